Background: an optimization exercise with open tools, aiming at small area and a short achievable clock period. Do not read the settings as production practice. At most, simulation tests tie the RTL to the original design; equivalence was not proved. Runs are listed by start time; runs that overlapped did not see each other's results, and the first one shown may already differ from the original design. Some runs may be left out. An edit can pass the tests and still lose a function that they never use. For runs 1 to 8, 12 to 17, 22, 25 to 28 and 32, only the layout was checked, not whether the RTL still works.

==> config.mk <==
export PLATFORM = sky130hd
export DESIGN_NAME = router_extended
export DESIGN_NICKNAME = router_extended
export VERILOG_FILES = /design/flow/design.v
export SDC_FILE = /design/flow/constraint.sdc
export NUM_CORES = 4
export LEC_CHECK = 0
export CAP_MARGIN = 20
export CORE_MARGIN = 2
export CORE_UTILIZATION = 40
export SLEW_MARGIN = 20
==> constraint.sdc <==
create_clock -name core_clock -period 10.0 [get_ports {clk}]
set_input_delay 2.0000 -clock core_clock [delete_from_list [all_inputs] [get_ports {clk}]]
set_output_delay 2.0000 -clock core_clock [all_outputs]
set_load 0.01 [all_outputs]
==> design.v <==
`timescale 1ns/1ps
module base2_alu #(
  parameter LAT_BIN = 1,   
  parameter LAT_DEC = 8,   
  parameter LAT_DUO = 6    
)(
  input  wire        clk,
  input  wire        rst,
  input  wire        start,
  input  wire [3:0]  opcode,
  input  wire [15:0] a,
  input  wire [15:0] b,
  output reg         busy,
  output reg         done,
  output reg  [31:0] result
);
  reg [7:0] countdown;
  wire [7:0] lat_sel =
      (opcode <= 4'd2) ? LAT_BIN :
      ((opcode <= 4'd5) ? LAT_DEC : LAT_DUO);
  wire [31:0] res_bin =
      (opcode==4'd0)   ? (a + b) :
      (opcode==4'd1)   ? (a - b) :
      (opcode==4'd2)   ? (a * b) :
      (opcode==4'd3)   ? (a + b) :
      (opcode==4'd4)   ? (a - b) :
      (opcode==4'd5) ? (a * 16'd10) :
      (opcode==4'd6) ? (a + b) :
      (opcode==4'd7) ? (a - b) :
      (opcode==4'd8)  ? (a * 16'd3) : 32'd0;
  always @(posedge clk) begin
    if (rst) begin
      busy <= 1'b0; done <= 1'b0; countdown <= 8'd0; result <= 32'd0;
    end else begin
      done <= 1'b0;
      if (start && !busy) begin
        busy      <= 1'b1;
        countdown <= (lat_sel==0) ? 1 : lat_sel;
      end else if (busy) begin
        if (countdown > 8'd1) begin
          countdown <= countdown - 8'd1;
        end else begin
          busy   <= 1'b0;
          done   <= 1'b1;
          result <= res_bin;
        end
      end
    end
  end
endmodule
`timescale 1ns/1ps
module base10_alu #(
  parameter LAT_DEC = 1,   
  parameter LAT_BIN = 6,   
  parameter LAT_DUO = 6    
)(
  input  wire        clk,
  input  wire        rst,
  input  wire        start,
  input  wire [3:0]  opcode,
  input  wire [15:0] a,
  input  wire [15:0] b,
  output reg         busy,
  output reg         done,
  output reg  [31:0] result
);
  reg [7:0] countdown;
  wire [7:0] lat_sel =
      ((opcode>=4'd3) && (opcode<=4'd5)) ? LAT_DEC :
      ((opcode<=4'd2) ? LAT_BIN : LAT_DUO);
  wire [31:0] res_bin =
      (opcode==4'd0)   ? (a + b) :
      (opcode==4'd1)   ? (a - b) :
      (opcode==4'd2)   ? (a * b) :
      (opcode==4'd3)   ? (a + b) :
      (opcode==4'd4)   ? (a - b) :
      (opcode==4'd5) ? (a * 16'd10) :
      (opcode==4'd6) ? (a + b) :
      (opcode==4'd7) ? (a - b) :
      (opcode==4'd8)  ? (a * 16'd3) : 32'd0;
  always @(posedge clk) begin
    if (rst) begin
      busy <= 1'b0; done <= 1'b0; countdown <= 8'd0; result <= 32'd0;
    end else begin
      done <= 1'b0;
      if (start && !busy) begin
        busy      <= 1'b1;
        countdown <= (lat_sel==0) ? 1 : lat_sel;
      end else if (busy) begin
        if (countdown > 8'd1) begin
          countdown <= countdown - 8'd1;
        end else begin
          busy   <= 1'b0;
          done   <= 1'b1;
          result <= res_bin;
        end
      end
    end
  end
endmodule
`timescale 1ns/1ps
module base12_alu #(
  parameter LAT_DUO = 1,   
  parameter LAT_BIN = 6,   
  parameter LAT_DEC = 8    
)(
  input  wire        clk,
  input  wire        rst,
  input  wire        start,
  input  wire [3:0]  opcode,
  input  wire [15:0] a,
  input  wire [15:0] b,
  output reg         busy,
  output reg         done,
  output reg  [31:0] result
);
  reg [7:0] countdown;
  wire [7:0] lat_sel =
      ((opcode>=4'd6) && (opcode<=4'd8)) ? LAT_DUO :
      ((opcode<=4'd2) ? LAT_BIN : LAT_DEC);
  wire [31:0] res_bin =
      (opcode==4'd0)   ? (a + b) :
      (opcode==4'd1)   ? (a - b) :
      (opcode==4'd2)   ? (a * b) :
      (opcode==4'd3)   ? (a + b) :
      (opcode==4'd4)   ? (a - b) :
      (opcode==4'd5) ? (a * 16'd10) :
      (opcode==4'd6) ? (a + b) :
      (opcode==4'd7) ? (a - b) :
      (opcode==4'd8)  ? (a * 16'd3) : 32'd0;
  always @(posedge clk) begin
    if (rst) begin
      busy <= 1'b0; done <= 1'b0; countdown <= 8'd0; result <= 32'd0;
    end else begin
      done <= 1'b0;
      if (start && !busy) begin
        busy      <= 1'b1;
        countdown <= (lat_sel==0) ? 1 : lat_sel;
      end else if (busy) begin
        if (countdown > 8'd1) begin
          countdown <= countdown - 8'd1;
        end else begin
          busy   <= 1'b0;
          done   <= 1'b1;
          result <= res_bin;
        end
      end
    end
  end
endmodule
`timescale 1ns/1ps
module router_extended #(
  parameter B2_LAT_BIN  = 1, B2_LAT_DEC  = 8, B2_LAT_DUO  = 6,
  parameter B10_LAT_DEC = 1, B10_LAT_BIN = 6, B10_LAT_DUO = 6,
  parameter B12_LAT_DUO = 1, B12_LAT_BIN = 6, B12_LAT_DEC = 8
)(
  input  wire        clk,
  input  wire        rst,
  input  wire        start,
  input  wire [2:0]  cond_sel,
  input  wire [3:0]  opcode,
  input  wire [15:0] op_a,
  input  wire [15:0] op_b,
  output reg         busy,
  output reg         done,
  output reg  [31:0] result
);
  localparam [1:0] ROUTE_SENTINEL = 2'd3;
  wire [1:0] forced_target = (cond_sel <= 3'd2) ? cond_sel[1:0] : ROUTE_SENTINEL;
  wire [1:0] full_router_target =
      (opcode <= 4'd2)   ? 2'd0 :
      (opcode <= 4'd5) ? 2'd1 :
                                  2'd2;
  localparam [1:0] DUO_FALLBACK_TARGET = (B10_LAT_DUO <= B2_LAT_DUO) ? 2'd1 : 2'd0;
  wire [1:0] router_210_target =
      (opcode <= 4'd2)   ? 2'd0 :
      (opcode <= 4'd5) ? 2'd1 :
                                  DUO_FALLBACK_TARGET;
  wire [1:0] routed_target =
      (forced_target != ROUTE_SENTINEL) ? forced_target :
      (cond_sel == 3'd3) ? full_router_target :
      (cond_sel == 3'd4) ? router_210_target :
                           full_router_target;  
  reg  start_b2, start_b10, start_b12;
  wire busy_b2, done_b2;   wire [31:0] res_b2;
  wire busy_b10, done_b10; wire [31:0] res_b10;
  wire busy_b12, done_b12; wire [31:0] res_b12;
  base2_alu #(.LAT_BIN(B2_LAT_BIN), .LAT_DEC(B2_LAT_DEC), .LAT_DUO(B2_LAT_DUO)) u_b2(
    .clk(clk), .rst(rst), .start(start_b2), .opcode(opcode), .a(op_a), .b(op_b),
    .busy(busy_b2), .done(done_b2), .result(res_b2)
  );
  base10_alu #(.LAT_DEC(B10_LAT_DEC), .LAT_BIN(B10_LAT_BIN), .LAT_DUO(B10_LAT_DUO)) u_b10(
    .clk(clk), .rst(rst), .start(start_b10), .opcode(opcode), .a(op_a), .b(op_b),
    .busy(busy_b10), .done(done_b10), .result(res_b10)
  );
  base12_alu #(.LAT_DUO(B12_LAT_DUO), .LAT_BIN(B12_LAT_BIN), .LAT_DEC(B12_LAT_DEC)) u_b12(
    .clk(clk), .rst(rst), .start(start_b12), .opcode(opcode), .a(op_a), .b(op_b),
    .busy(busy_b12), .done(done_b12), .result(res_b12)
  );
  localparam S_IDLE=0, S_WAIT=1;
  reg [0:0] st;
  always @(posedge clk) begin
    if (rst) begin
      st <= S_IDLE; busy <= 1'b0; done <= 1'b0;
      start_b2 <= 1'b0; start_b10 <= 1'b0; start_b12 <= 1'b0;
      result <= 32'd0;
    end else begin
      done <= 1'b0;
      start_b2 <= 1'b0; start_b10 <= 1'b0; start_b12 <= 1'b0;
      case (st)
        S_IDLE: begin
          if (start) begin
            busy <= 1'b1;
            if (routed_target==2'd0) start_b2  <= 1'b1;
            if (routed_target==2'd1) start_b10 <= 1'b1;
            if (routed_target==2'd2) start_b12 <= 1'b1;
            st <= S_WAIT;
          end
        end
        S_WAIT: begin
          if ( (routed_target==2'd0 && done_b2) ||
               (routed_target==2'd1 && done_b10) ||
               (routed_target==2'd2 && done_b12) ) begin
            result <= (routed_target==2'd0) ? res_b2 :
                      (routed_target==2'd1) ? res_b10 :
                                              res_b12;
            done   <= 1'b1;
            busy   <= 1'b0;
            st     <= S_IDLE;
          end
        end
      endcase
    end
  end
endmodule
==> run.sh <==
#!/bin/bash
# synth_recipe.tcl (not shown) runs the flow's synth.tcl, then flattens the netlist and writes it again
# the make line also repeats each setting of config.mk as NAME=value (left out here)
make -C /OpenROAD-flow-scripts/flow DESIGN_CONFIG=/design/flow/config.mk WORK_HOME=/design/flow/orfs CLKGATE_MAP_FILE= SYNTH_SCRIPT=/design/flow/synth_recipe.tcl finish
==> flow_metrics.py, run 1 <==
metrics = {
    "outcome": {
        "outcome": "no timing/DRC/antenna violations",
    },
    "global_routing": {
        "groute.usage.overall_pct": 25.12,
        "grt_first_pass_wirelength_um": 99120,
        "grt_antenna_before_repair": 0,
        "via_count_of_the_first_global_routing_pass": 17588,
        "pin_count_of_the_biggest_net_entering_global_routing": 73,
        "grt_remaining_overflow": 0,
    },
    "critical_path": {
        "cp-start-kind": "input port",
        "path_class": "in2reg",
        "critPathCaptureType": "register",
        "slowest_stage": "sky130_fd_sc_hd__clkdlybuf4s50_1",
        "worst_ep_arrival_time_ps": 9120,
        "cp_slowest_stage_delay_ps": 800,
        "crit_required_ps": 10350,
        "ff2ff_path_depth": 6,
        "critical_path.max_fanout": 8,
    },
    "sta": {
        "report.final.hold_viol_count": 0,
        "worst_pin_slew_ps": 1249,
        "setup-violations-final": 0,
        "worst_clock_skew_ps": 8.002,
        "worst_slew_margin_rel_pct": 15.65,
        "maxClockFrequency_ghz": 0.1140,
        "final_report_max_slew_violation_count": 0,
        "finalCriticalPeriod_ps": 8772,
        "tns_ps": 0,
        "final_min_period_over_clock_period_pct": 87.72,
        "grt_setup_unrepaired": "no",
    },
    "cts": {
        "tritoncts": "done",
        "cts-buffers-inserted": 17,
        "worst_skew_pair.late_latency_ps": 420,
        "htree_num_levels": 4,
        "cts.hold.buffers_added": 0,
        "clkSinkCount": 164,
        "clockBufferDepth": 2,
        "clock-root-buffer": "sky130_fd_sc_hd__clkbuf_16",
        "post_cts.resized_instances": 0,
        "cts.clk_slew.worst_paths_ps": 60,
        "post_cts.repair.setup_buffers": 0,
    },
    "detailed_routing": {
        "wirelength_routed_um": 62080,
        "route.detailed.vias_per_inst": 5.718,
        "final_antenna_net_count": 0,
        "drt_iter0_drc": 1387,
        "remaining_drc_errors": 0,
        "drtPass1Iterations": 6,
        "vias": 17412,
        "avgRoutedWirePerCell_um": 20.39,
    },
    "floorplanning": {
        "initial_standard_cell_utilization_of_the_core_pct": 40.65,
        "area_enclosed_by_the_die_boundary_um2": 50400,
        "dieWidth_um": 224.5,
        "chipHeight_um": 224.5,
        "floorplan.rows": 80,
        "core_um2": 47850,
        "num_io_pins": 76,
    },
    "finish": {
        "fin_nets": 2843,
        "layout_stage_area_growth_over_the_synthesis_result_pct": 9.837,
        "commonest_cells_after_routing_fill_and_taps_aside": "312 x sky130_fd_sc_hd__nand2_1, 290 x sky130_fd_sc_hd__inv_1, 201 x sky130_fd_sc_hd__nor2_1",
        "commonest_non_fill_non_tap_cell_in_the_layout": "sky130_fd_sc_hd__nand2_1",
        "layout-drive-gt1-share_pct": 4.033,
        "insertedDiodeCount": 0,
    },
    "yosys": {
        "post_synth.cell_area_avg_um2": 8.083,
        "ys_async_sr_fraction_pct": 0,
        "syn-cell-area_um2": 19450,
        "synth_enable_flop_cells": 0,
        "yosysWarnings": 4,
        "postSynthCellCount": 2406,
        "ys.flop_type": "sky130_fd_sc_hd__dfxtp_1",
        "ys_seq_elements": 164,
        "synth.net_count": 2832,
        "synth_cell_types": 80,
        "seq_area_frac_synth_pct": 16.88,
    },
    "placed_design": {
        "place.port_buffers": 75,
        "detailed_placement_wirelength_estimate_um": 48470,
        "routability_cong": 0.9325,
    },
    "flow_run": {
        "drv_cap": 0,
    },
    "worst_hold_path": {
        "min_path_cells": 2,
        "hold_path.class": "reg2reg",
    },
}
path summary, 6_finish.rpt:
path | from | end | slack [ps]
setup / recovery | op_a[7] | u_b12.result[30] | 1230
hold / removal | u_b10.result[24] | u_b10.result[24] | 450
setup reg to reg | u_b12.countdown[2] | u_b12.result[24] | 6920
hold reg to reg | u_b10.result[24] | u_b10.result[24] | 450
cells by family (layout without fill, tap and decap cells):
group                      Yosys count  count (layout)  share of synthesized area (%)
buffers and inverters              415             439                          8.261
DFF                                164             164                          16.88
and+or+nand+nor                    759             759                          17.67
xor gates and xnor gates            81              81                          3.648
AOI/OAI and AO/OA                  554             554                          18.64
muxes                               48              48                          2.496
adders and majority gates          385             385                          32.40
state kept, by name (all words and copies together) (netlist names), 8 cells and up:
signal           count
result              32
u_b10.result        32
u_b12.result        32
u_b2.result         32
u_b10.countdown      8
u_b12.countdown      8
u_b2.countdown       8
stage by stage:
| stage | setup slack, ps | instances | hold slack, ps | cell area [um2] | util, % |
|---|---|---|---|---|---|
| after floorplan | 2284 | 2406 | 424.4 | 19450 | - |
| after global placement | 982.2 | 3012 | 436.5 | 20770 | 43.41 |
| after detailed placement | 805.0 | 3013 | 440.1 | 20800 | 43.47 |
| after CTS | 1247 | 3045 | 453.8 | 21360 | 44.64 |
| after global routing | 787.9 | 3045 | 474.7 | 21360 | 44.64 |
| final | 1228 | 3045 | 451.1 | 21360 | 44.64 |
synthesized netlist by cell type (8+ instances only):
master	count	area (um2)
sky130_fd_sc_hd__a211oi_1	58	435.4
sky130_fd_sc_hd__a21o_1	19	142.6
sky130_fd_sc_hd__a21oi_1	165	825.8
sky130_fd_sc_hd__a221oi_1	8	70.07
sky130_fd_sc_hd__a22o_1	14	122.6
sky130_fd_sc_hd__a31oi_1	19	118.9
sky130_fd_sc_hd__and2_1	92	575.6
sky130_fd_sc_hd__and3_1	11	68.82
sky130_fd_sc_hd__buf_2	12	60.06
sky130_fd_sc_hd__clkbuf_1	97	364.1
sky130_fd_sc_hd__dfxtp_1	164	3283
sky130_fd_sc_hd__fa_1	198	3964
sky130_fd_sc_hd__ha_1	186	2327
sky130_fd_sc_hd__inv_1	290	1089
sky130_fd_sc_hd__mux2i_1	44	440.4
sky130_fd_sc_hd__nand2_1	312	1171
sky130_fd_sc_hd__nand2b_1	22	137.6
sky130_fd_sc_hd__nand3_1	19	95.09
sky130_fd_sc_hd__nor2_1	201	754.5
sky130_fd_sc_hd__nor2b_1	13	81.33
sky130_fd_sc_hd__nor3_1	34	170.2
sky130_fd_sc_hd__nor4_1	8	50.05
sky130_fd_sc_hd__o211ai_1	50	375.4
sky130_fd_sc_hd__o21a_1	20	150.1
sky130_fd_sc_hd__o21ai_0	98	490.5
sky130_fd_sc_hd__o221ai_1	8	70.07
sky130_fd_sc_hd__o22ai_1	9	56.30
sky130_fd_sc_hd__o31ai_1	12	90.09
sky130_fd_sc_hd__or3_1	13	81.33
sky130_fd_sc_hd__or4_1	10	75.07
sky130_fd_sc_hd__xnor2_1	48	420.4
sky130_fd_sc_hd__xor2_1	33	289.0
area by class of cell:
type	instances	area [um2]
fill	4806	26490
multi-input combinational	1827	14590
sequential	164	3283
inverter	293	1100
timing repair buffer	114	1061
tap	615	769.5
clock buffer	25	515.5
clock inverter	7	46.29
worst max-delay path, delay by kind of cell:
kind	cells	cell delay (ps)
adder cells (fa/ha/maj)	8	3450
AO/OA/AOI/OAI	7	1650
AND/OR/NAND/NOR	2	580
buffers and inverters	8	1430
metal layers:
metal / GRT usage (%) / up-vias / part of all wire, %
met5: 0 / - / 0
met1: 33.52 / 8563 / 44
met3: 2.691 / 131 / 5.5
li1: - / 8116 / -
met2: 42.26 / 602 / 47
met4: 8.908 / 0 / 3.6
Power of run 1 is not shown: the default activity estimate is doubtful for this run.
==> run 2, diff against run 1 <==
==> design.v (replaced) <==
`timescale 1ns/1ps
module router_extended (
  input  wire        clk,
  input  wire        rst,
  input  wire        start,
  input  wire [2:0]  cond_sel,
  input  wire [3:0]  opcode,
  input  wire [15:0] op_a,
  input  wire [15:0] op_b,
  output reg         busy,
  output reg         done,
  output reg  [31:0] result
);
  wire f_bin = (opcode <= 4'd2);
  wire f_dec = (opcode >= 4'd3)   && (opcode <= 4'd5);
  wire f_duo = (opcode >= 4'd6) && (opcode <= 4'd8);
  reg [3:0] lat1;
  always @(*) begin
    case (cond_sel)
      3'd0:    lat1 = f_bin ? 4'd2 : f_dec ? 4'd9 : 4'd7;
      3'd1:    lat1 = f_dec ? 4'd2 : 4'd7;
      3'd2:    lat1 = f_duo ? 4'd2 : f_bin ? 4'd7 : 4'd9;
      3'd4:    lat1 = (f_bin | f_dec) ? 4'd2 : 4'd7;
      default: lat1 = (f_bin | f_dec | f_duo) ? 4'd2 : 4'd9;
    endcase
  end
  reg  [3:0] cnt;
  wire       last = (cnt == 4'd0);
  always @(posedge clk) begin
    if (rst) begin
      busy <= 1'b0;
      done <= 1'b0;
      cnt  <= 4'd0;
    end else begin
      done <= busy & last;
      if (!busy) begin
        busy <= start;
        if (start) cnt <= lat1;
      end else if (last) begin
        busy <= 1'b0;
      end else begin
        cnt <= cnt - 4'd1;
      end
    end
  end
  wire is_add = (opcode == 4'd0) || (opcode == 4'd3) || (opcode == 4'd6);
  wire is_sub = (opcode == 4'd1) || (opcode == 4'd4) || (opcode == 4'd7);
  wire [16:0] h_init = is_add ? {1'b0, op_b} : is_sub ? {1'b1, ~op_b} : 17'd0;
  wire [15:0] m_init = (opcode == 4'd2)   ? op_b  :
                       (opcode == 4'd5) ? 16'd10 :
                       (opcode == 4'd8)  ? 16'd3  :
                       (is_add | is_sub)         ? 16'd1  : 16'd0;
  reg  [15:0] a_r;      
  reg  [16:0] h;        
  reg  [15:0] lb;       
  reg         ci;       
  wire        load  = !busy | (cnt == 4'd3);
  wire [5:0]  chunk = {lb[5:4] & {2{~last}}, lb[3:0]};
  wire [22:0] s     = {{6{h[16]}}, h} + a_r * chunk + {22'd0, ci};
  always @(posedge clk) begin
    a_r <= op_a;
    if (load) begin
      h  <= h_init;
      lb <= m_init;
      ci <= is_sub;
    end else begin
      h  <= s[22:6];
      lb <= {s[5:0], lb[15:6]};
      ci <= 1'b0;
    end
  end
  always @(posedge clk) begin
    if (rst)
      result <= 32'd0;
    else if (busy & last)
      result <= {s[19:0], lb[15:4]};
  end
endmodule
==> flow_metrics.py, run 2 <==
metrics = {
    "floorplanning": {
        "floorplan.rows": 49,
        "core_um2": 17960,
        "chipHeight_um": 139.3,
        "num_io_pins": 76,
        "initial_standard_cell_utilization_of_the_core_pct": 40.74,
        "dieWidth_um": 139.3,
        "area_enclosed_by_the_die_boundary_um2": 19390,
    },
    "sta": {
        "worst_clock_skew_ps": 8.492,
        "hold_slack_ps": 458.2,
        "tns_ps": 0,
        "finalCriticalPeriod_ps": 5524,
        "worst_slew_margin_rel_pct": 47.49,
        "final_min_period_over_clock_period_pct": 55.24,
        "maxClockFrequency_ghz": 0.1810,
        "setup-violations-final": 0,
        "report.final.hold_viol_count": 0,
        "grt_setup_unrepaired": "no",
        "final_critical_path_setup_slack_ps": 4476,
        "final_report_max_slew_violation_count": 0,
        "worst_pin_slew_ps": 786.6,
    },
    "placed_design": {
        "detailed_placement_wirelength_estimate_um": 14140,
        "place.port_buffers": 75,
        "preCtsSetupSlack_ps": 4491,
        "routability_cong": 0.9190,
    },
    "critical_path": {
        "worst_ep_arrival_time_ps": 5800,
        "path_class": "reg2reg",
        "r2r_start": "cnt[2]",
        "crit_path_cells": "nor2_1 > a21boi_0 > buf_4 > and2_1 > fa_1 > inv_1 > fa_1 > inv_1 > fa_1 > inv_1 > fa_1 > inv_1 > ha_1 > a41oi_1 > o21ai_1 > a221oi_4 > a31oi_2 > o211a_1 > nor3_1",
        "slowest_stage": "sky130_fd_sc_hd__fa_1",
        "cp-start-kind": "register",
        "timing.critical_path.from": "cnt[2]",
        "crit_required_ps": 10270,
        "critPathCaptureType": "register",
        "critical_path.max_fanout": 16,
        "cp_slowest_stage_delay_ps": 530,
    },
    "finish": {
        "multi_input_comb_area_um2": 4791,
        "reg.largest.list": "result: 32 flops, h: 17 flops",
        "final-seq-area_um2": 1762,
        "layout_stage_area_growth_over_the_synthesis_result_pct": 17.25,
        "largest_register": "result",
        "layout-drive-gt1-share_pct": 3.878,
        "commonest_cells_after_routing_fill_and_taps_aside": "167 x sky130_fd_sc_hd__inv_1, 117 x sky130_fd_sc_hd__nand2_1, 88 x sky130_fd_sc_hd__dfxtp_1",
        "largest_register_ffs": 32,
        "fin_nets": 1109,
        "commonest_non_fill_non_tap_cell_in_the_layout": "sky130_fd_sc_hd__inv_1",
        "insertedDiodeCount": 0,
        "final.fill_count": 1790,
    },
    "yosys": {
        "synthTopCellsByCount": "167 x sky130_fd_sc_hd__inv_1, 117 x sky130_fd_sc_hd__nand2_1, 88 x sky130_fd_sc_hd__dfxtp_1",
        "yosysTopAreaCellShare_pct": 24.07,
        "yosysMostFrequentCell": "sky130_fd_sc_hd__inv_1",
        "syn-cell-area_um2": 7318,
        "post_synth.cell_area_avg_um2": 8.195,
        "synth_cell_types": 62,
        "ys.flop_type": "sky130_fd_sc_hd__dfxtp_1",
        "seq_area_frac_synth_pct": 24.07,
        "ys_seq_elements": 88,
        "synth_top_cells_by_area": "sky130_fd_sc_hd__dfxtp_1 24%, sky130_fd_sc_hd__fa_1 21%, sky130_fd_sc_hd__inv_1 8.6%, sky130_fd_sc_hd__ha_1 7.0%, sky130_fd_sc_hd__nand2_1 6.0%",
        "synth.net_count": 1053,
        "postSynthCellCount": 893,
        "synth_enable_flop_cells": 0,
        "ys_async_sr_fraction_pct": 0,
        "synth_area_leader_cell": "sky130_fd_sc_hd__dfxtp_1",
        "yosysWarnings": 1,
    },
    "cts": {
        "cts.hold.buffers_added": 0,
        "cts.clk_slew.worst_paths_ps": 80,
        "cts-buffers-inserted": 9,
        "worst_skew_pair.late_latency_ps": 360,
        "clkSinkCount": 88,
        "post_cts.resized_instances": 0,
        "post_cts.repair.setup_buffers": 0,
        "clockBufferDepth": 2,
        "htree_num_levels": 3,
        "tritoncts": "done",
        "clock-root-buffer": "sky130_fd_sc_hd__clkbuf_16",
    },
    "detailed_routing": {
        "drt_iter0_drc": 385,
        "avgRoutedWirePerCell_um": 15.59,
        "vias": 6047,
        "route.detailed.vias_per_inst": 5.112,
        "drtPass1Iterations": 5,
        "wirelength_routed_um": 18450,
        "final_antenna_net_count": 0,
        "remaining_drc_errors": 0,
    },
    "worst_hold_path": {
        "hold_path.class": "reg2reg",
        "worst_min_delay_path_startpoint": "result[12]",
    },
    "outcome": {
        "outcome": "no timing/DRC/antenna violations",
    },
    "global_routing": {
        "grt_first_pass_wirelength_um": 30640,
        "via_count_of_the_first_global_routing_pass": 5818,
        "grt_antenna_before_repair": 0,
        "pin_count_of_the_biggest_net_entering_global_routing": 47,
        "groute.usage.overall_pct": 19.62,
        "grt_remaining_overflow": 0,
    },
    "flow_run": {
        "drv_cap": 0,
    },
}
==> run 2: cell count changes in the layout (fill, tap and decap cells not counted), sizes merged, moves of 49 or more <==
cell / before / now
nand2: 312 / 117
nor2: 202 / 46
ha: 186 / 41
fa: 198 / 77
inv: 291 / 170
a21oi: 166 / 67
dfxtp: 164 / 88
o21ai: 102 / 26
o211ai: 52 / 3
==> run 2: cells by family after synthesis <==
group	Yosys count	synth area share, %
fa+ha+maj	118	28.07
flops	88	24.07
mux	1	0.1368
xor+xnor	13	1.556
simple gates	288	18.82
buf+inv	204	10.62
compound gates	181	16.72
==> run 2: path summary, 6_finish.rpt <==
| kind | endpoint | slack, ps | depth (start not counted) |
|---|---|---|---|
| setup reg to reg | h[11] | 4480 | 19 |
| hold / removal | result[12] | 460 | 2 |
| setup / recovery | h[11] | 4480 | 19 |
| hold reg to reg | result[12] | 460 | 2 |
==> run 2: cell type report <==
cell class | instances | share of cell area [%]
sequential | 88 | 20.53
timing repair buffer | 82 | 9.361
inverter | 167 | 7.305
clock buffer | 9 | 2.625
clock inverter | 7 | 1.006
multi-input combinational | 601 | 55.83
tap | 229 | 3.339
==> run 2: layer usage <==
| layer | part of all wire, % | wire length [um] | track usage [%] |
|---|---|---|---|
| met1 | 48 | 8909 | 28.89 |
| met2 | 47 | 8581 | 30.50 |
| met3 | 3.7 | 682 | 2.615 |
| met4 | 1.5 | 272 | 5.051 |
| met5 | 0 | 0 | 0 |
==> run 2: worst max-delay path: cells and delay by family, from the launching register on <==
family / cells / cell delay [ps]
AO/OA/AOI/OAI: 6 / 1470
adder cells (fa/ha/maj): 5 / 2440
buffers and inverters: 5 / 400
flip-flops: 1 / 350
AND/OR/NAND/NOR: 3 / 750
==> run 2: metrics by stage <==
| stage | instance area, um2 | cells | utilization (%) |
|---|---|---|---|
| 2_1_floorplan | 7318 | 893 | - |
| 3_3_place_gp | 8269 | 1167 | 46.03 |
| 3_5_place_dp | 8269 | 1167 | 46.03 |
| 4_1_cts | 8581 | 1183 | 47.77 |
| 5_1_grt | 8581 | 1183 | 47.77 |
| 6_report | 8581 | 1183 | 47.77 |
Power of run 2 is not shown: the default activity estimate is doubtful for this run.
==> run 3, diff against run 2 <==
--- a/config.mk
+++ b/config.mk
@@ -5,7 +5,9 @@
 export SDC_FILE = /design/flow/constraint.sdc
 export NUM_CORES = 4
 export LEC_CHECK = 0
+export ABC_CLOCK_PERIOD_IN_PS = 3000
 export CAP_MARGIN = 20
 export CORE_MARGIN = 2
 export CORE_UTILIZATION = 40
+export SETUP_SLACK_MARGIN = 5
 export SLEW_MARGIN = 20
==> flow_metrics.py, run 3 <==
metrics = {
    "critical_path": {
        "crit_required_ps": 10280,
        "cp-start-kind": "register",
        "ff2ff_path_depth": 21,
        "worst_ep_arrival_time_ps": 5200,
        "r2r_start": "cnt[2]",
        "critical_path.max_fanout": 8,
        "path_class": "reg2reg",
        "timing.critical_path.from": "cnt[2]",
        "critPathCaptureType": "register",
    },
    "sta": {
        "final_min_period_over_clock_period_pct": 49.22,
        "worst_slew_margin_rel_pct": 51.63,
        "worst_pin_slew_ps": 723.7,
        "worst_clock_skew_ps": 14.85,
        "grt_setup_unrepaired": "yes",
        "maxClockFrequency_ghz": 0.2032,
        "setup-violations-final": 0,
        "tns_ps": 0,
        "finalCriticalPeriod_ps": 4922,
        "final_report_max_slew_violation_count": 0,
        "report.final.hold_viol_count": 0,
    },
    "detailed_routing": {
        "remaining_drc_errors": 0,
        "wl_met3_um": 966,
        "final_antenna_net_count": 0,
        "route.detailed.vias_per_inst": 5.260,
        "top_layer": "met4",
        "routedLengthMet1_um": 9376,
        "met2WireLength_um": 9750,
        "avgRoutedWirePerCell_um": 16.64,
        "wirelength_routed_um": 20290,
        "vias": 6412,
        "drt_iter0_drc": 459,
        "drtPass1Iterations": 5,
    },
    "yosys": {
        "yosysTopAreaCellShare_pct": 24.07,
        "synth_top_cells_by_area": "sky130_fd_sc_hd__dfxtp_1 24%, sky130_fd_sc_hd__fa_1 21%, sky130_fd_sc_hd__inv_1 8.6%, sky130_fd_sc_hd__ha_1 7.0%, sky130_fd_sc_hd__nand2_1 6.0%",
        "yosysWarnings": 1,
        "synthXorXnorAreaFrac_pct": 1.556,
        "multiplexer_share_of_the_synthesized_area_pct": 0.1368,
        "synth-simple-area-share_pct": 18.82,
        "ys_seq_elements": 88,
        "syn-cell-area_um2": 7318,
        "combinational_family_with_the_most_area_after_synthesis": "adder cells",
        "synth_cell_types": 62,
        "synth_area_leader_cell": "sky130_fd_sc_hd__dfxtp_1",
        "seq_area_frac_synth_pct": 24.07,
        "synth_enable_flop_cells": 0,
        "ys_async_sr_fraction_pct": 0,
        "post_synth.cell_area_avg_um2": 8.195,
        "ys.flop_type": "sky130_fd_sc_hd__dfxtp_1",
        "postSynthCellCount": 893,
        "synth.net_count": 1053,
        "synthTopCellsByCount": "167 x sky130_fd_sc_hd__inv_1, 117 x sky130_fd_sc_hd__nand2_1, 88 x sky130_fd_sc_hd__dfxtp_1",
        "synth_compound_gate_area_share_pct": 16.72,
        "yosysMostFrequentCell": "sky130_fd_sc_hd__inv_1",
        "synthAdderAreaFrac_pct": 28.07,
    },
    "finish": {
        "commonest_cells_after_routing_fill_and_taps_aside": "139 x sky130_fd_sc_hd__inv_1, 117 x sky130_fd_sc_hd__nand2_1, 81 x sky130_fd_sc_hd__dfxtp_1",
        "commonest_non_fill_non_tap_cell_in_the_layout": "sky130_fd_sc_hd__inv_1",
        "largest_register_ffs": 32,
        "largest_register": "result",
        "layout_stage_area_growth_over_the_synthesis_result_pct": 27.12,
        "insertedDiodeCount": 0,
        "reg.largest.list": "result: 32 flops, h: 17 flops",
        "layout-drive-gt1-share_pct": 15.86,
        "fin_nets": 1145,
    },
    "global_routing": {
        "grt_remaining_overflow": 0,
        "grt_first_pass_wirelength_um": 31680,
        "via_count_of_the_first_global_routing_pass": 6043,
        "grt_antenna_before_repair": 1,
        "groute.usage.overall_pct": 20.39,
        "pin_count_of_the_biggest_net_entering_global_routing": 47,
    },
    "placed_design": {
        "detailed_placement_wirelength_estimate_um": 14150,
        "routability_cong": 0.9511,
        "place.port_buffers": 75,
    },
    "cts": {
        "clock-root-buffer": "sky130_fd_sc_hd__clkbuf_16",
        "cts.hold.buffers_added": 0,
        "cts.clk_slew.worst_paths_ps": 90,
        "worst_skew_pair.late_latency_ps": 360,
        "htree_num_levels": 3,
        "clockBufferDepth": 2,
        "cts-buffers-inserted": 9,
        "tritoncts": "done",
        "clkSinkCount": 88,
    },
    "worst_hold_path": {
        "min_path_cells": 2,
        "worst_min_delay_path_startpoint": "result[19]",
        "hold_path.class": "reg2reg",
    },
    "floorplanning": {
        "initial_standard_cell_utilization_of_the_core_pct": 40.74,
        "num_io_pins": 76,
        "chipHeight_um": 139.3,
        "floorplan.rows": 49,
        "dieWidth_um": 139.3,
        "area_enclosed_by_the_die_boundary_um2": 19390,
        "core_um2": 17960,
    },
    "flow_run": {
        "drv_cap": 0,
    },
    "outcome": {
        "outcome": "no timing/DRC/antenna violations",
    },
}
-- run 3: cell counts after synthesis --
No cell type changed its count.
-- run 3: cell families (layout without fill, tap and decap cells) --
group / count (synthesis) / after routing
AO/OA/AOI/OAI: 181 / 182
XOR/XNOR: 13 / 13
adder cells (fa/ha/maj): 118 / 118
buffers and inverters: 204 / 300
flip-flops: 88 / 88
multiplexers: 1 / 1
AND/OR/NAND/NOR: 288 / 288
-- run 3: layer usage --
metal / global-route usage (%) / vias up
met2: 32.48 / 150
met3: 3.544 / 15
met1: 29.35 / 3172
li1: - / 3075
met4: 4.040 / 0
met5: 0 / -
-- run 3: what timing repair did --
| item | 4_1_cts | 5_1_grt |
|---|---|---|
| pin swaps | 11 | 63 |
| gates resized for setup | 35 | 74 |
| setup buffers | 9 | 26 |
| endpoints found under the setup margin | 23 | 22 |
| gates cloned | 1 | 1 |
-- run 3: stage by stage --
step	setup WS (ps)	cell area, um2	std cells	util (%)	hold WS (ps)
final	5078	9303	1219	51.79	454.9
after floorplan	4996	7337	893	-	424.9
after global routing	4933	9303	1219	51.79	479.6
after detailed placement	4531	8283	1166	46.11	445.9
after CTS	5006	8876	1192	49.41	456.7
after global placement	4287	8279	1166	46.09	443.9
-- run 3: critical path, cell delays in order (launching register included) --
cell                       delay (ps)
sky130_fd_sc_hd__dfxtp_4          360
sky130_fd_sc_hd__nor2_4           220
sky130_fd_sc_hd__buf_12           150
sky130_fd_sc_hd__a21boi_4          90
sky130_fd_sc_hd__and2_4           180
sky130_fd_sc_hd__fa_1             530
sky130_fd_sc_hd__inv_2             50
sky130_fd_sc_hd__fa_1             530
sky130_fd_sc_hd__inv_1             50
sky130_fd_sc_hd__fa_1             530
sky130_fd_sc_hd__inv_1             50
sky130_fd_sc_hd__fa_1             500
sky130_fd_sc_hd__inv_1             60
sky130_fd_sc_hd__ha_4             190
sky130_fd_sc_hd__a41oi_4          220
sky130_fd_sc_hd__o21ai_4          110
sky130_fd_sc_hd__a221oi_4         270
sky130_fd_sc_hd__buf_12           160
sky130_fd_sc_hd__a31oi_4          110
sky130_fd_sc_hd__buf_4            160
sky130_fd_sc_hd__o211a_1          190
sky130_fd_sc_hd__nor3_1           120
-- run 3: area by class of cell --
cell class	instances	area, um2
fill	1709	8661
multi-input combinational	602	5185
sequential	88	1775
timing repair buffer	117	1115
inverter	167	629.4
tap	229	286.5
clock buffer	9	225.2
clock inverter	7	86.33
-- run 3: final timing paths --
path	slack, ps	endpoint
setup reg to reg	5080	h[11]
setup / recovery	5080	h[11]
hold reg to reg	450	result[19]
hold / removal	450	result[19]
Power of run 3 is not shown: the default activity estimate is doubtful for this run.
==> run 4, diff against run 3 <==
--- a/design.v
+++ b/design.v
@@ -51,14 +51,25 @@
                        (opcode == 4'd8)  ? 16'd3  :
                        (is_add | is_sub)         ? 16'd1  : 16'd0;
   reg  [15:0] a_r;      
+  reg  [17:0] a3_r;     
   reg  [16:0] h;        
   reg  [15:0] lb;       
   reg         ci;       
-  wire        load  = !busy | (cnt == 4'd3);
-  wire [5:0]  chunk = {lb[5:4] & {2{~last}}, lb[3:0]};
-  wire [22:0] s     = {{6{h[16]}}, h} + a_r * chunk + {22'd0, ci};
+  wire        load = !busy | (cnt == 4'd3);
+  wire [5:0]  c = {lb[5:4] & {2{~last}}, lb[3:0]};
+  wire [17:0] r0 = ({18{~c[1] &  c[0]}} & {2'b0, a_r}) |
+                   ({18{ c[1] & ~c[0]}} & {1'b0, a_r, 1'b0}) |
+                   ({18{ c[1] &  c[0]}} & a3_r);
+  wire [17:0] r1 = ({18{~c[3] &  c[2]}} & {2'b0, a_r}) |
+                   ({18{ c[3] & ~c[2]}} & {1'b0, a_r, 1'b0}) |
+                   ({18{ c[3] &  c[2]}} & a3_r);
+  wire [17:0] r2 = ({18{~c[5] &  c[4]}} & {2'b0, a_r}) |
+                   ({18{ c[5] & ~c[4]}} & {1'b0, a_r, 1'b0}) |
+                   ({18{ c[5] &  c[4]}} & a3_r);
+  wire [22:0] s = {{6{h[16]}}, h} + {5'b0, r0} + {3'b0, r1, 2'b0} + {1'b0, r2, 4'b0} + {22'd0, ci};
   always @(posedge clk) begin
-    a_r <= op_a;
+    a_r  <= op_a;
+    a3_r <= {2'b0, op_a} + {1'b0, op_a, 1'b0};
     if (load) begin
       h  <= h_init;
       lb <= m_init;
==> flow/run.sh (new file) <==
#!/bin/bash
# The standard layout, with timing repair aimed past the 10 ns constraint.
set -euo pipefail
bash standard.sh SETUP_SLACK_MARGIN=7 finish > standard.log 2>&1
==> standard.sh (new file) <==
#!/bin/bash
# synth_recipe.tcl (not shown) runs the flow's synth.tcl, then flattens the netlist and writes it again
# the make line also repeats each setting of config.mk as NAME=value (left out here)
make -C /OpenROAD-flow-scripts/flow DESIGN_CONFIG=/design/flow/config.mk WORK_HOME=/design/flow/orfs CLKGATE_MAP_FILE= SYNTH_SCRIPT=/design/flow/synth_recipe.tcl "${@:-finish}"
--- a/config.mk
+++ b/config.mk
@@ -9,5 +9,4 @@
 export CAP_MARGIN = 20
 export CORE_MARGIN = 2
 export CORE_UTILIZATION = 40
-export SETUP_SLACK_MARGIN = 5
 export SLEW_MARGIN = 20
removed: run.sh
==> flow_metrics.py, run 4 <==
metrics = {
    "outcome": {
        "outcome": "no timing/DRC/antenna violations",
    },
    "finish": {
        "largest_register": "result",
        "commonest_cells_after_routing_fill_and_taps_aside": "100 x sky130_fd_sc_hd__dfxtp_1, 91 x sky130_fd_sc_hd__nand2_1, 77 x sky130_fd_sc_hd__nor2_1",
        "insertedDiodeCount": 0,
        "fin_nets": 1194,
        "commonest_non_fill_non_tap_cell_in_the_layout": "sky130_fd_sc_hd__dfxtp_1",
        "largest_register_ffs": 32,
        "layout-drive-gt1-share_pct": 30.51,
        "layout_stage_area_growth_over_the_synthesis_result_pct": 35.05,
        "reg.largest.list": "result: 32 flops, a3_r: 18 flops, h: 17 flops",
        "final.fill_count": 1823,
    },
    "floorplanning": {
        "chipHeight_um": 144.1,
        "floorplan.rows": 51,
        "core_um2": 19330,
        "initial_standard_cell_utilization_of_the_core_pct": 40.60,
        "dieWidth_um": 144.1,
        "num_io_pins": 76,
        "area_enclosed_by_the_die_boundary_um2": 20760,
    },
    "critical_path": {
        "path_class": "reg2reg",
        "critical_path.max_fanout": 8,
        "cp-start-kind": "register",
        "critPathCaptureType": "register",
        "crit_required_ps": 10290,
        "worst_ep_arrival_time_ps": 4900,
    },
    "cts": {
        "cts.hold.buffers_added": 0,
        "clkSinkCount": 105,
        "clockBufferDepth": 2,
        "worst_skew_pair.late_latency_ps": 360,
        "cts.clk_slew.worst_paths_ps": 80,
        "clock-root-buffer": "sky130_fd_sc_hd__clkbuf_16",
        "htree_num_levels": 3,
        "tritoncts": "done",
        "cts-buffers-inserted": 9,
    },
    "yosys": {
        "synth_area_leader_cell": "sky130_fd_sc_hd__dfxtp_1",
        "ys.flop_type": "sky130_fd_sc_hd__dfxtp_1",
        "postSynthCellCount": 968,
        "synthTopCellsByCount": "105 x sky130_fd_sc_hd__dfxtp_1, 94 x sky130_fd_sc_hd__nand2_1, 89 x sky130_fd_sc_hd__nor2_1",
        "synth_enable_flop_cells": 0,
        "synth_top_cells_by_area": "sky130_fd_sc_hd__dfxtp_1 27%, sky130_fd_sc_hd__ha_1 10%, sky130_fd_sc_hd__mux2_2 6.6%, sky130_fd_sc_hd__a21oi_1 5.5%, sky130_fd_sc_hd__fa_1 4.6%",
        "synth.net_count": 1091,
        "yosysTopAreaCellShare_pct": 26.78,
        "synth_cell_types": 64,
        "post_synth.cell_area_avg_um2": 8.110,
        "ys_async_sr_fraction_pct": 0,
        "yosysMostFrequentCell": "sky130_fd_sc_hd__dfxtp_1",
        "yosysWarnings": 1,
        "seq_area_frac_synth_pct": 26.78,
        "ys_seq_elements": 105,
        "syn-cell-area_um2": 7850,
    },
    "worst_hold_path": {
        "hold_path.class": "reg2reg",
    },
    "detailed_routing": {
        "avgRoutedWirePerCell_um": 16.76,
        "route.detailed.vias_per_inst": 5.393,
        "vias": 7226,
        "drt_iter0_drc": 453,
        "final_antenna_net_count": 0,
        "drtPass1Iterations": 5,
        "remaining_drc_errors": 0,
        "wirelength_routed_um": 22460,
    },
    "sta": {
        "grt_setup_unrepaired": "yes",
        "final_min_period_over_clock_period_pct": 46.07,
        "finalCriticalPeriod_ps": 4607,
        "maxClockFrequency_ghz": 0.2171,
        "worst_clock_skew_ps": 9.664,
        "worst_pin_slew_ps": 1097,
        "tns_ps": 0,
        "setup-violations-final": 0,
        "final_report_max_slew_violation_count": 0,
        "report.final.hold_viol_count": 0,
        "worst_slew_margin_rel_pct": 26.69,
    },
    "placed_design": {
        "routability_cong": 0.8956,
        "detailed_placement_wirelength_estimate_um": 16480,
        "place.port_buffers": 75,
    },
    "flow_run": {
        "drv_cap": 0,
    },
    "global_routing": {
        "pin_count_of_the_biggest_net_entering_global_routing": 47,
        "grt_antenna_before_repair": 0,
        "grt_first_pass_wirelength_um": 35610,
        "via_count_of_the_first_global_routing_pass": 6842,
        "groute.usage.overall_pct": 21.81,
        "grt_remaining_overflow": 0,
    },
}
[run 4: cells by family after synthesis]
| kind of cell | share of synthesized area (%) |
|---|---|
| and+or+nand+nor | 16.59 |
| DFF | 26.78 |
| buffers and inverters | 5.610 |
| AOI/OAI and AO/OA | 24.31 |
| adders and majority gates | 14.63 |
| muxes | 6.854 |
| xor gates and xnor gates | 5.228 |
[run 4: critical path, stage by stage (launching register included)]
cell and delay [ps]:
sky130_fd_sc_hd__dfxtp_4 420, sky130_fd_sc_hd__mux2_4 310, sky130_fd_sc_hd__a22o_1 190, sky130_fd_sc_hd__fa_2 570
sky130_fd_sc_hd__ha_4 220, sky130_fd_sc_hd__a211oi_4 270, sky130_fd_sc_hd__o21ai_2 90, sky130_fd_sc_hd__a211o_1 330
sky130_fd_sc_hd__a21o_1 220, sky130_fd_sc_hd__a211o_1 340, sky130_fd_sc_hd__a211oi_2 280, sky130_fd_sc_hd__nor2_4 60
sky130_fd_sc_hd__ha_4 310, sky130_fd_sc_hd__nand4_1 130, sky130_fd_sc_hd__nor4_4 190, sky130_fd_sc_hd__nor3_1 90
sky130_fd_sc_hd__or3b_1 390, sky130_fd_sc_hd__a21oi_2 110
[run 4: area by class of cell]
cell class              count  area, um2  share of cell area (%)
repair buffers            144       1256                   11.85
well taps                 265      331.6                   3.128
flip-flops and latches    105       2121                   20.00
inverters                  64      240.2                   2.266
clock inverters             5      41.29                  0.3895
clock buffers              10      229.0                   2.160
multi-input cells         747       6382                   60.20
[run 4: worst paths after layout]
path / slack (ps) / cells past startpoint / start / endpoint
min reg2reg: 460 / 2 / lb[14] / result[10]
max: 5390 / 17 / lb[0] / result[31]
min: 460 / 2 / lb[14] / result[10]
max reg2reg: 5390 / 17 / lb[0] / result[31]
[run 4: through the flow]
stage	area [um2]	hold WS, ps	util [%]	setup WS [ps]	cells
floorplan	8351	424.9	-	5648	968
global placement	9135	445.6	47.25	4703	1260
detailed placement	9135	449.5	47.25	4679	1260
CTS	10100	458.0	52.25	5498	1313
global route	10600	475.5	54.83	5209	1340
finish	10600	456.8	54.83	5393	1340
[run 4: routing by layer]
| layer | global-route usage, % | vias to the layer above | share of wire, % |
|---|---|---|---|
| met3 | 2.616 | 22 | 2.9 |
| met1 | 29.28 | 3437 | 46 |
| met5 | 0 | - | 0 |
| li1 | - | 3646 | - |
| met4 | 5.934 | 0 | 1.7 |
| met2 | 37.12 | 121 | 49 |
[run 4: what timing repair did]
action | 4_1_cts | 5_1_grt
setup buffers | 38 | 27
gates resized for setup | 221 | 111
endpoints found under the hold margin | 0 | 0
setup endpoints to repair | 106 | 72
pin swaps | 66 | 60
Power of run 4 is not shown: the default activity estimate is doubtful for this run.
==> run 5, diff against run 4 <==
==> run.sh (new file) <==
#!/bin/bash
# synth_recipe.tcl (not shown) runs the flow's synth.tcl, then flattens the netlist and writes it again
# the make line also repeats each setting of config.mk as NAME=value (left out here)
make -C /OpenROAD-flow-scripts/flow DESIGN_CONFIG=/design/flow/config.mk WORK_HOME=/design/flow/orfs CLKGATE_MAP_FILE= SYNTH_SCRIPT=/design/flow/synth_recipe.tcl finish
--- a/config.mk
+++ b/config.mk
@@ -9,4 +9,5 @@
 export CAP_MARGIN = 20
 export CORE_MARGIN = 2
 export CORE_UTILIZATION = 40
+export SETUP_SLACK_MARGIN = 5
 export SLEW_MARGIN = 20
removed: flow/run.sh
removed: standard.sh
==> flow_metrics.py, run 5 <==
metrics = {
    "outcome": {
        "outcome": "no timing/DRC/antenna violations",
    },
    "yosys": {
        "postSynthCellCount": 968,
        "yosysTopAreaCellShare_pct": 26.78,
        "synth_enable_flop_cells": 0,
        "ys_seq_elements": 105,
        "synth_cell_types": 64,
        "yosysMostFrequentCell": "sky130_fd_sc_hd__dfxtp_1",
        "synth.net_count": 1091,
        "synth_top_cells_by_area": "sky130_fd_sc_hd__dfxtp_1 27%, sky130_fd_sc_hd__ha_1 10%, sky130_fd_sc_hd__mux2_2 6.6%, sky130_fd_sc_hd__a21oi_1 5.5%, sky130_fd_sc_hd__fa_1 4.6%",
        "syn-cell-area_um2": 7850,
        "ys_async_sr_fraction_pct": 0,
        "post_synth.cell_area_avg_um2": 8.110,
        "ys.flop_type": "sky130_fd_sc_hd__dfxtp_1",
        "synthTopCellsByCount": "105 x sky130_fd_sc_hd__dfxtp_1, 94 x sky130_fd_sc_hd__nand2_1, 89 x sky130_fd_sc_hd__nor2_1",
        "seq_area_frac_synth_pct": 26.78,
        "synth_area_leader_cell": "sky130_fd_sc_hd__dfxtp_1",
        "yosysWarnings": 1,
    },
    "critical_path": {
        "cp-start-kind": "register",
        "cp_slowest_stage_delay_ps": 530,
        "slowest_stage": "sky130_fd_sc_hd__fa_1",
        "ff2ff_setup_slack_ps": 5180,
        "critPathCaptureType": "register",
        "worst_ep_arrival_time_ps": 5120,
        "cp_num_buf_inv": 1,
        "crit_required_ps": 10300,
        "crit_path_cells": "mux2_2 > a22o_1 > fa_1 > inv_1 > fa_2 > or2b_1 > a21oi_2 > o21ai_1 > nand2b_1 > a21oi_1 > xnor2_1 > ha_2 > nand2_1 > o21ai_0 > o21ba_2 > o21ba_2 > or4_1 > nand3_1",
        "cpLargestDelayFamily": "adder cells",
        "cpMostUsedCell": "sky130_fd_sc_hd__o21ba_2",
        "path_class": "reg2reg",
        "critical_path.max_fanout": 8,
    },
    "floorplanning": {
        "floorplan.rows": 51,
        "chipHeight_um": 144.1,
        "initial_standard_cell_utilization_of_the_core_pct": 40.60,
        "area_enclosed_by_the_die_boundary_um2": 20760,
        "dieWidth_um": 144.1,
        "num_io_pins": 76,
        "core_um2": 19330,
    },
    "worst_hold_path": {
        "hold_path.class": "reg2reg",
    },
    "placed_design": {
        "detailed_placement_wirelength_estimate_um": 16170,
        "place.port_buffers": 75,
        "routability_cong": 0.9288,
    },
    "finish": {
        "final.fill_count": 1927,
        "largest_register_ffs": 32,
        "layout-drive-gt1-share_pct": 11.84,
        "largest_register": "result",
        "commonest_cells_after_routing_fill_and_taps_aside": "101 x sky130_fd_sc_hd__dfxtp_1, 94 x sky130_fd_sc_hd__nand2_1, 86 x sky130_fd_sc_hd__nor2_1",
        "fin_nets": 1140,
        "reg.largest.list": "result: 32 flops, a3_r: 18 flops, h: 17 flops",
        "commonest_non_fill_non_tap_cell_in_the_layout": "sky130_fd_sc_hd__dfxtp_1",
        "insertedDiodeCount": 0,
        "layout_stage_area_growth_over_the_synthesis_result_pct": 18.71,
    },
    "detailed_routing": {
        "wirelength_routed_um": 21110,
        "avgRoutedWirePerCell_um": 16.40,
        "vias": 7029,
        "drt_iter0_drc": 445,
        "remaining_drc_errors": 0,
        "route.detailed.vias_per_inst": 5.462,
        "drtPass1Iterations": 7,
        "final_antenna_net_count": 0,
    },
    "sta": {
        "report.final.hold_viol_count": 0,
        "grt_setup_unrepaired": "yes",
        "final_report_max_slew_violation_count": 0,
        "final_min_period_over_clock_period_pct": 48.19,
        "worst_pin_slew_ps": 1009,
        "worst_slew_margin_rel_pct": 32.69,
        "worst_clock_skew_ps": 10.38,
        "maxClockFrequency_ghz": 0.2075,
        "setup-violations-final": 0,
        "tns_ps": 0,
        "finalCriticalPeriod_ps": 4819,
    },
    "global_routing": {
        "via_count_of_the_first_global_routing_pass": 6716,
        "grt_first_pass_wirelength_um": 34510,
        "groute.usage.overall_pct": 20.94,
        "grt_antenna_before_repair": 0,
        "pin_count_of_the_biggest_net_entering_global_routing": 47,
        "grt_remaining_overflow": 0,
    },
    "cts": {
        "cts.hold.buffers_added": 0,
        "clockBufferDepth": 2,
        "clkSinkCount": 105,
        "tritoncts": "done",
        "htree_num_levels": 3,
        "cts-buffers-inserted": 9,
        "clock-root-buffer": "sky130_fd_sc_hd__clkbuf_16",
        "cts.clk_slew.worst_paths_ps": 80,
        "worst_skew_pair.late_latency_ps": 360,
    },
    "flow_run": {
        "drv_cap": 0,
    },
}
## run 5: cell counts after synthesis
No cell type changed its count.
## run 5: layout make-up
class / instances / area (um2) / area share (%)
multi-input cells: 748 / 5461 / 58.61
flip-flops and latches: 105 / 2115 / 22.69
repair buffers: 89 / 880.8 / 9.452
well taps: 265 / 331.6 / 3.558
inverters: 64 / 240.2 / 2.578
clock buffers: 10 / 229.0 / 2.457
clock inverters: 6 / 61.31 / 0.6579
## run 5: per-layer routing
| metal | wire [um] | global-route usage, % | up-vias |
|---|---|---|---|
| met5 | 0 | 0 | - |
| met4 | 317 | 5.315 | 0 |
| met3 | 804 | 3.444 | 22 |
| met2 | 9996 | 34.99 | 145 |
| met1 | 9991 | 28.17 | 3324 |
| li1 | - | - | 3538 |
## run 5: path summary, 6_finish.rpt
path | startpoint | to | depth (start not counted)
max | lb[0] | result[28] | 18
min | result[5] | result[5] | 2
max reg2reg | lb[0] | result[28] | 18
min reg2reg | result[5] | result[5] | 2
## run 5: per-stage QoR
step,std cells,util [%],worst slack [ps],hold WS [ps],area [um2]
floorplan,968,-,4998,424.9,7856
global placement,1261,45.40,4334,445.2,8777
detailed placement,1261,45.40,4285,449.4,8777
CTS,1282,47.32,4992,460.2,9150
global route,1287,48.20,4928,475.7,9319
finish,1287,48.20,5181,457.9,9319
## run 5: cells by family after synthesis
| group | after synthesis | share of synthesized area [%] |
|---|---|---|
| buffers and inverters | 116 | 5.610 |
| AND/OR/NAND/NOR | 279 | 16.59 |
| multiplexers | 48 | 6.854 |
| AO/OA/AOI/OAI | 293 | 24.31 |
| flip-flops | 105 | 26.78 |
| XOR/XNOR | 46 | 5.228 |
| adder cells (fa/ha/maj) | 81 | 14.63 |
## run 5: what timing repair did
item	CTS	global route
setup buffers	5	4
cloned	0	1
setup endpoints to repair	23	16
pin swaps	1	4
hold endpoints to repair	0	0
gates resized for setup	12	32
## run 5: worst register-to-register path: cells and delay by family (launching register included)
kind	cells	cell delay [ps]
xor gates and xnor gates	1	140
muxes	1	340
AOI/OAI and AO/OA	7	1340
and+or+nand+nor	5	1080
adders and majority gates	3	1390
buffers and inverters	1	70
DFF	1	410
Power of run 5 is not shown: the default activity estimate is doubtful for this run.
==> run 6, diff against run 5 <==
--- a/design.v
+++ b/design.v
@@ -1,3 +1,289 @@
+module step_dp (
+  input  wire [16:0] h,
+  input  wire [17:0] r0,
+  input  wire [17:0] r1,
+  input  wire [17:0] r2,
+  input  wire        ci,
+  output wire [22:0] s
+);
+  wire t1 = h[4] ^ r0[4];
+  wire t2 = h[4] & r0[4];
+  wire t3 = h[5] ^ r0[5] ^ r1[3];
+  wire t4 = (h[5] & r0[5]) | (h[5] & r1[3]) | (r0[5] & r1[3]);
+  wire t5 = h[6] ^ r0[6] ^ r1[4];
+  wire t6 = (h[6] & r0[6]) | (h[6] & r1[4]) | (r0[6] & r1[4]);
+  wire t7 = h[7] ^ r0[7] ^ r1[5];
+  wire t8 = (h[7] & r0[7]) | (h[7] & r1[5]) | (r0[7] & r1[5]);
+  wire t9 = h[8] ^ r0[8] ^ r1[6];
+  wire t10 = (h[8] & r0[8]) | (h[8] & r1[6]) | (r0[8] & r1[6]);
+  wire t11 = h[9] ^ r0[9] ^ r1[7];
+  wire t12 = (h[9] & r0[9]) | (h[9] & r1[7]) | (r0[9] & r1[7]);
+  wire t13 = h[10] ^ r0[10] ^ r1[8];
+  wire t14 = (h[10] & r0[10]) | (h[10] & r1[8]) | (r0[10] & r1[8]);
+  wire t15 = h[11] ^ r0[11] ^ r1[9];
+  wire t16 = (h[11] & r0[11]) | (h[11] & r1[9]) | (r0[11] & r1[9]);
+  wire t17 = h[12] ^ r0[12] ^ r1[10];
+  wire t18 = (h[12] & r0[12]) | (h[12] & r1[10]) | (r0[12] & r1[10]);
+  wire t19 = h[13] ^ r0[13] ^ r1[11];
+  wire t20 = (h[13] & r0[13]) | (h[13] & r1[11]) | (r0[13] & r1[11]);
+  wire t21 = h[14] ^ r0[14] ^ r1[12];
+  wire t22 = (h[14] & r0[14]) | (h[14] & r1[12]) | (r0[14] & r1[12]);
+  wire t23 = h[15] ^ r0[15] ^ r1[13];
+  wire t24 = (h[15] & r0[15]) | (h[15] & r1[13]) | (r0[15] & r1[13]);
+  wire t25 = h[16] ^ r0[16] ^ r1[14];
+  wire t26 = (h[16] & r0[16]) | (h[16] & r1[14]) | (r0[16] & r1[14]);
+  wire t27 = r0[17] ^ r1[15];
+  wire t28 = r0[17] & r1[15];
+  wire t29 = h[0] ^ r0[0];
+  wire t30 = h[0] & r0[0];
+  wire t31 = h[1] ^ r0[1];
+  wire t32 = h[1] & r0[1];
+  wire t33 = h[2] ^ r0[2] ^ r1[0];
+  wire t34 = (h[2] & r0[2]) | (h[2] & r1[0]) | (r0[2] & r1[0]);
+  wire t35 = h[3] ^ r0[3] ^ r1[1];
+  wire t36 = (h[3] & r0[3]) | (h[3] & r1[1]) | (r0[3] & r1[1]);
+  wire t37 = r1[2] ^ r2[0] ^ t1;
+  wire t38 = (r1[2] & r2[0]) | (r1[2] & t1) | (r2[0] & t1);
+  wire t39 = r2[1] ^ t3 ^ t2;
+  wire t40 = (r2[1] & t3) | (r2[1] & t2) | (t3 & t2);
+  wire t41 = r2[2] ^ t5 ^ t4;
+  wire t42 = (r2[2] & t5) | (r2[2] & t4) | (t5 & t4);
+  wire t43 = r2[3] ^ t7 ^ t6;
+  wire t44 = (r2[3] & t7) | (r2[3] & t6) | (t7 & t6);
+  wire t45 = r2[4] ^ t9 ^ t8;
+  wire t46 = (r2[4] & t9) | (r2[4] & t8) | (t9 & t8);
+  wire t47 = r2[5] ^ t11 ^ t10;
+  wire t48 = (r2[5] & t11) | (r2[5] & t10) | (t11 & t10);
+  wire t49 = r2[6] ^ t13 ^ t12;
+  wire t50 = (r2[6] & t13) | (r2[6] & t12) | (t13 & t12);
+  wire t51 = r2[7] ^ t15 ^ t14;
+  wire t52 = (r2[7] & t15) | (r2[7] & t14) | (t15 & t14);
+  wire t53 = r2[8] ^ t17 ^ t16;
+  wire t54 = (r2[8] & t17) | (r2[8] & t16) | (t17 & t16);
+  wire t55 = r2[9] ^ t19 ^ t18;
+  wire t56 = (r2[9] & t19) | (r2[9] & t18) | (t19 & t18);
+  wire t57 = r2[10] ^ t21 ^ t20;
+  wire t58 = (r2[10] & t21) | (r2[10] & t20) | (t21 & t20);
+  wire t59 = r2[11] ^ t23 ^ t22;
+  wire t60 = (r2[11] & t23) | (r2[11] & t22) | (t23 & t22);
+  wire t61 = r2[12] ^ t25 ^ t24;
+  wire t62 = (r2[12] & t25) | (r2[12] & t24) | (t25 & t24);
+  wire t63 = r2[13] ^ t27 ^ t26;
+  wire t64 = (r2[13] & t27) | (r2[13] & t26) | (t27 & t26);
+  wire t65 = r1[16] ^ r2[14] ^ t28;
+  wire t66 = (r1[16] & r2[14]) | (r1[16] & t28) | (r2[14] & t28);
+  wire t67 = r1[17] ^ r2[15];
+  wire t68 = r1[17] & r2[15];
+  wire t69 = ci & t29;
+  wire t70 = ci ^ t29;
+  wire t71 = t31 & t30;
+  wire t72 = t31 ^ t30;
+  wire t73 = t33 & t32;
+  wire t74 = t33 ^ t32;
+  wire t75 = t35 & t34;
+  wire t76 = t35 ^ t34;
+  wire t77 = t37 & t36;
+  wire t78 = t37 ^ t36;
+  wire t79 = t39 & t38;
+  wire t80 = t39 ^ t38;
+  wire t81 = t41 & t40;
+  wire t82 = t41 ^ t40;
+  wire t83 = t43 & t42;
+  wire t84 = t43 ^ t42;
+  wire t85 = t45 & t44;
+  wire t86 = t45 ^ t44;
+  wire t87 = t47 & t46;
+  wire t88 = t47 ^ t46;
+  wire t89 = t49 & t48;
+  wire t90 = t49 ^ t48;
+  wire t91 = t51 & t50;
+  wire t92 = t51 ^ t50;
+  wire t93 = t53 & t52;
+  wire t94 = t53 ^ t52;
+  wire t95 = t55 & t54;
+  wire t96 = t55 ^ t54;
+  wire t97 = t57 & t56;
+  wire t98 = t57 ^ t56;
+  wire t99 = t59 & t58;
+  wire t100 = t59 ^ t58;
+  wire t101 = t61 & t60;
+  wire t102 = t61 ^ t60;
+  wire t103 = t63 & t62;
+  wire t104 = t63 ^ t62;
+  wire t105 = t65 & t64;
+  wire t106 = t65 ^ t64;
+  wire t107 = t67 & t66;
+  wire t108 = t67 ^ t66;
+  wire t109 = r2[16] & t68;
+  wire t110 = r2[16] ^ t68;
+  wire t111 = t71 | (t72 & t69);
+  wire t112 = t73 | (t74 & t71);
+  wire t113 = t74 & t72;
+  wire t114 = t75 | (t76 & t73);
+  wire t115 = t76 & t74;
+  wire t116 = t77 | (t78 & t75);
+  wire t117 = t78 & t76;
+  wire t118 = t79 | (t80 & t77);
+  wire t119 = t80 & t78;
+  wire t120 = t81 | (t82 & t79);
+  wire t121 = t82 & t80;
+  wire t122 = t83 | (t84 & t81);
+  wire t123 = t84 & t82;
+  wire t124 = t85 | (t86 & t83);
+  wire t125 = t86 & t84;
+  wire t126 = t87 | (t88 & t85);
+  wire t127 = t88 & t86;
+  wire t128 = t89 | (t90 & t87);
+  wire t129 = t90 & t88;
+  wire t130 = t91 | (t92 & t89);
+  wire t131 = t92 & t90;
+  wire t132 = t93 | (t94 & t91);
+  wire t133 = t94 & t92;
+  wire t134 = t95 | (t96 & t93);
+  wire t135 = t96 & t94;
+  wire t136 = t97 | (t98 & t95);
+  wire t137 = t98 & t96;
+  wire t138 = t99 | (t100 & t97);
+  wire t139 = t100 & t98;
+  wire t140 = t101 | (t102 & t99);
+  wire t141 = t102 & t100;
+  wire t142 = t103 | (t104 & t101);
+  wire t143 = t104 & t102;
+  wire t144 = t105 | (t106 & t103);
+  wire t145 = t106 & t104;
+  wire t146 = t107 | (t108 & t105);
+  wire t147 = t108 & t106;
+  wire t148 = t109 | (t110 & t107);
+  wire t149 = t110 & t108;
+  wire t150 = r2[17] & t109;
+  wire t151 = r2[17] & t110;
+  wire t152 = t112 | (t113 & t69);
+  wire t153 = t114 | (t115 & t111);
+  wire t154 = t116 | (t117 & t112);
+  wire t155 = t117 & t113;
+  wire t156 = t118 | (t119 & t114);
+  wire t157 = t119 & t115;
+  wire t158 = t120 | (t121 & t116);
+  wire t159 = t121 & t117;
+  wire t160 = t122 | (t123 & t118);
+  wire t161 = t123 & t119;
+  wire t162 = t124 | (t125 & t120);
+  wire t163 = t125 & t121;
+  wire t164 = t126 | (t127 & t122);
+  wire t165 = t127 & t123;
+  wire t166 = t128 | (t129 & t124);
+  wire t167 = t129 & t125;
+  wire t168 = t130 | (t131 & t126);
+  wire t169 = t131 & t127;
+  wire t170 = t132 | (t133 & t128);
+  wire t171 = t133 & t129;
+  wire t172 = t134 | (t135 & t130);
+  wire t173 = t135 & t131;
+  wire t174 = t136 | (t137 & t132);
+  wire t175 = t137 & t133;
+  wire t176 = t138 | (t139 & t134);
+  wire t177 = t139 & t135;
+  wire t178 = t140 | (t141 & t136);
+  wire t179 = t141 & t137;
+  wire t180 = t142 | (t143 & t138);
+  wire t181 = t143 & t139;
+  wire t182 = t144 | (t145 & t140);
+  wire t183 = t145 & t141;
+  wire t184 = t146 | (t147 & t142);
+  wire t185 = t147 & t143;
+  wire t186 = t148 | (t149 & t144);
+  wire t187 = t149 & t145;
+  wire t188 = t150 | (t151 & t146);
+  wire t189 = t151 & t147;
+  wire t190 = h[16] & t148;
+  wire t191 = h[16] & t149;
+  wire t192 = t154 | (t155 & t69);
+  wire t193 = t156 | (t157 & t111);
+  wire t194 = t158 | (t159 & t152);
+  wire t195 = t160 | (t161 & t153);
+  wire t196 = t162 | (t163 & t154);
+  wire t197 = t163 & t155;
+  wire t198 = t164 | (t165 & t156);
+  wire t199 = t165 & t157;
+  wire t200 = t166 | (t167 & t158);
+  wire t201 = t167 & t159;
+  wire t202 = t168 | (t169 & t160);
+  wire t203 = t169 & t161;
+  wire t204 = t170 | (t171 & t162);
+  wire t205 = t171 & t163;
+  wire t206 = t172 | (t173 & t164);
+  wire t207 = t173 & t165;
+  wire t208 = t174 | (t175 & t166);
+  wire t209 = t175 & t167;
+  wire t210 = t176 | (t177 & t168);
+  wire t211 = t177 & t169;
+  wire t212 = t178 | (t179 & t170);
+  wire t213 = t179 & t171;
+  wire t214 = t180 | (t181 & t172);
+  wire t215 = t181 & t173;
+  wire t216 = t182 | (t183 & t174);
+  wire t217 = t183 & t175;
+  wire t218 = t184 | (t185 & t176);
+  wire t219 = t185 & t177;
+  wire t220 = t186 | (t187 & t178);
+  wire t221 = t187 & t179;
+  wire t222 = t188 | (t189 & t180);
+  wire t223 = t189 & t181;
+  wire t224 = t190 | (t191 & t182);
+  wire t225 = t191 & t183;
+  wire t226 = t196 | (t197 & t69);
+  wire t227 = t198 | (t199 & t111);
+  wire t228 = t200 | (t201 & t152);
+  wire t229 = t202 | (t203 & t153);
+  wire t230 = t204 | (t205 & t192);
+  wire t231 = t206 | (t207 & t193);
+  wire t232 = t208 | (t209 & t194);
+  wire t233 = t210 | (t211 & t195);
+  wire t234 = t212 | (t213 & t196);
+  wire t235 = t213 & t197;
+  wire t236 = t214 | (t215 & t198);
+  wire t237 = t215 & t199;
+  wire t238 = t216 | (t217 & t200);
+  wire t239 = t217 & t201;
+  wire t240 = t218 | (t219 & t202);
+  wire t241 = t219 & t203;
+  wire t242 = t220 | (t221 & t204);
+  wire t243 = t221 & t205;
+  wire t244 = t222 | (t223 & t206);
+  wire t245 = t223 & t207;
+  wire t246 = t224 | (t225 & t208);
+  wire t247 = t225 & t209;
+  wire t248 = t234 | (t235 & t69);
+  wire t249 = t236 | (t237 & t111);
+  wire t250 = t238 | (t239 & t152);
+  wire t251 = t240 | (t241 & t153);
+  wire t252 = t242 | (t243 & t192);
+  wire t253 = t244 | (t245 & t193);
+  wire t254 = t246 | (t247 & t194);
+  wire t255 = t72 ^ t69;
+  wire t256 = t74 ^ t111;
+  wire t257 = t76 ^ t152;
+  wire t258 = t78 ^ t153;
+  wire t259 = t80 ^ t192;
+  wire t260 = t82 ^ t193;
+  wire t261 = t84 ^ t194;
+  wire t262 = t86 ^ t195;
+  wire t263 = t88 ^ t226;
+  wire t264 = t90 ^ t227;
+  wire t265 = t92 ^ t228;
+  wire t266 = t94 ^ t229;
+  wire t267 = t96 ^ t230;
+  wire t268 = t98 ^ t231;
+  wire t269 = t100 ^ t232;
+  wire t270 = t102 ^ t233;
+  wire t271 = t104 ^ t248;
+  wire t272 = t106 ^ t249;
+  wire t273 = t108 ^ t250;
+  wire t274 = t110 ^ t251;
+  wire t275 = r2[17] ^ t252;
+  wire t276 = h[16] ^ t253;
+  assign s = {t276, t275, t274, t273, t272, t271, t270, t269, t268, t267, t266, t265, t264, t263, t262, t261, t260, t259, t258, t257, t256, t255, t70};
+endmodule
 `timescale 1ns/1ps
 module router_extended (
   input  wire        clk,
@@ -56,17 +342,19 @@
   reg  [15:0] lb;       
   reg         ci;       
   wire        load = !busy | (cnt == 4'd3);
-  wire [5:0]  c = {lb[5:4] & {2{~last}}, lb[3:0]};
-  wire [17:0] r0 = ({18{~c[1] &  c[0]}} & {2'b0, a_r}) |
-                   ({18{ c[1] & ~c[0]}} & {1'b0, a_r, 1'b0}) |
-                   ({18{ c[1] &  c[0]}} & a3_r);
-  wire [17:0] r1 = ({18{~c[3] &  c[2]}} & {2'b0, a_r}) |
-                   ({18{ c[3] & ~c[2]}} & {1'b0, a_r, 1'b0}) |
-                   ({18{ c[3] &  c[2]}} & a3_r);
-  wire [17:0] r2 = ({18{~c[5] &  c[4]}} & {2'b0, a_r}) |
-                   ({18{ c[5] & ~c[4]}} & {1'b0, a_r, 1'b0}) |
-                   ({18{ c[5] &  c[4]}} & a3_r);
-  wire [22:0] s = {{6{h[16]}}, h} + {5'b0, r0} + {3'b0, r1, 2'b0} + {1'b0, r2, 4'b0} + {22'd0, ci};
+  wire [5:0]  c  = {lb[5:4] & {2{~last}}, lb[3:0]};
+  wire        hs = h[16];
+  wire [17:0] r0, r1, r2;
+  assign r0 = row(c[1:0], a_r, a3_r) | {hs, 17'd0};
+  assign r1 = row(c[3:2], a_r, a3_r) | {hs, hs, 16'd0};
+  assign r2 = row(c[5:4], a_r, a3_r) | {hs, hs, 16'd0};
+  function [17:0] row(input [1:0] d, input [15:0] a, input [17:0] a3);
+    row = ({18{~d[1] &  d[0]}} & {2'b0, a}) |
+          ({18{ d[1] & ~d[0]}} & {1'b0, a, 1'b0}) |
+          ({18{ d[1] &  d[0]}} & a3);
+  endfunction
+  wire [22:0] s;
+  step_dp u_dp (.h(h), .r0(r0), .r1(r1), .r2(r2), .ci(ci), .s(s));
   always @(posedge clk) begin
     a_r  <= op_a;
     a3_r <= {2'b0, op_a} + {1'b0, op_a, 1'b0};
==> flow/run.sh (new file) <==
#!/bin/bash
# The standard layout, with timing repair aimed past the 10 ns constraint.
set -euo pipefail
bash standard.sh SETUP_SLACK_MARGIN=7 finish > standard.log 2>&1
==> standard.sh (new file) <==
#!/bin/bash
# synth_recipe.tcl (not shown) runs the flow's synth.tcl, then flattens the netlist and writes it again
# the make line also repeats each setting of config.mk as NAME=value (left out here)
make -C /OpenROAD-flow-scripts/flow DESIGN_CONFIG=/design/flow/config.mk WORK_HOME=/design/flow/orfs CLKGATE_MAP_FILE= SYNTH_SCRIPT=/design/flow/synth_recipe.tcl "${@:-finish}"
--- a/config.mk
+++ b/config.mk
@@ -9,5 +9,4 @@
 export CAP_MARGIN = 20
 export CORE_MARGIN = 2
 export CORE_UTILIZATION = 40
-export SETUP_SLACK_MARGIN = 5
 export SLEW_MARGIN = 20
removed: run.sh
==> flow_metrics.py, run 6 <==
metrics = {
    "floorplanning": {
        "initial_standard_cell_utilization_of_the_core_pct": 40.70,
        "floorplan.rows": 50,
        "num_io_pins": 76,
        "chipHeight_um": 142.0,
        "area_enclosed_by_the_die_boundary_um2": 20150,
        "core_um2": 18710,
        "dieWidth_um": 142.0,
    },
    "yosys": {
        "yosysTopAreaCellShare_pct": 27.61,
        "synth_area_leader_cell": "sky130_fd_sc_hd__dfxtp_1",
        "syn-cell-area_um2": 7614,
        "post_synth.cell_area_avg_um2": 8.802,
        "yosysWarnings": 1,
        "synth.net_count": 983,
        "synth_top_cells_by_area": "sky130_fd_sc_hd__dfxtp_1 28%, sky130_fd_sc_hd__fa_1 8.2%, sky130_fd_sc_hd__ha_1 7.4%, sky130_fd_sc_hd__mux2_2 7.0%, sky130_fd_sc_hd__a21oi_1 4.7%",
        "synth_enable_flop_cells": 0,
        "ys_seq_elements": 105,
        "yosysMostFrequentCell": "sky130_fd_sc_hd__dfxtp_1",
        "ys_async_sr_fraction_pct": 0,
        "ys.flop_type": "sky130_fd_sc_hd__dfxtp_1",
        "postSynthCellCount": 865,
        "synth_cell_types": 79,
        "synthTopCellsByCount": "105 x sky130_fd_sc_hd__dfxtp_1, 75 x sky130_fd_sc_hd__nand2_1, 71 x sky130_fd_sc_hd__a21oi_1",
        "seq_area_frac_synth_pct": 27.61,
    },
    "outcome": {
        "outcome": "no timing/DRC/antenna violations",
    },
    "sta": {
        "finalCriticalPeriod_ps": 3829,
        "maxClockFrequency_ghz": 0.2612,
        "worst_pin_slew_ps": 1006,
        "final_report_max_slew_violation_count": 0,
        "setup-violations-final": 0,
        "final_min_period_over_clock_period_pct": 38.29,
        "grt_setup_unrepaired": "yes",
        "tns_ps": 0,
        "worst_slew_margin_rel_pct": 32.91,
        "report.final.hold_viol_count": 0,
        "worst_clock_skew_ps": 7.834,
    },
    "cts": {
        "clockBufferDepth": 2,
        "worst_skew_pair.late_latency_ps": 360,
        "tritoncts": "done",
        "clkSinkCount": 105,
        "htree_num_levels": 3,
        "cts.clk_slew.worst_paths_ps": 80,
        "cts-buffers-inserted": 9,
        "clock-root-buffer": "sky130_fd_sc_hd__clkbuf_16",
    },
    "placed_design": {
        "routability_cong": 0.8924,
        "place.port_buffers": 75,
        "detailed_placement_wirelength_estimate_um": 15640,
    },
    "finish": {
        "layout_stage_area_growth_over_the_synthesis_result_pct": 35.87,
        "multi_input_comb_area_um2": 6076,
        "commonest_non_fill_non_tap_cell_in_the_layout": "sky130_fd_sc_hd__dfxtp_1",
        "largest_register_ffs": 32,
        "final-seq-area_um2": 2125,
        "insertedDiodeCount": 0,
        "reg.largest.list": "result: 32 flops, a3_r: 18 flops, h: 17 flops",
        "final.fill_count": 1672,
        "fin_nets": 1097,
        "layout-drive-gt1-share_pct": 33.33,
        "largest_register": "result",
        "final_util_pct": 55.30,
        "commonest_cells_after_routing_fill_and_taps_aside": "97 x sky130_fd_sc_hd__dfxtp_1, 72 x sky130_fd_sc_hd__nand2_1, 64 x sky130_fd_sc_hd__buf_4",
    },
    "critical_path": {
        "cp-start-kind": "register",
        "crit_path_cells": "buf_4 > mux2_4 > a22o_1 > fa_1 > fa_1 > ha_4 > and3_4 > and4_4 > a21boi_4 > o31ai_4 > or4_1 > a31oi_1",
        "cp_num_buf_inv": 1,
        "critical_path.max_fanout": 8,
        "crit_required_ps": 10280,
        "slowest_stage": "sky130_fd_sc_hd__fa_1",
        "worst_ep_arrival_time_ps": 4110,
        "critPathCaptureType": "register",
        "ff2ff_path_depth": 12,
        "ff2ff_setup_slack_ps": 6170,
        "cp_slowest_stage_delay_ps": 500,
        "cpMostUsedCell": "sky130_fd_sc_hd__fa_1",
        "r2r_start": "lb[0]",
        "crit-reg2reg-capture": "result[31]",
        "path_class": "reg2reg",
        "cpLargestDelayFamily": "adder cells",
    },
    "global_routing": {
        "grt_remaining_overflow": 0,
        "groute.usage.overall_pct": 22.69,
        "pin_count_of_the_biggest_net_entering_global_routing": 53,
        "via_count_of_the_first_global_routing_pass": 6787,
        "grt_antenna_before_repair": 0,
        "grt_first_pass_wirelength_um": 36270,
    },
    "detailed_routing": {
        "remaining_drc_errors": 0,
        "route.detailed.vias_per_inst": 5.725,
        "drt_iter0_drc": 386,
        "wirelength_routed_um": 22360,
        "final_antenna_net_count": 0,
        "vias": 6973,
        "avgRoutedWirePerCell_um": 18.35,
        "drtPass1Iterations": 7,
    },
    "flow_run": {
        "drv_cap": 0,
    },
    "worst_hold_path": {
        "worstHoldEndpoint": "result[0]",
        "worst_min_delay_path_startpoint": "result[0]",
        "min_path_cells": 2,
        "hold_path.class": "reg2reg",
    },
}
-- run 6: cell count changes in the layout (fill, tap and decap cells not counted), sizes merged, moves of 25 or more --
cell and delta:
clkdlybuf4s50 -56, a22o +26, buf +85, a22oi -26, inv -29, nor2 -25
-- run 6: worst max path at each step --
stage,cells past startpoint,startpoint,end,slack (ps)
6_report,12,lb[0],result[31],6170
5_1_grt,13,lb[0],result[31],6050
4_1_cts,13,lb[0],result[31],6210
3_5_place_dp,7,opcode[1],h[14],5170
3_3_place_gp,7,opcode[1],h[14],5150
2_1_floorplan,14,lb[0],h[15],6180
-- run 6: stage by stage --
step | hold slack, ps | setup WS [ps] | instances | area [um2]
4_1_cts | 455.3 | 6212 | 1197 | 9966
6_report | 452.7 | 6171 | 1218 | 10340
3_5_place_dp | 445.6 | 5170 | 1124 | 8705
5_1_grt | 479.3 | 6052 | 1218 | 10340
2_1_floorplan | 424.9 | 6178 | 865 | 7990
3_3_place_gp | 439.9 | 5152 | 1123 | 8697
-- run 6: tightest hold or removal path: stages (launching register included) --
cell and delay, ps:
sky130_fd_sc_hd__dfxtp_1 310, sky130_fd_sc_hd__nand2_1 50, sky130_fd_sc_hd__a21oi_1 50
-- run 6: what timing repair did --
item | in CTS | in global routing
hold buffers | 0 | 0
pin swaps | 85 | 45
setup buffers | 57 | 21
setup endpoints to repair | 107 | 79
gates cloned | 0 | 0
resized for setup | 241 | 97
-- run 6: area by class of cell --
cell class | count | share of cell area [%]
clock buffers | 9 | 2.177
clock inverters | 7 | 0.8587
inverters | 33 | 1.234
multi-input cells | 671 | 58.73
flip-flops and latches | 105 | 20.54
well taps | 234 | 2.830
repair buffers | 159 | 13.63
-- run 6: cell families (layout without fill, tap and decap cells) --
group | count (synthesis) | count (layout) | synth area share [%]
AO/OA/AOI/OAI | 270 | 270 | 25.23
XOR/XNOR | 24 | 24 | 2.761
adder cells (fa/ha/maj) | 76 | 76 | 15.55
buffers and inverters | 89 | 208 | 5.045
flip-flops | 105 | 105 | 27.61
multiplexers | 55 | 55 | 8.003
AND/OR/NAND/NOR | 246 | 246 | 15.81
-- run 6: metal layers --
metal / share of wire, % / GRT usage, % / up-vias / wire [um]
li1: - / - / 3399 / -
met2: 51 / 40.29 / 166 / 11310
met4: 1.9 / 4.105 / 0 / 419
met1: 44 / 29.78 / 3374 / 9866
met5: 0 / 0 / - / 0
met3: 3.4 / 3.129 / 34 / 760
Power of run 6 is not shown: the default activity estimate is doubtful for this run.
==> run 7, diff against run 6 <==
==> run.sh (new file) <==
#!/bin/bash
# synth_recipe.tcl (not shown) runs the flow's synth.tcl, then flattens the netlist and writes it again
# the make line also repeats each setting of config.mk as NAME=value (left out here)
make -C /OpenROAD-flow-scripts/flow DESIGN_CONFIG=/design/flow/config.mk WORK_HOME=/design/flow/orfs CLKGATE_MAP_FILE= SYNTH_SCRIPT=/design/flow/synth_recipe.tcl finish
--- a/config.mk
+++ b/config.mk
@@ -9,4 +9,5 @@
 export CAP_MARGIN = 20
 export CORE_MARGIN = 2
 export CORE_UTILIZATION = 40
+export SETUP_SLACK_MARGIN = 5
 export SLEW_MARGIN = 20
removed: flow/run.sh
removed: standard.sh
==> flow_metrics.py, run 7 <==
metrics = {
    "cts": {
        "post_cts.repair.setup_buffers": 0,
        "cts.hold.buffers_added": 0,
        "cts.clk_slew.worst_paths_ps": 80,
        "cts-buffers-inserted": 9,
        "clkSinkCount": 105,
        "post_cts.resized_instances": 2,
        "clockBufferDepth": 2,
        "clock-root-buffer": "sky130_fd_sc_hd__clkbuf_16",
        "htree_num_levels": 3,
        "tritoncts": "done",
        "worst_skew_pair.late_latency_ps": 370,
    },
    "yosys": {
        "multiplexer_share_of_the_synthesized_area_pct": 8.003,
        "synth-simple-area-share_pct": 15.81,
        "ys_seq_elements": 105,
        "yosysTopAreaCellShare_pct": 27.61,
        "syn-cell-area_um2": 7614,
        "synth.net_count": 983,
        "yosysMostFrequentCell": "sky130_fd_sc_hd__dfxtp_1",
        "synthXorXnorAreaFrac_pct": 2.761,
        "synthAdderAreaFrac_pct": 15.55,
        "yosysWarnings": 1,
        "synth_enable_flop_cells": 0,
        "synth_area_leader_cell": "sky130_fd_sc_hd__dfxtp_1",
        "ys.flop_type": "sky130_fd_sc_hd__dfxtp_1",
        "synth_top_cells_by_area": "sky130_fd_sc_hd__dfxtp_1 28%, sky130_fd_sc_hd__fa_1 8.2%, sky130_fd_sc_hd__ha_1 7.4%, sky130_fd_sc_hd__mux2_2 7.0%, sky130_fd_sc_hd__a21oi_1 4.7%",
        "synthTopCellsByCount": "105 x sky130_fd_sc_hd__dfxtp_1, 75 x sky130_fd_sc_hd__nand2_1, 71 x sky130_fd_sc_hd__a21oi_1",
        "post_synth.cell_area_avg_um2": 8.802,
        "ys_async_sr_fraction_pct": 0,
        "synth_compound_gate_area_share_pct": 25.23,
        "postSynthCellCount": 865,
        "synth_cell_types": 79,
        "combinational_family_with_the_most_area_after_synthesis": "compound AO/OA/AOI/OAI gates",
        "seq_area_frac_synth_pct": 27.61,
    },
    "finish": {
        "layout_stage_area_growth_over_the_synthesis_result_pct": 15.53,
        "commonest_cells_after_routing_fill_and_taps_aside": "103 x sky130_fd_sc_hd__dfxtp_1, 75 x sky130_fd_sc_hd__nand2_1, 74 x sky130_fd_sc_hd__clkdlybuf4s50_1",
        "largest_register": "result",
        "final.fill_count": 1818,
        "fin_nets": 1023,
        "insertedDiodeCount": 0,
        "commonest_non_fill_non_tap_cell_in_the_layout": "sky130_fd_sc_hd__dfxtp_1",
        "layout-drive-gt1-share_pct": 10.99,
        "reg.largest.list": "result: 32 flops, a3_r: 18 flops, h: 17 flops",
        "largest_register_ffs": 32,
    },
    "global_routing": {
        "grt_first_pass_wirelength_um": 33040,
        "pin_count_of_the_biggest_net_entering_global_routing": 53,
        "grt_remaining_overflow": 0,
        "grt_antenna_before_repair": 0,
        "via_count_of_the_first_global_routing_pass": 6246,
        "groute.usage.overall_pct": 20.62,
    },
    "sta": {
        "final_report_max_slew_violation_count": 0,
        "finalCriticalPeriod_ps": 4663,
        "grt_setup_unrepaired": "no",
        "worst_pin_slew_ps": 1033,
        "tns_ps": 0,
        "report.final.hold_viol_count": 0,
        "maxClockFrequency_ghz": 0.2145,
        "setup-violations-final": 0,
        "final_min_period_over_clock_period_pct": 46.63,
        "worst_clock_skew_ps": 11.19,
        "worst_slew_margin_rel_pct": 30.91,
    },
    "critical_path": {
        "cp_num_buf_inv": 0,
        "worst_ep_arrival_time_ps": 4970,
        "crit_required_ps": 10310,
        "crit_path_cells": "nor2b_2 > a22o_1 > fa_1 > fa_1 > ha_1 > a21o_1 > a21o_1 > a211oi_1 > a21boi_1 > or4_1 > nand3b_1",
        "cp_slowest_stage_delay_ps": 610,
        "cpLargestDelayFamily": "compound AO/OA/AOI/OAI gates",
        "critical_path.max_fanout": 19,
        "path_class": "reg2reg",
        "critPathCaptureType": "register",
        "cp-start-kind": "register",
        "slowest_stage": "sky130_fd_sc_hd__nor2b_2",
    },
    "floorplanning": {
        "initial_standard_cell_utilization_of_the_core_pct": 40.70,
        "floorplan.rows": 50,
        "core_um2": 18710,
        "dieWidth_um": 142.0,
        "num_io_pins": 76,
        "area_enclosed_by_the_die_boundary_um2": 20150,
        "chipHeight_um": 142.0,
    },
    "detailed_routing": {
        "vias": 6550,
        "wirelength_routed_um": 20150,
        "remaining_drc_errors": 0,
        "drtPass1Iterations": 6,
        "final_antenna_net_count": 0,
        "route.detailed.vias_per_inst": 5.726,
        "avgRoutedWirePerCell_um": 17.62,
        "drt_iter0_drc": 440,
    },
    "placed_design": {
        "detailed_placement_wirelength_estimate_um": 15360,
        "place.port_buffers": 75,
        "routability_cong": 0.8554,
    },
    "worst_hold_path": {
        "hold_path.class": "reg2reg",
    },
    "flow_run": {
        "drv_cap": 0,
    },
    "outcome": {
        "outcome": "no timing/DRC/antenna violations",
    },
}
run 7: cell count changes in the layout (fill, tap and decap cells not counted), sizes merged:
cell and delta:
buf -88, clkinvlp -1, clkbuf -11, dlygate4sd2 -8
clkdlybuf4s50 +55, clkdlybuf4s15 -22, clkinv +1
run 7: kinds of logic after synthesis:
kind of cell | after synthesis
AO/OA/AOI/OAI | 270
XOR/XNOR | 24
adder cells (fa/ha/maj) | 76
buffers and inverters | 89
flip-flops | 105
multiplexers | 55
AND/OR/NAND/NOR | 246
run 7: metal layers:
layer,routed length [um],part of all wire [%],global-route usage (%),vias up
met5,0,0,0,-
met1,9233,46,27.59,3147
li1,-,-,-,3247
met4,395,2.0,6.579,0
met3,544,2.7,2.221,24
met2,9979,50,35.08,132
run 7: worst paths after layout:
check        startpoint    endpoint  slack, ps  depth (start not counted)
min          result[12]  result[12]        460                          2
max reg2reg       lb[0]       h[16]       5340                         11
min reg2reg  result[12]  result[12]        460                          2
max               lb[0]       h[16]       5340                         11
run 7: worst register-to-register path, cell delays in order (launching register included):
cell and delay, ps:
sky130_fd_sc_hd__dfxtp_2 600, sky130_fd_sc_hd__nor2b_2 620, sky130_fd_sc_hd__a22o_1 270, sky130_fd_sc_hd__fa_1 450, sky130_fd_sc_hd__fa_1 470, sky130_fd_sc_hd__ha_1 400, sky130_fd_sc_hd__a21o_1 220, sky130_fd_sc_hd__a21o_1 190
sky130_fd_sc_hd__a211oi_1 520, sky130_fd_sc_hd__a21boi_1 220, sky130_fd_sc_hd__or4_1 550, sky130_fd_sc_hd__nand3b_1 90
run 7: area by class of cell:
cell class,count,area (um2),share of cell area [%]
Multi-Input combinational cell,671,5140,58.44
Sequential cell,105,2105,23.93
Timing Repair Buffer,85,820.8,9.331
Tap cell,234,292.8,3.329
Clock buffer,9,225.2,2.560
Inverter,33,123.9,1.408
Clock inverter,7,88.84,1.010
run 7: through the flow:
step / std cells / utilization (%) / hold slack, ps / setup WS [ps] / cell area [um2]
after global placement: 1128 / 45.29 / 443.5 / 4982 / 8472
after CTS: 1144 / 47.00 / 457.4 / 5149 / 8791
after detailed placement: 1128 / 45.29 / 445.7 / 4928 / 8472
final: 1144 / 47.02 / 457.0 / 5337 / 8796
after floorplan: 865 / - / 424.9 / 5569 / 7614
after global routing: 1144 / 47.02 / 478.5 / 5002 / 8796
Power of run 7 is not shown: the default activity estimate is doubtful for this run.
==> run 8, diff against run 7 <==
--- a/config.mk
+++ b/config.mk
@@ -5,9 +5,9 @@
 export SDC_FILE = /design/flow/constraint.sdc
 export NUM_CORES = 4
 export LEC_CHECK = 0
-export ABC_CLOCK_PERIOD_IN_PS = 3000
+export ABC_CLOCK_PERIOD_IN_PS = 1500
 export CAP_MARGIN = 20
 export CORE_MARGIN = 2
-export CORE_UTILIZATION = 40
+export CORE_UTILIZATION = 60
 export SETUP_SLACK_MARGIN = 5
 export SLEW_MARGIN = 20
==> flow_metrics.py, run 8 <==
metrics = {
    "yosys": {
        "seq_area_frac_synth_pct": 27.61,
        "synth.net_count": 983,
        "yosysMostFrequentCell": "sky130_fd_sc_hd__dfxtp_1",
        "postSynthCellCount": 865,
        "yosysTopAreaCellShare_pct": 27.61,
        "ys.flop_type": "sky130_fd_sc_hd__dfxtp_1",
        "synth-simple-area-share_pct": 15.81,
        "post_synth.cell_area_avg_um2": 8.802,
        "syn-cell-area_um2": 7614,
        "ys_seq_elements": 105,
        "yosysWarnings": 1,
        "synthTopCellsByCount": "105 x sky130_fd_sc_hd__dfxtp_1, 75 x sky130_fd_sc_hd__nand2_1, 71 x sky130_fd_sc_hd__a21oi_1",
        "synthAdderAreaFrac_pct": 15.55,
        "multiplexer_share_of_the_synthesized_area_pct": 8.003,
        "ys_async_sr_fraction_pct": 0,
        "synth_top_cells_by_area": "sky130_fd_sc_hd__dfxtp_1 28%, sky130_fd_sc_hd__fa_1 8.2%, sky130_fd_sc_hd__ha_1 7.4%, sky130_fd_sc_hd__mux2_2 7.0%, sky130_fd_sc_hd__a21oi_1 4.7%",
        "synthXorXnorAreaFrac_pct": 2.761,
        "synth_cell_types": 79,
        "synth_compound_gate_area_share_pct": 25.23,
        "synth_enable_flop_cells": 0,
        "combinational_family_with_the_most_area_after_synthesis": "compound AO/OA/AOI/OAI gates",
        "synth_area_leader_cell": "sky130_fd_sc_hd__dfxtp_1",
    },
    "cts": {
        "worst_skew_pair.late_latency_ps": 360,
        "clkSinkCount": 105,
        "cts.clk_slew.worst_paths_ps": 70,
        "cts-buffers-inserted": 9,
        "htree_num_levels": 3,
        "cts.hold.buffers_added": 0,
        "post_cts.resized_instances": 2,
        "clock-root-buffer": "sky130_fd_sc_hd__clkbuf_16",
        "post_cts.repair.setup_buffers": 0,
        "clockBufferDepth": 2,
        "tritoncts": "done",
    },
    "sta": {
        "worst_clock_skew_ps": 10.90,
        "final_report_max_slew_violation_count": 0,
        "worst_slew_margin_rel_pct": 32.91,
        "setup-violations-final": 0,
        "final_critical_path_setup_slack_ps": 5369,
        "report.final.hold_viol_count": 0,
        "grt_setup_unrepaired": "no",
        "tns_ps": 0,
        "finalCriticalPeriod_ps": 4631,
        "final_min_period_over_clock_period_pct": 46.31,
        "worst_pin_slew_ps": 1006,
        "maxClockFrequency_ghz": 0.2159,
    },
    "finish": {
        "fin_nets": 1022,
        "layout-drive-gt1-share_pct": 10.56,
        "largest_register_ffs": 32,
        "layout_stage_area_growth_over_the_synthesis_result_pct": 14.68,
        "finalInstanceArea_um2": 8731,
        "largest_register": "result",
        "commonest_non_fill_non_tap_cell_in_the_layout": "sky130_fd_sc_hd__dfxtp_1",
        "reg.largest.list": "result: 32 flops, a3_r: 18 flops, h: 17 flops",
        "insertedDiodeCount": 0,
        "commonest_cells_after_routing_fill_and_taps_aside": "103 x sky130_fd_sc_hd__dfxtp_1, 75 x sky130_fd_sc_hd__nand2_1, 75 x sky130_fd_sc_hd__clkdlybuf4s50_1",
        "final-instance-count-excl-fill": 1081,
    },
    "critical_path": {
        "critical_path.max_fanout": 18,
        "slowest_stage": "sky130_fd_sc_hd__dfxtp_1",
        "crit_path_cells": "nor2b_4 > a22o_1 > fa_1 > fa_1 > ha_1 > a21o_1 > a21o_1 > a211oi_1 > a21boi_1 > or4_1 > nand3b_1",
        "crit_required_ps": 10290,
        "path_class": "reg2reg",
        "critPathCaptureType": "register",
        "cp_slowest_stage_delay_ps": 860,
        "cp-start-kind": "register",
        "worst_ep_arrival_time_ps": 4920,
    },
    "placed_design": {
        "placed_cell_area_um2": 8389,
        "routability_cong": 0.9037,
        "placedCellCount": 1065,
        "place.port_buffers": 75,
        "preCtsSetupSlack_ps": 4828,
        "detailed_placement_wirelength_estimate_um": 15350,
    },
    "flow_run": {
        "drv_cap": 0,
    },
    "floorplanning": {
        "area_enclosed_by_the_die_boundary_um2": 13610,
        "dieWidth_um": 116.6,
        "core_um2": 12520,
        "num_io_pins": 76,
        "chipHeight_um": 116.6,
        "floorplan.rows": 41,
        "initial_standard_cell_utilization_of_the_core_pct": 60.83,
    },
    "detailed_routing": {
        "final_antenna_net_count": 0,
        "remaining_drc_errors": 0,
        "avgRoutedWirePerCell_um": 18.55,
        "wirelength_routed_um": 20060,
        "vias": 6739,
        "drt_iter0_drc": 496,
        "route.detailed.vias_per_inst": 6.234,
        "drtPass1Iterations": 5,
    },
    "global_routing": {
        "grt_antenna_before_repair": 0,
        "grt_remaining_overflow": 0,
        "grt_first_pass_wirelength_um": 32290,
        "groute.usage.overall_pct": 30.50,
        "via_count_of_the_first_global_routing_pass": 6359,
        "pin_count_of_the_biggest_net_entering_global_routing": 53,
    },
    "worst_hold_path": {
        "hold_path.class": "reg2reg",
    },
    "outcome": {
        "outcome": "no timing/DRC/antenna violations",
    },
}
-- run 8: cell counts after synthesis --
No cell type changed its count.
-- run 8: cell type report --
class / instances / area (um2)
Fill cell: 1059 / 3786
Inverter: 33 / 123.9
Timing Repair Buffer: 84 / 818.3
Sequential cell: 105 / 2105
Tap cell: 172 / 215.2
Multi-Input combinational cell: 671 / 5145
Clock inverter: 6 / 95.09
Clock buffer: 10 / 229.0
-- run 8: logic make-up (layout without fill, tap and decap cells) --
logic type      count (synthesis)  count (layout)
simple gates                  246             246
flops                         105             105
mux                            55              55
compound gates                270             270
xor+xnor                       24              24
buf+inv                        89             133
fa+ha+maj                      76              76
-- run 8: metal layers --
layer	track usage, %	vias up	routed length (um)
met5	0	-	0
met4	10.43	0	526
met3	5.449	38	995
met2	50.89	211	9644
met1	40.03	3254	8890
li1	-	3236	-
-- run 8: worst paths after layout --
kind	cells past startpoint	end	start	slack, ps
worst min-delay path	2	result[8]	result[8]	460
worst max-delay path	11	h[16]	lb[1]	5370
worst min register to register	2	result[8]	result[8]	460
worst max register to register	11	h[16]	lb[1]	5370
-- run 8: through the flow --
stage	utilization (%)	hold slack [ps]
after floorplan	-	424.9
after global placement	67.00	444.8
after detailed placement	67.02	447.1
after CTS	69.65	457.3
after global routing	69.75	474.6
final	69.75	456.4
-- run 8: worst max-delay path: cells and delay by family, from the launching register on --
family | cells | cell delay [ps]
simple gates | 3 | 850
fa+ha+maj | 3 | 1360
compound gates | 5 | 1470
flops | 1 | 860
Power of run 8 is not shown: the default activity estimate is doubtful for this run.
==> run 9, diff against run 8 <==
--- a/design.v
+++ b/design.v
@@ -336,42 +336,48 @@
                        (opcode == 4'd5) ? 16'd10 :
                        (opcode == 4'd8)  ? 16'd3  :
                        (is_add | is_sub)         ? 16'd1  : 16'd0;
+  function [8:0] dec(input [5:0] c);
+    integer i;
+    for (i = 0; i < 3; i = i + 1)
+      dec[3*i +: 3] = {c[2*i+1] & c[2*i], c[2*i+1] & ~c[2*i], ~c[2*i+1] & c[2*i]};
+  endfunction
+  function [17:0] row(input [2:0] sel, input [15:0] a, input [17:0] a3);
+    row = ({18{sel[0]}} & {2'b0, a}) |
+          ({18{sel[1]}} & {1'b0, a, 1'b0}) |
+          ({18{sel[2]}} & a3);
+  endfunction
   reg  [15:0] a_r;      
   reg  [17:0] a3_r;     
   reg  [16:0] h;        
-  reg  [15:0] lb;       
+  reg  [8:0]  sel;      
+  reg  [11:0] lb;       
   reg         ci;       
   wire        load = !busy | (cnt == 4'd3);
-  wire [5:0]  c  = {lb[5:4] & {2{~last}}, lb[3:0]};
   wire        hs = h[16];
-  wire [17:0] r0, r1, r2;
-  assign r0 = row(c[1:0], a_r, a3_r) | {hs, 17'd0};
-  assign r1 = row(c[3:2], a_r, a3_r) | {hs, hs, 16'd0};
-  assign r2 = row(c[5:4], a_r, a3_r) | {hs, hs, 16'd0};
-  function [17:0] row(input [1:0] d, input [15:0] a, input [17:0] a3);
-    row = ({18{~d[1] &  d[0]}} & {2'b0, a}) |
-          ({18{ d[1] & ~d[0]}} & {1'b0, a, 1'b0}) |
-          ({18{ d[1] &  d[0]}} & a3);
-  endfunction
+  wire [17:0] r0 = row(sel[2:0], a_r, a3_r) | {hs, 17'd0};
+  wire [17:0] r1 = row(sel[5:3], a_r, a3_r) | {hs, hs, 16'd0};
+  wire [17:0] r2 = row(sel[8:6], a_r, a3_r) | {hs, hs, 16'd0};
   wire [22:0] s;
   step_dp u_dp (.h(h), .r0(r0), .r1(r1), .r2(r2), .ci(ci), .s(s));
   always @(posedge clk) begin
     a_r  <= op_a;
     a3_r <= {2'b0, op_a} + {1'b0, op_a, 1'b0};
     if (load) begin
-      h  <= h_init;
-      lb <= m_init;
-      ci <= is_sub;
+      h   <= h_init;
+      sel <= dec(m_init[5:0]);
+      lb  <= {2'b00, m_init[15:6]};
+      ci  <= is_sub;
     end else begin
-      h  <= s[22:6];
-      lb <= {s[5:0], lb[15:6]};
-      ci <= 1'b0;
+      h   <= s[22:6];
+      sel <= dec(lb[5:0]);
+      lb  <= {s[5:0], lb[11:6]};
+      ci  <= 1'b0;
     end
   end
   always @(posedge clk) begin
     if (rst)
       result <= 32'd0;
     else if (busy & last)
-      result <= {s[19:0], lb[15:4]};
+      result <= {s[19:0], lb};
   end
 endmodule
==> flow/run.sh (new file) <==
#!/bin/bash
# The standard layout, with timing repair aimed past the 10 ns constraint.
set -euo pipefail
bash standard.sh SETUP_SLACK_MARGIN=7 finish > standard.log 2>&1
==> standard.sh (new file) <==
#!/bin/bash
# synth_recipe.tcl (not shown) runs the flow's synth.tcl, then flattens the netlist and writes it again
# the make line also repeats each setting of config.mk as NAME=value (left out here)
make -C /OpenROAD-flow-scripts/flow DESIGN_CONFIG=/design/flow/config.mk WORK_HOME=/design/flow/orfs CLKGATE_MAP_FILE= SYNTH_SCRIPT=/design/flow/synth_recipe.tcl "${@:-finish}"
--- a/config.mk
+++ b/config.mk
@@ -8,6 +8,5 @@
 export ABC_CLOCK_PERIOD_IN_PS = 1500
 export CAP_MARGIN = 20
 export CORE_MARGIN = 2
-export CORE_UTILIZATION = 60
-export SETUP_SLACK_MARGIN = 5
+export CORE_UTILIZATION = 40
 export SLEW_MARGIN = 20
removed: run.sh
==> flow_metrics.py, run 9 <==
metrics = {
    "outcome": {
        "outcome": "no timing/DRC/antenna violations",
    },
    "finish": {
        "fin_nets": 1105,
        "largest_register_ffs": 32,
        "commonest_non_fill_non_tap_cell_in_the_layout": "sky130_fd_sc_hd__dfxtp_1",
        "layout-drive-gt1-share_pct": 25.83,
        "reg.largest.list": "result: 32 flops, a3_r: 18 flops, h: 17 flops",
        "commonest_cells_after_routing_fill_and_taps_aside": "98 x sky130_fd_sc_hd__dfxtp_1, 90 x sky130_fd_sc_hd__nand2_1, 78 x sky130_fd_sc_hd__inv_1",
        "layout_stage_area_growth_over_the_synthesis_result_pct": 34.99,
        "insertedDiodeCount": 0,
        "largest_register": "result",
    },
    "detailed_routing": {
        "wirelength_routed_um": 22130,
        "vias": 7087,
        "avgRoutedWirePerCell_um": 18.14,
        "final_antenna_net_count": 0,
        "route.detailed.vias_per_inst": 5.809,
        "drtPass1Iterations": 8,
        "drt_iter0_drc": 713,
        "remaining_drc_errors": 0,
    },
    "critical_path": {
        "cpLargestDelayFamily": "compound AO/OA/AOI/OAI gates",
        "critPathCaptureType": "register",
        "critical_path.max_fanout": 8,
        "cp_slowest_stage_delay_ps": 510,
        "path_class": "reg2reg",
        "cpMostUsedCell": "sky130_fd_sc_hd__fa_1",
        "cp-start-kind": "register",
        "cp_num_buf_inv": 2,
        "crit_path_cells": "buf_6 > a222oi_1 > inv_1 > fa_1 > fa_1 > ha_4 > nand2_1 > o21ai_4 > o21a_1 > o31a_1 > a211oi_2 > o31ai_2",
        "crit_required_ps": 10260,
        "slowest_stage": "sky130_fd_sc_hd__fa_1",
        "worst_ep_arrival_time_ps": 3860,
    },
    "cts": {
        "clkSinkCount": 110,
        "cts-buffers-inserted": 9,
        "cts.clk_slew.worst_paths_ps": 70,
        "clock-root-buffer": "sky130_fd_sc_hd__clkbuf_16",
        "worst_skew_pair.late_latency_ps": 360,
        "tritoncts": "done",
        "htree_num_levels": 3,
        "clockBufferDepth": 2,
    },
    "sta": {
        "final_min_period_over_clock_period_pct": 36.01,
        "worst_slew_margin_rel_pct": 42.24,
        "grt_setup_unrepaired": "yes",
        "setup-violations-final": 0,
        "worst_clock_skew_ps": 11.98,
        "final_report_max_slew_violation_count": 0,
        "maxClockFrequency_ghz": 0.2777,
        "tns_ps": 0,
        "worst_pin_slew_ps": 865.3,
        "report.final.hold_viol_count": 0,
        "finalCriticalPeriod_ps": 3601,
    },
    "yosys": {
        "syn-cell-area_um2": 7446,
        "yosysTopAreaCellShare_pct": 29.57,
        "synth_top_cells_by_area": "sky130_fd_sc_hd__dfxtp_1 30%, sky130_fd_sc_hd__fa_1 8.3%, sky130_fd_sc_hd__ha_1 7.7%, sky130_fd_sc_hd__a222oi_1 6.0%, sky130_fd_sc_hd__nand2_1 4.7%",
        "ys_async_sr_fraction_pct": 0,
        "synthXorXnorAreaFrac_pct": 3.294,
        "postSynthCellCount": 886,
        "synth_area_leader_cell": "sky130_fd_sc_hd__dfxtp_1",
        "synth_compound_gate_area_share_pct": 27.63,
        "ys.flop_type": "sky130_fd_sc_hd__dfxtp_1",
        "synth.net_count": 1005,
        "synthTopCellsByCount": "110 x sky130_fd_sc_hd__dfxtp_1, 93 x sky130_fd_sc_hd__nand2_1, 79 x sky130_fd_sc_hd__inv_1",
        "multiplexer_share_of_the_synthesized_area_pct": 0.7226,
        "ys_seq_elements": 110,
        "synth_cell_types": 75,
        "seq_area_frac_synth_pct": 29.57,
        "synth_enable_flop_cells": 0,
        "post_synth.cell_area_avg_um2": 8.404,
        "combinational_family_with_the_most_area_after_synthesis": "compound AO/OA/AOI/OAI gates",
        "yosysWarnings": 1,
        "synthAdderAreaFrac_pct": 16.06,
        "yosysMostFrequentCell": "sky130_fd_sc_hd__dfxtp_1",
        "synth-simple-area-share_pct": 15.69,
    },
    "worst_hold_path": {
        "hold_path.class": "reg2reg",
    },
    "floorplanning": {
        "area_enclosed_by_the_die_boundary_um2": 19720,
        "num_io_pins": 76,
        "chipHeight_um": 140.4,
        "initial_standard_cell_utilization_of_the_core_pct": 41.17,
        "floorplan.rows": 49,
        "core_um2": 18090,
        "dieWidth_um": 140.4,
    },
    "placed_design": {
        "place.port_buffers": 75,
        "detailed_placement_wirelength_estimate_um": 15430,
        "routability_cong": 0.8493,
    },
    "global_routing": {
        "via_count_of_the_first_global_routing_pass": 6854,
        "grt_remaining_overflow": 0,
        "pin_count_of_the_biggest_net_entering_global_routing": 51,
        "grt_antenna_before_repair": 0,
        "groute.usage.overall_pct": 22.51,
        "grt_first_pass_wirelength_um": 35790,
    },
    "flow_run": {
        "drv_cap": 0,
    },
}
==> run 9: changes by cell type in the layout (fill, tap and decap cells not counted), moves of 15 or more <==
cell                              change
sky130_fd_sc_hd__clkdlybuf4s50_1     -55
sky130_fd_sc_hd__buf_4               +46
sky130_fd_sc_hd__inv_1               +45
sky130_fd_sc_hd__a222oi_1            +44
sky130_fd_sc_hd__mux2_2              -44
sky130_fd_sc_hd__a22o_1              -38
sky130_fd_sc_hd__ha_1                -26
sky130_fd_sc_hd__ha_4                +25
sky130_fd_sc_hd__clkdlybuf4s15_1     +20
sky130_fd_sc_hd__a21oi_1             -17
sky130_fd_sc_hd__a22oi_1             -17
sky130_fd_sc_hd__nand3_1             +17
sky130_fd_sc_hd__nand2_1             +15
sky130_fd_sc_hd__nor2_1              -15
==> run 9: kinds of logic (layout without fill, tap and decap cells) <==
family | after synthesis | in the layout
compound gates | 283 | 283
simple gates | 249 | 249
buf+inv | 134 | 239
flops | 110 | 110
fa+ha+maj | 77 | 77
xor+xnor | 28 | 28
mux | 5 | 5
==> run 9: worst paths after layout <==
kind | start | endpoint | slack (ps) | cells after the start
setup reg to reg | sel[3] | h[11] | 6400 | 12
setup / recovery | sel[3] | h[11] | 6400 | 12
hold / removal | result[1] | result[1] | 450 | 2
hold reg to reg | result[1] | result[1] | 450 | 2
==> run 9: tightest hold or removal path: stages (launching register included) <==
cell and delay, ps:
sky130_fd_sc_hd__dfxtp_1 310, sky130_fd_sc_hd__nand2_1 50, sky130_fd_sc_hd__a21oi_1 50
==> run 9: cell type report <==
| class | instances | area [um2] |
|---|---|---|
| Inverter | 80 | 307.8 |
| Fill cell | 1629 | 8035 |
| Multi-Input combinational cell | 642 | 5644 |
| Clock inverter | 7 | 60.06 |
| Clock buffer | 9 | 225.2 |
| Tap cell | 229 | 286.5 |
| Timing Repair Buffer | 143 | 1295 |
| Sequential cell | 110 | 2232 |
==> run 9: what timing repair did <==
| item | in CTS | in global routing |
|---|---|---|
| resized for setup | 214 | 94 |
| endpoints found under the setup margin | 108 | 79 |
| hold buffers | 0 | 0 |
| pin swaps | 64 | 32 |
| buffers inserted | 51 | 12 |
| cloned | 0 | 0 |
==> run 9: through the flow <==
| step | utilization [%] | area [um2] | std cells | hold WS (ps) | setup slack (ps) |
|---|---|---|---|---|---|
| after floorplan | - | 7885 | 886 | 415.4 | 6490 |
| after global placement | 47.58 | 8605 | 1141 | 443.5 | 5368 |
| after detailed placement | 47.58 | 8605 | 1141 | 446.2 | 5328 |
| after CTS | 53.86 | 9742 | 1208 | 456.6 | 6443 |
| after global routing | 55.57 | 10050 | 1220 | 477.0 | 6232 |
| final | 55.57 | 10050 | 1220 | 454.4 | 6399 |
==> run 9: metal layers <==
layer	GRT usage, %	part of all wire, %	wire length, um
met4	7.337	2.7	594
met2	37.56	48	10660
met1	29.99	45	9972
met5	0	0	0
met3	3.419	4.1	904
Power of run 9 is not shown: the default activity estimate is doubtful for this run.
==> run 10, diff against run 9 <==
==> run.sh (new file) <==
#!/bin/bash
# synth_recipe.tcl (not shown) runs the flow's synth.tcl, then flattens the netlist and writes it again
# the make line also repeats each setting of config.mk as NAME=value (left out here)
make -C /OpenROAD-flow-scripts/flow DESIGN_CONFIG=/design/flow/config.mk WORK_HOME=/design/flow/orfs CLKGATE_MAP_FILE= SYNTH_SCRIPT=/design/flow/synth_recipe.tcl finish
--- a/config.mk
+++ b/config.mk
@@ -9,4 +9,5 @@
 export CAP_MARGIN = 20
 export CORE_MARGIN = 2
 export CORE_UTILIZATION = 40
+export SETUP_SLACK_MARGIN = 5
 export SLEW_MARGIN = 20
removed: flow/run.sh
removed: standard.sh
==> flow_metrics.py, run 10 <==
metrics = {
    "outcome": {
        "outcome": "no timing/DRC/antenna violations",
    },
    "global_routing": {
        "grt_antenna_before_repair": 0,
        "pin_count_of_the_biggest_net_entering_global_routing": 51,
        "groute.usage.overall_pct": 20.90,
        "grt_first_pass_wirelength_um": 32720,
        "via_count_of_the_first_global_routing_pass": 6434,
        "grt_remaining_overflow": 0,
    },
    "floorplanning": {
        "chipHeight_um": 140.4,
        "area_enclosed_by_the_die_boundary_um2": 19720,
        "core_um2": 18090,
        "dieWidth_um": 140.4,
        "floorplan.rows": 49,
        "initial_standard_cell_utilization_of_the_core_pct": 41.17,
        "num_io_pins": 76,
    },
    "finish": {
        "largest_register_ffs": 32,
        "final-seq-area_um2": 2202,
        "commonest_non_fill_non_tap_cell_in_the_layout": "sky130_fd_sc_hd__dfxtp_1",
        "final_util_pct": 47.71,
        "reg.largest.list": "result: 32 flops, a3_r: 18 flops, h: 17 flops",
        "final.fill_count": 1758,
        "layout_stage_area_growth_over_the_synthesis_result_pct": 15.88,
        "layout-drive-gt1-share_pct": 4.731,
        "commonest_cells_after_routing_fill_and_taps_aside": "110 x sky130_fd_sc_hd__dfxtp_1, 93 x sky130_fd_sc_hd__nand2_1, 79 x sky130_fd_sc_hd__inv_1",
        "multi_input_comb_area_um2": 4738,
        "final-instance-count-excl-fill": 1159,
        "insertedDiodeCount": 0,
        "fin_nets": 1044,
        "largest_register": "result",
    },
    "cts": {
        "clock-root-buffer": "sky130_fd_sc_hd__clkbuf_16",
        "htree_num_levels": 3,
        "clockBufferDepth": 2,
        "post_cts.resized_instances": 0,
        "clkSinkCount": 110,
        "cts.hold.buffers_added": 0,
        "worst_skew_pair.late_latency_ps": 370,
        "cts.clk_slew.worst_paths_ps": 80,
        "post_cts.repair.setup_buffers": 0,
        "cts-buffers-inserted": 9,
        "tritoncts": "done",
    },
    "critical_path": {
        "cp-start-kind": "register",
        "cp_slowest_stage_delay_ps": 920,
        "cpLargestDelayFamily": "adder cells",
        "cp_num_buf_inv": 1,
        "worst_ep_arrival_time_ps": 4550,
        "path_class": "reg2reg",
        "crit_required_ps": 10240,
        "slowest_stage": "sky130_fd_sc_hd__dfxtp_1",
        "r2r_start": "sel[2]",
        "cpMostUsedCell": "sky130_fd_sc_hd__fa_1",
        "critical_path.max_fanout": 18,
        "ff2ff_setup_slack_ps": 5690,
        "ff2ff_path_depth": 11,
        "crit_path_cells": "a222oi_1 > fa_1 > fa_1 > inv_1 > ha_1 > or3_1 > o211a_2 > a22oi_4 > o21ai_1 > a221oi_1 > o211ai_1",
        "crit-reg2reg-capture": "h[16]",
        "critPathCaptureType": "register",
    },
    "placed_design": {
        "preCtsSetupSlack_ps": 5465,
        "place.port_buffers": 75,
        "detailed_placement_wirelength_estimate_um": 15230,
        "placedCellCount": 1142,
        "routability_cong": 0.8346,
    },
    "yosys": {
        "ys_seq_elements": 110,
        "synth_area_leader_cell": "sky130_fd_sc_hd__dfxtp_1",
        "synth.net_count": 1005,
        "ys_async_sr_fraction_pct": 0,
        "postSynthCellCount": 886,
        "yosysMostFrequentCell": "sky130_fd_sc_hd__dfxtp_1",
        "synth_top_cells_by_area": "sky130_fd_sc_hd__dfxtp_1 30%, sky130_fd_sc_hd__fa_1 8.3%, sky130_fd_sc_hd__ha_1 7.7%, sky130_fd_sc_hd__a222oi_1 6.0%, sky130_fd_sc_hd__nand2_1 4.7%",
        "yosysWarnings": 1,
        "ys.flop_type": "sky130_fd_sc_hd__dfxtp_1",
        "synth_enable_flop_cells": 0,
        "syn-cell-area_um2": 7446,
        "post_synth.cell_area_avg_um2": 8.404,
        "seq_area_frac_synth_pct": 29.57,
        "yosysTopAreaCellShare_pct": 29.57,
        "synthTopCellsByCount": "110 x sky130_fd_sc_hd__dfxtp_1, 93 x sky130_fd_sc_hd__nand2_1, 79 x sky130_fd_sc_hd__inv_1",
        "synth_cell_types": 75,
    },
    "sta": {
        "tns_ps": 0,
        "finalCriticalPeriod_ps": 4308,
        "worst_clock_skew_ps": 14.55,
        "final_min_period_over_clock_period_pct": 43.08,
        "grt_setup_unrepaired": "no",
        "final_report_max_slew_violation_count": 0,
        "setup-violations-final": 0,
        "final_critical_path_setup_slack_ps": 5692,
        "maxClockFrequency_ghz": 0.2321,
        "worst_slew_margin_rel_pct": 39.60,
        "worst_pin_slew_ps": 904.7,
        "report.final.hold_viol_count": 0,
    },
    "detailed_routing": {
        "wirelength_routed_um": 20410,
        "avgRoutedWirePerCell_um": 17.61,
        "remaining_drc_errors": 0,
        "drtPass1Iterations": 9,
        "vias": 6735,
        "route.detailed.vias_per_inst": 5.811,
        "final_antenna_net_count": 0,
        "drt_iter0_drc": 745,
    },
    "worst_hold_path": {
        "min_path_cells": 2,
        "hold_path.class": "reg2reg",
        "worstHoldEndpoint": "result[21]",
        "worst_min_delay_path_startpoint": "result[21]",
    },
    "flow_run": {
        "drv_cap": 0,
    },
}
## run 10: kinds of logic (layout without fill, tap and decap cells)
kind of cell    Yosys count  count (layout)  share of synthesized area (%)
simple gates            249             249                          15.70
mux                       5               5                         0.7225
xor+xnor                 28              28                          3.294
compound gates          283             283                          27.63
fa+ha+maj                77              77                          16.06
buf+inv                 134             178                          7.024
flops                   110             110                          29.57
## run 10: cell type report
type / count / share of cell area (%)
Clock inverter: 7 / 0.8411
Multi-Input combinational cell: 642 / 54.92
Clock buffer: 9 / 2.610
Tap cell: 229 / 3.321
Inverter: 80 / 3.480
Sequential cell: 110 / 25.52
Timing Repair Buffer: 82 / 9.310
## run 10: routing by layer
layer | vias up | global-route usage [%] | part of all wire, %
li1 | 3318 | - | -
met1 | 3180 | 27.23 | 45
met2 | 199 | 35.19 | 47
met3 | 38 | 2.701 | 4.6
met4 | 0 | 8.400 | 3.1
met5 | - | 0 | 0
## run 10: tightest hold or removal path: stages, from the launching register on
cell                      delay, ps
sky130_fd_sc_hd__dfxtp_1        310
sky130_fd_sc_hd__nand2_1         50
sky130_fd_sc_hd__a21oi_1         50
## run 10: how the worst max path moves through the flow
stage / startpoint / endpoint / cells past startpoint
after global routing: sel[2] / result[31] / 10
after CTS: sel[0] / h[16] / 11
final: sel[2] / h[16] / 11
after detailed placement: opcode[2] / h[15] / 7
after global placement: opcode[2] / h[15] / 7
after floorplan: sel[1] / result[26] / 14
## run 10: through the flow
| stage | area [um2] | hold WS (ps) |
|---|---|---|
| after floorplan | 7446 | 415.4 |
| after global placement | 8323 | 445.2 |
| after detailed placement | 8323 | 443.6 |
| after CTS | 8621 | 460.0 |
| after global routing | 8628 | 484.4 |
| final | 8628 | 456.9 |
Power of run 10 is not shown: the default activity estimate is doubtful for this run.
==> run 11, diff against run 10 <==
==> flow/run.sh (new file) <==
#!/bin/bash
# The standard layout, with timing repair aimed past the 10 ns constraint.
set -euo pipefail
bash standard.sh SETUP_SLACK_MARGIN=6 finish > standard.log 2>&1
==> standard.sh (new file) <==
#!/bin/bash
# synth_recipe.tcl (not shown) runs the flow's synth.tcl, then flattens the netlist and writes it again
# the make line also repeats each setting of config.mk as NAME=value (left out here)
make -C /OpenROAD-flow-scripts/flow DESIGN_CONFIG=/design/flow/config.mk WORK_HOME=/design/flow/orfs CLKGATE_MAP_FILE= SYNTH_SCRIPT=/design/flow/synth_recipe.tcl "${@:-finish}"
--- a/config.mk
+++ b/config.mk
@@ -9,5 +9,4 @@
 export CAP_MARGIN = 20
 export CORE_MARGIN = 2
 export CORE_UTILIZATION = 40
-export SETUP_SLACK_MARGIN = 5
 export SLEW_MARGIN = 20
removed: run.sh
==> flow_metrics.py, run 11 <==
metrics = {
    "sta": {
        "final_report_max_slew_violation_count": 0,
        "setup-violations-final": 0,
        "tns_ps": 0,
        "worst_pin_slew_ps": 850.9,
        "final_min_period_over_clock_period_pct": 38.99,
        "finalCriticalPeriod_ps": 3899,
        "maxClockFrequency_ghz": 0.2565,
        "worst_clock_skew_ps": 13.88,
        "worst_slew_margin_rel_pct": 43.20,
        "grt_setup_unrepaired": "no",
        "report.final.hold_viol_count": 0,
    },
    "global_routing": {
        "grt_antenna_before_repair": 0,
        "via_count_of_the_first_global_routing_pass": 6437,
        "groute.usage.overall_pct": 20.94,
        "grt_first_pass_wirelength_um": 32750,
        "pin_count_of_the_biggest_net_entering_global_routing": 51,
        "grt_remaining_overflow": 0,
    },
    "placed_design": {
        "place.port_buffers": 75,
        "routability_cong": 0.8346,
        "detailed_placement_wirelength_estimate_um": 15230,
    },
    "critical_path": {
        "r2r_start": "sel[2]",
        "slowest_stage": "sky130_fd_sc_hd__clkdlybuf4s50_1",
        "cp_num_buf_inv": 1,
        "cp_slowest_stage_delay_ps": 560,
        "critPathCaptureType": "register",
        "timing.critical_path.from": "op_a[3]",
        "worst_ep_arrival_time_ps": 4190,
        "crit_required_ps": 10290,
        "path_class": "in2reg",
        "cpLargestDelayFamily": "compound AO/OA/AOI/OAI gates",
        "critical_path.max_fanout": 4,
        "crit_path_cells": "clkdlybuf4s50_1 > ha_4 > nor2b_2 > o31a_1 > o311ai_2 > a21oi_1 > o31ai_1 > xnor2_1",
        "cp-start-kind": "input port",
    },
    "yosys": {
        "multiplexer_share_of_the_synthesized_area_pct": 0.7226,
        "synthTopCellsByCount": "110 x sky130_fd_sc_hd__dfxtp_1, 93 x sky130_fd_sc_hd__nand2_1, 79 x sky130_fd_sc_hd__inv_1",
        "syn-cell-area_um2": 7446,
        "ys.flop_type": "sky130_fd_sc_hd__dfxtp_1",
        "ys_async_sr_fraction_pct": 0,
        "synth.net_count": 1005,
        "synth-simple-area-share_pct": 15.69,
        "synth_enable_flop_cells": 0,
        "yosysMostFrequentCell": "sky130_fd_sc_hd__dfxtp_1",
        "post_synth.cell_area_avg_um2": 8.404,
        "synth_compound_gate_area_share_pct": 27.63,
        "seq_area_frac_synth_pct": 29.57,
        "yosysTopAreaCellShare_pct": 29.57,
        "synth_area_leader_cell": "sky130_fd_sc_hd__dfxtp_1",
        "synth_cell_types": 75,
        "synthXorXnorAreaFrac_pct": 3.294,
        "synthAdderAreaFrac_pct": 16.06,
        "yosysWarnings": 1,
        "postSynthCellCount": 886,
        "combinational_family_with_the_most_area_after_synthesis": "compound AO/OA/AOI/OAI gates",
        "ys_seq_elements": 110,
        "synth_top_cells_by_area": "sky130_fd_sc_hd__dfxtp_1 30%, sky130_fd_sc_hd__fa_1 8.3%, sky130_fd_sc_hd__ha_1 7.7%, sky130_fd_sc_hd__a222oi_1 6.0%, sky130_fd_sc_hd__nand2_1 4.7%",
    },
    "cts": {
        "cts.clk_slew.worst_paths_ps": 80,
        "tritoncts": "done",
        "cts-buffers-inserted": 9,
        "worst_skew_pair.late_latency_ps": 370,
        "clock-root-buffer": "sky130_fd_sc_hd__clkbuf_16",
        "cts.hold.buffers_added": 0,
        "clockBufferDepth": 2,
        "htree_num_levels": 3,
        "clkSinkCount": 110,
    },
    "floorplanning": {
        "num_io_pins": 76,
        "initial_standard_cell_utilization_of_the_core_pct": 41.17,
        "area_enclosed_by_the_die_boundary_um2": 19720,
        "dieWidth_um": 140.4,
        "core_um2": 18090,
        "floorplan.rows": 49,
        "chipHeight_um": 140.4,
    },
    "detailed_routing": {
        "drt_iter0_drc": 689,
        "vias": 6810,
        "route.detailed.vias_per_inst": 5.835,
        "wirelength_routed_um": 20710,
        "avgRoutedWirePerCell_um": 17.74,
        "remaining_drc_errors": 0,
        "final_antenna_net_count": 0,
        "drtPass1Iterations": 12,
    },
    "finish": {
        "insertedDiodeCount": 0,
        "reg.largest.list": "result: 32 flops, a3_r: 18 flops, h: 17 flops",
        "commonest_non_fill_non_tap_cell_in_the_layout": "sky130_fd_sc_hd__dfxtp_1",
        "largest_register_ffs": 32,
        "layout_stage_area_growth_over_the_synthesis_result_pct": 19.01,
        "largest_register": "result",
        "final.fill_count": 1744,
        "multi_input_comb_area_um2": 4870,
        "layout-drive-gt1-share_pct": 8.635,
        "commonest_cells_after_routing_fill_and_taps_aside": "104 x sky130_fd_sc_hd__dfxtp_1, 93 x sky130_fd_sc_hd__nand2_1, 79 x sky130_fd_sc_hd__inv_1",
        "fin_nets": 1052,
        "final-seq-area_um2": 2217,
    },
    "flow_run": {
        "drv_cap": 0,
    },
    "worst_hold_path": {
        "worst_min_delay_path_startpoint": "result[21]",
        "hold_path.class": "reg2reg",
    },
    "outcome": {
        "outcome": "no timing/DRC/antenna violations",
    },
}
run 11: area by class of cell:
type	count	share of cell area, %
Clock buffer	9	2.542
Timing Repair Buffer	90	9.997
Multi-Input combinational cell	642	54.96
Inverter	80	3.431
Tap cell	229	3.234
Sequential cell	110	25.02
Clock inverter	7	0.8190
run 11: cells by family after synthesis:
kind of cell,count (synthesis)
muxes,5
AOI/OAI and AO/OA,283
xor gates and xnor gates,28
adders and majority gates,77
and+or+nand+nor,249
DFF,110
buffers and inverters,134
run 11: stage by stage:
step	setup WS, ps	util [%]	hold WS [ps]	instance area, um2	instances
3_5_place_dp	5465	46.02	443.6	8323	1142
5_1_grt	5979	48.99	484.4	8861	1167
4_1_cts	5941	47.96	460.0	8673	1160
3_3_place_gp	5516	46.02	445.2	8323	1142
6_report	6101	48.99	456.1	8861	1167
2_1_floorplan	6183	-	415.4	7446	886
run 11: final timing paths:
check                             endpoint  slack, ps  cells after the start
worst max-delay path              a3_r[15]       6100                      8
worst max register to register  result[31]       6150                     10
worst min-delay path            result[21]        460                      2
worst min register to register  result[21]        460                      2
run 11: timing repair:
item | 4_1_cts | 5_1_grt
pin swaps | 4 | 16
buffers inserted | 2 | 7
gates resized for setup | 10 | 35
endpoints found under the setup margin | 24 | 23
run 11: metal layers:
layer | global-route usage, % | routed length, um
met1 | 27.17 | 9203
met2 | 35.40 | 9905
met3 | 2.701 | 1010
met4 | 8.400 | 588
met5 | 0 | 0
run 11: worst min-delay path, stage by stage (launching register included):
cell                      delay [ps]
sky130_fd_sc_hd__dfxtp_1         310
sky130_fd_sc_hd__nand2_1          50
sky130_fd_sc_hd__a21oi_1          50
Power of run 11 is not shown: the default activity estimate is doubtful for this run.
==> run 12, diff against run 11 <==
==> design.v (replaced) <==
module step_csa (
  input  wire [15:0] hs,
  input  wire [15:0] hc,
  input  wire [17:0] r0,
  input  wire [17:0] r1,
  input  wire [17:0] r2,
  input  wire [17:0] r3,
  input  wire        cin,
  output wire [23:0] x,
  output wire [23:0] y
);
  wire t1 = hs[4] ^ hc[4];
  wire t2 = hs[4] & hc[4];
  wire t3 = hs[5] ^ hc[5] ^ r0[5];
  wire t4 = (hs[5] & hc[5]) | (hs[5] & r0[5]) | (hc[5] & r0[5]);
  wire t5 = hs[6] ^ hc[6] ^ r0[6];
  wire t6 = (hs[6] & hc[6]) | (hs[6] & r0[6]) | (hc[6] & r0[6]);
  wire t7 = r1[4] ^ r2[2];
  wire t8 = r1[4] & r2[2];
  wire t9 = hs[7] ^ hc[7] ^ r0[7];
  wire t10 = (hs[7] & hc[7]) | (hs[7] & r0[7]) | (hc[7] & r0[7]);
  wire t11 = r1[5] ^ r2[3] ^ r3[1];
  wire t12 = (r1[5] & r2[3]) | (r1[5] & r3[1]) | (r2[3] & r3[1]);
  wire t13 = hs[8] ^ hc[8] ^ r0[8];
  wire t14 = (hs[8] & hc[8]) | (hs[8] & r0[8]) | (hc[8] & r0[8]);
  wire t15 = r1[6] ^ r2[4] ^ r3[2];
  wire t16 = (r1[6] & r2[4]) | (r1[6] & r3[2]) | (r2[4] & r3[2]);
  wire t17 = hs[9] ^ hc[9] ^ r0[9];
  wire t18 = (hs[9] & hc[9]) | (hs[9] & r0[9]) | (hc[9] & r0[9]);
  wire t19 = r1[7] ^ r2[5] ^ r3[3];
  wire t20 = (r1[7] & r2[5]) | (r1[7] & r3[3]) | (r2[5] & r3[3]);
  wire t21 = hs[10] ^ hc[10] ^ r0[10];
  wire t22 = (hs[10] & hc[10]) | (hs[10] & r0[10]) | (hc[10] & r0[10]);
  wire t23 = r1[8] ^ r2[6] ^ r3[4];
  wire t24 = (r1[8] & r2[6]) | (r1[8] & r3[4]) | (r2[6] & r3[4]);
  wire t25 = hs[11] ^ hc[11] ^ r0[11];
  wire t26 = (hs[11] & hc[11]) | (hs[11] & r0[11]) | (hc[11] & r0[11]);
  wire t27 = r1[9] ^ r2[7] ^ r3[5];
  wire t28 = (r1[9] & r2[7]) | (r1[9] & r3[5]) | (r2[7] & r3[5]);
  wire t29 = hs[12] ^ hc[12] ^ r0[12];
  wire t30 = (hs[12] & hc[12]) | (hs[12] & r0[12]) | (hc[12] & r0[12]);
  wire t31 = r1[10] ^ r2[8] ^ r3[6];
  wire t32 = (r1[10] & r2[8]) | (r1[10] & r3[6]) | (r2[8] & r3[6]);
  wire t33 = hs[13] ^ hc[13] ^ r0[13];
  wire t34 = (hs[13] & hc[13]) | (hs[13] & r0[13]) | (hc[13] & r0[13]);
  wire t35 = r1[11] ^ r2[9] ^ r3[7];
  wire t36 = (r1[11] & r2[9]) | (r1[11] & r3[7]) | (r2[9] & r3[7]);
  wire t37 = hs[14] ^ hc[14] ^ r0[14];
  wire t38 = (hs[14] & hc[14]) | (hs[14] & r0[14]) | (hc[14] & r0[14]);
  wire t39 = r1[12] ^ r2[10] ^ r3[8];
  wire t40 = (r1[12] & r2[10]) | (r1[12] & r3[8]) | (r2[10] & r3[8]);
  wire t41 = hs[15] ^ hc[15] ^ r0[15];
  wire t42 = (hs[15] & hc[15]) | (hs[15] & r0[15]) | (hc[15] & r0[15]);
  wire t43 = r1[13] ^ r2[11] ^ r3[9];
  wire t44 = (r1[13] & r2[11]) | (r1[13] & r3[9]) | (r2[11] & r3[9]);
  wire t45 = r0[16] ^ r1[14] ^ r2[12];
  wire t46 = (r0[16] & r1[14]) | (r0[16] & r2[12]) | (r1[14] & r2[12]);
  wire t47 = r0[17] ^ r1[15];
  wire t48 = r0[17] & r1[15];
  wire t49 = hs[0] ^ hc[0];
  wire t50 = hs[0] & hc[0];
  wire t51 = hs[1] ^ hc[1];
  wire t52 = hs[1] & hc[1];
  wire t53 = hs[2] ^ hc[2] ^ r0[2];
  wire t54 = (hs[2] & hc[2]) | (hs[2] & r0[2]) | (hc[2] & r0[2]);
  wire t55 = hs[3] ^ hc[3] ^ r0[3];
  wire t56 = (hs[3] & hc[3]) | (hs[3] & r0[3]) | (hc[3] & r0[3]);
  wire t57 = r0[4] ^ r1[2] ^ r2[0];
  wire t58 = (r0[4] & r1[2]) | (r0[4] & r2[0]) | (r1[2] & r2[0]);
  wire t59 = r1[3] ^ r2[1] ^ t3;
  wire t60 = (r1[3] & r2[1]) | (r1[3] & t3) | (r2[1] & t3);
  wire t61 = r3[0] ^ t5 ^ t7;
  wire t62 = (r3[0] & t5) | (r3[0] & t7) | (t5 & t7);
  wire t63 = t9 ^ t11 ^ t6;
  wire t64 = (t9 & t11) | (t9 & t6) | (t11 & t6);
  wire t65 = t13 ^ t15 ^ t10;
  wire t66 = (t13 & t15) | (t13 & t10) | (t15 & t10);
  wire t67 = t17 ^ t19 ^ t14;
  wire t68 = (t17 & t19) | (t17 & t14) | (t19 & t14);
  wire t69 = t21 ^ t23 ^ t18;
  wire t70 = (t21 & t23) | (t21 & t18) | (t23 & t18);
  wire t71 = t25 ^ t27 ^ t22;
  wire t72 = (t25 & t27) | (t25 & t22) | (t27 & t22);
  wire t73 = t29 ^ t31 ^ t26;
  wire t74 = (t29 & t31) | (t29 & t26) | (t31 & t26);
  wire t75 = t33 ^ t35 ^ t30;
  wire t76 = (t33 & t35) | (t33 & t30) | (t35 & t30);
  wire t77 = t37 ^ t39 ^ t34;
  wire t78 = (t37 & t39) | (t37 & t34) | (t39 & t34);
  wire t79 = t41 ^ t43 ^ t38;
  wire t80 = (t41 & t43) | (t41 & t38) | (t43 & t38);
  wire t81 = r3[10] ^ t45 ^ t42;
  wire t82 = (r3[10] & t45) | (r3[10] & t42) | (t45 & t42);
  wire t83 = r2[13] ^ r3[11] ^ t47;
  wire t84 = (r2[13] & r3[11]) | (r2[13] & t47) | (r3[11] & t47);
  wire t85 = r1[16] ^ r2[14] ^ r3[12];
  wire t86 = (r1[16] & r2[14]) | (r1[16] & r3[12]) | (r2[14] & r3[12]);
  wire t87 = r1[17] ^ r2[15];
  wire t88 = r1[17] & r2[15];
  wire t89 = r0[0] ^ cin;
  wire t90 = r0[0] & cin;
  wire t91 = r0[1] ^ t51 ^ t50;
  wire t92 = (r0[1] & t51) | (r0[1] & t50) | (t51 & t50);
  wire t93 = r1[0] ^ t53 ^ t52;
  wire t94 = (r1[0] & t53) | (r1[0] & t52) | (t53 & t52);
  wire t95 = r1[1] ^ t55 ^ t54;
  wire t96 = (r1[1] & t55) | (r1[1] & t54) | (t55 & t54);
  wire t97 = t1 ^ t57 ^ t56;
  wire t98 = (t1 & t57) | (t1 & t56) | (t57 & t56);
  wire t99 = t2 ^ t59 ^ t58;
  wire t100 = (t2 & t59) | (t2 & t58) | (t59 & t58);
  wire t101 = t4 ^ t61 ^ t60;
  wire t102 = (t4 & t61) | (t4 & t60) | (t61 & t60);
  wire t103 = t8 ^ t63 ^ t62;
  wire t104 = (t8 & t63) | (t8 & t62) | (t63 & t62);
  wire t105 = t12 ^ t65 ^ t64;
  wire t106 = (t12 & t65) | (t12 & t64) | (t65 & t64);
  wire t107 = t16 ^ t67 ^ t66;
  wire t108 = (t16 & t67) | (t16 & t66) | (t67 & t66);
  wire t109 = t20 ^ t69 ^ t68;
  wire t110 = (t20 & t69) | (t20 & t68) | (t69 & t68);
  wire t111 = t24 ^ t71 ^ t70;
  wire t112 = (t24 & t71) | (t24 & t70) | (t71 & t70);
  wire t113 = t28 ^ t73 ^ t72;
  wire t114 = (t28 & t73) | (t28 & t72) | (t73 & t72);
  wire t115 = t32 ^ t75 ^ t74;
  wire t116 = (t32 & t75) | (t32 & t74) | (t75 & t74);
  wire t117 = t36 ^ t77 ^ t76;
  wire t118 = (t36 & t77) | (t36 & t76) | (t77 & t76);
  wire t119 = t40 ^ t79 ^ t78;
  wire t120 = (t40 & t79) | (t40 & t78) | (t79 & t78);
  wire t121 = t44 ^ t81 ^ t80;
  wire t122 = (t44 & t81) | (t44 & t80) | (t81 & t80);
  wire t123 = t46 ^ t83 ^ t82;
  wire t124 = (t46 & t83) | (t46 & t82) | (t83 & t82);
  wire t125 = t48 ^ t85 ^ t84;
  wire t126 = (t48 & t85) | (t48 & t84) | (t85 & t84);
  wire t127 = r3[13] ^ t87 ^ t86;
  wire t128 = (r3[13] & t87) | (r3[13] & t86) | (t87 & t86);
  wire t129 = r2[16] ^ r3[14] ^ t88;
  wire t130 = (r2[16] & r3[14]) | (r2[16] & t88) | (r3[14] & t88);
  wire t131 = r2[17] ^ r3[15];
  wire t132 = r2[17] & r3[15];
  assign x = {r3[17], r3[16], t131, t129, t127, t125, t123, t121, t119, t117, t115, t113, t111, t109, t107, t105, t103, t101, t99, t97, t95, t93, t91, t49};
  assign y = {1'b0, t132, t130, t128, t126, t124, t122, t120, t118, t116, t114, t112, t110, t108, t106, t104, t102, t100, t98, t96, t94, t92, t90, t89};
endmodule
`timescale 1ns/1ps
module router_extended (
  input  wire        clk,
  input  wire        rst,
  input  wire        start,
  input  wire [2:0]  cond_sel,
  input  wire [3:0]  opcode,
  input  wire [15:0] op_a,
  input  wire [15:0] op_b,
  output reg         busy,
  output reg         done,
  output reg  [31:0] result
);
  wire f_bin = (opcode <= 4'd2);
  wire f_dec = (opcode >= 4'd3)   && (opcode <= 4'd5);
  wire f_duo = (opcode >= 4'd6) && (opcode <= 4'd8);
  reg [3:0] lat1;
  always @(*) begin
    case (cond_sel)
      3'd0:    lat1 = f_bin ? 4'd2 : f_dec ? 4'd9 : 4'd7;
      3'd1:    lat1 = f_dec ? 4'd2 : 4'd7;
      3'd2:    lat1 = f_duo ? 4'd2 : f_bin ? 4'd7 : 4'd9;
      3'd4:    lat1 = (f_bin | f_dec) ? 4'd2 : 4'd7;
      default: lat1 = (f_bin | f_dec | f_duo) ? 4'd2 : 4'd9;
    endcase
  end
  reg  [3:0] cnt;
  wire       last = (cnt == 4'd0);
  always @(posedge clk) begin
    if (rst) begin
      busy <= 1'b0;
      done <= 1'b0;
      cnt  <= 4'd0;
    end else begin
      done <= busy & last;
      if (!busy) begin
        busy <= start;
        if (start) cnt <= lat1;
      end else if (last) begin
        busy <= 1'b0;
      end else begin
        cnt <= cnt - 4'd1;
      end
    end
  end
  wire is_add = (opcode == 4'd0) || (opcode == 4'd3) || (opcode == 4'd6);
  wire is_sub = (opcode == 4'd1) || (opcode == 4'd4) || (opcode == 4'd7);
  wire [15:0] h_init = is_add ? op_b : is_sub ? ~op_b : 16'd0;
  wire [15:0] m_init = (opcode == 4'd2)   ? op_b  :
                       (opcode == 4'd5) ? 16'd10 :
                       (opcode == 4'd8)  ? 16'd3  :
                       (is_add | is_sub)         ? 16'd1  : 16'd0;
  function [11:0] dec(input [7:0] c);
    integer i;
    for (i = 0; i < 4; i = i + 1)
      dec[3*i +: 3] = {c[2*i+1] & c[2*i], c[2*i+1] & ~c[2*i], ~c[2*i+1] & c[2*i]};
  endfunction
  function [17:0] row(input [2:0] sel, input [15:0] a, input [17:0] a3);
    row = ({18{sel[0]}} & {2'b0, a}) |
          ({18{sel[1]}} & {1'b0, a, 1'b0}) |
          ({18{sel[2]}} & a3);
  endfunction
  reg  [15:0] a_r;      
  reg  [17:0] a3_r;     
  reg         sub_r;    
  reg  [15:0] hs, hc;   
  reg  [7:0]  ls, lc;   
  reg  [11:0] sel;      
  reg  [7:0]  lb;       
  wire        load = !busy | (cnt == 4'd3);
  wire [8:0]  lo = {1'b0, ls} + {1'b0, lc};
  wire [23:0] x, y;
  step_csa u_csa (
    .hs(hs), .hc(hc),
    .r0(row(sel[2:0], a_r, a3_r)), .r1(row(sel[5:3], a_r, a3_r)),
    .r2(row(sel[8:6], a_r, a3_r)), .r3(row(sel[11:9], a_r, a3_r)),
    .cin(lo[8]), .x(x), .y(y)
  );
  always @(posedge clk) begin
    a_r   <= op_a;
    a3_r  <= {2'b0, op_a} + {1'b0, op_a, 1'b0};
    sub_r <= is_sub;
    if (load) begin
      hs  <= h_init;
      hc  <= {15'd0, is_sub};
      ls  <= 8'd0;
      lc  <= 8'd0;
      sel <= dec(m_init[7:0]);
      lb  <= m_init[15:8];
    end else begin
      hs  <= x[23:8];
      hc  <= y[23:8];
      ls  <= x[7:0];
      lc  <= y[7:0];
      sel <= dec(lb);
      lb  <= lo[7:0];
    end
  end
  wire [23:0] f = {hs, ls} + {hc, lc};
  wire        borrow = sub_r & ~f[8];
  wire [31:0] res = {f[23:9] | {15{borrow}}, f[8] ^ sub_r, f[7:0], lb};
  always @(posedge clk) begin
    if (rst)
      result <= 32'd0;
    else if (busy & last)
      result <= res;
  end
endmodule
==> run.sh (new file) <==
#!/bin/bash
# synth_recipe.tcl (not shown) runs the flow's synth.tcl, then flattens the netlist and writes it again
# the make line also repeats each setting of config.mk as NAME=value (left out here)
make -C /OpenROAD-flow-scripts/flow DESIGN_CONFIG=/design/flow/config.mk WORK_HOME=/design/flow/orfs CLKGATE_MAP_FILE= SYNTH_SCRIPT=/design/flow/synth_recipe.tcl finish
--- a/config.mk
+++ b/config.mk
@@ -9,4 +9,5 @@
 export CAP_MARGIN = 20
 export CORE_MARGIN = 2
 export CORE_UTILIZATION = 40
+export SETUP_SLACK_MARGIN = 5
 export SLEW_MARGIN = 20
removed: flow/run.sh
removed: standard.sh
==> flow_metrics.py, run 12 <==
metrics = {
    "yosys": {
        "ys.flop_type": "sky130_fd_sc_hd__dfxtp_1",
        "synth_enable_flop_cells": 0,
        "ys_seq_elements": 139,
        "synthTopCellsByCount": "139 x sky130_fd_sc_hd__dfxtp_1, 135 x sky130_fd_sc_hd__inv_1, 90 x sky130_fd_sc_hd__nand2_1",
        "post_synth.cell_area_avg_um2": 8.735,
        "synth_cell_types": 67,
        "seq_area_frac_synth_pct": 31.02,
        "synth.net_count": 1178,
        "yosysTopAreaCellShare_pct": 31.02,
        "postSynthCellCount": 1027,
        "yosysMostFrequentCell": "sky130_fd_sc_hd__dfxtp_1",
        "synth_top_cells_by_area": "sky130_fd_sc_hd__dfxtp_1 31%, sky130_fd_sc_hd__fa_1 13%, sky130_fd_sc_hd__ha_1 7.0%, sky130_fd_sc_hd__a222oi_1 6.7%, sky130_fd_sc_hd__inv_1 5.6%",
        "syn-cell-area_um2": 8971,
        "ys_async_sr_fraction_pct": 0,
        "yosysWarnings": 1,
        "synth_area_leader_cell": "sky130_fd_sc_hd__dfxtp_1",
    },
    "placed_design": {
        "routability_cong": 0.9314,
        "detailed_placement_wirelength_estimate_um": 18230,
        "place.port_buffers": 75,
    },
    "finish": {
        "insertedDiodeCount": 0,
        "fin_nets": 1208,
        "reg.largest.list": "result: 32 flops, a3_r: 18 flops, hs: 16 flops",
        "layout-drive-gt1-share_pct": 4.766,
        "layout_stage_area_growth_over_the_synthesis_result_pct": 15.70,
        "multi_input_comb_area_um2": 5331,
        "final.fill_count": 2188,
        "final-seq-area_um2": 2783,
        "commonest_non_fill_non_tap_cell_in_the_layout": "sky130_fd_sc_hd__dfxtp_1",
        "commonest_cells_after_routing_fill_and_taps_aside": "139 x sky130_fd_sc_hd__dfxtp_1, 135 x sky130_fd_sc_hd__inv_1, 90 x sky130_fd_sc_hd__nand2_1",
        "largest_register_ffs": 32,
        "largest_register": "result",
    },
    "global_routing": {
        "grt_first_pass_wirelength_um": 38430,
        "grt_antenna_before_repair": 0,
        "pin_count_of_the_biggest_net_entering_global_routing": 51,
        "grt_remaining_overflow": 0,
        "via_count_of_the_first_global_routing_pass": 7012,
        "groute.usage.overall_pct": 20.47,
    },
    "critical_path": {
        "cp-start-kind": "input port",
        "crit_required_ps": 10300,
        "critical_path.max_fanout": 4,
        "cp_num_buf_inv": 2,
        "cpLargestDelayFamily": "compound AO/OA/AOI/OAI gates",
        "timing.critical_path.from": "op_a[1]",
        "cp_slowest_stage_delay_ps": 470,
        "ff2ff_path_depth": 14,
        "path_class": "in2reg",
        "crit_path_cells": "clkdlybuf4s50_1 > ha_1 > inv_1 > fa_1 > nor2b_1 > o21a_1 > o2111ai_1 > nand2_1 > a2111oi_0 > nor3_1 > xor2_1",
        "r2r_start": "ls[0]",
        "worst_ep_arrival_time_ps": 4330,
        "slowest_stage": "sky130_fd_sc_hd__clkdlybuf4s50_1",
        "critPathCaptureType": "register",
        "critical_path_depth": 11,
    },
    "cts": {
        "cts-buffers-inserted": 17,
        "clock-root-buffer": "sky130_fd_sc_hd__clkbuf_16",
        "cts.hold.buffers_added": 0,
        "post_cts.repair.setup_buffers": 0,
        "worst_skew_pair.late_latency_ps": 420,
        "htree_num_levels": 4,
        "clockBufferDepth": 2,
        "clkSinkCount": 139,
        "post_cts.resized_instances": 0,
        "cts.clk_slew.worst_paths_ps": 60,
        "tritoncts": "done",
    },
    "floorplanning": {
        "core_um2": 21890,
        "chipHeight_um": 153.8,
        "num_io_pins": 76,
        "dieWidth_um": 153.8,
        "initial_standard_cell_utilization_of_the_core_pct": 40.98,
        "area_enclosed_by_the_die_boundary_um2": 23640,
        "floorplan.rows": 54,
    },
    "detailed_routing": {
        "final_antenna_net_count": 0,
        "remaining_drc_errors": 0,
        "wirelength_routed_um": 24080,
        "route.detailed.vias_per_inst": 5.599,
        "avgRoutedWirePerCell_um": 17.83,
        "drtPass1Iterations": 14,
        "drt_iter0_drc": 1328,
        "vias": 7559,
    },
    "worst_hold_path": {
        "worst_min_delay_path_startpoint": "result[7]",
        "min_path_cells": 2,
        "hold_path.class": "reg2reg",
    },
    "sta": {
        "worst_slew_margin_rel_pct": 36.70,
        "final_report_max_slew_violation_count": 0,
        "report.final.hold_viol_count": 0,
        "grt_setup_unrepaired": "no",
        "worst_pin_slew_ps": 947.3,
        "maxClockFrequency_ghz": 0.2480,
        "tns_ps": 0,
        "worst_clock_skew_ps": 8.686,
        "finalCriticalPeriod_ps": 4032,
        "final_min_period_over_clock_period_pct": 40.32,
        "setup-violations-final": 0,
    },
    "flow_run": {
        "drv_cap": 0,
    },
    "outcome": {
        "outcome": "no timing/DRC/antenna violations",
    },
}
run 12: tightest hold or removal path, delay by kind of cell (launching register included):
family	cells	cell delay (ps)
flip-flops	1	310
AND/OR/NAND/NOR	1	50
AO/OA/AOI/OAI	1	50
run 12: stage by stage:
step	hold WS, ps	utilization [%]	cell area (um2)	instances	worst slack, ps
2_1_floorplan	450.7	-	8971	1027	6294
5_1_grt	480.6	47.42	10380	1350	5792
4_1_cts	455.2	47.42	10380	1350	6050
6_report	451.0	47.42	10380	1350	5968
3_5_place_dp	446.5	44.68	9782	1318	5612
3_3_place_gp	441.6	44.68	9782	1318	5632
run 12: area by class of cell:
type / instances / area share [%]
multi-input combinational: 681 / 51.36
sequential: 139 / 26.81
clock buffer: 18 / 4.231
timing repair buffer: 83 / 7.811
tap: 280 / 3.375
clock inverter: 14 / 1.531
inverter: 135 / 4.882
run 12: kinds of logic (layout without fill, tap and decap cells):
kind of cell	after synthesis	count (layout)	share of synthesized area, %
AO/OA/AOI/OAI	277	277	22.08
XOR/XNOR	33	33	3.222
adder cells (fa/ha/maj)	109	109	20.14
multiplexers	3	3	0.3487
AND/OR/NAND/NOR	259	259	13.64
buffers and inverters	207	250	9.554
flip-flops	139	139	31.02
run 12: worst paths after layout:
kind	end	slack, ps
min	result[7]	450
min reg2reg	result[7]	450
max reg2reg	result[31]	6900
max	a3_r[11]	5970
run 12: layer usage:
layer  wire length (um)  track usage, %
met5                  0               0
met4                289           4.281
met3               2038           4.932
met2              10280           30.20
met1              11470           30.42
Power of run 12 is not shown: the default activity estimate is doubtful for this run.
==> run 13, diff against run 12 <==
==> flow/run.sh (new file) <==
#!/bin/bash
# The standard layout, with timing repair aimed past the 10 ns constraint.
set -euo pipefail
bash standard.sh SETUP_SLACK_MARGIN=7 finish > standard.log 2>&1
==> standard.sh (new file) <==
#!/bin/bash
# synth_recipe.tcl (not shown) runs the flow's synth.tcl, then flattens the netlist and writes it again
# the make line also repeats each setting of config.mk as NAME=value (left out here)
make -C /OpenROAD-flow-scripts/flow DESIGN_CONFIG=/design/flow/config.mk WORK_HOME=/design/flow/orfs CLKGATE_MAP_FILE= SYNTH_SCRIPT=/design/flow/synth_recipe.tcl "${@:-finish}"
--- a/config.mk
+++ b/config.mk
@@ -9,5 +9,4 @@
 export CAP_MARGIN = 20
 export CORE_MARGIN = 2
 export CORE_UTILIZATION = 40
-export SETUP_SLACK_MARGIN = 5
 export SLEW_MARGIN = 20
removed: run.sh
==> flow_metrics.py, run 13 <==
metrics = {
    "cts": {
        "clkSinkCount": 139,
        "htree_num_levels": 4,
        "cts.hold.buffers_added": 0,
        "cts-buffers-inserted": 17,
        "clock-root-buffer": "sky130_fd_sc_hd__clkbuf_16",
        "worst_skew_pair.late_latency_ps": 440,
        "cts.clk_slew.worst_paths_ps": 60,
        "tritoncts": "done",
        "clockBufferDepth": 2,
    },
    "floorplanning": {
        "initial_standard_cell_utilization_of_the_core_pct": 40.98,
        "floorplan.rows": 54,
        "chipHeight_um": 153.8,
        "area_enclosed_by_the_die_boundary_um2": 23640,
        "dieWidth_um": 153.8,
        "core_um2": 21890,
        "num_io_pins": 76,
    },
    "finish": {
        "insertedDiodeCount": 0,
        "largest_register": "result",
        "fin_nets": 1257,
        "final.fill_count": 2020,
        "commonest_cells_after_routing_fill_and_taps_aside": "130 x sky130_fd_sc_hd__inv_1, 111 x sky130_fd_sc_hd__dfxtp_1, 86 x sky130_fd_sc_hd__nand2_1",
        "reg.largest.list": "result: 32 flops, a3_r: 18 flops, hs: 16 flops",
        "largest_register_ffs": 32,
        "layout_stage_area_growth_over_the_synthesis_result_pct": 25.45,
        "commonest_non_fill_non_tap_cell_in_the_layout": "sky130_fd_sc_hd__inv_1",
        "layout-drive-gt1-share_pct": 22.25,
    },
    "yosys": {
        "ys_seq_elements": 139,
        "synth_area_leader_cell": "sky130_fd_sc_hd__dfxtp_1",
        "postSynthCellCount": 1027,
        "syn-cell-area_um2": 8971,
        "ys.flop_type": "sky130_fd_sc_hd__dfxtp_1",
        "synth_top_cells_by_area": "sky130_fd_sc_hd__dfxtp_1 31%, sky130_fd_sc_hd__fa_1 13%, sky130_fd_sc_hd__ha_1 7.0%, sky130_fd_sc_hd__a222oi_1 6.7%, sky130_fd_sc_hd__inv_1 5.6%",
        "seq_area_frac_synth_pct": 31.02,
        "yosysTopAreaCellShare_pct": 31.02,
        "synthTopCellsByCount": "139 x sky130_fd_sc_hd__dfxtp_1, 135 x sky130_fd_sc_hd__inv_1, 90 x sky130_fd_sc_hd__nand2_1",
        "synth_enable_flop_cells": 0,
        "synth_cell_types": 67,
        "post_synth.cell_area_avg_um2": 8.735,
        "ys_async_sr_fraction_pct": 0,
        "synth.net_count": 1178,
        "yosysWarnings": 1,
        "yosysMostFrequentCell": "sky130_fd_sc_hd__dfxtp_1",
    },
    "critical_path": {
        "path_class": "in2reg",
        "worst_ep_arrival_time_ps": 3720,
        "crit_required_ps": 10320,
        "critPathCaptureType": "register",
        "slowest_stage": "sky130_fd_sc_hd__a2111oi_4",
        "crit_path_cells": "buf_8 > ha_4 > inv_2 > fa_2 > nor2b_1 > o21a_1 > o2111ai_2 > nand2_2 > a2111oi_4 > nor3_2 > xor2_1",
        "cp-start-kind": "input port",
        "cpLargestDelayFamily": "compound AO/OA/AOI/OAI gates",
        "cp_num_buf_inv": 2,
        "cp_slowest_stage_delay_ps": 340,
        "critical_path.max_fanout": 3,
    },
    "placed_design": {
        "routability_cong": 0.8476,
        "place.port_buffers": 75,
        "detailed_placement_wirelength_estimate_um": 18570,
    },
    "sta": {
        "final_report_max_slew_violation_count": 0,
        "worst_clock_skew_ps": 10.16,
        "final_min_period_over_clock_period_pct": 34.00,
        "grt_setup_unrepaired": "yes",
        "maxClockFrequency_ghz": 0.2941,
        "setup-violations-final": 0,
        "finalCriticalPeriod_ps": 3400,
        "worst_pin_slew_ps": 871.6,
        "tns_ps": 0,
        "report.final.hold_viol_count": 0,
        "worst_slew_margin_rel_pct": 41.75,
    },
    "global_routing": {
        "groute.usage.overall_pct": 21.37,
        "grt_first_pass_wirelength_um": 40120,
        "grt_remaining_overflow": 0,
        "grt_antenna_before_repair": 0,
        "pin_count_of_the_biggest_net_entering_global_routing": 55,
        "via_count_of_the_first_global_routing_pass": 7393,
    },
    "detailed_routing": {
        "avgRoutedWirePerCell_um": 18.80,
        "final_antenna_net_count": 0,
        "wirelength_routed_um": 26310,
        "vias": 7943,
        "remaining_drc_errors": 0,
        "drt_iter0_drc": 1212,
        "drtPass1Iterations": 13,
        "route.detailed.vias_per_inst": 5.678,
    },
    "worst_hold_path": {
        "hold_path.class": "reg2reg",
    },
    "outcome": {
        "outcome": "no timing/DRC/antenna violations",
    },
    "flow_run": {
        "drv_cap": 0,
    },
}
run 13: final timing paths:
check                                 end  cells after the start      start  slack, ps
worst max-delay path             a3_r[11]                     11    op_a[1]       6600
worst min-delay path            result[3]                      2  result[3]        450
worst max register to register      ls[6]                      6     sel[0]       7060
worst min register to register  result[3]                      2  result[3]        450
run 13: cell families (layout without fill, tap and decap cells):
group                    count (synthesis)  in the layout  share of synthesized area, %
adder cells (fa/ha/maj)                109            109                         20.14
AO/OA/AOI/OAI                          277            277                         22.08
buffers and inverters                  207            299                         9.554
XOR/XNOR                                33             33                         3.222
multiplexers                             3              3                        0.3487
AND/OR/NAND/NOR                        259            259                         13.64
flip-flops                             139            139                         31.02
run 13: cell type report:
type | count | area [um2] | share of cell area, %
well taps | 280 | 350.3 | 3.113
multi-input cells | 681 | 5833 | 51.83
inverters | 135 | 506.7 | 4.503
clock inverters | 15 | 200.2 | 1.779
clock buffers | 17 | 425.4 | 3.780
repair buffers | 132 | 1114 | 9.894
flip-flops and latches | 139 | 2825 | 25.10
run 13: per-stage QoR:
| stage | hold WS [ps] | area, um2 | setup WS [ps] | utilization [%] | cells |
|---|---|---|---|---|---|
| final | 451.1 | 11250 | 6600 | 51.41 | 1399 |
| after global routing | 470.8 | 11250 | 6514 | 51.41 | 1399 |
| after CTS | 454.7 | 10860 | 6606 | 49.62 | 1371 |
| after detailed placement | 445.5 | 9878 | 5596 | 45.12 | 1317 |
| after global placement | 441.5 | 9878 | 5651 | 45.12 | 1317 |
| after floorplan | 450.7 | 9111 | 6429 | - | 1027 |
run 13: what timing repair did:
item / CTS / global route
cloned: 0 / 2
pin swaps: 23 / 49
gates resized for setup: 243 / 113
endpoints found under the hold margin: 0 / 0
setup buffers: 22 / 26
setup endpoints to repair: 96 / 65
run 13: worst reg2reg max path, stage by stage, from the launching register on:
cell	delay, ps
sky130_fd_sc_hd__dfxtp_4	370
sky130_fd_sc_hd__a222oi_1	700
sky130_fd_sc_hd__fa_1	570
sky130_fd_sc_hd__fa_1	510
sky130_fd_sc_hd__inv_1	50
sky130_fd_sc_hd__fa_1	500
sky130_fd_sc_hd__and3_4	180
run 13: metal layers:
metal / part of all wire (%) / track usage, %
met3: 8.0 / 4.961
met1: 46 / 30.96
met4: 1.5 / 5.155
met5: 0 / 0
met2: 44 / 32.28
Power of run 13 is not shown: the default activity estimate is doubtful for this run.
==> run 14, diff against run 13 <==
--- a/design.v
+++ b/design.v
@@ -145,6 +145,35 @@
   assign y = {1'b0, t132, t130, t128, t126, t124, t122, t120, t118, t116, t114, t112, t110, t108, t106, t104, t102, t100, t98, t96, t94, t92, t90, t89};
 endmodule
 `timescale 1ns/1ps
+module ks_add #(
+  parameter W = 18
+)(
+  input  wire [W-1:0] x,
+  input  wire [W-1:0] y,
+  output wire [W-1:0] s
+);
+  localparam N = $clog2(W);
+  wire [W-1:0] g [0:N];
+  wire [W-1:0] p [0:N];
+  assign g[0] = x & y;
+  assign p[0] = x ^ y;
+  genvar l, i;
+  generate
+    for (l = 0; l < N; l = l + 1) begin : lvl
+      for (i = 0; i < W; i = i + 1) begin : bit_
+        if (i >= (1 << l)) begin : comb
+          assign g[l+1][i] = g[l][i] | (p[l][i] & g[l][i-(1<<l)]);
+          assign p[l+1][i] = p[l][i] & p[l][i-(1<<l)];
+        end else begin : pass
+          assign g[l+1][i] = g[l][i];
+          assign p[l+1][i] = p[l][i];
+        end
+      end
+    end
+  endgenerate
+  assign s = p[0] ^ {g[N][W-2:0], 1'b0};
+endmodule
+`timescale 1ns/1ps
 module router_extended (
   input  wire        clk,
   input  wire        rst,
@@ -214,6 +243,8 @@
   reg  [11:0] sel;      
   reg  [7:0]  lb;       
   wire        load = !busy | (cnt == 4'd3);
+  wire [17:0] a3;
+  ks_add #(.W(18)) u_a3 (.x({2'b0, op_a}), .y({1'b0, op_a, 1'b0}), .s(a3));
   wire [8:0]  lo = {1'b0, ls} + {1'b0, lc};
   wire [23:0] x, y;
   step_csa u_csa (
@@ -224,7 +255,7 @@
   );
   always @(posedge clk) begin
     a_r   <= op_a;
-    a3_r  <= {2'b0, op_a} + {1'b0, op_a, 1'b0};
+    a3_r  <= a3;
     sub_r <= is_sub;
     if (load) begin
       hs  <= h_init;
==> run.sh (new file) <==
#!/bin/bash
# synth_recipe.tcl (not shown) runs the flow's synth.tcl, then flattens the netlist and writes it again
# the make line also repeats each setting of config.mk as NAME=value (left out here)
make -C /OpenROAD-flow-scripts/flow DESIGN_CONFIG=/design/flow/config.mk WORK_HOME=/design/flow/orfs CLKGATE_MAP_FILE= SYNTH_SCRIPT=/design/flow/synth_recipe.tcl finish
--- a/config.mk
+++ b/config.mk
@@ -5,8 +5,9 @@
 export SDC_FILE = /design/flow/constraint.sdc
 export NUM_CORES = 4
 export LEC_CHECK = 0
-export ABC_CLOCK_PERIOD_IN_PS = 1500
+export ABC_CLOCK_PERIOD_IN_PS = 1000
 export CAP_MARGIN = 20
 export CORE_MARGIN = 2
 export CORE_UTILIZATION = 40
+export SETUP_SLACK_MARGIN = 5
 export SLEW_MARGIN = 20
removed: flow/run.sh
removed: standard.sh
==> flow_metrics.py, run 14 <==
metrics = {
    "critical_path": {
        "critPathCaptureType": "register",
        "cp_slowest_stage_delay_ps": 470,
        "path_class": "in2reg",
        "slowest_stage": "sky130_fd_sc_hd__clkdlybuf4s50_1",
        "cpMostUsedCell": "sky130_fd_sc_hd__o21ai_0",
        "crit_path_cells": "clkdlybuf4s50_1 > ha_1 > inv_1 > fa_1 > nor2b_1 > o21ai_0 > a21oi_1 > o41ai_2 > o21ai_0 > o31ai_1 > xor2_1",
        "cp-start-kind": "input port",
        "crit_required_ps": 10360,
        "critical_path.max_fanout": 4,
        "worst_ep_arrival_time_ps": 4450,
    },
    "yosys": {
        "yosysTopAreaCellShare_pct": 30.40,
        "yosysMostFrequentCell": "sky130_fd_sc_hd__inv_1",
        "syn-cell-area_um2": 9154,
        "synth_cell_types": 74,
        "post_synth.cell_area_avg_um2": 8.579,
        "yosysWarnings": 2,
        "synthTopCellsByCount": "145 x sky130_fd_sc_hd__inv_1, 139 x sky130_fd_sc_hd__dfxtp_1, 77 x sky130_fd_sc_hd__nand2_1",
        "synth_area_leader_cell": "sky130_fd_sc_hd__dfxtp_1",
        "synth_enable_flop_cells": 0,
        "ys_async_sr_fraction_pct": 0,
        "synth.net_count": 1218,
        "synth_top_cells_by_area": "sky130_fd_sc_hd__dfxtp_1 30%, sky130_fd_sc_hd__fa_1 13%, sky130_fd_sc_hd__ha_1 6.8%, sky130_fd_sc_hd__a222oi_1 6.6%, sky130_fd_sc_hd__inv_1 5.9%",
        "ys_seq_elements": 139,
        "ys.flop_type": "sky130_fd_sc_hd__dfxtp_1",
        "seq_area_frac_synth_pct": 30.40,
        "postSynthCellCount": 1067,
    },
    "detailed_routing": {
        "avgRoutedWirePerCell_um": 17.44,
        "final_antenna_net_count": 0,
        "vias": 7715,
        "remaining_drc_errors": 0,
        "drt_iter0_drc": 1010,
        "wirelength_routed_um": 24240,
        "route.detailed.vias_per_inst": 5.550,
        "drtPass1Iterations": 13,
    },
    "global_routing": {
        "groute.usage.overall_pct": 20.65,
        "via_count_of_the_first_global_routing_pass": 7240,
        "grt_antenna_before_repair": 0,
        "grt_first_pass_wirelength_um": 38970,
        "pin_count_of_the_biggest_net_entering_global_routing": 41,
        "grt_remaining_overflow": 0,
    },
    "finish": {
        "insertedDiodeCount": 0,
        "commonest_non_fill_non_tap_cell_in_the_layout": "sky130_fd_sc_hd__inv_1",
        "commonest_cells_after_routing_fill_and_taps_aside": "145 x sky130_fd_sc_hd__inv_1, 139 x sky130_fd_sc_hd__dfxtp_1, 77 x sky130_fd_sc_hd__nand2_1",
        "fin_nets": 1243,
        "final.fill_count": 2201,
        "largest_register": "result",
        "layout_stage_area_growth_over_the_synthesis_result_pct": 15.32,
        "reg.largest.list": "result: 32 flops, a3_r: 18 flops, hs: 16 flops",
        "layout-drive-gt1-share_pct": 4.887,
        "largest_register_ffs": 32,
    },
    "cts": {
        "clock-root-buffer": "sky130_fd_sc_hd__clkbuf_16",
        "clockBufferDepth": 2,
        "cts.clk_slew.worst_paths_ps": 60,
        "cts.hold.buffers_added": 0,
        "worst_skew_pair.late_latency_ps": 430,
        "post_cts.resized_instances": 0,
        "clkSinkCount": 139,
        "tritoncts": "done",
        "post_cts.repair.setup_buffers": 0,
        "cts-buffers-inserted": 17,
        "htree_num_levels": 4,
    },
    "flow_run": {
        "drv_cap": 0,
    },
    "worst_hold_path": {
        "hold_path.class": "reg2reg",
    },
    "floorplanning": {
        "initial_standard_cell_utilization_of_the_core_pct": 40.55,
        "num_io_pins": 76,
        "chipHeight_um": 155.3,
        "core_um2": 22570,
        "area_enclosed_by_the_die_boundary_um2": 24110,
        "floorplan.rows": 55,
        "dieWidth_um": 155.3,
    },
    "sta": {
        "worst_pin_slew_ps": 1048,
        "worst_slew_margin_rel_pct": 29.93,
        "setup-violations-final": 0,
        "worst_clock_skew_ps": 13.24,
        "maxClockFrequency_ghz": 0.2450,
        "final_report_max_slew_violation_count": 0,
        "report.final.hold_viol_count": 0,
        "tns_ps": 0,
        "grt_setup_unrepaired": "no",
        "finalCriticalPeriod_ps": 4081,
        "final_min_period_over_clock_period_pct": 40.81,
    },
    "placed_design": {
        "place.port_buffers": 75,
        "detailed_placement_wirelength_estimate_um": 18530,
        "routability_cong": 0.8688,
    },
    "outcome": {
        "outcome": "no timing/DRC/antenna violations",
    },
}
-- run 14: cell count changes in the layout (fill, tap and decap cells not counted), moves of 17 or more --
| cell | previous run | this run |
|---|---|---|
| sky130_fd_sc_hd__buf_2 | 35 | 0 |
| sky130_fd_sc_hd__buf_4 | 43 | 7 |
| sky130_fd_sc_hd__a21oi_1 | 54 | 73 |
| sky130_fd_sc_hd__o21ai_0 | 27 | 65 |
| sky130_fd_sc_hd__clkdlybuf4s50_1 | 19 | 75 |
| sky130_fd_sc_hd__dfxtp_2 | 25 | 0 |
| sky130_fd_sc_hd__o21ai_1 | 18 | 1 |
| sky130_fd_sc_hd__dfxtp_1 | 111 | 139 |
| sky130_fd_sc_hd__nand3_1 | 17 | 37 |
-- run 14: kinds of logic after synthesis --
family | after synthesis | synth area share (%)
AND/OR/NAND/NOR | 286 | 15.28
AO/OA/AOI/OAI | 278 | 21.69
buffers and inverters | 221 | 9.568
flip-flops | 139 | 30.40
adder cells (fa/ha/maj) | 110 | 19.85
XOR/XNOR | 29 | 2.775
multiplexers | 4 | 0.4374
-- run 14: critical path: cells and delay by family --
| family | cells | cell delay, ps |
|---|---|---|
| xor+xnor | 1 | 160 |
| simple gates | 1 | 50 |
| buf+inv | 2 | 540 |
| compound gates | 5 | 1280 |
| fa+ha+maj | 2 | 420 |
-- run 14: area by class of cell --
cell class,count,area [um2],area share [%]
Clock buffer,19,442.9,4.196
Multi-Input combinational cell,707,5495,52.06
Clock inverter,13,131.4,1.245
Timing Repair Buffer,82,803.3,7.609
Tap cell,285,356.6,3.378
Inverter,145,544.3,5.156
Sequential cell,139,2783,26.36
-- run 14: final timing paths --
kind	to	from	cells past startpoint	slack [ps]
min reg2reg	result[6]	result[6]	2	450
min	result[6]	result[6]	2	450
max	a3_r[15]	op_a[1]	11	5920
max reg2reg	result[26]	lc[0]	14	6460
-- run 14: metrics by stage --
stage | hold slack, ps | worst slack (ps) | area, um2 | utilization (%) | std cells
after floorplan | 445.1 | 6264 | 9154 | - | 1067
after global placement | 443.4 | 5535 | 9982 | 44.22 | 1358
after detailed placement | 447.0 | 5460 | 9982 | 44.22 | 1358
after CTS | 456.2 | 5921 | 10560 | 46.77 | 1390
after global routing | 481.1 | 5750 | 10560 | 46.77 | 1390
final | 453.0 | 5919 | 10560 | 46.77 | 1390
-- run 14: routing by layer --
metal	wire (um)	GRT usage, %
met1	11950	30.41
met2	10260	30.67
met3	1658	4.095
met4	369	6.029
met5	0	0
Power of run 14 is not shown: the default activity estimate is doubtful for this run.
==> run 15, diff against run 14 <==
==> design.v (replaced) <==
module step_dp (
  input  wire [16:0] h,
  input  wire [17:0] r0,
  input  wire [17:0] r1,
  input  wire [17:0] r2,
  input  wire        ci,
  output wire [22:0] s
);
  wire t1 = h[4] ^ r0[4];
  wire t2 = h[4] & r0[4];
  wire t3 = h[5] ^ r0[5] ^ r1[3];
  wire t4 = (h[5] & r0[5]) | (h[5] & r1[3]) | (r0[5] & r1[3]);
  wire t5 = h[6] ^ r0[6] ^ r1[4];
  wire t6 = (h[6] & r0[6]) | (h[6] & r1[4]) | (r0[6] & r1[4]);
  wire t7 = h[7] ^ r0[7] ^ r1[5];
  wire t8 = (h[7] & r0[7]) | (h[7] & r1[5]) | (r0[7] & r1[5]);
  wire t9 = h[8] ^ r0[8] ^ r1[6];
  wire t10 = (h[8] & r0[8]) | (h[8] & r1[6]) | (r0[8] & r1[6]);
  wire t11 = h[9] ^ r0[9] ^ r1[7];
  wire t12 = (h[9] & r0[9]) | (h[9] & r1[7]) | (r0[9] & r1[7]);
  wire t13 = h[10] ^ r0[10] ^ r1[8];
  wire t14 = (h[10] & r0[10]) | (h[10] & r1[8]) | (r0[10] & r1[8]);
  wire t15 = h[11] ^ r0[11] ^ r1[9];
  wire t16 = (h[11] & r0[11]) | (h[11] & r1[9]) | (r0[11] & r1[9]);
  wire t17 = h[12] ^ r0[12] ^ r1[10];
  wire t18 = (h[12] & r0[12]) | (h[12] & r1[10]) | (r0[12] & r1[10]);
  wire t19 = h[13] ^ r0[13] ^ r1[11];
  wire t20 = (h[13] & r0[13]) | (h[13] & r1[11]) | (r0[13] & r1[11]);
  wire t21 = h[14] ^ r0[14] ^ r1[12];
  wire t22 = (h[14] & r0[14]) | (h[14] & r1[12]) | (r0[14] & r1[12]);
  wire t23 = h[15] ^ r0[15] ^ r1[13];
  wire t24 = (h[15] & r0[15]) | (h[15] & r1[13]) | (r0[15] & r1[13]);
  wire t25 = h[16] ^ r0[16] ^ r1[14];
  wire t26 = (h[16] & r0[16]) | (h[16] & r1[14]) | (r0[16] & r1[14]);
  wire t27 = r0[17] ^ r1[15];
  wire t28 = r0[17] & r1[15];
  wire t29 = h[0] ^ r0[0];
  wire t30 = h[0] & r0[0];
  wire t31 = h[1] ^ r0[1];
  wire t32 = h[1] & r0[1];
  wire t33 = h[2] ^ r0[2] ^ r1[0];
  wire t34 = (h[2] & r0[2]) | (h[2] & r1[0]) | (r0[2] & r1[0]);
  wire t35 = h[3] ^ r0[3] ^ r1[1];
  wire t36 = (h[3] & r0[3]) | (h[3] & r1[1]) | (r0[3] & r1[1]);
  wire t37 = r1[2] ^ r2[0] ^ t1;
  wire t38 = (r1[2] & r2[0]) | (r1[2] & t1) | (r2[0] & t1);
  wire t39 = r2[1] ^ t3 ^ t2;
  wire t40 = (r2[1] & t3) | (r2[1] & t2) | (t3 & t2);
  wire t41 = r2[2] ^ t5 ^ t4;
  wire t42 = (r2[2] & t5) | (r2[2] & t4) | (t5 & t4);
  wire t43 = r2[3] ^ t7 ^ t6;
  wire t44 = (r2[3] & t7) | (r2[3] & t6) | (t7 & t6);
  wire t45 = r2[4] ^ t9 ^ t8;
  wire t46 = (r2[4] & t9) | (r2[4] & t8) | (t9 & t8);
  wire t47 = r2[5] ^ t11 ^ t10;
  wire t48 = (r2[5] & t11) | (r2[5] & t10) | (t11 & t10);
  wire t49 = r2[6] ^ t13 ^ t12;
  wire t50 = (r2[6] & t13) | (r2[6] & t12) | (t13 & t12);
  wire t51 = r2[7] ^ t15 ^ t14;
  wire t52 = (r2[7] & t15) | (r2[7] & t14) | (t15 & t14);
  wire t53 = r2[8] ^ t17 ^ t16;
  wire t54 = (r2[8] & t17) | (r2[8] & t16) | (t17 & t16);
  wire t55 = r2[9] ^ t19 ^ t18;
  wire t56 = (r2[9] & t19) | (r2[9] & t18) | (t19 & t18);
  wire t57 = r2[10] ^ t21 ^ t20;
  wire t58 = (r2[10] & t21) | (r2[10] & t20) | (t21 & t20);
  wire t59 = r2[11] ^ t23 ^ t22;
  wire t60 = (r2[11] & t23) | (r2[11] & t22) | (t23 & t22);
  wire t61 = r2[12] ^ t25 ^ t24;
  wire t62 = (r2[12] & t25) | (r2[12] & t24) | (t25 & t24);
  wire t63 = r2[13] ^ t27 ^ t26;
  wire t64 = (r2[13] & t27) | (r2[13] & t26) | (t27 & t26);
  wire t65 = r1[16] ^ r2[14] ^ t28;
  wire t66 = (r1[16] & r2[14]) | (r1[16] & t28) | (r2[14] & t28);
  wire t67 = r1[17] ^ r2[15];
  wire t68 = r1[17] & r2[15];
  wire t69 = ci & t29;
  wire t70 = ci ^ t29;
  wire t71 = t31 & t30;
  wire t72 = t31 ^ t30;
  wire t73 = t33 & t32;
  wire t74 = t33 ^ t32;
  wire t75 = t35 & t34;
  wire t76 = t35 ^ t34;
  wire t77 = t37 & t36;
  wire t78 = t37 ^ t36;
  wire t79 = t39 & t38;
  wire t80 = t39 ^ t38;
  wire t81 = t41 & t40;
  wire t82 = t41 ^ t40;
  wire t83 = t43 & t42;
  wire t84 = t43 ^ t42;
  wire t85 = t45 & t44;
  wire t86 = t45 ^ t44;
  wire t87 = t47 & t46;
  wire t88 = t47 ^ t46;
  wire t89 = t49 & t48;
  wire t90 = t49 ^ t48;
  wire t91 = t51 & t50;
  wire t92 = t51 ^ t50;
  wire t93 = t53 & t52;
  wire t94 = t53 ^ t52;
  wire t95 = t55 & t54;
  wire t96 = t55 ^ t54;
  wire t97 = t57 & t56;
  wire t98 = t57 ^ t56;
  wire t99 = t59 & t58;
  wire t100 = t59 ^ t58;
  wire t101 = t61 & t60;
  wire t102 = t61 ^ t60;
  wire t103 = t63 & t62;
  wire t104 = t63 ^ t62;
  wire t105 = t65 & t64;
  wire t106 = t65 ^ t64;
  wire t107 = t67 & t66;
  wire t108 = t67 ^ t66;
  wire t109 = r2[16] & t68;
  wire t110 = r2[16] ^ t68;
  wire t111 = t71 | (t72 & t69);
  wire t112 = t73 | (t74 & t71);
  wire t113 = t74 & t72;
  wire t114 = t75 | (t76 & t73);
  wire t115 = t76 & t74;
  wire t116 = t77 | (t78 & t75);
  wire t117 = t78 & t76;
  wire t118 = t79 | (t80 & t77);
  wire t119 = t80 & t78;
  wire t120 = t81 | (t82 & t79);
  wire t121 = t82 & t80;
  wire t122 = t83 | (t84 & t81);
  wire t123 = t84 & t82;
  wire t124 = t85 | (t86 & t83);
  wire t125 = t86 & t84;
  wire t126 = t87 | (t88 & t85);
  wire t127 = t88 & t86;
  wire t128 = t89 | (t90 & t87);
  wire t129 = t90 & t88;
  wire t130 = t91 | (t92 & t89);
  wire t131 = t92 & t90;
  wire t132 = t93 | (t94 & t91);
  wire t133 = t94 & t92;
  wire t134 = t95 | (t96 & t93);
  wire t135 = t96 & t94;
  wire t136 = t97 | (t98 & t95);
  wire t137 = t98 & t96;
  wire t138 = t99 | (t100 & t97);
  wire t139 = t100 & t98;
  wire t140 = t101 | (t102 & t99);
  wire t141 = t102 & t100;
  wire t142 = t103 | (t104 & t101);
  wire t143 = t104 & t102;
  wire t144 = t105 | (t106 & t103);
  wire t145 = t106 & t104;
  wire t146 = t107 | (t108 & t105);
  wire t147 = t108 & t106;
  wire t148 = t109 | (t110 & t107);
  wire t149 = t110 & t108;
  wire t150 = r2[17] & t109;
  wire t151 = r2[17] & t110;
  wire t152 = t112 | (t113 & t69);
  wire t153 = t114 | (t115 & t111);
  wire t154 = t116 | (t117 & t112);
  wire t155 = t117 & t113;
  wire t156 = t118 | (t119 & t114);
  wire t157 = t119 & t115;
  wire t158 = t120 | (t121 & t116);
  wire t159 = t121 & t117;
  wire t160 = t122 | (t123 & t118);
  wire t161 = t123 & t119;
  wire t162 = t124 | (t125 & t120);
  wire t163 = t125 & t121;
  wire t164 = t126 | (t127 & t122);
  wire t165 = t127 & t123;
  wire t166 = t128 | (t129 & t124);
  wire t167 = t129 & t125;
  wire t168 = t130 | (t131 & t126);
  wire t169 = t131 & t127;
  wire t170 = t132 | (t133 & t128);
  wire t171 = t133 & t129;
  wire t172 = t134 | (t135 & t130);
  wire t173 = t135 & t131;
  wire t174 = t136 | (t137 & t132);
  wire t175 = t137 & t133;
  wire t176 = t138 | (t139 & t134);
  wire t177 = t139 & t135;
  wire t178 = t140 | (t141 & t136);
  wire t179 = t141 & t137;
  wire t180 = t142 | (t143 & t138);
  wire t181 = t143 & t139;
  wire t182 = t144 | (t145 & t140);
  wire t183 = t145 & t141;
  wire t184 = t146 | (t147 & t142);
  wire t185 = t147 & t143;
  wire t186 = t148 | (t149 & t144);
  wire t187 = t149 & t145;
  wire t188 = t150 | (t151 & t146);
  wire t189 = t151 & t147;
  wire t190 = h[16] & t148;
  wire t191 = h[16] & t149;
  wire t192 = t154 | (t155 & t69);
  wire t193 = t156 | (t157 & t111);
  wire t194 = t158 | (t159 & t152);
  wire t195 = t160 | (t161 & t153);
  wire t196 = t162 | (t163 & t154);
  wire t197 = t163 & t155;
  wire t198 = t164 | (t165 & t156);
  wire t199 = t165 & t157;
  wire t200 = t166 | (t167 & t158);
  wire t201 = t167 & t159;
  wire t202 = t168 | (t169 & t160);
  wire t203 = t169 & t161;
  wire t204 = t170 | (t171 & t162);
  wire t205 = t171 & t163;
  wire t206 = t172 | (t173 & t164);
  wire t207 = t173 & t165;
  wire t208 = t174 | (t175 & t166);
  wire t209 = t175 & t167;
  wire t210 = t176 | (t177 & t168);
  wire t211 = t177 & t169;
  wire t212 = t178 | (t179 & t170);
  wire t213 = t179 & t171;
  wire t214 = t180 | (t181 & t172);
  wire t215 = t181 & t173;
  wire t216 = t182 | (t183 & t174);
  wire t217 = t183 & t175;
  wire t218 = t184 | (t185 & t176);
  wire t219 = t185 & t177;
  wire t220 = t186 | (t187 & t178);
  wire t221 = t187 & t179;
  wire t222 = t188 | (t189 & t180);
  wire t223 = t189 & t181;
  wire t224 = t190 | (t191 & t182);
  wire t225 = t191 & t183;
  wire t226 = t196 | (t197 & t69);
  wire t227 = t198 | (t199 & t111);
  wire t228 = t200 | (t201 & t152);
  wire t229 = t202 | (t203 & t153);
  wire t230 = t204 | (t205 & t192);
  wire t231 = t206 | (t207 & t193);
  wire t232 = t208 | (t209 & t194);
  wire t233 = t210 | (t211 & t195);
  wire t234 = t212 | (t213 & t196);
  wire t235 = t213 & t197;
  wire t236 = t214 | (t215 & t198);
  wire t237 = t215 & t199;
  wire t238 = t216 | (t217 & t200);
  wire t239 = t217 & t201;
  wire t240 = t218 | (t219 & t202);
  wire t241 = t219 & t203;
  wire t242 = t220 | (t221 & t204);
  wire t243 = t221 & t205;
  wire t244 = t222 | (t223 & t206);
  wire t245 = t223 & t207;
  wire t246 = t224 | (t225 & t208);
  wire t247 = t225 & t209;
  wire t248 = t234 | (t235 & t69);
  wire t249 = t236 | (t237 & t111);
  wire t250 = t238 | (t239 & t152);
  wire t251 = t240 | (t241 & t153);
  wire t252 = t242 | (t243 & t192);
  wire t253 = t244 | (t245 & t193);
  wire t254 = t246 | (t247 & t194);
  wire t255 = t72 ^ t69;
  wire t256 = t74 ^ t111;
  wire t257 = t76 ^ t152;
  wire t258 = t78 ^ t153;
  wire t259 = t80 ^ t192;
  wire t260 = t82 ^ t193;
  wire t261 = t84 ^ t194;
  wire t262 = t86 ^ t195;
  wire t263 = t88 ^ t226;
  wire t264 = t90 ^ t227;
  wire t265 = t92 ^ t228;
  wire t266 = t94 ^ t229;
  wire t267 = t96 ^ t230;
  wire t268 = t98 ^ t231;
  wire t269 = t100 ^ t232;
  wire t270 = t102 ^ t233;
  wire t271 = t104 ^ t248;
  wire t272 = t106 ^ t249;
  wire t273 = t108 ^ t250;
  wire t274 = t110 ^ t251;
  wire t275 = r2[17] ^ t252;
  wire t276 = h[16] ^ t253;
  assign s = {t276, t275, t274, t273, t272, t271, t270, t269, t268, t267, t266, t265, t264, t263, t262, t261, t260, t259, t258, t257, t256, t255, t70};
endmodule
`timescale 1ns/1ps
module ks_add #(
  parameter W = 18
)(
  input  wire [W-1:0] x,
  input  wire [W-1:0] y,
  output wire [W-1:0] s
);
  localparam N = $clog2(W);
  wire [W-1:0] g [0:N];
  wire [W-1:0] p [0:N];
  assign g[0] = x & y;
  assign p[0] = x ^ y;
  genvar l, i;
  generate
    for (l = 0; l < N; l = l + 1) begin : lvl
      for (i = 0; i < W; i = i + 1) begin : bit_
        if (i >= (1 << l)) begin : comb
          assign g[l+1][i] = g[l][i] | (p[l][i] & g[l][i-(1<<l)]);
          assign p[l+1][i] = p[l][i] & p[l][i-(1<<l)];
        end else begin : pass
          assign g[l+1][i] = g[l][i];
          assign p[l+1][i] = p[l][i];
        end
      end
    end
  endgenerate
  assign s = p[0] ^ {g[N][W-2:0], 1'b0};
endmodule
`timescale 1ns/1ps
module router_extended (
  input  wire        clk,
  input  wire        rst,
  input  wire        start,
  input  wire [2:0]  cond_sel,
  input  wire [3:0]  opcode,
  input  wire [15:0] op_a,
  input  wire [15:0] op_b,
  output reg         busy,
  output reg         done,
  output reg  [31:0] result
);
  wire f_bin = (opcode <= 4'd2);
  wire f_dec = (opcode >= 4'd3)   && (opcode <= 4'd5);
  wire f_duo = (opcode >= 4'd6) && (opcode <= 4'd8);
  reg [1:0] cls_in;
  always @(*) begin
    case (cond_sel)
      3'd0:    cls_in = f_bin ? 2'd0 : f_dec ? 2'd2 : 2'd1;
      3'd1:    cls_in = f_dec ? 2'd0 : 2'd1;
      3'd2:    cls_in = f_duo ? 2'd0 : f_bin ? 2'd1 : 2'd2;
      3'd4:    cls_in = (f_bin | f_dec) ? 2'd0 : 2'd1;
      default: cls_in = (f_bin | f_dec | f_duo) ? 2'd0 : 2'd2;
    endcase
  end
  reg  [1:0] cls;
  reg  [3:0] cnt;
  reg        idle;
  wire       last  = (cls == 2'd0) ? (cnt == 4'd2) :
                     (cls == 2'd1) ? (cnt == 4'd7) : (cnt == 4'd9);
  wire       load  = idle | ((cls == 2'd1) ? (cnt == 4'd4) : (cnt == 4'd6));
  always @(posedge clk) begin
    cls <= cls_in;
    if (rst) begin
      busy <= 1'b0;
      idle <= 1'b1;
      done <= 1'b0;
      cnt  <= 4'd0;
    end else begin
      done <= ~idle & last;
      if (idle) begin
        busy <= start;
        idle <= ~start;
        cnt  <= 4'd0;
      end else if (last) begin
        busy <= 1'b0;
        idle <= 1'b1;
      end else begin
        cnt <= cnt + 4'd1;
      end
    end
  end
  wire is_add = (opcode == 4'd0) || (opcode == 4'd3) || (opcode == 4'd6);
  wire is_sub = (opcode == 4'd1) || (opcode == 4'd4) || (opcode == 4'd7);
  wire [16:0] h_init = is_add ? {1'b0, op_b} : is_sub ? {1'b1, ~op_b} : 17'd0;
  wire [15:0] m_init = (opcode == 4'd2)   ? op_b  :
                       (opcode == 4'd5) ? 16'd10 :
                       (opcode == 4'd8)  ? 16'd3  :
                       (is_add | is_sub)         ? 16'd1  : 16'd0;
  function [8:0] dec(input [5:0] c);
    integer i;
    for (i = 0; i < 3; i = i + 1)
      dec[3*i +: 3] = {c[2*i+1] & c[2*i], c[2*i+1] & ~c[2*i], ~c[2*i+1] & c[2*i]};
  endfunction
  function [17:0] row(input [2:0] sel, input [15:0] a, input [17:0] a3);
    row = ({18{sel[0]}} & {2'b0, a}) |
          ({18{sel[1]}} & {1'b0, a, 1'b0}) |
          ({18{sel[2]}} & a3);
  endfunction
  reg  [15:0] a_r;      
  reg  [17:0] a3_r;     
  reg  [16:0] h;        
  reg  [8:0]  sel;      
  reg  [11:0] lb;       
  reg         ci;       
  wire        hs = h[16];
  wire [17:0] r0 = row(sel[2:0], a_r, a3_r) | {hs, 17'd0};
  wire [17:0] r1 = row(sel[5:3], a_r, a3_r) | {hs, hs, 16'd0};
  wire [17:0] r2 = row(sel[8:6], a_r, a3_r) | {hs, hs, 16'd0};
  wire [17:0] a3;
  ks_add #(.W(18)) u_a3 (.x({2'b0, op_a}), .y({1'b0, op_a, 1'b0}), .s(a3));
  wire [22:0] s;
  step_dp u_dp (.h(h), .r0(r0), .r1(r1), .r2(r2), .ci(ci), .s(s));
  always @(posedge clk) begin
    a_r  <= op_a;
    a3_r <= a3;
    if (load) begin
      h   <= h_init;
      sel <= dec(m_init[5:0]);
      lb  <= {2'b00, m_init[15:6]};
      ci  <= is_sub;
    end else begin
      h   <= s[22:6];
      sel <= dec(lb[5:0]);
      lb  <= {s[5:0], lb[11:6]};
      ci  <= 1'b0;
    end
  end
  always @(posedge clk) begin
    if (rst)
      result <= 32'd0;
    else if (~idle & last)
      result <= {s[19:0], lb};
  end
endmodule
==> flow/run.sh (new file) <==
#!/bin/bash
# The standard layout, with buf_4 cells as the port buffers and timing
# repair aimed past the 10 ns constraint.
set -euo pipefail
bash standard.sh SETUP_SLACK_MARGIN=6 "BUFFER_PORTS_ARGS=-buffer_cell sky130_fd_sc_hd__buf_4" finish > standard.log 2>&1
==> standard.sh (new file) <==
#!/bin/bash
# synth_recipe.tcl (not shown) runs the flow's synth.tcl, then flattens the netlist and writes it again
# the make line also repeats each setting of config.mk as NAME=value (left out here)
make -C /OpenROAD-flow-scripts/flow DESIGN_CONFIG=/design/flow/config.mk WORK_HOME=/design/flow/orfs CLKGATE_MAP_FILE= SYNTH_SCRIPT=/design/flow/synth_recipe.tcl "${@:-finish}"
--- a/config.mk
+++ b/config.mk
@@ -9,5 +9,4 @@
 export CAP_MARGIN = 20
 export CORE_MARGIN = 2
 export CORE_UTILIZATION = 40
-export SETUP_SLACK_MARGIN = 5
 export SLEW_MARGIN = 20
removed: run.sh
==> flow_metrics.py, run 15 <==
metrics = {
    "finish": {
        "commonest_non_fill_non_tap_cell_in_the_layout": "sky130_fd_sc_hd__dfxtp_1",
        "reg.largest.list": "result: 32 flops, a3_r: 18 flops, h: 17 flops",
        "commonest_cells_after_routing_fill_and_taps_aside": "107 x sky130_fd_sc_hd__dfxtp_1, 95 x sky130_fd_sc_hd__nand2_1, 82 x sky130_fd_sc_hd__buf_4",
        "fin_nets": 1009,
        "final-instance-count-excl-fill": 1134,
        "insertedDiodeCount": 0,
        "layout-drive-gt1-share_pct": 17.13,
        "layout_stage_area_growth_over_the_synthesis_result_pct": 19.51,
        "largest_register": "result",
        "largest_register_ffs": 32,
    },
    "yosys": {
        "synth_top_cells_by_area": "sky130_fd_sc_hd__dfxtp_1 31%, sky130_fd_sc_hd__fa_1 8.6%, sky130_fd_sc_hd__ha_1 7.6%, sky130_fd_sc_hd__a222oi_1 6.2%, sky130_fd_sc_hd__a21oi_1 5.2%",
        "syn-cell-area_um2": 7214,
        "synth-simple-area-share_pct": 16.48,
        "ys_seq_elements": 113,
        "synthAdderAreaFrac_pct": 16.37,
        "synth_area_leader_cell": "sky130_fd_sc_hd__dfxtp_1",
        "postSynthCellCount": 836,
        "combinational_family_with_the_most_area_after_synthesis": "compound AO/OA/AOI/OAI gates",
        "yosysTopAreaCellShare_pct": 31.36,
        "synth_cell_types": 70,
        "yosysWarnings": 2,
        "synthXorXnorAreaFrac_pct": 4.128,
        "synth.net_count": 953,
        "yosysMostFrequentCell": "sky130_fd_sc_hd__dfxtp_1",
        "ys.flop_type": "sky130_fd_sc_hd__dfxtp_1",
        "synth_enable_flop_cells": 0,
        "multiplexer_share_of_the_synthesized_area_pct": 0.2775,
        "synthTopCellsByCount": "113 x sky130_fd_sc_hd__dfxtp_1, 95 x sky130_fd_sc_hd__nand2_1, 75 x sky130_fd_sc_hd__a21oi_1",
        "seq_area_frac_synth_pct": 31.36,
        "ys_async_sr_fraction_pct": 0,
        "post_synth.cell_area_avg_um2": 8.630,
        "synth_compound_gate_area_share_pct": 24.84,
    },
    "worst_hold_path": {
        "worst_min_delay_path_startpoint": "lb[6]",
        "hold_path.class": "reg2reg",
        "min_path_cells": 2,
        "worstHoldEndpoint": "lb[0]",
    },
    "cts": {
        "cts-buffers-inserted": 17,
        "clkSinkCount": 113,
        "clockBufferDepth": 2,
        "clock-root-buffer": "sky130_fd_sc_hd__clkbuf_16",
        "htree_num_levels": 4,
        "tritoncts": "done",
        "worst_skew_pair.late_latency_ps": 420,
        "cts.clk_slew.worst_paths_ps": 50,
    },
    "global_routing": {
        "via_count_of_the_first_global_routing_pass": 5739,
        "groute.usage.overall_pct": 19.95,
        "pin_count_of_the_biggest_net_entering_global_routing": 58,
        "grt_remaining_overflow": 0,
        "grt_antenna_before_repair": 0,
        "grt_first_pass_wirelength_um": 30790,
    },
    "critical_path": {
        "ff2ff_setup_slack_ps": 6100,
        "slowest_stage": "sky130_fd_sc_hd__fa_1",
        "cp_slowest_stage_delay_ps": 540,
        "worst_ep_arrival_time_ps": 4180,
        "critPathCaptureType": "register",
        "crit_path_cells": "clkbuf_4 > a222oi_1 > inv_1 > fa_1 > fa_1 > ha_1 > and3_1 > o21ai_1 > o21ai_4 > o41ai_4 > xor2_1 > a211oi_1",
        "path_class": "reg2reg",
        "cp-start-kind": "register",
        "crit_required_ps": 10280,
        "crit-reg2reg-capture": "result[23]",
        "ff2ff_path_depth": 12,
        "r2r_start": "sel[1]",
        "cpMostUsedCell": "sky130_fd_sc_hd__fa_1",
        "critical_path.max_fanout": 9,
    },
    "flow_run": {
        "drv_cap": 0,
    },
    "floorplanning": {
        "chipHeight_um": 138.3,
        "dieWidth_um": 138.3,
        "floorplan.rows": 49,
        "initial_standard_cell_utilization_of_the_core_pct": 40.44,
        "area_enclosed_by_the_die_boundary_um2": 19130,
        "num_io_pins": 76,
        "core_um2": 17840,
    },
    "sta": {
        "finalCriticalPeriod_ps": 3899,
        "grt_setup_unrepaired": "yes",
        "setup-violations-final": 0,
        "final_report_max_slew_violation_count": 0,
        "maxClockFrequency_ghz": 0.2565,
        "worst_pin_slew_ps": 1048,
        "report.final.hold_viol_count": 0,
        "worst_slew_margin_rel_pct": 29.85,
        "worst_clock_skew_ps": 8.822,
        "tns_ps": 0,
        "final_min_period_over_clock_period_pct": 38.99,
    },
    "detailed_routing": {
        "route.detailed.vias_per_inst": 5.486,
        "drt_iter0_drc": 640,
        "wirelength_routed_um": 18860,
        "drtPass1Iterations": 11,
        "avgRoutedWirePerCell_um": 16.63,
        "vias": 6221,
        "remaining_drc_errors": 0,
        "final_antenna_net_count": 0,
    },
    "outcome": {
        "outcome": "no timing/DRC/antenna violations",
    },
    "placed_design": {
        "routability_cong": 0.8769,
        "place.port_buffers": 75,
        "detailed_placement_wirelength_estimate_um": 14260,
        "placedCellCount": 1096,
    },
}
run 15: worst max path at each step:
| stage | startpoint | endpoint | depth (start not counted) |
|---|---|---|---|
| floorplan | sel[2] | result[26] | 14 |
| global placement | sel[2] | h[8] | 12 |
| detailed placement | sel[3] | h[8] | 12 |
| CTS | sel[3] | result[26] | 12 |
| global route | sel[1] | result[27] | 13 |
| finish | sel[1] | result[23] | 12 |
run 15: per-layer routing:
layer	global-route usage, %	vias up	wire [um]
li1	-	3126	-
met1	29.29	2886	9522
met2	29.57	193	8235
met3	4.260	16	884
met4	5.639	0	213
met5	0	-	0
run 15: critical path, delay by kind of cell, from the launching register on:
kind	cells	cell delay (ps)
AO/OA/AOI/OAI	5	1130
XOR/XNOR	1	370
adder cells (fa/ha/maj)	3	1340
buffers and inverters	2	300
flip-flops	1	380
AND/OR/NAND/NOR	1	250
run 15: repair_timing:
item / 4_1_cts / 5_1_grt
hold buffers: 0 / 0
setup endpoints to repair: 16 / 25
gates cloned: 0 / 0
endpoints found under the hold margin: 0 / 0
resized for setup: 7 / 16
setup buffers: 1 / 5
pin swaps: 3 / 10
run 15: through the flow:
step                      hold slack [ps]  cell area [um2]  setup WS [ps]  utilization, %
after CTS                           443.2             8508           5984           47.69
final                               438.3             8622           6101           48.33
after global routing                466.5             8622           5977           48.33
after detailed placement            432.9             7905           5782           44.31
after floorplan                     415.4             7214           6094               -
after global placement              426.1             7890           5899           44.22
run 15: cell families after synthesis:
group,Yosys count
buffers and inverters,118
AOI/OAI and AO/OA,247
adders and majority gates,76
DFF,113
muxes,2
and+or+nand+nor,246
xor gates and xnor gates,34
run 15: area by class of cell:
class	count	area (um2)
inverters	71	266.5
flip-flops and latches	113	2275
multi-input cells	605	4576
clock inverters	13	137.6
repair buffers	84	638.1
well taps	229	286.5
fillers	1759	9219
clock buffers	19	442.9
Power of run 15 is not shown: the default activity estimate is doubtful for this run.
==> run 16, diff against run 15 <==
==> run.sh (new file) <==
#!/bin/bash
# synth_recipe.tcl (not shown) runs the flow's synth.tcl, then flattens the netlist and writes it again
# the make line also repeats each setting of config.mk as NAME=value (left out here)
make -C /OpenROAD-flow-scripts/flow DESIGN_CONFIG=/design/flow/config.mk WORK_HOME=/design/flow/orfs CLKGATE_MAP_FILE= SYNTH_SCRIPT=/design/flow/synth_recipe.tcl finish
--- a/config.mk
+++ b/config.mk
@@ -9,4 +9,5 @@
 export CAP_MARGIN = 20
 export CORE_MARGIN = 2
 export CORE_UTILIZATION = 40
+export SETUP_SLACK_MARGIN = 5
 export SLEW_MARGIN = 20
removed: flow/run.sh
removed: standard.sh
==> flow_metrics.py, run 16 <==
metrics = {
    "finish": {
        "fin_nets": 1004,
        "commonest_cells_after_routing_fill_and_taps_aside": "113 x sky130_fd_sc_hd__dfxtp_1, 95 x sky130_fd_sc_hd__nand2_1, 75 x sky130_fd_sc_hd__a21oi_1, 75 x sky130_fd_sc_hd__clkdlybuf4s50_1, 71 x sky130_fd_sc_hd__inv_1",
        "insertedDiodeCount": 0,
        "reg.largest.list": "result: 32 flops, a3_r: 18 flops, h: 17 flops",
        "final-instance-count-excl-fill": 1129,
        "layout-drive-gt1-share_pct": 6.667,
        "commonest_non_fill_non_tap_cell_in_the_layout": "sky130_fd_sc_hd__dfxtp_1",
        "finalInstanceArea_um2": 8695,
        "layout_stage_area_growth_over_the_synthesis_result_pct": 20.52,
        "largest_register": "result",
        "largest_register_ffs": 32,
    },
    "placed_design": {
        "routability_cong": 0.8610,
        "place.port_buffers": 75,
        "placed_cell_area_um2": 8085,
        "placedCellCount": 1096,
        "preCtsSetupSlack_ps": 5537,
        "detailed_placement_wirelength_estimate_um": 13930,
    },
    "cts": {
        "cts-buffers-inserted": 17,
        "clockBufferDepth": 2,
        "post_cts.repair.setup_buffers": 0,
        "clkSinkCount": 113,
        "cts.hold.buffers_added": 0,
        "worst_skew_pair.late_latency_ps": 420,
        "tritoncts": "done",
        "clock-root-buffer": "sky130_fd_sc_hd__clkbuf_16",
        "cts.clk_slew.worst_paths_ps": 60,
        "post_cts.resized_instances": 0,
        "htree_num_levels": 4,
    },
    "global_routing": {
        "groute.usage.overall_pct": 19.32,
        "pin_count_of_the_biggest_net_entering_global_routing": 58,
        "grt_antenna_before_repair": 0,
        "grt_first_pass_wirelength_um": 30020,
        "grt_remaining_overflow": 0,
        "via_count_of_the_first_global_routing_pass": 5586,
    },
    "sta": {
        "report.final.hold_viol_count": 0,
        "final_min_period_over_clock_period_pct": 41.94,
        "tns_ps": 0,
        "final_critical_path_setup_slack_ps": 5806,
        "final_report_max_slew_violation_count": 0,
        "worst_slew_margin_rel_pct": 28.95,
        "grt_setup_unrepaired": "no",
        "setup-violations-final": 0,
        "maxClockFrequency_ghz": 0.2384,
        "worst_clock_skew_ps": 7.704,
        "worst_pin_slew_ps": 1062,
        "finalCriticalPeriod_ps": 4194,
    },
    "yosys": {
        "synth_compound_gate_area_share_pct": 24.84,
        "syn-cell-area_um2": 7214,
        "synthXorXnorAreaFrac_pct": 4.128,
        "ys.flop_type": "sky130_fd_sc_hd__dfxtp_1",
        "yosysWarnings": 2,
        "synth_cell_types": 70,
        "ys_async_sr_fraction_pct": 0,
        "yosysMostFrequentCell": "sky130_fd_sc_hd__dfxtp_1",
        "combinational_family_with_the_most_area_after_synthesis": "compound AO/OA/AOI/OAI gates",
        "synth-simple-area-share_pct": 16.48,
        "synthTopCellsByCount": "113 x sky130_fd_sc_hd__dfxtp_1, 95 x sky130_fd_sc_hd__nand2_1, 75 x sky130_fd_sc_hd__a21oi_1",
        "seq_area_frac_synth_pct": 31.36,
        "synthAdderAreaFrac_pct": 16.37,
        "yosysTopAreaCellShare_pct": 31.36,
        "post_synth.cell_area_avg_um2": 8.630,
        "synth_enable_flop_cells": 0,
        "multiplexer_share_of_the_synthesized_area_pct": 0.2775,
        "synth_area_leader_cell": "sky130_fd_sc_hd__dfxtp_1",
        "synth.net_count": 953,
        "synth_top_cells_by_area": "sky130_fd_sc_hd__dfxtp_1 31%, sky130_fd_sc_hd__fa_1 8.6%, sky130_fd_sc_hd__ha_1 7.6%, sky130_fd_sc_hd__a222oi_1 6.2%, sky130_fd_sc_hd__a21oi_1 5.2%",
        "ys_seq_elements": 113,
        "postSynthCellCount": 836,
    },
    "detailed_routing": {
        "drt_iter0_drc": 669,
        "avgRoutedWirePerCell_um": 16.15,
        "wirelength_routed_um": 18230,
        "final_antenna_net_count": 0,
        "route.detailed.vias_per_inst": 5.546,
        "vias": 6261,
        "drtPass1Iterations": 7,
        "remaining_drc_errors": 0,
    },
    "critical_path": {
        "critPathCaptureType": "register",
        "ff2ff_setup_slack_ps": 5810,
        "cp-start-kind": "register",
        "timing.critical_path.from": "sel[5]",
        "crit-reg2reg-capture": "h[8]",
        "path_class": "reg2reg",
        "critical_path.max_fanout": 18,
        "worst_ep_arrival_time_ps": 4470,
        "r2r_start": "sel[5]",
        "ff2ff_path_depth": 12,
        "crit_required_ps": 10280,
    },
    "floorplanning": {
        "dieWidth_um": 138.3,
        "chipHeight_um": 138.3,
        "area_enclosed_by_the_die_boundary_um2": 19130,
        "initial_standard_cell_utilization_of_the_core_pct": 40.44,
        "num_io_pins": 76,
        "floorplan.rows": 49,
        "core_um2": 17840,
    },
    "worst_hold_path": {
        "worstHoldEndpoint": "lb[5]",
        "min_path_cells": 2,
        "worst_min_delay_path_startpoint": "lb[11]",
        "hold_path.class": "reg2reg",
    },
    "flow_run": {
        "drv_cap": 0,
    },
    "outcome": {
        "outcome": "no timing/DRC/antenna violations",
    },
}
## run 16: cell counts after synthesis
Identical to the previous run, type by type.
## run 16: metal layers
layer  GRT usage [%]  wire length (um)
met5               0                 0
met4           5.747               287
met3           3.464               996
met2           29.00              7823
met1           28.39              9120
## run 16: worst max-delay path by stage
stage	endpoint	slack (ps)	cells after the start
after floorplan	result[26]	6090	14
after global placement	a3_r[17]	5560	11
after detailed placement	a3_r[17]	5540	9
after CTS	h[8]	5790	12
after global routing	h[8]	5520	12
final	h[8]	5810	12
## run 16: cell families (layout without fill, tap and decap cells)
logic type / Yosys count / after routing
compound gates: 247 / 247
simple gates: 246 / 246
buf+inv: 118 / 182
flops: 113 / 113
fa+ha+maj: 76 / 76
xor+xnor: 34 / 34
mux: 2 / 2
## run 16: final cells by class
| type | instances | area (um2) |
|---|---|---|
| tap | 229 | 286.5 |
| clock inverter | 15 | 171.4 |
| multi-input combinational | 605 | 4502 |
| sequential | 113 | 2262 |
| clock buffer | 17 | 425.4 |
| timing repair buffer | 79 | 780.7 |
| fill | 1732 | 9146 |
| inverter | 71 | 266.5 |
## run 16: worst max-delay path, stage by stage (launching register included)
cell,delay [ps]
sky130_fd_sc_hd__dfxtp_1,800
sky130_fd_sc_hd__a222oi_1,190
sky130_fd_sc_hd__fa_1,500
sky130_fd_sc_hd__fa_1,510
sky130_fd_sc_hd__inv_1,40
sky130_fd_sc_hd__ha_1,360
sky130_fd_sc_hd__and3_4,210
sky130_fd_sc_hd__a2111oi_4,460
sky130_fd_sc_hd__o21ai_2,120
sky130_fd_sc_hd__a21boi_2,270
sky130_fd_sc_hd__o21ai_1,170
sky130_fd_sc_hd__xnor2_1,310
sky130_fd_sc_hd__a21oi_1,110
## run 16: per-stage QoR
step | utilization [%] | hold WS, ps
after floorplan | - | 415.4
after global placement | 45.32 | 431.2
after detailed placement | 45.32 | 433.3
after CTS | 48.66 | 442.5
after global routing | 48.73 | 457.8
final | 48.73 | 441.0
Power of run 16 is not shown: the default activity estimate is doubtful for this run.
==> run 17, diff against run 16 <==
==> flow/run.sh (new file) <==
#!/bin/bash
# The standard layout, with buf_4 cells as the port buffers and timing
# repair aimed past the 10 ns constraint.
set -euo pipefail
bash standard.sh SETUP_SLACK_MARGIN=7 "BUFFER_PORTS_ARGS=-buffer_cell sky130_fd_sc_hd__buf_4" finish > standard.log 2>&1
==> standard.sh (new file) <==
#!/bin/bash
# synth_recipe.tcl (not shown) runs the flow's synth.tcl, then flattens the netlist and writes it again
# the make line also repeats each setting of config.mk as NAME=value (left out here)
make -C /OpenROAD-flow-scripts/flow DESIGN_CONFIG=/design/flow/config.mk WORK_HOME=/design/flow/orfs CLKGATE_MAP_FILE= SYNTH_SCRIPT=/design/flow/synth_recipe.tcl "${@:-finish}"
--- a/config.mk
+++ b/config.mk
@@ -9,5 +9,4 @@
 export CAP_MARGIN = 20
 export CORE_MARGIN = 2
 export CORE_UTILIZATION = 40
-export SETUP_SLACK_MARGIN = 5
 export SLEW_MARGIN = 20
removed: run.sh
==> flow_metrics.py, run 17 <==
metrics = {
    "outcome": {
        "outcome": "no timing/DRC/antenna violations",
    },
    "sta": {
        "hold_slack_ps": 453.0,
        "worst_clock_skew_ps": 12.68,
        "report.final.hold_viol_count": 0,
        "setup-violations-final": 0,
        "worst_pin_slew_ps": 776.5,
        "final_min_period_over_clock_period_pct": 37.15,
        "tns_ps": 0,
        "grt_setup_unrepaired": "yes",
        "worst_slew_margin_rel_pct": 48.16,
        "finalCriticalPeriod_ps": 3715,
        "maxClockFrequency_ghz": 0.2692,
        "final_report_max_slew_violation_count": 0,
    },
    "yosys": {
        "yosysWarnings": 2,
        "postSynthCellCount": 836,
        "yosysMostFrequentCell": "sky130_fd_sc_hd__dfxtp_1",
        "synth_top_cells_by_area": "sky130_fd_sc_hd__dfxtp_1 31%, sky130_fd_sc_hd__fa_1 8.6%, sky130_fd_sc_hd__ha_1 7.6%, sky130_fd_sc_hd__a222oi_1 6.2%, sky130_fd_sc_hd__a21oi_1 5.2%",
        "synth_enable_flop_cells": 0,
        "ys_async_sr_fraction_pct": 0,
        "post_synth.cell_area_avg_um2": 8.630,
        "ys.flop_type": "sky130_fd_sc_hd__dfxtp_1",
        "synth_area_leader_cell": "sky130_fd_sc_hd__dfxtp_1",
        "ys_seq_elements": 113,
        "synth.net_count": 953,
        "syn-cell-area_um2": 7214,
        "synth_cell_types": 70,
        "seq_area_frac_synth_pct": 31.36,
        "synthTopCellsByCount": "113 x sky130_fd_sc_hd__dfxtp_1, 95 x sky130_fd_sc_hd__nand2_1, 75 x sky130_fd_sc_hd__a21oi_1",
        "yosysTopAreaCellShare_pct": 31.36,
    },
    "global_routing": {
        "grt_busiest_layer": "met2",
        "grt_first_pass_wirelength_um": 33470,
        "via_count_of_the_first_global_routing_pass": 6537,
        "grt_met2_usage_pct": 37.15,
        "grt_remaining_overflow": 0,
        "grt_antenna_before_repair": 0,
        "grt_use_met1_pct": 26.67,
        "groute.usage.overall_pct": 21.59,
        "global_route.usage.met3_pct": 4.988,
        "pin_count_of_the_biggest_net_entering_global_routing": 58,
    },
    "critical_path": {
        "critical_path.max_fanout": 8,
        "path_class": "reg2reg",
        "worst_ep_arrival_time_ps": 4010,
        "crit_required_ps": 10290,
        "critPathCaptureType": "register",
        "cp-start-kind": "register",
    },
    "cts": {
        "worst_skew_pair.late_latency_ps": 420,
        "htree_num_levels": 4,
        "clockBufferDepth": 2,
        "clock-root-buffer": "sky130_fd_sc_hd__clkbuf_16",
        "clkSinkCount": 113,
        "cts-buffers-inserted": 17,
        "tritoncts": "done",
        "cts.clk_slew.worst_paths_ps": 60,
    },
    "detailed_routing": {
        "final_antenna_net_count": 0,
        "remaining_drc_errors": 0,
        "vias": 6611,
        "drtPass1Iterations": 8,
        "route.detailed.vias_per_inst": 5.626,
        "drt_iter0_drc": 583,
        "avgRoutedWirePerCell_um": 17.16,
        "wirelength_routed_um": 20160,
    },
    "placed_design": {
        "routability_cong": 0.8415,
        "placed_cell_area_um2": 8223,
        "detailed_placement_wirelength_estimate_um": 14150,
        "place.port_buffers": 75,
    },
    "finish": {
        "insertedDiodeCount": 0,
        "finalInstanceArea_um2": 9757,
        "commonest_non_fill_non_tap_cell_in_the_layout": "sky130_fd_sc_hd__buf_4",
        "layout_stage_area_growth_over_the_synthesis_result_pct": 35.24,
        "largest_register_ffs": 32,
        "layout-drive-gt1-share_pct": 30.44,
        "fin_nets": 1050,
        "largest_register": "result",
        "reg.largest.list": "result: 32 flops, a3_r: 18 flops, h: 17 flops",
        "commonest_cells_after_routing_fill_and_taps_aside": "107 x sky130_fd_sc_hd__buf_4, 105 x sky130_fd_sc_hd__dfxtp_1, 93 x sky130_fd_sc_hd__nand2_1",
    },
    "worst_hold_path": {
        "hold_path.class": "reg2reg",
    },
    "floorplanning": {
        "dieWidth_um": 138.3,
        "chipHeight_um": 138.3,
        "num_io_pins": 76,
        "area_enclosed_by_the_die_boundary_um2": 19130,
        "core_um2": 17840,
        "initial_standard_cell_utilization_of_the_core_pct": 40.44,
        "floorplan.rows": 49,
    },
    "flow_run": {
        "drv_cap": 0,
    },
}
==> run 17: cell counts after synthesis <==
Identical to the previous run, type by type.
==> run 17: critical path: stages (launching register included) <==
cell and delay, ps:
sky130_fd_sc_hd__dfxtp_4 390, sky130_fd_sc_hd__buf_6 160, sky130_fd_sc_hd__a222oi_1 320, sky130_fd_sc_hd__inv_1 120
sky130_fd_sc_hd__fa_1 540, sky130_fd_sc_hd__fa_1 420, sky130_fd_sc_hd__ha_1 460, sky130_fd_sc_hd__and3_1 270
sky130_fd_sc_hd__nand3_1 150, sky130_fd_sc_hd__a311o_1 390, sky130_fd_sc_hd__a31oi_4 160, sky130_fd_sc_hd__xnor2_1 130
sky130_fd_sc_hd__a21oi_1 80
==> run 17: logic make-up after synthesis <==
kind of cell    after synthesis  synth area share, %
fa+ha+maj                    76                16.37
buf+inv                     118                6.555
flops                       113                31.36
compound gates              247                24.84
simple gates                246                16.48
mux                           2               0.2775
xor+xnor                     34                4.128
==> run 17: through the flow <==
step	setup slack [ps]	util (%)	instances
2_1_floorplan	6256	-	836
3_3_place_gp	5973	46.09	1096
3_5_place_dp	5919	46.09	1096
4_1_cts	6334	53.68	1167
5_1_grt	6111	54.69	1175
6_report	6285	54.69	1175
==> run 17: worst paths after layout <==
| path | start | end | slack, ps | depth (start not counted) |
|---|---|---|---|---|
| min | result[19] | result[19] | 450 | 2 |
| min reg2reg | result[19] | result[19] | 450 | 2 |
| max | sel[1] | h[14] | 6280 | 12 |
| max reg2reg | sel[1] | h[14] | 6280 | 12 |
==> run 17: area by class of cell <==
type	instances	area (um2)
clock buffers	19	442.9
clock inverters	13	207.7
fillers	1591	8084
inverters	71	269.0
multi-input cells	605	5250
flip-flops and latches	113	2287
well taps	229	286.5
repair buffers	125	1013
==> run 17: repair_timing <==
action | in CTS | in global routing
buffers inserted | 39 | 8
endpoints found under the hold margin | 0 | 0
gates resized for setup | 93 | 25
hold buffers | 0 | 0
pin swaps | 64 | 26
endpoints found under the setup margin | 44 | 43
==> run 17: layer usage <==
metal  vias up  part of all wire, %
met4         0                  2.2
met2       187                   50
li1       3198                    -
met5         -                    0
met3        37                  5.6
met1      3189                   42
Power of run 17 is not shown: the default activity estimate is doubtful for this run.
==> run 18, diff against run 17 <==
--- a/design.v
+++ b/design.v
@@ -292,7 +292,7 @@
   input  wire [W-1:0] y,
   output wire [W-1:0] s
 );
-  localparam N = $clog2(W);
+  localparam N = (W > 16) ? 5 : (W > 8) ? 4 : (W > 4) ? 3 : (W > 2) ? 2 : 1;
   wire [W-1:0] g [0:N];
   wire [W-1:0] p [0:N];
   assign g[0] = x & y;
==> flow/run.sh (replaced) <==
#!/bin/bash
# The standard layout, with buf_4 cells as the port buffers and timing
# repair aimed past the 10 ns constraint.
set -euo pipefail
bash standard.sh SETUP_SLACK_MARGIN=6 "BUFFER_PORTS_ARGS=-buffer_cell sky130_fd_sc_hd__buf_4" finish > standard.log 2>&1
==> flow_metrics.py, run 18 <==
metrics = {
    "cts": {
        "cts.clk_slew.worst_paths_ps": 50,
        "htree_num_levels": 4,
        "cts-buffers-inserted": 17,
        "clkSinkCount": 113,
        "tritoncts": "done",
        "clockBufferDepth": 2,
        "cts.hold.buffers_added": 0,
        "worst_skew_pair.late_latency_ps": 420,
        "clock-root-buffer": "sky130_fd_sc_hd__clkbuf_16",
    },
    "global_routing": {
        "grt_antenna_before_repair": 0,
        "grt_first_pass_wirelength_um": 30790,
        "groute.usage.overall_pct": 19.95,
        "pin_count_of_the_biggest_net_entering_global_routing": 58,
        "via_count_of_the_first_global_routing_pass": 5739,
        "grt_remaining_overflow": 0,
    },
    "critical_path": {
        "ff2ff_path_depth": 12,
        "crit_required_ps": 10280,
        "crit-reg2reg-capture": "result[23]",
        "critical_path.max_fanout": 9,
        "r2r_start": "sel[1]",
        "worst_ep_arrival_time_ps": 4180,
        "ff2ff_setup_slack_ps": 6100,
        "path_class": "reg2reg",
        "critPathCaptureType": "register",
        "cp-start-kind": "register",
    },
    "finish": {
        "multi_input_comb_area_um2": 4576,
        "final_util_pct": 48.33,
        "largest_register_ffs": 32,
        "final-instance-count-excl-fill": 1134,
        "final-seq-area_um2": 2275,
        "layout_stage_area_growth_over_the_synthesis_result_pct": 19.51,
        "final.fill_count": 1759,
        "insertedDiodeCount": 0,
        "layout-drive-gt1-share_pct": 17.13,
        "reg.largest.list": "result: 32 flops, a3_r: 18 flops, h: 17 flops",
        "largest_register": "result",
        "fin_nets": 1009,
        "commonest_cells_after_routing_fill_and_taps_aside": "107 x sky130_fd_sc_hd__dfxtp_1, 95 x sky130_fd_sc_hd__nand2_1, 82 x sky130_fd_sc_hd__buf_4",
        "commonest_non_fill_non_tap_cell_in_the_layout": "sky130_fd_sc_hd__dfxtp_1",
    },
    "detailed_routing": {
        "final_antenna_net_count": 0,
        "remaining_drc_errors": 0,
        "route.detailed.vias_per_inst": 5.486,
        "vias": 6221,
        "drt_iter0_drc": 640,
        "wirelength_routed_um": 18860,
        "drtPass1Iterations": 11,
        "avgRoutedWirePerCell_um": 16.63,
    },
    "floorplanning": {
        "floorplan.rows": 49,
        "dieWidth_um": 138.3,
        "area_enclosed_by_the_die_boundary_um2": 19130,
        "core_um2": 17840,
        "initial_standard_cell_utilization_of_the_core_pct": 40.44,
        "chipHeight_um": 138.3,
        "num_io_pins": 76,
    },
    "placed_design": {
        "detailed_placement_wirelength_estimate_um": 14260,
        "place.port_buffers": 75,
        "placedCellCount": 1096,
        "routability_cong": 0.8769,
    },
    "yosys": {
        "synth-simple-area-share_pct": 16.48,
        "synth.net_count": 953,
        "yosysMostFrequentCell": "sky130_fd_sc_hd__dfxtp_1",
        "combinational_family_with_the_most_area_after_synthesis": "compound AO/OA/AOI/OAI gates",
        "post_synth.cell_area_avg_um2": 8.630,
        "multiplexer_share_of_the_synthesized_area_pct": 0.2775,
        "ys_seq_elements": 113,
        "yosysTopAreaCellShare_pct": 31.36,
        "postSynthCellCount": 836,
        "synth_cell_types": 70,
        "yosysWarnings": 2,
        "synth_enable_flop_cells": 0,
        "synth_top_cells_by_area": "sky130_fd_sc_hd__dfxtp_1 31%, sky130_fd_sc_hd__fa_1 8.6%, sky130_fd_sc_hd__ha_1 7.6%, sky130_fd_sc_hd__a222oi_1 6.2%, sky130_fd_sc_hd__a21oi_1 5.2%",
        "ys_async_sr_fraction_pct": 0,
        "syn-cell-area_um2": 7214,
        "synthXorXnorAreaFrac_pct": 4.128,
        "synthTopCellsByCount": "113 x sky130_fd_sc_hd__dfxtp_1, 95 x sky130_fd_sc_hd__nand2_1, 75 x sky130_fd_sc_hd__a21oi_1",
        "seq_area_frac_synth_pct": 31.36,
        "synthAdderAreaFrac_pct": 16.37,
        "synth_area_leader_cell": "sky130_fd_sc_hd__dfxtp_1",
        "synth_compound_gate_area_share_pct": 24.84,
        "ys.flop_type": "sky130_fd_sc_hd__dfxtp_1",
    },
    "sta": {
        "setup-violations-final": 0,
        "report.final.hold_viol_count": 0,
        "worst_slew_margin_rel_pct": 29.85,
        "tns_ps": 0,
        "hold_slack_ps": 438.3,
        "worst_pin_slew_ps": 1048,
        "worst_clock_skew_ps": 8.822,
        "final_min_period_over_clock_period_pct": 38.99,
        "final_report_max_slew_violation_count": 0,
        "maxClockFrequency_ghz": 0.2565,
        "grt_setup_unrepaired": "yes",
        "finalCriticalPeriod_ps": 3899,
    },
    "worst_hold_path": {
        "min_path_cells": 2,
        "worstHoldEndpoint": "lb[0]",
        "hold_path.class": "reg2reg",
        "worst_min_delay_path_startpoint": "lb[6]",
    },
    "flow_run": {
        "drv_cap": 0,
    },
    "outcome": {
        "outcome": "no timing/DRC/antenna violations",
    },
}
## run 18: stage by stage
step	worst slack, ps	instance area, um2
after detailed placement	5782	7905
final	6101	8622
after global placement	5899	7890
after floorplan	6094	7214
after CTS	5984	8508
after global routing	5977	8622
## run 18: layout make-up
class	instances	share of cell area, %
clock inverter	13	1.596
tap	229	3.323
inverter	71	3.091
multi-input combinational	605	53.07
timing repair buffer	84	7.401
clock buffer	19	5.137
sequential	113	26.38
## run 18: how the worst max path moves through the flow
stage                     startpoint          to  slack (ps)  depth (start not counted)
after floorplan               sel[2]  result[26]        6090                         14
after global placement        sel[2]        h[8]        5900                         12
after detailed placement      sel[3]        h[8]        5780                         12
after CTS                     sel[3]  result[26]        5980                         12
after global routing          sel[1]  result[27]        5980                         13
final                         sel[1]  result[23]        6100                         12
## run 18: repair_timing
| item | in CTS | in global routing |
|---|---|---|
| setup endpoints to repair | 16 | 25 |
| setup buffers | 1 | 5 |
| pin swaps | 3 | 10 |
| gates resized for setup | 7 | 16 |
## run 18: cell families after synthesis
| logic type | after synthesis |
|---|---|
| AO/OA/AOI/OAI | 247 |
| multiplexers | 2 |
| AND/OR/NAND/NOR | 246 |
| flip-flops | 113 |
| buffers and inverters | 118 |
| XOR/XNOR | 34 |
| adder cells (fa/ha/maj) | 76 |
## run 18: layer usage
layer,track usage [%],wire length [um],vias to the layer above
met5,0,0,-
met4,5.639,213,0
met3,4.260,884,16
met2,29.57,8235,193
met1,29.29,9522,2886
li1,-,-,3126
## run 18: critical path, stage by stage (launching register included)
cell and delay (ps):
sky130_fd_sc_hd__dfxtp_4 380, sky130_fd_sc_hd__clkbuf_4 200, sky130_fd_sc_hd__a222oi_1 320, sky130_fd_sc_hd__inv_1 100, sky130_fd_sc_hd__fa_1 540, sky130_fd_sc_hd__fa_1 420
sky130_fd_sc_hd__ha_1 380, sky130_fd_sc_hd__and3_1 250, sky130_fd_sc_hd__o21ai_1 150, sky130_fd_sc_hd__o21ai_4 130, sky130_fd_sc_hd__o41ai_4 410, sky130_fd_sc_hd__xor2_1 370
sky130_fd_sc_hd__a211oi_1 120
Power of run 18 is not shown: the default activity estimate is doubtful for this run.
==> run 19, diff against run 18 <==
--- a/config.mk
+++ b/config.mk
@@ -9,4 +9,5 @@
 export CAP_MARGIN = 20
 export CORE_MARGIN = 2
 export CORE_UTILIZATION = 40
+export CTS_BUF_LIST = sky130_fd_sc_hd__clkbuf_4 sky130_fd_sc_hd__clkbuf_8
 export SLEW_MARGIN = 20
==> flow_metrics.py, run 19 <==
metrics = {
    "floorplanning": {
        "chipHeight_um": 138.3,
        "dieWidth_um": 138.3,
        "initial_standard_cell_utilization_of_the_core_pct": 40.44,
        "num_io_pins": 76,
        "area_enclosed_by_the_die_boundary_um2": 19130,
        "core_um2": 17840,
        "floorplan.rows": 49,
    },
    "sta": {
        "worst_pin_slew_ps": 1041,
        "tns_ps": 0,
        "worst_clock_skew_ps": 18.67,
        "final_critical_path_setup_slack_ps": 6154,
        "worst_slew_margin_rel_pct": 30.37,
        "finalCriticalPeriod_ps": 3846,
        "maxClockFrequency_ghz": 0.2600,
        "hold_slack_ps": 440.4,
        "grt_setup_unrepaired": "yes",
        "report.final.hold_viol_count": 0,
        "final_report_max_slew_violation_count": 0,
        "final_min_period_over_clock_period_pct": 38.46,
        "setup-violations-final": 0,
    },
    "cts": {
        "clockBufferDepth": 2,
        "worst_skew_pair.late_latency_ps": 460,
        "tritoncts": "done",
        "htree_num_levels": 4,
        "cts.hold.buffers_added": 0,
        "cts-buffers-inserted": 17,
        "clkSinkCount": 113,
        "cts.clk_slew.worst_paths_ps": 70,
        "clock-root-buffer": "sky130_fd_sc_hd__clkbuf_8",
    },
    "placed_design": {
        "place.port_buffers": 75,
        "preCtsSetupSlack_ps": 5782,
        "routability_cong": 0.8769,
        "detailed_placement_wirelength_estimate_um": 14260,
    },
    "yosys": {
        "synth_enable_flop_cells": 0,
        "ys_async_sr_fraction_pct": 0,
        "yosysTopAreaCellShare_pct": 31.36,
        "postSynthCellCount": 836,
        "synth_area_leader_cell": "sky130_fd_sc_hd__dfxtp_1",
        "synthTopCellsByCount": "113 x sky130_fd_sc_hd__dfxtp_1, 95 x sky130_fd_sc_hd__nand2_1, 75 x sky130_fd_sc_hd__a21oi_1",
        "synth_top_cells_by_area": "sky130_fd_sc_hd__dfxtp_1 31%, sky130_fd_sc_hd__fa_1 8.6%, sky130_fd_sc_hd__ha_1 7.6%, sky130_fd_sc_hd__a222oi_1 6.2%, sky130_fd_sc_hd__a21oi_1 5.2%",
        "ys.flop_type": "sky130_fd_sc_hd__dfxtp_1",
        "synth_cell_types": 70,
        "post_synth.cell_area_avg_um2": 8.630,
        "ys_seq_elements": 113,
        "yosysWarnings": 2,
        "syn-cell-area_um2": 7214,
        "synth.net_count": 953,
        "seq_area_frac_synth_pct": 31.36,
        "yosysMostFrequentCell": "sky130_fd_sc_hd__dfxtp_1",
    },
    "detailed_routing": {
        "drt_iter0_drc": 530,
        "wirelength_routed_um": 18760,
        "vias": 6267,
        "remaining_drc_errors": 0,
        "final_antenna_net_count": 0,
        "route.detailed.vias_per_inst": 5.536,
        "avgRoutedWirePerCell_um": 16.58,
        "drtPass1Iterations": 7,
    },
    "worst_hold_path": {
        "hold_path.class": "reg2reg",
        "min_path_cells": 2,
        "worstHoldEndpoint": "lb[0]",
        "worst_min_delay_path_startpoint": "lb[6]",
    },
    "critical_path": {
        "cp_slowest_stage_delay_ps": 530,
        "crit_required_ps": 10320,
        "crit_path_cells": "a222oi_1 > fa_1 > fa_1 > inv_1 > ha_4 > and3_4 > a2111oi_4 > buf_4 > o21bai_1 > a21oi_1 > xor2_1 > o21ai_0 > nor2b_1",
        "slowest_stage": "sky130_fd_sc_hd__fa_1",
        "ff2ff_setup_slack_ps": 6150,
        "path_class": "reg2reg",
        "cp-start-kind": "register",
        "crit-reg2reg-capture": "result[20]",
        "r2r_start": "sel[3]",
        "critical_path.max_fanout": 16,
        "cpMostUsedCell": "sky130_fd_sc_hd__fa_1",
        "worst_ep_arrival_time_ps": 4170,
        "ff2ff_path_depth": 13,
        "critPathCaptureType": "register",
    },
    "finish": {
        "commonest_non_fill_non_tap_cell_in_the_layout": "sky130_fd_sc_hd__dfxtp_1",
        "reg.largest.list": "result: 32 flops, a3_r: 18 flops, h: 17 flops",
        "insertedDiodeCount": 0,
        "layout-drive-gt1-share_pct": 16.83,
        "final_util_pct": 47.12,
        "layout_stage_area_growth_over_the_synthesis_result_pct": 16.53,
        "fin_nets": 1007,
        "largest_register": "result",
        "commonest_cells_after_routing_fill_and_taps_aside": "107 x sky130_fd_sc_hd__dfxtp_1, 95 x sky130_fd_sc_hd__nand2_1, 80 x sky130_fd_sc_hd__buf_4",
        "largest_register_ffs": 32,
    },
    "global_routing": {
        "pin_count_of_the_biggest_net_entering_global_routing": 58,
        "grt_antenna_before_repair": 0,
        "via_count_of_the_first_global_routing_pass": 5740,
        "grt_remaining_overflow": 0,
        "groute.usage.overall_pct": 19.92,
        "grt_first_pass_wirelength_um": 30750,
    },
    "outcome": {
        "outcome": "no timing/DRC/antenna violations",
    },
    "flow_run": {
        "drv_cap": 0,
    },
}
[run 19: kinds of logic (layout without fill, tap and decap cells)]
kind of cell,Yosys count,in the layout,share of synthesized area [%]
xor+xnor,34,34,4.128
flops,113,113,31.36
mux,2,2,0.2775
fa+ha+maj,76,76,16.37
simple gates,246,246,16.48
buf+inv,118,185,6.555
compound gates,247,247,24.84
[run 19: cell type report]
type | instances | area [um2]
fill | 1773 | 9434
tap | 229 | 286.5
multi-input combinational | 605 | 4563
sequential | 113 | 2275
timing repair buffer | 82 | 623.1
clock buffer | 19 | 255.2
clock inverter | 13 | 137.6
inverter | 71 | 266.5
[run 19: what timing repair did]
action,4_1_cts,5_1_grt
endpoints found under the setup margin,16,25
cloned,0,0
resized for setup,7,12
buffers inserted,1,3
pin swaps,5,8
[run 19: metal layers]
| metal | track usage, % | vias up | share of wire [%] |
|---|---|---|---|
| met5 | 0 | - | 0 |
| met4 | 6.821 | 0 | 2.0 |
| met3 | 3.983 | 29 | 5.2 |
| met2 | 29.34 | 207 | 43 |
| met1 | 29.11 | 2912 | 50 |
| li1 | - | 3119 | - |
[run 19: worst max path at each step]
stage | to | slack, ps | startpoint | cells after the start
6_report | result[20] | 6150 | sel[3] | 13
5_1_grt | h[8] | 5930 | sel[2] | 12
4_1_cts | h[8] | 5990 | sel[3] | 12
3_5_place_dp | h[8] | 5780 | sel[3] | 12
3_3_place_gp | h[8] | 5900 | sel[2] | 12
2_1_floorplan | result[26] | 6090 | sel[2] | 14
[run 19: stage by stage]
stage | std cells | instance area [um2]
CTS | 1129 | 8320
floorplan | 836 | 7214
global route | 1132 | 8407
detailed placement | 1096 | 7905
global placement | 1095 | 7890
finish | 1132 | 8407
[run 19: critical path, delay by kind of cell, from the launching register on]
kind	cells	cell delay, ps
DFF	1	420
buffers and inverters	2	250
AOI/OAI and AO/OA	5	1150
xor gates and xnor gates	1	280
and+or+nand+nor	2	310
adders and majority gates	3	1300
Power of run 19 is not shown: the default activity estimate is doubtful for this run.
==> run 20, diff against run 19 <==
==> flow/run.sh (replaced) <==
#!/bin/bash
# The standard layout, with buf_2 cells as the port buffers and timing
# repair aimed past the 10 ns constraint.
set -euo pipefail
bash standard.sh SETUP_SLACK_MARGIN=6 "BUFFER_PORTS_ARGS=-buffer_cell sky130_fd_sc_hd__buf_2" finish > standard.log 2>&1
==> flow_metrics.py, run 20 <==
metrics = {
    "cts": {
        "cts.clk_slew.worst_paths_ps": 80,
        "clock-root-buffer": "sky130_fd_sc_hd__clkbuf_8",
        "cts.hold.buffers_added": 0,
        "tritoncts": "done",
        "clockBufferDepth": 2,
        "clkSinkCount": 113,
        "htree_num_levels": 4,
        "cts-buffers-inserted": 17,
        "worst_skew_pair.late_latency_ps": 440,
    },
    "detailed_routing": {
        "final_antenna_net_count": 0,
        "drtPass1Iterations": 8,
        "remaining_drc_errors": 0,
        "wirelength_routed_um": 18570,
        "drt_iter0_drc": 673,
        "route.detailed.vias_per_inst": 5.524,
        "vias": 6281,
        "avgRoutedWirePerCell_um": 16.33,
    },
    "critical_path": {
        "cp_slowest_stage_delay_ps": 540,
        "timing.critical_path.from": "sel[1]",
        "cp-start-kind": "register",
        "worst_ep_arrival_time_ps": 4120,
        "cpLargestDelayFamily": "adder cells",
        "path_class": "reg2reg",
        "slowest_stage": "sky130_fd_sc_hd__fa_1",
        "r2r_start": "sel[1]",
        "cpMostUsedCell": "sky130_fd_sc_hd__fa_1",
        "critPathCaptureType": "register",
        "crit_required_ps": 10280,
        "cp_num_buf_inv": 2,
        "crit_path_cells": "clkbuf_2 > a222oi_1 > inv_1 > fa_1 > fa_1 > ha_1 > a21o_1 > a211o_1 > or3_4 > nor3_2 > nor2_1 > xnor2_1 > a211oi_1",
        "critical_path.max_fanout": 6,
    },
    "sta": {
        "maxClockFrequency_ghz": 0.2607,
        "tns_ps": 0,
        "finalCriticalPeriod_ps": 3836,
        "grt_setup_unrepaired": "no",
        "final_report_max_slew_violation_count": 0,
        "final_critical_path_setup_slack_ps": 6164,
        "worst_slew_margin_rel_pct": 28.72,
        "final_min_period_over_clock_period_pct": 38.36,
        "setup-violations-final": 0,
        "worst_pin_slew_ps": 1065,
        "report.final.hold_viol_count": 0,
        "worst_clock_skew_ps": 10.86,
    },
    "finish": {
        "layout-drive-gt1-share_pct": 17.84,
        "final-instance-count-excl-fill": 1137,
        "fin_nets": 1013,
        "commonest_cells_after_routing_fill_and_taps_aside": "107 x sky130_fd_sc_hd__dfxtp_1, 95 x sky130_fd_sc_hd__nand2_1, 75 x sky130_fd_sc_hd__buf_2",
        "layout_stage_area_growth_over_the_synthesis_result_pct": 14.85,
        "final.fill_count": 1743,
        "commonest_non_fill_non_tap_cell_in_the_layout": "sky130_fd_sc_hd__dfxtp_1",
        "largest_register": "result",
        "largest_register_ffs": 32,
        "insertedDiodeCount": 0,
        "reg.largest.list": "result: 32 flops, a3_r: 18 flops, h: 17 flops",
    },
    "yosys": {
        "synthTopCellsByCount": "113 x sky130_fd_sc_hd__dfxtp_1, 95 x sky130_fd_sc_hd__nand2_1, 75 x sky130_fd_sc_hd__a21oi_1",
        "synth_cell_types": 70,
        "combinational_family_with_the_most_area_after_synthesis": "compound AO/OA/AOI/OAI gates",
        "ys.flop_type": "sky130_fd_sc_hd__dfxtp_1",
        "ys_seq_elements": 113,
        "seq_area_frac_synth_pct": 31.36,
        "synth_top_cells_by_area": "sky130_fd_sc_hd__dfxtp_1 31%, sky130_fd_sc_hd__fa_1 8.6%, sky130_fd_sc_hd__ha_1 7.6%, sky130_fd_sc_hd__a222oi_1 6.2%, sky130_fd_sc_hd__a21oi_1 5.2%",
        "synthAdderAreaFrac_pct": 16.37,
        "postSynthCellCount": 836,
        "ys_async_sr_fraction_pct": 0,
        "yosysWarnings": 2,
        "synth.net_count": 953,
        "multiplexer_share_of_the_synthesized_area_pct": 0.2775,
        "synth_compound_gate_area_share_pct": 24.84,
        "synth_enable_flop_cells": 0,
        "yosysTopAreaCellShare_pct": 31.36,
        "synthXorXnorAreaFrac_pct": 4.128,
        "synth_area_leader_cell": "sky130_fd_sc_hd__dfxtp_1",
        "synth-simple-area-share_pct": 16.48,
        "yosysMostFrequentCell": "sky130_fd_sc_hd__dfxtp_1",
        "syn-cell-area_um2": 7214,
        "post_synth.cell_area_avg_um2": 8.630,
    },
    "flow_run": {
        "drv_cap": 0,
    },
    "worst_hold_path": {
        "hold_path.class": "reg2reg",
        "worst_min_delay_path_startpoint": "lb[6]",
    },
    "floorplanning": {
        "dieWidth_um": 138.3,
        "floorplan.rows": 49,
        "area_enclosed_by_the_die_boundary_um2": 19130,
        "chipHeight_um": 138.3,
        "initial_standard_cell_utilization_of_the_core_pct": 40.44,
        "num_io_pins": 76,
        "core_um2": 17840,
    },
    "global_routing": {
        "grt_antenna_before_repair": 0,
        "groute.usage.overall_pct": 19.38,
        "pin_count_of_the_biggest_net_entering_global_routing": 58,
        "via_count_of_the_first_global_routing_pass": 5604,
        "grt_first_pass_wirelength_um": 30140,
        "grt_remaining_overflow": 0,
    },
    "placed_design": {
        "place.port_buffers": 75,
        "routability_cong": 0.8697,
        "preCtsSetupSlack_ps": 5827,
        "placedCellCount": 1096,
        "detailed_placement_wirelength_estimate_um": 14050,
    },
    "outcome": {
        "outcome": "no timing/DRC/antenna violations",
    },
}
-- run 20: cell counts after synthesis --
Identical to the previous run, type by type.
-- run 20: area by class of cell --
type	instances	area (um2)	share of cell area [%]
clock inverter	11	132.6	1.601
clock buffer	20	262.8	3.171
sequential	113	2280	27.51
multi-input combinational	605	4567	55.12
tap	229	286.5	3.458
inverter	71	266.5	3.217
timing repair buffer	88	490.5	5.920
-- run 20: metal layers --
layer / GRT usage, % / up-vias / wire (um) / share of wire [%]
met4: 7.304 / 0 / 436 / 2.3
li1: - / 3137 / - / -
met3: 4.018 / 34 / 1018 / 5.5
met1: 29.23 / 2898 / 9293 / 50
met5: 0 / - / 0 / 0
met2: 26.99 / 212 / 7819 / 42
-- run 20: kinds of logic after synthesis --
logic type | Yosys count
buffers and inverters | 118
adder cells (fa/ha/maj) | 76
flip-flops | 113
AO/OA/AOI/OAI | 247
AND/OR/NAND/NOR | 246
multiplexers | 2
XOR/XNOR | 34
-- run 20: path summary, 6_finish.rpt --
check | slack, ps | cells after the start | endpoint
max reg2reg | 6160 | 13 | result[29]
min | 440 | 2 | lb[0]
min reg2reg | 440 | 2 | lb[0]
max | 6160 | 13 | result[29]
-- run 20: repair_timing --
item | CTS | global route
pin swaps | 3 | 13
buffers inserted | 2 | 8
endpoints found under the hold margin | 0 | 0
resized for setup | 7 | 19
endpoints found under the setup margin | 11 | 26
-- run 20: metrics by stage --
step,util (%),hold slack [ps],cell area [um2]
after global routing,46.44,453.4,8285
final,46.44,441.3,8285
after floorplan,-,415.4,7214
after global placement,43.17,428.7,7702
after CTS,45.64,441.8,8143
after detailed placement,43.26,435.0,7717
-- run 20: worst reg2reg max path: stages, from the launching register on --
cell,delay (ps)
sky130_fd_sc_hd__dfxtp_4,380
sky130_fd_sc_hd__clkbuf_2,160
sky130_fd_sc_hd__a222oi_1,380
sky130_fd_sc_hd__inv_1,110
sky130_fd_sc_hd__fa_1,540
sky130_fd_sc_hd__fa_1,420
sky130_fd_sc_hd__ha_1,290
sky130_fd_sc_hd__a21o_1,180
sky130_fd_sc_hd__a211o_1,320
sky130_fd_sc_hd__or3_4,350
sky130_fd_sc_hd__nor3_2,140
sky130_fd_sc_hd__nor2_1,80
sky130_fd_sc_hd__xnor2_1,230
sky130_fd_sc_hd__a211oi_1,100
Power of run 20 is not shown: the default activity estimate is doubtful for this run.
==> run 21, diff against run 20 <==
==> design.v (replaced) <==
module step_dp (
  input  wire [16:0] h,
  input  wire [17:0] r0,
  input  wire [17:0] r1,
  input  wire [17:0] r2,
  input  wire        ci,
  output wire [22:0] s
);
  wire t1 = ci ^ h[0] ^ r0[0];
  wire t2 = (ci & h[0]) | (ci & r0[0]) | (h[0] & r0[0]);
  wire t3 = h[1] ^ r0[1] ^ t2;
  wire t4 = (h[1] & r0[1]) | (h[1] & t2) | (r0[1] & t2);
  wire t5 = h[2] ^ r0[2] ^ r1[0];
  wire t6 = (h[2] & r0[2]) | (h[2] & r1[0]) | (r0[2] & r1[0]);
  wire t7 = h[3] ^ r0[3] ^ r1[1];
  wire t8 = (h[3] & r0[3]) | (h[3] & r1[1]) | (r0[3] & r1[1]);
  wire t9 = h[4] ^ r0[4] ^ r1[2];
  wire t10 = (h[4] & r0[4]) | (h[4] & r1[2]) | (r0[4] & r1[2]);
  wire t11 = r2[0] ^ t8 ^ t9;
  wire t12 = (r2[0] & t8) | (r2[0] & t9) | (t8 & t9);
  wire t13 = h[5] ^ r0[5] ^ r1[3];
  wire t14 = (h[5] & r0[5]) | (h[5] & r1[3]) | (r0[5] & r1[3]);
  wire t15 = r2[1] ^ t10 ^ t13;
  wire t16 = (r2[1] & t10) | (r2[1] & t13) | (t10 & t13);
  wire t17 = h[6] ^ r0[6] ^ r1[4];
  wire t18 = (h[6] & r0[6]) | (h[6] & r1[4]) | (r0[6] & r1[4]);
  wire t19 = r2[2] ^ t14 ^ t17;
  wire t20 = (r2[2] & t14) | (r2[2] & t17) | (t14 & t17);
  wire t21 = h[7] ^ r0[7] ^ r1[5];
  wire t22 = (h[7] & r0[7]) | (h[7] & r1[5]) | (r0[7] & r1[5]);
  wire t23 = r2[3] ^ t18 ^ t21;
  wire t24 = (r2[3] & t18) | (r2[3] & t21) | (t18 & t21);
  wire t25 = h[8] ^ r0[8] ^ r1[6];
  wire t26 = (h[8] & r0[8]) | (h[8] & r1[6]) | (r0[8] & r1[6]);
  wire t27 = r2[4] ^ t22 ^ t25;
  wire t28 = (r2[4] & t22) | (r2[4] & t25) | (t22 & t25);
  wire t29 = h[9] ^ r0[9] ^ r1[7];
  wire t30 = (h[9] & r0[9]) | (h[9] & r1[7]) | (r0[9] & r1[7]);
  wire t31 = r2[5] ^ t26 ^ t29;
  wire t32 = (r2[5] & t26) | (r2[5] & t29) | (t26 & t29);
  wire t33 = h[10] ^ r0[10] ^ r1[8];
  wire t34 = (h[10] & r0[10]) | (h[10] & r1[8]) | (r0[10] & r1[8]);
  wire t35 = r2[6] ^ t30 ^ t33;
  wire t36 = (r2[6] & t30) | (r2[6] & t33) | (t30 & t33);
  wire t37 = h[11] ^ r0[11] ^ r1[9];
  wire t38 = (h[11] & r0[11]) | (h[11] & r1[9]) | (r0[11] & r1[9]);
  wire t39 = r2[7] ^ t34 ^ t37;
  wire t40 = (r2[7] & t34) | (r2[7] & t37) | (t34 & t37);
  wire t41 = h[12] ^ r0[12] ^ r1[10];
  wire t42 = (h[12] & r0[12]) | (h[12] & r1[10]) | (r0[12] & r1[10]);
  wire t43 = r2[8] ^ t38 ^ t41;
  wire t44 = (r2[8] & t38) | (r2[8] & t41) | (t38 & t41);
  wire t45 = h[13] ^ r0[13] ^ r1[11];
  wire t46 = (h[13] & r0[13]) | (h[13] & r1[11]) | (r0[13] & r1[11]);
  wire t47 = r2[9] ^ t42 ^ t45;
  wire t48 = (r2[9] & t42) | (r2[9] & t45) | (t42 & t45);
  wire t49 = h[14] ^ r0[14] ^ r1[12];
  wire t50 = (h[14] & r0[14]) | (h[14] & r1[12]) | (r0[14] & r1[12]);
  wire t51 = r2[10] ^ t46 ^ t49;
  wire t52 = (r2[10] & t46) | (r2[10] & t49) | (t46 & t49);
  wire t53 = h[15] ^ r0[15] ^ r1[13];
  wire t54 = (h[15] & r0[15]) | (h[15] & r1[13]) | (r0[15] & r1[13]);
  wire t55 = r2[11] ^ t50 ^ t53;
  wire t56 = (r2[11] & t50) | (r2[11] & t53) | (t50 & t53);
  wire t57 = h[16] ^ r1[14] ^ r2[12];
  wire t58 = (h[16] & r1[14]) | (h[16] & r2[12]) | (r1[14] & r2[12]);
  wire t59 = r0[16] ^ t54 ^ t57;
  wire t60 = (r0[16] & t54) | (r0[16] & t57) | (t54 & t57);
  wire t61 = r1[15] ^ r2[13] ^ r0[17];
  wire t62 = (r1[15] & r2[13]) | (r1[15] & r0[17]) | (r2[13] & r0[17]);
  wire t63 = t58 ^ t61 ^ t60;
  wire t64 = (t58 & t61) | (t58 & t60) | (t61 & t60);
  wire t65 = r2[14] ^ r1[16] ^ t62;
  wire t66 = (r2[14] & r1[16]) | (r2[14] & t62) | (r1[16] & t62);
  wire t67 = r2[15] ^ r1[17] ^ t66;
  wire t68 = (r2[15] & r1[17]) | (r2[15] & t66) | (r1[17] & t66);
  wire t69 = t5 & t4;
  wire t70 = t5 ^ t4;
  wire t71 = t6 & t7;
  wire t72 = t6 ^ t7;
  wire t73 = t12 & t15;
  wire t74 = t12 ^ t15;
  wire t75 = t16 & t19;
  wire t76 = t16 ^ t19;
  wire t77 = t20 & t23;
  wire t78 = t20 ^ t23;
  wire t79 = t24 & t27;
  wire t80 = t24 ^ t27;
  wire t81 = t28 & t31;
  wire t82 = t28 ^ t31;
  wire t83 = t32 & t35;
  wire t84 = t32 ^ t35;
  wire t85 = t36 & t39;
  wire t86 = t36 ^ t39;
  wire t87 = t40 & t43;
  wire t88 = t40 ^ t43;
  wire t89 = t44 & t47;
  wire t90 = t44 ^ t47;
  wire t91 = t48 & t51;
  wire t92 = t48 ^ t51;
  wire t93 = t52 & t55;
  wire t94 = t52 ^ t55;
  wire t95 = t56 & t59;
  wire t96 = t56 ^ t59;
  wire t97 = t65 & t64;
  wire t98 = t65 ^ t64;
  wire t99 = r2[16] & t68;
  wire t100 = r2[16] ^ t68;
  wire t101 = t70 & t3;
  wire t102 = t71 | (t72 & t69);
  wire t103 = t72 & t70;
  wire t104 = t11 & t71;
  wire t105 = t11 & t72;
  wire t106 = t74 & t11;
  wire t107 = t75 | (t76 & t73);
  wire t108 = t76 & t74;
  wire t109 = t77 | (t78 & t75);
  wire t110 = t78 & t76;
  wire t111 = t79 | (t80 & t77);
  wire t112 = t80 & t78;
  wire t113 = t81 | (t82 & t79);
  wire t114 = t82 & t80;
  wire t115 = t83 | (t84 & t81);
  wire t116 = t84 & t82;
  wire t117 = t85 | (t86 & t83);
  wire t118 = t86 & t84;
  wire t119 = t87 | (t88 & t85);
  wire t120 = t88 & t86;
  wire t121 = t89 | (t90 & t87);
  wire t122 = t90 & t88;
  wire t123 = t91 | (t92 & t89);
  wire t124 = t92 & t90;
  wire t125 = t93 | (t94 & t91);
  wire t126 = t94 & t92;
  wire t127 = t95 | (t96 & t93);
  wire t128 = t96 & t94;
  wire t129 = t63 & t95;
  wire t130 = t63 & t96;
  wire t131 = t98 & t63;
  wire t132 = t67 & t97;
  wire t133 = t67 & t98;
  wire t134 = t100 & t67;
  wire t135 = r2[17] & t99;
  wire t136 = r2[17] & t100;
  wire t137 = h[16] & r2[17];
  wire t138 = t104 | (t105 & t69);
  wire t139 = t105 & t101;
  wire t140 = t73 | (t106 & t102);
  wire t141 = t106 & t103;
  wire t142 = t107 | (t108 & t104);
  wire t143 = t108 & t105;
  wire t144 = t109 | (t110 & t73);
  wire t145 = t110 & t106;
  wire t146 = t111 | (t112 & t107);
  wire t147 = t112 & t108;
  wire t148 = t113 | (t114 & t109);
  wire t149 = t114 & t110;
  wire t150 = t115 | (t116 & t111);
  wire t151 = t116 & t112;
  wire t152 = t117 | (t118 & t113);
  wire t153 = t118 & t114;
  wire t154 = t119 | (t120 & t115);
  wire t155 = t120 & t116;
  wire t156 = t121 | (t122 & t117);
  wire t157 = t122 & t118;
  wire t158 = t123 | (t124 & t119);
  wire t159 = t124 & t120;
  wire t160 = t125 | (t126 & t121);
  wire t161 = t126 & t122;
  wire t162 = t127 | (t128 & t123);
  wire t163 = t128 & t124;
  wire t164 = t129 | (t130 & t125);
  wire t165 = t130 & t126;
  wire t166 = t97 | (t131 & t127);
  wire t167 = t131 & t128;
  wire t168 = t132 | (t133 & t129);
  wire t169 = t133 & t130;
  wire t170 = t99 | (t134 & t97);
  wire t171 = t134 & t131;
  wire t172 = t135 | (t136 & t132);
  wire t173 = t136 & t133;
  wire t174 = t137 & t99;
  wire t175 = t137 & t134;
  wire t176 = t142 | (t143 & t69);
  wire t177 = t144 | (t145 & t102);
  wire t178 = t146 | (t147 & t138);
  wire t179 = t147 & t139;
  wire t180 = t148 | (t149 & t140);
  wire t181 = t149 & t141;
  wire t182 = t150 | (t151 & t142);
  wire t183 = t151 & t143;
  wire t184 = t152 | (t153 & t144);
  wire t185 = t153 & t145;
  wire t186 = t154 | (t155 & t146);
  wire t187 = t155 & t147;
  wire t188 = t156 | (t157 & t148);
  wire t189 = t157 & t149;
  wire t190 = t158 | (t159 & t150);
  wire t191 = t159 & t151;
  wire t192 = t160 | (t161 & t152);
  wire t193 = t161 & t153;
  wire t194 = t162 | (t163 & t154);
  wire t195 = t163 & t155;
  wire t196 = t164 | (t165 & t156);
  wire t197 = t165 & t157;
  wire t198 = t166 | (t167 & t158);
  wire t199 = t167 & t159;
  wire t200 = t168 | (t169 & t160);
  wire t201 = t169 & t161;
  wire t202 = t170 | (t171 & t162);
  wire t203 = t171 & t163;
  wire t204 = t172 | (t173 & t164);
  wire t205 = t173 & t165;
  wire t206 = t174 | (t175 & t166);
  wire t207 = t175 & t167;
  wire t208 = t182 | (t183 & t69);
  wire t209 = t184 | (t185 & t102);
  wire t210 = t186 | (t187 & t138);
  wire t211 = t188 | (t189 & t140);
  wire t212 = t190 | (t191 & t176);
  wire t213 = t192 | (t193 & t177);
  wire t214 = t194 | (t195 & t178);
  wire t215 = t195 & t179;
  wire t216 = t196 | (t197 & t180);
  wire t217 = t197 & t181;
  wire t218 = t198 | (t199 & t182);
  wire t219 = t199 & t183;
  wire t220 = t200 | (t201 & t184);
  wire t221 = t201 & t185;
  wire t222 = t202 | (t203 & t186);
  wire t223 = t203 & t187;
  wire t224 = t204 | (t205 & t188);
  wire t225 = t205 & t189;
  wire t226 = t206 | (t207 & t190);
  wire t227 = t207 & t191;
  wire t228 = t218 | (t219 & t69);
  wire t229 = t220 | (t221 & t102);
  wire t230 = t222 | (t223 & t138);
  wire t231 = t224 | (t225 & t140);
  wire t232 = t226 | (t227 & t176);
  wire t233 = t72 ^ t69;
  wire t234 = t11 ^ t102;
  wire t235 = t74 ^ t138;
  wire t236 = t76 ^ t140;
  wire t237 = t78 ^ t176;
  wire t238 = t80 ^ t177;
  wire t239 = t82 ^ t178;
  wire t240 = t84 ^ t180;
  wire t241 = t86 ^ t208;
  wire t242 = t88 ^ t209;
  wire t243 = t90 ^ t210;
  wire t244 = t92 ^ t211;
  wire t245 = t94 ^ t212;
  wire t246 = t96 ^ t213;
  wire t247 = t63 ^ t214;
  wire t248 = t98 ^ t216;
  wire t249 = t67 ^ t228;
  wire t250 = t100 ^ t229;
  wire t251 = r2[17] ^ t230;
  wire t252 = h[16] ^ t231;
  assign s = {t252, t251, t250, t249, t248, t247, t246, t245, t244, t243, t242, t241, t240, t239, t238, t237, t236, t235, t234, t233, t70, t3, t1};
endmodule
`timescale 1ns/1ps
module ks_add #(
  parameter W = 18
)(
  input  wire [W-1:0] x,
  input  wire [W-1:0] y,
  output wire [W-1:0] s
);
  localparam N = (W > 16) ? 5 : (W > 8) ? 4 : (W > 4) ? 3 : (W > 2) ? 2 : 1;
  wire [W-1:0] g [0:N];
  wire [W-1:0] p [0:N];
  assign g[0] = x & y;
  assign p[0] = x ^ y;
  genvar l, i;
  generate
    for (l = 0; l < N; l = l + 1) begin : lvl
      for (i = 0; i < W; i = i + 1) begin : bit_
        if (i >= (1 << l)) begin : comb
          assign g[l+1][i] = g[l][i] | (p[l][i] & g[l][i-(1<<l)]);
          assign p[l+1][i] = p[l][i] & p[l][i-(1<<l)];
        end else begin : pass
          assign g[l+1][i] = g[l][i];
          assign p[l+1][i] = p[l][i];
        end
      end
    end
  endgenerate
  assign s = p[0] ^ {g[N][W-2:0], 1'b0};
endmodule
`timescale 1ns/1ps
module router_extended (
  input  wire        clk,
  input  wire        rst,
  input  wire        start,
  input  wire [2:0]  cond_sel,
  input  wire [3:0]  opcode,
  input  wire [15:0] op_a,
  input  wire [15:0] op_b,
  output reg         busy,
  output reg         done,
  output reg  [31:0] result
);
  wire f_bin = (opcode <= 4'd2);
  wire f_dec = (opcode >= 4'd3)   && (opcode <= 4'd5);
  wire f_duo = (opcode >= 4'd6) && (opcode <= 4'd8);
  reg [1:0] cls_in;
  always @(*) begin
    case (cond_sel)
      3'd0:    cls_in = f_bin ? 2'd0 : f_dec ? 2'd2 : 2'd1;
      3'd1:    cls_in = f_dec ? 2'd0 : 2'd1;
      3'd2:    cls_in = f_duo ? 2'd0 : f_bin ? 2'd1 : 2'd2;
      3'd4:    cls_in = (f_bin | f_dec) ? 2'd0 : 2'd1;
      default: cls_in = (f_bin | f_dec | f_duo) ? 2'd0 : 2'd2;
    endcase
  end
  reg  [1:0] cls;
  reg  [3:0] cnt;
  reg        idle;
  wire       last  = (cls == 2'd0) ? (cnt == 4'd2) :
                     (cls == 2'd1) ? (cnt == 4'd7) : (cnt == 4'd9);
  wire       load  = idle | ((cls == 2'd1) ? (cnt == 4'd4) : (cnt == 4'd6));
  always @(posedge clk) begin
    cls <= cls_in;
    if (rst) begin
      busy <= 1'b0;
      idle <= 1'b1;
      done <= 1'b0;
      cnt  <= 4'd0;
    end else begin
      done <= ~idle & last;
      if (idle) begin
        busy <= start;
        idle <= ~start;
        cnt  <= 4'd0;
      end else if (last) begin
        busy <= 1'b0;
        idle <= 1'b1;
      end else begin
        cnt <= cnt + 4'd1;
      end
    end
  end
  wire is_add = (opcode == 4'd0) || (opcode == 4'd3) || (opcode == 4'd6);
  wire is_sub = (opcode == 4'd1) || (opcode == 4'd4) || (opcode == 4'd7);
  wire [16:0] h_init = is_add ? {1'b0, op_b} : is_sub ? {1'b1, ~op_b} : 17'd0;
  wire [15:0] m_init = (opcode == 4'd2)   ? op_b  :
                       (opcode == 4'd5) ? 16'd10 :
                       (opcode == 4'd8)  ? 16'd3  :
                       (is_add | is_sub)         ? 16'd1  : 16'd0;
  function [8:0] dec(input [5:0] c);
    integer i;
    for (i = 0; i < 3; i = i + 1)
      dec[3*i +: 3] = {c[2*i+1] & c[2*i], c[2*i+1] & ~c[2*i], ~c[2*i+1] & c[2*i]};
  endfunction
  function [17:0] row(input [2:0] sel, input [15:0] a, input [17:0] a3);
    row = ({18{sel[0]}} & {2'b0, a}) |
          ({18{sel[1]}} & {1'b0, a, 1'b0}) |
          ({18{sel[2]}} & a3);
  endfunction
  reg  [15:0] a_r;      
  reg  [17:0] a3_r;     
  reg  [16:0] h;        
  reg  [8:0]  sel;      
  reg  [11:0] lb;       
  reg         ci;       
  wire        hs = h[16];
  wire [17:0] r0 = row(sel[2:0], a_r, a3_r) | {hs, 17'd0};
  wire [17:0] r1 = row(sel[5:3], a_r, a3_r) | {hs, hs, 16'd0};
  wire [17:0] r2 = row(sel[8:6], a_r, a3_r) | {hs, hs, 16'd0};
  wire [17:0] a3;
  ks_add #(.W(18)) u_a3 (.x({2'b0, op_a}), .y({1'b0, op_a, 1'b0}), .s(a3));
  wire [22:0] s;
  step_dp u_dp (.h(h), .r0(r0), .r1(r1), .r2(r2), .ci(ci), .s(s));
  always @(posedge clk) begin
    a_r  <= op_a;
    a3_r <= a3;
    if (load) begin
      h   <= h_init;
      sel <= dec(m_init[5:0]);
      lb  <= {2'b00, m_init[15:6]};
      ci  <= is_sub;
    end else begin
      h   <= s[22:6];
      sel <= dec(lb[5:0]);
      lb  <= {s[5:0], lb[11:6]};
      ci  <= 1'b0;
    end
  end
  always @(posedge clk) begin
    if (rst)
      result <= 32'd0;
    else if (~idle & last)
      result <= {s[19:0], lb};
  end
endmodule
==> flow/run.sh (replaced) <==
#!/bin/bash
# The standard layout, with buf_4 cells as the port buffers and timing
# repair aimed past the 10 ns constraint.
set -euo pipefail
bash standard.sh SETUP_SLACK_MARGIN=6 "BUFFER_PORTS_ARGS=-buffer_cell sky130_fd_sc_hd__buf_4" finish > standard.log 2>&1
==> flow_metrics.py, run 21 <==
metrics = {
    "global_routing": {
        "pin_count_of_the_biggest_net_entering_global_routing": 59,
        "groute.usage.overall_pct": 20.14,
        "grt_antenna_before_repair": 0,
        "grt_first_pass_wirelength_um": 29120,
        "via_count_of_the_first_global_routing_pass": 5484,
        "grt_remaining_overflow": 0,
    },
    "cts": {
        "clockBufferDepth": 2,
        "cts.clk_slew.worst_paths_ps": 80,
        "post_cts.repair.setup_buffers": 0,
        "post_cts.resized_instances": 0,
        "clkSinkCount": 113,
        "worst_skew_pair.late_latency_ps": 440,
        "clock-root-buffer": "sky130_fd_sc_hd__clkbuf_8",
        "tritoncts": "done",
        "cts-buffers-inserted": 17,
        "htree_num_levels": 4,
        "cts.hold.buffers_added": 0,
    },
    "yosys": {
        "synth_cell_types": 70,
        "ys_async_sr_fraction_pct": 0,
        "synth_top_cells_by_area": "sky130_fd_sc_hd__dfxtp_1 33%, sky130_fd_sc_hd__fa_1 10%, sky130_fd_sc_hd__a222oi_1 6.5%, sky130_fd_sc_hd__ha_1 6.2%, sky130_fd_sc_hd__a21oi_1 5.1%",
        "synth.net_count": 908,
        "postSynthCellCount": 796,
        "ys_seq_elements": 113,
        "ys.flop_type": "sky130_fd_sc_hd__dfxtp_1",
        "yosysMostFrequentCell": "sky130_fd_sc_hd__dfxtp_1",
        "yosysTopAreaCellShare_pct": 32.81,
        "seq_area_frac_synth_pct": 32.81,
        "synthTopCellsByCount": "113 x sky130_fd_sc_hd__dfxtp_1, 85 x sky130_fd_sc_hd__nand2_1, 70 x sky130_fd_sc_hd__a21oi_1",
        "synth_enable_flop_cells": 0,
        "yosysWarnings": 2,
        "post_synth.cell_area_avg_um2": 8.661,
        "syn-cell-area_um2": 6894,
        "synth_area_leader_cell": "sky130_fd_sc_hd__dfxtp_1",
    },
    "placed_design": {
        "routability_cong": 0.8679,
        "detailed_placement_wirelength_estimate_um": 13500,
        "place.port_buffers": 75,
    },
    "finish": {
        "layout-drive-gt1-share_pct": 15.13,
        "layout_stage_area_growth_over_the_synthesis_result_pct": 15.44,
        "reg.largest.list": "result: 32 flops, a3_r: 18 flops, h: 17 flops",
        "commonest_cells_after_routing_fill_and_taps_aside": "106 x sky130_fd_sc_hd__dfxtp_1, 85 x sky130_fd_sc_hd__nand2_1, 77 x sky130_fd_sc_hd__buf_4",
        "commonest_non_fill_non_tap_cell_in_the_layout": "sky130_fd_sc_hd__dfxtp_1",
        "largest_register_ffs": 32,
        "fin_nets": 958,
        "largest_register": "result",
        "insertedDiodeCount": 0,
        "final.fill_count": 1726,
    },
    "outcome": {
        "outcome": "no timing/DRC/antenna violations",
    },
    "critical_path": {
        "cp-start-kind": "register",
        "crit-reg2reg-capture": "h[16]",
        "worst_ep_arrival_time_ps": 4180,
        "timing.critical_path.from": "sel[6]",
        "ff2ff_path_depth": 11,
        "r2r_start": "sel[6]",
        "path_class": "reg2reg",
        "critPathCapture": "h[16]",
        "crit_required_ps": 10330,
        "ff2ff_setup_slack_ps": 6150,
        "critPathCaptureType": "register",
        "critical_path.max_fanout": 16,
        "crit_path_cells": "a222oi_1 > fa_1 > inv_1 > fa_1 > fa_1 > ha_1 > nand4b_1 > o21ai_0 > mux2i_1 > o31ai_1 > o31a_1",
        "cp_slowest_stage_delay_ps": 700,
        "cpMostUsedCell": "sky130_fd_sc_hd__fa_1",
        "slowest_stage": "sky130_fd_sc_hd__dfxtp_1",
    },
    "floorplanning": {
        "area_enclosed_by_the_die_boundary_um2": 18300,
        "dieWidth_um": 135.3,
        "num_io_pins": 76,
        "floorplan.rows": 48,
        "initial_standard_cell_utilization_of_the_core_pct": 40.42,
        "core_um2": 17060,
        "chipHeight_um": 135.3,
    },
    "sta": {
        "maxClockFrequency_ghz": 0.2595,
        "worst_slew_margin_rel_pct": 30.71,
        "final_min_period_over_clock_period_pct": 38.53,
        "worst_clock_skew_ps": 16.18,
        "final_report_max_slew_violation_count": 0,
        "worst_pin_slew_ps": 1036,
        "tns_ps": 0,
        "report.final.hold_viol_count": 0,
        "grt_setup_unrepaired": "no",
        "finalCriticalPeriod_ps": 3853,
        "setup-violations-final": 0,
    },
    "detailed_routing": {
        "avgRoutedWirePerCell_um": 16.45,
        "final_antenna_net_count": 0,
        "drt_iter0_drc": 664,
        "wirelength_routed_um": 17830,
        "drtPass1Iterations": 11,
        "vias": 6037,
        "route.detailed.vias_per_inst": 5.569,
        "remaining_drc_errors": 0,
    },
    "worst_hold_path": {
        "hold_path.class": "reg2reg",
    },
    "flow_run": {
        "drv_cap": 0,
    },
}
==> run 21: cell families after synthesis <==
group	after synthesis	share of synthesized area [%]
compound gates	241	24.76
xor+xnor	28	3.557
fa+ha+maj	71	16.77
buf+inv	113	6.298
flops	113	32.81
mux	2	0.2904
simple gates	228	15.52
==> run 21: stage by stage <==
step / instance area, um2 / worst slack [ps] / utilization [%] / cells / hold slack (ps)
global route: 7959 / 6028 / 46.66 / 1084 / 465.9
finish: 7959 / 6147 / 46.66 / 1084 / 443.3
floorplan: 6894 / 6161 / - / 796 / 415.4
detailed placement: 7586 / 5699 / 44.48 / 1052 / 431.4
global placement: 7586 / 5697 / 44.48 / 1052 / 432.1
CTS: 7938 / 6049 / 46.54 / 1084 / 444.2
==> run 21: worst max-delay path: cells and delay by family, from the launching register on <==
kind	cells	cell delay (ps)
fa+ha+maj	4	1710
mux	1	220
flops	1	700
simple gates	1	140
buf+inv	1	50
compound gates	4	930
==> run 21: layout make-up <==
type | count | area (um2) | area share [%]
repair buffers | 77 | 578.1 | 7.263
clock buffers | 18 | 241.5 | 3.034
inverters | 67 | 251.5 | 3.160
multi-input cells | 570 | 4225 | 53.09
flip-flops and latches | 113 | 2271 | 28.53
clock inverters | 14 | 110.1 | 1.383
well taps | 225 | 281.5 | 3.537
==> run 21: layer usage <==
metal  GRT usage, %  up-vias  share of wire (%)
li1               -     2997                  -
met1          31.01     2805                 50
met2          28.45      220                 42
met3          3.666       15                6.7
met4          5.961        0                1.5
met5              0        -                  0
==> run 21: worst min-delay path by stage <==
| stage | end | depth (start not counted) | startpoint |
|---|---|---|---|
| after floorplan | lb[0] | 2 | lb[6] |
| after global placement | lb[3] | 2 | lb[9] |
| after detailed placement | lb[2] | 2 | lb[8] |
| after CTS | lb[2] | 2 | lb[8] |
| after global routing | lb[2] | 2 | lb[8] |
| final | lb[2] | 2 | lb[8] |
Power of run 21 is not shown: the default activity estimate is doubtful for this run.
==> run 22, diff against run 21 <==
--- a/design.v
+++ b/design.v
@@ -359,16 +359,25 @@
           ({18{sel[1]}} & {1'b0, a, 1'b0}) |
           ({18{sel[2]}} & a3);
   endfunction
+  function [17:0] row2(input [2:0] sl, input [2:0] sh, input [15:0] a, input [17:0] a3);
+    reg [17:0] lo, hi;
+    begin
+      lo   = row(sl, a, a3);
+      hi   = row(sh, a, a3);
+      row2 = {hi[17:9], lo[8:0]};
+    end
+  endfunction
   reg  [15:0] a_r;      
   reg  [17:0] a3_r;     
   reg  [16:0] h;        
   reg  [8:0]  sel;      
+  reg  [8:0]  seln;     
   reg  [11:0] lb;       
   reg         ci;       
   wire        hs = h[16];
-  wire [17:0] r0 = row(sel[2:0], a_r, a3_r) | {hs, 17'd0};
-  wire [17:0] r1 = row(sel[5:3], a_r, a3_r) | {hs, hs, 16'd0};
-  wire [17:0] r2 = row(sel[8:6], a_r, a3_r) | {hs, hs, 16'd0};
+  wire [17:0] r0 = row2(sel[2:0], ~seln[2:0], a_r, a3_r) | {hs, 17'd0};
+  wire [17:0] r1 = row2(sel[5:3], ~seln[5:3], a_r, a3_r) | {hs, hs, 16'd0};
+  wire [17:0] r2 = row2(sel[8:6], ~seln[8:6], a_r, a3_r) | {hs, hs, 16'd0};
   wire [17:0] a3;
   ks_add #(.W(18)) u_a3 (.x({2'b0, op_a}), .y({1'b0, op_a, 1'b0}), .s(a3));
   wire [22:0] s;
@@ -379,11 +388,13 @@
     if (load) begin
       h   <= h_init;
       sel <= dec(m_init[5:0]);
+      seln <= ~dec(m_init[5:0]);
       lb  <= {2'b00, m_init[15:6]};
       ci  <= is_sub;
     end else begin
       h   <= s[22:6];
       sel <= dec(lb[5:0]);
+      seln <= ~dec(lb[5:0]);
       lb  <= {s[5:0], lb[11:6]};
       ci  <= 1'b0;
     end
==> flow/run.sh (replaced) <==
#!/bin/bash
# The standard layout, with buf_2 cells as the port buffers and timing
# repair aimed past the 10 ns constraint.
set -euo pipefail
bash standard.sh SETUP_SLACK_MARGIN=6 "BUFFER_PORTS_ARGS=-buffer_cell sky130_fd_sc_hd__buf_2" finish > standard.log 2>&1
==> flow_metrics.py, run 22 <==
metrics = {
    "outcome": {
        "outcome": "no timing/DRC/antenna violations",
    },
    "placed_design": {
        "place.port_buffers": 75,
        "placedCellCount": 1076,
        "routability_cong": 0.9263,
        "detailed_placement_wirelength_estimate_um": 13530,
    },
    "sta": {
        "tns_ps": 0,
        "worst_clock_skew_ps": 16.18,
        "grt_setup_unrepaired": "yes",
        "maxClockFrequency_ghz": 0.2581,
        "finalCriticalPeriod_ps": 3875,
        "worst_pin_slew_ps": 1056,
        "worst_slew_margin_rel_pct": 29.45,
        "final_report_max_slew_violation_count": 0,
        "final_min_period_over_clock_period_pct": 38.75,
        "setup-violations-final": 0,
        "report.final.hold_viol_count": 0,
    },
    "finish": {
        "layout_stage_area_growth_over_the_synthesis_result_pct": 13.70,
        "commonest_cells_after_routing_fill_and_taps_aside": "119 x sky130_fd_sc_hd__dfxtp_1, 116 x sky130_fd_sc_hd__nand2_1, 78 x sky130_fd_sc_hd__inv_1",
        "fin_nets": 984,
        "final-instance-count-excl-fill": 1110,
        "multi_input_comb_area_um2": 4187,
        "reg.largest.list": "result: 32 flops, a3_r: 18 flops, h: 17 flops",
        "final.fill_count": 1706,
        "layout-drive-gt1-share_pct": 14.92,
        "insertedDiodeCount": 0,
        "final-seq-area_um2": 2446,
        "largest_register": "result",
        "commonest_non_fill_non_tap_cell_in_the_layout": "sky130_fd_sc_hd__dfxtp_1",
        "largest_register_ffs": 32,
    },
    "cts": {
        "clock-root-buffer": "sky130_fd_sc_hd__clkbuf_8",
        "cts.clk_slew.worst_paths_ps": 70,
        "clockBufferDepth": 2,
        "clkSinkCount": 122,
        "worst_skew_pair.late_latency_ps": 450,
        "tritoncts": "done",
        "cts-buffers-inserted": 17,
        "htree_num_levels": 4,
    },
    "detailed_routing": {
        "drt_iter0_drc": 694,
        "vias": 6093,
        "remaining_drc_errors": 0,
        "avgRoutedWirePerCell_um": 15.93,
        "final_antenna_net_count": 0,
        "route.detailed.vias_per_inst": 5.489,
        "wirelength_routed_um": 17690,
        "routedLengthMet1_um": 8824,
        "wl_met3_um": 1184,
        "top_layer": "met4",
        "met2WireLength_um": 7461,
        "drtPass1Iterations": 7,
    },
    "yosys": {
        "yosysTopAreaCellShare_pct": 34.70,
        "synth_compound_gate_area_share_pct": 22.16,
        "postSynthCellCount": 813,
        "synthAdderAreaFrac_pct": 16.28,
        "post_synth.cell_area_avg_um2": 8.658,
        "synthXorXnorAreaFrac_pct": 3.982,
        "ys_seq_elements": 122,
        "ys.flop_type": "sky130_fd_sc_hd__dfxtp_1",
        "synth_cell_types": 60,
        "synth_enable_flop_cells": 0,
        "multiplexer_share_of_the_synthesized_area_pct": 0.7288,
        "yosysMostFrequentCell": "sky130_fd_sc_hd__dfxtp_1",
        "synthTopCellsByCount": "122 x sky130_fd_sc_hd__dfxtp_1, 116 x sky130_fd_sc_hd__nand2_1, 78 x sky130_fd_sc_hd__inv_1",
        "synth-simple-area-share_pct": 15.69,
        "yosysWarnings": 2,
        "syn-cell-area_um2": 7039,
        "combinational_family_with_the_most_area_after_synthesis": "compound AO/OA/AOI/OAI gates",
        "synth.net_count": 925,
        "synth_area_leader_cell": "sky130_fd_sc_hd__dfxtp_1",
        "seq_area_frac_synth_pct": 34.70,
        "synth_top_cells_by_area": "sky130_fd_sc_hd__dfxtp_1 35%, sky130_fd_sc_hd__fa_1 10%, sky130_fd_sc_hd__nand2_1 6.2%, sky130_fd_sc_hd__ha_1 6.0%, sky130_fd_sc_hd__a21oi_1 4.3%",
        "ys_async_sr_fraction_pct": 0,
    },
    "floorplanning": {
        "chipHeight_um": 136.7,
        "floorplan.rows": 48,
        "initial_standard_cell_utilization_of_the_core_pct": 40.84,
        "num_io_pins": 76,
        "area_enclosed_by_the_die_boundary_um2": 18670,
        "core_um2": 17240,
        "dieWidth_um": 136.7,
    },
    "critical_path": {
        "path_class": "in2reg",
        "critical_path.max_fanout": 4,
        "timing.critical_path.from": "op_a[1]",
        "crit_path_cells": "buf_2 > ha_1 > inv_1 > fa_1 > nor2b_1 > o21ai_1 > a21boi_2 > o41ai_2 > a311oi_2 > mux2i_1 > a2111oi_2",
        "r2r_start": "sel[3]",
        "cpLargestDelayFamily": "compound AO/OA/AOI/OAI gates",
        "worst_ep_arrival_time_ps": 4220,
        "ff2ff_setup_slack_ps": 6180,
        "critPathCaptureType": "register",
        "cp-start-kind": "input port",
        "cp_num_buf_inv": 2,
        "cp_slowest_stage_delay_ps": 410,
        "slowest_stage": "sky130_fd_sc_hd__fa_1",
        "crit_required_ps": 10340,
    },
    "global_routing": {
        "grt_antenna_before_repair": 0,
        "pin_count_of_the_biggest_net_entering_global_routing": 58,
        "grt_first_pass_wirelength_um": 29140,
        "grt_remaining_overflow": 0,
        "via_count_of_the_first_global_routing_pass": 5606,
        "groute.usage.overall_pct": 20.07,
    },
    "worst_hold_path": {
        "worst_min_delay_path_startpoint": "result[4]",
        "hold_path.class": "reg2reg",
    },
    "flow_run": {
        "drv_cap": 0,
    },
}
==> run 22: changes by cell type after synthesis, sizes merged, moves of 11 or more <==
cell / previous run / this run
o221ai: 1 / 18
a222oi: 45 / 27
inv: 67 / 78
nand2: 85 / 116
a211oi: 27 / 16
==> run 22: worst min-delay path: cells and delay by family, from the launching register on <==
kind,cells,cell delay [ps]
flip-flops,1,310
AO/OA/AOI/OAI,1,50
AND/OR/NAND/NOR,1,50
==> run 22: cell families after synthesis <==
logic type	count (synthesis)
xor+xnor	32
flops	122
simple gates	245
fa+ha+maj	70
mux	5
compound gates	221
buf+inv	118
==> run 22: area by class of cell <==
type	instances	area share [%]
Tap cell	225	3.517
Clock buffer	18	3.095
Sequential cell	122	30.56
Timing Repair Buffer	80	5.159
Inverter	78	3.658
Clock inverter	14	1.704
Multi-Input combinational cell	573	52.31
==> run 22: timing repair <==
action	4_1_cts	5_1_grt
endpoints found under the setup margin	0	8
hold buffers	0	0
resized for setup	0	6
setup buffers	0	2
==> run 22: stage by stage <==
stage          setup WS [ps]  util [%]  hold WS [ps]  instance area, um2
2_1_floorplan           6043         -         415.4                7039
3_3_place_gp            5607     44.00         434.1                7584
3_5_place_dp            5544     44.00         439.0                7584
4_1_cts                 6016     46.23         447.4                7968
5_1_grt                 5968     46.44         463.8                8004
6_report                6125     46.44         450.3                8004
==> run 22: final timing paths <==
kind,depth (start not counted),to
worst min register to register,2,result[4]
worst max-delay path,11,a3_r[15]
worst min-delay path,2,result[4]
worst max register to register,12,result[29]
==> run 22: metal layers <==
layer	up-vias	global-route usage [%]
met5	-	0
met4	0	6.019
met3	23	3.852
met2	245	29.28
met1	2828	29.85
li1	2997	-
Power of run 22 is not shown: the default activity estimate is doubtful for this run.
==> run 23, diff against run 22 <==
--- a/design.v
+++ b/design.v
@@ -359,25 +359,16 @@
           ({18{sel[1]}} & {1'b0, a, 1'b0}) |
           ({18{sel[2]}} & a3);
   endfunction
-  function [17:0] row2(input [2:0] sl, input [2:0] sh, input [15:0] a, input [17:0] a3);
-    reg [17:0] lo, hi;
-    begin
-      lo   = row(sl, a, a3);
-      hi   = row(sh, a, a3);
-      row2 = {hi[17:9], lo[8:0]};
-    end
-  endfunction
   reg  [15:0] a_r;      
   reg  [17:0] a3_r;     
   reg  [16:0] h;        
   reg  [8:0]  sel;      
-  reg  [8:0]  seln;     
   reg  [11:0] lb;       
   reg         ci;       
   wire        hs = h[16];
-  wire [17:0] r0 = row2(sel[2:0], ~seln[2:0], a_r, a3_r) | {hs, 17'd0};
-  wire [17:0] r1 = row2(sel[5:3], ~seln[5:3], a_r, a3_r) | {hs, hs, 16'd0};
-  wire [17:0] r2 = row2(sel[8:6], ~seln[8:6], a_r, a3_r) | {hs, hs, 16'd0};
+  wire [17:0] r0 = row(sel[2:0], a_r, a3_r) | {hs, 17'd0};
+  wire [17:0] r1 = row(sel[5:3], a_r, a3_r) | {hs, hs, 16'd0};
+  wire [17:0] r2 = row(sel[8:6], a_r, a3_r) | {hs, hs, 16'd0};
   wire [17:0] a3;
   ks_add #(.W(18)) u_a3 (.x({2'b0, op_a}), .y({1'b0, op_a, 1'b0}), .s(a3));
   wire [22:0] s;
@@ -388,13 +379,11 @@
     if (load) begin
       h   <= h_init;
       sel <= dec(m_init[5:0]);
-      seln <= ~dec(m_init[5:0]);
       lb  <= {2'b00, m_init[15:6]};
       ci  <= is_sub;
     end else begin
       h   <= s[22:6];
       sel <= dec(lb[5:0]);
-      seln <= ~dec(lb[5:0]);
       lb  <= {s[5:0], lb[11:6]};
       ci  <= 1'b0;
     end
==> flow_metrics.py, run 23 <==
metrics = {
    "outcome": {
        "outcome": "no timing/DRC/antenna violations",
    },
    "sta": {
        "worst_clock_skew_ps": 9.761,
        "final_report_max_slew_violation_count": 0,
        "report.final.hold_viol_count": 0,
        "maxClockFrequency_ghz": 0.2603,
        "worst_pin_slew_ps": 1023,
        "grt_setup_unrepaired": "yes",
        "setup-violations-final": 0,
        "worst_slew_margin_rel_pct": 31.54,
        "tns_ps": 0,
        "final_min_period_over_clock_period_pct": 38.42,
        "finalCriticalPeriod_ps": 3842,
    },
    "detailed_routing": {
        "wirelength_routed_um": 17970,
        "final_antenna_net_count": 0,
        "met2WireLength_um": 7627,
        "avgRoutedWirePerCell_um": 16.56,
        "drtPass1Iterations": 9,
        "wl_met3_um": 1141,
        "route.detailed.vias_per_inst": 5.610,
        "drt_iter0_drc": 538,
        "top_layer": "met5",
        "remaining_drc_errors": 0,
        "routedLengthMet1_um": 8925,
        "vias": 6087,
    },
    "cts": {
        "tritoncts": "done",
        "cts.clk_slew.worst_paths_ps": 80,
        "clockBufferDepth": 2,
        "worst_skew_pair.late_latency_ps": 450,
        "clock-root-buffer": "sky130_fd_sc_hd__clkbuf_8",
        "cts-buffers-inserted": 17,
        "clkSinkCount": 113,
        "htree_num_levels": 4,
        "cts.hold.buffers_added": 0,
    },
    "finish": {
        "largest_register": "result",
        "reg.largest.list": "result: 32 flops, a3_r: 18 flops, h: 17 flops",
        "layout-drive-gt1-share_pct": 15.35,
        "finalInstanceArea_um2": 7861,
        "final-seq-area_um2": 2271,
        "fin_nets": 960,
        "final.fill_count": 1725,
        "commonest_non_fill_non_tap_cell_in_the_layout": "sky130_fd_sc_hd__dfxtp_1",
        "commonest_cells_after_routing_fill_and_taps_aside": "106 x sky130_fd_sc_hd__dfxtp_1, 85 x sky130_fd_sc_hd__nand2_1, 75 x sky130_fd_sc_hd__buf_2",
        "final-instance-count-excl-fill": 1085,
        "layout_stage_area_growth_over_the_synthesis_result_pct": 14.03,
        "insertedDiodeCount": 0,
        "multi_input_comb_area_um2": 4238,
        "largest_register_ffs": 32,
    },
    "yosys": {
        "synth_area_leader_cell": "sky130_fd_sc_hd__dfxtp_1",
        "post_synth.cell_area_avg_um2": 8.661,
        "ys_async_sr_fraction_pct": 0,
        "synthTopCellsByCount": "113 x sky130_fd_sc_hd__dfxtp_1, 85 x sky130_fd_sc_hd__nand2_1, 70 x sky130_fd_sc_hd__a21oi_1",
        "postSynthCellCount": 796,
        "synth_top_cells_by_area": "sky130_fd_sc_hd__dfxtp_1 33%, sky130_fd_sc_hd__fa_1 10%, sky130_fd_sc_hd__a222oi_1 6.5%, sky130_fd_sc_hd__ha_1 6.2%, sky130_fd_sc_hd__a21oi_1 5.1%",
        "seq_area_frac_synth_pct": 32.81,
        "yosysTopAreaCellShare_pct": 32.81,
        "ys.flop_type": "sky130_fd_sc_hd__dfxtp_1",
        "ys_seq_elements": 113,
        "synth_enable_flop_cells": 0,
        "synth_cell_types": 70,
        "yosysMostFrequentCell": "sky130_fd_sc_hd__dfxtp_1",
        "synth.net_count": 908,
        "yosysWarnings": 2,
        "syn-cell-area_um2": 6894,
    },
    "floorplanning": {
        "core_um2": 17060,
        "initial_standard_cell_utilization_of_the_core_pct": 40.42,
        "dieWidth_um": 135.3,
        "floorplan.rows": 48,
        "chipHeight_um": 135.3,
        "num_io_pins": 76,
        "area_enclosed_by_the_die_boundary_um2": 18300,
    },
    "flow_run": {
        "drv_cap": 0,
    },
    "placed_design": {
        "routability_cong": 0.9043,
        "placedCellCount": 1054,
        "place.port_buffers": 75,
        "placed_cell_area_um2": 7413,
        "detailed_placement_wirelength_estimate_um": 13580,
    },
    "worst_hold_path": {
        "hold_path.class": "reg2reg",
    },
    "global_routing": {
        "groute.usage.overall_pct": 20.19,
        "grt_remaining_overflow": 0,
        "via_count_of_the_first_global_routing_pass": 5675,
        "grt_first_pass_wirelength_um": 29210,
        "pin_count_of_the_biggest_net_entering_global_routing": 59,
        "grt_antenna_before_repair": 1,
    },
    "critical_path": {
        "cp-start-kind": "register",
        "worst_ep_arrival_time_ps": 4190,
        "critPathCaptureType": "register",
        "critical_path.max_fanout": 16,
        "crit_required_ps": 10340,
        "ff2ff_setup_slack_ps": 6160,
        "path_class": "reg2reg",
    },
}
run 23: final timing paths:
kind,startpoint,end,depth (start not counted)
worst max-delay path,sel[7],h[16],11
worst min-delay path,lb[9],lb[3],2
worst max register to register,sel[7],h[16],11
worst min register to register,lb[9],lb[3],2
run 23: cells by family (layout without fill, tap and decap cells):
family          count (synthesis)  count (layout)  synth area share (%)
buf+inv                       113             177                 6.298
compound gates                241             241                 24.76
flops                         113             113                 32.81
mux                             2               2                0.2904
xor+xnor                       28              28                 3.557
simple gates                  228             228                 15.52
fa+ha+maj                      71              71                 16.77
run 23: worst max-delay path: stages, from the launching register on:
cell and delay (ps):
sky130_fd_sc_hd__dfxtp_1 710, sky130_fd_sc_hd__a222oi_1 240, sky130_fd_sc_hd__fa_1 520, sky130_fd_sc_hd__inv_1 50, sky130_fd_sc_hd__fa_1 380, sky130_fd_sc_hd__fa_1 390
sky130_fd_sc_hd__ha_1 400, sky130_fd_sc_hd__nand4b_1 150, sky130_fd_sc_hd__o21ai_0 340, sky130_fd_sc_hd__mux2i_1 220, sky130_fd_sc_hd__o31ai_1 80, sky130_fd_sc_hd__o31a_1 240
run 23: repair_timing:
item	4_1_cts	5_1_grt
endpoints found under the setup margin	0	16
buffers inserted	0	0
resized for setup	0	14
endpoints found under the hold margin	0	0
run 23: layout make-up:
cell class | count | area share, %
repair buffers | 79 | 5.157
flip-flops and latches | 113 | 28.89
well taps | 225 | 3.581
clock inverters | 14 | 2.292
clock buffers | 17 | 2.976
inverters | 67 | 3.199
multi-input cells | 570 | 53.91
run 23: routing by layer:
| layer | vias to the layer above | global-route usage [%] |
|---|---|---|
| li1 | 2995 | - |
| met2 | 203 | 29.67 |
| met4 | 2 | 6.366 |
| met5 | - | 0 |
| met3 | 23 | 4.153 |
| met1 | 2864 | 29.67 |
run 23: through the flow:
stage	util [%]	setup slack (ps)	hold WS [ps]
after floorplan	-	6161	415.4
after global placement	43.46	5700	428.4
after detailed placement	43.46	5617	430.8
after CTS	45.89	6014	428.6
after global routing	46.09	5982	469.0
final	46.09	6158	430.1
Power of run 23 is not shown: the default activity estimate is doubtful for this run.
==> run 24, diff against run 23 <==
--- a/config.mk
+++ b/config.mk
@@ -5,7 +5,7 @@
 export SDC_FILE = /design/flow/constraint.sdc
 export NUM_CORES = 4
 export LEC_CHECK = 0
-export ABC_CLOCK_PERIOD_IN_PS = 1000
+export ABC_CLOCK_PERIOD_IN_PS = 400
 export CAP_MARGIN = 20
 export CORE_MARGIN = 2
 export CORE_UTILIZATION = 40
==> flow_metrics.py, run 24 <==
metrics = {
    "outcome": {
        "outcome": "no timing/DRC/antenna violations",
    },
    "yosys": {
        "yosysWarnings": 2,
        "synth_enable_flop_cells": 0,
        "yosysMostFrequentCell": "sky130_fd_sc_hd__dfxtp_1",
        "ys_seq_elements": 113,
        "synth_cell_types": 70,
        "seq_area_frac_synth_pct": 32.81,
        "syn-cell-area_um2": 6894,
        "ys_async_sr_fraction_pct": 0,
        "yosysTopAreaCellShare_pct": 32.81,
        "post_synth.cell_area_avg_um2": 8.661,
        "postSynthCellCount": 796,
        "ys.flop_type": "sky130_fd_sc_hd__dfxtp_1",
        "synth_top_cells_by_area": "sky130_fd_sc_hd__dfxtp_1 33%, sky130_fd_sc_hd__fa_1 10%, sky130_fd_sc_hd__a222oi_1 6.5%, sky130_fd_sc_hd__ha_1 6.2%, sky130_fd_sc_hd__a21oi_1 5.1%",
        "synth_area_leader_cell": "sky130_fd_sc_hd__dfxtp_1",
        "synthTopCellsByCount": "113 x sky130_fd_sc_hd__dfxtp_1, 85 x sky130_fd_sc_hd__nand2_1, 70 x sky130_fd_sc_hd__a21oi_1",
        "synth.net_count": 908,
    },
    "sta": {
        "worst_pin_slew_ps": 1023,
        "finalCriticalPeriod_ps": 3842,
        "final_min_period_over_clock_period_pct": 38.42,
        "final_report_max_slew_violation_count": 0,
        "maxClockFrequency_ghz": 0.2603,
        "tns_ps": 0,
        "worst_slew_margin_rel_pct": 31.54,
        "worst_clock_skew_ps": 9.761,
        "final_critical_path_setup_slack_ps": 6158,
        "setup-violations-final": 0,
        "report.final.hold_viol_count": 0,
        "grt_setup_unrepaired": "yes",
    },
    "cts": {
        "post_cts.repair.setup_buffers": 0,
        "clkSinkCount": 113,
        "cts.clk_slew.worst_paths_ps": 80,
        "cts-buffers-inserted": 17,
        "worst_skew_pair.late_latency_ps": 450,
        "htree_num_levels": 4,
        "clockBufferDepth": 2,
        "cts.hold.buffers_added": 0,
        "tritoncts": "done",
        "clock-root-buffer": "sky130_fd_sc_hd__clkbuf_8",
    },
    "placed_design": {
        "preCtsSetupSlack_ps": 5617,
        "placedCellCount": 1054,
        "place.port_buffers": 75,
        "detailed_placement_wirelength_estimate_um": 13580,
        "routability_cong": 0.9043,
    },
    "critical_path": {
        "critPathCaptureType": "register",
        "cpLargestDelayFamily": "adder cells",
        "slowest_stage": "sky130_fd_sc_hd__dfxtp_1",
        "timing.critical_path.from": "sel[7]",
        "critical_path_depth": 11,
        "critical_path.max_fanout": 16,
        "ff2ff_path_depth": 11,
        "worst_ep_arrival_time_ps": 4190,
        "cp-start-kind": "register",
        "r2r_start": "sel[7]",
        "path_class": "reg2reg",
        "cpMostUsedCell": "sky130_fd_sc_hd__fa_1",
        "crit_required_ps": 10340,
        "cp_num_buf_inv": 1,
        "crit_path_cells": "a222oi_1 > fa_1 > inv_1 > fa_1 > fa_1 > ha_1 > nand4b_1 > o21ai_0 > mux2i_1 > o31ai_1 > o31a_1",
        "cp_slowest_stage_delay_ps": 710,
    },
    "floorplanning": {
        "num_io_pins": 76,
        "dieWidth_um": 135.3,
        "floorplan.rows": 48,
        "chipHeight_um": 135.3,
        "initial_standard_cell_utilization_of_the_core_pct": 40.42,
        "core_um2": 17060,
        "area_enclosed_by_the_die_boundary_um2": 18300,
    },
    "worst_hold_path": {
        "worst_min_delay_path_startpoint": "lb[9]",
        "hold_path.class": "reg2reg",
        "min_path_cells": 2,
    },
    "finish": {
        "insertedDiodeCount": 0,
        "commonest_cells_after_routing_fill_and_taps_aside": "106 x sky130_fd_sc_hd__dfxtp_1, 85 x sky130_fd_sc_hd__nand2_1, 75 x sky130_fd_sc_hd__buf_2",
        "largest_register": "result",
        "final_util_pct": 46.09,
        "reg.largest.list": "result: 32 flops, a3_r: 18 flops, h: 17 flops",
        "final-instance-count-excl-fill": 1085,
        "layout-drive-gt1-share_pct": 15.35,
        "largest_register_ffs": 32,
        "commonest_non_fill_non_tap_cell_in_the_layout": "sky130_fd_sc_hd__dfxtp_1",
        "layout_stage_area_growth_over_the_synthesis_result_pct": 14.03,
        "fin_nets": 960,
    },
    "detailed_routing": {
        "avgRoutedWirePerCell_um": 16.56,
        "wirelength_routed_um": 17970,
        "drt_iter0_drc": 538,
        "drtPass1Iterations": 9,
        "route.detailed.vias_per_inst": 5.610,
        "final_antenna_net_count": 0,
        "vias": 6087,
        "remaining_drc_errors": 0,
    },
    "global_routing": {
        "grt_remaining_overflow": 0,
        "pin_count_of_the_biggest_net_entering_global_routing": 59,
        "via_count_of_the_first_global_routing_pass": 5675,
        "groute.usage.overall_pct": 20.19,
        "grt_first_pass_wirelength_um": 29210,
        "grt_antenna_before_repair": 1,
    },
    "flow_run": {
        "drv_cap": 0,
    },
}
[run 24: cell counts in the layout (fill, tap and decap cells not counted)]
Identical to the previous run, type by type.
[run 24: worst paths after layout]
| check | end | slack [ps] |
|---|---|---|
| setup / recovery | h[16] | 6160 |
| setup reg to reg | h[16] | 6160 |
| hold / removal | lb[3] | 430 |
| hold reg to reg | lb[3] | 430 |
[run 24: tightest hold or removal path: stages, from the launching register on]
cell and delay [ps]:
sky130_fd_sc_hd__dfxtp_1 310, sky130_fd_sc_hd__nand2_1 50, sky130_fd_sc_hd__nand2_1 40
[run 24: final cells by class]
class / count / area (um2)
flip-flops and latches: 113 / 2271
well taps: 225 / 281.5
repair buffers: 79 / 405.4
fillers: 1725 / 9195
clock buffers: 17 / 234.0
clock inverters: 14 / 180.2
multi-input cells: 570 / 4238
inverters: 67 / 251.5
[run 24: metal layers]
metal  wire, um  track usage [%]
met5         13                0
met4        257            6.366
met3       1141            4.153
met2       7627            29.67
met1       8925            29.67
[run 24: cell families (layout without fill, tap and decap cells)]
kind of cell,after synthesis,after routing,synth area share (%)
mux,2,2,0.2904
compound gates,241,241,24.76
buf+inv,113,177,6.298
xor+xnor,28,28,3.557
simple gates,228,228,15.52
flops,113,113,32.81
fa+ha+maj,71,71,16.77
[run 24: stage by stage]
step | hold slack, ps | area, um2
detailed placement | 430.8 | 7413
finish | 430.1 | 7861
floorplan | 415.4 | 6894
global placement | 428.4 | 7413
CTS | 428.6 | 7828
global route | 469.0 | 7861
[run 24: timing repair]
action,in CTS,in global routing
setup endpoints to repair,0,16
hold endpoints to repair,0,0
resized for setup,0,14
Power of run 24 is not shown: the default activity estimate is doubtful for this run.
==> run 25, diff against run 24 <==
==> design.v (replaced) <==
module step_dp (
  input  wire [16:0] h,
  input  wire [16:0] x0,
  input  wire [16:0] x1,
  input  wire [16:0] x2,
  input  wire [2:0]  neg,
  input  wire        ci,
  output wire [22:0] s
);
  wire t1 = ci ^ h[0] ^ neg[0];
  wire t2 = (ci & h[0]) | (ci & neg[0]) | (h[0] & neg[0]);
  wire t3 = h[1] ^ t2 ^ x0[1];
  wire t4 = (h[1] & t2) | (h[1] & x0[1]) | (t2 & x0[1]);
  wire t5 = h[2] ^ neg[1] ^ x0[2];
  wire t6 = (h[2] & neg[1]) | (h[2] & x0[2]) | (neg[1] & x0[2]);
  wire t7 = x1[0] ^ t4 ^ t5;
  wire t8 = (x1[0] & t4) | (x1[0] & t5) | (t4 & t5);
  wire t9 = h[3] ^ x0[3] ^ x1[1];
  wire t10 = (h[3] & x0[3]) | (h[3] & x1[1]) | (x0[3] & x1[1]);
  wire t11 = t6 ^ t9 ^ t8;
  wire t12 = (t6 & t9) | (t6 & t8) | (t9 & t8);
  wire t13 = h[4] ^ neg[2] ^ x0[4];
  wire t14 = (h[4] & neg[2]) | (h[4] & x0[4]) | (neg[2] & x0[4]);
  wire t15 = x1[2] ^ x2[0] ^ t10;
  wire t16 = (x1[2] & x2[0]) | (x1[2] & t10) | (x2[0] & t10);
  wire t17 = t13 ^ t15 ^ t12;
  wire t18 = (t13 & t15) | (t13 & t12) | (t15 & t12);
  wire t19 = h[5] ^ x0[5] ^ x1[3];
  wire t20 = (h[5] & x0[5]) | (h[5] & x1[3]) | (x0[5] & x1[3]);
  wire t21 = x2[1] ^ t14 ^ t19;
  wire t22 = (x2[1] & t14) | (x2[1] & t19) | (t14 & t19);
  wire t23 = t16 ^ t21 ^ t18;
  wire t24 = (t16 & t21) | (t16 & t18) | (t21 & t18);
  wire t25 = h[6] ^ x0[6] ^ x1[4];
  wire t26 = (h[6] & x0[6]) | (h[6] & x1[4]) | (x0[6] & x1[4]);
  wire t27 = x2[2] ^ t20 ^ t25;
  wire t28 = (x2[2] & t20) | (x2[2] & t25) | (t20 & t25);
  wire t29 = t22 ^ t27 ^ t24;
  wire t30 = (t22 & t27) | (t22 & t24) | (t27 & t24);
  wire t31 = h[7] ^ x0[7] ^ x1[5];
  wire t32 = (h[7] & x0[7]) | (h[7] & x1[5]) | (x0[7] & x1[5]);
  wire t33 = x2[3] ^ t26 ^ t31;
  wire t34 = (x2[3] & t26) | (x2[3] & t31) | (t26 & t31);
  wire t35 = t28 ^ t33 ^ t30;
  wire t36 = (t28 & t33) | (t28 & t30) | (t33 & t30);
  wire t37 = h[8] ^ x0[8] ^ x1[6];
  wire t38 = (h[8] & x0[8]) | (h[8] & x1[6]) | (x0[8] & x1[6]);
  wire t39 = x2[4] ^ t32 ^ t37;
  wire t40 = (x2[4] & t32) | (x2[4] & t37) | (t32 & t37);
  wire t41 = t34 ^ t39 ^ t36;
  wire t42 = (t34 & t39) | (t34 & t36) | (t39 & t36);
  wire t43 = h[9] ^ x0[9] ^ x1[7];
  wire t44 = (h[9] & x0[9]) | (h[9] & x1[7]) | (x0[9] & x1[7]);
  wire t45 = x2[5] ^ t38 ^ t43;
  wire t46 = (x2[5] & t38) | (x2[5] & t43) | (t38 & t43);
  wire t47 = t40 ^ t45 ^ t42;
  wire t48 = (t40 & t45) | (t40 & t42) | (t45 & t42);
  wire t49 = h[10] ^ x0[10] ^ x1[8];
  wire t50 = (h[10] & x0[10]) | (h[10] & x1[8]) | (x0[10] & x1[8]);
  wire t51 = x2[6] ^ t44 ^ t49;
  wire t52 = (x2[6] & t44) | (x2[6] & t49) | (t44 & t49);
  wire t53 = t46 ^ t51 ^ t48;
  wire t54 = (t46 & t51) | (t46 & t48) | (t51 & t48);
  wire t55 = h[11] ^ x0[11] ^ x1[9];
  wire t56 = (h[11] & x0[11]) | (h[11] & x1[9]) | (x0[11] & x1[9]);
  wire t57 = x2[7] ^ t50 ^ t55;
  wire t58 = (x2[7] & t50) | (x2[7] & t55) | (t50 & t55);
  wire t59 = t52 ^ t57 ^ t54;
  wire t60 = (t52 & t57) | (t52 & t54) | (t57 & t54);
  wire t61 = h[12] ^ x0[12] ^ x1[10];
  wire t62 = (h[12] & x0[12]) | (h[12] & x1[10]) | (x0[12] & x1[10]);
  wire t63 = x2[8] ^ t56 ^ t61;
  wire t64 = (x2[8] & t56) | (x2[8] & t61) | (t56 & t61);
  wire t65 = t58 ^ t63 ^ t60;
  wire t66 = (t58 & t63) | (t58 & t60) | (t63 & t60);
  wire t67 = h[13] ^ x0[13] ^ x1[11];
  wire t68 = (h[13] & x0[13]) | (h[13] & x1[11]) | (x0[13] & x1[11]);
  wire t69 = x2[9] ^ t62 ^ t67;
  wire t70 = (x2[9] & t62) | (x2[9] & t67) | (t62 & t67);
  wire t71 = t64 ^ t69 ^ t66;
  wire t72 = (t64 & t69) | (t64 & t66) | (t69 & t66);
  wire t73 = h[14] ^ x0[14] ^ x1[12];
  wire t74 = (h[14] & x0[14]) | (h[14] & x1[12]) | (x0[14] & x1[12]);
  wire t75 = x2[10] ^ t68 ^ t73;
  wire t76 = (x2[10] & t68) | (x2[10] & t73) | (t68 & t73);
  wire t77 = t70 ^ t75 ^ t72;
  wire t78 = (t70 & t75) | (t70 & t72) | (t75 & t72);
  wire t79 = h[15] ^ x0[15] ^ x1[13];
  wire t80 = (h[15] & x0[15]) | (h[15] & x1[13]) | (x0[15] & x1[13]);
  wire t81 = x2[11] ^ t74 ^ t79;
  wire t82 = (x2[11] & t74) | (x2[11] & t79) | (t74 & t79);
  wire t83 = t76 ^ t81 ^ t78;
  wire t84 = (t76 & t81) | (t76 & t78) | (t81 & t78);
  wire t85 = 1'b1 ^ ~h[16] ^ x0[16];
  wire t86 = (1'b1 & ~h[16]) | (1'b1 & x0[16]) | (~h[16] & x0[16]);
  wire t87 = x1[14] ^ x2[12] ^ t80;
  wire t88 = (x1[14] & x2[12]) | (x1[14] & t80) | (x2[12] & t80);
  wire t89 = t85 ^ t82 ^ t87;
  wire t90 = (t85 & t82) | (t85 & t87) | (t82 & t87);
  wire t91 = ~neg[0] ^ x1[15] ^ x2[13];
  wire t92 = (~neg[0] & x1[15]) | (~neg[0] & x2[13]) | (x1[15] & x2[13]);
  wire t93 = t86 ^ t91 ^ t88;
  wire t94 = (t86 & t91) | (t86 & t88) | (t91 & t88);
  wire t95 = 1'b1 ^ x1[16] ^ x2[14];
  wire t96 = (1'b1 & x1[16]) | (1'b1 & x2[14]) | (x1[16] & x2[14]);
  wire t97 = t92 ^ t95 ^ t94;
  wire t98 = (t92 & t95) | (t92 & t94) | (t95 & t94);
  wire t99 = ~neg[1] ^ x2[15] ^ t96;
  wire t100 = (~neg[1] & x2[15]) | (~neg[1] & t96) | (x2[15] & t96);
  wire t101 = 1'b1 ^ x2[16] ^ t100;
  wire t102 = (1'b1 & x2[16]) | (1'b1 & t100) | (x2[16] & t100);
  wire t103 = t1 & x0[0];
  wire t104 = t1 ^ x0[0];
  wire t105 = t89 & t84;
  wire t106 = t89 ^ t84;
  wire t107 = t90 & t93;
  wire t108 = t90 ^ t93;
  wire t109 = t99 & t98;
  wire t110 = t99 ^ t98;
  wire t111 = ~neg[2] & t102;
  wire t112 = ~neg[2] ^ t102;
  wire t113 = t3 & t103;
  wire t114 = t7 & t3;
  wire t115 = t11 & t7;
  wire t116 = t17 & t11;
  wire t117 = t23 & t17;
  wire t118 = t29 & t23;
  wire t119 = t35 & t29;
  wire t120 = t41 & t35;
  wire t121 = t47 & t41;
  wire t122 = t53 & t47;
  wire t123 = t59 & t53;
  wire t124 = t65 & t59;
  wire t125 = t71 & t65;
  wire t126 = t77 & t71;
  wire t127 = t83 & t77;
  wire t128 = t106 & t83;
  wire t129 = t107 | (t108 & t105);
  wire t130 = t108 & t106;
  wire t131 = t97 & t107;
  wire t132 = t97 & t108;
  wire t133 = t110 & t97;
  wire t134 = t101 & t109;
  wire t135 = t101 & t110;
  wire t136 = t112 & t101;
  wire t137 = 1'b1 & t111;
  wire t138 = 1'b1 & t112;
  wire t139 = t114 & t103;
  wire t140 = t115 & t113;
  wire t141 = t116 & t114;
  wire t142 = t117 & t115;
  wire t143 = t118 & t116;
  wire t144 = t119 & t117;
  wire t145 = t120 & t118;
  wire t146 = t121 & t119;
  wire t147 = t122 & t120;
  wire t148 = t123 & t121;
  wire t149 = t124 & t122;
  wire t150 = t125 & t123;
  wire t151 = t126 & t124;
  wire t152 = t127 & t125;
  wire t153 = t128 & t126;
  wire t154 = t130 & t127;
  wire t155 = t131 | (t132 & t105);
  wire t156 = t132 & t128;
  wire t157 = t109 | (t133 & t129);
  wire t158 = t133 & t130;
  wire t159 = t134 | (t135 & t131);
  wire t160 = t135 & t132;
  wire t161 = t111 | (t136 & t109);
  wire t162 = t136 & t133;
  wire t163 = t137 | (t138 & t134);
  wire t164 = t138 & t135;
  wire t165 = t141 & t103;
  wire t166 = t142 & t113;
  wire t167 = t143 & t139;
  wire t168 = t144 & t140;
  wire t169 = t145 & t141;
  wire t170 = t146 & t142;
  wire t171 = t147 & t143;
  wire t172 = t148 & t144;
  wire t173 = t149 & t145;
  wire t174 = t150 & t146;
  wire t175 = t151 & t147;
  wire t176 = t152 & t148;
  wire t177 = t153 & t149;
  wire t178 = t154 & t150;
  wire t179 = t156 & t151;
  wire t180 = t158 & t152;
  wire t181 = t159 | (t160 & t105);
  wire t182 = t160 & t153;
  wire t183 = t161 | (t162 & t129);
  wire t184 = t162 & t154;
  wire t185 = t163 | (t164 & t155);
  wire t186 = t164 & t156;
  wire t187 = t169 & t103;
  wire t188 = t170 & t113;
  wire t189 = t171 & t139;
  wire t190 = t172 & t140;
  wire t191 = t173 & t165;
  wire t192 = t174 & t166;
  wire t193 = t175 & t167;
  wire t194 = t176 & t168;
  wire t195 = t177 & t169;
  wire t196 = t178 & t170;
  wire t197 = t179 & t171;
  wire t198 = t180 & t172;
  wire t199 = t182 & t173;
  wire t200 = t184 & t174;
  wire t201 = t186 & t175;
  wire t202 = t105 | (t195 & t103);
  wire t203 = t129 | (t196 & t113);
  wire t204 = t155 | (t197 & t139);
  wire t205 = t157 | (t198 & t140);
  wire t206 = t181 | (t199 & t165);
  wire t207 = t183 | (t200 & t166);
  wire t208 = t185 | (t201 & t167);
  wire t209 = t3 ^ t103;
  wire t210 = t7 ^ t113;
  wire t211 = t11 ^ t139;
  wire t212 = t17 ^ t140;
  wire t213 = t23 ^ t165;
  wire t214 = t29 ^ t166;
  wire t215 = t35 ^ t167;
  wire t216 = t41 ^ t168;
  wire t217 = t47 ^ t187;
  wire t218 = t53 ^ t188;
  wire t219 = t59 ^ t189;
  wire t220 = t65 ^ t190;
  wire t221 = t71 ^ t191;
  wire t222 = t77 ^ t192;
  wire t223 = t83 ^ t193;
  wire t224 = t106 ^ t194;
  wire t225 = t108 ^ t202;
  wire t226 = t97 ^ t203;
  wire t227 = t110 ^ t204;
  wire t228 = t101 ^ t205;
  wire t229 = t112 ^ t206;
  wire t230 = 1'b1 ^ t207;
  assign s = {t230, t229, t228, t227, t226, t225, t224, t223, t222, t221, t220, t219, t218, t217, t216, t215, t214, t213, t212, t211, t210, t209, t104};
endmodule
`timescale 1ns/1ps
module router_extended (
  input  wire        clk,
  input  wire        rst,
  input  wire        start,
  input  wire [2:0]  cond_sel,
  input  wire [3:0]  opcode,
  input  wire [15:0] op_a,
  input  wire [15:0] op_b,
  output reg         busy,
  output reg         done,
  output reg  [31:0] result
);
  wire f_bin = (opcode <= 4'd2);
  wire f_dec = (opcode >= 4'd3)   && (opcode <= 4'd5);
  wire f_duo = (opcode >= 4'd6) && (opcode <= 4'd8);
  reg [1:0] cls_in;
  always @(*) begin
    case (cond_sel)
      3'd0:    cls_in = f_bin ? 2'd0 : f_dec ? 2'd2 : 2'd1;
      3'd1:    cls_in = f_dec ? 2'd0 : 2'd1;
      3'd2:    cls_in = f_duo ? 2'd0 : f_bin ? 2'd1 : 2'd2;
      3'd4:    cls_in = (f_bin | f_dec) ? 2'd0 : 2'd1;
      default: cls_in = (f_bin | f_dec | f_duo) ? 2'd0 : 2'd2;
    endcase
  end
  reg  [1:0] cls;
  reg  [3:0] cnt;
  reg        idle;
  wire       last  = (cls == 2'd0) ? (cnt == 4'd2) :
                     (cls == 2'd1) ? (cnt == 4'd7) : (cnt == 4'd9);
  wire       load  = idle | ((cls == 2'd1) ? (cnt == 4'd4) : (cnt == 4'd6));
  always @(posedge clk) begin
    cls <= cls_in;
    if (rst) begin
      busy <= 1'b0;
      idle <= 1'b1;
      done <= 1'b0;
      cnt  <= 4'd0;
    end else begin
      done <= ~idle & last;
      if (idle) begin
        busy <= start;
        idle <= ~start;
        cnt  <= 4'd0;
      end else if (last) begin
        busy <= 1'b0;
        idle <= 1'b1;
      end else begin
        cnt <= cnt + 4'd1;
      end
    end
  end
  wire is_add = (opcode == 4'd0) || (opcode == 4'd3) || (opcode == 4'd6);
  wire is_sub = (opcode == 4'd1) || (opcode == 4'd4) || (opcode == 4'd7);
  wire [16:0] h_init = is_add ? {1'b0, op_b} : is_sub ? {1'b1, ~op_b} : 17'd0;
  wire [15:0] m_init = (opcode == 4'd2)   ? op_b  :
                       (opcode == 4'd5) ? 16'd10 :
                       (opcode == 4'd8)  ? 16'd3  :
                       (is_add | is_sub)         ? 16'd1  : 16'd0;
  function [8:0] dec(input [5:0] c, input p);
    integer i;
    reg [6:0] e;
    begin
      e = {c, p};
      for (i = 0; i < 3; i = i + 1)
        dec[3*i +: 3] = {e[2*i+2] & ~(e[2*i+1] & e[2*i]),
                         (e[2*i+2] & ~e[2*i+1] & ~e[2*i]) | (~e[2*i+2] & e[2*i+1] & e[2*i]),
                         e[2*i+1] ^ e[2*i]};
    end
  endfunction
  function [16:0] row(input [2:0] d, input [15:0] a);
    row = (({17{d[0]}} & {1'b0, a}) | ({17{d[1]}} & {a, 1'b0})) ^ {17{d[2]}};
  endfunction
  reg  [15:0] a_r;      
  reg  [16:0] h;        
  reg  [8:0]  sel;      
  reg  [11:0] lb;       
  reg         pb;       
  reg         ci;       
  wire [22:0] s;
  step_dp u_dp (
    .h(h), .x0(row(sel[2:0], a_r)), .x1(row(sel[5:3], a_r)), .x2(row(sel[8:6], a_r)),
    .neg({sel[8], sel[5], sel[2]}), .ci(ci), .s(s)
  );
  always @(posedge clk) begin
    a_r <= op_a;
    if (load) begin
      h   <= h_init;
      sel <= dec(m_init[5:0], 1'b0);
      lb  <= {2'b00, m_init[15:6]};
      pb  <= m_init[5];
      ci  <= is_sub;
    end else begin
      h   <= s[22:6];
      sel <= dec(lb[5:0], pb);
      lb  <= {s[5:0], lb[11:6]};
      pb  <= lb[5];
      ci  <= 1'b0;
    end
  end
  always @(posedge clk) begin
    if (rst)
      result <= 32'd0;
    else if (~idle & last)
      result <= {s[19:0], lb};
  end
endmodule
--- a/config.mk
+++ b/config.mk
@@ -5,7 +5,7 @@
 export SDC_FILE = /design/flow/constraint.sdc
 export NUM_CORES = 4
 export LEC_CHECK = 0
-export ABC_CLOCK_PERIOD_IN_PS = 400
+export ABC_CLOCK_PERIOD_IN_PS = 1000
 export CAP_MARGIN = 20
 export CORE_MARGIN = 2
 export CORE_UTILIZATION = 40
==> flow_metrics.py, run 25 <==
metrics = {
    "outcome": {
        "outcome": "no timing/DRC/antenna violations",
    },
    "floorplanning": {
        "initial_standard_cell_utilization_of_the_core_pct": 40.85,
        "num_io_pins": 76,
        "dieWidth_um": 131.4,
        "area_enclosed_by_the_die_boundary_um2": 17260,
        "floorplan.rows": 46,
        "core_um2": 15890,
        "chipHeight_um": 131.4,
    },
    "finish": {
        "reg.largest.list": "result: 32 flops, h: 17 flops, a_r: 16 flops",
        "largest_register_ffs": 32,
        "fin_nets": 879,
        "largest_register": "result",
        "layout_stage_area_growth_over_the_synthesis_result_pct": 19.63,
        "layout-drive-gt1-share_pct": 26.79,
        "insertedDiodeCount": 0,
        "commonest_non_fill_non_tap_cell_in_the_layout": "sky130_fd_sc_hd__dfxtp_1",
        "commonest_cells_after_routing_fill_and_taps_aside": "90 x sky130_fd_sc_hd__dfxtp_1, 75 x sky130_fd_sc_hd__buf_2, 56 x sky130_fd_sc_hd__inv_1",
    },
    "yosys": {
        "synth.net_count": 805,
        "synth_area_leader_cell": "sky130_fd_sc_hd__dfxtp_1",
        "ys_async_sr_fraction_pct": 0,
        "synth-simple-area-share_pct": 15.89,
        "synth_enable_flop_cells": 0,
        "seq_area_frac_synth_pct": 29.93,
        "multiplexer_share_of_the_synthesized_area_pct": 4.030,
        "yosysTopAreaCellShare_pct": 29.93,
        "synth_cell_types": 61,
        "synth_top_cells_by_area": "sky130_fd_sc_hd__dfxtp_1 30%, sky130_fd_sc_hd__fa_1 15%, sky130_fd_sc_hd__xnor2_1 7.6%, sky130_fd_sc_hd__a22oi_1 5.2%, sky130_fd_sc_hd__mux2i_1 3.9%",
        "post_synth.cell_area_avg_um2": 9.256,
        "synth_compound_gate_area_share_pct": 15.21,
        "combinational_family_with_the_most_area_after_synthesis": "adder cells",
        "yosysWarnings": 1,
        "ys_seq_elements": 97,
        "ys.flop_type": "sky130_fd_sc_hd__dfxtp_1",
        "synthXorXnorAreaFrac_pct": 9.988,
        "synthAdderAreaFrac_pct": 17.66,
        "yosysMostFrequentCell": "sky130_fd_sc_hd__dfxtp_1",
        "postSynthCellCount": 701,
        "syn-cell-area_um2": 6489,
        "synthTopCellsByCount": "97 x sky130_fd_sc_hd__dfxtp_1, 60 x sky130_fd_sc_hd__inv_1, 56 x sky130_fd_sc_hd__xnor2_1",
    },
    "critical_path": {
        "crit_required_ps": 10280,
        "ff2ff_setup_slack_ps": 2620,
        "critPathCaptureType": "register",
        "cp-start-kind": "register",
        "critical_path.max_fanout": 2,
        "worst_ep_arrival_time_ps": 7660,
        "path_class": "reg2reg",
    },
    "detailed_routing": {
        "avgRoutedWirePerCell_um": 17.31,
        "remaining_drc_errors": 0,
        "final_antenna_net_count": 0,
        "drtPass1Iterations": 6,
        "route.detailed.vias_per_inst": 5.396,
        "drt_iter0_drc": 363,
        "vias": 5374,
        "wirelength_routed_um": 17240,
    },
    "sta": {
        "worst_slew_margin_rel_pct": 45.08,
        "final_min_period_over_clock_period_pct": 73.77,
        "tns_ps": 0,
        "worst_clock_skew_ps": 19.23,
        "finalCriticalPeriod_ps": 7377,
        "final_report_max_slew_violation_count": 0,
        "setup-violations-final": 0,
        "maxClockFrequency_ghz": 0.1356,
        "grt_setup_unrepaired": "yes",
        "report.final.hold_viol_count": 0,
        "worst_pin_slew_ps": 823.8,
    },
    "global_routing": {
        "grt_first_pass_wirelength_um": 27900,
        "groute.usage.overall_pct": 20.42,
        "grt_remaining_overflow": 0,
        "pin_count_of_the_biggest_net_entering_global_routing": 49,
        "via_count_of_the_first_global_routing_pass": 5358,
        "grt_antenna_before_repair": 0,
    },
    "placed_design": {
        "routability_cong": 0.9560,
        "place.port_buffers": 75,
        "detailed_placement_wirelength_estimate_um": 12820,
    },
    "cts": {
        "cts.hold.buffers_added": 0,
        "tritoncts": "done",
        "worst_skew_pair.late_latency_ps": 400,
        "clkSinkCount": 97,
        "clock-root-buffer": "sky130_fd_sc_hd__clkbuf_8",
        "htree_num_levels": 3,
        "clockBufferDepth": 2,
        "cts.clk_slew.worst_paths_ps": 90,
        "cts-buffers-inserted": 9,
    },
    "worst_hold_path": {
        "hold_path.class": "reg2reg",
    },
    "flow_run": {
        "drv_cap": 0,
    },
}
==> run 25: cell types whose count changed in the layout (fill, tap and decap cells not counted), moves of 15 or more <==
| cell | previous run | this run |
|---|---|---|
| sky130_fd_sc_hd__nor2_1 | 60 | 42 |
| sky130_fd_sc_hd__a21oi_1 | 69 | 24 |
| sky130_fd_sc_hd__a222oi_1 | 45 | 0 |
| sky130_fd_sc_hd__xnor2_1 | 19 | 51 |
| sky130_fd_sc_hd__ha_1 | 34 | 13 |
| sky130_fd_sc_hd__nand2_1 | 85 | 52 |
| sky130_fd_sc_hd__fa_2 | 0 | 15 |
| sky130_fd_sc_hd__buf_4 | 4 | 29 |
| sky130_fd_sc_hd__mux2i_1 | 2 | 25 |
| sky130_fd_sc_hd__dfxtp_1 | 106 | 90 |
| sky130_fd_sc_hd__a22oi_1 | 0 | 43 |
| sky130_fd_sc_hd__o21ai_0 | 29 | 11 |
==> run 25: repair_timing <==
action,in CTS,in global routing
endpoints found under the hold margin,0,0
gates resized for setup,29,25
setup endpoints to repair,31,31
buffers inserted,16,12
pin swaps,18,15
==> run 25: cells by family (layout without fill, tap and decap cells) <==
| logic type | Yosys count | count (layout) |
|---|---|---|
| DFF | 97 | 97 |
| xor gates and xnor gates | 74 | 74 |
| buffers and inverters | 108 | 187 |
| and+or+nand+nor | 201 | 201 |
| muxes | 26 | 26 |
| adders and majority gates | 63 | 63 |
| AOI/OAI and AO/OA | 132 | 132 |
==> run 25: path summary, 6_finish.rpt <==
path,to,from,cells past startpoint
worst max-delay path,h[16],a_r[2],25
worst min-delay path,lb[2],lb[8],2
worst max register to register,h[16],a_r[2],25
worst min register to register,lb[2],lb[8],2
==> run 25: routing by layer <==
layer	track usage, %	wire, um	up-vias	share of wire [%]
li1	-	-	2523	-
met1	25.93	7112	2625	41
met2	34.85	8655	193	50
met3	3.549	993	33	5.8
met4	7.609	476	0	2.8
met5	0	0	-	0
==> run 25: worst max-delay path: stages, from the launching register on <==
cell,delay [ps]
sky130_fd_sc_hd__dfxtp_4,360
sky130_fd_sc_hd__a22oi_2,190
sky130_fd_sc_hd__xnor2_1,150
sky130_fd_sc_hd__fa_1,460
sky130_fd_sc_hd__fa_2,360
sky130_fd_sc_hd__fa_2,360
sky130_fd_sc_hd__inv_2,60
sky130_fd_sc_hd__fa_2,180
sky130_fd_sc_hd__inv_2,40
sky130_fd_sc_hd__fa_2,360
sky130_fd_sc_hd__fa_2,370
sky130_fd_sc_hd__fa_2,360
sky130_fd_sc_hd__fa_2,340
sky130_fd_sc_hd__fa_2,350
sky130_fd_sc_hd__fa_2,350
sky130_fd_sc_hd__fa_2,350
sky130_fd_sc_hd__fa_2,350
sky130_fd_sc_hd__fa_2,340
sky130_fd_sc_hd__fa_2,340
sky130_fd_sc_hd__inv_2,60
sky130_fd_sc_hd__fa_1,420
sky130_fd_sc_hd__nand3b_1,270
sky130_fd_sc_hd__nor3_4,200
sky130_fd_sc_hd__a21oi_2,90
sky130_fd_sc_hd__or3_1,320
sky130_fd_sc_hd__a31o_2,250
==> run 25: area by class of cell <==
type / instances / area [um2]
inverter: 61 / 232.7
multi-input combinational: 496 / 4432
fill: 1511 / 8123
sequential: 97 / 1958
clock inverter: 5 / 48.80
timing repair buffer: 110 / 669.4
tap: 216 / 270.3
clock buffer: 11 / 151.4
==> run 25: through the flow <==
step | setup slack [ps] | cells | hold WS [ps] | area (um2) | utilization, %
after global placement | 2295 | 952 | 446.9 | 7067 | 44.49
after global routing | 2440 | 996 | 489.3 | 7762 | 48.87
after CTS | 2598 | 984 | 468.3 | 7523 | 47.36
final | 2623 | 996 | 469.6 | 7762 | 48.87
after detailed placement | 2082 | 952 | 449.0 | 7067 | 44.49
after floorplan | 2568 | 701 | 415.3 | 6641 | -
Power of run 25 is not shown: the default activity estimate is doubtful for this run.
==> run 26, diff against run 25 <==
==> design.v (replaced) <==
module step_dp (
  input  wire [16:0] h,
  input  wire [17:0] r0,
  input  wire [17:0] r1,
  input  wire [17:0] r2,
  input  wire        ci,
  output wire [22:0] s
);
  wire t1 = ci ^ h[0];
  wire t2 = ci & h[0];
  wire t3 = h[1] ^ t2;
  wire t4 = h[1] & t2;
  wire t5 = h[2] ^ t4 ^ r0[2];
  wire t6 = (h[2] & t4) | (h[2] & r0[2]) | (t4 & r0[2]);
  wire t7 = h[3] ^ r0[3] ^ r1[1];
  wire t8 = (h[3] & r0[3]) | (h[3] & r1[1]) | (r0[3] & r1[1]);
  wire t9 = h[4] ^ r0[4] ^ r1[2];
  wire t10 = (h[4] & r0[4]) | (h[4] & r1[2]) | (r0[4] & r1[2]);
  wire t11 = r2[0] ^ t8;
  wire t12 = r2[0] & t8;
  wire t13 = h[5] ^ r0[5] ^ r1[3];
  wire t14 = (h[5] & r0[5]) | (h[5] & r1[3]) | (r0[5] & r1[3]);
  wire t15 = r2[1] ^ t10 ^ t13;
  wire t16 = (r2[1] & t10) | (r2[1] & t13) | (t10 & t13);
  wire t17 = h[6] ^ r0[6] ^ r1[4];
  wire t18 = (h[6] & r0[6]) | (h[6] & r1[4]) | (r0[6] & r1[4]);
  wire t19 = r2[2] ^ t14 ^ t17;
  wire t20 = (r2[2] & t14) | (r2[2] & t17) | (t14 & t17);
  wire t21 = h[7] ^ r0[7] ^ r1[5];
  wire t22 = (h[7] & r0[7]) | (h[7] & r1[5]) | (r0[7] & r1[5]);
  wire t23 = r2[3] ^ t18 ^ t21;
  wire t24 = (r2[3] & t18) | (r2[3] & t21) | (t18 & t21);
  wire t25 = h[8] ^ r0[8] ^ r1[6];
  wire t26 = (h[8] & r0[8]) | (h[8] & r1[6]) | (r0[8] & r1[6]);
  wire t27 = r2[4] ^ t22 ^ t25;
  wire t28 = (r2[4] & t22) | (r2[4] & t25) | (t22 & t25);
  wire t29 = h[9] ^ r0[9] ^ r1[7];
  wire t30 = (h[9] & r0[9]) | (h[9] & r1[7]) | (r0[9] & r1[7]);
  wire t31 = r2[5] ^ t26 ^ t29;
  wire t32 = (r2[5] & t26) | (r2[5] & t29) | (t26 & t29);
  wire t33 = h[10] ^ r0[10] ^ r1[8];
  wire t34 = (h[10] & r0[10]) | (h[10] & r1[8]) | (r0[10] & r1[8]);
  wire t35 = r2[6] ^ t30 ^ t33;
  wire t36 = (r2[6] & t30) | (r2[6] & t33) | (t30 & t33);
  wire t37 = h[11] ^ r0[11] ^ r1[9];
  wire t38 = (h[11] & r0[11]) | (h[11] & r1[9]) | (r0[11] & r1[9]);
  wire t39 = r2[7] ^ t34 ^ t37;
  wire t40 = (r2[7] & t34) | (r2[7] & t37) | (t34 & t37);
  wire t41 = h[12] ^ r0[12] ^ r1[10];
  wire t42 = (h[12] & r0[12]) | (h[12] & r1[10]) | (r0[12] & r1[10]);
  wire t43 = r2[8] ^ t38 ^ t41;
  wire t44 = (r2[8] & t38) | (r2[8] & t41) | (t38 & t41);
  wire t45 = h[13] ^ r0[13] ^ r1[11];
  wire t46 = (h[13] & r0[13]) | (h[13] & r1[11]) | (r0[13] & r1[11]);
  wire t47 = r2[9] ^ t42 ^ t45;
  wire t48 = (r2[9] & t42) | (r2[9] & t45) | (t42 & t45);
  wire t49 = h[14] ^ r0[14] ^ r1[12];
  wire t50 = (h[14] & r0[14]) | (h[14] & r1[12]) | (r0[14] & r1[12]);
  wire t51 = r2[10] ^ t46 ^ t49;
  wire t52 = (r2[10] & t46) | (r2[10] & t49) | (t46 & t49);
  wire t53 = h[15] ^ r0[15] ^ r1[13];
  wire t54 = (h[15] & r0[15]) | (h[15] & r1[13]) | (r0[15] & r1[13]);
  wire t55 = r2[11] ^ t50 ^ t53;
  wire t56 = (r2[11] & t50) | (r2[11] & t53) | (t50 & t53);
  wire t57 = h[16] ^ r1[14] ^ r2[12];
  wire t58 = (h[16] & r1[14]) | (h[16] & r2[12]) | (r1[14] & r2[12]);
  wire t59 = r0[16] ^ t54 ^ t57;
  wire t60 = (r0[16] & t54) | (r0[16] & t57) | (t54 & t57);
  wire t61 = r1[15] ^ r2[13] ^ r0[17];
  wire t62 = (r1[15] & r2[13]) | (r1[15] & r0[17]) | (r2[13] & r0[17]);
  wire t63 = t58 ^ t61;
  wire t64 = t58 & t61;
  wire t65 = r2[14] ^ r1[16] ^ t62;
  wire t66 = (r2[14] & r1[16]) | (r2[14] & t62) | (r1[16] & t62);
  wire t67 = r2[15] ^ r1[17];
  wire t68 = r2[15] & r1[17];
  wire t69 = t1 & r0[0];
  wire t70 = t1 ^ r0[0];
  wire t71 = r0[1] & t3;
  wire t72 = r0[1] ^ t3;
  wire t73 = r1[0] & t5;
  wire t74 = r1[0] ^ t5;
  wire t75 = t6 & t7;
  wire t76 = t6 ^ t7;
  wire t77 = t9 & t11;
  wire t78 = t9 ^ t11;
  wire t79 = t12 & t15;
  wire t80 = t12 ^ t15;
  wire t81 = t16 & t19;
  wire t82 = t16 ^ t19;
  wire t83 = t20 & t23;
  wire t84 = t20 ^ t23;
  wire t85 = t24 & t27;
  wire t86 = t24 ^ t27;
  wire t87 = t28 & t31;
  wire t88 = t28 ^ t31;
  wire t89 = t32 & t35;
  wire t90 = t32 ^ t35;
  wire t91 = t36 & t39;
  wire t92 = t36 ^ t39;
  wire t93 = t40 & t43;
  wire t94 = t40 ^ t43;
  wire t95 = t44 & t47;
  wire t96 = t44 ^ t47;
  wire t97 = t48 & t51;
  wire t98 = t48 ^ t51;
  wire t99 = t52 & t55;
  wire t100 = t52 ^ t55;
  wire t101 = t56 & t59;
  wire t102 = t56 ^ t59;
  wire t103 = t60 & t63;
  wire t104 = t60 ^ t63;
  wire t105 = t64 & t65;
  wire t106 = t64 ^ t65;
  wire t107 = t67 & t66;
  wire t108 = t67 ^ t66;
  wire t109 = r2[16] & t68;
  wire t110 = r2[16] ^ t68;
  wire t111 = t71 | (t72 & t69);
  wire t112 = t73 | (t74 & t71);
  wire t113 = t74 & t72;
  wire t114 = t75 | (t76 & t73);
  wire t115 = t76 & t74;
  wire t116 = t77 | (t78 & t75);
  wire t117 = t78 & t76;
  wire t118 = t79 | (t80 & t77);
  wire t119 = t80 & t78;
  wire t120 = t81 | (t82 & t79);
  wire t121 = t82 & t80;
  wire t122 = t83 | (t84 & t81);
  wire t123 = t84 & t82;
  wire t124 = t85 | (t86 & t83);
  wire t125 = t86 & t84;
  wire t126 = t87 | (t88 & t85);
  wire t127 = t88 & t86;
  wire t128 = t89 | (t90 & t87);
  wire t129 = t90 & t88;
  wire t130 = t91 | (t92 & t89);
  wire t131 = t92 & t90;
  wire t132 = t93 | (t94 & t91);
  wire t133 = t94 & t92;
  wire t134 = t95 | (t96 & t93);
  wire t135 = t96 & t94;
  wire t136 = t97 | (t98 & t95);
  wire t137 = t98 & t96;
  wire t138 = t99 | (t100 & t97);
  wire t139 = t100 & t98;
  wire t140 = t101 | (t102 & t99);
  wire t141 = t102 & t100;
  wire t142 = t103 | (t104 & t101);
  wire t143 = t104 & t102;
  wire t144 = t105 | (t106 & t103);
  wire t145 = t106 & t104;
  wire t146 = t107 | (t108 & t105);
  wire t147 = t108 & t106;
  wire t148 = t109 | (t110 & t107);
  wire t149 = t110 & t108;
  wire t150 = r2[17] & t109;
  wire t151 = r2[17] & t110;
  wire t152 = h[16] & r2[17];
  wire t153 = t112 | (t113 & t69);
  wire t154 = t114 | (t115 & t111);
  wire t155 = t116 | (t117 & t112);
  wire t156 = t117 & t113;
  wire t157 = t118 | (t119 & t114);
  wire t158 = t119 & t115;
  wire t159 = t120 | (t121 & t116);
  wire t160 = t121 & t117;
  wire t161 = t122 | (t123 & t118);
  wire t162 = t123 & t119;
  wire t163 = t124 | (t125 & t120);
  wire t164 = t125 & t121;
  wire t165 = t126 | (t127 & t122);
  wire t166 = t127 & t123;
  wire t167 = t128 | (t129 & t124);
  wire t168 = t129 & t125;
  wire t169 = t130 | (t131 & t126);
  wire t170 = t131 & t127;
  wire t171 = t132 | (t133 & t128);
  wire t172 = t133 & t129;
  wire t173 = t134 | (t135 & t130);
  wire t174 = t135 & t131;
  wire t175 = t136 | (t137 & t132);
  wire t176 = t137 & t133;
  wire t177 = t138 | (t139 & t134);
  wire t178 = t139 & t135;
  wire t179 = t140 | (t141 & t136);
  wire t180 = t141 & t137;
  wire t181 = t142 | (t143 & t138);
  wire t182 = t143 & t139;
  wire t183 = t144 | (t145 & t140);
  wire t184 = t145 & t141;
  wire t185 = t146 | (t147 & t142);
  wire t186 = t147 & t143;
  wire t187 = t148 | (t149 & t144);
  wire t188 = t149 & t145;
  wire t189 = t150 | (t151 & t146);
  wire t190 = t151 & t147;
  wire t191 = t152 & t148;
  wire t192 = t152 & t149;
  wire t193 = t155 | (t156 & t69);
  wire t194 = t157 | (t158 & t111);
  wire t195 = t159 | (t160 & t153);
  wire t196 = t161 | (t162 & t154);
  wire t197 = t163 | (t164 & t155);
  wire t198 = t164 & t156;
  wire t199 = t165 | (t166 & t157);
  wire t200 = t166 & t158;
  wire t201 = t167 | (t168 & t159);
  wire t202 = t168 & t160;
  wire t203 = t169 | (t170 & t161);
  wire t204 = t170 & t162;
  wire t205 = t171 | (t172 & t163);
  wire t206 = t172 & t164;
  wire t207 = t173 | (t174 & t165);
  wire t208 = t174 & t166;
  wire t209 = t175 | (t176 & t167);
  wire t210 = t176 & t168;
  wire t211 = t177 | (t178 & t169);
  wire t212 = t178 & t170;
  wire t213 = t179 | (t180 & t171);
  wire t214 = t180 & t172;
  wire t215 = t181 | (t182 & t173);
  wire t216 = t182 & t174;
  wire t217 = t183 | (t184 & t175);
  wire t218 = t184 & t176;
  wire t219 = t185 | (t186 & t177);
  wire t220 = t186 & t178;
  wire t221 = t187 | (t188 & t179);
  wire t222 = t188 & t180;
  wire t223 = t189 | (t190 & t181);
  wire t224 = t190 & t182;
  wire t225 = t191 | (t192 & t183);
  wire t226 = t192 & t184;
  wire t227 = t197 | (t198 & t69);
  wire t228 = t199 | (t200 & t111);
  wire t229 = t201 | (t202 & t153);
  wire t230 = t203 | (t204 & t154);
  wire t231 = t205 | (t206 & t193);
  wire t232 = t207 | (t208 & t194);
  wire t233 = t209 | (t210 & t195);
  wire t234 = t211 | (t212 & t196);
  wire t235 = t213 | (t214 & t197);
  wire t236 = t214 & t198;
  wire t237 = t215 | (t216 & t199);
  wire t238 = t216 & t200;
  wire t239 = t217 | (t218 & t201);
  wire t240 = t218 & t202;
  wire t241 = t219 | (t220 & t203);
  wire t242 = t220 & t204;
  wire t243 = t221 | (t222 & t205);
  wire t244 = t222 & t206;
  wire t245 = t223 | (t224 & t207);
  wire t246 = t224 & t208;
  wire t247 = t225 | (t226 & t209);
  wire t248 = t226 & t210;
  wire t249 = t235 | (t236 & t69);
  wire t250 = t237 | (t238 & t111);
  wire t251 = t239 | (t240 & t153);
  wire t252 = t241 | (t242 & t154);
  wire t253 = t243 | (t244 & t193);
  wire t254 = t245 | (t246 & t194);
  wire t255 = t247 | (t248 & t195);
  wire t256 = t72 ^ t69;
  wire t257 = t74 ^ t111;
  wire t258 = t76 ^ t153;
  wire t259 = t78 ^ t154;
  wire t260 = t80 ^ t193;
  wire t261 = t82 ^ t194;
  wire t262 = t84 ^ t195;
  wire t263 = t86 ^ t196;
  wire t264 = t88 ^ t227;
  wire t265 = t90 ^ t228;
  wire t266 = t92 ^ t229;
  wire t267 = t94 ^ t230;
  wire t268 = t96 ^ t231;
  wire t269 = t98 ^ t232;
  wire t270 = t100 ^ t233;
  wire t271 = t102 ^ t234;
  wire t272 = t104 ^ t249;
  wire t273 = t106 ^ t250;
  wire t274 = t108 ^ t251;
  wire t275 = t110 ^ t252;
  wire t276 = r2[17] ^ t253;
  wire t277 = h[16] ^ t254;
  assign s = {t277, t276, t275, t274, t273, t272, t271, t270, t269, t268, t267, t266, t265, t264, t263, t262, t261, t260, t259, t258, t257, t256, t70};
endmodule
`timescale 1ns/1ps
module ks_add #(
  parameter W = 18
)(
  input  wire [W-1:0] x,
  input  wire [W-1:0] y,
  output wire [W-1:0] s
);
  localparam N = (W > 16) ? 5 : (W > 8) ? 4 : (W > 4) ? 3 : (W > 2) ? 2 : 1;
  wire [W-1:0] g [0:N];
  wire [W-1:0] p [0:N];
  assign g[0] = x & y;
  assign p[0] = x ^ y;
  genvar l, i;
  generate
    for (l = 0; l < N; l = l + 1) begin : lvl
      for (i = 0; i < W; i = i + 1) begin : bit_
        if (i >= (1 << l)) begin : comb
          assign g[l+1][i] = g[l][i] | (p[l][i] & g[l][i-(1<<l)]);
          assign p[l+1][i] = p[l][i] & p[l][i-(1<<l)];
        end else begin : pass
          assign g[l+1][i] = g[l][i];
          assign p[l+1][i] = p[l][i];
        end
      end
    end
  endgenerate
  assign s = p[0] ^ {g[N][W-2:0], 1'b0};
endmodule
`timescale 1ns/1ps
module router_extended (
  input  wire        clk,
  input  wire        rst,
  input  wire        start,
  input  wire [2:0]  cond_sel,
  input  wire [3:0]  opcode,
  input  wire [15:0] op_a,
  input  wire [15:0] op_b,
  output reg         busy,
  output reg         done,
  output reg  [31:0] result
);
  wire f_bin = (opcode <= 4'd2);
  wire f_dec = (opcode >= 4'd3)   && (opcode <= 4'd5);
  wire f_duo = (opcode >= 4'd6) && (opcode <= 4'd8);
  reg [1:0] cls_in;
  always @(*) begin
    case (cond_sel)
      3'd0:    cls_in = f_bin ? 2'd0 : f_dec ? 2'd2 : 2'd1;
      3'd1:    cls_in = f_dec ? 2'd0 : 2'd1;
      3'd2:    cls_in = f_duo ? 2'd0 : f_bin ? 2'd1 : 2'd2;
      3'd4:    cls_in = (f_bin | f_dec) ? 2'd0 : 2'd1;
      default: cls_in = (f_bin | f_dec | f_duo) ? 2'd0 : 2'd2;
    endcase
  end
  reg  [1:0] cls;
  reg  [3:0] cnt;
  reg        idle;
  wire       last  = (cls == 2'd0) ? (cnt == 4'd2) :
                     (cls == 2'd1) ? (cnt == 4'd7) : (cnt == 4'd9);
  wire       load  = idle | ((cls == 2'd1) ? (cnt == 4'd4) : (cnt == 4'd6));
  always @(posedge clk) begin
    cls <= cls_in;
    if (rst) begin
      busy <= 1'b0;
      idle <= 1'b1;
      done <= 1'b0;
      cnt  <= 4'd0;
    end else begin
      done <= ~idle & last;
      if (idle) begin
        busy <= start;
        idle <= ~start;
        cnt  <= 4'd0;
      end else if (last) begin
        busy <= 1'b0;
        idle <= 1'b1;
      end else begin
        cnt <= cnt + 4'd1;
      end
    end
  end
  wire is_add = (opcode == 4'd0) || (opcode == 4'd3) || (opcode == 4'd6);
  wire is_sub = (opcode == 4'd1) || (opcode == 4'd4) || (opcode == 4'd7);
  wire [16:0] h_init = is_add ? {1'b0, op_b} : is_sub ? {1'b1, ~op_b} : 17'd0;
  wire [15:0] m_init = (opcode == 4'd2)   ? op_b  :
                       (opcode == 4'd5) ? 16'd10 :
                       (opcode == 4'd8)  ? 16'd3  :
                       (is_add | is_sub)         ? 16'd1  : 16'd0;
  function [8:0] dec(input [5:0] c);
    integer i;
    for (i = 0; i < 3; i = i + 1)
      dec[3*i +: 3] = {c[2*i+1] & c[2*i], c[2*i+1] & ~c[2*i], ~c[2*i+1] & c[2*i]};
  endfunction
  function [17:0] row(input [2:0] sel, input [15:0] a, input [17:0] a3);
    row = ({18{sel[0]}} & {2'b0, a}) |
          ({18{sel[1]}} & {1'b0, a, 1'b0}) |
          ({18{sel[2]}} & a3);
  endfunction
  reg  [15:0] a_r;      
  reg  [17:0] a3_r;     
  reg  [16:0] h;        
  reg  [8:0]  sel;      
  reg  [11:0] lb;       
  reg         ci;       
  wire        hs = h[16];
  wire [17:0] r0 = row(sel[2:0], a_r, a3_r) | {hs, 17'd0};
  wire [17:0] r1 = row(sel[5:3], a_r, a3_r) | {hs, hs, 16'd0};
  wire [17:0] r2 = row(sel[8:6], a_r, a3_r) | {hs, hs, 16'd0};
  wire [17:0] a3;
  ks_add #(.W(18)) u_a3 (.x({2'b0, op_a}), .y({1'b0, op_a, 1'b0}), .s(a3));
  wire [22:0] s;
  step_dp u_dp (.h(h), .r0(r0), .r1(r1), .r2(r2), .ci(ci), .s(s));
  always @(posedge clk) begin
    a_r  <= op_a;
    a3_r <= a3;
    if (load) begin
      h   <= h_init;
      sel <= dec(m_init[5:0]);
      lb  <= {2'b00, m_init[15:6]};
      ci  <= is_sub;
    end else begin
      h   <= s[22:6];
      sel <= dec(lb[5:0]);
      lb  <= {s[5:0], lb[11:6]};
      ci  <= 1'b0;
    end
  end
  always @(posedge clk) begin
    if (rst)
      result <= 32'd0;
    else if (~idle & last)
      result <= {s[19:0], lb};
  end
endmodule
==> flow_metrics.py, run 26 <==
metrics = {
    "detailed_routing": {
        "final_antenna_net_count": 0,
        "vias": 6427,
        "wirelength_routed_um": 19020,
        "drtPass1Iterations": 14,
        "drt_iter0_drc": 696,
        "remaining_drc_errors": 0,
        "avgRoutedWirePerCell_um": 16.70,
        "route.detailed.vias_per_inst": 5.643,
    },
    "outcome": {
        "outcome": "no timing/DRC/antenna violations",
    },
    "finish": {
        "largest_register": "result",
        "commonest_cells_after_routing_fill_and_taps_aside": "106 x sky130_fd_sc_hd__dfxtp_1, 100 x sky130_fd_sc_hd__nand2_1, 75 x sky130_fd_sc_hd__buf_2",
        "reg.largest.list": "result: 32 flops, a3_r: 18 flops, h: 17 flops",
        "fin_nets": 1018,
        "layout-drive-gt1-share_pct": 15.10,
        "layout_stage_area_growth_over_the_synthesis_result_pct": 14.24,
        "commonest_non_fill_non_tap_cell_in_the_layout": "sky130_fd_sc_hd__dfxtp_1",
        "final.fill_count": 1739,
        "largest_register_ffs": 32,
        "insertedDiodeCount": 0,
    },
    "critical_path": {
        "cp_num_buf_inv": 2,
        "path_class": "in2reg",
        "cp-start-kind": "input port",
        "ff2ff_setup_slack_ps": 6220,
        "worst_ep_arrival_time_ps": 4130,
        "slowest_stage": "sky130_fd_sc_hd__a211oi_1",
        "crit_required_ps": 10320,
        "critical_path.max_fanout": 4,
        "cp_slowest_stage_delay_ps": 420,
        "critPathCaptureType": "register",
        "crit_path_cells": "buf_2 > ha_1 > inv_1 > fa_1 > nor2b_1 > o21ai_0 > a211oi_1 > nor3_1 > o31ai_1 > a21oi_1 > xor2_1",
        "cpLargestDelayFamily": "compound AO/OA/AOI/OAI gates",
    },
    "sta": {
        "worst_clock_skew_ps": 9.331,
        "worst_slew_margin_rel_pct": 24.39,
        "final_min_period_over_clock_period_pct": 38.07,
        "report.final.hold_viol_count": 0,
        "maxClockFrequency_ghz": 0.2627,
        "final_report_max_slew_violation_count": 0,
        "finalCriticalPeriod_ps": 3807,
        "tns_ps": 0,
        "setup-violations-final": 0,
        "worst_pin_slew_ps": 1130,
        "grt_setup_unrepaired": "no",
    },
    "floorplanning": {
        "num_io_pins": 76,
        "area_enclosed_by_the_die_boundary_um2": 18920,
        "dieWidth_um": 137.6,
        "chipHeight_um": 137.6,
        "core_um2": 17360,
        "initial_standard_cell_utilization_of_the_core_pct": 41.10,
        "floorplan.rows": 48,
    },
    "yosys": {
        "ys.flop_type": "sky130_fd_sc_hd__dfxtp_1",
        "synth_area_leader_cell": "sky130_fd_sc_hd__dfxtp_1",
        "ys_seq_elements": 113,
        "synth_cell_types": 68,
        "post_synth.cell_area_avg_um2": 8.403,
        "postSynthCellCount": 849,
        "synthTopCellsByCount": "113 x sky130_fd_sc_hd__dfxtp_1, 100 x sky130_fd_sc_hd__nand2_1, 72 x sky130_fd_sc_hd__inv_1",
        "yosysWarnings": 2,
        "synth_top_cells_by_area": "sky130_fd_sc_hd__dfxtp_1 32%, sky130_fd_sc_hd__fa_1 8.7%, sky130_fd_sc_hd__ha_1 7.7%, sky130_fd_sc_hd__a222oi_1 6.3%, sky130_fd_sc_hd__nand2_1 5.3%",
        "yosysTopAreaCellShare_pct": 31.71,
        "synth.net_count": 966,
        "yosysMostFrequentCell": "sky130_fd_sc_hd__dfxtp_1",
        "syn-cell-area_um2": 7134,
        "ys_async_sr_fraction_pct": 0,
        "seq_area_frac_synth_pct": 31.71,
        "synth_enable_flop_cells": 0,
    },
    "global_routing": {
        "grt_remaining_overflow": 0,
        "grt_first_pass_wirelength_um": 30550,
        "pin_count_of_the_biggest_net_entering_global_routing": 53,
        "via_count_of_the_first_global_routing_pass": 6129,
        "grt_antenna_before_repair": 0,
        "groute.usage.overall_pct": 20.84,
    },
    "cts": {
        "clock-root-buffer": "sky130_fd_sc_hd__clkbuf_8",
        "htree_num_levels": 4,
        "clockBufferDepth": 2,
        "cts.clk_slew.worst_paths_ps": 70,
        "cts-buffers-inserted": 17,
        "clkSinkCount": 113,
        "worst_skew_pair.late_latency_ps": 440,
        "cts.hold.buffers_added": 0,
        "tritoncts": "done",
    },
    "worst_hold_path": {
        "hold_path.class": "reg2reg",
    },
    "placed_design": {
        "detailed_placement_wirelength_estimate_um": 14240,
        "place.port_buffers": 75,
        "routability_cong": 0.9063,
    },
    "flow_run": {
        "drv_cap": 0,
    },
}
==> run 26: kinds of logic (layout without fill, tap and decap cells) <==
| kind of cell | count (synthesis) | in the layout | synth area share, % |
|---|---|---|---|
| simple gates | 261 | 261 | 17.10 |
| compound gates | 248 | 248 | 24.34 |
| buf+inv | 121 | 186 | 6.594 |
| flops | 113 | 113 | 31.71 |
| fa+ha+maj | 76 | 76 | 16.56 |
| xor+xnor | 29 | 29 | 3.560 |
| mux | 1 | 1 | 0.1403 |
==> run 26: area by class of cell <==
type | instances | area, um2 | area share (%)
Clock buffer | 20 | 275.3 | 3.377
Clock inverter | 12 | 131.4 | 1.612
Inverter | 72 | 270.3 | 3.316
Multi-Input combinational cell | 615 | 4488 | 55.07
Sequential cell | 113 | 2276 | 27.92
Tap cell | 225 | 281.5 | 3.454
Timing Repair Buffer | 82 | 427.9 | 5.250
==> run 26: repair_timing <==
action                     4_1_cts  5_1_grt
setup endpoints to repair        6       22
gates resized for setup          4       19
setup buffers                    0        1
pin swaps                        0        5
==> run 26: final timing paths <==
| check | start | end | cells past startpoint |
|---|---|---|---|
| max | op_a[1] | a3_r[15] | 11 |
| min | lb[9] | lb[3] | 2 |
| max reg2reg | sel[6] | h[16] | 13 |
| min reg2reg | lb[9] | lb[3] | 2 |
==> run 26: per-stage QoR <==
| step | cell area, um2 | setup slack, ps | cells | util, % | hold WS [ps] |
|---|---|---|---|---|---|
| final | 8150 | 6193 | 1139 | 46.96 | 439.8 |
| after global routing | 8150 | 5973 | 1139 | 46.96 | 467.7 |
| after floorplan | 7134 | 6249 | 849 | - | 415.4 |
| after global placement | 7644 | 5825 | 1105 | 44.04 | 434.0 |
| after CTS | 8064 | 6006 | 1137 | 46.46 | 441.9 |
| after detailed placement | 7644 | 5799 | 1105 | 44.04 | 433.6 |
==> run 26: tightest hold or removal path, cell delays in order, from the launching register on <==
cell and delay, ps:
sky130_fd_sc_hd__dfxtp_1 310, sky130_fd_sc_hd__nand2_1 50, sky130_fd_sc_hd__nand2_1 40
==> run 26: metal layers <==
layer / vias to the layer above / routed length [um] / GRT usage [%]
li1: 3168 / - / -
met1: 3021 / 8064 / 25.34
met2: 209 / 9590 / 36.51
met3: 29 / 1005 / 4.268
met4: 0 / 356 / 7.216
met5: - / 0 / 0
Power of run 26 is not shown: the default activity estimate is doubtful for this run.
==> run 27, diff against run 26 <==
==> design.v (replaced) <==
module step_dp (
  input  wire [16:0] h,
  input  wire [16:0] x0,
  input  wire [16:0] x1,
  input  wire [16:0] x2,
  input  wire [2:0]  neg,
  input  wire        ci,
  output wire [22:0] s
);
  wire t1 = ci ^ h[0] ^ neg[0];
  wire t2 = (ci & h[0]) | (ci & neg[0]) | (h[0] & neg[0]);
  wire t3 = h[1] ^ t2;
  wire t4 = h[1] & t2;
  wire t5 = h[2] ^ neg[1] ^ x0[2];
  wire t6 = (h[2] & neg[1]) | (h[2] & x0[2]) | (neg[1] & x0[2]);
  wire t7 = x1[0] ^ t4;
  wire t8 = x1[0] & t4;
  wire t9 = h[3] ^ x0[3] ^ x1[1];
  wire t10 = (h[3] & x0[3]) | (h[3] & x1[1]) | (x0[3] & x1[1]);
  wire t11 = t8 ^ t6;
  wire t12 = t8 & t6;
  wire t13 = h[4] ^ neg[2] ^ x0[4];
  wire t14 = (h[4] & neg[2]) | (h[4] & x0[4]) | (neg[2] & x0[4]);
  wire t15 = x1[2] ^ x2[0] ^ t10;
  wire t16 = (x1[2] & x2[0]) | (x1[2] & t10) | (x2[0] & t10);
  wire t17 = t13 ^ t12;
  wire t18 = t13 & t12;
  wire t19 = h[5] ^ x0[5] ^ x1[3];
  wire t20 = (h[5] & x0[5]) | (h[5] & x1[3]) | (x0[5] & x1[3]);
  wire t21 = x2[1] ^ t14 ^ t19;
  wire t22 = (x2[1] & t14) | (x2[1] & t19) | (t14 & t19);
  wire t23 = t16 ^ t18;
  wire t24 = t16 & t18;
  wire t25 = h[6] ^ x0[6] ^ x1[4];
  wire t26 = (h[6] & x0[6]) | (h[6] & x1[4]) | (x0[6] & x1[4]);
  wire t27 = x2[2] ^ t20 ^ t25;
  wire t28 = (x2[2] & t20) | (x2[2] & t25) | (t20 & t25);
  wire t29 = t22 ^ t27;
  wire t30 = t22 & t27;
  wire t31 = h[7] ^ x0[7] ^ x1[5];
  wire t32 = (h[7] & x0[7]) | (h[7] & x1[5]) | (x0[7] & x1[5]);
  wire t33 = x2[3] ^ t26 ^ t31;
  wire t34 = (x2[3] & t26) | (x2[3] & t31) | (t26 & t31);
  wire t35 = t28 ^ t33;
  wire t36 = t28 & t33;
  wire t37 = h[8] ^ x0[8] ^ x1[6];
  wire t38 = (h[8] & x0[8]) | (h[8] & x1[6]) | (x0[8] & x1[6]);
  wire t39 = x2[4] ^ t32 ^ t37;
  wire t40 = (x2[4] & t32) | (x2[4] & t37) | (t32 & t37);
  wire t41 = t34 ^ t39;
  wire t42 = t34 & t39;
  wire t43 = h[9] ^ x0[9] ^ x1[7];
  wire t44 = (h[9] & x0[9]) | (h[9] & x1[7]) | (x0[9] & x1[7]);
  wire t45 = x2[5] ^ t38 ^ t43;
  wire t46 = (x2[5] & t38) | (x2[5] & t43) | (t38 & t43);
  wire t47 = t40 ^ t45;
  wire t48 = t40 & t45;
  wire t49 = h[10] ^ x0[10] ^ x1[8];
  wire t50 = (h[10] & x0[10]) | (h[10] & x1[8]) | (x0[10] & x1[8]);
  wire t51 = x2[6] ^ t44 ^ t49;
  wire t52 = (x2[6] & t44) | (x2[6] & t49) | (t44 & t49);
  wire t53 = t46 ^ t51;
  wire t54 = t46 & t51;
  wire t55 = h[11] ^ x0[11] ^ x1[9];
  wire t56 = (h[11] & x0[11]) | (h[11] & x1[9]) | (x0[11] & x1[9]);
  wire t57 = x2[7] ^ t50 ^ t55;
  wire t58 = (x2[7] & t50) | (x2[7] & t55) | (t50 & t55);
  wire t59 = t52 ^ t57;
  wire t60 = t52 & t57;
  wire t61 = h[12] ^ x0[12] ^ x1[10];
  wire t62 = (h[12] & x0[12]) | (h[12] & x1[10]) | (x0[12] & x1[10]);
  wire t63 = x2[8] ^ t56 ^ t61;
  wire t64 = (x2[8] & t56) | (x2[8] & t61) | (t56 & t61);
  wire t65 = t58 ^ t63;
  wire t66 = t58 & t63;
  wire t67 = h[13] ^ x0[13] ^ x1[11];
  wire t68 = (h[13] & x0[13]) | (h[13] & x1[11]) | (x0[13] & x1[11]);
  wire t69 = x2[9] ^ t62 ^ t67;
  wire t70 = (x2[9] & t62) | (x2[9] & t67) | (t62 & t67);
  wire t71 = t64 ^ t69;
  wire t72 = t64 & t69;
  wire t73 = h[14] ^ x0[14] ^ x1[12];
  wire t74 = (h[14] & x0[14]) | (h[14] & x1[12]) | (x0[14] & x1[12]);
  wire t75 = x2[10] ^ t68 ^ t73;
  wire t76 = (x2[10] & t68) | (x2[10] & t73) | (t68 & t73);
  wire t77 = t70 ^ t75;
  wire t78 = t70 & t75;
  wire t79 = h[15] ^ x0[15] ^ x1[13];
  wire t80 = (h[15] & x0[15]) | (h[15] & x1[13]) | (x0[15] & x1[13]);
  wire t81 = x2[11] ^ t74 ^ t79;
  wire t82 = (x2[11] & t74) | (x2[11] & t79) | (t74 & t79);
  wire t83 = t76 ^ t81;
  wire t84 = t76 & t81;
  wire t85 = 1'b1 ^ ~h[16] ^ x0[16];
  wire t86 = (1'b1 & ~h[16]) | (1'b1 & x0[16]) | (~h[16] & x0[16]);
  wire t87 = x1[14] ^ x2[12] ^ t80;
  wire t88 = (x1[14] & x2[12]) | (x1[14] & t80) | (x2[12] & t80);
  wire t89 = t85 ^ t82 ^ t87;
  wire t90 = (t85 & t82) | (t85 & t87) | (t82 & t87);
  wire t91 = ~neg[0] ^ x1[15] ^ x2[13];
  wire t92 = (~neg[0] & x1[15]) | (~neg[0] & x2[13]) | (x1[15] & x2[13]);
  wire t93 = t86 ^ t91 ^ t88;
  wire t94 = (t86 & t91) | (t86 & t88) | (t91 & t88);
  wire t95 = 1'b1 ^ x1[16] ^ x2[14];
  wire t96 = (1'b1 & x1[16]) | (1'b1 & x2[14]) | (x1[16] & x2[14]);
  wire t97 = t92 ^ t95;
  wire t98 = t92 & t95;
  wire t99 = ~neg[1] ^ x2[15] ^ t96;
  wire t100 = (~neg[1] & x2[15]) | (~neg[1] & t96) | (x2[15] & t96);
  wire t101 = 1'b1 ^ x2[16];
  wire t102 = 1'b1 & x2[16];
  wire t103 = t1 & x0[0];
  wire t104 = t1 ^ x0[0];
  wire t105 = x0[1] & t3;
  wire t106 = x0[1] ^ t3;
  wire t107 = t7 & t5;
  wire t108 = t7 ^ t5;
  wire t109 = t9 & t11;
  wire t110 = t9 ^ t11;
  wire t111 = t15 & t17;
  wire t112 = t15 ^ t17;
  wire t113 = t21 & t23;
  wire t114 = t21 ^ t23;
  wire t115 = t24 & t29;
  wire t116 = t24 ^ t29;
  wire t117 = t30 & t35;
  wire t118 = t30 ^ t35;
  wire t119 = t36 & t41;
  wire t120 = t36 ^ t41;
  wire t121 = t42 & t47;
  wire t122 = t42 ^ t47;
  wire t123 = t48 & t53;
  wire t124 = t48 ^ t53;
  wire t125 = t54 & t59;
  wire t126 = t54 ^ t59;
  wire t127 = t60 & t65;
  wire t128 = t60 ^ t65;
  wire t129 = t66 & t71;
  wire t130 = t66 ^ t71;
  wire t131 = t72 & t77;
  wire t132 = t72 ^ t77;
  wire t133 = t78 & t83;
  wire t134 = t78 ^ t83;
  wire t135 = t84 & t89;
  wire t136 = t84 ^ t89;
  wire t137 = t90 & t93;
  wire t138 = t90 ^ t93;
  wire t139 = t97 & t94;
  wire t140 = t97 ^ t94;
  wire t141 = t98 & t99;
  wire t142 = t98 ^ t99;
  wire t143 = t101 & t100;
  wire t144 = t101 ^ t100;
  wire t145 = ~neg[2] & t102;
  wire t146 = ~neg[2] ^ t102;
  wire t147 = t105 | (t106 & t103);
  wire t148 = t107 | (t108 & t105);
  wire t149 = t108 & t106;
  wire t150 = t109 | (t110 & t107);
  wire t151 = t110 & t108;
  wire t152 = t111 | (t112 & t109);
  wire t153 = t112 & t110;
  wire t154 = t113 | (t114 & t111);
  wire t155 = t114 & t112;
  wire t156 = t115 | (t116 & t113);
  wire t157 = t116 & t114;
  wire t158 = t117 | (t118 & t115);
  wire t159 = t118 & t116;
  wire t160 = t119 | (t120 & t117);
  wire t161 = t120 & t118;
  wire t162 = t121 | (t122 & t119);
  wire t163 = t122 & t120;
  wire t164 = t123 | (t124 & t121);
  wire t165 = t124 & t122;
  wire t166 = t125 | (t126 & t123);
  wire t167 = t126 & t124;
  wire t168 = t127 | (t128 & t125);
  wire t169 = t128 & t126;
  wire t170 = t129 | (t130 & t127);
  wire t171 = t130 & t128;
  wire t172 = t131 | (t132 & t129);
  wire t173 = t132 & t130;
  wire t174 = t133 | (t134 & t131);
  wire t175 = t134 & t132;
  wire t176 = t135 | (t136 & t133);
  wire t177 = t136 & t134;
  wire t178 = t137 | (t138 & t135);
  wire t179 = t138 & t136;
  wire t180 = t139 | (t140 & t137);
  wire t181 = t140 & t138;
  wire t182 = t141 | (t142 & t139);
  wire t183 = t142 & t140;
  wire t184 = t143 | (t144 & t141);
  wire t185 = t144 & t142;
  wire t186 = t145 | (t146 & t143);
  wire t187 = t146 & t144;
  wire t188 = 1'b1 & t145;
  wire t189 = 1'b1 & t146;
  wire t190 = t148 | (t149 & t103);
  wire t191 = t150 | (t151 & t147);
  wire t192 = t152 | (t153 & t148);
  wire t193 = t153 & t149;
  wire t194 = t154 | (t155 & t150);
  wire t195 = t155 & t151;
  wire t196 = t156 | (t157 & t152);
  wire t197 = t157 & t153;
  wire t198 = t158 | (t159 & t154);
  wire t199 = t159 & t155;
  wire t200 = t160 | (t161 & t156);
  wire t201 = t161 & t157;
  wire t202 = t162 | (t163 & t158);
  wire t203 = t163 & t159;
  wire t204 = t164 | (t165 & t160);
  wire t205 = t165 & t161;
  wire t206 = t166 | (t167 & t162);
  wire t207 = t167 & t163;
  wire t208 = t168 | (t169 & t164);
  wire t209 = t169 & t165;
  wire t210 = t170 | (t171 & t166);
  wire t211 = t171 & t167;
  wire t212 = t172 | (t173 & t168);
  wire t213 = t173 & t169;
  wire t214 = t174 | (t175 & t170);
  wire t215 = t175 & t171;
  wire t216 = t176 | (t177 & t172);
  wire t217 = t177 & t173;
  wire t218 = t178 | (t179 & t174);
  wire t219 = t179 & t175;
  wire t220 = t180 | (t181 & t176);
  wire t221 = t181 & t177;
  wire t222 = t182 | (t183 & t178);
  wire t223 = t183 & t179;
  wire t224 = t184 | (t185 & t180);
  wire t225 = t185 & t181;
  wire t226 = t186 | (t187 & t182);
  wire t227 = t187 & t183;
  wire t228 = t188 | (t189 & t184);
  wire t229 = t189 & t185;
  wire t230 = t192 | (t193 & t103);
  wire t231 = t194 | (t195 & t147);
  wire t232 = t196 | (t197 & t190);
  wire t233 = t198 | (t199 & t191);
  wire t234 = t200 | (t201 & t192);
  wire t235 = t201 & t193;
  wire t236 = t202 | (t203 & t194);
  wire t237 = t203 & t195;
  wire t238 = t204 | (t205 & t196);
  wire t239 = t205 & t197;
  wire t240 = t206 | (t207 & t198);
  wire t241 = t207 & t199;
  wire t242 = t208 | (t209 & t200);
  wire t243 = t209 & t201;
  wire t244 = t210 | (t211 & t202);
  wire t245 = t211 & t203;
  wire t246 = t212 | (t213 & t204);
  wire t247 = t213 & t205;
  wire t248 = t214 | (t215 & t206);
  wire t249 = t215 & t207;
  wire t250 = t216 | (t217 & t208);
  wire t251 = t217 & t209;
  wire t252 = t218 | (t219 & t210);
  wire t253 = t219 & t211;
  wire t254 = t220 | (t221 & t212);
  wire t255 = t221 & t213;
  wire t256 = t222 | (t223 & t214);
  wire t257 = t223 & t215;
  wire t258 = t224 | (t225 & t216);
  wire t259 = t225 & t217;
  wire t260 = t226 | (t227 & t218);
  wire t261 = t227 & t219;
  wire t262 = t228 | (t229 & t220);
  wire t263 = t229 & t221;
  wire t264 = t234 | (t235 & t103);
  wire t265 = t236 | (t237 & t147);
  wire t266 = t238 | (t239 & t190);
  wire t267 = t240 | (t241 & t191);
  wire t268 = t242 | (t243 & t230);
  wire t269 = t244 | (t245 & t231);
  wire t270 = t246 | (t247 & t232);
  wire t271 = t248 | (t249 & t233);
  wire t272 = t250 | (t251 & t234);
  wire t273 = t251 & t235;
  wire t274 = t252 | (t253 & t236);
  wire t275 = t253 & t237;
  wire t276 = t254 | (t255 & t238);
  wire t277 = t255 & t239;
  wire t278 = t256 | (t257 & t240);
  wire t279 = t257 & t241;
  wire t280 = t258 | (t259 & t242);
  wire t281 = t259 & t243;
  wire t282 = t260 | (t261 & t244);
  wire t283 = t261 & t245;
  wire t284 = t262 | (t263 & t246);
  wire t285 = t263 & t247;
  wire t286 = t272 | (t273 & t103);
  wire t287 = t274 | (t275 & t147);
  wire t288 = t276 | (t277 & t190);
  wire t289 = t278 | (t279 & t191);
  wire t290 = t280 | (t281 & t230);
  wire t291 = t282 | (t283 & t231);
  wire t292 = t284 | (t285 & t232);
  wire t293 = t106 ^ t103;
  wire t294 = t108 ^ t147;
  wire t295 = t110 ^ t190;
  wire t296 = t112 ^ t191;
  wire t297 = t114 ^ t230;
  wire t298 = t116 ^ t231;
  wire t299 = t118 ^ t232;
  wire t300 = t120 ^ t233;
  wire t301 = t122 ^ t264;
  wire t302 = t124 ^ t265;
  wire t303 = t126 ^ t266;
  wire t304 = t128 ^ t267;
  wire t305 = t130 ^ t268;
  wire t306 = t132 ^ t269;
  wire t307 = t134 ^ t270;
  wire t308 = t136 ^ t271;
  wire t309 = t138 ^ t286;
  wire t310 = t140 ^ t287;
  wire t311 = t142 ^ t288;
  wire t312 = t144 ^ t289;
  wire t313 = t146 ^ t290;
  wire t314 = 1'b1 ^ t291;
  assign s = {t314, t313, t312, t311, t310, t309, t308, t307, t306, t305, t304, t303, t302, t301, t300, t299, t298, t297, t296, t295, t294, t293, t104};
endmodule
`timescale 1ns/1ps
module router_extended (
  input  wire        clk,
  input  wire        rst,
  input  wire        start,
  input  wire [2:0]  cond_sel,
  input  wire [3:0]  opcode,
  input  wire [15:0] op_a,
  input  wire [15:0] op_b,
  output reg         busy,
  output reg         done,
  output reg  [31:0] result
);
  wire f_bin = (opcode <= 4'd2);
  wire f_dec = (opcode >= 4'd3)   && (opcode <= 4'd5);
  wire f_duo = (opcode >= 4'd6) && (opcode <= 4'd8);
  reg [1:0] cls_in;
  always @(*) begin
    case (cond_sel)
      3'd0:    cls_in = f_bin ? 2'd0 : f_dec ? 2'd2 : 2'd1;
      3'd1:    cls_in = f_dec ? 2'd0 : 2'd1;
      3'd2:    cls_in = f_duo ? 2'd0 : f_bin ? 2'd1 : 2'd2;
      3'd4:    cls_in = (f_bin | f_dec) ? 2'd0 : 2'd1;
      default: cls_in = (f_bin | f_dec | f_duo) ? 2'd0 : 2'd2;
    endcase
  end
  reg  [1:0] cls;
  reg  [3:0] cnt;
  reg        idle;
  wire       last  = (cls == 2'd0) ? (cnt == 4'd2) :
                     (cls == 2'd1) ? (cnt == 4'd7) : (cnt == 4'd9);
  wire       load  = idle | ((cls == 2'd1) ? (cnt == 4'd4) : (cnt == 4'd6));
  always @(posedge clk) begin
    cls <= cls_in;
    if (rst) begin
      busy <= 1'b0;
      idle <= 1'b1;
      done <= 1'b0;
      cnt  <= 4'd0;
    end else begin
      done <= ~idle & last;
      if (idle) begin
        busy <= start;
        idle <= ~start;
        cnt  <= 4'd0;
      end else if (last) begin
        busy <= 1'b0;
        idle <= 1'b1;
      end else begin
        cnt <= cnt + 4'd1;
      end
    end
  end
  wire is_add = (opcode == 4'd0) || (opcode == 4'd3) || (opcode == 4'd6);
  wire is_sub = (opcode == 4'd1) || (opcode == 4'd4) || (opcode == 4'd7);
  wire [16:0] h_init = is_add ? {1'b0, op_b} : is_sub ? {1'b1, ~op_b} : 17'd0;
  wire [15:0] m_init = (opcode == 4'd2)   ? op_b  :
                       (opcode == 4'd5) ? 16'd10 :
                       (opcode == 4'd8)  ? 16'd3  :
                       (is_add | is_sub)         ? 16'd1  : 16'd0;
  function [8:0] dec(input [5:0] c, input p);
    integer i;
    reg [6:0] e;
    begin
      e = {c, p};
      for (i = 0; i < 3; i = i + 1)
        dec[3*i +: 3] = {e[2*i+2] & ~(e[2*i+1] & e[2*i]),
                         (e[2*i+2] & ~e[2*i+1] & ~e[2*i]) | (~e[2*i+2] & e[2*i+1] & e[2*i]),
                         e[2*i+1] ^ e[2*i]};
    end
  endfunction
  function [16:0] row(input [2:0] d, input [15:0] a);
    row = (({17{d[0]}} & {1'b0, a}) | ({17{d[1]}} & {a, 1'b0})) ^ {17{d[2]}};
  endfunction
  reg  [15:0] a_r;      
  reg  [16:0] h;        
  reg  [8:0]  sel;      
  reg  [11:0] lb;       
  reg         pb;       
  reg         ci;       
  wire [22:0] s;
  step_dp u_dp (
    .h(h), .x0(row(sel[2:0], a_r)), .x1(row(sel[5:3], a_r)), .x2(row(sel[8:6], a_r)),
    .neg({sel[8], sel[5], sel[2]}), .ci(ci), .s(s)
  );
  always @(posedge clk) begin
    a_r <= op_a;
    if (load) begin
      h   <= h_init;
      sel <= dec(m_init[5:0], 1'b0);
      lb  <= {2'b00, m_init[15:6]};
      pb  <= m_init[5];
      ci  <= is_sub;
    end else begin
      h   <= s[22:6];
      sel <= dec(lb[5:0], pb);
      lb  <= {s[5:0], lb[11:6]};
      pb  <= lb[5];
      ci  <= 1'b0;
    end
  end
  always @(posedge clk) begin
    if (rst)
      result <= 32'd0;
    else if (~idle & last)
      result <= {s[19:0], lb};
  end
endmodule
==> flow_metrics.py, run 27 <==
metrics = {
    "critical_path": {
        "critical_path_depth": 14,
        "cp_num_buf_inv": 2,
        "crit_required_ps": 10330,
        "cp-start-kind": "register",
        "crit_path_cells": "clkbuf_4 > a22oi_2 > xor2_1 > fa_1 > fa_1 > inv_1 > ha_1 > ha_2 > a21oi_2 > o21bai_1 > a211oi_2 > o211a_1 > mux2_2 > nand3_1",
        "slowest_stage": "sky130_fd_sc_hd__fa_1",
        "worst_ep_arrival_time_ps": 4230,
        "cp_slowest_stage_delay_ps": 500,
        "path_class": "reg2reg",
        "critical_path.max_fanout": 8,
        "cpMostUsedCell": "sky130_fd_sc_hd__fa_1",
        "cpLargestDelayFamily": "adder cells",
        "ff2ff_path_depth": 14,
        "critPathCaptureType": "register",
    },
    "global_routing": {
        "global_route.usage.met3_pct": 4.639,
        "pin_count_of_the_biggest_net_entering_global_routing": 52,
        "grt_antenna_before_repair": 0,
        "grt_met2_usage_pct": 36.13,
        "grt_first_pass_wirelength_um": 30390,
        "via_count_of_the_first_global_routing_pass": 5785,
        "groute.usage.overall_pct": 21.38,
        "grt_use_met1_pct": 27.57,
        "grt_remaining_overflow": 0,
        "grt_busiest_layer": "met2",
    },
    "cts": {
        "cts-buffers-inserted": 9,
        "clkSinkCount": 97,
        "clock-root-buffer": "sky130_fd_sc_hd__clkbuf_8",
        "tritoncts": "done",
        "htree_num_levels": 3,
        "worst_skew_pair.late_latency_ps": 400,
        "cts.clk_slew.worst_paths_ps": 120,
        "cts.hold.buffers_added": 0,
        "clockBufferDepth": 2,
    },
    "placed_design": {
        "place.port_buffers": 75,
        "routability_cong": 0.8975,
        "detailed_placement_wirelength_estimate_um": 14670,
    },
    "floorplanning": {
        "dieWidth_um": 135.2,
        "core_um2": 16700,
        "floorplan.rows": 47,
        "initial_standard_cell_utilization_of_the_core_pct": 41.22,
        "chipHeight_um": 135.2,
        "num_io_pins": 76,
        "area_enclosed_by_the_die_boundary_um2": 18280,
    },
    "sta": {
        "report.final.hold_viol_count": 0,
        "setup-violations-final": 0,
        "tns_ps": 0,
        "worst_slew_margin_rel_pct": 40.76,
        "finalCriticalPeriod_ps": 3900,
        "final_report_max_slew_violation_count": 0,
        "worst_pin_slew_ps": 885.3,
        "maxClockFrequency_ghz": 0.2564,
        "grt_setup_unrepaired": "no",
        "final_min_period_over_clock_period_pct": 39.00,
        "worst_clock_skew_ps": 15.77,
    },
    "yosys": {
        "ys.flop_type": "sky130_fd_sc_hd__dfxtp_1",
        "yosysWarnings": 1,
        "synth_enable_flop_cells": 0,
        "ys_async_sr_fraction_pct": 0,
        "synth_cell_types": 63,
        "synthTopCellsByCount": "97 x sky130_fd_sc_hd__dfxtp_1, 96 x sky130_fd_sc_hd__nand2_1, 65 x sky130_fd_sc_hd__inv_1",
        "postSynthCellCount": 836,
        "yosysTopAreaCellShare_pct": 28.21,
        "syn-cell-area_um2": 6884,
        "synth_area_leader_cell": "sky130_fd_sc_hd__dfxtp_1",
        "ys_seq_elements": 97,
        "synth_top_cells_by_area": "sky130_fd_sc_hd__dfxtp_1 28%, sky130_fd_sc_hd__fa_1 9.6%, sky130_fd_sc_hd__ha_1 8.2%, sky130_fd_sc_hd__xnor2_1 5.5%, sky130_fd_sc_hd__nand2_1 5.2%",
        "yosysMostFrequentCell": "sky130_fd_sc_hd__dfxtp_1",
        "post_synth.cell_area_avg_um2": 8.235,
        "seq_area_frac_synth_pct": 28.21,
        "synth.net_count": 956,
    },
    "detailed_routing": {
        "route.detailed.vias_per_inst": 5.520,
        "final_antenna_net_count": 0,
        "wirelength_routed_um": 19790,
        "drt_iter0_drc": 466,
        "avgRoutedWirePerCell_um": 17.73,
        "remaining_drc_errors": 0,
        "vias": 6160,
        "drtPass1Iterations": 5,
    },
    "worst_hold_path": {
        "min_path_cells": 2,
        "hold_path.class": "reg2reg",
    },
    "finish": {
        "commonest_non_fill_non_tap_cell_in_the_layout": "sky130_fd_sc_hd__nand2_1",
        "fin_nets": 1011,
        "largest_register_ffs": 32,
        "layout_stage_area_growth_over_the_synthesis_result_pct": 18.08,
        "insertedDiodeCount": 0,
        "largest_register": "result",
        "commonest_cells_after_routing_fill_and_taps_aside": "96 x sky130_fd_sc_hd__nand2_1, 89 x sky130_fd_sc_hd__dfxtp_1, 75 x sky130_fd_sc_hd__buf_2",
        "reg.largest.list": "result: 32 flops, h: 17 flops, a_r: 16 flops",
        "layout-drive-gt1-share_pct": 20.31,
    },
    "flow_run": {
        "drv_cap": 0,
    },
    "outcome": {
        "outcome": "no timing/DRC/antenna violations",
    },
}
[run 27: layer usage]
metal | routed length, um | share of wire, %
met4 | 442 | 2.2
met2 | 9766 | 49
met1 | 8467 | 43
met5 | 0 | 0
met3 | 1115 | 5.6
[run 27: final cells by class]
cell class | count | area [um2]
Clock buffer | 9 | 123.9
Clock inverter | 7 | 78.83
Inverter | 67 | 254.0
Multi-Input combinational cell | 624 | 4886
Fill cell | 1692 | 8572
Timing Repair Buffer | 92 | 544.3
Tap cell | 220 | 275.3
Sequential cell | 97 | 1967
[run 27: kinds of logic (layout without fill, tap and decap cells)]
kind of cell	after synthesis	in the layout	synth area share (%)
buffers and inverters	115	175	6.361
adders and majority gates	78	78	17.78
AOI/OAI and AO/OA	225	225	21.65
and+or+nand+nor	255	255	17.54
xor gates and xnor gates	64	64	8.143
DFF	97	97	28.21
muxes	2	2	0.3271
[run 27: what timing repair did]
item,4_1_cts,5_1_grt
pin swaps,0,27
setup endpoints to repair,30,25
gates resized for setup,31,58
setup buffers,0,13
[run 27: through the flow]
step	setup slack [ps]	cell area, um2	std cells	utilization, %	hold slack [ps]
2_1_floorplan	5996	6904	836	-	415.4
3_3_place_gp	5278	7402	1087	44.32	438.9
3_5_place_dp	5246	7402	1087	44.32	433.2
4_1_cts	6009	7701	1103	46.11	458.6
5_1_grt	5987	8129	1116	48.67	477.8
6_report	6100	8129	1116	48.67	453.9
[run 27: final timing paths]
check          from     to  slack [ps]
max          sel[0]  h[12]        6100
min           lb[7]  lb[1]         450
max reg2reg  sel[0]  h[12]        6100
min reg2reg   lb[7]  lb[1]         450
[run 27: worst min-delay path: cells and delay by family, from the launching register on]
| kind | cells | cell delay [ps] |
|---|---|---|
| simple gates | 2 | 100 |
| flops | 1 | 340 |
Power of run 27 is not shown: the default activity estimate is doubtful for this run.
==> run 28, diff against run 27 <==
==> design.v: back to that of run 26 <==
--- a/config.mk
+++ b/config.mk
@@ -5,7 +5,6 @@
 export SDC_FILE = /design/flow/constraint.sdc
 export NUM_CORES = 4
 export LEC_CHECK = 0
-export ABC_CLOCK_PERIOD_IN_PS = 1000
 export CAP_MARGIN = 20
 export CORE_MARGIN = 2
 export CORE_UTILIZATION = 40
==> flow_metrics.py, run 28 <==
metrics = {
    "finish": {
        "commonest_cells_after_routing_fill_and_taps_aside": "106 x sky130_fd_sc_hd__dfxtp_1, 100 x sky130_fd_sc_hd__nand2_1, 75 x sky130_fd_sc_hd__buf_2",
        "finalInstanceArea_um2": 8150,
        "commonest_non_fill_non_tap_cell_in_the_layout": "sky130_fd_sc_hd__dfxtp_1",
        "reg.largest.list": "result: 32 flops, a3_r: 18 flops, h: 17 flops",
        "fin_nets": 1018,
        "layout-drive-gt1-share_pct": 15.10,
        "insertedDiodeCount": 0,
        "layout_stage_area_growth_over_the_synthesis_result_pct": 14.24,
        "final.fill_count": 1739,
        "largest_register_ffs": 32,
        "largest_register": "result",
    },
    "critical_path": {
        "critical_path.max_fanout": 4,
        "path_class": "in2reg",
        "critPathCaptureType": "register",
        "cpLargestDelayFamily": "compound AO/OA/AOI/OAI gates",
        "worst_ep_arrival_time_ps": 4130,
        "critical_path_depth": 11,
        "cp-start-kind": "input port",
        "ff2ff_path_depth": 13,
        "crit_path_cells": "buf_2 > ha_1 > inv_1 > fa_1 > nor2b_1 > o21ai_0 > a211oi_1 > nor3_1 > o31ai_1 > a21oi_1 > xor2_1",
        "crit_required_ps": 10320,
        "cp_num_buf_inv": 2,
        "slowest_stage": "sky130_fd_sc_hd__a211oi_1",
        "cp_slowest_stage_delay_ps": 420,
    },
    "flow_run": {
        "drv_cap": 0,
    },
    "cts": {
        "clock-root-buffer": "sky130_fd_sc_hd__clkbuf_8",
        "clockBufferDepth": 2,
        "cts-buffers-inserted": 17,
        "tritoncts": "done",
        "worst_skew_pair.late_latency_ps": 440,
        "clkSinkCount": 113,
        "cts.clk_slew.worst_paths_ps": 70,
        "htree_num_levels": 4,
    },
    "sta": {
        "finalCriticalPeriod_ps": 3807,
        "maxClockFrequency_ghz": 0.2627,
        "final_min_period_over_clock_period_pct": 38.07,
        "hold_slack_ps": 439.8,
        "worst_slew_margin_rel_pct": 24.39,
        "worst_pin_slew_ps": 1130,
        "final_critical_path_setup_slack_ps": 6193,
        "final_report_max_slew_violation_count": 0,
        "report.final.hold_viol_count": 0,
        "worst_clock_skew_ps": 9.331,
        "setup-violations-final": 0,
        "tns_ps": 0,
        "grt_setup_unrepaired": "no",
    },
    "detailed_routing": {
        "drt_iter0_drc": 696,
        "wirelength_routed_um": 19020,
        "top_layer": "met4",
        "final_antenna_net_count": 0,
        "vias": 6427,
        "route.detailed.vias_per_inst": 5.643,
        "met2WireLength_um": 9590,
        "wl_met3_um": 1005,
        "avgRoutedWirePerCell_um": 16.70,
        "remaining_drc_errors": 0,
        "drtPass1Iterations": 14,
        "routedLengthMet1_um": 8064,
    },
    "placed_design": {
        "preCtsSetupSlack_ps": 5799,
        "detailed_placement_wirelength_estimate_um": 14240,
        "place.port_buffers": 75,
        "placed_cell_area_um2": 7644,
        "routability_cong": 0.9063,
    },
    "floorplanning": {
        "area_enclosed_by_the_die_boundary_um2": 18920,
        "num_io_pins": 76,
        "dieWidth_um": 137.6,
        "core_um2": 17360,
        "floorplan.rows": 48,
        "initial_standard_cell_utilization_of_the_core_pct": 41.10,
        "chipHeight_um": 137.6,
    },
    "global_routing": {
        "grt_remaining_overflow": 0,
        "pin_count_of_the_biggest_net_entering_global_routing": 53,
        "via_count_of_the_first_global_routing_pass": 6129,
        "grt_antenna_before_repair": 0,
        "grt_first_pass_wirelength_um": 30550,
        "groute.usage.overall_pct": 20.84,
    },
    "yosys": {
        "post_synth.cell_area_avg_um2": 8.403,
        "ys_async_sr_fraction_pct": 0,
        "synth.net_count": 966,
        "synth_cell_types": 68,
        "yosysMostFrequentCell": "sky130_fd_sc_hd__dfxtp_1",
        "yosysWarnings": 2,
        "synthXorXnorAreaFrac_pct": 3.560,
        "yosysTopAreaCellShare_pct": 31.71,
        "synth_top_cells_by_area": "sky130_fd_sc_hd__dfxtp_1 32%, sky130_fd_sc_hd__fa_1 8.7%, sky130_fd_sc_hd__ha_1 7.7%, sky130_fd_sc_hd__a222oi_1 6.3%, sky130_fd_sc_hd__nand2_1 5.3%",
        "combinational_family_with_the_most_area_after_synthesis": "compound AO/OA/AOI/OAI gates",
        "synthTopCellsByCount": "113 x sky130_fd_sc_hd__dfxtp_1, 100 x sky130_fd_sc_hd__nand2_1, 72 x sky130_fd_sc_hd__inv_1",
        "synth_enable_flop_cells": 0,
        "postSynthCellCount": 849,
        "synth_area_leader_cell": "sky130_fd_sc_hd__dfxtp_1",
        "ys.flop_type": "sky130_fd_sc_hd__dfxtp_1",
        "syn-cell-area_um2": 7134,
        "seq_area_frac_synth_pct": 31.71,
        "multiplexer_share_of_the_synthesized_area_pct": 0.1403,
        "synth_compound_gate_area_share_pct": 24.34,
        "ys_seq_elements": 113,
        "synth-simple-area-share_pct": 17.10,
        "synthAdderAreaFrac_pct": 16.56,
    },
    "worst_hold_path": {
        "hold_path.class": "reg2reg",
        "min_path_cells": 2,
    },
    "outcome": {
        "outcome": "no timing/DRC/antenna violations",
    },
}
-- run 28: cell count changes in the layout (fill, tap and decap cells not counted), sizes merged, moves of 10 or more --
cell    change
xor2       -11
clkbuf     +10
a222oi     +45
dfxtp      +16
a22oi      -44
xnor2      -24
o31ai      +10
-- run 28: through the flow --
step	util, %	std cells
2_1_floorplan	-	849
3_3_place_gp	44.04	1105
3_5_place_dp	44.04	1105
4_1_cts	46.46	1137
5_1_grt	46.96	1139
6_report	46.96	1139
-- run 28: area by class of cell --
| type | count | area, um2 | share of cell area [%] |
|---|---|---|---|
| clock buffers | 20 | 275.3 | 3.377 |
| clock inverters | 12 | 131.4 | 1.612 |
| inverters | 72 | 270.3 | 3.316 |
| multi-input cells | 615 | 4488 | 55.07 |
| flip-flops and latches | 113 | 2276 | 27.92 |
| well taps | 225 | 281.5 | 3.454 |
| repair buffers | 82 | 427.9 | 5.250 |
-- run 28: what timing repair did --
action	CTS	global route
pin swaps	0	5
hold buffers	0	0
setup buffers	0	1
endpoints found under the hold margin	0	0
resized for setup	4	19
setup endpoints to repair	6	22
-- run 28: worst min-delay path, cell delays in order (launching register included) --
cell	delay (ps)
sky130_fd_sc_hd__dfxtp_1	310
sky130_fd_sc_hd__nand2_1	50
sky130_fd_sc_hd__nand2_1	40
-- run 28: cell families after synthesis --
| group | Yosys count |
|---|---|
| AO/OA/AOI/OAI | 248 |
| XOR/XNOR | 29 |
| adder cells (fa/ha/maj) | 76 |
| buffers and inverters | 121 |
| flip-flops | 113 |
| multiplexers | 1 |
| AND/OR/NAND/NOR | 261 |
-- run 28: worst paths after layout --
kind / start / endpoint / slack, ps
worst max-delay path: op_a[1] / a3_r[15] / 6190
worst min-delay path: lb[9] / lb[3] / 440
worst max register to register: sel[6] / h[16] / 6220
worst min register to register: lb[9] / lb[3] / 440
-- run 28: per-layer routing --
layer | global-route usage [%] | vias up
li1 | - | 3168
met1 | 25.34 | 3021
met2 | 36.51 | 209
met3 | 4.268 | 29
met4 | 7.216 | 0
met5 | 0 | -
Power of run 28 is not shown: the default activity estimate is doubtful for this run.
==> run 29, diff against run 28 <==
==> design.v: back to that of run 21 <==
==> flow/run.sh (replaced) <==
#!/bin/bash
# The standard layout, with buf_2 cells as the port buffers and timing
# repair aimed past the 10 ns constraint.
set -euo pipefail
bash standard.sh SETUP_SLACK_MARGIN=5.5 "BUFFER_PORTS_ARGS=-buffer_cell sky130_fd_sc_hd__buf_2" finish > standard.log 2>&1
--- a/config.mk
+++ b/config.mk
@@ -5,6 +5,7 @@
 export SDC_FILE = /design/flow/constraint.sdc
 export NUM_CORES = 4
 export LEC_CHECK = 0
+export ABC_CLOCK_PERIOD_IN_PS = 1000
 export CAP_MARGIN = 20
 export CORE_MARGIN = 2
 export CORE_UTILIZATION = 40
==> flow_metrics.py, run 29 <==
metrics = {
    "yosys": {
        "multiplexer_share_of_the_synthesized_area_pct": 0.2904,
        "yosysTopAreaCellShare_pct": 32.81,
        "yosysWarnings": 2,
        "synth-simple-area-share_pct": 15.52,
        "synth_compound_gate_area_share_pct": 24.75,
        "combinational_family_with_the_most_area_after_synthesis": "compound AO/OA/AOI/OAI gates",
        "syn-cell-area_um2": 6894,
        "synthTopCellsByCount": "113 x sky130_fd_sc_hd__dfxtp_1, 85 x sky130_fd_sc_hd__nand2_1, 70 x sky130_fd_sc_hd__a21oi_1",
        "synth_area_leader_cell": "sky130_fd_sc_hd__dfxtp_1",
        "postSynthCellCount": 796,
        "synth_top_cells_by_area": "sky130_fd_sc_hd__dfxtp_1 33%, sky130_fd_sc_hd__fa_1 10%, sky130_fd_sc_hd__a222oi_1 6.5%, sky130_fd_sc_hd__ha_1 6.2%, sky130_fd_sc_hd__a21oi_1 5.1%",
        "ys_async_sr_fraction_pct": 0,
        "synthXorXnorAreaFrac_pct": 3.557,
        "synthAdderAreaFrac_pct": 16.77,
        "yosysMostFrequentCell": "sky130_fd_sc_hd__dfxtp_1",
        "ys_seq_elements": 113,
        "post_synth.cell_area_avg_um2": 8.661,
        "synth.net_count": 908,
        "synth_cell_types": 70,
        "seq_area_frac_synth_pct": 32.81,
        "ys.flop_type": "sky130_fd_sc_hd__dfxtp_1",
        "synth_enable_flop_cells": 0,
    },
    "cts": {
        "clkSinkCount": 113,
        "cts.hold.buffers_added": 0,
        "cts.clk_slew.worst_paths_ps": 80,
        "tritoncts": "done",
        "clockBufferDepth": 2,
        "cts-buffers-inserted": 17,
        "worst_skew_pair.late_latency_ps": 450,
        "htree_num_levels": 4,
        "clock-root-buffer": "sky130_fd_sc_hd__clkbuf_8",
        "post_cts.resized_instances": 0,
        "post_cts.repair.setup_buffers": 0,
    },
    "global_routing": {
        "grt_antenna_before_repair": 1,
        "grt_first_pass_wirelength_um": 29210,
        "grt_remaining_overflow": 0,
        "groute.usage.overall_pct": 20.19,
        "via_count_of_the_first_global_routing_pass": 5675,
        "pin_count_of_the_biggest_net_entering_global_routing": 59,
    },
    "floorplanning": {
        "dieWidth_um": 135.3,
        "core_um2": 17060,
        "initial_standard_cell_utilization_of_the_core_pct": 40.42,
        "floorplan.rows": 48,
        "num_io_pins": 76,
        "area_enclosed_by_the_die_boundary_um2": 18300,
        "chipHeight_um": 135.3,
    },
    "finish": {
        "layout_stage_area_growth_over_the_synthesis_result_pct": 13.54,
        "largest_register": "result",
        "commonest_non_fill_non_tap_cell_in_the_layout": "sky130_fd_sc_hd__dfxtp_1",
        "fin_nets": 960,
        "insertedDiodeCount": 0,
        "largest_register_ffs": 32,
        "commonest_cells_after_routing_fill_and_taps_aside": "113 x sky130_fd_sc_hd__dfxtp_1, 85 x sky130_fd_sc_hd__nand2_1, 75 x sky130_fd_sc_hd__buf_2",
        "final.fill_count": 1726,
        "reg.largest.list": "result: 32 flops, a3_r: 18 flops, h: 17 flops",
        "layout-drive-gt1-share_pct": 14.07,
        "final_util_pct": 45.89,
    },
    "sta": {
        "maxClockFrequency_ghz": 0.2471,
        "finalCriticalPeriod_ps": 4046,
        "setup-violations-final": 0,
        "final_report_max_slew_violation_count": 0,
        "final_critical_path_setup_slack_ps": 5954,
        "worst_slew_margin_rel_pct": 29.05,
        "report.final.hold_viol_count": 0,
        "worst_pin_slew_ps": 1060,
        "tns_ps": 0,
        "final_min_period_over_clock_period_pct": 40.46,
        "worst_clock_skew_ps": 13.63,
        "grt_setup_unrepaired": "no",
    },
    "critical_path": {
        "path_class": "reg2reg",
        "cp-start-kind": "register",
        "worst_ep_arrival_time_ps": 4380,
        "crit_required_ps": 10340,
        "critical_path.max_fanout": 16,
        "critPathCaptureType": "register",
        "ff2ff_path_depth": 11,
    },
    "detailed_routing": {
        "final_antenna_net_count": 0,
        "remaining_drc_errors": 0,
        "route.detailed.vias_per_inst": 5.596,
        "drt_iter0_drc": 592,
        "vias": 6072,
        "drtPass1Iterations": 9,
        "wirelength_routed_um": 17930,
        "avgRoutedWirePerCell_um": 16.53,
    },
    "placed_design": {
        "routability_cong": 0.9043,
        "detailed_placement_wirelength_estimate_um": 13580,
        "place.port_buffers": 75,
        "preCtsSetupSlack_ps": 5617,
    },
    "worst_hold_path": {
        "hold_path.class": "reg2reg",
        "min_path_cells": 2,
    },
    "outcome": {
        "outcome": "no timing/DRC/antenna violations",
    },
    "flow_run": {
        "drv_cap": 0,
    },
}
[run 29: cell count changes after synthesis, moves of 6 or more]
cell,before,now
sky130_fd_sc_hd__nand2_1,100,85
sky130_fd_sc_hd__a21o_1,15,7
sky130_fd_sc_hd__a211oi_1,16,27
sky130_fd_sc_hd__nor2_1,54,60
sky130_fd_sc_hd__nand3_1,33,20
sky130_fd_sc_hd__ha_1,44,34
sky130_fd_sc_hd__o31ai_1,14,7
sky130_fd_sc_hd__nor3_1,22,13
[run 29: worst paths after layout]
path          start    endpoint  slack (ps)
max          sel[0]  result[23]        5950
min           lb[9]       lb[3]         430
max reg2reg  sel[0]  result[23]        5950
min reg2reg   lb[9]       lb[3]         430
[run 29: per-stage QoR]
stage	hold WS, ps	area (um2)	instances
after CTS	428.6	7828	1085
final	431.8	7828	1085
after global placement	428.4	7413	1054
after detailed placement	430.8	7413	1054
after floorplan	415.4	6894	796
after global routing	469.0	7828	1085
[run 29: cells by family after synthesis]
| kind of cell | after synthesis |
|---|---|
| AO/OA/AOI/OAI | 241 |
| AND/OR/NAND/NOR | 228 |
| buffers and inverters | 113 |
| flip-flops | 113 |
| adder cells (fa/ha/maj) | 71 |
| XOR/XNOR | 28 |
| multiplexers | 2 |
[run 29: worst max-delay path, cell delays in order (launching register included)]
cell and delay, ps:
sky130_fd_sc_hd__dfxtp_1 490, sky130_fd_sc_hd__a222oi_1 430, sky130_fd_sc_hd__inv_1 100, sky130_fd_sc_hd__fa_1 530, sky130_fd_sc_hd__fa_1 420, sky130_fd_sc_hd__ha_1 370
sky130_fd_sc_hd__nand3b_1 120, sky130_fd_sc_hd__o21ai_0 410, sky130_fd_sc_hd__a31oi_1 200, sky130_fd_sc_hd__o21ai_0 380, sky130_fd_sc_hd__nor4b_1 110, sky130_fd_sc_hd__a311o_1 360
[run 29: area by class of cell]
type	count	area (um2)	share of cell area [%]
multi-input combinational	570	4213	53.82
inverter	67	251.5	3.213
clock buffer	17	234.0	2.989
clock inverter	14	180.2	2.302
timing repair buffer	79	405.4	5.179
tap	225	281.5	3.597
sequential	113	2262	28.90
[run 29: layer usage]
metal / share of wire, % / GRT usage, % / up-vias
li1: - / - / 2994
met2: 42 / 29.67 / 225
met5: 0.073 / 0 / -
met3: 6.2 / 4.153 / 18
met1: 50 / 29.67 / 2833
met4: 1.3 / 6.366 / 2
Power of run 29 is not shown: the default activity estimate is doubtful for this run.
==> run 30, diff against run 29 <==
==> flow/run.sh (replaced) <==
#!/bin/bash
# The standard layout, with buf_2 cells as the port buffers and timing
# repair aimed past the 10 ns constraint.
set -euo pipefail
bash standard.sh SETUP_SLACK_MARGIN=6.5 "BUFFER_PORTS_ARGS=-buffer_cell sky130_fd_sc_hd__buf_2" finish > standard.log 2>&1
==> flow_metrics.py, run 30 <==
metrics = {
    "sta": {
        "grt_setup_unrepaired": "yes",
        "report.final.hold_viol_count": 0,
        "tns_ps": 0,
        "finalCriticalPeriod_ps": 3689,
        "setup-violations-final": 0,
        "worst_slew_margin_rel_pct": 37.02,
        "worst_clock_skew_ps": 14.72,
        "final_min_period_over_clock_period_pct": 36.89,
        "worst_pin_slew_ps": 944.8,
        "final_critical_path_setup_slack_ps": 6311,
        "maxClockFrequency_ghz": 0.2711,
        "final_report_max_slew_violation_count": 0,
    },
    "critical_path": {
        "critPathCapture": "result[28]",
        "ff2ff_setup_slack_ps": 6310,
        "r2r_start": "sel[3]",
        "critical_path.max_fanout": 8,
        "path_class": "reg2reg",
        "crit_required_ps": 10340,
        "ff2ff_path_depth": 12,
        "cp-start-kind": "register",
        "critPathCaptureType": "register",
        "crit-reg2reg-capture": "result[28]",
        "worst_ep_arrival_time_ps": 4030,
        "timing.critical_path.from": "sel[3]",
    },
    "detailed_routing": {
        "drt_iter0_drc": 582,
        "route.detailed.vias_per_inst": 5.611,
        "vias": 6251,
        "drtPass1Iterations": 11,
        "final_antenna_net_count": 0,
        "wirelength_routed_um": 19650,
        "remaining_drc_errors": 0,
        "avgRoutedWirePerCell_um": 17.64,
    },
    "placed_design": {
        "detailed_placement_wirelength_estimate_um": 13540,
        "routability_cong": 0.8349,
        "place.port_buffers": 75,
        "preCtsSetupSlack_ps": 5976,
    },
    "cts": {
        "clock-root-buffer": "sky130_fd_sc_hd__clkbuf_8",
        "htree_num_levels": 4,
        "cts-buffers-inserted": 17,
        "tritoncts": "done",
        "clkSinkCount": 113,
        "clockBufferDepth": 2,
        "cts.clk_slew.worst_paths_ps": 70,
        "worst_skew_pair.late_latency_ps": 450,
        "cts.hold.buffers_added": 0,
    },
    "floorplanning": {
        "initial_standard_cell_utilization_of_the_core_pct": 40.42,
        "chipHeight_um": 135.3,
        "floorplan.rows": 48,
        "core_um2": 17060,
        "num_io_pins": 76,
        "dieWidth_um": 135.3,
        "area_enclosed_by_the_die_boundary_um2": 18300,
    },
    "yosys": {
        "post_synth.cell_area_avg_um2": 8.661,
        "seq_area_frac_synth_pct": 32.81,
        "synth.net_count": 908,
        "ys.flop_type": "sky130_fd_sc_hd__dfxtp_1",
        "synth_enable_flop_cells": 0,
        "synthTopCellsByCount": "113 x sky130_fd_sc_hd__dfxtp_1, 85 x sky130_fd_sc_hd__nand2_1, 70 x sky130_fd_sc_hd__a21oi_1",
        "ys_seq_elements": 113,
        "yosysMostFrequentCell": "sky130_fd_sc_hd__dfxtp_1",
        "yosysTopAreaCellShare_pct": 32.81,
        "postSynthCellCount": 796,
        "synth_cell_types": 70,
        "ys_async_sr_fraction_pct": 0,
        "synth_area_leader_cell": "sky130_fd_sc_hd__dfxtp_1",
        "synth_top_cells_by_area": "sky130_fd_sc_hd__dfxtp_1 33%, sky130_fd_sc_hd__fa_1 10%, sky130_fd_sc_hd__a222oi_1 6.5%, sky130_fd_sc_hd__ha_1 6.2%, sky130_fd_sc_hd__a21oi_1 5.1%",
        "yosysWarnings": 2,
        "syn-cell-area_um2": 6894,
    },
    "finish": {
        "layout-drive-gt1-share_pct": 27.11,
        "commonest_non_fill_non_tap_cell_in_the_layout": "sky130_fd_sc_hd__dfxtp_1",
        "largest_register": "result",
        "fin_nets": 989,
        "insertedDiodeCount": 0,
        "layout_stage_area_growth_over_the_synthesis_result_pct": 26.26,
        "commonest_cells_after_routing_fill_and_taps_aside": "106 x sky130_fd_sc_hd__dfxtp_1, 83 x sky130_fd_sc_hd__nand2_1, 74 x sky130_fd_sc_hd__buf_2",
        "largest_register_ffs": 32,
        "reg.largest.list": "result: 32 flops, a3_r: 18 flops, h: 17 flops",
        "final.fill_count": 1606,
    },
    "flow_run": {
        "drv_cap": 0,
    },
    "global_routing": {
        "via_count_of_the_first_global_routing_pass": 5699,
        "groute.usage.overall_pct": 20.49,
        "grt_first_pass_wirelength_um": 29310,
        "pin_count_of_the_biggest_net_entering_global_routing": 59,
        "grt_antenna_before_repair": 0,
        "grt_remaining_overflow": 0,
    },
    "outcome": {
        "outcome": "no timing/DRC/antenna violations",
    },
    "worst_hold_path": {
        "hold_path.class": "reg2reg",
    },
}
## run 30: cell types whose count changed in the layout (fill, tap and decap cells not counted), moves of 5 or more
cell / before / now
sky130_fd_sc_hd__a21oi_2: 1 / 15
sky130_fd_sc_hd__dfxtp_1: 113 / 106
sky130_fd_sc_hd__o21ai_2: 0 / 6
sky130_fd_sc_hd__fa_2: 0 / 10
sky130_fd_sc_hd__ha_4: 0 / 18
sky130_fd_sc_hd__fa_1: 36 / 26
sky130_fd_sc_hd__ha_1: 34 / 16
sky130_fd_sc_hd__buf_4: 4 / 29
sky130_fd_sc_hd__a21oi_1: 70 / 53
sky130_fd_sc_hd__o21ai_1: 0 / 5
sky130_fd_sc_hd__o21ai_0: 32 / 20
sky130_fd_sc_hd__a211oi_1: 27 / 22
## run 30: cell type report
type                       instances  area, um2  area share, %
inverter                          67      251.5          2.889
sequential                       113       2281          26.20
clock inverter                    10      157.7          1.811
multi-input combinational        570       4810          55.25
tap                              225      281.5          3.234
clock buffer                      21      270.3          3.105
timing repair buffer             108      653.1          7.503
## run 30: logic make-up after synthesis
family                   count (synthesis)  share of synthesized area (%)
buffers and inverters                  113                          6.298
XOR/XNOR                                28                          3.557
adder cells (fa/ha/maj)                 71                          16.77
flip-flops                             113                          32.81
AND/OR/NAND/NOR                        228                          15.52
AO/OA/AOI/OAI                          241                          24.76
multiplexers                             2                         0.2904
## run 30: worst min-delay path by stage
stage,start,to,depth (start not counted)
after global routing,result[19],result[19],2
after global placement,lb[9],lb[3],2
final,lb[8],lb[2],2
after detailed placement,lb[8],lb[2],2
after CTS,lb[8],lb[2],2
after floorplan,lb[6],lb[0],2
## run 30: critical path, cell delays in order, from the launching register on
cell	delay, ps
sky130_fd_sc_hd__dfxtp_4	380
sky130_fd_sc_hd__buf_4	170
sky130_fd_sc_hd__a222oi_1	360
sky130_fd_sc_hd__inv_1	120
sky130_fd_sc_hd__fa_2	350
sky130_fd_sc_hd__fa_1	490
sky130_fd_sc_hd__ha_4	290
sky130_fd_sc_hd__and3b_2	230
sky130_fd_sc_hd__o221ai_4	130
sky130_fd_sc_hd__o31a_1	310
sky130_fd_sc_hd__a31o_2	310
sky130_fd_sc_hd__xor2_2	220
sky130_fd_sc_hd__a2bb2o_4	230
## run 30: per-stage QoR
step / area (um2) / instances / util, % / hold slack [ps]
after global placement: 7518 / 1055 / 44.08 / 434.2
after CTS: 8118 / 1090 / 47.59 / 446.3
final: 8705 / 1114 / 51.03 / 447.2
after floorplan: 7017 / 796 / - / 415.4
after global routing: 8705 / 1114 / 51.03 / 473.9
after detailed placement: 7518 / 1055 / 44.08 / 435.6
## run 30: per-layer routing
metal	GRT usage [%]	wire length, um	up-vias
met5	0	0	-
met4	7.060	447	0
met3	4.452	1236	28
met2	30.12	8657	244
met1	29.70	9305	2928
li1	-	-	3051
## run 30: what timing repair did
action,in CTS,in global routing
setup buffers,4,24
hold endpoints to repair,0,0
gates cloned,0,0
endpoints found under the setup margin,26,29
pin swaps,8,70
gates resized for setup,36,90
Power of run 30 is not shown: the default activity estimate is doubtful for this run.
==> run 31, diff against run 30 <==
==> flow/run.sh (replaced) <==
#!/bin/bash
# The standard layout, with buf_2 cells as the port buffers and timing
# repair aimed past the 10 ns constraint.
set -euo pipefail
bash standard.sh SETUP_SLACK_MARGIN=6 "BUFFER_PORTS_ARGS=-buffer_cell sky130_fd_sc_hd__buf_2" finish > standard.log 2>&1
--- a/config.mk
+++ b/config.mk
@@ -5,9 +5,8 @@
 export SDC_FILE = /design/flow/constraint.sdc
 export NUM_CORES = 4
 export LEC_CHECK = 0
-export ABC_CLOCK_PERIOD_IN_PS = 1000
 export CAP_MARGIN = 20
 export CORE_MARGIN = 2
-export CORE_UTILIZATION = 40
+export CORE_UTILIZATION = 60
 export CTS_BUF_LIST = sky130_fd_sc_hd__clkbuf_4 sky130_fd_sc_hd__clkbuf_8
 export SLEW_MARGIN = 20
==> flow_metrics.py, run 31 <==
metrics = {
    "yosys": {
        "postSynthCellCount": 796,
        "combinational_family_with_the_most_area_after_synthesis": "compound AO/OA/AOI/OAI gates",
        "syn-cell-area_um2": 6894,
        "multiplexer_share_of_the_synthesized_area_pct": 0.2904,
        "synth_area_leader_cell": "sky130_fd_sc_hd__dfxtp_1",
        "ys_seq_elements": 113,
        "post_synth.cell_area_avg_um2": 8.661,
        "ys.flop_type": "sky130_fd_sc_hd__dfxtp_1",
        "synth_top_cells_by_area": "sky130_fd_sc_hd__dfxtp_1 33%, sky130_fd_sc_hd__fa_1 10%, sky130_fd_sc_hd__a222oi_1 6.5%, sky130_fd_sc_hd__ha_1 6.2%, sky130_fd_sc_hd__a21oi_1 5.1%",
        "yosysTopAreaCellShare_pct": 32.81,
        "synth_compound_gate_area_share_pct": 24.75,
        "yosysWarnings": 2,
        "synth-simple-area-share_pct": 15.52,
        "synthAdderAreaFrac_pct": 16.77,
        "synth_enable_flop_cells": 0,
        "ys_async_sr_fraction_pct": 0,
        "synth_cell_types": 70,
        "synth.net_count": 908,
        "seq_area_frac_synth_pct": 32.81,
        "yosysMostFrequentCell": "sky130_fd_sc_hd__dfxtp_1",
        "synthTopCellsByCount": "113 x sky130_fd_sc_hd__dfxtp_1, 85 x sky130_fd_sc_hd__nand2_1, 70 x sky130_fd_sc_hd__a21oi_1",
        "synthXorXnorAreaFrac_pct": 3.557,
    },
    "cts": {
        "clkSinkCount": 113,
        "cts-buffers-inserted": 17,
        "tritoncts": "done",
        "htree_num_levels": 4,
        "clock-root-buffer": "sky130_fd_sc_hd__clkbuf_8",
        "cts.clk_slew.worst_paths_ps": 70,
        "worst_skew_pair.late_latency_ps": 430,
        "clockBufferDepth": 2,
    },
    "detailed_routing": {
        "route.detailed.vias_per_inst": 6.282,
        "vias": 6295,
        "remaining_drc_errors": 0,
        "final_antenna_net_count": 0,
        "drt_iter0_drc": 808,
        "wirelength_routed_um": 17640,
        "avgRoutedWirePerCell_um": 17.60,
        "drtPass1Iterations": 10,
    },
    "sta": {
        "grt_setup_unrepaired": "no",
        "final_min_period_over_clock_period_pct": 38.33,
        "worst_pin_slew_ps": 1110,
        "worst_slew_margin_rel_pct": 25.75,
        "setup-violations-final": 0,
        "final_report_max_slew_violation_count": 0,
        "tns_ps": 0,
        "maxClockFrequency_ghz": 0.2609,
        "worst_clock_skew_ps": 13.67,
        "report.final.hold_viol_count": 0,
        "final_critical_path_setup_slack_ps": 6167,
        "finalCriticalPeriod_ps": 3833,
    },
    "critical_path": {
        "ff2ff_setup_slack_ps": 6170,
        "cp-start-kind": "register",
        "crit_required_ps": 10270,
        "critPathCaptureType": "register",
        "path_class": "reg2reg",
        "worst_ep_arrival_time_ps": 4100,
        "critical_path.max_fanout": 19,
    },
    "finish": {
        "multi_input_comb_area_um2": 4230,
        "final-seq-area_um2": 2270,
        "largest_register_ffs": 32,
        "fin_nets": 959,
        "commonest_non_fill_non_tap_cell_in_the_layout": "sky130_fd_sc_hd__dfxtp_1",
        "largest_register": "result",
        "final-instance-count-excl-fill": 1002,
        "layout-drive-gt1-share_pct": 15.02,
        "commonest_cells_after_routing_fill_and_taps_aside": "107 x sky130_fd_sc_hd__dfxtp_1, 85 x sky130_fd_sc_hd__nand2_1, 75 x sky130_fd_sc_hd__buf_2",
        "reg.largest.list": "result: 32 flops, a3_r: 18 flops, h: 17 flops",
        "insertedDiodeCount": 0,
        "layout_stage_area_growth_over_the_synthesis_result_pct": 12.00,
        "final.fill_count": 955,
        "final_util_pct": 68.20,
    },
    "floorplanning": {
        "dieWidth_um": 111.2,
        "floorplan.rows": 39,
        "num_io_pins": 76,
        "core_um2": 11320,
        "chipHeight_um": 111.2,
        "area_enclosed_by_the_die_boundary_um2": 12360,
        "initial_standard_cell_utilization_of_the_core_pct": 60.90,
    },
    "placed_design": {
        "place.port_buffers": 75,
        "preCtsSetupSlack_ps": 5729,
        "placedCellCount": 970,
        "detailed_placement_wirelength_estimate_um": 13310,
        "routability_cong": 0.8903,
    },
    "flow_run": {
        "drv_cap": 0,
    },
    "global_routing": {
        "grt_antenna_before_repair": 0,
        "grt_first_pass_wirelength_um": 28910,
        "groute.usage.overall_pct": 28.86,
        "grt_remaining_overflow": 0,
        "via_count_of_the_first_global_routing_pass": 5773,
        "pin_count_of_the_biggest_net_entering_global_routing": 59,
    },
    "worst_hold_path": {
        "hold_path.class": "reg2reg",
    },
    "outcome": {
        "outcome": "no timing/DRC/antenna violations",
    },
}
[run 31: kinds of logic (layout without fill, tap and decap cells)]
| family | Yosys count | after routing |
|---|---|---|
| AOI/OAI and AO/OA | 241 | 241 |
| xor gates and xnor gates | 28 | 28 |
| adders and majority gates | 71 | 71 |
| buffers and inverters | 113 | 176 |
| DFF | 113 | 113 |
| muxes | 2 | 2 |
| and+or+nand+nor | 228 | 228 |
[run 31: final cells by class]
| class | instances | area share [%] |
|---|---|---|
| Clock buffer | 21 | 3.662 |
| Clock inverter | 10 | 1.426 |
| Inverter | 67 | 3.257 |
| Multi-Input combinational cell | 570 | 54.79 |
| Sequential cell | 113 | 29.40 |
| Tap cell | 143 | 2.317 |
| Timing Repair Buffer | 78 | 5.153 |
[run 31: repair_timing]
action | in CTS | in global routing
buffers inserted | 0 | 1
resized for setup | 1 | 10
setup endpoints to repair | 2 | 18
hold buffers | 0 | 0
endpoints found under the hold margin | 0 | 0
pin swaps | 0 | 6
[run 31: per-stage QoR]
step	cell area [um2]	hold slack, ps
floorplan	6894	415.4
global placement	7296	434.4
detailed placement	7296	430.3
CTS	7689	438.6
global route	7721	468.9
finish	7721	438.8
[run 31: worst paths after layout]
kind | depth (start not counted) | startpoint | to
min reg2reg | 2 | lb[9] | lb[3]
min | 2 | lb[9] | lb[3]
max | 11 | sel[8] | h[13]
max reg2reg | 11 | sel[8] | h[13]
[run 31: worst max-delay path: stages, from the launching register on]
cell and delay, ps:
sky130_fd_sc_hd__dfxtp_1 780, sky130_fd_sc_hd__a222oi_1 190, sky130_fd_sc_hd__fa_1 530, sky130_fd_sc_hd__inv_1 50, sky130_fd_sc_hd__fa_1 430, sky130_fd_sc_hd__ha_1 440, sky130_fd_sc_hd__nand3_1 250, sky130_fd_sc_hd__nor4_1 310
sky130_fd_sc_hd__a32oi_1 130, sky130_fd_sc_hd__a21oi_1 200, sky130_fd_sc_hd__xnor2_1 200, sky130_fd_sc_hd__a21oi_1 150
[run 31: routing by layer]
layer,global-route usage [%],share of wire [%],vias to the layer above
li1,-,-,2988
met1,40.74,46,2966
met2,44.92,45,310
met3,5.303,7.5,31
met4,9.712,2.0,0
met5,0,0,-
Power of run 31 is not shown: the default activity estimate is doubtful for this run.
==> run 32, diff against run 31 <==
==> design.v (replaced) <==
module step_dp (
  input  wire [16:0] h_n,
  input  wire [17:0] r0n,
  input  wire [17:0] r1n,
  input  wire [17:0] r2n,
  input  wire        ci_n,
  output wire [22:0] s
);
  wire t1 = ci_n ^ h_n[0] ^ r0n[0];
  wire t2 = (ci_n & h_n[0]) | (ci_n & r0n[0]) | (h_n[0] & r0n[0]);
  wire t3 = h_n[1] ^ r0n[1] ^ t2;
  wire t4 = (h_n[1] & r0n[1]) | (h_n[1] & t2) | (r0n[1] & t2);
  wire t5 = h_n[2] ^ r0n[2] ^ r1n[0];
  wire t6 = (h_n[2] & r0n[2]) | (h_n[2] & r1n[0]) | (r0n[2] & r1n[0]);
  wire t7 = h_n[3] ^ r0n[3] ^ r1n[1];
  wire t8 = (h_n[3] & r0n[3]) | (h_n[3] & r1n[1]) | (r0n[3] & r1n[1]);
  wire t9 = h_n[4] ^ r0n[4] ^ r1n[2];
  wire t10 = (h_n[4] & r0n[4]) | (h_n[4] & r1n[2]) | (r0n[4] & r1n[2]);
  wire t11 = r2n[0] ^ t8 ^ t9;
  wire t12 = (r2n[0] & t8) | (r2n[0] & t9) | (t8 & t9);
  wire t13 = h_n[5] ^ r0n[5] ^ r1n[3];
  wire t14 = (h_n[5] & r0n[5]) | (h_n[5] & r1n[3]) | (r0n[5] & r1n[3]);
  wire t15 = r2n[1] ^ t10 ^ t13;
  wire t16 = (r2n[1] & t10) | (r2n[1] & t13) | (t10 & t13);
  wire t17 = h_n[6] ^ r0n[6] ^ r1n[4];
  wire t18 = (h_n[6] & r0n[6]) | (h_n[6] & r1n[4]) | (r0n[6] & r1n[4]);
  wire t19 = r2n[2] ^ t14 ^ t17;
  wire t20 = (r2n[2] & t14) | (r2n[2] & t17) | (t14 & t17);
  wire t21 = h_n[7] ^ r0n[7] ^ r1n[5];
  wire t22 = (h_n[7] & r0n[7]) | (h_n[7] & r1n[5]) | (r0n[7] & r1n[5]);
  wire t23 = r2n[3] ^ t18 ^ t21;
  wire t24 = (r2n[3] & t18) | (r2n[3] & t21) | (t18 & t21);
  wire t25 = h_n[8] ^ r0n[8] ^ r1n[6];
  wire t26 = (h_n[8] & r0n[8]) | (h_n[8] & r1n[6]) | (r0n[8] & r1n[6]);
  wire t27 = r2n[4] ^ t22 ^ t25;
  wire t28 = (r2n[4] & t22) | (r2n[4] & t25) | (t22 & t25);
  wire t29 = h_n[9] ^ r0n[9] ^ r1n[7];
  wire t30 = (h_n[9] & r0n[9]) | (h_n[9] & r1n[7]) | (r0n[9] & r1n[7]);
  wire t31 = r2n[5] ^ t26 ^ t29;
  wire t32 = (r2n[5] & t26) | (r2n[5] & t29) | (t26 & t29);
  wire t33 = h_n[10] ^ r0n[10] ^ r1n[8];
  wire t34 = (h_n[10] & r0n[10]) | (h_n[10] & r1n[8]) | (r0n[10] & r1n[8]);
  wire t35 = r2n[6] ^ t30 ^ t33;
  wire t36 = (r2n[6] & t30) | (r2n[6] & t33) | (t30 & t33);
  wire t37 = h_n[11] ^ r0n[11] ^ r1n[9];
  wire t38 = (h_n[11] & r0n[11]) | (h_n[11] & r1n[9]) | (r0n[11] & r1n[9]);
  wire t39 = r2n[7] ^ t34 ^ t37;
  wire t40 = (r2n[7] & t34) | (r2n[7] & t37) | (t34 & t37);
  wire t41 = h_n[12] ^ r0n[12] ^ r1n[10];
  wire t42 = (h_n[12] & r0n[12]) | (h_n[12] & r1n[10]) | (r0n[12] & r1n[10]);
  wire t43 = r2n[8] ^ t38 ^ t41;
  wire t44 = (r2n[8] & t38) | (r2n[8] & t41) | (t38 & t41);
  wire t45 = h_n[13] ^ r0n[13] ^ r1n[11];
  wire t46 = (h_n[13] & r0n[13]) | (h_n[13] & r1n[11]) | (r0n[13] & r1n[11]);
  wire t47 = r2n[9] ^ t42 ^ t45;
  wire t48 = (r2n[9] & t42) | (r2n[9] & t45) | (t42 & t45);
  wire t49 = h_n[14] ^ r0n[14] ^ r1n[12];
  wire t50 = (h_n[14] & r0n[14]) | (h_n[14] & r1n[12]) | (r0n[14] & r1n[12]);
  wire t51 = r2n[10] ^ t46 ^ t49;
  wire t52 = (r2n[10] & t46) | (r2n[10] & t49) | (t46 & t49);
  wire t53 = h_n[15] ^ r0n[15] ^ r1n[13];
  wire t54 = (h_n[15] & r0n[15]) | (h_n[15] & r1n[13]) | (r0n[15] & r1n[13]);
  wire t55 = r2n[11] ^ t50 ^ t53;
  wire t56 = (r2n[11] & t50) | (r2n[11] & t53) | (t50 & t53);
  wire t57 = h_n[16] ^ r1n[14] ^ r2n[12];
  wire t58 = (h_n[16] & r1n[14]) | (h_n[16] & r2n[12]) | (r1n[14] & r2n[12]);
  wire t59 = r0n[16] ^ t54 ^ t57;
  wire t60 = (r0n[16] & t54) | (r0n[16] & t57) | (t54 & t57);
  wire t61 = r1n[15] ^ r2n[13] ^ r0n[17];
  wire t62 = (r1n[15] & r2n[13]) | (r1n[15] & r0n[17]) | (r2n[13] & r0n[17]);
  wire t63 = t58 ^ t61 ^ t60;
  wire t64 = (t58 & t61) | (t58 & t60) | (t61 & t60);
  wire t65 = r2n[14] ^ r1n[16] ^ t62;
  wire t66 = (r2n[14] & r1n[16]) | (r2n[14] & t62) | (r1n[16] & t62);
  wire t67 = r2n[15] ^ r1n[17] ^ t66;
  wire t68 = (r2n[15] & r1n[17]) | (r2n[15] & t66) | (r1n[17] & t66);
  wire t69 = ~t1;
  wire t70 = ~t3;
  wire t71 = ~(t5 | t4);
  wire t72 = t5 ^ t4;
  wire t73 = ~(t6 | t7);
  wire t74 = t6 ^ t7;
  wire t75 = ~t11;
  wire t76 = ~(t12 | t15);
  wire t77 = t12 ^ t15;
  wire t78 = ~(t16 | t19);
  wire t79 = t16 ^ t19;
  wire t80 = ~(t20 | t23);
  wire t81 = t20 ^ t23;
  wire t82 = ~(t24 | t27);
  wire t83 = t24 ^ t27;
  wire t84 = ~(t28 | t31);
  wire t85 = t28 ^ t31;
  wire t86 = ~(t32 | t35);
  wire t87 = t32 ^ t35;
  wire t88 = ~(t36 | t39);
  wire t89 = t36 ^ t39;
  wire t90 = ~(t40 | t43);
  wire t91 = t40 ^ t43;
  wire t92 = ~(t44 | t47);
  wire t93 = t44 ^ t47;
  wire t94 = ~(t48 | t51);
  wire t95 = t48 ^ t51;
  wire t96 = ~(t52 | t55);
  wire t97 = t52 ^ t55;
  wire t98 = ~(t56 | t59);
  wire t99 = t56 ^ t59;
  wire t100 = ~t63;
  wire t101 = ~(t65 | t64);
  wire t102 = t65 ^ t64;
  wire t103 = ~t67;
  wire t104 = ~(r2n[16] | t68);
  wire t105 = r2n[16] ^ t68;
  wire t106 = ~r2n[17];
  wire t107 = ~h_n[16];
  wire t108 = t72 & t70;
  wire t109 = t73 | (t74 & t71);
  wire t110 = t74 & t72;
  wire t111 = t75 & t73;
  wire t112 = t75 & t74;
  wire t113 = t77 & t75;
  wire t114 = t78 | (t79 & t76);
  wire t115 = t79 & t77;
  wire t116 = t80 | (t81 & t78);
  wire t117 = t81 & t79;
  wire t118 = t82 | (t83 & t80);
  wire t119 = t83 & t81;
  wire t120 = t84 | (t85 & t82);
  wire t121 = t85 & t83;
  wire t122 = t86 | (t87 & t84);
  wire t123 = t87 & t85;
  wire t124 = t88 | (t89 & t86);
  wire t125 = t89 & t87;
  wire t126 = t90 | (t91 & t88);
  wire t127 = t91 & t89;
  wire t128 = t92 | (t93 & t90);
  wire t129 = t93 & t91;
  wire t130 = t94 | (t95 & t92);
  wire t131 = t95 & t93;
  wire t132 = t96 | (t97 & t94);
  wire t133 = t97 & t95;
  wire t134 = t98 | (t99 & t96);
  wire t135 = t99 & t97;
  wire t136 = t100 & t98;
  wire t137 = t100 & t99;
  wire t138 = t102 & t100;
  wire t139 = t103 & t101;
  wire t140 = t103 & t102;
  wire t141 = t105 & t103;
  wire t142 = t106 & t104;
  wire t143 = t106 & t105;
  wire t144 = t107 & t106;
  wire t145 = t111 | (t112 & t71);
  wire t146 = t112 & t108;
  wire t147 = t76 | (t113 & t109);
  wire t148 = t113 & t110;
  wire t149 = t114 | (t115 & t111);
  wire t150 = t115 & t112;
  wire t151 = t116 | (t117 & t76);
  wire t152 = t117 & t113;
  wire t153 = t118 | (t119 & t114);
  wire t154 = t119 & t115;
  wire t155 = t120 | (t121 & t116);
  wire t156 = t121 & t117;
  wire t157 = t122 | (t123 & t118);
  wire t158 = t123 & t119;
  wire t159 = t124 | (t125 & t120);
  wire t160 = t125 & t121;
  wire t161 = t126 | (t127 & t122);
  wire t162 = t127 & t123;
  wire t163 = t128 | (t129 & t124);
  wire t164 = t129 & t125;
  wire t165 = t130 | (t131 & t126);
  wire t166 = t131 & t127;
  wire t167 = t132 | (t133 & t128);
  wire t168 = t133 & t129;
  wire t169 = t134 | (t135 & t130);
  wire t170 = t135 & t131;
  wire t171 = t136 | (t137 & t132);
  wire t172 = t137 & t133;
  wire t173 = t101 | (t138 & t134);
  wire t174 = t138 & t135;
  wire t175 = t139 | (t140 & t136);
  wire t176 = t140 & t137;
  wire t177 = t104 | (t141 & t101);
  wire t178 = t141 & t138;
  wire t179 = t142 | (t143 & t139);
  wire t180 = t143 & t140;
  wire t181 = t144 & t104;
  wire t182 = t144 & t141;
  wire t183 = t149 | (t150 & t71);
  wire t184 = t151 | (t152 & t109);
  wire t185 = t153 | (t154 & t145);
  wire t186 = t154 & t146;
  wire t187 = t155 | (t156 & t147);
  wire t188 = t156 & t148;
  wire t189 = t157 | (t158 & t149);
  wire t190 = t158 & t150;
  wire t191 = t159 | (t160 & t151);
  wire t192 = t160 & t152;
  wire t193 = t161 | (t162 & t153);
  wire t194 = t162 & t154;
  wire t195 = t163 | (t164 & t155);
  wire t196 = t164 & t156;
  wire t197 = t165 | (t166 & t157);
  wire t198 = t166 & t158;
  wire t199 = t167 | (t168 & t159);
  wire t200 = t168 & t160;
  wire t201 = t169 | (t170 & t161);
  wire t202 = t170 & t162;
  wire t203 = t171 | (t172 & t163);
  wire t204 = t172 & t164;
  wire t205 = t173 | (t174 & t165);
  wire t206 = t174 & t166;
  wire t207 = t175 | (t176 & t167);
  wire t208 = t176 & t168;
  wire t209 = t177 | (t178 & t169);
  wire t210 = t178 & t170;
  wire t211 = t179 | (t180 & t171);
  wire t212 = t180 & t172;
  wire t213 = t181 | (t182 & t173);
  wire t214 = t182 & t174;
  wire t215 = t189 | (t190 & t71);
  wire t216 = t191 | (t192 & t109);
  wire t217 = t193 | (t194 & t145);
  wire t218 = t195 | (t196 & t147);
  wire t219 = t197 | (t198 & t183);
  wire t220 = t199 | (t200 & t184);
  wire t221 = t201 | (t202 & t185);
  wire t222 = t202 & t186;
  wire t223 = t203 | (t204 & t187);
  wire t224 = t204 & t188;
  wire t225 = t205 | (t206 & t189);
  wire t226 = t206 & t190;
  wire t227 = t207 | (t208 & t191);
  wire t228 = t208 & t192;
  wire t229 = t209 | (t210 & t193);
  wire t230 = t210 & t194;
  wire t231 = t211 | (t212 & t195);
  wire t232 = t212 & t196;
  wire t233 = t213 | (t214 & t197);
  wire t234 = t214 & t198;
  wire t235 = t225 | (t226 & t71);
  wire t236 = t227 | (t228 & t109);
  wire t237 = t229 | (t230 & t145);
  wire t238 = t231 | (t232 & t147);
  wire t239 = t233 | (t234 & t183);
  wire t240 = t74 ^ t71;
  wire t241 = t75 ^ t109;
  wire t242 = t77 ^ t145;
  wire t243 = t79 ^ t147;
  wire t244 = t81 ^ t183;
  wire t245 = t83 ^ t184;
  wire t246 = t85 ^ t185;
  wire t247 = t87 ^ t187;
  wire t248 = t89 ^ t215;
  wire t249 = t91 ^ t216;
  wire t250 = t93 ^ t217;
  wire t251 = t95 ^ t218;
  wire t252 = t97 ^ t219;
  wire t253 = t99 ^ t220;
  wire t254 = t100 ^ t221;
  wire t255 = t102 ^ t223;
  wire t256 = t103 ^ t235;
  wire t257 = t105 ^ t236;
  wire t258 = t106 ^ t237;
  wire t259 = t107 ^ t238;
  assign s = {t259, t258, t257, t256, t255, t254, t253, t252, t251, t250, t249, t248, t247, t246, t245, t244, t243, t242, t241, t240, t72, t70, t69};
endmodule
`timescale 1ns/1ps
module ks_add #(
  parameter W = 18
)(
  input  wire [W-1:0] x,
  input  wire [W-1:0] y,
  output wire [W-1:0] s
);
  localparam N = (W > 16) ? 5 : (W > 8) ? 4 : (W > 4) ? 3 : (W > 2) ? 2 : 1;
  wire [W-1:0] g [0:N];
  wire [W-1:0] p [0:N];
  assign g[0] = x & y;
  assign p[0] = x ^ y;
  genvar l, i;
  generate
    for (l = 0; l < N; l = l + 1) begin : lvl
      for (i = 0; i < W; i = i + 1) begin : bit_
        if (i >= (1 << l)) begin : comb
          assign g[l+1][i] = g[l][i] | (p[l][i] & g[l][i-(1<<l)]);
          assign p[l+1][i] = p[l][i] & p[l][i-(1<<l)];
        end else begin : pass
          assign g[l+1][i] = g[l][i];
          assign p[l+1][i] = p[l][i];
        end
      end
    end
  endgenerate
  assign s = p[0] ^ {g[N][W-2:0], 1'b0};
endmodule
`timescale 1ns/1ps
module router_extended (
  input  wire        clk,
  input  wire        rst,
  input  wire        start,
  input  wire [2:0]  cond_sel,
  input  wire [3:0]  opcode,
  input  wire [15:0] op_a,
  input  wire [15:0] op_b,
  output reg         busy,
  output reg         done,
  output reg  [31:0] result
);
  wire f_bin = (opcode <= 4'd2);
  wire f_dec = (opcode >= 4'd3)   && (opcode <= 4'd5);
  wire f_duo = (opcode >= 4'd6) && (opcode <= 4'd8);
  reg [1:0] cls_in;
  always @(*) begin
    case (cond_sel)
      3'd0:    cls_in = f_bin ? 2'd0 : f_dec ? 2'd2 : 2'd1;
      3'd1:    cls_in = f_dec ? 2'd0 : 2'd1;
      3'd2:    cls_in = f_duo ? 2'd0 : f_bin ? 2'd1 : 2'd2;
      3'd4:    cls_in = (f_bin | f_dec) ? 2'd0 : 2'd1;
      default: cls_in = (f_bin | f_dec | f_duo) ? 2'd0 : 2'd2;
    endcase
  end
  reg  [1:0] cls;
  reg  [3:0] cnt;
  reg        idle;
  wire       last  = (cls == 2'd0) ? (cnt == 4'd2) :
                     (cls == 2'd1) ? (cnt == 4'd7) : (cnt == 4'd9);
  wire       load  = idle | ((cls == 2'd1) ? (cnt == 4'd4) : (cnt == 4'd6));
  always @(posedge clk) begin
    cls <= cls_in;
    if (rst) begin
      busy <= 1'b0;
      idle <= 1'b1;
      done <= 1'b0;
      cnt  <= 4'd0;
    end else begin
      done <= ~idle & last;
      if (idle) begin
        busy <= start;
        idle <= ~start;
        cnt  <= 4'd0;
      end else if (last) begin
        busy <= 1'b0;
        idle <= 1'b1;
      end else begin
        cnt <= cnt + 4'd1;
      end
    end
  end
  wire is_add = (opcode == 4'd0) || (opcode == 4'd3) || (opcode == 4'd6);
  wire is_sub = (opcode == 4'd1) || (opcode == 4'd4) || (opcode == 4'd7);
  wire [16:0] h_init = is_add ? {1'b0, op_b} : is_sub ? {1'b1, ~op_b} : 17'd0;
  wire [15:0] m_init = (opcode == 4'd2)   ? op_b  :
                       (opcode == 4'd5) ? 16'd10 :
                       (opcode == 4'd8)  ? 16'd3  :
                       (is_add | is_sub)         ? 16'd1  : 16'd0;
  function [8:0] dec(input [5:0] c);
    integer i;
    for (i = 0; i < 3; i = i + 1)
      dec[3*i +: 3] = {c[2*i+1] & c[2*i], c[2*i+1] & ~c[2*i], ~c[2*i+1] & c[2*i]};
  endfunction
  function [17:0] row(input [2:0] sel, input [15:0] a, input [17:0] a3);
    row = ({18{sel[0]}} & {2'b0, a}) |
          ({18{sel[1]}} & {1'b0, a, 1'b0}) |
          ({18{sel[2]}} & a3);
  endfunction
  reg  [15:0] a_r;      
  reg  [17:0] a3_r;     
  reg  [16:0] h_n;      
  reg  [8:0]  sel;      
  reg  [11:0] lb;       
  reg         ci_n;     
  wire        hs = ~h_n[16];
  wire [17:0] r0n = ~(row(sel[2:0], a_r, a3_r) | {hs, 17'd0});
  wire [17:0] r1n = ~(row(sel[5:3], a_r, a3_r) | {hs, hs, 16'd0});
  wire [17:0] r2n = ~(row(sel[8:6], a_r, a3_r) | {hs, hs, 16'd0});
  wire [17:0] a3;
  ks_add #(.W(18)) u_a3 (.x({2'b0, op_a}), .y({1'b0, op_a, 1'b0}), .s(a3));
  wire [22:0] s;
  step_dp u_dp (.h_n(h_n), .r0n(r0n), .r1n(r1n), .r2n(r2n), .ci_n(ci_n), .s(s));
  always @(posedge clk) begin
    a_r  <= op_a;
    a3_r <= a3;
    if (load) begin
      h_n  <= ~h_init;
      sel  <= dec(m_init[5:0]);
      lb   <= {2'b00, m_init[15:6]};
      ci_n <= ~is_sub;
    end else begin
      h_n  <= ~s[22:6];
      sel  <= dec(lb[5:0]);
      lb   <= {s[5:0], lb[11:6]};
      ci_n <= 1'b1;
    end
  end
  always @(posedge clk) begin
    if (rst)
      result <= 32'd0;
    else if (~idle & last)
      result <= {s[19:0], lb};
  end
endmodule
--- a/config.mk
+++ b/config.mk
@@ -5,8 +5,9 @@
 export SDC_FILE = /design/flow/constraint.sdc
 export NUM_CORES = 4
 export LEC_CHECK = 0
+export ABC_CLOCK_PERIOD_IN_PS = 1000
 export CAP_MARGIN = 20
 export CORE_MARGIN = 2
-export CORE_UTILIZATION = 60
+export CORE_UTILIZATION = 40
 export CTS_BUF_LIST = sky130_fd_sc_hd__clkbuf_4 sky130_fd_sc_hd__clkbuf_8
 export SLEW_MARGIN = 20
==> flow_metrics.py, run 32 <==
metrics = {
    "critical_path": {
        "critPathCapture": "h_n[13]",
        "crit_required_ps": 10290,
        "critPathCaptureType": "register",
        "path_class": "reg2reg",
        "crit-reg2reg-capture": "h_n[13]",
        "ff2ff_setup_slack_ps": 6130,
        "timing.critical_path.from": "sel[8]",
        "critical_path.max_fanout": 19,
        "worst_ep_arrival_time_ps": 4160,
        "cp-start-kind": "register",
        "ff2ff_path_depth": 12,
        "r2r_start": "sel[8]",
    },
    "floorplanning": {
        "floorplan.rows": 48,
        "dieWidth_um": 136.3,
        "chipHeight_um": 136.3,
        "core_um2": 17180,
        "area_enclosed_by_the_die_boundary_um2": 18580,
        "initial_standard_cell_utilization_of_the_core_pct": 40.76,
        "num_io_pins": 76,
    },
    "cts": {
        "cts.hold.buffers_added": 0,
        "tritoncts": "done",
        "clock-root-buffer": "sky130_fd_sc_hd__clkbuf_8",
        "cts-buffers-inserted": 17,
        "clockBufferDepth": 2,
        "cts.clk_slew.worst_paths_ps": 80,
        "htree_num_levels": 4,
        "clkSinkCount": 113,
        "worst_skew_pair.late_latency_ps": 440,
    },
    "yosys": {
        "yosysMostFrequentCell": "sky130_fd_sc_hd__dfxtp_1",
        "synthTopCellsByCount": "113 x sky130_fd_sc_hd__dfxtp_1, 103 x sky130_fd_sc_hd__nand2_1, 87 x sky130_fd_sc_hd__a21oi_1, 87 x sky130_fd_sc_hd__inv_1, 74 x sky130_fd_sc_hd__nor2_1",
        "synth_cell_types": 57,
        "synth_area_leader_cell": "sky130_fd_sc_hd__dfxtp_1",
        "ys_seq_elements": 113,
        "yosysTopAreaCellShare_pct": 32.31,
        "seq_area_frac_synth_pct": 32.31,
        "yosysWarnings": 2,
        "ys_async_sr_fraction_pct": 0,
        "synth.net_count": 954,
        "post_synth.cell_area_avg_um2": 8.314,
        "ys.flop_type": "sky130_fd_sc_hd__dfxtp_1",
        "synth_enable_flop_cells": 0,
        "postSynthCellCount": 842,
        "synth_top_cells_by_area": "sky130_fd_sc_hd__dfxtp_1 32%, sky130_fd_sc_hd__fa_1 10%, sky130_fd_sc_hd__a222oi_1 6.4%, sky130_fd_sc_hd__a21oi_1 6.2%, sky130_fd_sc_hd__ha_1 6.1%",
        "syn-cell-area_um2": 7000,
    },
    "worst_hold_path": {
        "hold_path.class": "reg2reg",
        "min_path_cells": 2,
    },
    "finish": {
        "final_util_pct": 46.79,
        "reg.largest.list": "result: 32 flops, a3_r: 18 flops, h_n: 17 flops",
        "insertedDiodeCount": 0,
        "layout_stage_area_growth_over_the_synthesis_result_pct": 14.80,
        "layout-drive-gt1-share_pct": 15.33,
        "commonest_cells_after_routing_fill_and_taps_aside": "107 x sky130_fd_sc_hd__dfxtp_1, 103 x sky130_fd_sc_hd__nand2_1, 87 x sky130_fd_sc_hd__inv_1",
        "fin_nets": 1012,
        "final.fill_count": 1757,
        "largest_register_ffs": 32,
        "largest_register": "result",
        "final-instance-count-excl-fill": 1138,
        "commonest_non_fill_non_tap_cell_in_the_layout": "sky130_fd_sc_hd__dfxtp_1",
    },
    "sta": {
        "report.final.hold_viol_count": 0,
        "worst_slew_margin_rel_pct": 28.71,
        "tns_ps": 0,
        "setup-violations-final": 0,
        "worst_clock_skew_ps": 13.03,
        "grt_setup_unrepaired": "no",
        "final_report_max_slew_violation_count": 0,
        "final_min_period_over_clock_period_pct": 38.67,
        "worst_pin_slew_ps": 1065,
        "finalCriticalPeriod_ps": 3867,
        "maxClockFrequency_ghz": 0.2586,
    },
    "global_routing": {
        "grt_remaining_overflow": 0,
        "via_count_of_the_first_global_routing_pass": 5544,
        "grt_antenna_before_repair": 0,
        "groute.usage.overall_pct": 19.69,
        "pin_count_of_the_biggest_net_entering_global_routing": 60,
        "grt_first_pass_wirelength_um": 28650,
    },
    "detailed_routing": {
        "vias": 6120,
        "wirelength_routed_um": 17670,
        "final_antenna_net_count": 0,
        "drt_iter0_drc": 637,
        "avgRoutedWirePerCell_um": 15.52,
        "remaining_drc_errors": 0,
        "drtPass1Iterations": 10,
        "route.detailed.vias_per_inst": 5.378,
    },
    "flow_run": {
        "drv_cap": 0,
    },
    "outcome": {
        "outcome": "no timing/DRC/antenna violations",
    },
    "placed_design": {
        "placedCellCount": 1099,
        "place.port_buffers": 75,
        "routability_cong": 0.8419,
        "detailed_placement_wirelength_estimate_um": 13170,
    },
}
-- run 32: cell types whose count changed in the layout (fill, tap and decap cells not counted), sizes merged, moves of 6 or more --
cell    delta
inv       +24
a211oi    -22
nand2     +18
a21oi     +17
nor2      +13
nor2b      +8
o21ai      -8
buf        +7
o21a       -6
-- run 32: kinds of logic after synthesis --
| logic type | after synthesis | share of synthesized area, % |
|---|---|---|
| and+or+nand+nor | 267 | 17.37 |
| buffers and inverters | 133 | 7.203 |
| DFF | 113 | 32.31 |
| muxes | 1 | 0.2144 |
| AOI/OAI and AO/OA | 226 | 22.50 |
| adders and majority gates | 71 | 16.51 |
| xor gates and xnor gates | 31 | 3.878 |
-- run 32: area by class of cell --
| type | count | area (um2) | area share, % |
|---|---|---|---|
| Sequential cell | 113 | 2275 | 28.30 |
| Timing Repair Buffer | 85 | 447.9 | 5.574 |
| Multi-Input combinational cell | 596 | 4284 | 53.31 |
| Clock buffer | 18 | 241.5 | 3.005 |
| Tap cell | 225 | 281.5 | 3.503 |
| Clock inverter | 14 | 180.2 | 2.242 |
| Inverter | 87 | 326.6 | 4.064 |
-- run 32: timing repair --
action,4_1_cts,5_1_grt
setup endpoints to repair,1,18
gates resized for setup,1,13
gates cloned,0,0
pin swaps,0,6
setup buffers,0,7
-- run 32: how the worst min path moves through the flow --
stage | from | end
6_report | lb[6] | lb[0]
5_1_grt | lb[6] | lb[0]
2_1_floorplan | lb[6] | lb[0]
3_3_place_gp | lb[6] | lb[0]
4_1_cts | lb[6] | lb[0]
3_5_place_dp | lb[6] | lb[0]
-- run 32: metrics by stage --
| step | cell area [um2] | hold WS [ps] | setup slack [ps] |
|---|---|---|---|
| 4_1_cts | 7943 | 447.9 | 6007 |
| 3_3_place_gp | 7520 | 436.1 | 5940 |
| 6_report | 8036 | 444.1 | 6133 |
| 2_1_floorplan | 7000 | 415.4 | 6222 |
| 5_1_grt | 8036 | 464.4 | 5964 |
| 3_5_place_dp | 7520 | 436.0 | 5894 |
-- run 32: critical path, cell delays in order (launching register included) --
cell and delay [ps]:
sky130_fd_sc_hd__dfxtp_1 860, sky130_fd_sc_hd__a222oi_1 220, sky130_fd_sc_hd__fa_1 500, sky130_fd_sc_hd__fa_1 490, sky130_fd_sc_hd__inv_1 40, sky130_fd_sc_hd__ha_1 370, sky130_fd_sc_hd__a21oi_1 180, sky130_fd_sc_hd__o21ai_0 120
sky130_fd_sc_hd__a41oi_1 230, sky130_fd_sc_hd__a21oi_1 140, sky130_fd_sc_hd__nor2_1 190, sky130_fd_sc_hd__xor2_2 240, sky130_fd_sc_hd__a21oi_1 120
-- run 32: layer usage --
layer / wire length [um] / share of wire, % / vias to the layer above / global-route usage, %
li1: - / - / 3085 / -
met1: 9150 / 52 / 2819 / 29.82
met2: 7297 / 41 / 197 / 27.81
met3: 928 / 5.3 / 19 / 3.207
met4: 291 / 1.6 / 0 / 7.292
met5: 0 / 0 / - / 0
Power of run 32 is not shown: the default activity estimate is doubtful for this run.
==> run 33, diff against run 32 <==
==> design.v: back to that of run 21 <==
--- a/config.mk
+++ b/config.mk
@@ -5,9 +5,9 @@
 export SDC_FILE = /design/flow/constraint.sdc
 export NUM_CORES = 4
 export LEC_CHECK = 0
-export ABC_CLOCK_PERIOD_IN_PS = 1000
 export CAP_MARGIN = 20
 export CORE_MARGIN = 2
 export CORE_UTILIZATION = 40
 export CTS_BUF_LIST = sky130_fd_sc_hd__clkbuf_4 sky130_fd_sc_hd__clkbuf_8
+export PLACE_DENSITY = 0.8
 export SLEW_MARGIN = 20
==> flow_metrics.py, run 33 <==
metrics = {
    "placed_design": {
        "routability_cong": 0.9487,
        "place.port_buffers": 75,
        "placed_cell_area_um2": 7406,
        "preCtsSetupSlack_ps": 5742,
        "detailed_placement_wirelength_estimate_um": 13060,
    },
    "floorplanning": {
        "num_io_pins": 76,
        "core_um2": 17060,
        "dieWidth_um": 135.3,
        "initial_standard_cell_utilization_of_the_core_pct": 40.42,
        "floorplan.rows": 48,
        "area_enclosed_by_the_die_boundary_um2": 18300,
        "chipHeight_um": 135.3,
    },
    "yosys": {
        "yosysMostFrequentCell": "sky130_fd_sc_hd__dfxtp_1",
        "synthTopCellsByCount": "113 x sky130_fd_sc_hd__dfxtp_1, 85 x sky130_fd_sc_hd__nand2_1, 70 x sky130_fd_sc_hd__a21oi_1",
        "postSynthCellCount": 796,
        "ys_async_sr_fraction_pct": 0,
        "post_synth.cell_area_avg_um2": 8.661,
        "yosysTopAreaCellShare_pct": 32.81,
        "ys.flop_type": "sky130_fd_sc_hd__dfxtp_1",
        "ys_seq_elements": 113,
        "synth.net_count": 908,
        "yosysWarnings": 2,
        "synth_enable_flop_cells": 0,
        "synth_area_leader_cell": "sky130_fd_sc_hd__dfxtp_1",
        "synth_top_cells_by_area": "sky130_fd_sc_hd__dfxtp_1 33%, sky130_fd_sc_hd__fa_1 10%, sky130_fd_sc_hd__a222oi_1 6.5%, sky130_fd_sc_hd__ha_1 6.2%, sky130_fd_sc_hd__a21oi_1 5.1%",
        "synth_cell_types": 70,
        "syn-cell-area_um2": 6894,
        "seq_area_frac_synth_pct": 32.81,
    },
    "finish": {
        "reg.largest.list": "result: 32 flops, a3_r: 18 flops, h: 17 flops",
        "multi_input_comb_area_um2": 4240,
        "final-seq-area_um2": 2275,
        "finalInstanceArea_um2": 7858,
        "largest_register": "result",
        "layout-drive-gt1-share_pct": 15.58,
        "insertedDiodeCount": 0,
        "commonest_cells_after_routing_fill_and_taps_aside": "105 x sky130_fd_sc_hd__dfxtp_1, 85 x sky130_fd_sc_hd__nand2_1, 75 x sky130_fd_sc_hd__buf_2",
        "commonest_non_fill_non_tap_cell_in_the_layout": "sky130_fd_sc_hd__dfxtp_1",
        "fin_nets": 959,
        "final.fill_count": 1634,
        "layout_stage_area_growth_over_the_synthesis_result_pct": 13.97,
        "largest_register_ffs": 32,
    },
    "cts": {
        "tritoncts": "done",
        "post_cts.resized_instances": 0,
        "cts.clk_slew.worst_paths_ps": 70,
        "htree_num_levels": 4,
        "cts-buffers-inserted": 17,
        "clockBufferDepth": 2,
        "worst_skew_pair.late_latency_ps": 450,
        "clkSinkCount": 113,
        "cts.hold.buffers_added": 0,
        "clock-root-buffer": "sky130_fd_sc_hd__clkbuf_8",
        "post_cts.repair.setup_buffers": 0,
    },
    "critical_path": {
        "cp_slowest_stage_delay_ps": 510,
        "path_class": "in2reg",
        "critical_path.max_fanout": 4,
        "crit_required_ps": 10340,
        "slowest_stage": "sky130_fd_sc_hd__o41ai_1",
        "worst_ep_arrival_time_ps": 4150,
        "critPathCaptureType": "register",
        "crit_path_cells": "buf_2 > ha_1 > inv_1 > fa_1 > nor2b_1 > o31ai_1 > a21oi_1 > o41ai_1 > o21ai_0 > a21o_1",
        "ff2ff_setup_slack_ps": 6220,
        "cp-start-kind": "input port",
    },
    "outcome": {
        "outcome": "no timing/DRC/antenna violations",
    },
    "sta": {
        "setup-violations-final": 0,
        "maxClockFrequency_ghz": 0.2627,
        "report.final.hold_viol_count": 0,
        "finalCriticalPeriod_ps": 3806,
        "grt_setup_unrepaired": "no",
        "final_min_period_over_clock_period_pct": 38.06,
        "worst_clock_skew_ps": 17.40,
        "worst_pin_slew_ps": 1036,
        "final_critical_path_setup_slack_ps": 6194,
        "tns_ps": 0,
        "worst_slew_margin_rel_pct": 30.69,
        "final_report_max_slew_violation_count": 0,
    },
    "detailed_routing": {
        "final_antenna_net_count": 0,
        "drtPass1Iterations": 8,
        "wirelength_routed_um": 17390,
        "remaining_drc_errors": 0,
        "route.detailed.vias_per_inst": 5.771,
        "drt_iter0_drc": 695,
        "vias": 6262,
        "avgRoutedWirePerCell_um": 16.03,
    },
    "flow_run": {
        "drv_cap": 0,
    },
    "global_routing": {
        "grt_remaining_overflow": 0,
        "grt_first_pass_wirelength_um": 28310,
        "pin_count_of_the_biggest_net_entering_global_routing": 59,
        "grt_antenna_before_repair": 0,
        "groute.usage.overall_pct": 19.54,
        "via_count_of_the_first_global_routing_pass": 5619,
    },
    "worst_hold_path": {
        "hold_path.class": "reg2reg",
    },
}
run 33: stage by stage:
step / util (%) / cells / hold slack, ps
finish: 46.07 / 1085 / 445.3
global route: 46.07 / 1085 / 466.7
CTS: 45.83 / 1085 / 448.6
detailed placement: 43.42 / 1053 / 432.0
global placement: 43.42 / 1053 / 431.6
floorplan: - / 796 / 415.4
run 33: layout make-up:
cell class	instances	area share, %
clock inverter	13	2.070
clock buffer	19	3.169
multi-input combinational	570	53.96
tap	225	3.583
inverter	67	3.201
timing repair buffer	78	5.064
sequential	113	28.95
run 33: worst max-delay path: cells and delay by family:
kind / cells / cell delay, ps
AND/OR/NAND/NOR: 1 / 70
buffers and inverters: 2 / 200
AO/OA/AOI/OAI: 5 / 1480
adder cells (fa/ha/maj): 2 / 410
run 33: final timing paths:
path / from / end / cells past startpoint
min reg2reg: lb[11] / lb[5] / 2
max: op_a[1] / a3_r[17] / 10
max reg2reg: sel[6] / h[16] / 11
min: lb[11] / lb[5] / 2
run 33: routing by layer:
metal | routed length, um | vias up | global-route usage [%]
li1 | - | 2997 | -
met1 | 8187 | 2957 | 28.56
met2 | 7400 | 293 | 28.93
met3 | 1567 | 15 | 4.040
met4 | 233 | 0 | 6.019
met5 | 0 | - | 0
run 33: logic make-up after synthesis:
kind of cell | share of synthesized area, %
buf+inv | 6.298
compound gates | 24.76
simple gates | 15.52
mux | 0.2904
fa+ha+maj | 16.77
xor+xnor | 3.557
flops | 32.81
Power of run 33 is not shown: the default activity estimate is doubtful for this run.
==> run 34, diff against run 33 <==
==> flow/run.sh (replaced) <==
#!/bin/bash
# The standard layout, with buf_2 cells as the port buffers and timing
# repair aimed past the 10 ns constraint.
set -euo pipefail
bash standard.sh SETUP_SLACK_MARGIN=6.3 "BUFFER_PORTS_ARGS=-buffer_cell sky130_fd_sc_hd__buf_2" finish > standard.log 2>&1
==> flow_metrics.py, run 34 <==
metrics = {
    "detailed_routing": {
        "vias": 6394,
        "avgRoutedWirePerCell_um": 16.94,
        "drtPass1Iterations": 10,
        "remaining_drc_errors": 0,
        "drt_iter0_drc": 827,
        "final_antenna_net_count": 0,
        "wirelength_routed_um": 18580,
        "route.detailed.vias_per_inst": 5.829,
    },
    "yosys": {
        "synth_cell_types": 70,
        "yosysMostFrequentCell": "sky130_fd_sc_hd__dfxtp_1",
        "ys_seq_elements": 113,
        "synth_area_leader_cell": "sky130_fd_sc_hd__dfxtp_1",
        "yosysTopAreaCellShare_pct": 32.81,
        "synth_top_cells_by_area": "sky130_fd_sc_hd__dfxtp_1 33%, sky130_fd_sc_hd__fa_1 10%, sky130_fd_sc_hd__a222oi_1 6.5%, sky130_fd_sc_hd__ha_1 6.2%, sky130_fd_sc_hd__a21oi_1 5.1%",
        "synth.net_count": 908,
        "seq_area_frac_synth_pct": 32.81,
        "synth_enable_flop_cells": 0,
        "postSynthCellCount": 796,
        "yosysWarnings": 2,
        "synthTopCellsByCount": "113 x sky130_fd_sc_hd__dfxtp_1, 85 x sky130_fd_sc_hd__nand2_1, 70 x sky130_fd_sc_hd__a21oi_1",
        "syn-cell-area_um2": 6894,
        "post_synth.cell_area_avg_um2": 8.661,
        "ys_async_sr_fraction_pct": 0,
        "ys.flop_type": "sky130_fd_sc_hd__dfxtp_1",
    },
    "critical_path": {
        "ff2ff_setup_slack_ps": 6220,
        "crit_required_ps": 10350,
        "crit-reg2reg-capture": "result[28]",
        "ff2ff_path_depth": 12,
        "critical_path.max_fanout": 6,
        "cp-start-kind": "register",
        "path_class": "reg2reg",
        "r2r_start": "sel[3]",
        "critPathCaptureType": "register",
        "worst_ep_arrival_time_ps": 4130,
        "timing.critical_path.from": "sel[3]",
    },
    "finish": {
        "insertedDiodeCount": 0,
        "reg.largest.list": "result: 32 flops, a3_r: 18 flops, h: 17 flops",
        "layout_stage_area_growth_over_the_synthesis_result_pct": 19.22,
        "layout-drive-gt1-share_pct": 20.53,
        "fin_nets": 971,
        "largest_register": "result",
        "largest_register_ffs": 32,
        "commonest_cells_after_routing_fill_and_taps_aside": "102 x sky130_fd_sc_hd__dfxtp_1, 85 x sky130_fd_sc_hd__nand2_1, 75 x sky130_fd_sc_hd__buf_2",
        "commonest_non_fill_non_tap_cell_in_the_layout": "sky130_fd_sc_hd__dfxtp_1",
    },
    "cts": {
        "cts.clk_slew.worst_paths_ps": 70,
        "worst_skew_pair.late_latency_ps": 460,
        "tritoncts": "done",
        "clkSinkCount": 113,
        "clockBufferDepth": 2,
        "cts-buffers-inserted": 17,
        "htree_num_levels": 4,
        "clock-root-buffer": "sky130_fd_sc_hd__clkbuf_8",
    },
    "worst_hold_path": {
        "min_path_cells": 2,
        "hold_path.class": "reg2reg",
        "worstHoldEndpoint": "lb[5]",
        "worst_min_delay_path_startpoint": "lb[11]",
    },
    "sta": {
        "maxClockFrequency_ghz": 0.2647,
        "finalCriticalPeriod_ps": 3777,
        "worst_clock_skew_ps": 17.12,
        "final_report_max_slew_violation_count": 0,
        "tns_ps": 0,
        "setup-violations-final": 0,
        "grt_setup_unrepaired": "yes",
        "worst_slew_margin_rel_pct": 28.15,
        "worst_pin_slew_ps": 1074,
        "report.final.hold_viol_count": 0,
        "final_min_period_over_clock_period_pct": 37.77,
    },
    "floorplanning": {
        "num_io_pins": 76,
        "floorplan.rows": 48,
        "chipHeight_um": 135.3,
        "dieWidth_um": 135.3,
        "initial_standard_cell_utilization_of_the_core_pct": 40.42,
        "area_enclosed_by_the_die_boundary_um2": 18300,
        "core_um2": 17060,
    },
    "global_routing": {
        "grt_remaining_overflow": 0,
        "via_count_of_the_first_global_routing_pass": 5659,
        "grt_antenna_before_repair": 0,
        "pin_count_of_the_biggest_net_entering_global_routing": 59,
        "groute.usage.overall_pct": 19.73,
        "grt_first_pass_wirelength_um": 28540,
    },
    "placed_design": {
        "place.port_buffers": 75,
        "detailed_placement_wirelength_estimate_um": 12930,
        "routability_cong": 0.9162,
    },
    "flow_run": {
        "drv_cap": 0,
    },
    "outcome": {
        "outcome": "no timing/DRC/antenna violations",
    },
}
run 34: cell count changes in the layout (fill, tap and decap cells not counted), sizes merged:
cell	before	now
buf	78	89
clkinv	9	6
clkinvlp	0	1
inv	68	70
bufinv	3	4
run 34: worst max-delay path: stages, from the launching register on:
cell,delay (ps)
sky130_fd_sc_hd__dfxtp_4,370
sky130_fd_sc_hd__buf_6,130
sky130_fd_sc_hd__a222oi_1,330
sky130_fd_sc_hd__inv_1,100
sky130_fd_sc_hd__fa_1,480
sky130_fd_sc_hd__fa_1,430
sky130_fd_sc_hd__ha_1,450
sky130_fd_sc_hd__o21a_4,190
sky130_fd_sc_hd__o221ai_4,120
sky130_fd_sc_hd__o31a_1,290
sky130_fd_sc_hd__a31o_2,270
sky130_fd_sc_hd__xor2_2,270
sky130_fd_sc_hd__a2bb2o_4,240
run 34: cell families after synthesis:
group | after synthesis | share of synthesized area [%]
multiplexers | 2 | 0.2904
buffers and inverters | 113 | 6.298
AO/OA/AOI/OAI | 241 | 24.76
AND/OR/NAND/NOR | 228 | 15.52
XOR/XNOR | 28 | 3.557
flip-flops | 113 | 32.81
adder cells (fa/ha/maj) | 71 | 16.77
run 34: layer usage:
layer  routed length (um)  vias to the layer above  global-route usage [%]
li1                     -                     3029                       -
met1                 8195                     2938                   28.17
met2                 7965                      379                   28.93
met3                 1902                       48                   4.527
met4                  515                        0                   7.639
met5                    0                        -                       0
run 34: timing repair:
item                                    in CTS  in global routing
setup buffers                                0                 12
hold buffers                                 0                  0
endpoints found under the setup margin      14                 23
endpoints found under the hold margin        0                  0
resized for setup                           14                 52
pin swaps                                    1                 20
run 34: through the flow:
| step | hold WS [ps] | cells | cell area, um2 | util (%) | setup slack, ps |
|---|---|---|---|---|---|
| 3_3_place_gp | 428.6 | 1053 | 7418 | 43.49 | 6044 |
| 5_1_grt | 459.0 | 1097 | 8219 | 48.19 | 6143 |
| 6_report | 442.4 | 1097 | 8219 | 48.19 | 6223 |
| 2_1_floorplan | 415.4 | 796 | 6907 | - | 6319 |
| 4_1_cts | 443.9 | 1085 | 7898 | 46.30 | 6277 |
| 3_5_place_dp | 430.9 | 1053 | 7418 | 43.49 | 5977 |
run 34: worst max path at each step:
stage                      end
floorplan             a3_r[17]
global placement      a3_r[17]
detailed placement    a3_r[17]
CTS                 result[28]
global route        result[28]
finish              result[28]
run 34: layout make-up:
| cell class | instances | area (um2) |
|---|---|---|
| Timing Repair Buffer | 90 | 491.7 |
| Multi-Input combinational cell | 570 | 4456 |
| Clock buffer | 18 | 247.7 |
| Inverter | 67 | 251.5 |
| Fill cell | 1573 | 8837 |
| Sequential cell | 113 | 2288 |
| Clock inverter | 14 | 202.7 |
| Tap cell | 225 | 281.5 |
Power of run 34 is not shown: the default activity estimate is doubtful for this run.
==> run 35, diff against run 34 <==
==> flow/run.sh (replaced) <==
#!/bin/bash
# The standard layout, with buf_2 cells as the port buffers and timing
# repair aimed past the 10 ns constraint.
set -euo pipefail
bash standard.sh SETUP_SLACK_MARGIN=5.8 "BUFFER_PORTS_ARGS=-buffer_cell sky130_fd_sc_hd__buf_2" finish > standard.log 2>&1
==> flow_metrics.py, run 35 <==
metrics = {
    "yosys": {
        "synth_cell_types": 70,
        "synth_enable_flop_cells": 0,
        "synth.net_count": 908,
        "yosysMostFrequentCell": "sky130_fd_sc_hd__dfxtp_1",
        "yosysTopAreaCellShare_pct": 32.81,
        "synth_top_cells_by_area": "sky130_fd_sc_hd__dfxtp_1 33%, sky130_fd_sc_hd__fa_1 10%, sky130_fd_sc_hd__a222oi_1 6.5%, sky130_fd_sc_hd__ha_1 6.2%, sky130_fd_sc_hd__a21oi_1 5.1%",
        "synthTopCellsByCount": "113 x sky130_fd_sc_hd__dfxtp_1, 85 x sky130_fd_sc_hd__nand2_1, 70 x sky130_fd_sc_hd__a21oi_1",
        "ys_seq_elements": 113,
        "postSynthCellCount": 796,
        "seq_area_frac_synth_pct": 32.81,
        "post_synth.cell_area_avg_um2": 8.661,
        "synth_area_leader_cell": "sky130_fd_sc_hd__dfxtp_1",
        "syn-cell-area_um2": 6894,
        "ys.flop_type": "sky130_fd_sc_hd__dfxtp_1",
        "yosysWarnings": 2,
        "ys_async_sr_fraction_pct": 0,
    },
    "detailed_routing": {
        "final_antenna_net_count": 0,
        "drtPass1Iterations": 13,
        "drt_iter0_drc": 694,
        "wirelength_routed_um": 17280,
        "avgRoutedWirePerCell_um": 15.92,
        "vias": 6212,
        "route.detailed.vias_per_inst": 5.725,
        "remaining_drc_errors": 0,
    },
    "finish": {
        "finalInstanceArea_um2": 7825,
        "layout-drive-gt1-share_pct": 14.30,
        "final-seq-area_um2": 2263,
        "largest_register": "result",
        "final.fill_count": 1643,
        "insertedDiodeCount": 0,
        "fin_nets": 959,
        "largest_register_ffs": 32,
        "reg.largest.list": "result: 32 flops, a3_r: 18 flops, h: 17 flops",
        "multi_input_comb_area_um2": 4219,
        "commonest_non_fill_non_tap_cell_in_the_layout": "sky130_fd_sc_hd__dfxtp_1",
        "commonest_cells_after_routing_fill_and_taps_aside": "112 x sky130_fd_sc_hd__dfxtp_1, 85 x sky130_fd_sc_hd__nand2_1, 75 x sky130_fd_sc_hd__buf_2",
        "layout_stage_area_growth_over_the_synthesis_result_pct": 13.50,
    },
    "critical_path": {
        "critical_path.max_fanout": 18,
        "worst_ep_arrival_time_ps": 4300,
        "cp-start-kind": "register",
        "critPathCapture": "result[28]",
        "path_class": "reg2reg",
        "ff2ff_path_depth": 11,
        "critPathCaptureType": "register",
        "ff2ff_setup_slack_ps": 6040,
        "crit-reg2reg-capture": "result[28]",
        "timing.critical_path.from": "sel[5]",
        "crit_required_ps": 10340,
        "r2r_start": "sel[5]",
    },
    "sta": {
        "final_report_max_slew_violation_count": 0,
        "finalCriticalPeriod_ps": 3964,
        "worst_clock_skew_ps": 15.88,
        "worst_slew_margin_rel_pct": 33.42,
        "report.final.hold_viol_count": 0,
        "maxClockFrequency_ghz": 0.2523,
        "grt_setup_unrepaired": "no",
        "final_min_period_over_clock_period_pct": 39.64,
        "setup-violations-final": 0,
        "tns_ps": 0,
        "worst_pin_slew_ps": 995.1,
    },
    "floorplanning": {
        "num_io_pins": 76,
        "floorplan.rows": 48,
        "core_um2": 17060,
        "area_enclosed_by_the_die_boundary_um2": 18300,
        "initial_standard_cell_utilization_of_the_core_pct": 40.42,
        "chipHeight_um": 135.3,
        "dieWidth_um": 135.3,
    },
    "cts": {
        "clockBufferDepth": 2,
        "post_cts.repair.setup_buffers": 0,
        "worst_skew_pair.late_latency_ps": 460,
        "cts.hold.buffers_added": 0,
        "clkSinkCount": 113,
        "cts-buffers-inserted": 17,
        "htree_num_levels": 4,
        "cts.clk_slew.worst_paths_ps": 80,
        "post_cts.resized_instances": 0,
        "clock-root-buffer": "sky130_fd_sc_hd__clkbuf_8",
        "tritoncts": "done",
    },
    "global_routing": {
        "grt_remaining_overflow": 0,
        "pin_count_of_the_biggest_net_entering_global_routing": 59,
        "groute.usage.overall_pct": 19.54,
        "via_count_of_the_first_global_routing_pass": 5619,
        "grt_antenna_before_repair": 0,
        "grt_first_pass_wirelength_um": 28310,
    },
    "worst_hold_path": {
        "hold_path.class": "reg2reg",
        "worst_min_delay_path_startpoint": "lb[11]",
    },
    "placed_design": {
        "placed_cell_area_um2": 7406,
        "place.port_buffers": 75,
        "routability_cong": 0.9487,
        "detailed_placement_wirelength_estimate_um": 13060,
    },
    "flow_run": {
        "drv_cap": 0,
    },
    "outcome": {
        "outcome": "no timing/DRC/antenna violations",
    },
}
## run 35: cell count changes in the layout (fill, tap and decap cells not counted), sizes merged
| cell | previous run | this run |
|---|---|---|
| buf | 89 | 78 |
| clkinv | 6 | 9 |
| inv | 70 | 68 |
| bufinv | 4 | 3 |
| clkinvlp | 1 | 0 |
## run 35: area by class of cell
type                            count  area share, %
Multi-Input combinational cell    570          53.92
Sequential cell                   113          28.93
Timing Repair Buffer               78          5.085
Tap cell                          225          3.598
Inverter                           67          3.214
Clock buffer                       19          3.182
Clock inverter                     13          2.079
## run 35: how the worst min path moves through the flow
stage	to	slack [ps]	cells past startpoint
2_1_floorplan	lb[0]	420	2
3_3_place_gp	lb[3]	430	2
3_5_place_dp	lb[3]	430	2
4_1_cts	lb[4]	450	2
5_1_grt	result[11]	470	2
6_report	lb[5]	440	2
## run 35: cell families after synthesis
logic type                 Yosys count  share of synthesized area (%)
muxes                                2                         0.2904
and+or+nand+nor                    228                          15.52
DFF                                113                          32.81
buffers and inverters              113                          6.298
adders and majority gates           71                          16.77
AOI/OAI and AO/OA                  241                          24.76
xor gates and xnor gates            28                          3.557
## run 35: stage by stage
step / std cells / util, % / setup WS [ps] / hold WS [ps]
after detailed placement: 1053 / 43.42 / 5742 / 432.0
after floorplan: 796 / - / 6161 / 415.4
after global placement: 1053 / 43.42 / 5782 / 431.6
final: 1085 / 45.88 / 6036 / 442.5
after global routing: 1085 / 45.88 / 5814 / 466.7
after CTS: 1085 / 45.83 / 6026 / 448.6
## run 35: per-layer routing
layer / vias to the layer above / GRT usage, % / routed length (um)
met3: 21 / 4.040 / 1495
met1: 2913 / 28.56 / 8192
met5: - / 0 / 0
li1: 2998 / - / -
met4: 0 / 6.019 / 276
met2: 280 / 28.93 / 7314
## run 35: critical path, cell delays in order (launching register included)
cell	delay, ps
sky130_fd_sc_hd__dfxtp_1	790
sky130_fd_sc_hd__a222oi_1	160
sky130_fd_sc_hd__inv_1	120
sky130_fd_sc_hd__fa_1	430
sky130_fd_sc_hd__fa_1	450
sky130_fd_sc_hd__ha_1	350
sky130_fd_sc_hd__and3b_1	240
sky130_fd_sc_hd__o221ai_2	150
sky130_fd_sc_hd__o31a_1	340
sky130_fd_sc_hd__a31o_2	250
sky130_fd_sc_hd__xor2_1	250
sky130_fd_sc_hd__a2bb2o_1	310
Power of run 35 is not shown: the default activity estimate is doubtful for this run.

-- separate check: timing with driven ports --
The results above use ideal ports. As a check the final layouts listed here were re-extracted and re-timed, cells and wires unchanged.
Step 1 sets driving cells, clkbuf_16 on the clock port and buf_2 on the other inputs (assumed; they add their load-dependent delay and slew).
Step 2, shift: input delay + t, output delay - t, t = (earliest + latest rising clock arrival at the registers) / 2. This alone moves slack from input paths to output paths.
Slacks: ideal / step 1 / step 2; pairs: ideal / step 1.
run | t, ns | setup slack, ns | pins driven straight from the clock port
run 1 | 0.465 | 1.228 / 1.245 / 0.780 | 1
run 2 | 0.401 | 4.476 / 4.476 / 4.476 | 1
run 3 | 0.402 | 5.078 / 5.078 / 5.078 | 1
run 4 | 0.398 | 5.393 / 5.393 / 5.393 | 1
run 5 | 0.404 | 5.181 / 5.181 / 5.074 | 1
run 6 | 0.406 | 6.171 / 6.171 / 6.088 | 1
run 7 | 0.406 | 5.337 / 5.337 / 5.251 | 1
run 8 | 0.401 | 5.369 / 5.369 / 5.212 | 1
run 9 | 0.401 | 6.399 / 6.399 / 6.191 | 1
run 10 | 0.408 | 5.692 / 5.692 / 5.491 | 1
run 11 | 0.407 | 6.101 / 6.121 / 5.714 | 1
run 12 | 0.459 | 5.968 / 5.989 / 5.531 | 1
run 13 | 0.475 | 6.600 / 6.599 / 6.123 | 1
run 14 | 0.466 | 5.919 / 5.938 / 5.473 | 1
run 15 | 0.459 | 6.101 / 6.101 / 5.873 | 1
run 16 | 0.458 | 5.806 / 5.806 / 5.531 | 1
run 17 | 0.464 | 6.285 / 6.285 / 5.943 | 1
run 18 | 0.459 | 6.101 / 6.101 / 5.873 | 1
run 19 | 0.491 | 6.154 / 6.154 / 5.871 | 1
run 20 | 0.473 | 6.164 / 6.164 / 5.880 | 1
run 21 | 0.466 | 6.147 / 6.147 / 5.714 | 1
run 22 | 0.481 | 6.125 / 6.140 / 5.659 | 1
run 23 | 0.484 | 6.158 / 6.158 / 5.771 | 1
run 24 | 0.484 | 6.158 / 6.158 / 5.771 | 1
run 25 | 0.424 | 2.623 / 2.623 / 2.623 | 1
run 26 | 0.477 | 6.193 / 6.209 / 5.732 | 1
run 27 | 0.433 | 6.100 / 6.100 / 6.020 | 1
run 28 | 0.477 | 6.193 / 6.209 / 5.732 | 1
run 29 | 0.480 | 5.954 / 5.954 / 5.638 | 1
run 30 | 0.481 | 6.311 / 6.311 / 6.082 | 1
run 31 | 0.459 | 6.167 / 6.167 / 5.731 | 1
run 32 | 0.473 | 6.133 / 6.133 / 5.898 | 1
run 33 | 0.480 | 6.194 / 6.210 / 5.729 | 1
run 34 | 0.485 | 6.223 / 6.223 / 5.965 | 1
run 35 | 0.483 | 6.036 / 6.036 / 5.732 | 1
After both steps setup and hold are still met in every run listed. For run 13, which loses most, drivers alone change the setup slack by -0.001 ns; drivers and shift together by -0.477 ns.
